Background: an optimization exercise with open tools, aiming at small area. Do not read the settings as production practice. At most, simulation tests tie the RTL to the original design; equivalence was not proved. Runs are listed by start time; runs that overlapped did not see each other's results, and the first one shown may already differ from the original design. The series may have gaps, and a smaller design here may also do less where the tests do not look. The RTL of runs 1 to 3, 6 to 10, 12 to 15, 18 to 21, 23 and 24 was laid out without a check of its function.

==> design/flow/design.v <==
module  cordic_sin_cos
#(    
    parameter PIPELINE  = 16                         
)
(
    input                               clk,
    input                               rst_n,
    input       signed  [31:0]          angle,       
    input                               pre_vaild,
    output  reg signed  [31:0]          sin, 
    output  reg signed  [31:0]          cos,
    output  reg                         post_vaild
); 
wire signed [31:0]  angle_array[15:0];
assign angle_array[0]  = 32'sd2949120;     
assign angle_array[1]  = 32'sd1740992;     
assign angle_array[2]  = 32'sd919872;      
assign angle_array[3]  = 32'sd466944;      
assign angle_array[4]  = 32'sd234368;      
assign angle_array[5]  = 32'sd117312;      
assign angle_array[6]  = 32'sd58688;       
assign angle_array[7]  = 32'sd29312;       
assign angle_array[8]  = 32'sd14656;       
assign angle_array[9]  = 32'sd7360;        
assign angle_array[10] = 32'sd3648;        
assign angle_array[11] = 32'sd1856;	      
assign angle_array[12] = 32'sd896;         
assign angle_array[13] = 32'sd448;         
assign angle_array[14] = 32'sd256;         
assign angle_array[15] = 32'sd128;         
localparam K        = 32'h09b74;	   
reg signed  [31:0]  angle_map;
reg         [1:0]   site;
wire signed [15:0]  angle_t;
assign  angle_t = angle >>> 16;
always@(posedge clk or negedge rst_n)begin 
    if(!rst_n)begin
        angle_map   <=  0;
        site        <=  2'd1;
    end
    else    if((angle_t >= (-16'sd90))&&(angle_t <= 16'sd90))begin
        angle_map   <=  angle;
        site        <=  2'd1;
    end
    else    if(angle_t > 16'sd90 && angle_t <= 16'sd180)begin
        angle_map   <=  32'sd11796480 - angle;                   
        site        <=  2'd2;
    end
    else    begin
        angle_map   <=  -32'sd11796480 - angle;
        site        <=  2'd3;
    end
end   
reg signed 	[31:0] 		x[PIPELINE:0];
reg signed 	[31:0] 		y[PIPELINE:0];
reg signed 	[31:0] 		z[PIPELINE:0];
always@(posedge clk or negedge rst_n)begin
   if(!rst_n)begin
       x[0]    <=  32'sd0;
       y[0]    <=  32'sd0;
       z[0]    <=  32'sd0;
   end
   else    begin
       x[0]    <=   K;
       y[0]    <=   32'sd0;
       z[0]    <=   angle_map;
   end
end
genvar i;
generate
    for(i = 1;i < PIPELINE+1;i = i + 1)begin:cal_xyz
        always@(posedge clk or negedge rst_n)begin
            if(!rst_n)begin
                x[i]    <=  32'sd0;
                y[i]    <=  32'sd0;
                z[i]    <=  32'sd0;
            end
            else    if(z[i-1][31])begin
                x[i]    <=  x[i-1] + (y[i-1] >>> (i-1));
                y[i]    <=  y[i-1] - (x[i-1] >>> (i-1));
                z[i]    <=  z[i-1] + angle_array[i-1];
            end
            else    begin
                x[i]    <=  x[i-1] - (y[i-1] >>> (i-1));
                y[i]    <=  y[i-1] + (x[i-1] >>> (i-1));
                z[i]    <=  z[i-1] - angle_array[i-1];
            end
        end 
    end
endgenerate
reg     [PIPELINE+1:0]      vaild_r;
reg     [2*PIPELINE+1:0]    site_r;
always@(posedge clk or negedge rst_n)begin
    if(!rst_n)
        vaild_r <=  {(PIPELINE+2){1'b0}};
    else
        vaild_r <=  {vaild_r[PIPELINE:0],pre_vaild};
end
always@(posedge clk )begin
    site_r  <=  {site_r[2*PIPELINE-1:0],site};   
end
always@(posedge clk or negedge rst_n)begin
    if(!rst_n)
        post_vaild  <=  0;
    else
        post_vaild  <=  vaild_r[PIPELINE+1];
end
always@(posedge clk or negedge rst_n)begin
    if(!rst_n)begin
        sin <=  0;
        cos <=  0;
    end
    else    if(~vaild_r[PIPELINE+1])begin
        sin <=  0;
        cos <=  0;
    end
    else    begin
        case(site_r[2*PIPELINE+1:2*PIPELINE])
            2'd1:begin
                sin <=  y[PIPELINE];
                cos <=  x[PIPELINE];
            end
            2'd2:begin
                sin <=  y[PIPELINE];
                cos <=  ~x[PIPELINE] + 1;
            end
            2'd3:begin
                sin <=  y[PIPELINE];
                cos <=  ~x[PIPELINE] + 1;
            end      
            default:begin
                sin <=  y[PIPELINE];
                cos <=  x[PIPELINE];
            end
        endcase  
    end
end
endmodule
==> design/flow/run.sh <==
#!/bin/bash
# synth_recipe.tcl (not shown) runs the flow's synth.tcl, then flattens the netlist and writes it again
# the make line also repeats each setting of config.mk as NAME=value (left out here)
make -C /OpenROAD-flow-scripts/flow DESIGN_CONFIG=/design/flow/config.mk WORK_HOME=/design/flow/orfs CLKGATE_MAP_FILE= SYNTH_SCRIPT=/design/flow/synth_recipe.tcl finish
==> design/flow/config.mk <==
export PLATFORM = sky130hd
export DESIGN_NAME = cordic_sin_cos
export DESIGN_NICKNAME = cordic_sin_cos
export VERILOG_FILES = /design/flow/design.v
export SDC_FILE = /design/flow/constraint.sdc
export NUM_CORES = 4
export LEC_CHECK = 0
export CAP_MARGIN = 20
export CORE_MARGIN = 2
export CORE_UTILIZATION = 40
export SLEW_MARGIN = 20
==> design/flow/constraint.sdc <==
create_clock -name core_clock -period 6.0 [get_ports {clk}]
set_input_delay 1.2000 -clock core_clock [delete_from_list [all_inputs] [get_ports {clk}]]
set_output_delay 1.2000 -clock core_clock [all_outputs]
set_load 0.01 [all_outputs]
==> notes.md, run 1 <==
================================================================================
Multiplexer share of the synthesized area .........................      0.00999
Setup clock skew after layout .....................................    0.0633 ns
Number of H-tree branching levels .................................            4
Vias after detailed routing .......................................       86,300
Fraction of the yosys area taken by sequential cells ..............        0.336
Num CTS Buffers ...................................................          176
Max Freq ..........................................................      197 MHz
Max Transition Viols Final ........................................            0
Avg Vias per Cell .................................................         5.42
Antenna violations before repair ..................................            2
Share of the synthesized area in compound gates (AO/OA/AOI/OAI) ...        0.196
Antenna-violating nets left .......................................            0
Critical Path End Type ............................................     register
Fraction of layout instances using a drive strength above 1 .......       0.0434
Clock tree buffer depth ...........................................            4
Hold slack ........................................................     0.320 ns
Synthesized cell area ............................................. 110,000 sq um
Crit Path Max Fanout ..............................................            6
Worst flop-to-flop path endpoint ..................................     x[6][30]
Residual DRC ......................................................            0
Number of maximum-capacitance violations ..........................            0
Total number of nets in the final design ..........................       13,500
Number of core rows ...............................................          192
Worst Reg2Reg Path Length in Cells ................................           16
Post-DP HPWL ......................................................       217 mm
Placeable core region ............................................. 273,000 sq um
GR Util All Layers ................................................        0.192
Input/output buffers ..............................................           99
Run status ........................................................  timing/DRC/antenna clean
Final period util .................................................        0.845
Leading cell type in the layout, fill and taps excluded ........... sky130_fd_sc_hd__dfrtp_1
TNS Setup .........................................................         0 ns
Resize count post-CTS .............................................            0
Number of warning messages in the yosys log .......................            4
Cell with the largest stage delay on the worst path ............... sky130_fd_sc_hd__or4_1
Slew Limit Headroom ...............................................        0.301
IO Pins ...........................................................          100
Initial standard-cell utilization of the core .....................        0.402
Die outline height ................................................       528 um
Final count of hold timing violations .............................            0
CTS clk-pin slew, worst paths .....................................      0.06 ns
Async set-or-reset flop fraction in the synthesized netlist .......        0.988
Setup repair after global routing missed its margin ...............        false
Post-layout instance count excluding filler cells .................       15,900
Drt wl/cell .......................................................      17.1 um
Final min period ..................................................      5.07 ns
Share of the synthesized netlist area taken by xor and xnor gates .        0.137
Final weighted congestion in routability-driven placement .........        0.900
Dominant combinational cell family by area after synthesis ........ compound AO/OA/AOI/OAI gates
CP startpoint kind ................................................     register
Pin slew with the least headroom to its limit .....................      1.04 ns
Count of flip-flops with a built-in enable after synthesis ........            0
Die outline width .................................................       528 um
Yosys reg bits ....................................................        1,477
CTS tree ..........................................................          yes
Crit path arrival time ............................................      5.78 ns
Total global routing overflow .....................................            0
Number of cells produced by synthesis .............................       12,000
Quantity of hold-fixing buffers added after cts ...................            0
Final Setup Violations ............................................            0
Maximum number of pins on one net before global-route repair ......          162
Top flip-flop cell by instance count after synthesis .............. sky130_fd_sc_hd__dfrtp_1
Number of clock sinks seen by CTS .................................        1,477
Wire length of the first global-routing pass ......................       443 mm
Maximum cell stage delay along the critical path ..................      0.65 ns
Startpoint of the worst-slack reg-to-reg timing path ..............      y[5][8]
Most frequent cells in the layout ................................. sky130_fd_sc_hd__dfrtp_1, sky130_fd_sc_hd__ha_1, sky130_fd_sc_hd__a21oi_1
Clk latency of the worst-skew pair ................................      0.84 ns
Cell chain of the critical path ................................... or4_1 -> nor3b_1 -> a21oi_1 -> xor2_1 -> ha_1 -> or4_1 -> nor3_1 -> o21ai_0 -> a221o_1 -> o2bb2ai_1 -> o41ai_2 -> o21ai_1 -> o41ai_2 -> o21ai_0 -> o21ai_0 -> xnor2_1
Detailed-router iteration count before antenna repair .............            6
Register-to-Register Setup Slack ..................................      0.93 ns
Most frequent cell on the critical path ........................... sky130_fd_sc_hd__o21ai_0
Kind of critical path ............................................. register to register
Data required time of the worst path ..............................      6.71 ns
Inst Count DP .....................................................       15,600
Post CTS Setup Buffer Count .......................................            0
Synth Area in Adders ..............................................        0.152
Routed WL .........................................................       271 mm
Worst hold path type .............................................. input port to async pin
Area share of and/or/nand/nor cells after synthesis ...............        0.144
Net count after synthesis .........................................       13,400
Mean post-synth cell area .........................................   9.14 sq um
Total of fill cells in the finished design ........................       26,700
Die area .......................................................... 279,000 sq um
DRC violation total after the first TritonRoute iteration .........        5,357
Number of global-route vias before repair .........................       83,800
Layout overhead on the synthesized area ...........................        10.4%
Distinct cell type count of the synthesized netlist ...............           93
Root cell of the clock tree ....................................... sky130_fd_sc_hd__clkbuf_16
================================================================================
[critical path: cells and delay by family (launching register included)]
family,cells,cell delay (ns)
AOI/OAI and AO/OA,9,2.04
xor gates and xnor gates,2,0.31
adders and majority gates,1,0.25
DFF,1,0.46
and+or+nand+nor,4,1.90
[cells in the mapped netlist (18+ instances only)]
cell	n	area, sq um
sky130_fd_sc_hd__a31oi_1	144	901
sky130_fd_sc_hd__nand2_1	572	2150
sky130_fd_sc_hd__and2_1	125	782
sky130_fd_sc_hd__inv_1	508	1910
sky130_fd_sc_hd__a311oi_1	23	201
sky130_fd_sc_hd__mux2_2	53	597
sky130_fd_sc_hd__or3_1	106	663
sky130_fd_sc_hd__a21boi_0	24	180
sky130_fd_sc_hd__a41oi_1	20	175
sky130_fd_sc_hd__clkbuf_1	167	627
sky130_fd_sc_hd__o31a_1	26	228
sky130_fd_sc_hd__nand3_1	204	1020
sky130_fd_sc_hd__a21o_1	489	3670
sky130_fd_sc_hd__a211oi_1	111	833
sky130_fd_sc_hd__nor3_1	364	1820
sky130_fd_sc_hd__or2_2	34	213
sky130_fd_sc_hd__nand4_1	78	488
sky130_fd_sc_hd__and3_1	111	694
sky130_fd_sc_hd__a211o_1	28	245
sky130_fd_sc_hd__a31o_2	33	289
sky130_fd_sc_hd__buf_1	31	116
sky130_fd_sc_hd__o21ai_0	537	2690
sky130_fd_sc_hd__nor3b_1	23	173
sky130_fd_sc_hd__nor2b_1	176	1100
sky130_fd_sc_hd__or4_1	33	248
sky130_fd_sc_hd__a2111oi_0	24	210
sky130_fd_sc_hd__o41ai_1	37	324
sky130_fd_sc_hd__o211ai_1	65	488
sky130_fd_sc_hd__ha_1	1267	15900
sky130_fd_sc_hd__nor2_1	1120	4200
sky130_fd_sc_hd__dfrtp_1	1460	36500
sky130_fd_sc_hd__nor4_1	92	576
sky130_fd_sc_hd__xnor2_1	1157	10100
sky130_fd_sc_hd__o21bai_1	157	1180
sky130_fd_sc_hd__a21oi_1	1245	6230
sky130_fd_sc_hd__xor2_1	563	4930
sky130_fd_sc_hd__nand2b_1	164	1030
sky130_fd_sc_hd__mux2i_1	50	500
sky130_fd_sc_hd__fa_1	42	841
sky130_fd_sc_hd__o21a_1	182	1370
sky130_fd_sc_hd__nand3b_1	27	203
sky130_fd_sc_hd__o31ai_1	64	480
sky130_fd_sc_hd__o2111ai_1	18	158
[logic make-up after synthesis]
group	Yosys count
fa+ha+maj	1309
xor+xnor	1720
compound gates	3412
mux	103
other cells	1
simple gates	3283
flops	1477
buf+inv	713
[per-stage QoR]
step                setup WS [ns]  cell area (sq um)   util
floorplan                    1.38             110000      -
global placement            0.508             115000  0.422
finish                      0.930             121000  0.443
CTS                         0.917             121000  0.443
detailed placement          0.575             115000  0.422
global route                0.472             121000  0.443
[worst max-delay path by stage]
stage	from	endpoint	slack, ns	depth (start not counted)
after global placement	angle[22]	angle_map[31]	0.51	20
after floorplan	angle[22]	angle_map[31]	1.38	19
after global routing	y[12][21]	x[13][31]	0.47	18
after CTS	y[5][8]	x[6][30]	0.92	16
final	y[5][8]	x[6][30]	0.93	16
after detailed placement	angle[22]	angle_map[31]	0.58	20
[area by class of cell]
| class | count | area (sq um) | area share |
|---|---|---|---|
| inverter | 513 | 1930 | 0.0159 |
| timing repair buffer | 183 | 1740 | 0.0143 |
| clock buffer | 229 | 4870 | 0.0402 |
| multi-input combinational | 9828 | 70300 | 0.580 |
| sequential | 1477 | 36900 | 0.304 |
| tap | 3589 | 4490 | 0.0370 |
| clock inverter | 83 | 1020 | 0.00839 |
| antenna | 1 | 2.50 | 0.0000206 |
[state kept, by name, indices dropped and copies added, names as in the netlist]
register    count
cos            32
y             481
site_r         17
z             389
post_vaild      1
vaild_r        18
sin            32
x             480
angle_map      26
site            1
[layer usage]
layer | vias up | wire length, um | global-route usage
li1 | 43400 | - | -
met1 | 41200 | 124000 | 0.252
met2 | 1318 | 133000 | 0.339
met3 | 325 | 8900 | 0.0188
met4 | 2 | 5580 | 0.0414
met5 | - | 13 | 0
Power of run 1 is left out: the tool's default activity adds up to more than one toggle a clock period on the data nets, which glitch-free logic cannot reach.
==> run 2: changes to the inputs <==
==> design/flow/design.v (replaced) <==
module cordic_sin_cos (
    input clk, input rst_n,
    input signed [31:0] angle, input pre_vaild,
    output signed [31:0] sin, output signed [31:0] cos, output post_vaild);
wire [24:0] a = angle[24:0];
wire signed [8:0] at = a[24:16];
wire site1 = (at >= -9'sd90) && (at <= 9'sd90);
wire site2 = (at > 9'sd90);
wire amin = (a == 25'd21757952);
wire nz = |a[5:0];
wire s = ~site1;
wire d0 = site1 ? ~a[24] : (site2 | amin);
wire [16:0] k1 = site1 ? (d0 ? 17'd84992 : 17'd46080) : (site2 ? 17'd7168 : (amin ? 17'd31744 : 17'd123904));
wire ci1 = s & ~nz;
wire [16:0] h1 = k1 + (a[22:6] ^ {17{s}}) + ci1;
wire d1 = ~h1_q1[16];
wire [15:0] h2 = h1_q1[15:0] + (d1 ? 16'd38333 : 16'd27203);
wire d2 = ~h2[15];
wire [14:0] h3 = h2[14:0] + (d2 ? 15'd18395 : 15'd14373);
wire d3 = ~h3_q2[14];
wire [13:0] h4 = h3_q2[13:0] + (d3 ? 14'd9088 : 14'd7296);
wire d4 = ~h4[13];
wire [12:0] h5 = h4[12:0] + (d4 ? 13'd4530 : 13'd3662);
wire d5 = ~h5_q3[12];
wire [11:0] h6 = h5_q3[11:0] + (d5 ? 12'd2263 : 12'd1833);
wire d6 = ~h6[11];
wire [10:0] h7 = h6[10:0] + (d6 ? 11'd1131 : 11'd917);
wire d7 = ~h7_q4[10];
wire [9:0] h8 = h7_q4[9:0] + (d7 ? 10'd566 : 10'd458);
wire d8 = ~h8[9];
wire [8:0] h9 = h8[8:0] + (d8 ? 9'd283 : 9'd229);
wire d9 = ~h9_q5[8];
wire [7:0] h10 = h9_q5[7:0] + (d9 ? 8'd141 : 8'd115);
wire d10 = ~h10[7];
wire [6:0] h11 = h10[6:0] + (d10 ? 7'd71 : 7'd57);
wire d11 = ~h11_q6[6];
wire [5:0] h12 = h11_q6[5:0] + (d11 ? 6'd35 : 6'd29);
wire d12 = ~h12[5];
wire [4:0] h13 = h12[4:0] + (d12 ? 5'd18 : 5'd14);
wire d13 = ~h13[4];
wire [3:0] h14 = h13[3:0] + (d13 ? 4'd9 : 4'd7);
wire d14 = ~h14[3];
wire [2:0] h15 = h14[2:0] + (d14 ? 3'd4 : 3'd4);
wire d15 = ~h15[2];
reg [16:0] x4, yt4;
always @* begin
  case ({d3,d2_q2,d1_q2,d0_q2})
    4'd0: begin x4 = 17'd127962; yt4 = 17'd65783; end
    4'd1: begin x4 = 17'd65289; yt4 = 17'd127964; end
    4'd2: begin x4 = 17'd50366; yt4 = 17'd89412; end
    4'd3: begin x4 = 17'd41661; yt4 = 17'd50368; end
    4'd4: begin x4 = 17'd27982; yt4 = 17'd72000; end
    4'd5: begin x4 = 17'd59072; yt4 = 17'd27981; end
    4'd6: begin x4 = 17'd64047; yt4 = 17'd118014; end
    4'd7: begin x4 = 17'd13058; yt4 = 17'd64047; end
    4'd8: begin x4 = 17'd13058; yt4 = 17'd67025; end
    4'd9: begin x4 = 17'd64047; yt4 = 17'd13058; end
    4'd10: begin x4 = 17'd59072; yt4 = 17'd103090; end
    4'd11: begin x4 = 17'd27981; yt4 = 17'd59072; end
    4'd12: begin x4 = 17'd41662; yt4 = 17'd80704; end
    4'd13: begin x4 = 17'd50368; yt4 = 17'd41661; end
    4'd14: begin x4 = 17'd65291; yt4 = 17'd3108; end
    4'd15: begin x4 = 17'd127964; yt4 = 17'd65289; end
    default: begin x4 = 17'd0; yt4 = 17'd0; end
  endcase
end
wire [16:0] y4 = yt4 ^ {17{~d4}};
wire signed [16:0] xe4 = $signed(x4_q3);
wire signed [16:0] ye4 = $signed(y4_q3);
wire signed [16:0] sy4 = $signed(y4_q3) >>> 4;
wire signed [16:0] sx4 = $signed(x4_q3) >>> 4;
wire [16:0] x5 = xe4 + ~sy4 + d4_q3;
wire [16:0] yh5 = ye4 + sx4;
wire f4 = d4_q3 ^ d5;
wire [16:0] y5 = yh5 ^ {17{f4}};
wire signed [16:0] xe5 = $signed(x5);
wire signed [16:0] ye5 = $signed(y5);
wire signed [16:0] sy5 = $signed(y5) >>> 5;
wire signed [16:0] sx5 = $signed(x5) >>> 5;
wire [16:0] x6 = xe5 + ~sy5 + d5;
wire [16:0] yh6 = ye5 + sx5;
wire f5 = d5 ^ d6;
wire [16:0] y6 = yh6 ^ {17{f5}};
wire signed [16:0] xe6 = $signed(x6_q4);
wire signed [16:0] ye6 = $signed(y6_q4);
wire signed [16:0] sy6 = $signed(y6_q4) >>> 6;
wire signed [16:0] sx6 = $signed(x6_q4) >>> 6;
wire [16:0] x7 = xe6 + ~sy6 + d6_q4;
wire [16:0] yh7 = ye6 + sx6;
wire f6 = d6_q4 ^ d7;
wire [16:0] y7 = yh7 ^ {17{f6}};
wire signed [16:0] xe7 = $signed(x7);
wire signed [16:0] ye7 = $signed(y7);
wire signed [16:0] sy7 = $signed(y7) >>> 7;
wire signed [16:0] sx7 = $signed(x7) >>> 7;
wire [16:0] x8 = xe7 + ~sy7 + d7;
wire [16:0] yh8 = ye7 + sx7;
wire f7 = d7 ^ d8;
wire [16:0] y8 = yh8 ^ {17{f7}};
wire signed [16:0] xe8 = $signed(x8_q5);
wire signed [16:0] ye8 = $signed(y8_q5);
wire signed [16:0] sy8 = $signed(y8_q5) >>> 8;
wire signed [16:0] sx8 = $signed(x8_q5) >>> 8;
wire [16:0] x9 = xe8 + ~sy8 + d8_q5;
wire [16:0] yh9 = ye8 + sx8;
wire f8 = d8_q5 ^ d9;
wire [16:0] y9 = yh9 ^ {17{f8}};
wire signed [16:0] xe9 = $signed(x9);
wire signed [16:0] ye9 = $signed(y9);
wire signed [16:0] sy9 = $signed(y9) >>> 9;
wire signed [16:0] sx9 = $signed(x9) >>> 9;
wire [16:0] x10 = xe9 + ~sy9 + d9;
wire [16:0] yh10 = ye9 + sx9;
wire f9 = d9 ^ d10;
wire [16:0] y10 = yh10 ^ {17{f9}};
wire signed [17:0] xe10 = $signed(x10_q6);
wire signed [17:0] ye10 = $signed(y10_q6);
wire signed [17:0] sy10 = $signed(y10_q6) >>> 10;
wire signed [17:0] sx10 = $signed(x10_q6) >>> 10;
wire [17:0] x11 = xe10 + ~sy10 + d10_q6;
wire [17:0] yh11 = ye10 + sx10;
wire f10 = d10_q6 ^ d11;
wire [17:0] y11 = yh11 ^ {18{f10}};
wire signed [17:0] xe11 = $signed(x11);
wire signed [17:0] ye11 = $signed(y11);
wire signed [17:0] sy11 = $signed(y11) >>> 11;
wire signed [17:0] sx11 = $signed(x11) >>> 11;
wire [17:0] x12 = xe11 + ~sy11 + d11;
wire [17:0] yh12 = ye11 + sx11;
wire f11 = d11 ^ d12;
wire [17:0] y12 = yh12 ^ {18{f11}};
wire signed [17:0] xe12 = $signed(x12_q7);
wire signed [17:0] ye12 = $signed(y12_q7);
wire signed [17:0] sy12 = $signed(y12_q7) >>> 12;
wire signed [17:0] sx12 = $signed(x12_q7) >>> 12;
wire [17:0] x13 = xe12 + ~sy12 + d12_q7;
wire [17:0] yh13 = ye12 + sx12;
wire f12 = d12_q7 ^ d13_q7;
wire [17:0] y13 = yh13 ^ {18{f12}};
wire signed [17:0] xe13 = $signed(x13);
wire signed [17:0] ye13 = $signed(y13);
wire signed [17:0] sy13 = $signed(y13) >>> 13;
wire signed [17:0] sx13 = $signed(x13) >>> 13;
wire [17:0] x14 = xe13 + ~sy13 + d13_q7;
wire [17:0] yh14 = ye13 + sx13;
wire f13 = d13_q7 ^ d14_q7;
wire [17:0] y14 = yh14 ^ {18{f13}};
wire signed [17:0] xe14 = $signed(x14_q8);
wire signed [17:0] ye14 = $signed(y14_q8);
wire signed [17:0] sy14 = $signed(y14_q8) >>> 14;
wire signed [17:0] sx14 = $signed(x14_q8) >>> 14;
wire [17:0] x15 = xe14 + ~sy14 + d14_q8;
wire [17:0] yh15 = ye14 + sx14;
wire f14 = d14_q8 ^ d15_q8;
wire [17:0] y15 = yh15 ^ {18{f14}};
wire signed [4:0] v15 = $signed(y15_q9[17:15]);
wire signed [4:0] g15 = s_q9 ? (v15 + 5'sd2 - {4'd0,d15_q9}) : (-v15 - 5'sd1 + {4'd0,d15_q9});
wire [17:0] c16 = (x15_q9 ^ {18{s_q9}}) + {{13{g15[4]}}, g15};
wire signed [17:0] sx15 = $signed(x15_q9) >>> 15;
wire [17:0] y16 = (y15_q9 + sx15) ^ {18{~d15_q9}};
reg [16:0] h1_q1;
always @(posedge clk) h1_q1 <= h1;
reg [14:0] h3_q2;
always @(posedge clk) h3_q2 <= h3;
reg [12:0] h5_q3;
always @(posedge clk) h5_q3 <= h5;
reg [10:0] h7_q4;
always @(posedge clk) h7_q4 <= h7;
reg [8:0] h9_q5;
always @(posedge clk) h9_q5 <= h9;
reg [6:0] h11_q6;
always @(posedge clk) h11_q6 <= h11;
reg d2_q2;
always @(posedge clk) d2_q2 <= d2;
reg d1_q2;
always @(posedge clk) d1_q2 <= d1;
reg d0_q1;
always @(posedge clk) d0_q1 <= d0;
reg d0_q2;
always @(posedge clk) d0_q2 <= d0_q1;
reg [16:0] x4_q3;
always @(posedge clk) x4_q3 <= x4;
reg [16:0] y4_q3;
always @(posedge clk) y4_q3 <= y4;
reg d4_q3;
always @(posedge clk) d4_q3 <= d4;
reg [16:0] x6_q4;
always @(posedge clk) x6_q4 <= x6;
reg [16:0] y6_q4;
always @(posedge clk) y6_q4 <= y6;
reg d6_q4;
always @(posedge clk) d6_q4 <= d6;
reg [16:0] x8_q5;
always @(posedge clk) x8_q5 <= x8;
reg [16:0] y8_q5;
always @(posedge clk) y8_q5 <= y8;
reg d8_q5;
always @(posedge clk) d8_q5 <= d8;
reg [16:0] x10_q6;
always @(posedge clk) x10_q6 <= x10;
reg [16:0] y10_q6;
always @(posedge clk) y10_q6 <= y10;
reg d10_q6;
always @(posedge clk) d10_q6 <= d10;
reg [17:0] x12_q7;
always @(posedge clk) x12_q7 <= x12;
reg [17:0] y12_q7;
always @(posedge clk) y12_q7 <= y12;
reg d12_q7;
always @(posedge clk) d12_q7 <= d12;
reg d13_q7;
always @(posedge clk) d13_q7 <= d13;
reg d14_q7;
always @(posedge clk) d14_q7 <= d14;
reg [17:0] x14_q8;
always @(posedge clk) x14_q8 <= x14;
reg [17:0] y14_q8;
always @(posedge clk) y14_q8 <= y14;
reg d14_q8;
always @(posedge clk) d14_q8 <= d14_q7;
reg d15_q7;
always @(posedge clk) d15_q7 <= d15;
reg d15_q8;
always @(posedge clk) d15_q8 <= d15_q7;
reg s_q1;
always @(posedge clk) s_q1 <= s;
reg s_q2;
always @(posedge clk) s_q2 <= s_q1;
reg s_q3;
always @(posedge clk) s_q3 <= s_q2;
reg s_q4;
always @(posedge clk) s_q4 <= s_q3;
reg s_q5;
always @(posedge clk) s_q5 <= s_q4;
reg s_q6;
always @(posedge clk) s_q6 <= s_q5;
reg s_q7;
always @(posedge clk) s_q7 <= s_q6;
reg s_q8;
always @(posedge clk) s_q8 <= s_q7;
reg s_q9;
always @(posedge clk) s_q9 <= s_q8;
reg [17:0] x15_q9;
always @(posedge clk) x15_q9 <= x15;
reg [17:0] y15_q9;
always @(posedge clk) y15_q9 <= y15;
reg d15_q9;
always @(posedge clk) d15_q9 <= d15_q8;
reg [8:0] vr;
always @(posedge clk or negedge rst_n)
  if (!rst_n) vr <= 9'd0;
  else vr <= {vr[7:0], pre_vaild};
assign post_vaild = vr[8];
assign sin = {{14{y16[17]}}, y16};
assign cos = {{14{c16[17]}}, c16};
endmodule
==> run 2 against run 1 <==
Effect of this change:
- global-route usage shrank 2.5 points
- worst setup slack lost 0.61 ns
- largest cell class unchanged
- synthesized area is 70% lower
==> notes.md, run 2 <==
================================================================================
Run status ........................................................  timing/DRC/antenna clean
CP startpoint kind ................................................     register
Final standard cell utilization of the core .......................        0.450
Crit Path Max Fanout ..............................................            4
Total inserted antenna cells ......................................            0
Synth area leader ................................................. sky130_fd_sc_hd__dfxtp_1
Worst hold path type .............................................. register to register
Vias after detailed routing .......................................       26,000
Number of H-tree branching levels .................................            2
Total global routing overflow .....................................            0
Number of cells produced by synthesis .............................        3,870
Top-count cell post-synth ......................................... sky130_fd_sc_hd__xnor2_1
Detailed-router iteration count before antenna repair .............            6
Final min period ..................................................      5.68 ns
CTS tree ..........................................................          yes
Multi-input logic area ............................................ 24,600 sq um
Maximum cell stage delay along the critical path ..................      0.35 ns
Area taken by flip-flops and latches ..............................   7030 sq um
Routed metal-1 wire length ........................................      34.0 mm
Total number of nets in the final design ..........................        4,533
Net count after synthesis .........................................        4,429
Root cell of the clock tree ....................................... sky130_fd_sc_hd__clkbuf_16
DRC violation total after the first TritonRoute iteration .........        1,038
Quantity of hold-fixing buffers added after cts ...................            0
Num CTS Buffers ...................................................           40
Input/output buffers ..............................................           92
Fraction of the yosys area taken by sequential cells ..............        0.213
Clk latency of the worst-skew pair ................................      0.59 ns
WL met3 ...........................................................      1.71 mm
Leading cell type in the layout, fill and taps excluded ........... sky130_fd_sc_hd__xnor2_1
CTS clk-pin slew, worst paths .....................................      0.06 ns
Die outline height ................................................       291 um
Antenna-violating nets left .......................................            0
Die outline width .................................................       291 um
Top flip-flop cell by instance count after synthesis .............. sky130_fd_sc_hd__dfxtp_1
GR Util All Layers ................................................        0.167
Count of flip-flops with a built-in enable after synthesis ........            0
Die area .......................................................... 84,900 sq um
Initial standard-cell utilization of the core .....................        0.403
Clock tree buffer depth ...........................................            3
Crit path arrival time ............................................      4.48 ns
Layout overhead on the synthesized area ...........................        11.5%
Maximum number of pins on one net before global-route repair ......           39
Final Setup Violations ............................................            0
Synth cell count leaders .......................................... sky130_fd_sc_hd__xnor2_1, sky130_fd_sc_hd__ha_1, sky130_fd_sc_hd__dfxtp_1
Sum of met2 wire segment lengths after detailed routing ...........      34.2 mm
Most frequent cells in the layout ................................. sky130_fd_sc_hd__xnor2_1, sky130_fd_sc_hd__ha_1, sky130_fd_sc_hd__dfxtp_1
Number of maximum-capacitance violations ..........................            0
Setup clock skew after layout .....................................    0.0230 ns
Hold slack ........................................................     0.325 ns
Cell with the largest stage delay on the worst path ............... sky130_fd_sc_hd__o41a_1
Final count of hold timing violations .............................            0
Max Freq ..........................................................      176 MHz
Critical Path End Type ............................................  output port
Mean post-synth cell area .........................................   8.53 sq um
Distinct cell type count of the synthesized netlist ...............           98
Post-DP HPWL ......................................................      58.7 mm
Routed WL .........................................................      71.5 mm
Residual DRC ......................................................            0
Total of fill cells in the finished design ........................        8,087
Wire length of the first global-routing pass ......................       120 mm
Cell chain of the critical path ................................... inv_1 -> ha_2 -> inv_1 -> ha_1 -> inv_1 -> ha_1 -> mux2i_1 -> ha_1 -> a21oi_2 -> nand2b_4 -> a21boi_1 -> o41a_1 -> a41o_1 -> o41ai_4 -> o21ai_2 -> o41ai_2 -> xnor2_1 -> buf_2 -> buf_4 -> buf_4 -> clkdlybuf4s15_2
Placeable core region ............................................. 81,800 sq um
Pin slew with the least headroom to its limit .....................     0.973 ns
Synthesized cell area ............................................. 33,000 sq um
Async set-or-reset flop fraction in the synthesized netlist .......       0.0258
Max Transition Viols Final ........................................            0
Most area-consuming cells after synthesis ......................... sky130_fd_sc_hd__dfxtp_1, sky130_fd_sc_hd__ha_1, sky130_fd_sc_hd__xnor2_1, sky130_fd_sc_hd__xor2_1, sky130_fd_sc_hd__a21oi_1
Number of core rows ...............................................          105
Drt wl/cell .......................................................      14.1 um
Antenna violations before repair ..................................            0
Fraction of synthesized cell area taken by the top area cell type .        0.206
Yosys reg bits ....................................................          349
Final weighted congestion in routability-driven placement .........        0.850
Setup repair after global routing missed its margin ...............        false
Data required time of the worst path ..............................      4.80 ns
Avg Vias per Cell .................................................         5.12
TNS Setup .........................................................         0 ns
Fraction of layout instances using a drive strength above 1 .......       0.0509
IO Pins ...........................................................          100
Slew Limit Headroom ...............................................        0.351
Number of warning messages in the yosys log .......................            1
Number of global-route vias before repair .........................       24,700
Kind of critical path ............................................. register to output port
Final period util .................................................        0.946
Top routing layer in use ..........................................         met4
Number of clock sinks seen by CTS .................................          349
================================================================================
## run 2: critical path: cells and delay by family (launching register included)
kind | cells | cell delay (ns)
adder cells (fa/ha/maj) | 4 | 0.87
AND/OR/NAND/NOR | 1 | 0.14
XOR/XNOR | 1 | 0.19
multiplexers | 1 | 0.16
flip-flops | 1 | 0.32
AO/OA/AOI/OAI | 7 | 1.46
buffers and inverters | 7 | 0.75
## run 2: metrics by stage
step                area, sq um  worst slack, ns  cells
floorplan                 33000            0.301   3870
detailed placement        35200            0.129   4993
finish                    36800            0.323   5074
CTS                       36800           0.0106   5073
global placement          35200            0.171   4993
global route              36800           0.0545   5074
## run 2: cells by family (layout without fill, tap and decap cells)
kind of cell | Yosys count | count (layout) | synth area share
AOI/OAI and AO/OA | 988 | 988 | 0.200
adders and majority gates | 525 | 525 | 0.209
and+or+nand+nor | 884 | 884 | 0.131
buffers and inverters | 390 | 524 | 0.0479
DFF | 349 | 349 | 0.213
xor gates and xnor gates | 727 | 727 | 0.197
muxes | 7 | 7 | 0.00212
## run 2: path summary, 6_finish.rpt
path | startpoint | endpoint | slack, ns | cells after the start
max in group asynchronous | rst_n | vr[1] | 4.81 | 1
worst min-delay path | s_q5 | s_q6 | 0.33 | 0
worst min register to register | s_q5 | s_q6 | 0.33 | 0
worst max register to register | y10_q6[10] | y12_q7[17] | 0.52 | 22
min in group asynchronous | rst_n | vr[3] | 0.92 | 1
worst max-delay path | y15_q9[15] | cos[24] | 0.32 | 21
## run 2: layout make-up
type | count | area share
sequential | 349 | 0.191
timing repair buffer | 142 | 0.0353
tap | 1070 | 0.0364
clock buffer | 46 | 0.0294
inverter | 310 | 0.0316
multi-input combinational | 3131 | 0.667
clock inverter | 26 | 0.00898
## run 2: repair_timing
| action | CTS | global route |
|---|---|---|
| pin swaps | 9 | 7 |
| cloned | 1 | 0 |
| resized for setup | 43 | 8 |
| endpoints found under the setup margin | 17 | 18 |
| setup buffers | 7 | 1 |
## run 2: per-layer routing
layer | track usage | vias up
met4 | 0.0456 | 0
met3 | 0.0180 | 88
li1 | - | 13900
met1 | 0.215 | 11800
met5 | 0 | -
met2 | 0.295 | 251
Power of run 2 is left out for the same reason.
==> run 3: changes to the inputs <==
==> design/flow/design.v (replaced) <==
module cordic_sin_cos (
    input clk, input rst_n,
    input signed [31:0] angle, input pre_vaild,
    output signed [31:0] sin, output signed [31:0] cos, output post_vaild);
wire [24:0] a = angle[24:0];
wire signed [8:0] at = a[24:16];
wire site1 = (at >= -9'sd90) && (at <= 9'sd90);
wire site2 = (at > 9'sd90);
wire amin = (a == 25'd21757952);
wire nz = |a[5:0];
wire s = ~site1;
wire d0 = site1 ? ~a[24] : (site2 | amin);
wire [16:0] k1 = site1 ? (d0 ? 17'd84992 : 17'd46080) : (site2 ? 17'd7168 : (amin ? 17'd31744 : 17'd123904));
wire ci1 = s & ~nz;
wire [16:0] h1 = k1 + (a[22:6] ^ {17{s}}) + ci1;
wire d1 = ~h1_q1[16];
wire signed [20:0] hs1 = $signed(h1_q1);
wire [1:0] cm2;
assign cm2[0] = hs1 >= -21'sd27203;
assign cm2[1] = hs1 >= 21'sd27203;
wire d2 = cm2[{d1}];
wire [3:0] cm3;
assign cm3[0] = hs1 >= -21'sd41576;
assign cm3[1] = hs1 >= 21'sd12830;
assign cm3[2] = hs1 >= -21'sd12830;
assign cm3[3] = hs1 >= 21'sd41576;
wire d3 = cm3[{d2,d1}];
wire [7:0] cm4;
assign cm4[0] = hs1 >= -21'sd48872;
assign cm4[1] = hs1 >= 21'sd5534;
assign cm4[2] = hs1 >= -21'sd20126;
assign cm4[3] = hs1 >= 21'sd34280;
assign cm4[4] = hs1 >= -21'sd34280;
assign cm4[5] = hs1 >= 21'sd20126;
assign cm4[6] = hs1 >= -21'sd5534;
assign cm4[7] = hs1 >= 21'sd48872;
wire d4 = cm4[{d3,d2,d1}];
reg [12:0] t5;
always @* begin
  case ({d4,d3,d2,d1})
    4'd0: t5 = 13'd3382;
    4'd1: t5 = 13'd6320;
    4'd2: t5 = 13'd7404;
    4'd3: t5 = 13'd2150;
    4'd4: t5 = 13'd5174;
    4'd5: t5 = 13'd8112;
    4'd6: t5 = 13'd1004;
    4'd7: t5 = 13'd3942;
    4'd8: t5 = 13'd4250;
    4'd9: t5 = 13'd7188;
    4'd10: t5 = 13'd80;
    4'd11: t5 = 13'd3018;
    4'd12: t5 = 13'd6042;
    4'd13: t5 = 13'd788;
    4'd14: t5 = 13'd1872;
    4'd15: t5 = 13'd4810;
    default: t5 = 13'd0;
  endcase
end
wire [12:0] h5 = h1_q1[12:0] + t5;
wire d5 = ~h5_q2[12];
wire signed [16:0] hs5 = $signed(h5_q2);
wire [1:0] cm6;
assign cm6[0] = hs5 >= -17'sd1833;
assign cm6[1] = hs5 >= 17'sd1833;
wire d6 = cm6[{d5}];
wire [3:0] cm7;
assign cm7[0] = hs5 >= -17'sd2750;
assign cm7[1] = hs5 >= 17'sd916;
assign cm7[2] = hs5 >= -17'sd916;
assign cm7[3] = hs5 >= 17'sd2750;
wire d7 = cm7[{d6,d5}];
wire [7:0] cm8;
assign cm8[0] = hs5 >= -17'sd3208;
assign cm8[1] = hs5 >= 17'sd458;
assign cm8[2] = hs5 >= -17'sd1374;
assign cm8[3] = hs5 >= 17'sd2292;
assign cm8[4] = hs5 >= -17'sd2292;
assign cm8[5] = hs5 >= 17'sd1374;
assign cm8[6] = hs5 >= -17'sd458;
assign cm8[7] = hs5 >= 17'sd3208;
wire d8 = cm8[{d7,d6,d5}];
reg [8:0] t9;
always @* begin
  case ({d8,d7,d6,d5})
    4'd0: t9 = 9'd365;
    4'd1: t9 = 9'd283;
    4'd2: t9 = 9'd67;
    4'd3: t9 = 9'd497;
    4'd4: t9 = 9'd473;
    4'd5: t9 = 9'd391;
    4'd6: t9 = 9'd175;
    4'd7: t9 = 9'd93;
    4'd8: t9 = 9'd419;
    4'd9: t9 = 9'd337;
    4'd10: t9 = 9'd121;
    4'd11: t9 = 9'd39;
    4'd12: t9 = 9'd15;
    4'd13: t9 = 9'd445;
    4'd14: t9 = 9'd229;
    4'd15: t9 = 9'd147;
    default: t9 = 9'd0;
  endcase
end
wire [8:0] h9 = h5_q2[8:0] + t9;
wire d9 = ~h9_q3[8];
wire signed [12:0] hs9 = $signed(h9_q3);
wire [1:0] cm10;
assign cm10[0] = hs9 >= -13'sd115;
assign cm10[1] = hs9 >= 13'sd115;
wire d10 = cm10[{d9}];
wire [3:0] cm11;
assign cm11[0] = hs9 >= -13'sd172;
assign cm11[1] = hs9 >= 13'sd58;
assign cm11[2] = hs9 >= -13'sd58;
assign cm11[3] = hs9 >= 13'sd172;
wire d11 = cm11[{d10,d9}];
wire [7:0] cm12;
assign cm12[0] = hs9 >= -13'sd201;
assign cm12[1] = hs9 >= 13'sd29;
assign cm12[2] = hs9 >= -13'sd87;
assign cm12[3] = hs9 >= 13'sd143;
assign cm12[4] = hs9 >= -13'sd143;
assign cm12[5] = hs9 >= 13'sd87;
assign cm12[6] = hs9 >= -13'sd29;
assign cm12[7] = hs9 >= 13'sd201;
wire d12 = cm12[{d11,d10,d9}];
reg [4:0] t13;
always @* begin
  case ({d12,d11,d10,d9})
    4'd0: t13 = 5'd23;
    4'd1: t13 = 5'd17;
    4'd2: t13 = 5'd5;
    4'd3: t13 = 5'd31;
    4'd4: t13 = 5'd29;
    4'd5: t13 = 5'd23;
    4'd6: t13 = 5'd11;
    4'd7: t13 = 5'd5;
    4'd8: t13 = 5'd27;
    4'd9: t13 = 5'd21;
    4'd10: t13 = 5'd9;
    4'd11: t13 = 5'd3;
    4'd12: t13 = 5'd1;
    4'd13: t13 = 5'd27;
    4'd14: t13 = 5'd15;
    4'd15: t13 = 5'd9;
    default: t13 = 5'd0;
  endcase
end
wire [4:0] h13 = h9_q3[4:0] + t13;
wire d13 = ~h13[4];
wire signed [8:0] hs13 = $signed(h13);
wire [1:0] cm14;
assign cm14[0] = hs13 >= -9'sd7;
assign cm14[1] = hs13 >= 9'sd7;
wire d14 = cm14[{d13}];
wire [3:0] cm15;
assign cm15[0] = hs13 >= -9'sd11;
assign cm15[1] = hs13 >= 9'sd3;
assign cm15[2] = hs13 >= -9'sd3;
assign cm15[3] = hs13 >= 9'sd11;
wire d15 = cm15[{d14,d13}];
reg [16:0] x5, yt5;
always @* begin
  case ({d4_q2,d3_q2,d2_q2,d1_q2,d0_q2})
    5'd0: begin x5 = 17'd123881; yt5 = 17'd65978; end
    5'd1: begin x5 = 17'd65094; yt5 = 17'd123884; end
    5'd2: begin x5 = 17'd47762; yt5 = 17'd86265; end
    5'd3: begin x5 = 17'd44809; yt5 = 17'd47765; end
    5'd4: begin x5 = 17'd24290; yt5 = 17'd70252; end
    5'd5: begin x5 = 17'd60820; yt5 = 17'd24289; end
    5'd6: begin x5 = 17'd63230; yt5 = 17'd114012; end
    5'd7: begin x5 = 17'd17060; yt5 = 17'd63231; end
    5'd8: begin x5 = 17'd9055; yt5 = 17'd66209; end
    5'd9: begin x5 = 17'd64863; yt5 = 17'd9056; end
    5'd10: begin x5 = 17'd57323; yt5 = 17'd99398; end
    5'd11: begin x5 = 17'd31673; yt5 = 17'd57324; end
    5'd12: begin x5 = 17'd38514; yt5 = 17'd78101; end
    5'd13: begin x5 = 17'd52971; yt5 = 17'd38513; end
    5'd14: begin x5 = 17'd65485; yt5 = 17'd130100; end
    5'd15: begin x5 = 17'd972; yt5 = 17'd65484; end
    5'd16: begin x5 = 17'd971; yt5 = 17'd65588; end
    5'd17: begin x5 = 17'd65484; yt5 = 17'd972; end
    5'd18: begin x5 = 17'd52970; yt5 = 17'd92559; end
    5'd19: begin x5 = 17'd38513; yt5 = 17'd52971; end
    5'd20: begin x5 = 17'd31674; yt5 = 17'd73748; end
    5'd21: begin x5 = 17'd57324; yt5 = 17'd31673; end
    5'd22: begin x5 = 17'd64864; yt5 = 17'd122016; end
    5'd23: begin x5 = 17'd9056; yt5 = 17'd64863; end
    5'd24: begin x5 = 17'd17061; yt5 = 17'd67841; end
    5'd25: begin x5 = 17'd63231; yt5 = 17'd17060; end
    5'd26: begin x5 = 17'd60821; yt5 = 17'd106782; end
    5'd27: begin x5 = 17'd24289; yt5 = 17'd60820; end
    5'd28: begin x5 = 17'd44810; yt5 = 17'd83307; end
    5'd29: begin x5 = 17'd47765; yt5 = 17'd44809; end
    5'd30: begin x5 = 17'd65097; yt5 = 17'd7188; end
    5'd31: begin x5 = 17'd123884; yt5 = 17'd65094; end
    default: begin x5 = 17'd0; yt5 = 17'd0; end
  endcase
end
wire [16:0] y5 = yt5 ^ {17{~d5}};
wire [17:0] x6_c;
wire [16:0] x6;
assign x6_c[0] = d5_q3;
wire [12:0] x6_l = {1'b0, x5_q3[11], x5_q3[10], x5_q3[9], x5_q3[8], x5_q3[7], x5_q3[6], x5_q3[5], x5_q3[4], x5_q3[3], x5_q3[2], x5_q3[1], x5_q3[0]} + {1'b0, ~y5_q3[16], ~y5_q3[15], ~y5_q3[14], ~y5_q3[13], ~y5_q3[12], ~y5_q3[11], ~y5_q3[10], ~y5_q3[9], ~y5_q3[8], ~y5_q3[7], ~y5_q3[6], ~y5_q3[5]} + d5_q3;
assign x6[11:0] = x6_l[11:0];
assign x6_c[12] = x6_l[12];
wire x6_t = ~y5_q3[16];
assign x6[12] = x5_q3[12] ^ x6_t ^ x6_c[12];
wire x6_lc13 = x6_t ? (x5_q3[12] | x6_c[12]) : (x5_q3[12] & x6_c[12]);
assign x6[13] = x5_q3[13] ^ x6_t ^ x6_lc13;
wire x6_lc14 = x6_t ? (x5_q3[13] | x6_lc13) : (x5_q3[13] & x6_lc13);
assign x6[14] = x5_q3[14] ^ x6_t ^ x6_lc14;
wire x6_lc15 = x6_t ? (x5_q3[14] | x6_lc14) : (x5_q3[14] & x6_lc14);
assign x6[15] = x5_q3[15] ^ x6_t ^ x6_lc15;
assign x6_c[16] = x6_t ? ((x5_q3[12] | x5_q3[13] | x5_q3[14] | x5_q3[15]) | x6_c[12]) : ((x5_q3[12] & x5_q3[13] & x5_q3[14] & x5_q3[15]) & x6_c[12]);
assign x6[16] = x5_q3[16] ^ x6_t ^ x6_c[16];
assign x6_c[17] = x6_t ? ((x5_q3[16]) | x6_c[16]) : ((x5_q3[16]) & x6_c[16]);
wire [17:0] yh6_c;
wire [16:0] yh6;
assign yh6_c[0] = 1'b0;
wire [12:0] yh6_l = {1'b0, y5_q3[11], y5_q3[10], y5_q3[9], y5_q3[8], y5_q3[7], y5_q3[6], y5_q3[5], y5_q3[4], y5_q3[3], y5_q3[2], y5_q3[1], y5_q3[0]} + {1'b0, x5_q3[16], x5_q3[15], x5_q3[14], x5_q3[13], x5_q3[12], x5_q3[11], x5_q3[10], x5_q3[9], x5_q3[8], x5_q3[7], x5_q3[6], x5_q3[5]} + 1'b0;
assign yh6[11:0] = yh6_l[11:0];
assign yh6_c[12] = yh6_l[12];
wire yh6_t = x5_q3[16];
assign yh6[12] = y5_q3[12] ^ yh6_t ^ yh6_c[12];
wire yh6_lc13 = yh6_t ? (y5_q3[12] | yh6_c[12]) : (y5_q3[12] & yh6_c[12]);
assign yh6[13] = y5_q3[13] ^ yh6_t ^ yh6_lc13;
wire yh6_lc14 = yh6_t ? (y5_q3[13] | yh6_lc13) : (y5_q3[13] & yh6_lc13);
assign yh6[14] = y5_q3[14] ^ yh6_t ^ yh6_lc14;
wire yh6_lc15 = yh6_t ? (y5_q3[14] | yh6_lc14) : (y5_q3[14] & yh6_lc14);
assign yh6[15] = y5_q3[15] ^ yh6_t ^ yh6_lc15;
assign yh6_c[16] = yh6_t ? ((y5_q3[12] | y5_q3[13] | y5_q3[14] | y5_q3[15]) | yh6_c[12]) : ((y5_q3[12] & y5_q3[13] & y5_q3[14] & y5_q3[15]) & yh6_c[12]);
assign yh6[16] = y5_q3[16] ^ yh6_t ^ yh6_c[16];
assign yh6_c[17] = yh6_t ? ((y5_q3[16]) | yh6_c[16]) : ((y5_q3[16]) & yh6_c[16]);
wire f5 = d5_q3 ^ d6_q3;
wire [16:0] y6 = yh6 ^ {17{f5}};
wire [17:0] x7_c;
wire [16:0] x7;
assign x7_c[0] = d6_q3;
wire [11:0] x7_l = {1'b0, x6[10], x6[9], x6[8], x6[7], x6[6], x6[5], x6[4], x6[3], x6[2], x6[1], x6[0]} + {1'b0, ~y6[16], ~y6[15], ~y6[14], ~y6[13], ~y6[12], ~y6[11], ~y6[10], ~y6[9], ~y6[8], ~y6[7], ~y6[6]} + d6_q3;
assign x7[10:0] = x7_l[10:0];
assign x7_c[11] = x7_l[11];
wire x7_t = ~y6[16];
assign x7[11] = x6[11] ^ x7_t ^ x7_c[11];
wire x7_lc12 = x7_t ? (x6[11] | x7_c[11]) : (x6[11] & x7_c[11]);
assign x7[12] = x6[12] ^ x7_t ^ x7_lc12;
wire x7_lc13 = x7_t ? (x6[12] | x7_lc12) : (x6[12] & x7_lc12);
assign x7[13] = x6[13] ^ x7_t ^ x7_lc13;
wire x7_lc14 = x7_t ? (x6[13] | x7_lc13) : (x6[13] & x7_lc13);
assign x7[14] = x6[14] ^ x7_t ^ x7_lc14;
assign x7_c[15] = x7_t ? ((x6[11] | x6[12] | x6[13] | x6[14]) | x7_c[11]) : ((x6[11] & x6[12] & x6[13] & x6[14]) & x7_c[11]);
assign x7[15] = x6[15] ^ x7_t ^ x7_c[15];
wire x7_lc16 = x7_t ? (x6[15] | x7_c[15]) : (x6[15] & x7_c[15]);
assign x7[16] = x6[16] ^ x7_t ^ x7_lc16;
assign x7_c[17] = x7_t ? ((x6[15] | x6[16]) | x7_c[15]) : ((x6[15] & x6[16]) & x7_c[15]);
wire [17:0] yh7_c;
wire [16:0] yh7;
assign yh7_c[0] = 1'b0;
wire [11:0] yh7_l = {1'b0, y6[10], y6[9], y6[8], y6[7], y6[6], y6[5], y6[4], y6[3], y6[2], y6[1], y6[0]} + {1'b0, x6[16], x6[15], x6[14], x6[13], x6[12], x6[11], x6[10], x6[9], x6[8], x6[7], x6[6]} + 1'b0;
assign yh7[10:0] = yh7_l[10:0];
assign yh7_c[11] = yh7_l[11];
wire yh7_t = x6[16];
assign yh7[11] = y6[11] ^ yh7_t ^ yh7_c[11];
wire yh7_lc12 = yh7_t ? (y6[11] | yh7_c[11]) : (y6[11] & yh7_c[11]);
assign yh7[12] = y6[12] ^ yh7_t ^ yh7_lc12;
wire yh7_lc13 = yh7_t ? (y6[12] | yh7_lc12) : (y6[12] & yh7_lc12);
assign yh7[13] = y6[13] ^ yh7_t ^ yh7_lc13;
wire yh7_lc14 = yh7_t ? (y6[13] | yh7_lc13) : (y6[13] & yh7_lc13);
assign yh7[14] = y6[14] ^ yh7_t ^ yh7_lc14;
assign yh7_c[15] = yh7_t ? ((y6[11] | y6[12] | y6[13] | y6[14]) | yh7_c[11]) : ((y6[11] & y6[12] & y6[13] & y6[14]) & yh7_c[11]);
assign yh7[15] = y6[15] ^ yh7_t ^ yh7_c[15];
wire yh7_lc16 = yh7_t ? (y6[15] | yh7_c[15]) : (y6[15] & yh7_c[15]);
assign yh7[16] = y6[16] ^ yh7_t ^ yh7_lc16;
assign yh7_c[17] = yh7_t ? ((y6[15] | y6[16]) | yh7_c[15]) : ((y6[15] & y6[16]) & yh7_c[15]);
wire f6 = d6_q3 ^ d7_q3;
wire [16:0] y7 = yh7 ^ {17{f6}};
wire [17:0] x8_c;
wire [16:0] x8;
assign x8_c[0] = d7_q4;
wire [10:0] x8_l = {1'b0, x7_q4[9], x7_q4[8], x7_q4[7], x7_q4[6], x7_q4[5], x7_q4[4], x7_q4[3], x7_q4[2], x7_q4[1], x7_q4[0]} + {1'b0, ~y7_q4[16], ~y7_q4[15], ~y7_q4[14], ~y7_q4[13], ~y7_q4[12], ~y7_q4[11], ~y7_q4[10], ~y7_q4[9], ~y7_q4[8], ~y7_q4[7]} + d7_q4;
assign x8[9:0] = x8_l[9:0];
assign x8_c[10] = x8_l[10];
wire x8_t = ~y7_q4[16];
assign x8[10] = x7_q4[10] ^ x8_t ^ x8_c[10];
wire x8_lc11 = x8_t ? (x7_q4[10] | x8_c[10]) : (x7_q4[10] & x8_c[10]);
assign x8[11] = x7_q4[11] ^ x8_t ^ x8_lc11;
wire x8_lc12 = x8_t ? (x7_q4[11] | x8_lc11) : (x7_q4[11] & x8_lc11);
assign x8[12] = x7_q4[12] ^ x8_t ^ x8_lc12;
wire x8_lc13 = x8_t ? (x7_q4[12] | x8_lc12) : (x7_q4[12] & x8_lc12);
assign x8[13] = x7_q4[13] ^ x8_t ^ x8_lc13;
assign x8_c[14] = x8_t ? ((x7_q4[10] | x7_q4[11] | x7_q4[12] | x7_q4[13]) | x8_c[10]) : ((x7_q4[10] & x7_q4[11] & x7_q4[12] & x7_q4[13]) & x8_c[10]);
assign x8[14] = x7_q4[14] ^ x8_t ^ x8_c[14];
wire x8_lc15 = x8_t ? (x7_q4[14] | x8_c[14]) : (x7_q4[14] & x8_c[14]);
assign x8[15] = x7_q4[15] ^ x8_t ^ x8_lc15;
wire x8_lc16 = x8_t ? (x7_q4[15] | x8_lc15) : (x7_q4[15] & x8_lc15);
assign x8[16] = x7_q4[16] ^ x8_t ^ x8_lc16;
assign x8_c[17] = x8_t ? ((x7_q4[14] | x7_q4[15] | x7_q4[16]) | x8_c[14]) : ((x7_q4[14] & x7_q4[15] & x7_q4[16]) & x8_c[14]);
wire [17:0] yh8_c;
wire [16:0] yh8;
assign yh8_c[0] = 1'b0;
wire [10:0] yh8_l = {1'b0, y7_q4[9], y7_q4[8], y7_q4[7], y7_q4[6], y7_q4[5], y7_q4[4], y7_q4[3], y7_q4[2], y7_q4[1], y7_q4[0]} + {1'b0, x7_q4[16], x7_q4[15], x7_q4[14], x7_q4[13], x7_q4[12], x7_q4[11], x7_q4[10], x7_q4[9], x7_q4[8], x7_q4[7]} + 1'b0;
assign yh8[9:0] = yh8_l[9:0];
assign yh8_c[10] = yh8_l[10];
wire yh8_t = x7_q4[16];
assign yh8[10] = y7_q4[10] ^ yh8_t ^ yh8_c[10];
wire yh8_lc11 = yh8_t ? (y7_q4[10] | yh8_c[10]) : (y7_q4[10] & yh8_c[10]);
assign yh8[11] = y7_q4[11] ^ yh8_t ^ yh8_lc11;
wire yh8_lc12 = yh8_t ? (y7_q4[11] | yh8_lc11) : (y7_q4[11] & yh8_lc11);
assign yh8[12] = y7_q4[12] ^ yh8_t ^ yh8_lc12;
wire yh8_lc13 = yh8_t ? (y7_q4[12] | yh8_lc12) : (y7_q4[12] & yh8_lc12);
assign yh8[13] = y7_q4[13] ^ yh8_t ^ yh8_lc13;
assign yh8_c[14] = yh8_t ? ((y7_q4[10] | y7_q4[11] | y7_q4[12] | y7_q4[13]) | yh8_c[10]) : ((y7_q4[10] & y7_q4[11] & y7_q4[12] & y7_q4[13]) & yh8_c[10]);
assign yh8[14] = y7_q4[14] ^ yh8_t ^ yh8_c[14];
wire yh8_lc15 = yh8_t ? (y7_q4[14] | yh8_c[14]) : (y7_q4[14] & yh8_c[14]);
assign yh8[15] = y7_q4[15] ^ yh8_t ^ yh8_lc15;
wire yh8_lc16 = yh8_t ? (y7_q4[15] | yh8_lc15) : (y7_q4[15] & yh8_lc15);
assign yh8[16] = y7_q4[16] ^ yh8_t ^ yh8_lc16;
assign yh8_c[17] = yh8_t ? ((y7_q4[14] | y7_q4[15] | y7_q4[16]) | yh8_c[14]) : ((y7_q4[14] & y7_q4[15] & y7_q4[16]) & yh8_c[14]);
wire f7 = d7_q4 ^ d8_q4;
wire [16:0] y8 = yh8 ^ {17{f7}};
wire [17:0] x9_c;
wire [16:0] x9;
assign x9_c[0] = d8_q4;
wire [9:0] x9_l = {1'b0, x8[8], x8[7], x8[6], x8[5], x8[4], x8[3], x8[2], x8[1], x8[0]} + {1'b0, ~y8[16], ~y8[15], ~y8[14], ~y8[13], ~y8[12], ~y8[11], ~y8[10], ~y8[9], ~y8[8]} + d8_q4;
assign x9[8:0] = x9_l[8:0];
assign x9_c[9] = x9_l[9];
wire x9_t = ~y8[16];
assign x9[9] = x8[9] ^ x9_t ^ x9_c[9];
wire x9_lc10 = x9_t ? (x8[9] | x9_c[9]) : (x8[9] & x9_c[9]);
assign x9[10] = x8[10] ^ x9_t ^ x9_lc10;
wire x9_lc11 = x9_t ? (x8[10] | x9_lc10) : (x8[10] & x9_lc10);
assign x9[11] = x8[11] ^ x9_t ^ x9_lc11;
wire x9_lc12 = x9_t ? (x8[11] | x9_lc11) : (x8[11] & x9_lc11);
assign x9[12] = x8[12] ^ x9_t ^ x9_lc12;
assign x9_c[13] = x9_t ? ((x8[9] | x8[10] | x8[11] | x8[12]) | x9_c[9]) : ((x8[9] & x8[10] & x8[11] & x8[12]) & x9_c[9]);
assign x9[13] = x8[13] ^ x9_t ^ x9_c[13];
wire x9_lc14 = x9_t ? (x8[13] | x9_c[13]) : (x8[13] & x9_c[13]);
assign x9[14] = x8[14] ^ x9_t ^ x9_lc14;
wire x9_lc15 = x9_t ? (x8[14] | x9_lc14) : (x8[14] & x9_lc14);
assign x9[15] = x8[15] ^ x9_t ^ x9_lc15;
wire x9_lc16 = x9_t ? (x8[15] | x9_lc15) : (x8[15] & x9_lc15);
assign x9[16] = x8[16] ^ x9_t ^ x9_lc16;
assign x9_c[17] = x9_t ? ((x8[13] | x8[14] | x8[15] | x8[16]) | x9_c[13]) : ((x8[13] & x8[14] & x8[15] & x8[16]) & x9_c[13]);
wire [17:0] yh9_c;
wire [16:0] yh9;
assign yh9_c[0] = 1'b0;
wire [9:0] yh9_l = {1'b0, y8[8], y8[7], y8[6], y8[5], y8[4], y8[3], y8[2], y8[1], y8[0]} + {1'b0, x8[16], x8[15], x8[14], x8[13], x8[12], x8[11], x8[10], x8[9], x8[8]} + 1'b0;
assign yh9[8:0] = yh9_l[8:0];
assign yh9_c[9] = yh9_l[9];
wire yh9_t = x8[16];
assign yh9[9] = y8[9] ^ yh9_t ^ yh9_c[9];
wire yh9_lc10 = yh9_t ? (y8[9] | yh9_c[9]) : (y8[9] & yh9_c[9]);
assign yh9[10] = y8[10] ^ yh9_t ^ yh9_lc10;
wire yh9_lc11 = yh9_t ? (y8[10] | yh9_lc10) : (y8[10] & yh9_lc10);
assign yh9[11] = y8[11] ^ yh9_t ^ yh9_lc11;
wire yh9_lc12 = yh9_t ? (y8[11] | yh9_lc11) : (y8[11] & yh9_lc11);
assign yh9[12] = y8[12] ^ yh9_t ^ yh9_lc12;
assign yh9_c[13] = yh9_t ? ((y8[9] | y8[10] | y8[11] | y8[12]) | yh9_c[9]) : ((y8[9] & y8[10] & y8[11] & y8[12]) & yh9_c[9]);
assign yh9[13] = y8[13] ^ yh9_t ^ yh9_c[13];
wire yh9_lc14 = yh9_t ? (y8[13] | yh9_c[13]) : (y8[13] & yh9_c[13]);
assign yh9[14] = y8[14] ^ yh9_t ^ yh9_lc14;
wire yh9_lc15 = yh9_t ? (y8[14] | yh9_lc14) : (y8[14] & yh9_lc14);
assign yh9[15] = y8[15] ^ yh9_t ^ yh9_lc15;
wire yh9_lc16 = yh9_t ? (y8[15] | yh9_lc15) : (y8[15] & yh9_lc15);
assign yh9[16] = y8[16] ^ yh9_t ^ yh9_lc16;
assign yh9_c[17] = yh9_t ? ((y8[13] | y8[14] | y8[15] | y8[16]) | yh9_c[13]) : ((y8[13] & y8[14] & y8[15] & y8[16]) & yh9_c[13]);
wire f8 = d8_q4 ^ d9_q4;
wire [16:0] y9 = yh9 ^ {17{f8}};
wire [17:0] x10_c;
wire [16:0] x10;
assign x10_c[0] = d9_q5;
wire [8:0] x10_l = {1'b0, x9_q5[7], x9_q5[6], x9_q5[5], x9_q5[4], x9_q5[3], x9_q5[2], x9_q5[1], x9_q5[0]} + {1'b0, ~y9_q5[16], ~y9_q5[15], ~y9_q5[14], ~y9_q5[13], ~y9_q5[12], ~y9_q5[11], ~y9_q5[10], ~y9_q5[9]} + d9_q5;
assign x10[7:0] = x10_l[7:0];
assign x10_c[8] = x10_l[8];
wire x10_t = ~y9_q5[16];
assign x10[8] = x9_q5[8] ^ x10_t ^ x10_c[8];
wire x10_lc9 = x10_t ? (x9_q5[8] | x10_c[8]) : (x9_q5[8] & x10_c[8]);
assign x10[9] = x9_q5[9] ^ x10_t ^ x10_lc9;
wire x10_lc10 = x10_t ? (x9_q5[9] | x10_lc9) : (x9_q5[9] & x10_lc9);
assign x10[10] = x9_q5[10] ^ x10_t ^ x10_lc10;
wire x10_lc11 = x10_t ? (x9_q5[10] | x10_lc10) : (x9_q5[10] & x10_lc10);
assign x10[11] = x9_q5[11] ^ x10_t ^ x10_lc11;
assign x10_c[12] = x10_t ? ((x9_q5[8] | x9_q5[9] | x9_q5[10] | x9_q5[11]) | x10_c[8]) : ((x9_q5[8] & x9_q5[9] & x9_q5[10] & x9_q5[11]) & x10_c[8]);
assign x10[12] = x9_q5[12] ^ x10_t ^ x10_c[12];
wire x10_lc13 = x10_t ? (x9_q5[12] | x10_c[12]) : (x9_q5[12] & x10_c[12]);
assign x10[13] = x9_q5[13] ^ x10_t ^ x10_lc13;
wire x10_lc14 = x10_t ? (x9_q5[13] | x10_lc13) : (x9_q5[13] & x10_lc13);
assign x10[14] = x9_q5[14] ^ x10_t ^ x10_lc14;
wire x10_lc15 = x10_t ? (x9_q5[14] | x10_lc14) : (x9_q5[14] & x10_lc14);
assign x10[15] = x9_q5[15] ^ x10_t ^ x10_lc15;
assign x10_c[16] = x10_t ? ((x9_q5[12] | x9_q5[13] | x9_q5[14] | x9_q5[15]) | x10_c[12]) : ((x9_q5[12] & x9_q5[13] & x9_q5[14] & x9_q5[15]) & x10_c[12]);
assign x10[16] = x9_q5[16] ^ x10_t ^ x10_c[16];
assign x10_c[17] = x10_t ? ((x9_q5[16]) | x10_c[16]) : ((x9_q5[16]) & x10_c[16]);
wire [17:0] yh10_c;
wire [16:0] yh10;
assign yh10_c[0] = 1'b0;
wire [8:0] yh10_l = {1'b0, y9_q5[7], y9_q5[6], y9_q5[5], y9_q5[4], y9_q5[3], y9_q5[2], y9_q5[1], y9_q5[0]} + {1'b0, x9_q5[16], x9_q5[15], x9_q5[14], x9_q5[13], x9_q5[12], x9_q5[11], x9_q5[10], x9_q5[9]} + 1'b0;
assign yh10[7:0] = yh10_l[7:0];
assign yh10_c[8] = yh10_l[8];
wire yh10_t = x9_q5[16];
assign yh10[8] = y9_q5[8] ^ yh10_t ^ yh10_c[8];
wire yh10_lc9 = yh10_t ? (y9_q5[8] | yh10_c[8]) : (y9_q5[8] & yh10_c[8]);
assign yh10[9] = y9_q5[9] ^ yh10_t ^ yh10_lc9;
wire yh10_lc10 = yh10_t ? (y9_q5[9] | yh10_lc9) : (y9_q5[9] & yh10_lc9);
assign yh10[10] = y9_q5[10] ^ yh10_t ^ yh10_lc10;
wire yh10_lc11 = yh10_t ? (y9_q5[10] | yh10_lc10) : (y9_q5[10] & yh10_lc10);
assign yh10[11] = y9_q5[11] ^ yh10_t ^ yh10_lc11;
assign yh10_c[12] = yh10_t ? ((y9_q5[8] | y9_q5[9] | y9_q5[10] | y9_q5[11]) | yh10_c[8]) : ((y9_q5[8] & y9_q5[9] & y9_q5[10] & y9_q5[11]) & yh10_c[8]);
assign yh10[12] = y9_q5[12] ^ yh10_t ^ yh10_c[12];
wire yh10_lc13 = yh10_t ? (y9_q5[12] | yh10_c[12]) : (y9_q5[12] & yh10_c[12]);
assign yh10[13] = y9_q5[13] ^ yh10_t ^ yh10_lc13;
wire yh10_lc14 = yh10_t ? (y9_q5[13] | yh10_lc13) : (y9_q5[13] & yh10_lc13);
assign yh10[14] = y9_q5[14] ^ yh10_t ^ yh10_lc14;
wire yh10_lc15 = yh10_t ? (y9_q5[14] | yh10_lc14) : (y9_q5[14] & yh10_lc14);
assign yh10[15] = y9_q5[15] ^ yh10_t ^ yh10_lc15;
assign yh10_c[16] = yh10_t ? ((y9_q5[12] | y9_q5[13] | y9_q5[14] | y9_q5[15]) | yh10_c[12]) : ((y9_q5[12] & y9_q5[13] & y9_q5[14] & y9_q5[15]) & yh10_c[12]);
assign yh10[16] = y9_q5[16] ^ yh10_t ^ yh10_c[16];
assign yh10_c[17] = yh10_t ? ((y9_q5[16]) | yh10_c[16]) : ((y9_q5[16]) & yh10_c[16]);
wire f9 = d9_q5 ^ d10_q5;
wire [16:0] y10 = yh10 ^ {17{f9}};
wire [18:0] x11_c;
wire [17:0] x11;
assign x11_c[0] = d10_q5;
wire [7:0] x11_l = {1'b0, x10[6], x10[5], x10[4], x10[3], x10[2], x10[1], x10[0]} + {1'b0, ~y10[16], ~y10[15], ~y10[14], ~y10[13], ~y10[12], ~y10[11], ~y10[10]} + d10_q5;
assign x11[6:0] = x11_l[6:0];
assign x11_c[7] = x11_l[7];
wire x11_t = ~y10[16];
assign x11[7] = x10[7] ^ x11_t ^ x11_c[7];
wire x11_lc8 = x11_t ? (x10[7] | x11_c[7]) : (x10[7] & x11_c[7]);
assign x11[8] = x10[8] ^ x11_t ^ x11_lc8;
wire x11_lc9 = x11_t ? (x10[8] | x11_lc8) : (x10[8] & x11_lc8);
assign x11[9] = x10[9] ^ x11_t ^ x11_lc9;
wire x11_lc10 = x11_t ? (x10[9] | x11_lc9) : (x10[9] & x11_lc9);
assign x11[10] = x10[10] ^ x11_t ^ x11_lc10;
assign x11_c[11] = x11_t ? ((x10[7] | x10[8] | x10[9] | x10[10]) | x11_c[7]) : ((x10[7] & x10[8] & x10[9] & x10[10]) & x11_c[7]);
assign x11[11] = x10[11] ^ x11_t ^ x11_c[11];
wire x11_lc12 = x11_t ? (x10[11] | x11_c[11]) : (x10[11] & x11_c[11]);
assign x11[12] = x10[12] ^ x11_t ^ x11_lc12;
wire x11_lc13 = x11_t ? (x10[12] | x11_lc12) : (x10[12] & x11_lc12);
assign x11[13] = x10[13] ^ x11_t ^ x11_lc13;
wire x11_lc14 = x11_t ? (x10[13] | x11_lc13) : (x10[13] & x11_lc13);
assign x11[14] = x10[14] ^ x11_t ^ x11_lc14;
assign x11_c[15] = x11_t ? ((x10[11] | x10[12] | x10[13] | x10[14]) | x11_c[11]) : ((x10[11] & x10[12] & x10[13] & x10[14]) & x11_c[11]);
assign x11[15] = x10[15] ^ x11_t ^ x11_c[15];
wire x11_lc16 = x11_t ? (x10[15] | x11_c[15]) : (x10[15] & x11_c[15]);
assign x11[16] = x10[16] ^ x11_t ^ x11_lc16;
wire x11_lc17 = x11_t ? (x10[16] | x11_lc16) : (x10[16] & x11_lc16);
assign x11[17] = x10[16] ^ x11_t ^ x11_lc17;
assign x11_c[18] = x11_t ? ((x10[15] | x10[16] | x10[16]) | x11_c[15]) : ((x10[15] & x10[16] & x10[16]) & x11_c[15]);
wire [18:0] yh11_c;
wire [17:0] yh11;
assign yh11_c[0] = 1'b0;
wire [7:0] yh11_l = {1'b0, y10[6], y10[5], y10[4], y10[3], y10[2], y10[1], y10[0]} + {1'b0, x10[16], x10[15], x10[14], x10[13], x10[12], x10[11], x10[10]} + 1'b0;
assign yh11[6:0] = yh11_l[6:0];
assign yh11_c[7] = yh11_l[7];
wire yh11_t = x10[16];
assign yh11[7] = y10[7] ^ yh11_t ^ yh11_c[7];
wire yh11_lc8 = yh11_t ? (y10[7] | yh11_c[7]) : (y10[7] & yh11_c[7]);
assign yh11[8] = y10[8] ^ yh11_t ^ yh11_lc8;
wire yh11_lc9 = yh11_t ? (y10[8] | yh11_lc8) : (y10[8] & yh11_lc8);
assign yh11[9] = y10[9] ^ yh11_t ^ yh11_lc9;
wire yh11_lc10 = yh11_t ? (y10[9] | yh11_lc9) : (y10[9] & yh11_lc9);
assign yh11[10] = y10[10] ^ yh11_t ^ yh11_lc10;
assign yh11_c[11] = yh11_t ? ((y10[7] | y10[8] | y10[9] | y10[10]) | yh11_c[7]) : ((y10[7] & y10[8] & y10[9] & y10[10]) & yh11_c[7]);
assign yh11[11] = y10[11] ^ yh11_t ^ yh11_c[11];
wire yh11_lc12 = yh11_t ? (y10[11] | yh11_c[11]) : (y10[11] & yh11_c[11]);
assign yh11[12] = y10[12] ^ yh11_t ^ yh11_lc12;
wire yh11_lc13 = yh11_t ? (y10[12] | yh11_lc12) : (y10[12] & yh11_lc12);
assign yh11[13] = y10[13] ^ yh11_t ^ yh11_lc13;
wire yh11_lc14 = yh11_t ? (y10[13] | yh11_lc13) : (y10[13] & yh11_lc13);
assign yh11[14] = y10[14] ^ yh11_t ^ yh11_lc14;
assign yh11_c[15] = yh11_t ? ((y10[11] | y10[12] | y10[13] | y10[14]) | yh11_c[11]) : ((y10[11] & y10[12] & y10[13] & y10[14]) & yh11_c[11]);
assign yh11[15] = y10[15] ^ yh11_t ^ yh11_c[15];
wire yh11_lc16 = yh11_t ? (y10[15] | yh11_c[15]) : (y10[15] & yh11_c[15]);
assign yh11[16] = y10[16] ^ yh11_t ^ yh11_lc16;
wire yh11_lc17 = yh11_t ? (y10[16] | yh11_lc16) : (y10[16] & yh11_lc16);
assign yh11[17] = y10[16] ^ yh11_t ^ yh11_lc17;
assign yh11_c[18] = yh11_t ? ((y10[15] | y10[16] | y10[16]) | yh11_c[15]) : ((y10[15] & y10[16] & y10[16]) & yh11_c[15]);
wire f10 = d10_q5 ^ d11_q5;
wire [17:0] y11 = yh11 ^ {18{f10}};
wire [18:0] x12_c;
wire [17:0] x12;
assign x12_c[0] = d11_q6;
wire [7:0] x12_l = {1'b0, x11_q6[6], x11_q6[5], x11_q6[4], x11_q6[3], x11_q6[2], x11_q6[1], x11_q6[0]} + {1'b0, ~y11_q6[17], ~y11_q6[16], ~y11_q6[15], ~y11_q6[14], ~y11_q6[13], ~y11_q6[12], ~y11_q6[11]} + d11_q6;
assign x12[6:0] = x12_l[6:0];
assign x12_c[7] = x12_l[7];
wire x12_t = ~y11_q6[17];
assign x12[7] = x11_q6[7] ^ x12_t ^ x12_c[7];
wire x12_lc8 = x12_t ? (x11_q6[7] | x12_c[7]) : (x11_q6[7] & x12_c[7]);
assign x12[8] = x11_q6[8] ^ x12_t ^ x12_lc8;
wire x12_lc9 = x12_t ? (x11_q6[8] | x12_lc8) : (x11_q6[8] & x12_lc8);
assign x12[9] = x11_q6[9] ^ x12_t ^ x12_lc9;
wire x12_lc10 = x12_t ? (x11_q6[9] | x12_lc9) : (x11_q6[9] & x12_lc9);
assign x12[10] = x11_q6[10] ^ x12_t ^ x12_lc10;
assign x12_c[11] = x12_t ? ((x11_q6[7] | x11_q6[8] | x11_q6[9] | x11_q6[10]) | x12_c[7]) : ((x11_q6[7] & x11_q6[8] & x11_q6[9] & x11_q6[10]) & x12_c[7]);
assign x12[11] = x11_q6[11] ^ x12_t ^ x12_c[11];
wire x12_lc12 = x12_t ? (x11_q6[11] | x12_c[11]) : (x11_q6[11] & x12_c[11]);
assign x12[12] = x11_q6[12] ^ x12_t ^ x12_lc12;
wire x12_lc13 = x12_t ? (x11_q6[12] | x12_lc12) : (x11_q6[12] & x12_lc12);
assign x12[13] = x11_q6[13] ^ x12_t ^ x12_lc13;
wire x12_lc14 = x12_t ? (x11_q6[13] | x12_lc13) : (x11_q6[13] & x12_lc13);
assign x12[14] = x11_q6[14] ^ x12_t ^ x12_lc14;
assign x12_c[15] = x12_t ? ((x11_q6[11] | x11_q6[12] | x11_q6[13] | x11_q6[14]) | x12_c[11]) : ((x11_q6[11] & x11_q6[12] & x11_q6[13] & x11_q6[14]) & x12_c[11]);
assign x12[15] = x11_q6[15] ^ x12_t ^ x12_c[15];
wire x12_lc16 = x12_t ? (x11_q6[15] | x12_c[15]) : (x11_q6[15] & x12_c[15]);
assign x12[16] = x11_q6[16] ^ x12_t ^ x12_lc16;
wire x12_lc17 = x12_t ? (x11_q6[16] | x12_lc16) : (x11_q6[16] & x12_lc16);
assign x12[17] = x11_q6[17] ^ x12_t ^ x12_lc17;
assign x12_c[18] = x12_t ? ((x11_q6[15] | x11_q6[16] | x11_q6[17]) | x12_c[15]) : ((x11_q6[15] & x11_q6[16] & x11_q6[17]) & x12_c[15]);
wire [18:0] yh12_c;
wire [17:0] yh12;
assign yh12_c[0] = 1'b0;
wire [7:0] yh12_l = {1'b0, y11_q6[6], y11_q6[5], y11_q6[4], y11_q6[3], y11_q6[2], y11_q6[1], y11_q6[0]} + {1'b0, x11_q6[17], x11_q6[16], x11_q6[15], x11_q6[14], x11_q6[13], x11_q6[12], x11_q6[11]} + 1'b0;
assign yh12[6:0] = yh12_l[6:0];
assign yh12_c[7] = yh12_l[7];
wire yh12_t = x11_q6[17];
assign yh12[7] = y11_q6[7] ^ yh12_t ^ yh12_c[7];
wire yh12_lc8 = yh12_t ? (y11_q6[7] | yh12_c[7]) : (y11_q6[7] & yh12_c[7]);
assign yh12[8] = y11_q6[8] ^ yh12_t ^ yh12_lc8;
wire yh12_lc9 = yh12_t ? (y11_q6[8] | yh12_lc8) : (y11_q6[8] & yh12_lc8);
assign yh12[9] = y11_q6[9] ^ yh12_t ^ yh12_lc9;
wire yh12_lc10 = yh12_t ? (y11_q6[9] | yh12_lc9) : (y11_q6[9] & yh12_lc9);
assign yh12[10] = y11_q6[10] ^ yh12_t ^ yh12_lc10;
assign yh12_c[11] = yh12_t ? ((y11_q6[7] | y11_q6[8] | y11_q6[9] | y11_q6[10]) | yh12_c[7]) : ((y11_q6[7] & y11_q6[8] & y11_q6[9] & y11_q6[10]) & yh12_c[7]);
assign yh12[11] = y11_q6[11] ^ yh12_t ^ yh12_c[11];
wire yh12_lc12 = yh12_t ? (y11_q6[11] | yh12_c[11]) : (y11_q6[11] & yh12_c[11]);
assign yh12[12] = y11_q6[12] ^ yh12_t ^ yh12_lc12;
wire yh12_lc13 = yh12_t ? (y11_q6[12] | yh12_lc12) : (y11_q6[12] & yh12_lc12);
assign yh12[13] = y11_q6[13] ^ yh12_t ^ yh12_lc13;
wire yh12_lc14 = yh12_t ? (y11_q6[13] | yh12_lc13) : (y11_q6[13] & yh12_lc13);
assign yh12[14] = y11_q6[14] ^ yh12_t ^ yh12_lc14;
assign yh12_c[15] = yh12_t ? ((y11_q6[11] | y11_q6[12] | y11_q6[13] | y11_q6[14]) | yh12_c[11]) : ((y11_q6[11] & y11_q6[12] & y11_q6[13] & y11_q6[14]) & yh12_c[11]);
assign yh12[15] = y11_q6[15] ^ yh12_t ^ yh12_c[15];
wire yh12_lc16 = yh12_t ? (y11_q6[15] | yh12_c[15]) : (y11_q6[15] & yh12_c[15]);
assign yh12[16] = y11_q6[16] ^ yh12_t ^ yh12_lc16;
wire yh12_lc17 = yh12_t ? (y11_q6[16] | yh12_lc16) : (y11_q6[16] & yh12_lc16);
assign yh12[17] = y11_q6[17] ^ yh12_t ^ yh12_lc17;
assign yh12_c[18] = yh12_t ? ((y11_q6[15] | y11_q6[16] | y11_q6[17]) | yh12_c[15]) : ((y11_q6[15] & y11_q6[16] & y11_q6[17]) & yh12_c[15]);
wire f11 = d11_q6 ^ d12_q6;
wire [17:0] y12 = yh12 ^ {18{f11}};
wire [18:0] x13_c;
wire [17:0] x13;
assign x13_c[0] = d12_q6;
wire [6:0] x13_l = {1'b0, x12[5], x12[4], x12[3], x12[2], x12[1], x12[0]} + {1'b0, ~y12[17], ~y12[16], ~y12[15], ~y12[14], ~y12[13], ~y12[12]} + d12_q6;
assign x13[5:0] = x13_l[5:0];
assign x13_c[6] = x13_l[6];
wire x13_t = ~y12[17];
assign x13[6] = x12[6] ^ x13_t ^ x13_c[6];
wire x13_lc7 = x13_t ? (x12[6] | x13_c[6]) : (x12[6] & x13_c[6]);
assign x13[7] = x12[7] ^ x13_t ^ x13_lc7;
wire x13_lc8 = x13_t ? (x12[7] | x13_lc7) : (x12[7] & x13_lc7);
assign x13[8] = x12[8] ^ x13_t ^ x13_lc8;
wire x13_lc9 = x13_t ? (x12[8] | x13_lc8) : (x12[8] & x13_lc8);
assign x13[9] = x12[9] ^ x13_t ^ x13_lc9;
assign x13_c[10] = x13_t ? ((x12[6] | x12[7] | x12[8] | x12[9]) | x13_c[6]) : ((x12[6] & x12[7] & x12[8] & x12[9]) & x13_c[6]);
assign x13[10] = x12[10] ^ x13_t ^ x13_c[10];
wire x13_lc11 = x13_t ? (x12[10] | x13_c[10]) : (x12[10] & x13_c[10]);
assign x13[11] = x12[11] ^ x13_t ^ x13_lc11;
wire x13_lc12 = x13_t ? (x12[11] | x13_lc11) : (x12[11] & x13_lc11);
assign x13[12] = x12[12] ^ x13_t ^ x13_lc12;
wire x13_lc13 = x13_t ? (x12[12] | x13_lc12) : (x12[12] & x13_lc12);
assign x13[13] = x12[13] ^ x13_t ^ x13_lc13;
assign x13_c[14] = x13_t ? ((x12[10] | x12[11] | x12[12] | x12[13]) | x13_c[10]) : ((x12[10] & x12[11] & x12[12] & x12[13]) & x13_c[10]);
assign x13[14] = x12[14] ^ x13_t ^ x13_c[14];
wire x13_lc15 = x13_t ? (x12[14] | x13_c[14]) : (x12[14] & x13_c[14]);
assign x13[15] = x12[15] ^ x13_t ^ x13_lc15;
wire x13_lc16 = x13_t ? (x12[15] | x13_lc15) : (x12[15] & x13_lc15);
assign x13[16] = x12[16] ^ x13_t ^ x13_lc16;
wire x13_lc17 = x13_t ? (x12[16] | x13_lc16) : (x12[16] & x13_lc16);
assign x13[17] = x12[17] ^ x13_t ^ x13_lc17;
assign x13_c[18] = x13_t ? ((x12[14] | x12[15] | x12[16] | x12[17]) | x13_c[14]) : ((x12[14] & x12[15] & x12[16] & x12[17]) & x13_c[14]);
wire [18:0] yh13_c;
wire [17:0] yh13;
assign yh13_c[0] = 1'b0;
wire [6:0] yh13_l = {1'b0, y12[5], y12[4], y12[3], y12[2], y12[1], y12[0]} + {1'b0, x12[17], x12[16], x12[15], x12[14], x12[13], x12[12]} + 1'b0;
assign yh13[5:0] = yh13_l[5:0];
assign yh13_c[6] = yh13_l[6];
wire yh13_t = x12[17];
assign yh13[6] = y12[6] ^ yh13_t ^ yh13_c[6];
wire yh13_lc7 = yh13_t ? (y12[6] | yh13_c[6]) : (y12[6] & yh13_c[6]);
assign yh13[7] = y12[7] ^ yh13_t ^ yh13_lc7;
wire yh13_lc8 = yh13_t ? (y12[7] | yh13_lc7) : (y12[7] & yh13_lc7);
assign yh13[8] = y12[8] ^ yh13_t ^ yh13_lc8;
wire yh13_lc9 = yh13_t ? (y12[8] | yh13_lc8) : (y12[8] & yh13_lc8);
assign yh13[9] = y12[9] ^ yh13_t ^ yh13_lc9;
assign yh13_c[10] = yh13_t ? ((y12[6] | y12[7] | y12[8] | y12[9]) | yh13_c[6]) : ((y12[6] & y12[7] & y12[8] & y12[9]) & yh13_c[6]);
assign yh13[10] = y12[10] ^ yh13_t ^ yh13_c[10];
wire yh13_lc11 = yh13_t ? (y12[10] | yh13_c[10]) : (y12[10] & yh13_c[10]);
assign yh13[11] = y12[11] ^ yh13_t ^ yh13_lc11;
wire yh13_lc12 = yh13_t ? (y12[11] | yh13_lc11) : (y12[11] & yh13_lc11);
assign yh13[12] = y12[12] ^ yh13_t ^ yh13_lc12;
wire yh13_lc13 = yh13_t ? (y12[12] | yh13_lc12) : (y12[12] & yh13_lc12);
assign yh13[13] = y12[13] ^ yh13_t ^ yh13_lc13;
assign yh13_c[14] = yh13_t ? ((y12[10] | y12[11] | y12[12] | y12[13]) | yh13_c[10]) : ((y12[10] & y12[11] & y12[12] & y12[13]) & yh13_c[10]);
assign yh13[14] = y12[14] ^ yh13_t ^ yh13_c[14];
wire yh13_lc15 = yh13_t ? (y12[14] | yh13_c[14]) : (y12[14] & yh13_c[14]);
assign yh13[15] = y12[15] ^ yh13_t ^ yh13_lc15;
wire yh13_lc16 = yh13_t ? (y12[15] | yh13_lc15) : (y12[15] & yh13_lc15);
assign yh13[16] = y12[16] ^ yh13_t ^ yh13_lc16;
wire yh13_lc17 = yh13_t ? (y12[16] | yh13_lc16) : (y12[16] & yh13_lc16);
assign yh13[17] = y12[17] ^ yh13_t ^ yh13_lc17;
assign yh13_c[18] = yh13_t ? ((y12[14] | y12[15] | y12[16] | y12[17]) | yh13_c[14]) : ((y12[14] & y12[15] & y12[16] & y12[17]) & yh13_c[14]);
wire f12 = d12_q6 ^ d13_q6;
wire [17:0] y13 = yh13 ^ {18{f12}};
wire [18:0] x14_c;
wire [17:0] x14;
assign x14_c[0] = d13_q7;
wire [5:0] x14_l = {1'b0, x13_q7[4], x13_q7[3], x13_q7[2], x13_q7[1], x13_q7[0]} + {1'b0, ~y13_q7[17], ~y13_q7[16], ~y13_q7[15], ~y13_q7[14], ~y13_q7[13]} + d13_q7;
assign x14[4:0] = x14_l[4:0];
assign x14_c[5] = x14_l[5];
wire x14_t = ~y13_q7[17];
assign x14[5] = x13_q7[5] ^ x14_t ^ x14_c[5];
wire x14_lc6 = x14_t ? (x13_q7[5] | x14_c[5]) : (x13_q7[5] & x14_c[5]);
assign x14[6] = x13_q7[6] ^ x14_t ^ x14_lc6;
wire x14_lc7 = x14_t ? (x13_q7[6] | x14_lc6) : (x13_q7[6] & x14_lc6);
assign x14[7] = x13_q7[7] ^ x14_t ^ x14_lc7;
wire x14_lc8 = x14_t ? (x13_q7[7] | x14_lc7) : (x13_q7[7] & x14_lc7);
assign x14[8] = x13_q7[8] ^ x14_t ^ x14_lc8;
assign x14_c[9] = x14_t ? ((x13_q7[5] | x13_q7[6] | x13_q7[7] | x13_q7[8]) | x14_c[5]) : ((x13_q7[5] & x13_q7[6] & x13_q7[7] & x13_q7[8]) & x14_c[5]);
assign x14[9] = x13_q7[9] ^ x14_t ^ x14_c[9];
wire x14_lc10 = x14_t ? (x13_q7[9] | x14_c[9]) : (x13_q7[9] & x14_c[9]);
assign x14[10] = x13_q7[10] ^ x14_t ^ x14_lc10;
wire x14_lc11 = x14_t ? (x13_q7[10] | x14_lc10) : (x13_q7[10] & x14_lc10);
assign x14[11] = x13_q7[11] ^ x14_t ^ x14_lc11;
wire x14_lc12 = x14_t ? (x13_q7[11] | x14_lc11) : (x13_q7[11] & x14_lc11);
assign x14[12] = x13_q7[12] ^ x14_t ^ x14_lc12;
assign x14_c[13] = x14_t ? ((x13_q7[9] | x13_q7[10] | x13_q7[11] | x13_q7[12]) | x14_c[9]) : ((x13_q7[9] & x13_q7[10] & x13_q7[11] & x13_q7[12]) & x14_c[9]);
assign x14[13] = x13_q7[13] ^ x14_t ^ x14_c[13];
wire x14_lc14 = x14_t ? (x13_q7[13] | x14_c[13]) : (x13_q7[13] & x14_c[13]);
assign x14[14] = x13_q7[14] ^ x14_t ^ x14_lc14;
wire x14_lc15 = x14_t ? (x13_q7[14] | x14_lc14) : (x13_q7[14] & x14_lc14);
assign x14[15] = x13_q7[15] ^ x14_t ^ x14_lc15;
wire x14_lc16 = x14_t ? (x13_q7[15] | x14_lc15) : (x13_q7[15] & x14_lc15);
assign x14[16] = x13_q7[16] ^ x14_t ^ x14_lc16;
assign x14_c[17] = x14_t ? ((x13_q7[13] | x13_q7[14] | x13_q7[15] | x13_q7[16]) | x14_c[13]) : ((x13_q7[13] & x13_q7[14] & x13_q7[15] & x13_q7[16]) & x14_c[13]);
assign x14[17] = x13_q7[17] ^ x14_t ^ x14_c[17];
assign x14_c[18] = x14_t ? ((x13_q7[17]) | x14_c[17]) : ((x13_q7[17]) & x14_c[17]);
wire [18:0] yh14_c;
wire [17:0] yh14;
assign yh14_c[0] = 1'b0;
wire [5:0] yh14_l = {1'b0, y13_q7[4], y13_q7[3], y13_q7[2], y13_q7[1], y13_q7[0]} + {1'b0, x13_q7[17], x13_q7[16], x13_q7[15], x13_q7[14], x13_q7[13]} + 1'b0;
assign yh14[4:0] = yh14_l[4:0];
assign yh14_c[5] = yh14_l[5];
wire yh14_t = x13_q7[17];
assign yh14[5] = y13_q7[5] ^ yh14_t ^ yh14_c[5];
wire yh14_lc6 = yh14_t ? (y13_q7[5] | yh14_c[5]) : (y13_q7[5] & yh14_c[5]);
assign yh14[6] = y13_q7[6] ^ yh14_t ^ yh14_lc6;
wire yh14_lc7 = yh14_t ? (y13_q7[6] | yh14_lc6) : (y13_q7[6] & yh14_lc6);
assign yh14[7] = y13_q7[7] ^ yh14_t ^ yh14_lc7;
wire yh14_lc8 = yh14_t ? (y13_q7[7] | yh14_lc7) : (y13_q7[7] & yh14_lc7);
assign yh14[8] = y13_q7[8] ^ yh14_t ^ yh14_lc8;
assign yh14_c[9] = yh14_t ? ((y13_q7[5] | y13_q7[6] | y13_q7[7] | y13_q7[8]) | yh14_c[5]) : ((y13_q7[5] & y13_q7[6] & y13_q7[7] & y13_q7[8]) & yh14_c[5]);
assign yh14[9] = y13_q7[9] ^ yh14_t ^ yh14_c[9];
wire yh14_lc10 = yh14_t ? (y13_q7[9] | yh14_c[9]) : (y13_q7[9] & yh14_c[9]);
assign yh14[10] = y13_q7[10] ^ yh14_t ^ yh14_lc10;
wire yh14_lc11 = yh14_t ? (y13_q7[10] | yh14_lc10) : (y13_q7[10] & yh14_lc10);
assign yh14[11] = y13_q7[11] ^ yh14_t ^ yh14_lc11;
wire yh14_lc12 = yh14_t ? (y13_q7[11] | yh14_lc11) : (y13_q7[11] & yh14_lc11);
assign yh14[12] = y13_q7[12] ^ yh14_t ^ yh14_lc12;
assign yh14_c[13] = yh14_t ? ((y13_q7[9] | y13_q7[10] | y13_q7[11] | y13_q7[12]) | yh14_c[9]) : ((y13_q7[9] & y13_q7[10] & y13_q7[11] & y13_q7[12]) & yh14_c[9]);
assign yh14[13] = y13_q7[13] ^ yh14_t ^ yh14_c[13];
wire yh14_lc14 = yh14_t ? (y13_q7[13] | yh14_c[13]) : (y13_q7[13] & yh14_c[13]);
assign yh14[14] = y13_q7[14] ^ yh14_t ^ yh14_lc14;
wire yh14_lc15 = yh14_t ? (y13_q7[14] | yh14_lc14) : (y13_q7[14] & yh14_lc14);
assign yh14[15] = y13_q7[15] ^ yh14_t ^ yh14_lc15;
wire yh14_lc16 = yh14_t ? (y13_q7[15] | yh14_lc15) : (y13_q7[15] & yh14_lc15);
assign yh14[16] = y13_q7[16] ^ yh14_t ^ yh14_lc16;
assign yh14_c[17] = yh14_t ? ((y13_q7[13] | y13_q7[14] | y13_q7[15] | y13_q7[16]) | yh14_c[13]) : ((y13_q7[13] & y13_q7[14] & y13_q7[15] & y13_q7[16]) & yh14_c[13]);
assign yh14[17] = y13_q7[17] ^ yh14_t ^ yh14_c[17];
assign yh14_c[18] = yh14_t ? ((y13_q7[17]) | yh14_c[17]) : ((y13_q7[17]) & yh14_c[17]);
wire f13 = d13_q7 ^ d14_q7;
wire [17:0] y14 = yh14 ^ {18{f13}};
wire [18:0] x15_c;
wire [17:0] x15;
assign x15_c[0] = d14_q7;
wire [4:0] x15_l = {1'b0, x14[3], x14[2], x14[1], x14[0]} + {1'b0, ~y14[17], ~y14[16], ~y14[15], ~y14[14]} + d14_q7;
assign x15[3:0] = x15_l[3:0];
assign x15_c[4] = x15_l[4];
wire x15_t = ~y14[17];
assign x15[4] = x14[4] ^ x15_t ^ x15_c[4];
wire x15_lc5 = x15_t ? (x14[4] | x15_c[4]) : (x14[4] & x15_c[4]);
assign x15[5] = x14[5] ^ x15_t ^ x15_lc5;
wire x15_lc6 = x15_t ? (x14[5] | x15_lc5) : (x14[5] & x15_lc5);
assign x15[6] = x14[6] ^ x15_t ^ x15_lc6;
wire x15_lc7 = x15_t ? (x14[6] | x15_lc6) : (x14[6] & x15_lc6);
assign x15[7] = x14[7] ^ x15_t ^ x15_lc7;
assign x15_c[8] = x15_t ? ((x14[4] | x14[5] | x14[6] | x14[7]) | x15_c[4]) : ((x14[4] & x14[5] & x14[6] & x14[7]) & x15_c[4]);
assign x15[8] = x14[8] ^ x15_t ^ x15_c[8];
wire x15_lc9 = x15_t ? (x14[8] | x15_c[8]) : (x14[8] & x15_c[8]);
assign x15[9] = x14[9] ^ x15_t ^ x15_lc9;
wire x15_lc10 = x15_t ? (x14[9] | x15_lc9) : (x14[9] & x15_lc9);
assign x15[10] = x14[10] ^ x15_t ^ x15_lc10;
wire x15_lc11 = x15_t ? (x14[10] | x15_lc10) : (x14[10] & x15_lc10);
assign x15[11] = x14[11] ^ x15_t ^ x15_lc11;
assign x15_c[12] = x15_t ? ((x14[8] | x14[9] | x14[10] | x14[11]) | x15_c[8]) : ((x14[8] & x14[9] & x14[10] & x14[11]) & x15_c[8]);
assign x15[12] = x14[12] ^ x15_t ^ x15_c[12];
wire x15_lc13 = x15_t ? (x14[12] | x15_c[12]) : (x14[12] & x15_c[12]);
assign x15[13] = x14[13] ^ x15_t ^ x15_lc13;
wire x15_lc14 = x15_t ? (x14[13] | x15_lc13) : (x14[13] & x15_lc13);
assign x15[14] = x14[14] ^ x15_t ^ x15_lc14;
wire x15_lc15 = x15_t ? (x14[14] | x15_lc14) : (x14[14] & x15_lc14);
assign x15[15] = x14[15] ^ x15_t ^ x15_lc15;
assign x15_c[16] = x15_t ? ((x14[12] | x14[13] | x14[14] | x14[15]) | x15_c[12]) : ((x14[12] & x14[13] & x14[14] & x14[15]) & x15_c[12]);
assign x15[16] = x14[16] ^ x15_t ^ x15_c[16];
wire x15_lc17 = x15_t ? (x14[16] | x15_c[16]) : (x14[16] & x15_c[16]);
assign x15[17] = x14[17] ^ x15_t ^ x15_lc17;
assign x15_c[18] = x15_t ? ((x14[16] | x14[17]) | x15_c[16]) : ((x14[16] & x14[17]) & x15_c[16]);
wire [18:0] yh15_c;
wire [17:0] yh15;
assign yh15_c[0] = 1'b0;
wire [4:0] yh15_l = {1'b0, y14[3], y14[2], y14[1], y14[0]} + {1'b0, x14[17], x14[16], x14[15], x14[14]} + 1'b0;
assign yh15[3:0] = yh15_l[3:0];
assign yh15_c[4] = yh15_l[4];
wire yh15_t = x14[17];
assign yh15[4] = y14[4] ^ yh15_t ^ yh15_c[4];
wire yh15_lc5 = yh15_t ? (y14[4] | yh15_c[4]) : (y14[4] & yh15_c[4]);
assign yh15[5] = y14[5] ^ yh15_t ^ yh15_lc5;
wire yh15_lc6 = yh15_t ? (y14[5] | yh15_lc5) : (y14[5] & yh15_lc5);
assign yh15[6] = y14[6] ^ yh15_t ^ yh15_lc6;
wire yh15_lc7 = yh15_t ? (y14[6] | yh15_lc6) : (y14[6] & yh15_lc6);
assign yh15[7] = y14[7] ^ yh15_t ^ yh15_lc7;
assign yh15_c[8] = yh15_t ? ((y14[4] | y14[5] | y14[6] | y14[7]) | yh15_c[4]) : ((y14[4] & y14[5] & y14[6] & y14[7]) & yh15_c[4]);
assign yh15[8] = y14[8] ^ yh15_t ^ yh15_c[8];
wire yh15_lc9 = yh15_t ? (y14[8] | yh15_c[8]) : (y14[8] & yh15_c[8]);
assign yh15[9] = y14[9] ^ yh15_t ^ yh15_lc9;
wire yh15_lc10 = yh15_t ? (y14[9] | yh15_lc9) : (y14[9] & yh15_lc9);
assign yh15[10] = y14[10] ^ yh15_t ^ yh15_lc10;
wire yh15_lc11 = yh15_t ? (y14[10] | yh15_lc10) : (y14[10] & yh15_lc10);
assign yh15[11] = y14[11] ^ yh15_t ^ yh15_lc11;
assign yh15_c[12] = yh15_t ? ((y14[8] | y14[9] | y14[10] | y14[11]) | yh15_c[8]) : ((y14[8] & y14[9] & y14[10] & y14[11]) & yh15_c[8]);
assign yh15[12] = y14[12] ^ yh15_t ^ yh15_c[12];
wire yh15_lc13 = yh15_t ? (y14[12] | yh15_c[12]) : (y14[12] & yh15_c[12]);
assign yh15[13] = y14[13] ^ yh15_t ^ yh15_lc13;
wire yh15_lc14 = yh15_t ? (y14[13] | yh15_lc13) : (y14[13] & yh15_lc13);
assign yh15[14] = y14[14] ^ yh15_t ^ yh15_lc14;
wire yh15_lc15 = yh15_t ? (y14[14] | yh15_lc14) : (y14[14] & yh15_lc14);
assign yh15[15] = y14[15] ^ yh15_t ^ yh15_lc15;
assign yh15_c[16] = yh15_t ? ((y14[12] | y14[13] | y14[14] | y14[15]) | yh15_c[12]) : ((y14[12] & y14[13] & y14[14] & y14[15]) & yh15_c[12]);
assign yh15[16] = y14[16] ^ yh15_t ^ yh15_c[16];
wire yh15_lc17 = yh15_t ? (y14[16] | yh15_c[16]) : (y14[16] & yh15_c[16]);
assign yh15[17] = y14[17] ^ yh15_t ^ yh15_lc17;
assign yh15_c[18] = yh15_t ? ((y14[16] | y14[17]) | yh15_c[16]) : ((y14[16] & y14[17]) & yh15_c[16]);
wire f14 = d14_q7 ^ d15_q7;
wire [17:0] y15 = yh15 ^ {18{f14}};
wire signed [4:0] v15 = $signed(y15_q8[17:15]);
wire signed [4:0] g15 = s_q8 ? (v15 + 5'sd2 - {4'd0,d15_q8}) : (-v15 - 5'sd1 + {4'd0,d15_q8});
wire [17:0] c16 = (x15_q8 ^ {18{s_q8}}) + {{13{g15[4]}}, g15};
wire signed [17:0] sx15 = $signed(x15_q8) >>> 15;
wire [17:0] y16 = (y15_q8 + sx15) ^ {18{~d15_q8}};
reg [16:0] h1_q1;
always @(posedge clk) h1_q1 <= h1;
reg [12:0] h5_q2;
always @(posedge clk) h5_q2 <= h5;
reg [8:0] h9_q3;
always @(posedge clk) h9_q3 <= h9;
reg d4_q2;
always @(posedge clk) d4_q2 <= d4;
reg d3_q2;
always @(posedge clk) d3_q2 <= d3;
reg d2_q2;
always @(posedge clk) d2_q2 <= d2;
reg d1_q2;
always @(posedge clk) d1_q2 <= d1;
reg d0_q1;
always @(posedge clk) d0_q1 <= d0;
reg d0_q2;
always @(posedge clk) d0_q2 <= d0_q1;
reg [16:0] x5_q3;
always @(posedge clk) x5_q3 <= x5;
reg [16:0] y5_q3;
always @(posedge clk) y5_q3 <= y5;
reg d5_q3;
always @(posedge clk) d5_q3 <= d5;
reg d6_q3;
always @(posedge clk) d6_q3 <= d6;
reg d7_q3;
always @(posedge clk) d7_q3 <= d7;
reg [16:0] x7_q4;
always @(posedge clk) x7_q4 <= x7;
reg [16:0] y7_q4;
always @(posedge clk) y7_q4 <= y7;
reg d7_q4;
always @(posedge clk) d7_q4 <= d7_q3;
reg d8_q3;
always @(posedge clk) d8_q3 <= d8;
reg d8_q4;
always @(posedge clk) d8_q4 <= d8_q3;
reg d9_q4;
always @(posedge clk) d9_q4 <= d9;
reg [16:0] x9_q5;
always @(posedge clk) x9_q5 <= x9;
reg [16:0] y9_q5;
always @(posedge clk) y9_q5 <= y9;
reg d9_q5;
always @(posedge clk) d9_q5 <= d9_q4;
reg d10_q4;
always @(posedge clk) d10_q4 <= d10;
reg d10_q5;
always @(posedge clk) d10_q5 <= d10_q4;
reg d11_q4;
always @(posedge clk) d11_q4 <= d11;
reg d11_q5;
always @(posedge clk) d11_q5 <= d11_q4;
reg [17:0] x11_q6;
always @(posedge clk) x11_q6 <= x11;
reg [17:0] y11_q6;
always @(posedge clk) y11_q6 <= y11;
reg d11_q6;
always @(posedge clk) d11_q6 <= d11_q5;
reg d12_q4;
always @(posedge clk) d12_q4 <= d12;
reg d12_q5;
always @(posedge clk) d12_q5 <= d12_q4;
reg d12_q6;
always @(posedge clk) d12_q6 <= d12_q5;
reg d13_q4;
always @(posedge clk) d13_q4 <= d13;
reg d13_q5;
always @(posedge clk) d13_q5 <= d13_q4;
reg d13_q6;
always @(posedge clk) d13_q6 <= d13_q5;
reg [17:0] x13_q7;
always @(posedge clk) x13_q7 <= x13;
reg [17:0] y13_q7;
always @(posedge clk) y13_q7 <= y13;
reg d13_q7;
always @(posedge clk) d13_q7 <= d13_q6;
reg d14_q4;
always @(posedge clk) d14_q4 <= d14;
reg d14_q5;
always @(posedge clk) d14_q5 <= d14_q4;
reg d14_q6;
always @(posedge clk) d14_q6 <= d14_q5;
reg d14_q7;
always @(posedge clk) d14_q7 <= d14_q6;
reg d15_q4;
always @(posedge clk) d15_q4 <= d15;
reg d15_q5;
always @(posedge clk) d15_q5 <= d15_q4;
reg d15_q6;
always @(posedge clk) d15_q6 <= d15_q5;
reg d15_q7;
always @(posedge clk) d15_q7 <= d15_q6;
reg s_q1;
always @(posedge clk) s_q1 <= s;
reg s_q2;
always @(posedge clk) s_q2 <= s_q1;
reg s_q3;
always @(posedge clk) s_q3 <= s_q2;
reg s_q4;
always @(posedge clk) s_q4 <= s_q3;
reg s_q5;
always @(posedge clk) s_q5 <= s_q4;
reg s_q6;
always @(posedge clk) s_q6 <= s_q5;
reg s_q7;
always @(posedge clk) s_q7 <= s_q6;
reg s_q8;
always @(posedge clk) s_q8 <= s_q7;
reg [17:0] x15_q8;
always @(posedge clk) x15_q8 <= x15;
reg [17:0] y15_q8;
always @(posedge clk) y15_q8 <= y15;
reg d15_q8;
always @(posedge clk) d15_q8 <= d15_q7;
reg [7:0] vr;
always @(posedge clk or negedge rst_n)
  if (!rst_n) vr <= 8'd0;
  else vr <= {vr[6:0], pre_vaild};
assign post_vaild = vr[7];
assign sin = {{14{y16[17]}}, y16};
assign cos = {{14{c16[17]}}, c16};
endmodule
==> run 3 against run 2 <==
Effect of this change:
- still clean on timing, DRC and antenna
- register-to-register slack worse by 0.14 ns
- via count down 11%
- synthesized cell count down 14%
- fmax up 1.1%
- non-clock buffer count up 26
- routed wire length down 9.0%
- utilization up 0.65 points
- critical endpoint is now x11_q6[16]
- highest routed layer is now met5
==> notes.md, run 3 <==
================================================================================
Die outline width .................................................       268 um
Yosys reg bits ....................................................          329
Total of fill cells in the finished design ........................        6,839
Final weighted congestion in routability-driven placement .........        0.915
Routed metal-1 wire length ........................................      29.5 mm
Total global routing overflow .....................................            0
WL met3 ...........................................................      2.68 mm
Drt wl/cell .......................................................      14.9 um
Hold slack ........................................................     0.323 ns
Number of core rows ...............................................           96
Cell with the largest stage delay on the worst path ............... sky130_fd_sc_hd__fa_1
Avg Vias per Cell .................................................         5.27
Run status ........................................................  timing/DRC/antenna clean
Top routing layer in use ..........................................         met5
CTS clk-pin slew, worst paths .....................................      0.06 ns
Kind of critical path ............................................. register to register
Post-DP HPWL ......................................................      51.2 mm
Placeable core region ............................................. 68,700 sq um
Max Freq ..........................................................      178 MHz
Clock tree buffer depth ...........................................            3
Net count after synthesis .........................................        3,651
Final count of hold timing violations .............................            0
Quantity of hold-fixing buffers added after cts ...................            0
Sum of met2 wire segment lengths after detailed routing ...........      31.0 mm
Crit path arrival time ............................................      6.08 ns
Final min period ..................................................      5.62 ns
Initial standard-cell utilization of the core .....................        0.405
Number of cells produced by synthesis .............................        3,347
Data required time of the worst path ..............................      6.46 ns
Number of global-route vias before repair .........................       21,500
Die outline height ................................................       268 um
Async set-or-reset flop fraction in the synthesized netlist .......       0.0243
Most area-consuming cells after synthesis ......................... sky130_fd_sc_hd__dfxtp_1, sky130_fd_sc_hd__xnor2_1, sky130_fd_sc_hd__ha_1, sky130_fd_sc_hd__xor2_1, sky130_fd_sc_hd__a21oi_1
Total inserted antenna cells ......................................            0
Top-count cell post-synth ......................................... sky130_fd_sc_hd__xnor2_1
Cell chain of the critical path ................................... ha_1 -> inv_1 -> fa_1 -> nor2b_1 -> o2111ai_1 -> and3_1 -> o41a_1 -> a311oi_2 -> xor2_2 -> ha_1 -> a21oi_1 -> o21bai_1 -> a2111oi_1 -> or3_1 -> or2_2 -> o31ai_1 -> a22oi_2 -> nor3_1 -> a21oi_1 -> fa_1 -> inv_1
Count of flip-flops with a built-in enable after synthesis ........            0
CP startpoint kind ................................................     register
Maximum number of pins on one net before global-route repair ......           36
Max Transition Viols Final ........................................            0
Slew Limit Headroom ...............................................        0.412
Most frequent cells in the layout ................................. sky130_fd_sc_hd__xnor2_1, sky130_fd_sc_hd__dfxtp_1, sky130_fd_sc_hd__ha_1
Pin slew with the least headroom to its limit .....................     0.876 ns
Total number of nets in the final design ..........................        3,705
Layout overhead on the synthesized area ...........................        12.7%
Final Setup Violations ............................................            0
Critical Path End Type ............................................     register
Vias after detailed routing .......................................       23,000
DRC violation total after the first TritonRoute iteration .........        1,277
GR Util All Layers ................................................        0.180
Num CTS Buffers ...................................................           39
Worst hold path type .............................................. register to register
Top flip-flop cell by instance count after synthesis .............. sky130_fd_sc_hd__dfxtp_1
Antenna-violating nets left .......................................            0
Synthesized cell area ............................................. 27,800 sq um
Die area .......................................................... 71,700 sq um
IO Pins ...........................................................          100
Maximum cell stage delay along the critical path ..................      0.54 ns
Number of warning messages in the yosys log .......................            1
Number of H-tree branching levels .................................            2
Number of maximum-capacitance violations ..........................            0
Setup repair after global routing missed its margin ...............         true
Routed WL .........................................................      65.1 mm
Mean post-synth cell area .........................................   8.31 sq um
Fraction of the yosys area taken by sequential cells ..............        0.238
Input/output buffers ..............................................           92
Detailed-router iteration count before antenna repair .............            6
Synth cell count leaders .......................................... sky130_fd_sc_hd__xnor2_1, sky130_fd_sc_hd__dfxtp_1, sky130_fd_sc_hd__ha_1
Antenna violations before repair ..................................            1
Fraction of layout instances using a drive strength above 1 .......       0.0700
Leading cell type in the layout, fill and taps excluded ........... sky130_fd_sc_hd__xnor2_1
Root cell of the clock tree ....................................... sky130_fd_sc_hd__clkbuf_16
Register-to-Register Setup Slack ..................................      0.38 ns
Fraction of synthesized cell area taken by the top area cell type .        0.231
Crit Path Max Fanout ..............................................            6
Distinct cell type count of the synthesized netlist ...............          110
CTS tree ..........................................................          yes
Wire length of the first global-routing pass ......................       107 mm
Setup clock skew after layout .....................................    0.0154 ns
Clk latency of the worst-skew pair ................................      0.57 ns
Residual DRC ......................................................            0
Synth area leader ................................................. sky130_fd_sc_hd__dfxtp_1
Number of clock sinks seen by CTS .................................          329
Final period util .................................................        0.936
================================================================================
==> run 3: cell count changes after synthesis, sizes merged, moves of 21 or more <==
cell	previous run	this run
xnor2	551	447
o21a	53	26
mux2i	7	42
o21ai	170	149
a21oi	275	215
a21boi	36	10
clkbuf	38	102
ha	480	232
inv	309	197
or3	56	32
a21o	122	88
==> run 3: metrics by stage <==
stage               setup WS (ns)   util  area, sq um  cells  setup TNS (ns)
floorplan                   0.219      -        27800   3347               0
detailed placement          0.185  0.434        29800   4287               0
CTS                        0.0420  0.454        31200   4357               0
global placement            0.199  0.434        29800   4287               0
finish                      0.382  0.456        31300   4361               0
global route              -0.0496  0.456        31300   4361         -0.0496
==> run 3: kinds of logic after synthesis <==
kind of cell / after synthesis / share of synthesized area
adders and majority gates: 270 / 0.131
AOI/OAI and AO/OA: 808 / 0.195
buffers and inverters: 353 / 0.0521
muxes: 47 / 0.0171
DFF: 329 / 0.238
xor gates and xnor gates: 635 / 0.202
and+or+nand+nor: 905 / 0.164
==> run 3: layout make-up <==
class                   count  area, sq um  share of cell area
multi-input cells        2665        19900               0.635
flip-flops and latches    329         6630               0.211
repair buffers            168         1530              0.0489
well taps                 931         1160              0.0372
clock buffers              48         1070              0.0341
inverters                 198          743              0.0237
clock inverters            22          294             0.00938
==> run 3: metal layers <==
metal | GRT usage | vias to the layer above
li1 | - | 11900
met4 | 0.0592 | 2
met3 | 0.0264 | 114
met2 | 0.312 | 440
met1 | 0.228 | 10600
met5 | 0 | -
==> run 3: path summary, 6_finish.rpt <==
kind / depth (start not counted) / start / to
max: 21 / x9_q5[9] / x11_q6[16]
min: 0 / x5[4] / x5_q3[4]
max reg2reg: 21 / x9_q5[9] / x11_q6[16]
min reg2reg: 0 / x5[4] / x5_q3[4]
max in group asynchronous: 1 / rst_n / vr[3]
min in group asynchronous: 1 / rst_n / vr[5]
==> run 3: worst max-delay path, delay by kind of cell (launching register included) <==
kind                       cells  cell delay, ns
AOI/OAI and AO/OA              9            1.82
xor gates and xnor gates       1            0.34
adders and majority gates      4            1.37
buffers and inverters          2            0.09
DFF                            1            0.41
and+or+nand+nor                5            1.45
==> run 3: repair_timing <==
item	in CTS	in global routing
cloned	0	1
resized for setup	1	36
pin swaps	0	5
endpoints found under the setup margin	15	21
buffers inserted	0	2
Power of run 3 is left out for the same reason.
==> run 4: changes to the inputs <==
--- a/design/flow/design.v
+++ b/design/flow/design.v
@@ -14,7 +14,7 @@
 wire ci1 = s & ~nz;
 wire [16:0] h1 = k1 + (a[22:6] ^ {17{s}}) + ci1;
 wire d1 = ~h1_q1[16];
-wire signed [20:0] hs1 = $signed(h1_q1);
+wire signed [20:0] hs1 = {{4{h1_q1[16]}}, h1_q1};
 wire [1:0] cm2;
 assign cm2[0] = hs1 >= -21'sd27203;
 assign cm2[1] = hs1 >= 21'sd27203;
@@ -59,7 +59,7 @@
 end
 wire [12:0] h5 = h1_q1[12:0] + t5;
 wire d5 = ~h5_q2[12];
-wire signed [16:0] hs5 = $signed(h5_q2);
+wire signed [16:0] hs5 = {{4{h5_q2[12]}}, h5_q2};
 wire [1:0] cm6;
 assign cm6[0] = hs5 >= -17'sd1833;
 assign cm6[1] = hs5 >= 17'sd1833;
@@ -104,7 +104,7 @@
 end
 wire [8:0] h9 = h5_q2[8:0] + t9;
 wire d9 = ~h9_q3[8];
-wire signed [12:0] hs9 = $signed(h9_q3);
+wire signed [12:0] hs9 = {{4{h9_q3[8]}}, h9_q3};
 wire [1:0] cm10;
 assign cm10[0] = hs9 >= -13'sd115;
 assign cm10[1] = hs9 >= 13'sd115;
@@ -149,7 +149,7 @@
 end
 wire [4:0] h13 = h9_q3[4:0] + t13;
 wire d13 = ~h13[4];
-wire signed [8:0] hs13 = $signed(h13);
+wire signed [8:0] hs13 = {{4{h13[4]}}, h13};
 wire [1:0] cm14;
 assign cm14[0] = hs13 >= -9'sd7;
 assign cm14[1] = hs13 >= 9'sd7;
@@ -743,10 +743,11 @@
 assign yh15_c[18] = yh15_t ? ((y14[16] | y14[17]) | yh15_c[16]) : ((y14[16] & y14[17]) & yh15_c[16]);
 wire f14 = d14_q7 ^ d15_q7;
 wire [17:0] y15 = yh15 ^ {18{f14}};
-wire signed [4:0] v15 = $signed(y15_q8[17:15]);
+wire signed [4:0] v15 = {y15_q8[17], y15_q8[17], y15_q8[17:15]};
 wire signed [4:0] g15 = s_q8 ? (v15 + 5'sd2 - {4'd0,d15_q8}) : (-v15 - 5'sd1 + {4'd0,d15_q8});
 wire [17:0] c16 = (x15_q8 ^ {18{s_q8}}) + {{13{g15[4]}}, g15};
-wire signed [17:0] sx15 = $signed(x15_q8) >>> 15;
+wire signed [17:0] xs15 = x15_q8;
+wire signed [17:0] sx15 = xs15 >>> 15;
 wire [17:0] y16 = (y15_q8 + sx15) ^ {18{~d15_q8}};
 reg [16:0] h1_q1;
 always @(posedge clk) h1_q1 <= h1;
==> run 4 against run 3 <==
Effect of this change:
- synthesized cell count unchanged
- sequential share of layout area unchanged
- cell count unchanged
- first-iteration DRC count did not move
- synthesized area stayed put
- register-to-register slack is essentially flat
- global-route usage unchanged
- critical endpoint unchanged
==> notes.md, run 4 <==
================================================================================
Max Freq ..........................................................      178 MHz
Die outline width .................................................       268 um
Run status ........................................................  timing/DRC/antenna clean
Die area .......................................................... 71,700 sq um
Async set-or-reset flop fraction in the synthesized netlist .......       0.0243
Crit path arrival time ............................................      6.08 ns
Slew Limit Headroom ...............................................        0.412
Detailed-router iteration count before antenna repair .............            6
Fraction of synthesized cell area taken by the top area cell type .        0.231
Yosys reg bits ....................................................          329
Synth area leader ................................................. sky130_fd_sc_hd__dfxtp_1
Setup clock skew after layout .....................................    0.0154 ns
DRC violation total after the first TritonRoute iteration .........        1,277
Post-DP HPWL ......................................................      51.2 mm
Final Setup Violations ............................................            0
IO Pins ...........................................................          100
Synthesized cell area ............................................. 27,800 sq um
Worst path bufs/invs ..............................................            2
Root cell of the clock tree ....................................... sky130_fd_sc_hd__clkbuf_16
Total global routing overflow .....................................            0
CTS tree ..........................................................          yes
Placeable core region ............................................. 68,700 sq um
Number of global-route vias before repair .........................       21,500
Fraction of the yosys area taken by sequential cells ..............        0.238
Quantity of hold-fixing buffers added after cts ...................            0
Top-count cell post-synth ......................................... sky130_fd_sc_hd__xnor2_1
Antenna-violating nets left .......................................            0
Die outline height ................................................       268 um
Routed WL .........................................................      65.1 mm
Final count of hold timing violations .............................            0
Antenna violations before repair ..................................            1
Data required time of the worst path ..............................      6.46 ns
Startpoint of the worst setup timing path .........................     x9_q5[9]
Vias after detailed routing .......................................       23,000
Number of maximum-capacitance violations ..........................            0
Wire length of the first global-routing pass ......................       107 mm
Initial standard-cell utilization of the core .....................        0.405
Startpoint of the worst-slack reg-to-reg timing path ..............     x9_q5[9]
Clk latency of the worst-skew pair ................................      0.57 ns
Mean post-synth cell area .........................................   8.31 sq um
Worst hold path type .............................................. register to register
Number of core rows ...............................................           96
Number of cells produced by synthesis .............................        3,347
Residual DRC ......................................................            0
Maximum number of pins on one net before global-route repair ......           36
Clock tree buffer depth ...........................................            3
CTS clk-pin slew, worst paths .....................................      0.06 ns
Maximum cell stage delay along the critical path ..................      0.54 ns
Leading cell type in the layout, fill and taps excluded ........... sky130_fd_sc_hd__xnor2_1
Number of clock sinks seen by CTS .................................          329
Max Transition Viols Final ........................................            0
Total of fill cells in the finished design ........................        6,839
Pin slew with the least headroom to its limit .....................     0.876 ns
Final weighted congestion in routability-driven placement .........        0.915
Cell with the largest stage delay on the worst path ............... sky130_fd_sc_hd__fa_1
Distinct cell type count of the synthesized netlist ...............          110
Launch point of the worst hold path ...............................        x5[4]
Synth cell count leaders .......................................... sky130_fd_sc_hd__xnor2_1, sky130_fd_sc_hd__dfxtp_1, sky130_fd_sc_hd__ha_1
Setup repair after global routing missed its margin ...............         true
Post-DP Area ...................................................... 29,800 sq um
Final standard cell area without fillers .......................... 31,300 sq um
Avg Vias per Cell .................................................         5.27
Layout overhead on the synthesized area ...........................        12.7%
Critical Path End Type ............................................     register
Final period util .................................................        0.936
CP startpoint kind ................................................     register
Total number of nets in the final design ..........................        3,705
Count of flip-flops with a built-in enable after synthesis ........            0
GR Util All Layers ................................................        0.180
Number of warning messages in the yosys log .......................            1
Most frequent cells in the layout ................................. sky130_fd_sc_hd__xnor2_1, sky130_fd_sc_hd__dfxtp_1, sky130_fd_sc_hd__ha_1
Input/output buffers ..............................................           92
Top flip-flop cell by instance count after synthesis .............. sky130_fd_sc_hd__dfxtp_1
Most area-consuming cells after synthesis ......................... sky130_fd_sc_hd__dfxtp_1, sky130_fd_sc_hd__xnor2_1, sky130_fd_sc_hd__ha_1, sky130_fd_sc_hd__xor2_1, sky130_fd_sc_hd__a21oi_1
TNS Setup .........................................................         0 ns
Cell chain of the critical path ................................... ha_1 -> inv_1 -> fa_1 -> nor2b_1 -> o2111ai_1 -> and3_1 -> o41a_1 -> a311oi_2 -> xor2_2 -> ha_1 -> a21oi_1 -> o21bai_1 -> a2111oi_1 -> or3_1 -> or2_2 -> o31ai_1 -> a22oi_2 -> nor3_1 -> a21oi_1 -> fa_1 -> inv_1
Num CTS Buffers ...................................................           39
Number of H-tree branching levels .................................            2
Final min period ..................................................      5.62 ns
Crit Path Max Fanout ..............................................            6
Kind of critical path ............................................. register to register
Fraction of layout instances using a drive strength above 1 .......       0.0700
Drt wl/cell .......................................................      14.9 um
Top delay family on crit path ..................................... compound AO/OA/AOI/OAI gates
Total inserted antenna cells ......................................            0
Net count after synthesis .........................................        3,651
================================================================================
run 4: cell counts after synthesis:
Identical to the previous run, type by type.
run 4: cells by family (layout without fill, tap and decap cells):
group                    count (synthesis)  after routing  share of synthesized area
adder cells (fa/ha/maj)                270            270                      0.131
multiplexers                            47             47                     0.0171
buffers and inverters                  353            436                     0.0521
AND/OR/NAND/NOR                        905            905                      0.164
flip-flops                             329            329                      0.238
AO/OA/AOI/OAI                          808            808                      0.195
XOR/XNOR                               635            635                      0.202
run 4: metrics by stage:
step | hold WS, ns | std cells | util | setup slack (ns)
floorplan | 0.310 | 3347 | - | 0.219
global placement | 0.311 | 4287 | 0.434 | 0.199
detailed placement | 0.312 | 4287 | 0.434 | 0.185
CTS | 0.325 | 4357 | 0.454 | 0.0420
global route | 0.326 | 4361 | 0.456 | -0.0496
finish | 0.323 | 4361 | 0.456 | 0.382
run 4: final timing paths:
check,endpoint,slack [ns],cells past startpoint
min,x5_q3[4],0.32,0
max,x11_q6[16],0.38,21
min reg2reg,x5_q3[4],0.32,0
max reg2reg,x11_q6[16],0.38,21
min in group asynchronous,vr[5],0.91,1
max in group asynchronous,vr[3],4.84,1
run 4: worst reg2reg max path, delay by kind of cell, from the launching register on:
family	cells	cell delay, ns
buffers and inverters	2	0.09
flip-flops	1	0.41
AND/OR/NAND/NOR	5	1.46
adder cells (fa/ha/maj)	4	1.37
AO/OA/AOI/OAI	9	1.82
XOR/XNOR	1	0.34
run 4: area by class of cell:
class	instances	area (sq um)	area share
Multi-Input combinational cell	2665	19900	0.635
Sequential cell	329	6630	0.211
Timing Repair Buffer	168	1530	0.0489
Tap cell	931	1160	0.0372
Clock buffer	48	1070	0.0341
Inverter	198	743	0.0237
Clock inverter	22	294	0.00938
run 4: what timing repair did:
| item | in CTS | in global routing |
|---|---|---|
| buffers inserted | 0 | 2 |
| endpoints found under the hold margin | 0 | 0 |
| endpoints found under the setup margin | 15 | 21 |
| cloned | 0 | 1 |
| pin swaps | 0 | 5 |
| gates resized for setup | 1 | 36 |
run 4: metal layers:
layer  up-vias  routed length [um]  track usage
met4         2                1870       0.0592
met3       114                2680       0.0264
met1     10600               29500        0.228
met2       440               31000        0.312
li1      11900                   -            -
met5         -                  13            0
Power of run 4 is left out for the same reason.
==> run 5: changes to the inputs <==
--- a/design/flow/config.mk
+++ b/design/flow/config.mk
@@ -8,4 +8,6 @@
 export CAP_MARGIN = 20
 export CORE_MARGIN = 2
 export CORE_UTILIZATION = 40
+export CTS_BUF_LIST = sky130_fd_sc_hd__clkbuf_4
+export CTS_CLUSTER_SIZE = 20
 export SLEW_MARGIN = 20
==> run 5 against run 4 <==
Effect of this change:
- fmax down 1.3%
- count of clock-buffer cells in the layout up 71
- synthesized cell count unchanged
- critical endpoint is now cos[31]
- flip-flop and latch count unchanged
- design area down 1.2%
- still clean
- routed wire length up 0.82%
- first-iteration DRC count up 0.16%
- synthesized area unchanged
- via count up 1.7%
==> notes.md, run 5 <==
================================================================================
Inst Count DP .....................................................        4,287
Avg Vias per Cell .................................................         5.26
Number of cells produced by synthesis .............................        3,347
Number of global-route vias before repair .........................       22,000
Count of flip-flops with a built-in enable after synthesis ........            0
Top-count cell post-synth ......................................... sky130_fd_sc_hd__xnor2_1
Fraction of layout instances using a drive strength above 1 .......       0.0929
Setup clock skew after layout .....................................    0.0705 ns
Async set-or-reset flop fraction in the synthesized netlist .......       0.0243
Mean post-synth cell area .........................................   8.31 sq um
Layout overhead on the synthesized area ...........................        11.3%
Number of H-tree branching levels .................................            3
Residual DRC ......................................................            0
Distinct cell type count of the synthesized netlist ...............          110
Fraction of synthesized cell area taken by the top area cell type .        0.231
Critical Path End Type ............................................  output port
Register-to-Register Setup Slack ..................................      0.39 ns
Kind of critical path ............................................. register to output port
Antenna-violating nets left .......................................            0
Antenna violations before repair ..................................            4
DRC violation total after the first TritonRoute iteration .........        1,279
Synthesized cell area ............................................. 27,800 sq um
Number of clock sinks seen by CTS .................................          329
Run status ........................................................  timing/DRC/antenna clean
Capture point of the worst path ...................................      cos[31]
Leading cell type in the layout, fill and taps excluded ........... sky130_fd_sc_hd__xnor2_1
Quantity of hold-fixing buffers added after cts ...................            0
Worst hold path type .............................................. register to register
Input/output buffers ..............................................           92
Top flip-flop cell by instance count after synthesis .............. sky130_fd_sc_hd__dfxtp_1
Initial standard-cell utilization of the core .....................        0.405
Final standard cell area without fillers .......................... 31,000 sq um
Fraction of the yosys area taken by sequential cells ..............        0.238
Post-DP Area ...................................................... 29,800 sq um
Yosys reg bits ....................................................          329
Number of maximum-capacitance violations ..........................            0
Number of core rows ...............................................           96
Slew Limit Headroom ...............................................        0.412
Synth cell count leaders .......................................... sky130_fd_sc_hd__xnor2_1, sky130_fd_sc_hd__dfxtp_1, sky130_fd_sc_hd__ha_1
GR Util All Layers ................................................        0.182
Root cell of the clock tree ....................................... sky130_fd_sc_hd__clkbuf_4
Total global routing overflow .....................................            0
Final Setup Violations ............................................            0
Most area-consuming cells after synthesis ......................... sky130_fd_sc_hd__dfxtp_1, sky130_fd_sc_hd__xnor2_1, sky130_fd_sc_hd__ha_1, sky130_fd_sc_hd__xor2_1, sky130_fd_sc_hd__a21oi_1
Final period util .................................................        0.948
Post-DP HPWL ......................................................      51.2 mm
Net count after synthesis .........................................        3,651
Vias after detailed routing .......................................       23,400
TNS Setup .........................................................         0 ns
Detailed-router iteration count before antenna repair .............            5
Wire length of the first global-routing pass ......................       108 mm
Post-layout instance count excluding filler cells .................        4,444
Drt wl/cell .......................................................      14.8 um
Pin slew with the least headroom to its limit .....................     0.875 ns
Crit Path Max Fanout ..............................................           12
Final count of hold timing violations .............................            0
Worst flop-to-flop path endpoint ..................................   x11_q6[16]
Total number of nets in the final design ..........................        3,754
Max Transition Viols Final ........................................            0
Clock tree buffer depth ...........................................            3
Routed WL .........................................................      65.6 mm
Final min period ..................................................      5.69 ns
Final weighted congestion in routability-driven placement .........        0.915
Maximum number of pins on one net before global-route repair ......           36
Die area .......................................................... 71,700 sq um
Clk latency of the worst-skew pair ................................      0.87 ns
Num CTS Buffers ...................................................           88
IO Pins ...........................................................          100
Data required time of the worst path ..............................      4.80 ns
Number of warning messages in the yosys log .......................            1
Max Freq ..........................................................      176 MHz
Die outline width .................................................       268 um
Die outline height ................................................       268 um
Most frequent cells in the layout ................................. sky130_fd_sc_hd__xnor2_1, sky130_fd_sc_hd__dfxtp_1, sky130_fd_sc_hd__ha_1
CTS tree ..........................................................          yes
CP startpoint kind ................................................     register
Synth area leader ................................................. sky130_fd_sc_hd__dfxtp_1
Startpoint of the worst setup timing path .........................   y15_q8[15]
Startpoint of the worst-slack reg-to-reg timing path ..............     x9_q5[9]
Crit path arrival time ............................................      4.49 ns
Worst Reg2Reg Path Length in Cells ................................           21
CTS clk-pin slew, worst paths .....................................      0.07 ns
Placeable core region ............................................. 68,700 sq um
================================================================================
[run 5: cell types whose count changed in the layout (fill, tap and decap cells not counted), moves of 5 or more]
cell / before / now
sky130_fd_sc_hd__clkbuf_16: 39 / 0
sky130_fd_sc_hd__clkbuf_2: 0 / 15
sky130_fd_sc_hd__clkbuf_4: 0 / 119
sky130_fd_sc_hd__clkbuf_8: 6 / 0
sky130_fd_sc_hd__clkinv_1: 1 / 16
sky130_fd_sc_hd__clkinv_2: 1 / 6
sky130_fd_sc_hd__diode_2: 0 / 5
sky130_fd_sc_hd__dlymetal6s2s_1: 15 / 1
[run 5: metal layers]
metal | up-vias | global-route usage | routed length (um)
li1 | 12000 | - | -
met1 | 10800 | 0.227 | 29700
met2 | 437 | 0.312 | 31200
met3 | 151 | 0.0326 | 2480
met4 | 4 | 0.0717 | 2240
met5 | - | 0 | 27
[run 5: timing repair]
item,in CTS,in global routing
setup endpoints to repair,17,22
resized for setup,22,53
gates cloned,0,1
buffers inserted,0,2
pin swaps,0,8
[run 5: worst max-delay path, cell delays in order, from the launching register on]
cell	delay, ns
sky130_fd_sc_hd__dfxtp_2	0.33
sky130_fd_sc_hd__inv_1	0.04
sky130_fd_sc_hd__ha_1	0.20
sky130_fd_sc_hd__inv_1	0.07
sky130_fd_sc_hd__ha_1	0.14
sky130_fd_sc_hd__inv_1	0.04
sky130_fd_sc_hd__ha_1	0.19
sky130_fd_sc_hd__nand2_1	0.08
sky130_fd_sc_hd__o21ai_0	0.14
sky130_fd_sc_hd__buf_4	0.22
sky130_fd_sc_hd__ha_1	0.25
sky130_fd_sc_hd__or4_4	0.56
sky130_fd_sc_hd__a31oi_4	0.22
sky130_fd_sc_hd__a21oi_2	0.09
sky130_fd_sc_hd__nand2b_1	0.08
sky130_fd_sc_hd__nand3_1	0.10
sky130_fd_sc_hd__o41ai_2	0.34
sky130_fd_sc_hd__xor2_1	0.24
sky130_fd_sc_hd__buf_4	0.19
sky130_fd_sc_hd__clkbuf_2	0.14
[run 5: worst min-delay path by stage]
stage                start     end  slack (ns)  depth (start not counted)
floorplan           d10_q4  d10_q5        0.31                          0
global placement      s_q1    s_q2        0.31                          0
detailed placement    s_q4    s_q5        0.31                          0
CTS                  d8_q3   d8_q4        0.31                          0
global route        d10_q4  d10_q5        0.30                          0
finish               d8_q3   d8_q4        0.30                          0
[run 5: metrics by stage]
| step | worst slack (ns) | hold slack, ns | utilization |
|---|---|---|---|
| 3_3_place_gp | 0.199 | 0.311 | 0.434 |
| 4_1_cts | 0.0713 | 0.309 | 0.450 |
| 5_1_grt | -0.0328 | 0.298 | 0.451 |
| 3_5_place_dp | 0.185 | 0.312 | 0.434 |
| 2_1_floorplan | 0.219 | 0.310 | - |
| 6_report | 0.311 | 0.299 | 0.451 |
[run 5: logic make-up (layout without fill, tap and decap cells)]
kind of cell / Yosys count / in the layout / synth area share
simple gates: 905 / 905 / 0.164
compound gates: 808 / 808 / 0.195
xor+xnor: 635 / 635 / 0.202
buf+inv: 353 / 514 / 0.0521
flops: 329 / 329 / 0.238
fa+ha+maj: 270 / 270 / 0.131
mux: 47 / 47 / 0.0171
other cells: 0 / 5 / 0
[run 5: final cells by class]
type / instances / area, sq um
Fill cell: 6934 / 37700
Inverter: 198 / 743
Antenna cell: 5 / 12.5
Clock inverter: 29 / 176
Sequential cell: 329 / 6630
Timing Repair Buffer: 168 / 1420
Tap cell: 931 / 1160
Clock buffer: 119 / 893
Multi-Input combinational cell: 2665 / 19900
Power of run 5 is left out for the same reason.
==> run 6: too many edits to list; what changed since run 5 <==
design/flow/design.v: 875 -> 781 lines; modules unchanged: 0
  cordic_sin_cos: edited, 875 -> 781 lines, shown in part
==> module cordic_sin_cos as of run 6, first 40 of 781 lines <==
module cordic_sin_cos (
    input clk, input rst_n,
    input signed [31:0] angle, input pre_vaild,
    output signed [31:0] sin, output signed [31:0] cos, output post_vaild);
wire [24:0] a = angle[24:0];
wire signed [8:0] at = a[24:16];
wire site1 = (at >= -9'sd90) && (at <= 9'sd90);
wire site2 = (at > 9'sd90);
wire amin = (a == 25'd21757952);
wire nz = |a[5:0];
wire s = ~site1;
wire d0 = site1 ? ~a[24] : (site2 | amin);
wire [16:0] k1 = site1 ? (d0 ? 17'd84992 : 17'd46080) : (site2 ? 17'd7168 : (amin ? 17'd31744 : 17'd123904));
wire ci1 = s & ~nz;
wire [16:0] h1 = k1 + (a[22:6] ^ {17{s}}) + ci1;
wire d1 = ~h1_q1[16];
wire signed [20:0] hs1 = {{4{h1_q1[16]}}, h1_q1};
wire [1:0] cm2;
assign cm2[0] = hs1 >= -21'sd27203;
assign cm2[1] = hs1 >= 21'sd27203;
wire d2 = cm2[{d1}];
wire [3:0] cm3;
assign cm3[0] = hs1 >= -21'sd41576;
assign cm3[1] = hs1 >= 21'sd12830;
assign cm3[2] = hs1 >= -21'sd12830;
assign cm3[3] = hs1 >= 21'sd41576;
wire d3 = cm3[{d2,d1}];
wire [7:0] cm4;
assign cm4[0] = hs1 >= -21'sd48872;
assign cm4[1] = hs1 >= 21'sd5534;
assign cm4[2] = hs1 >= -21'sd20126;
assign cm4[3] = hs1 >= 21'sd34280;
assign cm4[4] = hs1 >= -21'sd34280;
assign cm4[5] = hs1 >= 21'sd20126;
assign cm4[6] = hs1 >= -21'sd5534;
assign cm4[7] = hs1 >= 21'sd48872;
wire d4 = cm4[{d3,d2,d1}];
wire [3:0] ts5 = {d4,d3,d2,d1};
wire [12:0] t5 = (ts5 == 4'd0) ? 13'd3382 : (ts5 == 4'd1) ? 13'd6320 : (ts5 == 4'd2) ? 13'd7404 : (ts5 == 4'd3) ? 13'd2150 : (ts5 == 4'd4) ? 13'd5174 : (ts5 == 4'd5) ? 13'd8112 : (ts5 == 4'd6) ? 13'd1004 : (ts5 == 4'd7) ? 13'd3942 : (ts5 == 4'd8) ? 13'd4250 : (ts5 == 4'd9) ? 13'd7188 : (ts5 == 4'd10) ? 13'd80 : (ts5 == 4'd11) ? 13'd3018 : (ts5 == 4'd12) ? 13'd6042 : (ts5 == 4'd13) ? 13'd788 : (ts5 == 4'd14) ? 13'd1872 : 13'd4810;
wire [12:0] h5 = h1_q1[12:0] + t5;
--- a/design/flow/config.mk
+++ b/design/flow/config.mk
@@ -8,6 +8,4 @@
 export CAP_MARGIN = 20
 export CORE_MARGIN = 2
 export CORE_UTILIZATION = 40
-export CTS_BUF_LIST = sky130_fd_sc_hd__clkbuf_4
-export CTS_CLUSTER_SIZE = 20
 export SLEW_MARGIN = 20
==> run 6 against run 5 <==
Effect of this change:
- design area shrank 6.2%
- worst hold slack better by 0.024 ns
- global-route usage decreased by 1.4 points
- critical path depth increased by 3
- synthesized cell count is 5.9% lower
- sequential share of layout area fell by 0.91 points
- register-to-register slack better by 0.13 ns
- die area shrank 7.1%
- count of clock-buffer cells in the layout down 73
- largest cell class unchanged
- cell count fell by 7.9%
==> notes.md, run 6 <==
================================================================================
Most area-consuming cells after synthesis ......................... sky130_fd_sc_hd__dfxtp_1, sky130_fd_sc_hd__xnor2_1, sky130_fd_sc_hd__ha_1, sky130_fd_sc_hd__xor2_1, sky130_fd_sc_hd__a21oi_1
Antenna-violating nets left .......................................            0
Cell with the largest stage delay on the worst path ............... sky130_fd_sc_hd__a211o_1
Number of H-tree branching levels .................................            2
Synth area leader ................................................. sky130_fd_sc_hd__dfxtp_1
Kind of critical path ............................................. register to output port
Number of maximum-capacitance violations ..........................            0
Worst path bufs/invs ..............................................            5
Total number of nets in the final design ..........................        3,492
Top-count cell post-synth ......................................... sky130_fd_sc_hd__xnor2_1
Final min period ..................................................      5.83 ns
Residual DRC ......................................................            0
Max Freq ..........................................................      172 MHz
Detailed-router iteration count before antenna repair .............            5
Top delay family on crit path ..................................... compound AO/OA/AOI/OAI gates
CP startpoint kind ................................................     register
Fraction of synthesized cell area taken by the top area cell type .        0.223
Fraction of the yosys area taken by sequential cells ..............        0.230
CTS tree ..........................................................          yes
Distinct cell type count of the synthesized netlist ...............           95
Cell chain of the critical path ................................... inv_2 -> ha_4 -> mux2i_1 -> inv_1 -> ha_2 -> mux2_4 -> a22oi_2 -> xnor2_1 -> ha_1 -> a21oi_2 -> nand2b_4 -> a21boi_2 -> nor4_1 -> nor3_1 -> nand3_1 -> a31oi_4 -> a211o_1 -> o31ai_2 -> xnor2_1 -> buf_2 -> buf_4 -> clkbuf_2
Die area .......................................................... 66,500 sq um
Synthesized cell area ............................................. 25,800 sq um
Clock tree buffer depth ...........................................            3
Input/output buffers ..............................................           92
Total global routing overflow .....................................            0
Die outline width .................................................       258 um
Number of warning messages in the yosys log .......................            1
Slew Limit Headroom ...............................................        0.418
Root cell of the clock tree ....................................... sky130_fd_sc_hd__clkbuf_16
Data required time of the worst path ..............................      4.80 ns
Crit path arrival time ............................................      4.63 ns
Num CTS Buffers ...................................................           36
Most frequent cells in the layout ................................. sky130_fd_sc_hd__xnor2_1, sky130_fd_sc_hd__dfxtp_1, sky130_fd_sc_hd__nor2_1
Total inserted antenna cells ......................................            0
Leading cell type in the layout, fill and taps excluded ........... sky130_fd_sc_hd__xnor2_1
Critical Path End Type ............................................  output port
Avg Vias per Cell .................................................         5.19
Quantity of hold-fixing buffers added after cts ...................            0
Placeable core region ............................................. 64,100 sq um
Final Setup Violations ............................................            0
Maximum number of pins on one net before global-route repair ......           37
Maximum cell stage delay along the critical path ..................      0.35 ns
Initial standard-cell utilization of the core .....................        0.402
Async set-or-reset flop fraction in the synthesized netlist .......       0.0271
Run status ........................................................  timing/DRC/antenna clean
Synth cell count leaders .......................................... sky130_fd_sc_hd__xnor2_1, sky130_fd_sc_hd__dfxtp_1, sky130_fd_sc_hd__nor2_1
Crit Path Max Fanout ..............................................            4
Clk latency of the worst-skew pair ................................      0.55 ns
Register-to-Register Setup Slack ..................................      0.52 ns
Drt wl/cell .......................................................      14.1 um
Wire length of the first global-routing pass ......................      95.4 mm
Count of flip-flops with a built-in enable after synthesis ........            0
IO Pins ...........................................................          100
Net count after synthesis .........................................        3,434
DRC violation total after the first TritonRoute iteration .........        1,168
Most frequent cell on the critical path ........................... sky130_fd_sc_hd__xnor2_1
Number of cells produced by synthesis .............................        3,150
Top flip-flop cell by instance count after synthesis .............. sky130_fd_sc_hd__dfxtp_1
Number of core rows ...............................................           93
Worst hold path type .............................................. register to register
Hold slack ........................................................     0.323 ns
Layout overhead on the synthesized area ...........................        12.5%
Routed WL .........................................................      57.5 mm
Mean post-synth cell area .........................................   8.19 sq um
Post-DP HPWL ......................................................      45.4 mm
Yosys reg bits ....................................................          295
Final count of hold timing violations .............................            0
Antenna violations before repair ..................................            0
Setup clock skew after layout .....................................    0.0187 ns
Die outline height ................................................       258 um
Number of clock sinks seen by CTS .................................          295
GR Util All Layers ................................................        0.169
Final period util .................................................        0.972
Pin slew with the least headroom to its limit .....................     0.867 ns
Vias after detailed routing .......................................       21,200
CTS clk-pin slew, worst paths .....................................      0.06 ns
Max Transition Viols Final ........................................            0
Final weighted congestion in routability-driven placement .........        0.882
Fraction of layout instances using a drive strength above 1 .......       0.0742
Number of global-route vias before repair .........................       19,800
================================================================================
-- run 6: cell count changes in the layout (fill, tap and decap cells not counted), moves of 30 or more --
cell,change
sky130_fd_sc_hd__nand2_1,-36
sky130_fd_sc_hd__clkbuf_4,-119
sky130_fd_sc_hd__nand3_1,-30
sky130_fd_sc_hd__clkbuf_16,+37
sky130_fd_sc_hd__dfxtp_1,-36
sky130_fd_sc_hd__o21ai_0,+31
-- run 6: stage by stage --
step | instances | util | setup TNS [ns] | setup WS, ns | cell area (sq um)
2_1_floorplan | 3150 | - | 0 | 0.335 | 25800
3_5_place_dp | 4007 | 0.430 | 0 | 0.251 | 27600
6_report | 4091 | 0.453 | 0 | 0.170 | 29000
5_1_grt | 4091 | 0.453 | -0.232 | -0.0440 | 29000
4_1_cts | 4079 | 0.451 | 0 | 0.00586 | 28900
3_3_place_gp | 4007 | 0.430 | 0 | 0.254 | 27600
-- run 6: final timing paths --
check	startpoint	end	cells after the start
setup / recovery	y15_q8[15]	cos[24]	22
hold / removal	d12_q4	d12_q5	0
setup reg to reg	x12_q6[12]	x14_q7[17]	23
hold reg to reg	d12_q4	d12_q5	0
max in group asynchronous	rst_n	vr[7]	1
min in group asynchronous	rst_n	vr[0]	1
-- run 6: metal layers --
| layer | track usage | up-vias | wire (um) |
|---|---|---|---|
| met5 | 0 | - | 0 |
| met4 | 0.0615 | 0 | 1640 |
| met3 | 0.0204 | 91 | 1810 |
| met2 | 0.309 | 346 | 28900 |
| met1 | 0.202 | 9698 | 25200 |
| li1 | - | 11100 | - |
-- run 6: worst reg2reg max path, stage by stage, from the launching register on --
cell	delay [ns]
sky130_fd_sc_hd__dfxtp_1	0.50
sky130_fd_sc_hd__ha_1	0.24
sky130_fd_sc_hd__fa_1	0.22
sky130_fd_sc_hd__a21oi_1	0.09
sky130_fd_sc_hd__o21ai_1	0.32
sky130_fd_sc_hd__a21o_1	0.23
sky130_fd_sc_hd__nand3_1	0.13
sky130_fd_sc_hd__or3_1	0.42
sky130_fd_sc_hd__nor2_1	0.20
sky130_fd_sc_hd__a21oi_1	0.12
sky130_fd_sc_hd__xnor2_1	0.14
sky130_fd_sc_hd__buf_4	0.17
sky130_fd_sc_hd__ha_1	0.27
sky130_fd_sc_hd__a21o_1	0.17
sky130_fd_sc_hd__a21oi_1	0.22
sky130_fd_sc_hd__nor2b_1	0.07
sky130_fd_sc_hd__o21ai_0	0.15
sky130_fd_sc_hd__nand2b_1	0.12
sky130_fd_sc_hd__a2111oi_2	0.35
sky130_fd_sc_hd__and4_1	0.34
sky130_fd_sc_hd__nor4bb_1	0.35
sky130_fd_sc_hd__nor3b_1	0.29
sky130_fd_sc_hd__mux2i_1	0.13
sky130_fd_sc_hd__xnor2_1	0.14
-- run 6: repair_timing --
item                       4_1_cts  5_1_grt
pin swaps                        0       15
gates cloned                     1        1
setup endpoints to repair       33       38
setup buffers                    5       11
gates resized for setup         24       57
-- run 6: area by class of cell --
cell class	instances	area (sq um)
Clock inverter	20	255
Tap cell	855	1070
Sequential cell	295	5950
Multi-Input combinational cell	2515	18600
Timing Repair Buffer	167	1430
Fill cell	6414	35100
Inverter	193	724
Clock buffer	46	1020
-- run 6: logic make-up after synthesis --
| family | after synthesis | synth area share |
|---|---|---|
| AO/OA/AOI/OAI | 788 | 0.195 |
| XOR/XNOR | 612 | 0.210 |
| adder cells (fa/ha/maj) | 249 | 0.132 |
| buffers and inverters | 340 | 0.0538 |
| flip-flops | 295 | 0.230 |
| multiplexers | 51 | 0.0202 |
| AND/OR/NAND/NOR | 815 | 0.158 |
Power of run 6 is left out for the same reason.
==> run 7: changes to the inputs <==
--- a/design/flow/design.v
+++ b/design/flow/design.v
@@ -25,71 +25,56 @@
 assign cm3[2] = hs1 >= -21'sd12830;
 assign cm3[3] = hs1 >= 21'sd41576;
 wire d3 = cm3[{d2,d1}];
-wire [7:0] cm4;
-assign cm4[0] = hs1 >= -21'sd48872;
-assign cm4[1] = hs1 >= 21'sd5534;
-assign cm4[2] = hs1 >= -21'sd20126;
-assign cm4[3] = hs1 >= 21'sd34280;
-assign cm4[4] = hs1 >= -21'sd34280;
-assign cm4[5] = hs1 >= 21'sd20126;
-assign cm4[6] = hs1 >= -21'sd5534;
-assign cm4[7] = hs1 >= 21'sd48872;
-wire d4 = cm4[{d3,d2,d1}];
-wire [3:0] ts5 = {d4,d3,d2,d1};
-wire [12:0] t5 = (ts5 == 4'd0) ? 13'd3382 : (ts5 == 4'd1) ? 13'd6320 : (ts5 == 4'd2) ? 13'd7404 : (ts5 == 4'd3) ? 13'd2150 : (ts5 == 4'd4) ? 13'd5174 : (ts5 == 4'd5) ? 13'd8112 : (ts5 == 4'd6) ? 13'd1004 : (ts5 == 4'd7) ? 13'd3942 : (ts5 == 4'd8) ? 13'd4250 : (ts5 == 4'd9) ? 13'd7188 : (ts5 == 4'd10) ? 13'd80 : (ts5 == 4'd11) ? 13'd3018 : (ts5 == 4'd12) ? 13'd6042 : (ts5 == 4'd13) ? 13'd788 : (ts5 == 4'd14) ? 13'd1872 : 13'd4810;
-wire [12:0] h5 = h1_q1[12:0] + t5;
-wire d5 = ~h5_q2[12];
-wire signed [16:0] hs5 = {{4{h5_q2[12]}}, h5_q2};
-wire [1:0] cm6;
-assign cm6[0] = hs5 >= -17'sd1833;
-assign cm6[1] = hs5 >= 17'sd1833;
-wire d6 = cm6[{d5}];
-wire [3:0] cm7;
-assign cm7[0] = hs5 >= -17'sd2750;
-assign cm7[1] = hs5 >= 17'sd916;
-assign cm7[2] = hs5 >= -17'sd916;
-assign cm7[3] = hs5 >= 17'sd2750;
-wire d7 = cm7[{d6,d5}];
-wire [7:0] cm8;
-assign cm8[0] = hs5 >= -17'sd3208;
-assign cm8[1] = hs5 >= 17'sd458;
-assign cm8[2] = hs5 >= -17'sd1374;
-assign cm8[3] = hs5 >= 17'sd2292;
-assign cm8[4] = hs5 >= -17'sd2292;
-assign cm8[5] = hs5 >= 17'sd1374;
-assign cm8[6] = hs5 >= -17'sd458;
-assign cm8[7] = hs5 >= 17'sd3208;
-wire d8 = cm8[{d7,d6,d5}];
-wire [3:0] ts9 = {d8,d7,d6,d5};
-wire [8:0] t9 = (ts9 == 4'd0) ? 9'd365 : (ts9 == 4'd1) ? 9'd283 : (ts9 == 4'd2) ? 9'd67 : (ts9 == 4'd3) ? 9'd497 : (ts9 == 4'd4) ? 9'd473 : (ts9 == 4'd5) ? 9'd391 : (ts9 == 4'd6) ? 9'd175 : (ts9 == 4'd7) ? 9'd93 : (ts9 == 4'd8) ? 9'd419 : (ts9 == 4'd9) ? 9'd337 : (ts9 == 4'd10) ? 9'd121 : (ts9 == 4'd11) ? 9'd39 : (ts9 == 4'd12) ? 9'd15 : (ts9 == 4'd13) ? 9'd445 : (ts9 == 4'd14) ? 9'd229 : 9'd147;
-wire [8:0] h9 = h5_q2[8:0] + t9;
-wire d9 = ~h9_q3[8];
-wire signed [12:0] hs9 = {{4{h9_q3[8]}}, h9_q3};
-wire [1:0] cm10;
-assign cm10[0] = hs9 >= -13'sd115;
-assign cm10[1] = hs9 >= 13'sd115;
-wire d10 = cm10[{d9}];
-wire [3:0] cm11;
-assign cm11[0] = hs9 >= -13'sd172;
-assign cm11[1] = hs9 >= 13'sd58;
-assign cm11[2] = hs9 >= -13'sd58;
-assign cm11[3] = hs9 >= 13'sd172;
-wire d11 = cm11[{d10,d9}];
-wire [7:0] cm12;
-assign cm12[0] = hs9 >= -13'sd201;
-assign cm12[1] = hs9 >= 13'sd29;
-assign cm12[2] = hs9 >= -13'sd87;
-assign cm12[3] = hs9 >= 13'sd143;
-assign cm12[4] = hs9 >= -13'sd143;
-assign cm12[5] = hs9 >= 13'sd87;
-assign cm12[6] = hs9 >= -13'sd29;
-assign cm12[7] = hs9 >= 13'sd201;
-wire d12 = cm12[{d11,d10,d9}];
-wire [3:0] ts13 = {d12,d11,d10,d9};
-wire [4:0] t13 = (ts13 == 4'd0) ? 5'd23 : (ts13 == 4'd1) ? 5'd17 : (ts13 == 4'd2) ? 5'd5 : (ts13 == 4'd3) ? 5'd31 : (ts13 == 4'd4) ? 5'd29 : (ts13 == 4'd5) ? 5'd23 : (ts13 == 4'd6) ? 5'd11 : (ts13 == 4'd7) ? 5'd5 : (ts13 == 4'd8) ? 5'd27 : (ts13 == 4'd9) ? 5'd21 : (ts13 == 4'd10) ? 5'd9 : (ts13 == 4'd11) ? 5'd3 : (ts13 == 4'd12) ? 5'd1 : (ts13 == 4'd13) ? 5'd27 : (ts13 == 4'd14) ? 5'd15 : 5'd9;
-wire [4:0] h13 = h9_q3[4:0] + t13;
-wire d13 = ~h13[4];
-wire signed [8:0] hs13 = {{4{h13[4]}}, h13};
+wire [2:0] ts4 = {d3,d2,d1};
+wire [13:0] t4 = (ts4 == 3'd0) ? 14'd16104 : (ts4 == 3'd1) ? 14'd10850 : (ts4 == 3'd2) ? 14'd3742 : (ts4 == 3'd3) ? 14'd14872 : (ts4 == 3'd4) ? 14'd1512 : (ts4 == 3'd5) ? 14'd12642 : (ts4 == 3'd6) ? 14'd5534 : 14'd280;
+wire [13:0] h4 = h1_q1[13:0] + t4;
+wire d4 = ~h4[13];
+wire signed [17:0] hs4 = {{4{h4[13]}}, h4};
+wire [1:0] cm5;
+assign cm5[0] = hs4 >= -18'sd3662;
+assign cm5[1] = hs4 >= 18'sd3662;
+wire d5 = cm5[{d4}];
+wire [3:0] cm6;
+assign cm6[0] = hs4 >= -18'sd5495;
+assign cm6[1] = hs4 >= 18'sd1829;
+assign cm6[2] = hs4 >= -18'sd1829;
+assign cm6[3] = hs4 >= 18'sd5495;
+wire d6 = cm6[{d5,d4}];
+wire [2:0] ts7 = {d6,d5,d4};
+wire [10:0] t7 = (ts7 == 3'd0) ? 11'd268 : (ts7 == 3'd1) ? 11'd1136 : (ts7 == 3'd2) ? 11'd698 : (ts7 == 3'd3) ? 11'd1566 : (ts7 == 3'd4) ? 11'd482 : (ts7 == 3'd5) ? 11'd1350 : (ts7 == 3'd6) ? 11'd912 : 11'd1780;
+wire [10:0] h7 = h4[10:0] + t7;
+wire d7 = ~h7_q2[10];
+wire signed [14:0] hs7 = {{4{h7_q2[10]}}, h7_q2};
+wire [1:0] cm8;
+assign cm8[0] = hs7 >= -15'sd458;
+assign cm8[1] = hs7 >= 15'sd458;
+wire d8 = cm8[{d7}];
+wire [3:0] cm9;
+assign cm9[0] = hs7 >= -15'sd687;
+assign cm9[1] = hs7 >= 15'sd229;
+assign cm9[2] = hs7 >= -15'sd229;
+assign cm9[3] = hs7 >= 15'sd687;
+wire d9 = cm9[{d8,d7}];
+wire [2:0] ts10 = {d9,d8,d7};
+wire [7:0] t10 = (ts10 == 3'd0) ? 8'd34 : (ts10 == 3'd1) ? 8'd142 : (ts10 == 3'd2) ? 8'd88 : (ts10 == 3'd3) ? 8'd196 : (ts10 == 3'd4) ? 8'd60 : (ts10 == 3'd5) ? 8'd168 : (ts10 == 3'd6) ? 8'd114 : 8'd222;
+wire [7:0] h10 = h7_q2[7:0] + t10;
+wire d10 = ~h10[7];
+wire signed [11:0] hs10 = {{4{h10[7]}}, h10};
+wire [1:0] cm11;
+assign cm11[0] = hs10 >= -12'sd57;
+assign cm11[1] = hs10 >= 12'sd57;
+wire d11 = cm11[{d10}];
+wire [3:0] cm12;
+assign cm12[0] = hs10 >= -12'sd86;
+assign cm12[1] = hs10 >= 12'sd28;
+assign cm12[2] = hs10 >= -12'sd28;
+assign cm12[3] = hs10 >= 12'sd86;
+wire d12 = cm12[{d11,d10}];
+wire [2:0] ts13 = {d12,d11,d10};
+wire [4:0] t13 = (ts13 == 3'd0) ? 5'd4 : (ts13 == 3'd1) ? 5'd18 : (ts13 == 3'd2) ? 5'd10 : (ts13 == 3'd3) ? 5'd24 : (ts13 == 3'd4) ? 5'd8 : (ts13 == 3'd5) ? 5'd22 : (ts13 == 3'd6) ? 5'd14 : 5'd28;
+wire [4:0] h13 = h10[4:0] + t13;
+wire d13 = ~h13_q3[4];
+wire signed [8:0] hs13 = {{4{h13_q3[4]}}, h13_q3};
 wire [1:0] cm14;
 assign cm14[0] = hs13 >= -9'sd7;
 assign cm14[1] = hs13 >= 9'sd7;
@@ -103,11 +88,11 @@
 wire [4:0] rs5 = {d4_q2,d3_q2,d2_q2,d1_q2,d0_q2};
 wire [16:0] x5 = (rs5 == 5'd0) ? 17'd123881 : (rs5 == 5'd1) ? 17'd65094 : (rs5 == 5'd2) ? 17'd47762 : (rs5 == 5'd3) ? 17'd44809 : (rs5 == 5'd4) ? 17'd24290 : (rs5 == 5'd5) ? 17'd60820 : (rs5 == 5'd6) ? 17'd63230 : (rs5 == 5'd7) ? 17'd17060 : (rs5 == 5'd8) ? 17'd9055 : (rs5 == 5'd9) ? 17'd64863 : (rs5 == 5'd10) ? 17'd57323 : (rs5 == 5'd11) ? 17'd31673 : (rs5 == 5'd12) ? 17'd38514 : (rs5 == 5'd13) ? 17'd52971 : (rs5 == 5'd14) ? 17'd65485 : (rs5 == 5'd15) ? 17'd972 : (rs5 == 5'd16) ? 17'd971 : (rs5 == 5'd17) ? 17'd65484 : (rs5 == 5'd18) ? 17'd52970 : (rs5 == 5'd19) ? 17'd38513 : (rs5 == 5'd20) ? 17'd31674 : (rs5 == 5'd21) ? 17'd57324 : (rs5 == 5'd22) ? 17'd64864 : (rs5 == 5'd23) ? 17'd9056 : (rs5 == 5'd24) ? 17'd17061 : (rs5 == 5'd25) ? 17'd63231 : (rs5 == 5'd26) ? 17'd60821 : (rs5 == 5'd27) ? 17'd24289 : (rs5 == 5'd28) ? 17'd44810 : (rs5 == 5'd29) ? 17'd47765 : (rs5 == 5'd30) ? 17'd65097 : 17'd123884;
 wire [16:0] yt5 = (rs5 == 5'd0) ? 17'd65978 : (rs5 == 5'd1) ? 17'd123884 : (rs5 == 5'd2) ? 17'd86265 : (rs5 == 5'd3) ? 17'd47765 : (rs5 == 5'd4) ? 17'd70252 : (rs5 == 5'd5) ? 17'd24289 : (rs5 == 5'd6) ? 17'd114012 : (rs5 == 5'd7) ? 17'd63231 : (rs5 == 5'd8) ? 17'd66209 : (rs5 == 5'd9) ? 17'd9056 : (rs5 == 5'd10) ? 17'd99398 : (rs5 == 5'd11) ? 17'd57324 : (rs5 == 5'd12) ? 17'd78101 : (rs5 == 5'd13) ? 17'd38513 : (rs5 == 5'd14) ? 17'd130100 : (rs5 == 5'd15) ? 17'd65484 : (rs5 == 5'd16) ? 17'd65588 : (rs5 == 5'd17) ? 17'd972 : (rs5 == 5'd18) ? 17'd92559 : (rs5 == 5'd19) ? 17'd52971 : (rs5 == 5'd20) ? 17'd73748 : (rs5 == 5'd21) ? 17'd31673 : (rs5 == 5'd22) ? 17'd122016 : (rs5 == 5'd23) ? 17'd64863 : (rs5 == 5'd24) ? 17'd67841 : (rs5 == 5'd25) ? 17'd17060 : (rs5 == 5'd26) ? 17'd106782 : (rs5 == 5'd27) ? 17'd60820 : (rs5 == 5'd28) ? 17'd83307 : (rs5 == 5'd29) ? 17'd44809 : (rs5 == 5'd30) ? 17'd7188 : 17'd65094;
-wire [16:0] y5 = yt5 ^ {17{~d5}};
+wire [16:0] y5 = yt5 ^ {17{~d5_q2}};
 wire [17:0] x6_c;
 wire [16:0] x6;
-assign x6_c[0] = d5;
-wire [12:0] x6_l = {1'b0, x5[11], x5[10], x5[9], x5[8], x5[7], x5[6], x5[5], x5[4], x5[3], x5[2], x5[1], x5[0]} + {1'b0, ~y5[16], ~y5[15], ~y5[14], ~y5[13], ~y5[12], ~y5[11], ~y5[10], ~y5[9], ~y5[8], ~y5[7], ~y5[6], ~y5[5]} + d5;
+assign x6_c[0] = d5_q2;
+wire [12:0] x6_l = {1'b0, x5[11], x5[10], x5[9], x5[8], x5[7], x5[6], x5[5], x5[4], x5[3], x5[2], x5[1], x5[0]} + {1'b0, ~y5[16], ~y5[15], ~y5[14], ~y5[13], ~y5[12], ~y5[11], ~y5[10], ~y5[9], ~y5[8], ~y5[7], ~y5[6], ~y5[5]} + d5_q2;
 assign x6[11:0] = x6_l[11:0];
 assign x6_c[12] = x6_l[12];
 wire x6_t = ~y5[16];
@@ -138,7 +123,7 @@
 assign yh6_c[16] = yh6_t ? ((y5[12] | y5[13] | y5[14] | y5[15]) | yh6_c[12]) : ((y5[12] & y5[13] & y5[14] & y5[15]) & yh6_c[12]);
 assign yh6[16] = y5[16] ^ yh6_t ^ yh6_c[16];
 assign yh6_c[17] = yh6_t ? ((y5[16]) | yh6_c[16]) : ((y5[16]) & yh6_c[16]);
-wire f5 = d5 ^ d6;
+wire f5 = d5_q2 ^ d6_q2;
 wire [16:0] y6 = yh6 ^ {17{f5}};
 wire [17:0] x7_c;
 wire [16:0] x7;
@@ -658,19 +643,21 @@
 assign yh15_c[18] = yh15_t ? ((y14_q7[16] | y14_q7[17]) | yh15_c[16]) : ((y14_q7[16] & y14_q7[17]) & yh15_c[16]);
 wire f14 = ~d14_q7;
 wire [17:0] y15 = yh15 ^ {18{f14}};
+wire [17:0] x15n = x15 ^ {18{s_q7}};
 wire signed [3:0] v15 = {y15_q8[17], y15_q8[17:15]};
 wire signed [3:0] e15 = d15_q8 ? v15 : -v15;
 wire signed [3:0] g15 = s_q8 ? (4'sd1 + e15) : -e15;
-wire [17:0] c16 = (x15_q8 ^ {18{s_q8}}) + {{14{g15[3]}}, g15};
-wire signed [3:0] u15 = {x15_q8[17], x15_q8[17:15]};
+wire [17:0] c16 = x15n_q8 + {{14{g15[3]}}, g15};
+wire [2:0] xt15 = x15n_q8[17:15] ^ {3{s_q8}};
+wire signed [3:0] u15 = {xt15[2], xt15};
 wire signed [3:0] w15 = d15_q8 ? u15 : -u15;
 wire [17:0] y16 = y15_q8 + {{14{w15[3]}}, w15};
 reg [16:0] h1_q1;
 always @(posedge clk) h1_q1 <= h1;
-reg [12:0] h5_q2;
-always @(posedge clk) h5_q2 <= h5;
-reg [8:0] h9_q3;
-always @(posedge clk) h9_q3 <= h9;
+reg [10:0] h7_q2;
+always @(posedge clk) h7_q2 <= h7;
+reg [4:0] h13_q3;
+always @(posedge clk) h13_q3 <= h13;
 reg d4_q2;
 always @(posedge clk) d4_q2 <= d4;
 reg d3_q2;
@@ -683,12 +670,16 @@
 always @(posedge clk) d0_q1 <= d0;
 reg d0_q2;
 always @(posedge clk) d0_q2 <= d0_q1;
+reg d5_q2;
+always @(posedge clk) d5_q2 <= d5;
+reg d6_q2;
+always @(posedge clk) d6_q2 <= d6;
 reg [16:0] x6_q3;
 always @(posedge clk) x6_q3 <= x6;
 reg [16:0] y6_q3;
 always @(posedge clk) y6_q3 <= y6;
 reg d6_q3;
-always @(posedge clk) d6_q3 <= d6;
+always @(posedge clk) d6_q3 <= d6_q2;
 reg d7_q3;
 always @(posedge clk) d7_q3 <= d7;
 reg d8_q3;
@@ -699,22 +690,30 @@
 always @(posedge clk) y8_q4 <= y8;
 reg d8_q4;
 always @(posedge clk) d8_q4 <= d8_q3;
+reg d9_q3;
+always @(posedge clk) d9_q3 <= d9;
 reg d9_q4;
-always @(posedge clk) d9_q4 <= d9;
+always @(posedge clk) d9_q4 <= d9_q3;
+reg d10_q3;
+always @(posedge clk) d10_q3 <= d10;
 reg d10_q4;
-always @(posedge clk) d10_q4 <= d10;
+always @(posedge clk) d10_q4 <= d10_q3;
 reg [16:0] x10_q5;
 always @(posedge clk) x10_q5 <= x10;
 reg [16:0] y10_q5;
 always @(posedge clk) y10_q5 <= y10;
 reg d10_q5;
 always @(posedge clk) d10_q5 <= d10_q4;
+reg d11_q3;
+always @(posedge clk) d11_q3 <= d11;
 reg d11_q4;
-always @(posedge clk) d11_q4 <= d11;
+always @(posedge clk) d11_q4 <= d11_q3;
 reg d11_q5;
 always @(posedge clk) d11_q5 <= d11_q4;
+reg d12_q3;
+always @(posedge clk) d12_q3 <= d12;
 reg d12_q4;
-always @(posedge clk) d12_q4 <= d12;
+always @(posedge clk) d12_q4 <= d12_q3;
 reg d12_q5;
 always @(posedge clk) d12_q5 <= d12_q4;
 reg [17:0] x12_q6;
@@ -765,12 +764,12 @@
 always @(posedge clk) s_q7 <= s_q6;
 reg s_q8;
 always @(posedge clk) s_q8 <= s_q7;
-reg [17:0] x15_q8;
-always @(posedge clk) x15_q8 <= x15;
 reg [17:0] y15_q8;
 always @(posedge clk) y15_q8 <= y15;
 reg d15_q8;
 always @(posedge clk) d15_q8 <= d15_q7;
+reg [17:0] x15n_q8;
+always @(posedge clk) x15n_q8 <= x15n;
 reg [7:0] vr;
 always @(posedge clk or negedge rst_n)
   if (!rst_n) vr <= 8'd0;
--- a/design/flow/config.mk
+++ b/design/flow/config.mk
@@ -8,4 +8,7 @@
 export CAP_MARGIN = 20
 export CORE_MARGIN = 2
 export CORE_UTILIZATION = 40
+export CTS_BUF_LIST = sky130_fd_sc_hd__clkbuf_8
+export CTS_CLUSTER_DIAMETER = 50
+export CTS_CLUSTER_SIZE = 20
 export SLEW_MARGIN = 20
==> run 7 against run 6 <==
Effect of this change:
- still clean on timing, DRC and antenna
- first-iteration DRC count decreased by 11%
- flip-flop and latch count unchanged
- global-route usage up 0.62 points
- design area is 0.42% higher
- count of clock-buffer cells in the layout down 5
- via count increased by 0.26%
- synthesized area fell by 0.14%
- worst setup slack improved by 0.070 ns
- synthesized cell count down 0.79%
- critical path depth shrank 1
- non-clock buffer count grew 21
- routed wire length grew 2.8%
- critical path type unchanged
- largest cell class unchanged
==> notes.md, run 7 <==
================================================================================
Die outline height ................................................       258 um
Detailed-router iteration count before antenna repair .............            5
Synth cell count leaders .......................................... sky130_fd_sc_hd__xnor2_1, sky130_fd_sc_hd__dfxtp_1, sky130_fd_sc_hd__a21oi_1
Top-count cell post-synth ......................................... sky130_fd_sc_hd__xnor2_1
Die area .......................................................... 66,500 sq um
Residual DRC ......................................................            0
Number of H-tree branching levels .................................            2
Setup clock skew after layout .....................................    0.0292 ns
Num CTS Buffers ...................................................           40
Met1 layer usage reported by global route .........................        0.215
Number of clock sinks seen by CTS .................................          295
Pin slew with the least headroom to its limit .....................      1.11 ns
Routed WL .........................................................      59.1 mm
Crit Path Max Fanout ..............................................            7
Leading cell type in the layout, fill and taps excluded ........... sky130_fd_sc_hd__xnor2_1
Wire length of the first global-routing pass ......................      98.2 mm
Top flip-flop cell by instance count after synthesis .............. sky130_fd_sc_hd__dfxtp_1
Root cell of the clock tree ....................................... sky130_fd_sc_hd__clkbuf_8
Kind of critical path ............................................. register to output port
Most area-consuming cells after synthesis ......................... sky130_fd_sc_hd__dfxtp_1, sky130_fd_sc_hd__xnor2_1, sky130_fd_sc_hd__ha_1, sky130_fd_sc_hd__xor2_1, sky130_fd_sc_hd__a21oi_1
Post-layout instance count excluding filler cells .................        4,126
Quantity of hold-fixing buffers added after cts ...................            0
Mean post-synth cell area .........................................   8.24 sq um
Initial standard-cell utilization of the core .....................        0.402
Synthesized cell area ............................................. 25,800 sq um
Inst Count DP .....................................................        4,030
IO Pins ...........................................................          100
Met2 Track Usage GR ...............................................        0.314
Drt wl/cell .......................................................      14.3 um
Number of core rows ...............................................           93
Vias after detailed routing .......................................       21,300
Post-DP HPWL ......................................................      47.1 mm
Synth area leader ................................................. sky130_fd_sc_hd__dfxtp_1
Max Transition Viols Final ........................................            0
Final count of hold timing violations .............................            0
Clk latency of the worst-skew pair ................................      0.63 ns
Post-DP Area ...................................................... 27,800 sq um
Die outline width .................................................       258 um
CP startpoint kind ................................................     register
Async set-or-reset flop fraction in the synthesized netlist .......       0.0271
Number of maximum-capacitance violations ..........................            0
Antenna-violating nets left .......................................            0
Fraction of layout instances using a drive strength above 1 .......       0.0832
CTS tree ..........................................................          yes
Clock tree buffer depth ...........................................            3
Number of global-route vias before repair .........................       20,200
Max Freq ..........................................................      174 MHz
Total number of nets in the final design ..........................        3,534
Number of cells produced by synthesis .............................        3,125
Distinct cell type count of the synthesized netlist ...............           94
Layout overhead on the synthesized area ...........................        13.2%
Number of warning messages in the yosys log .......................            1
Run status ........................................................  timing/DRC/antenna clean
CTS clk-pin slew, worst paths .....................................      0.09 ns
Worst hold path type .............................................. register to register
GR Util All Layers ................................................        0.175
Final min period ..................................................      5.76 ns
GR Util met3 ......................................................       0.0228
Maximum number of pins on one net before global-route repair ......           31
Final standard cell area without fillers .......................... 29,200 sq um
Avg Vias per Cell .................................................         5.16
Input/output buffers ..............................................           92
Net count after synthesis .........................................        3,420
Crit path arrival time ............................................      4.56 ns
Slew Limit Headroom ...............................................        0.260
Final weighted congestion in routability-driven placement .........        0.894
Total global routing overflow .....................................            0
Fraction of synthesized cell area taken by the top area cell type .        0.223
Yosys reg bits ....................................................          295
Antenna violations before repair ..................................            1
Critical Path End Type ............................................  output port
TNS Setup .........................................................         0 ns
Most frequent cells in the layout ................................. sky130_fd_sc_hd__xnor2_1, sky130_fd_sc_hd__dfxtp_1, sky130_fd_sc_hd__a21oi_1
Count of flip-flops with a built-in enable after synthesis ........            0
Final Setup Violations ............................................            0
Final period util .................................................        0.960
Fraction of the yosys area taken by sequential cells ..............        0.231
DRC violation total after the first TritonRoute iteration .........        1,036
Data required time of the worst path ..............................      4.80 ns
Placeable core region ............................................. 64,100 sq um
Layer with the highest usage ......................................         met2
Setup repair after global routing missed its margin ...............         true
Hold slack ........................................................     0.328 ns
================================================================================
-- run 7: cell count changes after synthesis, sizes merged, moves of 9 or more --
cell    change
a211oi      -9
clkbuf     -30
ha         +10
inv        +11
mux2i      +11
nand2      +25
nor2       -30
nor3       +10
o21ai      -24
xnor2      +21
xor2       -16
-- run 7: repair_timing --
action,in CTS,in global routing
buffers inserted,6,14
pin swaps,2,22
resized for setup,34,72
setup endpoints to repair,32,36
cloned,1,1
-- run 7: worst max-delay path, stage by stage (launching register included) --
cell                            delay [ns]
sky130_fd_sc_hd__dfxtp_4              0.41
sky130_fd_sc_hd__xor2_2               0.17
sky130_fd_sc_hd__inv_1                0.07
sky130_fd_sc_hd__ha_1                 0.29
sky130_fd_sc_hd__nor2_2               0.04
sky130_fd_sc_hd__a21oi_2              0.16
sky130_fd_sc_hd__ha_1                 0.25
sky130_fd_sc_hd__a21o_1               0.17
sky130_fd_sc_hd__a21oi_2              0.16
sky130_fd_sc_hd__o21ai_1              0.12
sky130_fd_sc_hd__o41ai_2              0.30
sky130_fd_sc_hd__buf_4                0.16
sky130_fd_sc_hd__o21bai_1             0.10
sky130_fd_sc_hd__o21a_1               0.23
sky130_fd_sc_hd__nand2b_1             0.10
sky130_fd_sc_hd__nand3_2              0.11
sky130_fd_sc_hd__o31ai_4              0.27
sky130_fd_sc_hd__xnor2_2              0.19
sky130_fd_sc_hd__buf_4                0.17
sky130_fd_sc_hd__buf_6                0.11
sky130_fd_sc_hd__buf_4                0.10
sky130_fd_sc_hd__dlygate4sd2_1        0.25
-- run 7: per-layer routing --
layer  share of wire  vias to the layer above
li1                -                    11200
met1            0.45                     9712
met2            0.49                      343
met3           0.034                       93
met4           0.029                        0
met5               0                        -
-- run 7: metrics by stage --
step	util	setup WS [ns]
floorplan	-	0.263
global placement	0.434	0.0458
detailed placement	0.434	0.0636
CTS	0.449	0.00206
global route	0.455	-0.198
finish	0.455	0.240
-- run 7: path summary, 6_finish.rpt --
check,startpoint,end,slack [ns],cells after the start
worst max-delay path,s_q8,sin[24],0.24,21
worst min-delay path,s_q4,s_q5,0.33,0
worst max register to register,h1_q1[1],h7_q2[10],0.31,28
worst min register to register,s_q4,s_q5,0.33,0
max in group asynchronous,rst_n,vr[7],4.90,1
min in group asynchronous,rst_n,vr[6],0.85,1
-- run 7: final cells by class --
type / count / area, sq um
antenna: 1 / 2.50
clock buffer: 41 / 564
clock inverter: 32 / 298
fill: 6369 / 35000
inverter: 203 / 762
multi-input combinational: 2511 / 18800
sequential: 295 / 5960
tap: 855 / 1070
timing repair buffer: 188 / 1680
-- run 7: logic make-up after synthesis --
| logic type | Yosys count | share of synthesized area |
|---|---|---|
| buf+inv | 319 | 0.0510 |
| simple gates | 813 | 0.156 |
| fa+ha+maj | 261 | 0.139 |
| xor+xnor | 617 | 0.210 |
| flops | 295 | 0.231 |
| compound gates | 761 | 0.190 |
| mux | 59 | 0.0236 |
Power of run 7 is left out for the same reason.
==> run 8: changes to the inputs <==
--- a/design/flow/config.mk
+++ b/design/flow/config.mk
@@ -8,7 +8,7 @@
 export CAP_MARGIN = 20
 export CORE_MARGIN = 2
 export CORE_UTILIZATION = 40
-export CTS_BUF_LIST = sky130_fd_sc_hd__clkbuf_8
-export CTS_CLUSTER_DIAMETER = 50
-export CTS_CLUSTER_SIZE = 20
+export CTS_BUF_LIST = sky130_fd_sc_hd__clkbuf_4
+export CTS_CLUSTER_DIAMETER = 40
+export CTS_CLUSTER_SIZE = 12
 export SLEW_MARGIN = 20
==> run 8 against run 7 <==
Effect of this change:
- count of clock-buffer cells in the layout grew 11
- worst setup slack gained 0.0071 ns
- cell count grew 0.63%
- critical endpoint is now h7_q2[10]
- utilization shrank 0.055 points
==> notes.md, run 8 <==
================================================================================
Vias after detailed routing .......................................       21,400
Top-count cell post-synth ......................................... sky130_fd_sc_hd__xnor2_1
Number of warning messages in the yosys log .......................            1
Leading cell type in the layout, fill and taps excluded ........... sky130_fd_sc_hd__xnor2_1
Placeable core region ............................................. 64,100 sq um
Inst Count DP .....................................................        4,030
Number of global-route vias before repair .........................       20,300
Initial standard-cell utilization of the core .....................        0.402
Total global routing overflow .....................................            0
CTS clk-pin slew, worst paths .....................................      0.11 ns
Layout overhead on the synthesized area ...........................        13.0%
Worst Reg2Reg Path Length in Cells ................................           30
Final min period ..................................................      5.75 ns
Critical Path End Type ............................................     register
Mean post-synth cell area .........................................   8.24 sq um
Worst hold path type .............................................. register to register
Cell with the largest stage delay on the worst path ............... sky130_fd_sc_hd__or4_4
Most frequent cells in the layout ................................. sky130_fd_sc_hd__xnor2_1, sky130_fd_sc_hd__dfxtp_1, sky130_fd_sc_hd__a21oi_1
Root cell of the clock tree ....................................... sky130_fd_sc_hd__clkbuf_4
Die area .......................................................... 66,500 sq um
Fraction of layout instances using a drive strength above 1 .......        0.102
Run status ........................................................  timing/DRC/antenna clean
Slew Limit Headroom ...............................................        0.258
Count of flip-flops with a built-in enable after synthesis ........            0
Detailed-router iteration count before antenna repair .............            6
Final weighted congestion in routability-driven placement .........        0.894
Max Freq ..........................................................      174 MHz
Most area-consuming cells after synthesis ......................... sky130_fd_sc_hd__dfxtp_1, sky130_fd_sc_hd__xnor2_1, sky130_fd_sc_hd__ha_1, sky130_fd_sc_hd__xor2_1, sky130_fd_sc_hd__a21oi_1
Clock tree buffer depth ...........................................            3
Synth area leader ................................................. sky130_fd_sc_hd__dfxtp_1
DRC violation total after the first TritonRoute iteration .........        1,098
Number of maximum-capacitance violations ..........................            0
Crit path arrival time ............................................      6.47 ns
Data required time of the worst path ..............................      6.71 ns
Hold Crit Depth ...................................................            0
Kind of critical path ............................................. register to register
Fraction of the yosys area taken by sequential cells ..............        0.231
CP startpoint kind ................................................     register
Num CTS Buffers ...................................................           49
Final period util .................................................        0.959
Antenna-violating nets left .......................................            0
GR Util All Layers ................................................        0.176
CTS tree ..........................................................          yes
Number of cells produced by synthesis .............................        3,125
Number of clock sinks seen by CTS .................................          295
Avg Vias per Cell .................................................         5.16
IO Pins ...........................................................          100
Die outline height ................................................       258 um
Yosys reg bits ....................................................          295
Final count of hold timing violations .............................            0
Final standard cell utilization of the core .......................        0.454
Input/output buffers ..............................................           92
Synthesized cell area ............................................. 25,800 sq um
Maximum cell stage delay along the critical path ..................      0.51 ns
Crit Path Max Fanout ..............................................            5
Routed WL .........................................................      59.4 mm
Top flip-flop cell by instance count after synthesis .............. sky130_fd_sc_hd__dfxtp_1
Setup repair after global routing missed its margin ...............         true
Quantity of hold-fixing buffers added after cts ...................            0
Die outline width .................................................       258 um
Maximum number of pins on one net before global-route repair ......           31
Setup clock skew after layout .....................................    0.0512 ns
Total number of nets in the final design ..........................        3,554
Post-layout instance count excluding filler cells .................        4,152
Number of core rows ...............................................           93
Antenna violations before repair ..................................            2
Clk latency of the worst-skew pair ................................      0.81 ns
Synth cell count leaders .......................................... sky130_fd_sc_hd__xnor2_1, sky130_fd_sc_hd__dfxtp_1, sky130_fd_sc_hd__a21oi_1
Residual DRC ......................................................            0
Async set-or-reset flop fraction in the synthesized netlist .......       0.0271
Post-DP Area ...................................................... 27,800 sq um
Final Setup Violations ............................................            0
Fraction of synthesized cell area taken by the top area cell type .        0.223
Drt wl/cell .......................................................      14.3 um
Wire length of the first global-routing pass ......................      98.8 mm
Distinct cell type count of the synthesized netlist ...............           94
Number of H-tree branching levels .................................            2
Post-DP HPWL ......................................................      47.1 mm
Final standard cell area without fillers .......................... 29,100 sq um
Pin slew with the least headroom to its limit .....................      1.11 ns
Net count after synthesis .........................................        3,420
Max Transition Viols Final ........................................            0
================================================================================
-- run 8: cell count changes in the layout (fill, tap and decap cells not counted), sizes merged, moves of 5 or more --
cell           previous run  this run
buf                      95       124
dlymetal6s2s             20         4
clkbuf                   44        57
inv                     222       212
dlygate4sd2               9         2
clkinv                   11        17
bufinv                    0         5
clkdlybuf4s15             1         6
-- run 8: layout make-up --
class                   count  area (sq um)
fillers                  6380         35000
multi-input cells        2512         18900
flip-flops and latches    295          5960
repair buffers            198          1660
well taps                 855          1070
inverters                 203           762
clock buffers              52           390
clock inverters            36           375
diodes                      1          2.50
-- run 8: what timing repair did --
item	in CTS	in global routing
resized for setup	101	100
endpoints found under the setup margin	39	48
buffers inserted	19	12
pin swaps	20	34
cloned	1	1
-- run 8: worst max-delay path, delay by kind of cell, from the launching register on --
kind	cells	cell delay (ns)
AO/OA/AOI/OAI	16	2.91
AND/OR/NAND/NOR	5	0.98
buffers and inverters	5	0.61
adder cells (fa/ha/maj)	2	0.52
flip-flops	1	0.35
XOR/XNOR	2	0.32
-- run 8: metal layers --
metal	vias up	track usage	wire length [um]
met5	-	0	12
met3	103	0.0231	2080
li1	11200	-	-
met4	2	0.0617	1800
met1	9763	0.215	26300
met2	370	0.317	29300
-- run 8: final timing paths --
kind | startpoint | to | slack (ns)
worst max-delay path | h1_q1[0] | h7_q2[10] | 0.25
min in group asynchronous | rst_n | vr[7] | 0.66
worst max register to register | h1_q1[0] | h7_q2[10] | 0.25
max in group asynchronous | rst_n | vr[3] | 5.09
worst min-delay path | s_q4 | s_q5 | 0.30
worst min register to register | s_q4 | s_q5 | 0.30
-- run 8: stage by stage --
| stage | setup slack (ns) | TNS, ns | hold WS [ns] |
|---|---|---|---|
| final | 0.247 | 0 | 0.302 |
| after global routing | -0.249 | -0.296 | 0.334 |
| after CTS | -0.0504 | -0.518 | 0.298 |
| after detailed placement | 0.0636 | 0 | 0.312 |
| after global placement | 0.0458 | 0 | 0.310 |
| after floorplan | 0.263 | 0 | 0.310 |
-- run 8: cell families (layout without fill, tap and decap cells) --
logic type               Yosys count  count (layout)  synth area share
multiplexers                      59              59            0.0236
other                              0               1                 0
adder cells (fa/ha/maj)          261             261             0.139
XOR/XNOR                         617             618             0.210
AND/OR/NAND/NOR                  813             813             0.156
flip-flops                       295             295             0.231
buffers and inverters            319             489            0.0510
AO/OA/AOI/OAI                    761             761             0.190
Power of run 8 is left out for the same reason.
==> run 9: too many edits to list; what changed since run 8 <==
design/flow/design.v: 780 -> 726 lines; modules unchanged: 0
  cordic_sin_cos: edited, 780 -> 726 lines, shown in part
==> module cordic_sin_cos as of run 9, first 43 of 726 lines <==
module cordic_sin_cos (
    input clk, input rst_n,
    input signed [31:0] angle, input pre_vaild,
    output signed [31:0] sin, output signed [31:0] cos, output post_vaild);
wire [24:0] a = angle[24:0];
wire signed [8:0] at = a[24:16];
wire site1 = (at >= -9'sd90) && (at <= 9'sd90);
wire site2 = (at > 9'sd90);
wire amin = (a == 25'd21757952);
wire nz = |a[5:0];
wire s = ~site1;
wire d0 = site1 ? ~a[24] : (site2 | amin);
wire [16:0] k1 = site1 ? (d0 ? 17'd84992 : 17'd46080) : (site2 ? 17'd7168 : (amin ? 17'd31744 : 17'd123904));
wire ci1 = s & ~nz;
wire [16:0] h1 = k1 + (a[22:6] ^ {17{s}}) + ci1;
wire d1 = ~h1_q1[16];
wire signed [20:0] hs1 = {{4{h1_q1[16]}}, h1_q1};
wire [1:0] cm2;
assign cm2[0] = hs1 >= -21'sd27203;
assign cm2[1] = hs1 >= 21'sd27203;
wire d2 = cm2[{d1}];
wire [3:0] cm3;
assign cm3[0] = hs1 >= -21'sd41576;
assign cm3[1] = hs1 >= 21'sd12830;
assign cm3[2] = hs1 >= -21'sd12830;
assign cm3[3] = hs1 >= 21'sd41576;
wire d3 = cm3[{d2,d1}];
wire [2:0] ts4 = {d3,d2,d1};
wire [13:0] t4 = (ts4 == 3'd0) ? 14'd16104 : (ts4 == 3'd1) ? 14'd10850 : (ts4 == 3'd2) ? 14'd3742 : (ts4 == 3'd3) ? 14'd14872 : (ts4 == 3'd4) ? 14'd1512 : (ts4 == 3'd5) ? 14'd12642 : (ts4 == 3'd6) ? 14'd5534 : 14'd280;
wire [13:0] h4 = h1_q1[13:0] + t4;
wire d4 = ~h4[13];
wire signed [17:0] hs4 = {{4{h4[13]}}, h4};
wire [1:0] cm5;
assign cm5[0] = hs4 >= -18'sd3662;
assign cm5[1] = hs4 >= 18'sd3662;
wire d5 = cm5[{d4}];
wire [3:0] cm6;
assign cm6[0] = hs4 >= -18'sd5495;
assign cm6[1] = hs4 >= 18'sd1829;
assign cm6[2] = hs4 >= -18'sd1829;
assign cm6[3] = hs4 >= 18'sd5495;
wire d6 = cm6[{d5,d4}];
wire [2:0] ts7 = {d6,d5,d4};
--- a/design/flow/config.mk
+++ b/design/flow/config.mk
@@ -8,7 +8,7 @@
 export CAP_MARGIN = 20
 export CORE_MARGIN = 2
 export CORE_UTILIZATION = 40
-export CTS_BUF_LIST = sky130_fd_sc_hd__clkbuf_4
-export CTS_CLUSTER_DIAMETER = 40
-export CTS_CLUSTER_SIZE = 12
+export CTS_BUF_LIST = sky130_fd_sc_hd__clkbuf_8
+export CTS_CLUSTER_DIAMETER = 50
+export CTS_CLUSTER_SIZE = 20
 export SLEW_MARGIN = 20
==> run 9 against run 8 <==
Effect of this change:
- fmax decreased by 0.44%
- global-route usage increased by 1.9 points
- non-clock buffer count up 103
- synthesized cell count barely moved
- worst hold slack gained 0.014 ns
- worst setup slack got worse by 0.025 ns
- critical path depth up 1
- cell count down 0.55%
- register-to-register slack got worse by 0.03 ns
- synthesized area is 3.6% lower
==> notes.md, run 9 <==
================================================================================
Share of the synthesized netlist area taken by xor and xnor gates .        0.203
Final count of hold timing violations .............................            0
Synth Area in Adders ..............................................        0.130
Crit Path Max Fanout ..............................................            5
Maximum number of pins on one net before global-route repair ......           85
Pin slew with the least headroom to its limit .....................      1.03 ns
Fraction of synthesized cell area taken by the top area cell type .        0.198
Final Setup Violations ............................................            0
CTS clk-pin slew, worst paths .....................................      0.08 ns
Number of clock sinks seen by CTS .................................          253
Routed WL .........................................................      64.1 mm
Final period util .................................................        0.963
Maximum cell stage delay along the critical path ..................      0.34 ns
Data required time of the worst path ..............................      6.52 ns
Placeable core region ............................................. 61,500 sq um
Final min period ..................................................      5.78 ns
Dominant combinational cell family by area after synthesis ........ compound AO/OA/AOI/OAI gates
Residual DRC ......................................................            0
Async set-or-reset flop fraction in the synthesized netlist .......       0.0277
Fraction of the yosys area taken by sequential cells ..............        0.205
Detailed-router iteration count before antenna repair .............           10
Startpoint of the worst-slack reg-to-reg timing path ..............     h1_q1[1]
Mean post-synth cell area .........................................   7.95 sq um
Kind of critical path ............................................. register to register
Final weighted congestion in routability-driven placement .........        0.974
Synthesized cell area ............................................. 24,800 sq um
Net count after synthesis .........................................        3,391
Setup clock skew after layout .....................................    0.0222 ns
Total number of nets in the final design ..........................        3,581
Top-count cell post-synth ......................................... sky130_fd_sc_hd__xnor2_1
Number of warning messages in the yosys log .......................            1
Top flip-flop cell by instance count after synthesis .............. sky130_fd_sc_hd__dfxtp_1
Startpoint of the worst setup timing path .........................     h1_q1[1]
Antenna violations before repair ..................................            1
Drt wl/cell .......................................................      15.5 um
Cell with the largest stage delay on the worst path ............... sky130_fd_sc_hd__a2111oi_2
IO Pins ...........................................................          100
CTS tree ..........................................................          yes
Number of H-tree branching levels .................................            2
Total global routing overflow .....................................            0
Multiplexer share of the synthesized area .........................       0.0159
Wire length of the first global-routing pass ......................       104 mm
Area share of and/or/nand/nor cells after synthesis ...............        0.169
Post-layout instance count excluding filler cells .................        4,129
Root cell of the clock tree ....................................... sky130_fd_sc_hd__clkbuf_8
Inst Count DP .....................................................        4,052
Die area .......................................................... 64,100 sq um
Number of core rows ...............................................           91
Number of cells produced by synthesis .............................        3,122
Critical Path End Type ............................................     register
Vias after detailed routing .......................................       22,400
Share of the synthesized area in compound gates (AO/OA/AOI/OAI) ...        0.222
Fraction of layout instances using a drive strength above 1 .......        0.121
Antenna-violating nets left .......................................            0
Max Transition Viols Final ........................................            0
Initial standard-cell utilization of the core .....................        0.404
Post-DP HPWL ......................................................      50.4 mm
Layout overhead on the synthesized area ...........................        16.1%
Distinct cell type count of the synthesized netlist ...............           91
Yosys reg bits ....................................................          253
Run status ........................................................  timing/DRC/antenna clean
Num CTS Buffers ...................................................           35
Crit path arrival time ............................................      6.30 ns
Clk latency of the worst-skew pair ................................      0.60 ns
Final standard cell utilization of the core .......................        0.469
Max Freq ..........................................................      173 MHz
Count of flip-flops with a built-in enable after synthesis ........            0
Setup repair after global routing missed its margin ...............         true
Leading cell type in the layout, fill and taps excluded ........... sky130_fd_sc_hd__xnor2_1
Die outline width .................................................       253 um
GR Util All Layers ................................................        0.195
Most frequent cells in the layout ................................. sky130_fd_sc_hd__xnor2_1, sky130_fd_sc_hd__nor2_1, sky130_fd_sc_hd__dfxtp_1
TNS Setup .........................................................         0 ns
Register-to-Register Setup Slack ..................................      0.22 ns
Most area-consuming cells after synthesis ......................... sky130_fd_sc_hd__dfxtp_1, sky130_fd_sc_hd__xnor2_1, sky130_fd_sc_hd__ha_1, sky130_fd_sc_hd__xor2_1, sky130_fd_sc_hd__a21oi_1
Die outline height ................................................       253 um
Input/output buffers ..............................................           92
Clock tree buffer depth ...........................................            3
Synth cell count leaders .......................................... sky130_fd_sc_hd__xnor2_1, sky130_fd_sc_hd__dfxtp_1, sky130_fd_sc_hd__nor2_1
Number of global-route vias before repair .........................       21,000
Worst hold path type .............................................. register to register
Synth area leader ................................................. sky130_fd_sc_hd__dfxtp_1
Launch point of the worst hold path ...............................       d15_q6
Avg Vias per Cell .................................................         5.43
Slew Limit Headroom ...............................................        0.301
DRC violation total after the first TritonRoute iteration .........        1,667
Number of maximum-capacitance violations ..........................            0
CP startpoint kind ................................................     register
================================================================================
## run 9: cell count changes in the layout (fill, tap and decap cells not counted), moves of 16 or more
cell,before,now
sky130_fd_sc_hd__buf_4,103,205
sky130_fd_sc_hd__clkbuf_4,52,0
sky130_fd_sc_hd__dfxtp_1,277,236
sky130_fd_sc_hd__clkbuf_8,0,39
sky130_fd_sc_hd__xnor2_1,453,420
sky130_fd_sc_hd__nor2_1,206,236
sky130_fd_sc_hd__o22ai_1,20,41
sky130_fd_sc_hd__or2_2,15,34
sky130_fd_sc_hd__mux2i_1,54,36
sky130_fd_sc_hd__o21ai_0,137,154
sky130_fd_sc_hd__ha_1,212,196
## run 9: per-stage QoR
step                hold slack [ns]  cell area, sq um  worst slack (ns)
CTS                           0.314             28500           0.00851
finish                        0.317             28800             0.221
floorplan                     0.310             24800             0.153
detailed placement            0.312             27600            -0.264
global placement              0.310             27600            -0.259
global route                  0.325             28800            -0.198
## run 9: cell families after synthesis
family          count (synthesis)
compound gates                849
simple gates                  840
xor+xnor                      572
buf+inv                       334
flops                         253
fa+ha+maj                     235
mux                            39
## run 9: final timing paths
path                             end  cells past startpoint
setup / recovery           h7_q2[10]                     31
hold / removal                d15_q7                      0
setup reg to reg           h7_q2[10]                     31
hold reg to reg               d15_q7                      0
max in group asynchronous      vr[3]                      1
min in group asynchronous      vr[1]                      1
## run 9: metal layers
metal | track usage | wire length, um
met4 | 0.0722 | 2030
met1 | 0.247 | 28300
met5 | 0 | 0
met3 | 0.0237 | 3230
met2 | 0.339 | 30500
## run 9: worst max-delay path, delay by kind of cell (launching register included)
family          cells  cell delay (ns)
compound gates     18             3.18
xor+xnor            2             0.34
fa+ha+maj           2             0.47
buf+inv             4             0.61
flops               1             0.32
simple gates        5             0.77
## run 9: area by class of cell
type	count	area [sq um]
antenna	1	2.50
clock buffer	39	537
clock inverter	24	236
fill	6146	32700
inverter	186	698
multi-input combinational	2535	18700
sequential	253	5110
tap	790	988
timing repair buffer	301	2530
## run 9: timing repair
| item | CTS | global route |
|---|---|---|
| endpoints found under the setup margin | 38 | 53 |
| gates resized for setup | 41 | 70 |
| setup buffers | 7 | 4 |
| cloned | 1 | 1 |
| hold buffers | 0 | 0 |
| pin swaps | 9 | 20 |
Power of run 9 is left out for the same reason.
==> run 10: changes to the inputs <==
--- a/design/flow/config.mk
+++ b/design/flow/config.mk
@@ -8,7 +8,4 @@
 export CAP_MARGIN = 20
 export CORE_MARGIN = 2
 export CORE_UTILIZATION = 40
-export CTS_BUF_LIST = sky130_fd_sc_hd__clkbuf_8
-export CTS_CLUSTER_DIAMETER = 50
-export CTS_CLUSTER_SIZE = 20
 export SLEW_MARGIN = 20
==> run 10 against run 9 <==
Effect of this change:
- still clean on timing, DRC and antenna
- worst hold slack better by 0.0037 ns
- utilization up 0.45 points
- synthesized area unchanged
- fmax up 0.54%
- synthesized cell count unchanged
- register-to-register slack better by 0.05 ns
- count of clock-buffer cells in the layout down 1
- flip-flop and latch count unchanged
- design area up 0.95%
- clock skew down 0.0092 ns
- critical path type is now register to output port
- highest routed layer unchanged
==> notes.md, run 10 <==
================================================================================
Total inserted antenna cells ......................................            0
Total global routing overflow .....................................            0
Data required time of the worst path ..............................      4.80 ns
Root cell of the clock tree ....................................... sky130_fd_sc_hd__clkbuf_16
Mean post-synth cell area .........................................   7.95 sq um
Die outline width .................................................       253 um
Input/output buffers ..............................................           92
DRC violation total after the first TritonRoute iteration .........        1,628
Setup repair after global routing missed its margin ...............         true
Crit Path Max Fanout ..............................................            7
Synthesized cell area ............................................. 24,800 sq um
Number of core rows ...............................................           91
Async set-or-reset flop fraction in the synthesized netlist .......       0.0277
Number of cells produced by synthesis .............................        3,122
Number of warning messages in the yosys log .......................            1
Top-count cell post-synth ......................................... sky130_fd_sc_hd__xnor2_1
Die area .......................................................... 64,100 sq um
Final min period ..................................................      5.75 ns
Number of global-route vias before repair .........................       21,000
Cell chain of the critical path ................................... xnor2_1 -> ha_1 -> nor2_1 -> a21oi_2 -> ha_1 -> a21o_1 -> a21oi_2 -> o21bai_1 -> a21oi_2 -> o21ai_2 -> a41oi_2 -> a21oi_1 -> nor2b_1 -> nor3b_2 -> a21oi_1 -> xnor2_1 -> buf_2 -> clkdlybuf4s50_1
Total of fill cells in the finished design ........................        6,091
Max Transition Viols Final ........................................            0
Wire length of the first global-routing pass ......................       105 mm
Quantity of hold-fixing buffers added after cts ...................            0
Maximum cell stage delay along the critical path ..................      0.55 ns
CP startpoint kind ................................................     register
Final Setup Violations ............................................            0
Most frequent cell on the critical path ........................... sky130_fd_sc_hd__a21oi_2
Clk latency of the worst-skew pair ................................      0.58 ns
Critical Path End Type ............................................  output port
Count of flip-flops with a built-in enable after synthesis ........            0
IO Pins ...........................................................          100
Fraction of synthesized cell area taken by the top area cell type .        0.198
Antenna-violating nets left .......................................            0
Fraction of the yosys area taken by sequential cells ..............        0.205
Cell with the largest stage delay on the worst path ............... sky130_fd_sc_hd__clkdlybuf4s50_1
Avg Vias per Cell .................................................         5.43
Drt wl/cell .......................................................      15.6 um
Leading cell type in the layout, fill and taps excluded ........... sky130_fd_sc_hd__xnor2_1
Run status ........................................................  timing/DRC/antenna clean
Most area-consuming cells after synthesis ......................... sky130_fd_sc_hd__dfxtp_1, sky130_fd_sc_hd__xnor2_1, sky130_fd_sc_hd__ha_1, sky130_fd_sc_hd__xor2_1, sky130_fd_sc_hd__a21oi_1
Number of clock sinks seen by CTS .................................          253
Worst hold path type .............................................. register to register
Post-DP HPWL ......................................................      50.4 mm
Layout overhead on the synthesized area ...........................        17.2%
Vias after detailed routing .......................................       22,400
Yosys reg bits ....................................................          253
Net count after synthesis .........................................        3,391
GR Util All Layers ................................................        0.195
Final period util .................................................        0.958
Die outline height ................................................       253 um
Synth cell count leaders .......................................... sky130_fd_sc_hd__xnor2_1, sky130_fd_sc_hd__dfxtp_1, sky130_fd_sc_hd__nor2_1
Number of H-tree branching levels .................................            1
CTS tree ..........................................................          yes
Synth area leader ................................................. sky130_fd_sc_hd__dfxtp_1
Placeable core region ............................................. 61,500 sq um
Max Freq ..........................................................      174 MHz
Slew Limit Headroom ...............................................        0.298
Initial standard-cell utilization of the core .....................        0.404
CTS clk-pin slew, worst paths .....................................      0.06 ns
Total number of nets in the final design ..........................        3,577
Num CTS Buffers ...................................................           31
Final count of hold timing violations .............................            0
Crit path arrival time ............................................      4.55 ns
Distinct cell type count of the synthesized netlist ...............           91
Routed WL .........................................................      64.4 mm
Pin slew with the least headroom to its limit .....................      1.04 ns
Number of maximum-capacitance violations ..........................            0
Clock tree buffer depth ...........................................            3
Final weighted congestion in routability-driven placement .........        0.974
Residual DRC ......................................................            0
Final standard cell area without fillers .......................... 29,100 sq um
Setup clock skew after layout .....................................    0.0130 ns
Post-DP Area ...................................................... 27,600 sq um
Antenna violations before repair ..................................            0
Top flip-flop cell by instance count after synthesis .............. sky130_fd_sc_hd__dfxtp_1
Fraction of layout instances using a drive strength above 1 .......        0.116
Detailed-router iteration count before antenna repair .............            8
Maximum number of pins on one net before global-route repair ......           85
Most frequent cells in the layout ................................. sky130_fd_sc_hd__xnor2_1, sky130_fd_sc_hd__dfxtp_1, sky130_fd_sc_hd__nor2_1
Kind of critical path ............................................. register to output port
================================================================================
-- run 10: cell families after synthesis --
logic type,Yosys count,share of synthesized area
AOI/OAI and AO/OA,849,0.222
and+or+nand+nor,840,0.169
xor gates and xnor gates,572,0.203
buffers and inverters,334,0.0552
DFF,253,0.205
adders and majority gates,235,0.130
muxes,39,0.0159
-- run 10: per-stage QoR --
stage	instances	hold WS, ns	setup WS [ns]	TNS [ns]	util
5_1_grt	4122	0.322	-0.147	-0.310	0.473
2_1_floorplan	3122	0.310	0.153	0	-
3_3_place_gp	4052	0.310	-0.259	-0.274	0.449
4_1_cts	4115	0.326	0.00576	0	0.469
3_5_place_dp	4052	0.312	-0.264	-0.318	0.449
6_report	4122	0.320	0.252	0	0.473
-- run 10: final cells by class --
type | instances | area, sq um | area share
tap | 790 | 988 | 0.0340
inverter | 186 | 698 | 0.0240
clock inverter | 19 | 267 | 0.00916
clock buffer | 38 | 832 | 0.0286
sequential | 253 | 5110 | 0.176
timing repair buffer | 301 | 2520 | 0.0866
multi-input combinational | 2535 | 18700 | 0.642
-- run 10: worst paths after layout --
check / depth (start not counted) / from / slack, ns / endpoint
worst max register to register: 31 / h1_q1[8] / 0.27 / h7_q2[10]
worst min-delay path: 0 / d15_q6 / 0.32 / d15_q7
worst max-delay path: 18 / s_q7 / 0.25 / sin[29]
max in group asynchronous: 1 / rst_n / 4.90 / vr[0]
min in group asynchronous: 1 / rst_n / 0.88 / vr[6]
worst min register to register: 0 / d15_q6 / 0.32 / d15_q7
-- run 10: per-layer routing --
layer	wire (um)	track usage
met1	28500	0.248
met2	30600	0.342
met3	3240	0.0232
met4	2090	0.0607
met5	0	0
-- run 10: critical path, delay by kind of cell, from the launching register on --
family	cells	cell delay [ns]
buffers and inverters	2	0.76
xor gates and xnor gates	2	0.50
DFF	1	0.34
AOI/OAI and AO/OA	9	1.31
adders and majority gates	2	0.58
and+or+nand+nor	3	0.49
-- run 10: repair_timing --
action,CTS,global route
setup buffers,5,6
resized for setup,36,63
gates cloned,1,1
hold endpoints to repair,0,0
pin swaps,6,13
endpoints found under the setup margin,37,52
Power of run 10 is left out for the same reason.
==> run 11: changes to the inputs <==
--- a/design/flow/design.v
+++ b/design/flow/design.v
@@ -25,56 +25,71 @@
 assign cm3[2] = hs1 >= -21'sd12830;
 assign cm3[3] = hs1 >= 21'sd41576;
 wire d3 = cm3[{d2,d1}];
-wire [2:0] ts4 = {d3,d2,d1};
-wire [13:0] t4 = (ts4 == 3'd0) ? 14'd16104 : (ts4 == 3'd1) ? 14'd10850 : (ts4 == 3'd2) ? 14'd3742 : (ts4 == 3'd3) ? 14'd14872 : (ts4 == 3'd4) ? 14'd1512 : (ts4 == 3'd5) ? 14'd12642 : (ts4 == 3'd6) ? 14'd5534 : 14'd280;
-wire [13:0] h4 = h1_q1[13:0] + t4;
-wire d4 = ~h4[13];
-wire signed [17:0] hs4 = {{4{h4[13]}}, h4};
-wire [1:0] cm5;
-assign cm5[0] = hs4 >= -18'sd3662;
-assign cm5[1] = hs4 >= 18'sd3662;
-wire d5 = cm5[{d4}];
-wire [3:0] cm6;
-assign cm6[0] = hs4 >= -18'sd5495;
-assign cm6[1] = hs4 >= 18'sd1829;
-assign cm6[2] = hs4 >= -18'sd1829;
-assign cm6[3] = hs4 >= 18'sd5495;
-wire d6 = cm6[{d5,d4}];
-wire [2:0] ts7 = {d6,d5,d4};
-wire [10:0] t7 = (ts7 == 3'd0) ? 11'd268 : (ts7 == 3'd1) ? 11'd1136 : (ts7 == 3'd2) ? 11'd698 : (ts7 == 3'd3) ? 11'd1566 : (ts7 == 3'd4) ? 11'd482 : (ts7 == 3'd5) ? 11'd1350 : (ts7 == 3'd6) ? 11'd912 : 11'd1780;
-wire [10:0] h7 = h4[10:0] + t7;
-wire d7 = ~h7_q2[10];
-wire signed [14:0] hs7 = {{4{h7_q2[10]}}, h7_q2};
-wire [1:0] cm8;
-assign cm8[0] = hs7 >= -15'sd458;
-assign cm8[1] = hs7 >= 15'sd458;
-wire d8 = cm8[{d7}];
-wire [3:0] cm9;
-assign cm9[0] = hs7 >= -15'sd687;
-assign cm9[1] = hs7 >= 15'sd229;
-assign cm9[2] = hs7 >= -15'sd229;
-assign cm9[3] = hs7 >= 15'sd687;
-wire d9 = cm9[{d8,d7}];
-wire [2:0] ts10 = {d9,d8,d7};
-wire [7:0] t10 = (ts10 == 3'd0) ? 8'd34 : (ts10 == 3'd1) ? 8'd142 : (ts10 == 3'd2) ? 8'd88 : (ts10 == 3'd3) ? 8'd196 : (ts10 == 3'd4) ? 8'd60 : (ts10 == 3'd5) ? 8'd168 : (ts10 == 3'd6) ? 8'd114 : 8'd222;
-wire [7:0] h10 = h7_q2[7:0] + t10;
-wire d10 = ~h10[7];
-wire signed [11:0] hs10 = {{4{h10[7]}}, h10};
-wire [1:0] cm11;
-assign cm11[0] = hs10 >= -12'sd57;
-assign cm11[1] = hs10 >= 12'sd57;
-wire d11 = cm11[{d10}];
-wire [3:0] cm12;
-assign cm12[0] = hs10 >= -12'sd86;
-assign cm12[1] = hs10 >= 12'sd28;
-assign cm12[2] = hs10 >= -12'sd28;
-assign cm12[3] = hs10 >= 12'sd86;
-wire d12 = cm12[{d11,d10}];
-wire [2:0] ts13 = {d12,d11,d10};
-wire [4:0] t13 = (ts13 == 3'd0) ? 5'd4 : (ts13 == 3'd1) ? 5'd18 : (ts13 == 3'd2) ? 5'd10 : (ts13 == 3'd3) ? 5'd24 : (ts13 == 3'd4) ? 5'd8 : (ts13 == 3'd5) ? 5'd22 : (ts13 == 3'd6) ? 5'd14 : 5'd28;
-wire [4:0] h13 = h10[4:0] + t13;
-wire d13 = ~h13_q3[4];
-wire signed [8:0] hs13 = {{4{h13_q3[4]}}, h13_q3};
+wire [7:0] cm4;
+assign cm4[0] = hs1 >= -21'sd48872;
+assign cm4[1] = hs1 >= 21'sd5534;
+assign cm4[2] = hs1 >= -21'sd20126;
+assign cm4[3] = hs1 >= 21'sd34280;
+assign cm4[4] = hs1 >= -21'sd34280;
+assign cm4[5] = hs1 >= 21'sd20126;
+assign cm4[6] = hs1 >= -21'sd5534;
+assign cm4[7] = hs1 >= 21'sd48872;
+wire d4 = cm4[{d3,d2,d1}];
+wire [3:0] ts5 = {d4,d3,d2,d1};
+wire [12:0] t5 = (ts5 == 4'd0) ? 13'd3382 : (ts5 == 4'd1) ? 13'd6320 : (ts5 == 4'd2) ? 13'd7404 : (ts5 == 4'd3) ? 13'd2150 : (ts5 == 4'd4) ? 13'd5174 : (ts5 == 4'd5) ? 13'd8112 : (ts5 == 4'd6) ? 13'd1004 : (ts5 == 4'd7) ? 13'd3942 : (ts5 == 4'd8) ? 13'd4250 : (ts5 == 4'd9) ? 13'd7188 : (ts5 == 4'd10) ? 13'd80 : (ts5 == 4'd11) ? 13'd3018 : (ts5 == 4'd12) ? 13'd6042 : (ts5 == 4'd13) ? 13'd788 : (ts5 == 4'd14) ? 13'd1872 : 13'd4810;
+wire [12:0] h5 = h1_q1[12:0] + t5;
+wire d5 = ~h5_q2[12];
+wire signed [16:0] hs5 = {{4{h5_q2[12]}}, h5_q2};
+wire [1:0] cm6;
+assign cm6[0] = hs5 >= -17'sd1833;
+assign cm6[1] = hs5 >= 17'sd1833;
+wire d6 = cm6[{d5}];
+wire [3:0] cm7;
+assign cm7[0] = hs5 >= -17'sd2750;
+assign cm7[1] = hs5 >= 17'sd916;
+assign cm7[2] = hs5 >= -17'sd916;
+assign cm7[3] = hs5 >= 17'sd2750;
+wire d7 = cm7[{d6,d5}];
+wire [7:0] cm8;
+assign cm8[0] = hs5 >= -17'sd3208;
+assign cm8[1] = hs5 >= 17'sd458;
+assign cm8[2] = hs5 >= -17'sd1374;
+assign cm8[3] = hs5 >= 17'sd2292;
+assign cm8[4] = hs5 >= -17'sd2292;
+assign cm8[5] = hs5 >= 17'sd1374;
+assign cm8[6] = hs5 >= -17'sd458;
+assign cm8[7] = hs5 >= 17'sd3208;
+wire d8 = cm8[{d7,d6,d5}];
+wire [3:0] ts9 = {d8,d7,d6,d5};
+wire [8:0] t9 = (ts9 == 4'd0) ? 9'd365 : (ts9 == 4'd1) ? 9'd283 : (ts9 == 4'd2) ? 9'd67 : (ts9 == 4'd3) ? 9'd497 : (ts9 == 4'd4) ? 9'd473 : (ts9 == 4'd5) ? 9'd391 : (ts9 == 4'd6) ? 9'd175 : (ts9 == 4'd7) ? 9'd93 : (ts9 == 4'd8) ? 9'd419 : (ts9 == 4'd9) ? 9'd337 : (ts9 == 4'd10) ? 9'd121 : (ts9 == 4'd11) ? 9'd39 : (ts9 == 4'd12) ? 9'd15 : (ts9 == 4'd13) ? 9'd445 : (ts9 == 4'd14) ? 9'd229 : 9'd147;
+wire [8:0] h9 = h5_q2[8:0] + t9;
+wire d9 = ~h9_q3[8];
+wire signed [12:0] hs9 = {{4{h9_q3[8]}}, h9_q3};
+wire [1:0] cm10;
+assign cm10[0] = hs9 >= -13'sd115;
+assign cm10[1] = hs9 >= 13'sd115;
+wire d10 = cm10[{d9}];
+wire [3:0] cm11;
+assign cm11[0] = hs9 >= -13'sd172;
+assign cm11[1] = hs9 >= 13'sd58;
+assign cm11[2] = hs9 >= -13'sd58;
+assign cm11[3] = hs9 >= 13'sd172;
+wire d11 = cm11[{d10,d9}];
+wire [7:0] cm12;
+assign cm12[0] = hs9 >= -13'sd201;
+assign cm12[1] = hs9 >= 13'sd29;
+assign cm12[2] = hs9 >= -13'sd87;
+assign cm12[3] = hs9 >= 13'sd143;
+assign cm12[4] = hs9 >= -13'sd143;
+assign cm12[5] = hs9 >= 13'sd87;
+assign cm12[6] = hs9 >= -13'sd29;
+assign cm12[7] = hs9 >= 13'sd201;
+wire d12 = cm12[{d11,d10,d9}];
+wire [3:0] ts13 = {d12,d11,d10,d9};
+wire [4:0] t13 = (ts13 == 4'd0) ? 5'd23 : (ts13 == 4'd1) ? 5'd17 : (ts13 == 4'd2) ? 5'd5 : (ts13 == 4'd3) ? 5'd31 : (ts13 == 4'd4) ? 5'd29 : (ts13 == 4'd5) ? 5'd23 : (ts13 == 4'd6) ? 5'd11 : (ts13 == 4'd7) ? 5'd5 : (ts13 == 4'd8) ? 5'd27 : (ts13 == 4'd9) ? 5'd21 : (ts13 == 4'd10) ? 5'd9 : (ts13 == 4'd11) ? 5'd3 : (ts13 == 4'd12) ? 5'd1 : (ts13 == 4'd13) ? 5'd27 : (ts13 == 4'd14) ? 5'd15 : 5'd9;
+wire [4:0] h13 = h9_q3[4:0] + t13;
+wire d13 = ~h13[4];
+wire signed [8:0] hs13 = {{4{h13[4]}}, h13};
 wire [1:0] cm14;
 assign cm14[0] = hs13 >= -9'sd7;
 assign cm14[1] = hs13 >= 9'sd7;
@@ -85,14 +100,14 @@
 assign cm15[2] = hs13 >= -9'sd3;
 assign cm15[3] = hs13 >= 9'sd11;
 wire d15 = cm15[{d14,d13}];
-wire [5:0] rs6 = {d5_q2,d4_q2,d3_q2,d2_q2,d1_q2,d0_q2};
+wire [5:0] rs6 = {d5,d4_q2,d3_q2,d2_q2,d1_q2,d0_q2};
 wire [16:0] x6 = (rs6 == 6'd0) ? 17'd121846 : (rs6 == 6'd1) ? 17'd64869 : (rs6 == 6'd2) ? 17'd46361 : (rs6 == 6'd3) ? 17'd46301 : (rs6 == 6'd4) ? 17'd22389 : (rs6 == 6'd5) ? 17'd61579 : (rs6 == 6'd6) ? 17'd62696 : (rs6 == 6'd7) ? 17'd19035 : (rs6 == 6'd8) ? 17'd7028 : (rs6 == 6'd9) ? 17'd65146 : (rs6 == 6'd10) ? 17'd56333 : (rs6 == 6'd11) ? 17'd33464 : (rs6 == 6'd12) ? 17'd36858 : (rs6 == 6'd13) ? 17'd54174 : (rs6 == 6'd14) ? 17'd65454 : (rs6 == 6'd15) ? 17'd3018 : (rs6 == 6'd16) ? 17'd129996 : (rs6 == 6'd17) ? 17'd65514 : (rs6 == 6'd18) ? 17'd51766 : (rs6 == 6'd19) ? 17'd40168 : (rs6 == 6'd20) ? 17'd29882 : (rs6 == 6'd21) ? 17'd58313 : (rs6 == 6'd22) ? 17'd64581 : (rs6 == 6'd23) ? 17'd11082 : (rs6 == 6'd24) ? 17'd15085 : (rs6 == 6'd25) ? 17'd63764 : (rs6 == 6'd26) ? 17'd60061 : (rs6 == 6'd27) ? 17'd26189 : (rs6 == 6'd28) ? 17'd43317 : (rs6 == 6'd29) ? 17'd49165 : (rs6 == 6'd30) ? 17'd65321 : (rs6 == 6'd31) ? 17'd125918 : (rs6 == 6'd32) ? 17'd125916 : (rs6 == 6'd33) ? 17'd65319 : (rs6 == 6'd34) ? 17'd49163 : (rs6 == 6'd35) ? 17'd43317 : (rs6 == 6'd36) ? 17'd26191 : (rs6 == 6'd37) ? 17'd60061 : (rs6 == 6'd38) ? 17'd63764 : (rs6 == 6'd39) ? 17'd15085 : (rs6 == 6'd40) ? 17'd11082 : (rs6 == 6'd41) ? 17'd64580 : (rs6 == 6'd42) ? 17'd58313 : (rs6 == 6'd43) ? 17'd29882 : (rs6 == 6'd44) ? 17'd40170 : (rs6 == 6'd45) ? 17'd51768 : (rs6 == 6'd46) ? 17'd65516 : (rs6 == 6'd47) ? 17'd129998 : (rs6 == 6'd48) ? 17'd3018 : (rs6 == 6'd49) ? 17'd65454 : (rs6 == 6'd50) ? 17'd54174 : (rs6 == 6'd51) ? 17'd36858 : (rs6 == 6'd52) ? 17'd33466 : (rs6 == 6'd53) ? 17'd56335 : (rs6 == 6'd54) ? 17'd65147 : (rs6 == 6'd55) ? 17'd7030 : (rs6 == 6'd56) ? 17'd19037 : (rs6 == 6'd57) ? 17'd62698 : (rs6 == 6'd58) ? 17'd61581 : (rs6 == 6'd59) ? 17'd22389 : (rs6 == 6'd60) ? 17'd46303 : (rs6 == 6'd61) ? 17'd46365 : (rs6 == 6'd62) ? 17'd64873 : 17'd121850;
 wire [16:0] yt6 = (rs6 == 6'd0) ? 17'd66203 : (rs6 == 6'd1) ? 17'd121850 : (rs6 == 6'd2) ? 17'd84773 : (rs6 == 6'd3) ? 17'd46365 : (rs6 == 6'd4) ? 17'd69493 : (rs6 == 6'd5) ? 17'd22389 : (rs6 == 6'd6) ? 17'd112037 : (rs6 == 6'd7) ? 17'd62698 : (rs6 == 6'd8) ? 17'd65927 : (rs6 == 6'd9) ? 17'd7030 : (rs6 == 6'd10) ? 17'd97607 : (rs6 == 6'd11) ? 17'd56335 : (rs6 == 6'd12) ? 17'd76898 : (rs6 == 6'd13) ? 17'd36858 : (rs6 == 6'd14) ? 17'd128054 : (rs6 == 6'd15) ? 17'd65454 : (rs6 == 6'd16) ? 17'd65558 : (rs6 == 6'd17) ? 17'd129998 : (rs6 == 6'd18) ? 17'd90904 : (rs6 == 6'd19) ? 17'd51768 : (rs6 == 6'd20) ? 17'd72759 : (rs6 == 6'd21) ? 17'd29882 : (rs6 == 6'd22) ? 17'd119989 : (rs6 == 6'd23) ? 17'd64580 : (rs6 == 6'd24) ? 17'd67308 : (rs6 == 6'd25) ? 17'd15085 : (rs6 == 6'd26) ? 17'd104882 : (rs6 == 6'd27) ? 17'd60061 : (rs6 == 6'd28) ? 17'd81907 : (rs6 == 6'd29) ? 17'd43317 : (rs6 == 6'd30) ? 17'd5154 : (rs6 == 6'd31) ? 17'd65319 : (rs6 == 6'd32) ? 17'd65753 : (rs6 == 6'd33) ? 17'd125918 : (rs6 == 6'd34) ? 17'd87757 : (rs6 == 6'd35) ? 17'd49165 : (rs6 == 6'd36) ? 17'd71011 : (rs6 == 6'd37) ? 17'd26189 : (rs6 == 6'd38) ? 17'd115987 : (rs6 == 6'd39) ? 17'd63764 : (rs6 == 6'd40) ? 17'd66491 : (rs6 == 6'd41) ? 17'd11082 : (rs6 == 6'd42) ? 17'd101189 : (rs6 == 6'd43) ? 17'd58313 : (rs6 == 6'd44) ? 17'd79304 : (rs6 == 6'd45) ? 17'd40168 : (rs6 == 6'd46) ? 17'd1074 : (rs6 == 6'd47) ? 17'd65514 : (rs6 == 6'd48) ? 17'd65618 : (rs6 == 6'd49) ? 17'd3018 : (rs6 == 6'd50) ? 17'd94214 : (rs6 == 6'd51) ? 17'd54174 : (rs6 == 6'd52) ? 17'd74737 : (rs6 == 6'd53) ? 17'd33464 : (rs6 == 6'd54) ? 17'd124043 : (rs6 == 6'd55) ? 17'd65146 : (rs6 == 6'd56) ? 17'd68374 : (rs6 == 6'd57) ? 17'd19035 : (rs6 == 6'd58) ? 17'd108682 : (rs6 == 6'd59) ? 17'd61579 : (rs6 == 6'd60) ? 17'd84707 : (rs6 == 6'd61) ? 17'd46301 : (rs6 == 6'd62) ? 17'd9222 : 17'd64869;
-wire [16:0] y6 = yt6 ^ {17{~d6_q2}};
+wire [16:0] y6 = yt6 ^ {17{~d6}};
 wire [17:0] x7_c;
 wire [16:0] x7;
-assign x7_c[0] = d6_q2;
-wire [11:0] x7_l = {1'b0, x6[10], x6[9], x6[8], x6[7], x6[6], x6[5], x6[4], x6[3], x6[2], x6[1], x6[0]} + {1'b0, ~y6[16], ~y6[15], ~y6[14], ~y6[13], ~y6[12], ~y6[11], ~y6[10], ~y6[9], ~y6[8], ~y6[7], ~y6[6]} + d6_q2;
+assign x7_c[0] = d6;
+wire [11:0] x7_l = {1'b0, x6[10], x6[9], x6[8], x6[7], x6[6], x6[5], x6[4], x6[3], x6[2], x6[1], x6[0]} + {1'b0, ~y6[16], ~y6[15], ~y6[14], ~y6[13], ~y6[12], ~y6[11], ~y6[10], ~y6[9], ~y6[8], ~y6[7], ~y6[6]} + d6;
 assign x7[10:0] = x7_l[10:0];
 assign x7_c[11] = x7_l[11];
 wire x7_t = ~y6[16];
@@ -127,7 +142,7 @@
 wire yh7_lc16 = yh7_t ? (y6[15] | yh7_c[15]) : (y6[15] & yh7_c[15]);
 assign yh7[16] = y6[16] ^ yh7_t ^ yh7_lc16;
 assign yh7_c[17] = yh7_t ? ((y6[15] | y6[16]) | yh7_c[15]) : ((y6[15] & y6[16]) & yh7_c[15]);
-wire f6 = d6_q2 ^ d7;
+wire f6 = d6 ^ d7;
 wire [16:0] y7 = yh7 ^ {17{f6}};
 wire [17:0] x8_c;
 wire [16:0] x8;
@@ -219,7 +234,7 @@
 wire yh9_lc16 = yh9_t ? (y8[15] | yh9_lc15) : (y8[15] & yh9_lc15);
 assign yh9[16] = y8[16] ^ yh9_t ^ yh9_lc16;
 assign yh9_c[17] = yh9_t ? ((y8[13] | y8[14] | y8[15] | y8[16]) | yh9_c[13]) : ((y8[13] & y8[14] & y8[15] & y8[16]) & yh9_c[13]);
-wire f8 = d8_q3 ^ d9_q3;
+wire f8 = d8_q3 ^ d9;
 wire [16:0] y9 = yh9 ^ {17{f8}};
 wire [17:0] x10_c;
 wire [16:0] x10;
@@ -528,14 +543,9 @@
 wire [18:0] x15_c;
 wire [17:0] x15;
 assign x15_c[0] = d14_q6;
-assign x15[0] = x14[0] ^ ~y14[14] ^ x15_c[0];
-assign x15_c[1] = (x14[0] & ~y14[14]) | (x14[0] & x15_c[0]) | (~y14[14] & x15_c[0]);
-assign x15[1] = x14[1] ^ ~y14[15] ^ x15_c[1];
-assign x15_c[2] = (x14[1] & ~y14[15]) | (x14[1] & x15_c[1]) | (~y14[15] & x15_c[1]);
-assign x15[2] = x14[2] ^ ~y14[16] ^ x15_c[2];
-assign x15_c[3] = (x14[2] & ~y14[16]) | (x14[2] & x15_c[2]) | (~y14[16] & x15_c[2]);
-assign x15[3] = x14[3] ^ ~y14[17] ^ x15_c[3];
-assign x15_c[4] = (x14[3] & ~y14[17]) | (x14[3] & x15_c[3]) | (~y14[17] & x15_c[3]);
+wire [4:0] x15_l = {1'b0, x14[3], x14[2], x14[1], x14[0]} + {1'b0, ~y14[17], ~y14[16], ~y14[15], ~y14[14]} + d14_q6;
+assign x15[3:0] = x15_l[3:0];
+assign x15_c[4] = x15_l[4];
 wire x15_t = ~y14[17];
 assign x15[4] = x14[4] ^ x15_t ^ x15_c[4];
 wire x15_lc5 = x15_t ? (x14[4] | x15_c[4]) : (x14[4] & x15_c[4]);
@@ -568,14 +578,9 @@
 wire [18:0] yh15_c;
 wire [17:0] yh15;
 assign yh15_c[0] = 1'b0;
-assign yh15[0] = y14[0] ^ x14[14] ^ yh15_c[0];
-assign yh15_c[1] = (y14[0] & x14[14]) | (y14[0] & yh15_c[0]) | (x14[14] & yh15_c[0]);
-assign yh15[1] = y14[1] ^ x14[15] ^ yh15_c[1];
-assign yh15_c[2] = (y14[1] & x14[15]) | (y14[1] & yh15_c[1]) | (x14[15] & yh15_c[1]);
-assign yh15[2] = y14[2] ^ x14[16] ^ yh15_c[2];
-assign yh15_c[3] = (y14[2] & x14[16]) | (y14[2] & yh15_c[2]) | (x14[16] & yh15_c[2]);
-assign yh15[3] = y14[3] ^ x14[17] ^ yh15_c[3];
-assign yh15_c[4] = (y14[3] & x14[17]) | (y14[3] & yh15_c[3]) | (x14[17] & yh15_c[3]);
+wire [4:0] yh15_l = {1'b0, y14[3], y14[2], y14[1], y14[0]} + {1'b0, x14[17], x14[16], x14[15], x14[14]} + 1'b0;
+assign yh15[3:0] = yh15_l[3:0];
+assign yh15_c[4] = yh15_l[4];
 wire yh15_t = x14[17];
 assign yh15[4] = y14[4] ^ yh15_t ^ yh15_c[4];
 wire yh15_lc5 = yh15_t ? (y14[4] | yh15_c[4]) : (y14[4] & yh15_c[4]);
@@ -618,12 +623,10 @@
 wire [17:0] y16 = y15_q7 + {{14{w15[3]}}, w15};
 reg [16:0] h1_q1;
 always @(posedge clk) h1_q1 <= h1;
-reg [10:0] h7_q2;
-always @(posedge clk) h7_q2 <= h7;
-reg [4:0] h13_q3;
-always @(posedge clk) h13_q3 <= h13;
-reg d5_q2;
-always @(posedge clk) d5_q2 <= d5;
+reg [12:0] h5_q2;
+always @(posedge clk) h5_q2 <= h5;
+reg [8:0] h9_q3;
+always @(posedge clk) h9_q3 <= h9;
 reg d4_q2;
 always @(posedge clk) d4_q2 <= d4;
 reg d3_q2;
@@ -636,8 +639,6 @@
 always @(posedge clk) d0_q1 <= d0;
 reg d0_q2;
 always @(posedge clk) d0_q2 <= d0_q1;
-reg d6_q2;
-always @(posedge clk) d6_q2 <= d6;
 reg [16:0] x7_q3;
 always @(posedge clk) x7_q3 <= x7;
 reg [16:0] y7_q3;
@@ -646,32 +647,24 @@
 always @(posedge clk) d7_q3 <= d7;
 reg d8_q3;
 always @(posedge clk) d8_q3 <= d8;
-reg d9_q3;
-always @(posedge clk) d9_q3 <= d9;
 reg [16:0] x9_q4;
 always @(posedge clk) x9_q4 <= x9;
 reg [16:0] y9_q4;
 always @(posedge clk) y9_q4 <= y9;
 reg d9_q4;
-always @(posedge clk) d9_q4 <= d9_q3;
-reg d10_q3;
-always @(posedge clk) d10_q3 <= d10;
+always @(posedge clk) d9_q4 <= d9;
 reg d10_q4;
-always @(posedge clk) d10_q4 <= d10_q3;
-reg d11_q3;
-always @(posedge clk) d11_q3 <= d11;
+always @(posedge clk) d10_q4 <= d10;
 reg d11_q4;
-always @(posedge clk) d11_q4 <= d11_q3;
+always @(posedge clk) d11_q4 <= d11;
 reg [17:0] x11_q5;
 always @(posedge clk) x11_q5 <= x11;
 reg [17:0] y11_q5;
 always @(posedge clk) y11_q5 <= y11;
 reg d11_q5;
 always @(posedge clk) d11_q5 <= d11_q4;
-reg d12_q3;
-always @(posedge clk) d12_q3 <= d12;
 reg d12_q4;
-always @(posedge clk) d12_q4 <= d12_q3;
+always @(posedge clk) d12_q4 <= d12;
 reg d12_q5;
 always @(posedge clk) d12_q5 <= d12_q4;
 reg d13_q4;
==> design/flow/flow/run.sh (new file) <==
#!/bin/bash
set -euo pipefail
export BUFFER_PORTS_ARGS="-buffer_cell sky130_fd_sc_hd__buf_1"
export CTS_ARGS="-sink_clustering_enable -repair_clock_nets -dont_use_dummy_load -buf_list sky130_fd_sc_hd__clkbuf_8 -sink_clustering_size 20 -sink_clustering_max_diameter 50"
bash standard.sh > standard.log 2>&1
==> design/flow/standard.sh (new file) <==
#!/bin/bash
# synth_recipe.tcl (not shown) runs the flow's synth.tcl, then flattens the netlist and writes it again
# the make line also repeats each setting of config.mk as NAME=value (left out here)
make -C /OpenROAD-flow-scripts/flow DESIGN_CONFIG=/design/flow/config.mk WORK_HOME=/design/flow/orfs CLKGATE_MAP_FILE= SYNTH_SCRIPT=/design/flow/synth_recipe.tcl "${@:-finish}"
removed: design/flow/run.sh
==> run 11 against run 10 <==
Effect of this change:
- count of clock-buffer cells in the layout unchanged
- global-route usage increased by 0.75 points
- critical path depth increased by 2
- flip-flop and latch count unchanged
- worst setup slack got worse by 0.0092 ns
- non-clock buffer count decreased by 117
- die area increased by 3.1%
- synthesized area increased by 3.2%
- worst hold slack got worse by 0.045 ns
- design area decreased by 4.9%
- still clean
==> notes.md, run 11 <==
================================================================================
Run status ........................................................  timing/DRC/antenna clean
Async set-or-reset flop fraction in the synthesized netlist .......       0.0277
Total inserted antenna cells ......................................            0
Number of maximum-capacitance violations ..........................            0
Top flip-flop cell by instance count after synthesis .............. sky130_fd_sc_hd__dfxtp_1
Startpoint of the worst setup timing path .........................   y15_q7[15]
Number of global-route vias before repair .........................       21,800
Input/output buffers ..............................................           92
Number of warning messages in the yosys log .......................            1
CTS clk-pin slew, worst paths .....................................      0.07 ns
Quantity of hold-fixing buffers added after cts ...................            0
Startpoint of the worst-slack reg-to-reg timing path ..............       d11_q5
Layout overhead on the synthesized area ...........................        8.09%
Avg Vias per Cell .................................................         5.55
Num CTS Buffers ...................................................           38
DRC violation total after the first TritonRoute iteration .........        1,649
Final weighted congestion in routability-driven placement .........        0.957
Synth area leader ................................................. sky130_fd_sc_hd__dfxtp_1
Top-count cell post-synth ......................................... sky130_fd_sc_hd__xnor2_1
CTS tree ..........................................................          yes
Placeable core region ............................................. 63,200 sq um
Critical Path End Type ............................................  output port
Number of cells produced by synthesis .............................        3,268
Mean post-synth cell area .........................................   7.84 sq um
Worst path bufs/invs ..............................................            4
Wire length of the first global-routing pass ......................       112 mm
Max Transition Viols Final ........................................            0
Synthesized cell area ............................................. 25,600 sq um
Total global routing overflow .....................................            0
Most area-consuming cells after synthesis ......................... sky130_fd_sc_hd__dfxtp_1, sky130_fd_sc_hd__xnor2_1, sky130_fd_sc_hd__ha_1, sky130_fd_sc_hd__a21oi_1, sky130_fd_sc_hd__xor2_1
Top delay family on crit path ..................................... compound AO/OA/AOI/OAI gates
Fraction of the yosys area taken by sequential cells ..............        0.199
IO Pins ...........................................................          100
Vias after detailed routing .......................................       23,100
Pin slew with the least headroom to its limit .....................      1.05 ns
CP startpoint kind ................................................     register
Detailed-router iteration count before antenna repair .............            8
Routed WL .........................................................      68.8 mm
Most frequent cell on the critical path ........................... sky130_fd_sc_hd__ha_1
Setup repair after global routing missed its margin ...............         true
Antenna-violating nets left .......................................            0
Final count of hold timing violations .............................            0
Final period util .................................................        0.959
Crit path arrival time ............................................      4.56 ns
Synth cell count leaders .......................................... sky130_fd_sc_hd__xnor2_1, sky130_fd_sc_hd__dfxtp_1, sky130_fd_sc_hd__nor2_1
Slew Limit Headroom ...............................................        0.300
Clock tree buffer depth ...........................................            3
Final Setup Violations ............................................            0
Launch point of the worst hold path ...............................         s_q4
Final min period ..................................................      5.76 ns
GR Util All Layers ................................................        0.202
Most frequent cells in the layout ................................. sky130_fd_sc_hd__xnor2_1, sky130_fd_sc_hd__nor2_1, sky130_fd_sc_hd__dfxtp_1
Kind of critical path ............................................. register to output port
Total number of nets in the final design ..........................        3,569
Residual DRC ......................................................            0
Clk latency of the worst-skew pair ................................      0.61 ns
Root cell of the clock tree ....................................... sky130_fd_sc_hd__clkbuf_8
Max Freq ..........................................................      174 MHz
Setup clock skew after layout .....................................    0.0673 ns
Antenna violations before repair ..................................            0
Cell with the largest stage delay on the worst path ............... sky130_fd_sc_hd__o41a_1
Die outline width .................................................       257 um
Register-to-Register Setup Slack ..................................      0.37 ns
Worst hold path type .............................................. register to register
Post-DP HPWL ......................................................      53.5 mm
Inst Count DP .....................................................        4,107
Maximum number of pins on one net before global-route repair ......           80
Data required time of the worst path ..............................      4.80 ns
Die outline height ................................................       257 um
Initial standard-cell utilization of the core .....................        0.405
Die area .......................................................... 66,100 sq um
Maximum cell stage delay along the critical path ..................      0.41 ns
Cell chain of the critical path ................................... inv_2 -> ha_4 -> mux2i_4 -> inv_1 -> ha_1 -> nand2_1 -> o21ai_1 -> xnor2_1 -> ha_1 -> a21oi_2 -> nor2b_1 -> o21a_1 -> o41a_1 -> a21bo_2 -> o21ai_2 -> o211ai_1 -> o31ai_2 -> buf_4 -> xnor2_4 -> buf_1
Number of clock sinks seen by CTS .................................          253
Count of flip-flops with a built-in enable after synthesis ........            0
Fraction of synthesized cell area taken by the top area cell type .        0.192
Drt wl/cell .......................................................      16.6 um
Net count after synthesis .........................................        3,528
Total of fill cells in the finished design ........................        6,491
Leading cell type in the layout, fill and taps excluded ........... sky130_fd_sc_hd__xnor2_1
Number of core rows ...............................................           92
Distinct cell type count of the synthesized netlist ...............           99
Yosys reg bits ....................................................          253
Fraction of layout instances using a drive strength above 1 .......       0.0699
Number of H-tree branching levels .................................            2
Crit Path Max Fanout ..............................................            8
Post-layout instance count excluding filler cells .................        4,153
================================================================================
[run 11: changes by cell type in the layout (fill, tap and decap cells not counted), sizes merged, moves of 11 or more]
cell / change
nand3: +11
buf: -26
nor3: +15
xor2: -20
and2: +15
clkdlybuf4s50: -71
inv: -11
[run 11: metrics by stage]
step	setup slack (ns)	setup TNS [ns]	utilization	hold slack (ns)	area, sq um
finish	0.243	0	0.438	0.276	27700
global route	-0.0293	-0.131	0.438	0.277	27700
CTS	0.0382	0	0.435	0.266	27500
detailed placement	0.185	0	0.426	0.312	26900
global placement	0.312	0	0.426	0.310	26900
floorplan	0.320	0	-	0.310	25600
[run 11: final timing paths]
| check | endpoint | cells past startpoint |
|---|---|---|
| min reg2reg | s_q5 | 0 |
| min in group asynchronous | vr[3] | 1 |
| max in group asynchronous | vr[2] | 1 |
| max | cos[20] | 20 |
| max reg2reg | y13_q6[16] | 21 |
| min | s_q5 | 0 |
[run 11: what timing repair did]
item | CTS | global route
gates cloned | 1 | 1
gates resized for setup | 12 | 36
pin swaps | 2 | 13
setup buffers | 1 | 5
endpoints found under the hold margin | 0 | 0
endpoints found under the setup margin | 30 | 38
[run 11: final cells by class]
| type | instances | area [sq um] | share of cell area |
|---|---|---|---|
| sequential | 253 | 5110 | 0.185 |
| inverter | 179 | 672 | 0.0243 |
| tap | 846 | 1060 | 0.0382 |
| multi-input combinational | 2653 | 19300 | 0.696 |
| timing repair buffer | 184 | 1070 | 0.0386 |
| clock buffer | 38 | 523 | 0.0189 |
[run 11: layer usage]
layer	global-route usage	share of wire	up-vias
met5	0	0	-
met3	0.0292	0.053	167
met2	0.344	0.47	667
met4	0.0785	0.038	0
met1	0.258	0.44	10500
li1	-	-	11700
[run 11: cells by family after synthesis]
kind of cell,after synthesis,share of synthesized area
multiplexers,31,0.0122
buffers and inverters,364,0.0578
flip-flops,253,0.199
adder cells (fa/ha/maj),225,0.120
AO/OA/AOI/OAI,942,0.244
AND/OR/NAND/NOR,893,0.174
XOR/XNOR,560,0.194
Power of run 11 is left out for the same reason.
==> run 12: changes to the inputs <==
--- a/design/flow/design.v
+++ b/design/flow/design.v
@@ -543,9 +543,14 @@
 wire [18:0] x15_c;
 wire [17:0] x15;
 assign x15_c[0] = d14_q6;
-wire [4:0] x15_l = {1'b0, x14[3], x14[2], x14[1], x14[0]} + {1'b0, ~y14[17], ~y14[16], ~y14[15], ~y14[14]} + d14_q6;
-assign x15[3:0] = x15_l[3:0];
-assign x15_c[4] = x15_l[4];
+assign x15[0] = x14[0] ^ ~y14[14] ^ x15_c[0];
+assign x15_c[1] = (x14[0] & ~y14[14]) | (x14[0] & x15_c[0]) | (~y14[14] & x15_c[0]);
+assign x15[1] = x14[1] ^ ~y14[15] ^ x15_c[1];
+assign x15_c[2] = (x14[1] & ~y14[15]) | (x14[1] & x15_c[1]) | (~y14[15] & x15_c[1]);
+assign x15[2] = x14[2] ^ ~y14[16] ^ x15_c[2];
+assign x15_c[3] = (x14[2] & ~y14[16]) | (x14[2] & x15_c[2]) | (~y14[16] & x15_c[2]);
+assign x15[3] = x14[3] ^ ~y14[17] ^ x15_c[3];
+assign x15_c[4] = (x14[3] & ~y14[17]) | (x14[3] & x15_c[3]) | (~y14[17] & x15_c[3]);
 wire x15_t = ~y14[17];
 assign x15[4] = x14[4] ^ x15_t ^ x15_c[4];
 wire x15_lc5 = x15_t ? (x14[4] | x15_c[4]) : (x14[4] & x15_c[4]);
@@ -578,9 +583,14 @@
 wire [18:0] yh15_c;
 wire [17:0] yh15;
 assign yh15_c[0] = 1'b0;
-wire [4:0] yh15_l = {1'b0, y14[3], y14[2], y14[1], y14[0]} + {1'b0, x14[17], x14[16], x14[15], x14[14]} + 1'b0;
-assign yh15[3:0] = yh15_l[3:0];
-assign yh15_c[4] = yh15_l[4];
+assign yh15[0] = y14[0] ^ x14[14] ^ yh15_c[0];
+assign yh15_c[1] = (y14[0] & x14[14]) | (y14[0] & yh15_c[0]) | (x14[14] & yh15_c[0]);
+assign yh15[1] = y14[1] ^ x14[15] ^ yh15_c[1];
+assign yh15_c[2] = (y14[1] & x14[15]) | (y14[1] & yh15_c[1]) | (x14[15] & yh15_c[1]);
+assign yh15[2] = y14[2] ^ x14[16] ^ yh15_c[2];
+assign yh15_c[3] = (y14[2] & x14[16]) | (y14[2] & yh15_c[2]) | (x14[16] & yh15_c[2]);
+assign yh15[3] = y14[3] ^ x14[17] ^ yh15_c[3];
+assign yh15_c[4] = (y14[3] & x14[17]) | (y14[3] & yh15_c[3]) | (x14[17] & yh15_c[3]);
 wire yh15_t = x14[17];
 assign yh15[4] = y14[4] ^ yh15_t ^ yh15_c[4];
 wire yh15_lc5 = yh15_t ? (y14[4] | yh15_c[4]) : (y14[4] & yh15_c[4]);
==> run 12 against run 11 <==
Effect of this change:
- still clean
- routed wire length fell by 8.4%
- via count fell by 2.6%
- global-route usage fell by 1.5 points
- count of clock-buffer cells in the layout fell by 2
- die area fell by 1.2%
- synthesized area fell by 1.3%
- design area fell by 1.2%
- flip-flop and latch count did not move
- fmax rose by 0.99%
- critical path type unchanged
- highest routed layer unchanged
==> notes.md, run 12 <==
================================================================================
Mean post-synth cell area .........................................   7.83 sq um
Input/output buffers ..............................................           92
Residual DRC ......................................................            0
Final Setup Violations ............................................            0
Fraction of the yosys area taken by sequential cells ..............        0.202
Critical Path End Type ............................................  output port
Root cell of the clock tree ....................................... sky130_fd_sc_hd__clkbuf_8
Crit Path Max Fanout ..............................................            4
Top delay family on crit path ..................................... compound AO/OA/AOI/OAI gates
Final period util .................................................        0.950
Wire length of the first global-routing pass ......................       103 mm
IO Pins ...........................................................          100
Clk latency of the worst-skew pair ................................      0.62 ns
Final min period ..................................................      5.70 ns
Total global routing overflow .....................................            0
Synth area leader ................................................. sky130_fd_sc_hd__dfxtp_1
Num CTS Buffers ...................................................           36
Cell chain of the critical path ................................... inv_1 -> ha_1 -> mux2_2 -> ha_1 -> inv_1 -> mux2i_1 -> xnor2_1 -> ha_1 -> a21o_1 -> a21oi_2 -> o21bai_1 -> a21o_1 -> a21oi_1 -> o21ai_1 -> o41ai_2 -> buf_4 -> o21ai_0 -> a21oi_1 -> xnor2_1 -> clkbuf_2
Fraction of synthesized cell area taken by the top area cell type .        0.195
Total number of nets in the final design ..........................        3,536
Antenna-violating nets left .......................................            0
Layout overhead on the synthesized area ...........................        8.16%
Synthesized cell area ............................................. 25,300 sq um
Die outline width .................................................       255 um
Crit path arrival time ............................................      4.50 ns
Number of global-route vias before repair .........................       20,900
Placeable core region ............................................. 62,700 sq um
Detailed-router iteration count before antenna repair .............            7
Distinct cell type count of the synthesized netlist ...............           93
Number of maximum-capacitance violations ..........................            0
Final weighted congestion in routability-driven placement .........        0.956
Final count of hold timing violations .............................            0
Kind of critical path ............................................. register to output port
Async set-or-reset flop fraction in the synthesized netlist .......       0.0277
Avg Vias per Cell .................................................         5.44
Max Transition Viols Final ........................................            0
Data required time of the worst path ..............................      4.80 ns
Inst Count DP .....................................................        4,083
Number of cells produced by synthesis .............................        3,230
Die outline height ................................................       255 um
Maximum cell stage delay along the critical path ..................      0.35 ns
DRC violation total after the first TritonRoute iteration .........        1,745
Vias after detailed routing .......................................       22,400
Initial standard-cell utilization of the core .....................        0.403
Antenna violations before repair ..................................            0
Final standard cell utilization of the core .......................        0.436
Post-DP HPWL ......................................................      49.7 mm
Number of clock sinks seen by CTS .................................          253
Most frequent cells in the layout ................................. sky130_fd_sc_hd__xnor2_1, sky130_fd_sc_hd__nor2_1, sky130_fd_sc_hd__a21oi_1, sky130_fd_sc_hd__dfxtp_1, sky130_fd_sc_hd__nand2_1
Most area-consuming cells after synthesis ......................... sky130_fd_sc_hd__dfxtp_1, sky130_fd_sc_hd__xnor2_1, sky130_fd_sc_hd__ha_1, sky130_fd_sc_hd__xor2_1, sky130_fd_sc_hd__a21oi_1
Cell with the largest stage delay on the worst path ............... sky130_fd_sc_hd__dfxtp_2
Top flip-flop cell by instance count after synthesis .............. sky130_fd_sc_hd__dfxtp_1
Max Freq ..........................................................      175 MHz
Synth cell count leaders .......................................... sky130_fd_sc_hd__xnor2_1, sky130_fd_sc_hd__nor2_1, sky130_fd_sc_hd__dfxtp_1
Top-count cell post-synth ......................................... sky130_fd_sc_hd__xnor2_1
Run status ........................................................  timing/DRC/antenna clean
Count of flip-flops with a built-in enable after synthesis ........            0
Pin slew with the least headroom to its limit .....................     0.941 ns
Die area .......................................................... 65,300 sq um
Worst hold path type .............................................. register to register
CTS tree ..........................................................          yes
Hold slack ........................................................     0.321 ns
Yosys reg bits ....................................................          253
Slew Limit Headroom ...............................................        0.356
Number of warning messages in the yosys log .......................            1
Net count after synthesis .........................................        3,488
Setup clock skew after layout .....................................    0.0689 ns
Fraction of layout instances using a drive strength above 1 .......       0.0647
Routed WL .........................................................      63.0 mm
Drt wl/cell .......................................................      15.3 um
Worst path bufs/invs ..............................................            4
Number of H-tree branching levels .................................            2
Clock tree buffer depth ...........................................            3
Leading cell type in the layout, fill and taps excluded ........... sky130_fd_sc_hd__xnor2_1
GR Util All Layers ................................................        0.187
Number of core rows ...............................................           92
CTS clk-pin slew, worst paths .....................................      0.09 ns
Most frequent cell on the critical path ........................... sky130_fd_sc_hd__ha_1
Quantity of hold-fixing buffers added after cts ...................            0
CP startpoint kind ................................................     register
Maximum number of pins on one net before global-route repair ......           84
Post-layout instance count excluding filler cells .................        4,123
================================================================================
-- run 12: changes by cell type in the layout (fill, tap and decap cells not counted), sizes merged, moves of 12 or more --
cell    change
a22oi      -16
o211ai     -14
o21ai      +21
o21a       -15
nand2      +17
a21oi      +15
a21o       -21
xor2       +28
and2       -19
mux2i      +12
xnor2      -24
nand2b     +14
-- run 12: path summary, 6_finish.rpt --
| kind | from | endpoint | slack [ns] | cells after the start |
|---|---|---|---|---|
| worst min-delay path | h1_q1[0] | h5_q2[0] | 0.32 | 0 |
| worst max-delay path | y15_q7[16] | cos[16] | 0.30 | 20 |
| worst min register to register | h1_q1[0] | h5_q2[0] | 0.32 | 0 |
| min in group asynchronous | rst_n | vr[5] | 0.50 | 1 |
| max in group asynchronous | rst_n | vr[0] | 5.24 | 1 |
| worst max register to register | d9_q4 | y11_q5[16] | 0.42 | 24 |
-- run 12: layer usage --
layer | up-vias | GRT usage | part of all wire
met5 | - | 0 | 0
met4 | 0 | 0.0796 | 0.038
met3 | 146 | 0.0254 | 0.048
met2 | 569 | 0.321 | 0.48
met1 | 10200 | 0.234 | 0.44
li1 | 11500 | - | -
-- run 12: logic make-up (layout without fill, tap and decap cells) --
kind of cell / after synthesis / in the layout / synth area share
muxes: 47 / 47 / 0.0188
adders and majority gates: 223 / 223 / 0.121
xor gates and xnor gates: 567 / 568 / 0.198
other: 0 / 1 / 0
buffers and inverters: 347 / 392 / 0.0561
DFF: 253 / 253 / 0.202
and+or+nand+nor: 927 / 927 / 0.184
AOI/OAI and AO/OA: 866 / 866 / 0.221
-- run 12: repair_timing --
item                                    in CTS  in global routing
cloned                                       1                  0
resized for setup                            8                 20
endpoints found under the setup margin      31                 36
pin swaps                                    1                  4
setup buffers                                0                  2
-- run 12: through the flow --
stage / worst slack, ns / TNS (ns) / instance area (sq um)
floorplan: 0.176 / 0 / 25300
global placement: 0.291 / 0 / 26700
detailed placement: 0.277 / 0 / 26700
CTS: 0.0395 / 0 / 27300
global route: -0.0142 / -0.147 / 27400
finish: 0.299 / 0 / 27400
-- run 12: final cells by class --
type,count,area (sq um)
Antenna cell,1,2.50
Inverter,174,653
Sequential cell,253,5110
Fill cell,6388,35400
Multi-Input combinational cell,2631,19000
Tap cell,846,1060
Clock buffer,36,495
Timing Repair Buffer,182,1060
Power of run 12 is left out for the same reason.
==> run 13: changes to the inputs <==
--- a/design/flow/config.mk
+++ b/design/flow/config.mk
@@ -5,7 +5,7 @@
 export SDC_FILE = /design/flow/constraint.sdc
 export NUM_CORES = 4
 export LEC_CHECK = 0
-export CAP_MARGIN = 20
+export CAP_MARGIN = 0
 export CORE_MARGIN = 2
 export CORE_UTILIZATION = 40
-export SLEW_MARGIN = 20
+export SLEW_MARGIN = 0
==> run 13 against run 12 <==
Effect of this change:
- via count grew 0.16%
- critical endpoint unchanged
- flip-flop and latch count stayed put
- non-clock buffer count unchanged
- count of clock-buffer cells in the layout did not move
==> notes.md, run 13 <==
================================================================================
Routed WL .........................................................      63.1 mm
CTS tree ..........................................................          yes
Clk latency of the worst-skew pair ................................      0.62 ns
Final min period ..................................................      5.70 ns
Max Freq ..........................................................      175 MHz
TNS Setup .........................................................         0 ns
Multiplexer share of the synthesized area .........................       0.0188
Fraction of synthesized cell area taken by the top area cell type .        0.195
Clock tree buffer depth ...........................................            3
Worst flop-to-flop path endpoint ..................................   y11_q5[16]
Total number of nets in the final design ..........................        3,536
Number of global-route vias before repair .........................       20,900
Total of fill cells in the finished design ........................        6,387
Top-count cell post-synth ......................................... sky130_fd_sc_hd__xnor2_1
Kind of critical path ............................................. register to output port
Crit path arrival time ............................................      4.50 ns
Antenna-violating nets left .......................................            0
GR Util All Layers ................................................        0.187
Quantity of hold-fixing buffers added after cts ...................            0
Number of H-tree branching levels .................................            2
Inst Count DP .....................................................        4,083
Number of maximum-capacitance violations ..........................            0
IO Pins ...........................................................          100
Maximum number of pins on one net before global-route repair ......           84
Area taken by flip-flops and latches ..............................   5110 sq um
Share of the synthesized netlist area taken by xor and xnor gates .        0.198
Initial standard-cell utilization of the core .....................        0.403
Synth area leader ................................................. sky130_fd_sc_hd__dfxtp_1
Most frequent cells in the layout ................................. sky130_fd_sc_hd__xnor2_1, sky130_fd_sc_hd__nor2_1, sky130_fd_sc_hd__a21oi_1, sky130_fd_sc_hd__dfxtp_1, sky130_fd_sc_hd__nand2_1
Dominant combinational cell family by area after synthesis ........ compound AO/OA/AOI/OAI gates
Worst Hold Endpoint ...............................................     h5_q2[0]
Async set-or-reset flop fraction in the synthesized netlist .......       0.0277
Multi-input logic area ............................................ 19,000 sq um
Vias after detailed routing .......................................       22,500
Area share of and/or/nand/nor cells after synthesis ...............        0.184
Hold slack ........................................................     0.319 ns
Share of the synthesized area in compound gates (AO/OA/AOI/OAI) ...        0.221
Post-layout instance count excluding filler cells .................        4,123
Hold Crit Depth ...................................................            0
Wire length of the first global-routing pass ......................       103 mm
Distinct cell type count of the synthesized netlist ...............           93
Detailed-router iteration count before antenna repair .............            6
Worst hold path type .............................................. register to register
Final weighted congestion in routability-driven placement .........        0.956
Avg Vias per Cell .................................................         5.45
Register-to-Register Setup Slack ..................................      0.43 ns
Fraction of the yosys area taken by sequential cells ..............        0.202
Leading cell type in the layout, fill and taps excluded ........... sky130_fd_sc_hd__xnor2_1
Number of clock sinks seen by CTS .................................          253
Total global routing overflow .....................................            0
Worst Reg2Reg Path Length in Cells ................................           24
Net count after synthesis .........................................        3,488
Launch point of the worst hold path ...............................     h1_q1[0]
Num CTS Buffers ...................................................           36
Top flip-flop cell by instance count after synthesis .............. sky130_fd_sc_hd__dfxtp_1
DRC violation total after the first TritonRoute iteration .........        1,639
Final count of hold timing violations .............................            0
Setup clock skew after layout .....................................    0.0676 ns
CP startpoint kind ................................................     register
Number of core rows ...............................................           92
Residual DRC ......................................................            0
Synthesized cell area ............................................. 25,300 sq um
Pin slew with the least headroom to its limit .....................      1.11 ns
Critical Path End Type ............................................  output port
Startpoint of the worst-slack reg-to-reg timing path ..............        d9_q4
Die outline width .................................................       255 um
Number of warning messages in the yosys log .......................            1
Max Transition Viols Final ........................................            0
Input/output buffers ..............................................           92
Root cell of the clock tree ....................................... sky130_fd_sc_hd__clkbuf_8
Layout overhead on the synthesized area ...........................        8.12%
Post-DP HPWL ......................................................      49.7 mm
Placeable core region ............................................. 62,700 sq um
Synth Area in Adders ..............................................        0.121
Mean post-synth cell area .........................................   7.83 sq um
Fraction of layout instances using a drive strength above 1 .......       0.0647
Final Setup Violations ............................................            0
Slew Limit Headroom ...............................................        0.263
Synth cell count leaders .......................................... sky130_fd_sc_hd__xnor2_1, sky130_fd_sc_hd__nor2_1, sky130_fd_sc_hd__dfxtp_1
Die area .......................................................... 65,300 sq um
Final standard cell utilization of the core .......................        0.436
Final period util .................................................        0.950
Count of flip-flops with a built-in enable after synthesis ........            0
Run status ........................................................  timing/DRC/antenna clean
Drt wl/cell .......................................................      15.3 um
Die outline height ................................................       255 um
Antenna violations before repair ..................................            0
Crit Path Max Fanout ..............................................            4
Yosys reg bits ....................................................          253
CTS clk-pin slew, worst paths .....................................      0.09 ns
Number of cells produced by synthesis .............................        3,230
Data required time of the worst path ..............................      4.80 ns
Most area-consuming cells after synthesis ......................... sky130_fd_sc_hd__dfxtp_1, sky130_fd_sc_hd__xnor2_1, sky130_fd_sc_hd__ha_1, sky130_fd_sc_hd__xor2_1, sky130_fd_sc_hd__a21oi_1
================================================================================
==> run 13: cell count changes in the layout (fill, tap and decap cells not counted) <==
| cell | previous run | this run |
|---|---|---|
| sky130_fd_sc_hd__xor2_2 | 7 | 8 |
| sky130_fd_sc_hd__xor2_4 | 1 | 0 |
==> run 13: how the worst max path moves through the flow <==
stage	startpoint	end	cells after the start
detailed placement	d9_q4	y11_q5[16]	24
global route	s_q7	sin[28]	18
floorplan	s_q7	sin[18]	14
global placement	d9_q4	y11_q5[16]	24
CTS	y15_q7[16]	cos[16]	20
finish	y15_q7[16]	cos[16]	20
==> run 13: metrics by stage <==
stage                     setup slack [ns]  area (sq um)
after global placement               0.291         26700
after CTS                           0.0395         27300
final                                0.298         27300
after detailed placement             0.277         26700
after floorplan                      0.176         25300
after global routing               -0.0142         27300
==> run 13: cells by family after synthesis <==
group           Yosys count
simple gates            927
compound gates          866
xor+xnor                567
buf+inv                 347
flops                   253
fa+ha+maj               223
mux                      47
==> run 13: per-layer routing <==
layer	track usage	vias to the layer above	part of all wire
met5	0	-	0
met4	0.0796	0	0.038
met3	0.0254	147	0.047
met2	0.321	601	0.48
met1	0.234	10200	0.44
li1	-	11500	-
==> run 13: final cells by class <==
class | count | share of cell area
multi-input combinational | 2631 | 0.693
sequential | 253 | 0.187
timing repair buffer | 182 | 0.0388
tap | 846 | 0.0387
inverter | 174 | 0.0239
clock buffer | 36 | 0.0181
antenna | 1 | 0.0000915
==> run 13: worst max-delay path, stage by stage (launching register included) <==
cell,delay [ns]
sky130_fd_sc_hd__dfxtp_2,0.35
sky130_fd_sc_hd__inv_1,0.06
sky130_fd_sc_hd__ha_1,0.28
sky130_fd_sc_hd__mux2_2,0.30
sky130_fd_sc_hd__ha_1,0.18
sky130_fd_sc_hd__inv_1,0.05
sky130_fd_sc_hd__mux2i_1,0.07
sky130_fd_sc_hd__xnor2_1,0.13
sky130_fd_sc_hd__ha_1,0.33
sky130_fd_sc_hd__a21o_1,0.23
sky130_fd_sc_hd__a21oi_2,0.21
sky130_fd_sc_hd__o21bai_1,0.08
sky130_fd_sc_hd__a21o_1,0.21
sky130_fd_sc_hd__a21oi_1,0.20
sky130_fd_sc_hd__o21ai_1,0.18
sky130_fd_sc_hd__o41ai_2,0.26
sky130_fd_sc_hd__buf_4,0.19
sky130_fd_sc_hd__o21ai_0,0.08
sky130_fd_sc_hd__a21oi_1,0.19
sky130_fd_sc_hd__xnor2_1,0.17
sky130_fd_sc_hd__clkbuf_2,0.17
==> run 13: timing repair <==
action / in CTS / in global routing
endpoints found under the setup margin: 31 / 36
pin swaps: 1 / 4
buffers inserted: 0 / 2
cloned: 1 / 0
gates resized for setup: 8 / 20
Power of run 13 is left out for the same reason.
==> run 14: changes to the inputs <==
==> design/flow/flow/run.sh (replaced) <==
#!/bin/bash
set -euo pipefail
export BUFFER_PORTS_ARGS="-buffer_cell sky130_fd_sc_hd__buf_1"
export CTS_ARGS="-sink_clustering_enable -repair_clock_nets -dont_use_dummy_load -buf_list sky130_fd_sc_hd__clkbuf_8 -sink_clustering_size 20 -sink_clustering_max_diameter 80"
bash standard.sh > standard.log 2>&1
==> run 14 against run 13 <==
Effect of this change:
- via count decreased by 0.16%
- global-route usage decreased by 0.17 points
- design area decreased by 0.55%
- fmax about the same
- sequential share of layout area increased by 0.12 points
- non-clock buffer count unchanged
- largest cell class unchanged
- critical endpoint unchanged
- register-to-register slack got worse by 0.02 ns
- clock skew increased by 0.0059 ns
==> notes.md, run 14 <==
================================================================================
Run status ........................................................  timing/DRC/antenna clean
Number of global-route vias before repair .........................       20,800
Max Transition Viols Final ........................................            0
Count of flip-flops with a built-in enable after synthesis ........            0
Fraction of layout instances using a drive strength above 1 .......       0.0622
Share of the synthesized netlist area taken by xor and xnor gates .        0.198
Top delay family on crit path ..................................... compound AO/OA/AOI/OAI gates
Most frequent cell on the critical path ........................... sky130_fd_sc_hd__ha_1
Mean post-synth cell area .........................................   7.83 sq um
Final count of hold timing violations .............................            0
Distinct cell type count of the synthesized netlist ...............           93
Slew Limit Headroom ...............................................        0.257
Multiplexer share of the synthesized area .........................       0.0188
Die outline width .................................................       255 um
Critical Path End Type ............................................  output port
Number of H-tree branching levels .................................            1
Die area .......................................................... 65,300 sq um
Total global routing overflow .....................................            0
Yosys reg bits ....................................................          253
Initial standard-cell utilization of the core .....................        0.403
Number of cells produced by synthesis .............................        3,230
Layout overhead on the synthesized area ...........................        7.52%
Post-DP HPWL ......................................................      49.7 mm
Worst flop-to-flop path endpoint ..................................   y11_q5[16]
Data required time of the worst path ..............................      4.80 ns
Num CTS Buffers ...................................................           22
Startpoint of the worst setup timing path .........................   y15_q7[16]
Final weighted congestion in routability-driven placement .........        0.956
Vias after detailed routing .......................................       22,400
Most frequent cells in the layout ................................. sky130_fd_sc_hd__xnor2_1, sky130_fd_sc_hd__nor2_1, sky130_fd_sc_hd__dfxtp_1
Routed WL .........................................................      62.8 mm
Synthesized cell area ............................................. 25,300 sq um
Synth Area in Adders ..............................................        0.121
Register-to-Register Setup Slack ..................................      0.41 ns
Worst Reg2Reg Path Length in Cells ................................           24
Worst Setup Slack post-DPL ........................................     0.277 ns
Top-count cell post-synth ......................................... sky130_fd_sc_hd__xnor2_1
Number of core rows ...............................................           92
Avg Vias per Cell .................................................         5.46
Max Freq ..........................................................      175 MHz
Fraction of synthesized cell area taken by the top area cell type .        0.195
Synth area leader ................................................. sky130_fd_sc_hd__dfxtp_1
Drt wl/cell .......................................................      15.3 um
Setup clock skew after layout .....................................    0.0736 ns
Kind of critical path ............................................. register to output port
CTS tree ..........................................................          yes
Net count after synthesis .........................................        3,488
Placeable core region ............................................. 62,700 sq um
Antenna violations before repair ..................................            1
Input/output buffers ..............................................           92
Maximum number of pins on one net before global-route repair ......           84
Wire length of the first global-routing pass ......................       103 mm
Share of the synthesized area in compound gates (AO/OA/AOI/OAI) ...        0.221
Fraction of the yosys area taken by sequential cells ..............        0.202
Number of warning messages in the yosys log .......................            1
Top flip-flop cell by instance count after synthesis .............. sky130_fd_sc_hd__dfxtp_1
Final period util .................................................        0.951
Clk latency of the worst-skew pair ................................      0.61 ns
Worst path bufs/invs ..............................................            4
Leading cell type in the layout, fill and taps excluded ........... sky130_fd_sc_hd__xnor2_1
Dominant combinational cell family by area after synthesis ........ compound AO/OA/AOI/OAI gates
Clock tree buffer depth ...........................................            3
Most area-consuming cells after synthesis ......................... sky130_fd_sc_hd__dfxtp_1, sky130_fd_sc_hd__xnor2_1, sky130_fd_sc_hd__ha_1, sky130_fd_sc_hd__xor2_1, sky130_fd_sc_hd__a21oi_1
Count of cell instances traversed by the critical path ............           20
Die outline height ................................................       255 um
Final min period ..................................................      5.71 ns
Crit Path Max Fanout ..............................................            4
Antenna-violating nets left .......................................            0
CP startpoint kind ................................................     register
Total number of nets in the final design ..........................        3,522
Synth cell count leaders .......................................... sky130_fd_sc_hd__xnor2_1, sky130_fd_sc_hd__nor2_1, sky130_fd_sc_hd__dfxtp_1
Final Setup Violations ............................................            0
Area share of and/or/nand/nor cells after synthesis ...............        0.184
Final setup slack of the worst path ...............................     0.294 ns
Launch point of the worst hold path ...............................        d0_q1
CTS clk-pin slew, worst paths .....................................      0.09 ns
Number of clock sinks seen by CTS .................................          253
Startpoint of the worst-slack reg-to-reg timing path ..............        d9_q4
Async set-or-reset flop fraction in the synthesized netlist .......       0.0277
DRC violation total after the first TritonRoute iteration .........        1,812
Residual DRC ......................................................            0
Pin slew with the least headroom to its limit .....................      1.11 ns
Detailed-router iteration count before antenna repair .............            6
Capture point of the worst path ...................................      cos[16]
Cell chain of the critical path ................................... inv_1 -> ha_1 -> mux2_2 -> ha_1 -> inv_1 -> mux2i_1 -> xnor2_1 -> ha_1 -> a21o_1 -> a21oi_2 -> o21bai_1 -> a21o_1 -> a21oi_1 -> o21ai_1 -> o41ai_2 -> buf_4 -> o21ai_0 -> a21oi_1 -> xnor2_1 -> buf_1
Root cell of the clock tree ....................................... sky130_fd_sc_hd__clkbuf_8
Cell with the largest stage delay on the worst path ............... sky130_fd_sc_hd__dfxtp_2
Inst Count DP .....................................................        4,083
Post-layout instance count excluding filler cells .................        4,109
IO Pins ...........................................................          100
Number of maximum-capacitance violations ..........................            0
Worst hold path type .............................................. register to register
GR Util All Layers ................................................        0.185
Crit path arrival time ............................................      4.51 ns
Maximum cell stage delay along the critical path ..................      0.37 ns
Quantity of hold-fixing buffers added after cts ...................            0
================================================================================
run 14: cell counts after synthesis:
Identical to the previous run, type by type.
run 14: worst min path at each step:
stage               slack, ns  cells after the start      to
finish                   0.33                      0   d0_q2
global route             0.34                      0  d15_q5
CTS                      0.33                      0   d0_q2
detailed placement       0.31                      0   d0_q2
global placement         0.31                      0   d0_q2
floorplan                0.31                      0   d0_q2
run 14: cell families after synthesis:
| logic type | after synthesis |
|---|---|
| DFF | 253 |
| adders and majority gates | 223 |
| buffers and inverters | 347 |
| muxes | 47 |
| and+or+nand+nor | 927 |
| AOI/OAI and AO/OA | 866 |
| xor gates and xnor gates | 567 |
run 14: layout make-up:
| class | count | area [sq um] |
|---|---|---|
| Fill cell | 6386 | 35500 |
| Timing Repair Buffer | 182 | 1060 |
| Tap cell | 846 | 1060 |
| Multi-Input combinational cell | 2631 | 19000 |
| Antenna cell | 1 | 2.50 |
| Sequential cell | 253 | 5110 |
| Inverter | 174 | 653 |
| Clock buffer | 22 | 303 |
run 14: through the flow:
step	util	hold slack [ns]	instance area, sq um	setup TNS (ns)
6_report	0.433	0.329	27200	0
5_1_grt	0.433	0.340	27200	-0.0401
4_1_cts	0.431	0.329	27100	0
3_5_place_dp	0.425	0.312	26700	0
3_3_place_gp	0.425	0.310	26700	0
2_1_floorplan	-	0.310	25300	0
run 14: what timing repair did:
action / 4_1_cts / 5_1_grt
buffers inserted: 0 / 2
gates resized for setup: 8 / 28
setup endpoints to repair: 31 / 36
pin swaps: 1 / 4
cloned: 1 / 0
run 14: routing by layer:
| layer | part of all wire | track usage | up-vias |
|---|---|---|---|
| met5 | 0 | 0 | - |
| met4 | 0.040 | 0.0747 | 0 |
| met3 | 0.044 | 0.0165 | 144 |
| met2 | 0.48 | 0.323 | 592 |
| met1 | 0.44 | 0.235 | 10300 |
| li1 | - | - | 11500 |
run 14: worst register-to-register path, cell delays in order, from the launching register on:
cell and delay (ns):
sky130_fd_sc_hd__dfxtp_1 0.39, sky130_fd_sc_hd__inv_1 0.07, sky130_fd_sc_hd__fa_1 0.38, sky130_fd_sc_hd__inv_1 0.08
sky130_fd_sc_hd__fa_1 0.21, sky130_fd_sc_hd__a21oi_1 0.11, sky130_fd_sc_hd__nand4b_1 0.28, sky130_fd_sc_hd__a41oi_4 0.28
sky130_fd_sc_hd__nor3_1 0.10, sky130_fd_sc_hd__a2bb2oi_1 0.28, sky130_fd_sc_hd__xor2_2 0.29, sky130_fd_sc_hd__inv_1 0.13
sky130_fd_sc_hd__ha_1 0.30, sky130_fd_sc_hd__a21o_1 0.18, sky130_fd_sc_hd__a21o_1 0.20, sky130_fd_sc_hd__a21o_1 0.17
sky130_fd_sc_hd__a21oi_1 0.27, sky130_fd_sc_hd__o2bb2ai_1 0.23, sky130_fd_sc_hd__and4_1 0.28, sky130_fd_sc_hd__nand4_1 0.16
sky130_fd_sc_hd__nor3_1 0.24, sky130_fd_sc_hd__o21a_1 0.14, sky130_fd_sc_hd__a21oi_1 0.05, sky130_fd_sc_hd__fa_1 0.45
sky130_fd_sc_hd__xor2_1 0.16
Power of run 14 is left out for the same reason.
==> run 15: changes to the inputs <==
--- a/design/flow/design.v
+++ b/design/flow/design.v
@@ -44,50 +44,36 @@
 assign cm6[0] = hs5 >= -17'sd1833;
 assign cm6[1] = hs5 >= 17'sd1833;
 wire d6 = cm6[{d5}];
-wire [3:0] cm7;
-assign cm7[0] = hs5 >= -17'sd2750;
-assign cm7[1] = hs5 >= 17'sd916;
-assign cm7[2] = hs5 >= -17'sd916;
-assign cm7[3] = hs5 >= 17'sd2750;
-wire d7 = cm7[{d6,d5}];
-wire [7:0] cm8;
-assign cm8[0] = hs5 >= -17'sd3208;
-assign cm8[1] = hs5 >= 17'sd458;
-assign cm8[2] = hs5 >= -17'sd1374;
-assign cm8[3] = hs5 >= 17'sd2292;
-assign cm8[4] = hs5 >= -17'sd2292;
-assign cm8[5] = hs5 >= 17'sd1374;
-assign cm8[6] = hs5 >= -17'sd458;
-assign cm8[7] = hs5 >= 17'sd3208;
-wire d8 = cm8[{d7,d6,d5}];
-wire [3:0] ts9 = {d8,d7,d6,d5};
-wire [8:0] t9 = (ts9 == 4'd0) ? 9'd365 : (ts9 == 4'd1) ? 9'd283 : (ts9 == 4'd2) ? 9'd67 : (ts9 == 4'd3) ? 9'd497 : (ts9 == 4'd4) ? 9'd473 : (ts9 == 4'd5) ? 9'd391 : (ts9 == 4'd6) ? 9'd175 : (ts9 == 4'd7) ? 9'd93 : (ts9 == 4'd8) ? 9'd419 : (ts9 == 4'd9) ? 9'd337 : (ts9 == 4'd10) ? 9'd121 : (ts9 == 4'd11) ? 9'd39 : (ts9 == 4'd12) ? 9'd15 : (ts9 == 4'd13) ? 9'd445 : (ts9 == 4'd14) ? 9'd229 : 9'd147;
-wire [8:0] h9 = h5_q2[8:0] + t9;
+wire [1:0] ts7 = {d6,d5};
+wire [10:0] t7 = (ts7 == 2'd0) ? 11'd702 : (ts7 == 2'd1) ? 11'd1132 : (ts7 == 2'd2) ? 11'd916 : 11'd1346;
+wire [10:0] h7 = h5_q2[10:0] + t7;
+wire d7 = ~h7[10];
+wire signed [14:0] hs7 = {{4{h7[10]}}, h7};
+wire [1:0] cm8;
+assign cm8[0] = hs7 >= -15'sd458;
+assign cm8[1] = hs7 >= 15'sd458;
+wire d8 = cm8[{d7}];
+wire [1:0] ts9 = {d8,d7};
+wire [8:0] t9 = (ts9 == 2'd0) ? 9'd175 : (ts9 == 2'd1) ? 9'd283 : (ts9 == 2'd2) ? 9'd229 : 9'd337;
+wire [8:0] h9 = h7[8:0] + t9;
 wire d9 = ~h9_q3[8];
 wire signed [12:0] hs9 = {{4{h9_q3[8]}}, h9_q3};
 wire [1:0] cm10;
 assign cm10[0] = hs9 >= -13'sd115;
 assign cm10[1] = hs9 >= 13'sd115;
 wire d10 = cm10[{d9}];
-wire [3:0] cm11;
-assign cm11[0] = hs9 >= -13'sd172;
-assign cm11[1] = hs9 >= 13'sd58;
-assign cm11[2] = hs9 >= -13'sd58;
-assign cm11[3] = hs9 >= 13'sd172;
-wire d11 = cm11[{d10,d9}];
-wire [7:0] cm12;
-assign cm12[0] = hs9 >= -13'sd201;
-assign cm12[1] = hs9 >= 13'sd29;
-assign cm12[2] = hs9 >= -13'sd87;
-assign cm12[3] = hs9 >= 13'sd143;
-assign cm12[4] = hs9 >= -13'sd143;
-assign cm12[5] = hs9 >= 13'sd87;
-assign cm12[6] = hs9 >= -13'sd29;
-assign cm12[7] = hs9 >= 13'sd201;
-wire d12 = cm12[{d11,d10,d9}];
-wire [3:0] ts13 = {d12,d11,d10,d9};
-wire [4:0] t13 = (ts13 == 4'd0) ? 5'd23 : (ts13 == 4'd1) ? 5'd17 : (ts13 == 4'd2) ? 5'd5 : (ts13 == 4'd3) ? 5'd31 : (ts13 == 4'd4) ? 5'd29 : (ts13 == 4'd5) ? 5'd23 : (ts13 == 4'd6) ? 5'd11 : (ts13 == 4'd7) ? 5'd5 : (ts13 == 4'd8) ? 5'd27 : (ts13 == 4'd9) ? 5'd21 : (ts13 == 4'd10) ? 5'd9 : (ts13 == 4'd11) ? 5'd3 : (ts13 == 4'd12) ? 5'd1 : (ts13 == 4'd13) ? 5'd27 : (ts13 == 4'd14) ? 5'd15 : 5'd9;
-wire [4:0] h13 = h9_q3[4:0] + t13;
+wire [1:0] ts11 = {d10,d9};
+wire [6:0] t11 = (ts11 == 2'd0) ? 7'd44 : (ts11 == 2'd1) ? 7'd70 : (ts11 == 2'd2) ? 7'd58 : 7'd84;
+wire [6:0] h11 = h9_q3[6:0] + t11;
+wire d11 = ~h11[6];
+wire signed [10:0] hs11 = {{4{h11[6]}}, h11};
+wire [1:0] cm12;
+assign cm12[0] = hs11 >= -11'sd29;
+assign cm12[1] = hs11 >= 11'sd29;
+wire d12 = cm12[{d11}];
+wire [1:0] ts13 = {d12,d11};
+wire [4:0] t13 = (ts13 == 2'd0) ? 5'd11 : (ts13 == 2'd1) ? 5'd17 : (ts13 == 2'd2) ? 5'd15 : 5'd21;
+wire [4:0] h13 = h11[4:0] + t13;
 wire d13 = ~h13[4];
 wire signed [8:0] hs13 = {{4{h13[4]}}, h13};
 wire [1:0] cm14;
@@ -626,11 +612,21 @@
 wire signed [3:0] v15 = {y15_q7[17], y15_q7[17:15]};
 wire signed [3:0] e15 = d15_q7 ? v15 : -v15;
 wire signed [3:0] g15 = s_q7 ? (4'sd1 + e15) : -e15;
-wire [17:0] c16 = x15n_q7 + {{14{g15[3]}}, g15};
+wire [4:0] c16_l = {1'b0, x15n_q7[3:0]} + {1'b0, g15[3:0]};
+wire [13:0] c16_p = x15n_q7[17:4] + 14'd1;
+wire [13:0] c16_m = x15n_q7[17:4] - 14'd1;
+wire c16_inc = c16_l[4] & ~g15[3];
+wire c16_dec = ~c16_l[4] & g15[3];
+wire [17:0] c16 = {c16_inc ? c16_p : (c16_dec ? c16_m : x15n_q7[17:4]), c16_l[3:0]};
 wire [2:0] xt15 = x15n_q7[17:15] ^ {3{s_q7}};
 wire signed [3:0] u15 = {xt15[2], xt15};
 wire signed [3:0] w15 = d15_q7 ? u15 : -u15;
-wire [17:0] y16 = y15_q7 + {{14{w15[3]}}, w15};
+wire [4:0] y16_l = {1'b0, y15_q7[3:0]} + {1'b0, w15[3:0]};
+wire [13:0] y16_p = y15_q7[17:4] + 14'd1;
+wire [13:0] y16_m = y15_q7[17:4] - 14'd1;
+wire y16_inc = y16_l[4] & ~w15[3];
+wire y16_dec = ~y16_l[4] & w15[3];
+wire [17:0] y16 = {y16_inc ? y16_p : (y16_dec ? y16_m : y15_q7[17:4]), y16_l[3:0]};
 reg [16:0] h1_q1;
 always @(posedge clk) h1_q1 <= h1;
 reg [12:0] h5_q2;
==> design/flow/flow/run.sh (replaced) <==
#!/bin/bash
set -euo pipefail
export BUFFER_PORTS_ARGS="-buffer_cell sky130_fd_sc_hd__buf_1"
export CTS_ARGS="-sink_clustering_enable -repair_clock_nets -dont_use_dummy_load -buf_list sky130_fd_sc_hd__clkbuf_8 -sink_clustering_size 20 -sink_clustering_max_diameter 65"
bash standard.sh > standard.log 2>&1
--- a/design/flow/config.mk
+++ b/design/flow/config.mk
@@ -5,7 +5,7 @@
 export SDC_FILE = /design/flow/constraint.sdc
 export NUM_CORES = 4
 export LEC_CHECK = 0
-export CAP_MARGIN = 0
+export CAP_MARGIN = 20
 export CORE_MARGIN = 2
 export CORE_UTILIZATION = 40
-export SLEW_MARGIN = 0
+export SLEW_MARGIN = 20
==> run 15 against run 14 <==
Effect of this change:
- still clean on timing, DRC and antenna
- flip-flop and latch count did not move
- global-route usage rose by 1.1 points
- register-to-register slack got worse by 0.02 ns
- critical path depth rose by 7
- non-clock buffer count rose by 6
- worst setup slack improved by 0.094 ns
- via count fell by 0.37%
- utilization fell by 0.15 points
- routed wire length rose by 3.7%
- cell count fell by 0.46%
- highest routed layer unchanged
==> notes.md, run 15 <==
================================================================================
Num CTS Buffers ...................................................           24
Final weighted congestion in routability-driven placement .........        0.984
Count of flip-flops with a built-in enable after synthesis ........            0
Wire length of the first global-routing pass ......................       106 mm
Worst Setup Slack post-DPL ........................................    0.0808 ns
Pin slew with the least headroom to its limit .....................      1.13 ns
Final min period ..................................................      5.61 ns
Top flip-flop cell by instance count after synthesis .............. sky130_fd_sc_hd__dfxtp_1
Number of clock sinks seen by CTS .................................          253
Input/output buffers ..............................................           92
Routed WL .........................................................      65.1 mm
Critical Path End Type ............................................     register
IO Pins ...........................................................          100
Fraction of layout instances using a drive strength above 1 .......       0.0642
Final Setup Violations ............................................            0
Setup clock skew after layout .....................................    0.0591 ns
Synthesized cell area ............................................. 25,300 sq um
Crit path arrival time ............................................      6.06 ns
Initial standard-cell utilization of the core .....................        0.403
Run status ........................................................  timing/DRC/antenna clean
Most frequent cells in the layout ................................. sky130_fd_sc_hd__xnor2_1, sky130_fd_sc_hd__nor2_1, sky130_fd_sc_hd__dfxtp_1
Most area-consuming cells after synthesis ......................... sky130_fd_sc_hd__dfxtp_1, sky130_fd_sc_hd__xnor2_1, sky130_fd_sc_hd__ha_1, sky130_fd_sc_hd__xor2_1, sky130_fd_sc_hd__a21oi_1
Synth area leader ................................................. sky130_fd_sc_hd__dfxtp_1
Max Transition Viols Final ........................................            0
Antenna violations before repair ..................................            1
Fraction of synthesized cell area taken by the top area cell type .        0.195
Number of core rows ...............................................           92
CTS tree ..........................................................          yes
Die outline width .................................................       255 um
Maximum number of pins on one net before global-route repair ......           79
Number of maximum-capacitance violations ..........................            0
Synth cell count leaders .......................................... sky130_fd_sc_hd__xnor2_1, sky130_fd_sc_hd__dfxtp_1, sky130_fd_sc_hd__nor2_1
Drt wl/cell .......................................................      15.9 um
Kind of critical path ............................................. register to register
Root cell of the clock tree ....................................... sky130_fd_sc_hd__clkbuf_8
Die outline height ................................................       255 um
Top-count cell post-synth ......................................... sky130_fd_sc_hd__xnor2_1
Post-DP HPWL ......................................................      51.2 mm
Vias after detailed routing .......................................       22,400
Number of warning messages in the yosys log .......................            1
Final count of hold timing violations .............................            0
Antenna-violating nets left .......................................            0
Data required time of the worst path ..............................      6.45 ns
Detailed-router iteration count before antenna repair .............            8
Leading cell type in the layout, fill and taps excluded ........... sky130_fd_sc_hd__xnor2_1
Async set-or-reset flop fraction in the synthesized netlist .......       0.0277
Number of H-tree branching levels .................................            1
Slew Limit Headroom ...............................................        0.224
Worst hold path type .............................................. register to register
Clock tree buffer depth ...........................................            3
Number of cells produced by synthesis .............................        3,193
Mean post-synth cell area .........................................   7.91 sq um
Final period util .................................................        0.935
Avg Vias per Cell .................................................         5.47
Final setup slack of the worst path ...............................     0.388 ns
CP startpoint kind ................................................     register
Total number of nets in the final design ..........................        3,500
Final standard cell utilization of the core .......................        0.432
Max Freq ..........................................................      178 MHz
Layout overhead on the synthesized area ...........................        7.30%
Die area .......................................................... 65,200 sq um
DRC violation total after the first TritonRoute iteration .........        1,802
CTS clk-pin slew, worst paths .....................................      0.11 ns
GR Util All Layers ................................................        0.197
Placeable core region ............................................. 62,700 sq um
Number of global-route vias before repair .........................       20,900
Residual DRC ......................................................            0
Yosys reg bits ....................................................          253
Crit Path Max Fanout ..............................................            6
Clk latency of the worst-skew pair ................................      0.61 ns
Net count after synthesis .........................................        3,449
Total of fill cells in the finished design ........................        6,462
Total global routing overflow .....................................            0
Distinct cell type count of the synthesized netlist ...............          103
Quantity of hold-fixing buffers added after cts ...................            0
Fraction of the yosys area taken by sequential cells ..............        0.202
================================================================================
## run 15: area by class of cell
type                    count  area [sq um]  share of cell area
clock buffers              24           330              0.0122
well taps                 846          1060              0.0391
inverters                 174           653              0.0241
flip-flops and latches    253          5110               0.189
multi-input cells        2603         18900               0.697
diodes                      2          5.00            0.000185
repair buffers            188          1070              0.0393
## run 15: timing repair
item / in CTS / in global routing
endpoints found under the setup margin: 0 / 51
gates resized for setup: 0 / 21
buffers inserted: 0 / 2
## run 15: worst max-delay path: stages, from the launching register on
cell,delay (ns)
sky130_fd_sc_hd__dfxtp_1,0.32
sky130_fd_sc_hd__inv_1,0.06
sky130_fd_sc_hd__fa_1,0.17
sky130_fd_sc_hd__inv_1,0.06
sky130_fd_sc_hd__fa_1,0.38
sky130_fd_sc_hd__a21o_1,0.18
sky130_fd_sc_hd__a21oi_2,0.16
sky130_fd_sc_hd__o21bai_2,0.11
sky130_fd_sc_hd__a2111oi_2,0.30
sky130_fd_sc_hd__buf_4,0.19
sky130_fd_sc_hd__nor3_1,0.06
sky130_fd_sc_hd__or3_1,0.39
sky130_fd_sc_hd__nand2_1,0.10
sky130_fd_sc_hd__inv_1,0.06
sky130_fd_sc_hd__ha_1,0.29
sky130_fd_sc_hd__a21o_1,0.15
sky130_fd_sc_hd__a21o_1,0.19
sky130_fd_sc_hd__a21o_1,0.20
sky130_fd_sc_hd__a2111oi_2,0.36
sky130_fd_sc_hd__nor3_1,0.10
sky130_fd_sc_hd__buf_4,0.17
sky130_fd_sc_hd__nor4bb_4,0.30
sky130_fd_sc_hd__nand2_1,0.08
sky130_fd_sc_hd__o2bb2ai_1,0.16
sky130_fd_sc_hd__o31ai_1,0.21
sky130_fd_sc_hd__a21oi_1,0.11
sky130_fd_sc_hd__fa_1,0.45
sky130_fd_sc_hd__xor2_1,0.17
## run 15: logic make-up (layout without fill, tap and decap cells)
kind of cell / Yosys count / after routing / share of synthesized area
multiplexers: 41 / 41 / 0.0169
buffers and inverters: 337 / 386 / 0.0559
AND/OR/NAND/NOR: 893 / 893 / 0.172
other: 0 / 2 / 0
adder cells (fa/ha/maj): 221 / 221 / 0.121
AO/OA/AOI/OAI: 865 / 865 / 0.227
XOR/XNOR: 583 / 583 / 0.205
flip-flops: 253 / 253 / 0.202
## run 15: worst paths after layout
check	startpoint	cells past startpoint	slack, ns	endpoint
setup / recovery	d9_q4	27	0.39	y11_q5[16]
hold / removal	s_q1	0	0.29	s_q2
setup reg to reg	d9_q4	27	0.39	y11_q5[16]
hold reg to reg	s_q1	0	0.29	s_q2
max in group asynchronous	rst_n	1	5.26	vr[5]
min in group asynchronous	rst_n	1	0.49	vr[4]
## run 15: metrics by stage
step | area [sq um] | hold slack [ns] | setup TNS [ns] | cells
3_3_place_gp | 26700 | 0.311 | 0 | 4062
5_1_grt | 27100 | 0.287 | -0.00180 | 4090
2_1_floorplan | 25300 | 0.310 | 0 | 3193
3_5_place_dp | 26700 | 0.312 | 0 | 4062
6_report | 27100 | 0.287 | 0 | 4090
4_1_cts | 27000 | 0.272 | 0 | 4086
## run 15: per-layer routing
| metal | global-route usage | vias up | wire, um |
|---|---|---|---|
| met5 | 0 | - | 0 |
| met4 | 0.0693 | 0 | 2400 |
| met1 | 0.257 | 10300 | 29500 |
| met3 | 0.0223 | 136 | 2890 |
| li1 | - | 11400 | - |
| met2 | 0.334 | 584 | 30300 |
Power of run 15 is left out for the same reason.
==> run 16: changes to the inputs <==
--- a/design/flow/design.v
+++ b/design/flow/design.v
@@ -44,36 +44,50 @@
 assign cm6[0] = hs5 >= -17'sd1833;
 assign cm6[1] = hs5 >= 17'sd1833;
 wire d6 = cm6[{d5}];
-wire [1:0] ts7 = {d6,d5};
-wire [10:0] t7 = (ts7 == 2'd0) ? 11'd702 : (ts7 == 2'd1) ? 11'd1132 : (ts7 == 2'd2) ? 11'd916 : 11'd1346;
-wire [10:0] h7 = h5_q2[10:0] + t7;
-wire d7 = ~h7[10];
-wire signed [14:0] hs7 = {{4{h7[10]}}, h7};
-wire [1:0] cm8;
-assign cm8[0] = hs7 >= -15'sd458;
-assign cm8[1] = hs7 >= 15'sd458;
-wire d8 = cm8[{d7}];
-wire [1:0] ts9 = {d8,d7};
-wire [8:0] t9 = (ts9 == 2'd0) ? 9'd175 : (ts9 == 2'd1) ? 9'd283 : (ts9 == 2'd2) ? 9'd229 : 9'd337;
-wire [8:0] h9 = h7[8:0] + t9;
+wire [3:0] cm7;
+assign cm7[0] = hs5 >= -17'sd2750;
+assign cm7[1] = hs5 >= 17'sd916;
+assign cm7[2] = hs5 >= -17'sd916;
+assign cm7[3] = hs5 >= 17'sd2750;
+wire d7 = cm7[{d6,d5}];
+wire [7:0] cm8;
+assign cm8[0] = hs5 >= -17'sd3208;
+assign cm8[1] = hs5 >= 17'sd458;
+assign cm8[2] = hs5 >= -17'sd1374;
+assign cm8[3] = hs5 >= 17'sd2292;
+assign cm8[4] = hs5 >= -17'sd2292;
+assign cm8[5] = hs5 >= 17'sd1374;
+assign cm8[6] = hs5 >= -17'sd458;
+assign cm8[7] = hs5 >= 17'sd3208;
+wire d8 = cm8[{d7,d6,d5}];
+wire [3:0] ts9 = {d8,d7,d6,d5};
+wire [8:0] t9 = (ts9 == 4'd0) ? 9'd365 : (ts9 == 4'd1) ? 9'd283 : (ts9 == 4'd2) ? 9'd67 : (ts9 == 4'd3) ? 9'd497 : (ts9 == 4'd4) ? 9'd473 : (ts9 == 4'd5) ? 9'd391 : (ts9 == 4'd6) ? 9'd175 : (ts9 == 4'd7) ? 9'd93 : (ts9 == 4'd8) ? 9'd419 : (ts9 == 4'd9) ? 9'd337 : (ts9 == 4'd10) ? 9'd121 : (ts9 == 4'd11) ? 9'd39 : (ts9 == 4'd12) ? 9'd15 : (ts9 == 4'd13) ? 9'd445 : (ts9 == 4'd14) ? 9'd229 : 9'd147;
+wire [8:0] h9 = h5_q2[8:0] + t9;
 wire d9 = ~h9_q3[8];
 wire signed [12:0] hs9 = {{4{h9_q3[8]}}, h9_q3};
 wire [1:0] cm10;
 assign cm10[0] = hs9 >= -13'sd115;
 assign cm10[1] = hs9 >= 13'sd115;
 wire d10 = cm10[{d9}];
-wire [1:0] ts11 = {d10,d9};
-wire [6:0] t11 = (ts11 == 2'd0) ? 7'd44 : (ts11 == 2'd1) ? 7'd70 : (ts11 == 2'd2) ? 7'd58 : 7'd84;
-wire [6:0] h11 = h9_q3[6:0] + t11;
-wire d11 = ~h11[6];
-wire signed [10:0] hs11 = {{4{h11[6]}}, h11};
-wire [1:0] cm12;
-assign cm12[0] = hs11 >= -11'sd29;
-assign cm12[1] = hs11 >= 11'sd29;
-wire d12 = cm12[{d11}];
-wire [1:0] ts13 = {d12,d11};
-wire [4:0] t13 = (ts13 == 2'd0) ? 5'd11 : (ts13 == 2'd1) ? 5'd17 : (ts13 == 2'd2) ? 5'd15 : 5'd21;
-wire [4:0] h13 = h11[4:0] + t13;
+wire [3:0] cm11;
+assign cm11[0] = hs9 >= -13'sd172;
+assign cm11[1] = hs9 >= 13'sd58;
+assign cm11[2] = hs9 >= -13'sd58;
+assign cm11[3] = hs9 >= 13'sd172;
+wire d11 = cm11[{d10,d9}];
+wire [7:0] cm12;
+assign cm12[0] = hs9 >= -13'sd201;
+assign cm12[1] = hs9 >= 13'sd29;
+assign cm12[2] = hs9 >= -13'sd87;
+assign cm12[3] = hs9 >= 13'sd143;
+assign cm12[4] = hs9 >= -13'sd143;
+assign cm12[5] = hs9 >= 13'sd87;
+assign cm12[6] = hs9 >= -13'sd29;
+assign cm12[7] = hs9 >= 13'sd201;
+wire d12 = cm12[{d11,d10,d9}];
+wire [3:0] ts13 = {d12,d11,d10,d9};
+wire [4:0] t13 = (ts13 == 4'd0) ? 5'd23 : (ts13 == 4'd1) ? 5'd17 : (ts13 == 4'd2) ? 5'd5 : (ts13 == 4'd3) ? 5'd31 : (ts13 == 4'd4) ? 5'd29 : (ts13 == 4'd5) ? 5'd23 : (ts13 == 4'd6) ? 5'd11 : (ts13 == 4'd7) ? 5'd5 : (ts13 == 4'd8) ? 5'd27 : (ts13 == 4'd9) ? 5'd21 : (ts13 == 4'd10) ? 5'd9 : (ts13 == 4'd11) ? 5'd3 : (ts13 == 4'd12) ? 5'd1 : (ts13 == 4'd13) ? 5'd27 : (ts13 == 4'd14) ? 5'd15 : 5'd9;
+wire [4:0] h13 = h9_q3[4:0] + t13;
 wire d13 = ~h13[4];
 wire signed [8:0] hs13 = {{4{h13[4]}}, h13};
 wire [1:0] cm14;
--- a/design/flow/config.mk
+++ b/design/flow/config.mk
@@ -7,5 +7,5 @@
 export LEC_CHECK = 0
 export CAP_MARGIN = 20
 export CORE_MARGIN = 2
-export CORE_UTILIZATION = 40
+export CORE_UTILIZATION = 60
 export SLEW_MARGIN = 20
==> run 16 against run 15 <==
Effect of this change:
- count of clock-buffer cells in the layout grew 1
- flip-flop and latch count is the same
- routed wire length up 1.6%
- fmax down 1.7%
- cell count decreased by 8.1%
- design area down 2.3%
- die area fell by 33%
- global-route usage increased by 9.7 points
- first-iteration DRC count is 10% higher
- synthesized area about the same
- worst setup slack worse by 0.095 ns
- sequential share of layout area increased by 0.43 points
==> notes.md, run 16 <==
================================================================================
Maximum number of pins on one net before global-route repair ......           56
Setup clock skew after layout .....................................    0.0644 ns
Number of clock sinks seen by CTS .................................          253
Placeable core region ............................................. 41,800 sq um
Fraction of layout instances using a drive strength above 1 .......       0.0525
Input/output buffers ..............................................           92
Final count of hold timing violations .............................            0
Fraction of the yosys area taken by sequential cells ..............        0.202
Data required time of the worst path ..............................      4.80 ns
Share of the synthesized area in compound gates (AO/OA/AOI/OAI) ...        0.237
Area share of and/or/nand/nor cells after synthesis ...............        0.177
DRC violation total after the first TritonRoute iteration .........        1,985
CP startpoint kind ................................................     register
Number of H-tree branching levels .................................            1
Count of flip-flops with a built-in enable after synthesis ........            0
Distinct cell type count of the synthesized netlist ...............           91
Mean post-synth cell area .........................................   7.85 sq um
Most frequent cells in the layout ................................. sky130_fd_sc_hd__xnor2_1, sky130_fd_sc_hd__dfxtp_1, sky130_fd_sc_hd__nor2_1
Run status ........................................................  timing/DRC/antenna clean
Drt wl/cell .......................................................      17.6 um
Quantity of hold-fixing buffers added after cts ...................            0
Number of core rows ...............................................           75
Max Transition Viols Final ........................................            0
Dominant combinational cell family by area after synthesis ........ compound AO/OA/AOI/OAI gates
Fraction of synthesized cell area taken by the top area cell type .        0.195
Multi-input logic area ............................................ 18,900 sq um
Multiplexer share of the synthesized area .........................       0.0153
Yosys reg bits ....................................................          253
Area taken by flip-flops and latches ..............................   5110 sq um
Post-DP HPWL ......................................................      51.3 mm
Total inserted antenna cells ......................................            0
Residual DRC ......................................................            0
CTS clk-pin slew, worst paths .....................................      0.10 ns
Share of the synthesized netlist area taken by xor and xnor gates .        0.201
Avg Vias per Cell .................................................         6.22
CTS tree ..........................................................          yes
Final weighted congestion in routability-driven placement .........         1.03
Critical Path End Type ............................................  output port
Num CTS Buffers ...................................................           25
Routed WL .........................................................      66.1 mm
Antenna violations before repair ..................................            0
Die outline height ................................................       209 um
Crit Path Max Fanout ..............................................            8
GR Util All Layers ................................................        0.293
Layout overhead on the synthesized area ...........................        4.83%
Root cell of the clock tree ....................................... sky130_fd_sc_hd__clkbuf_8
Detailed-router iteration count before antenna repair .............            7
Final period util .................................................        0.951
Top flip-flop cell by instance count after synthesis .............. sky130_fd_sc_hd__dfxtp_1
Setup repair after global routing missed its margin ...............        false
Most area-consuming cells after synthesis ......................... sky130_fd_sc_hd__dfxtp_1, sky130_fd_sc_hd__xnor2_1, sky130_fd_sc_hd__ha_1, sky130_fd_sc_hd__a21oi_1, sky130_fd_sc_hd__xor2_1
Final Setup Violations ............................................            0
Number of cells produced by synthesis .............................        3,219
Number of maximum-capacitance violations ..........................            0
Synth cell count leaders .......................................... sky130_fd_sc_hd__xnor2_1, sky130_fd_sc_hd__dfxtp_1, sky130_fd_sc_hd__nor2_1
Synthesized cell area ............................................. 25,300 sq um
Die outline width .................................................       209 um
IO Pins ...........................................................          100
Kind of critical path ............................................. register to output port
Wire length of the first global-routing pass ......................       108 mm
Antenna-violating nets left .......................................            0
Clock tree buffer depth ...........................................            3
Pin slew with the least headroom to its limit .....................      1.04 ns
Synth Area in Adders ..............................................        0.112
Total number of nets in the final design ..........................        3,462
Clk latency of the worst-skew pair ................................      0.62 ns
Total global routing overflow .....................................            0
Net count after synthesis .........................................        3,458
Number of warning messages in the yosys log .......................            1
TNS Setup .........................................................         0 ns
Leading cell type in the layout, fill and taps excluded ........... sky130_fd_sc_hd__xnor2_1
Number of global-route vias before repair .........................       21,800
Die area .......................................................... 43,800 sq um
Top-count cell post-synth ......................................... sky130_fd_sc_hd__xnor2_1
Worst hold path type .............................................. register to register
Initial standard-cell utilization of the core .....................        0.605
Max Freq ..........................................................      175 MHz
Final standard cell utilization of the core .......................        0.634
Crit path arrival time ............................................      4.51 ns
Total of fill cells in the finished design ........................        3,725
Final min period ..................................................      5.71 ns
Synth area leader ................................................. sky130_fd_sc_hd__dfxtp_1
Async set-or-reset flop fraction in the synthesized netlist .......       0.0277
Slew Limit Headroom ...............................................        0.307
Vias after detailed routing .......................................       23,400
================================================================================
run 16: cell count changes after synthesis, moves of 8 or more:
cell / previous run / this run
sky130_fd_sc_hd__ha_1: 182 / 167
sky130_fd_sc_hd__xor2_1: 141 / 128
sky130_fd_sc_hd__clkbuf_1: 93 / 128
sky130_fd_sc_hd__a22oi_1: 33 / 23
sky130_fd_sc_hd__nand3_1: 64 / 72
sky130_fd_sc_hd__and2_1: 19 / 34
sky130_fd_sc_hd__o31ai_1: 12 / 28
sky130_fd_sc_hd__a31oi_1: 39 / 50
sky130_fd_sc_hd__a31o_2: 2 / 11
sky130_fd_sc_hd__buf_1: 25 / 16
sky130_fd_sc_hd__o21ai_1: 10 / 2
sky130_fd_sc_hd__a21oi_1: 222 / 238
sky130_fd_sc_hd__nand2_1: 233 / 209
run 16: path summary, 6_finish.rpt:
kind	from	end	slack [ns]	cells after the start
worst max register to register	y13_q6[17]	y15_q7[16]	0.38	18
worst max-delay path	y15_q7[15]	cos[13]	0.29	16
worst min register to register	d15_q5	d15_q6	0.28	0
min in group asynchronous	rst_n	vr[0]	0.46	1
max in group asynchronous	rst_n	vr[1]	5.25	1
worst min-delay path	d15_q5	d15_q6	0.28	0
run 16: area by class of cell:
class	count	area share
Tap cell	539	0.0255
Sequential cell	253	0.193
Clock buffer	25	0.0130
Inverter	162	0.0230
Multi-Input combinational cell	2624	0.714
Timing Repair Buffer	157	0.0319
run 16: logic make-up (layout without fill, tap and decap cells):
kind of cell             Yosys count  after routing
AO/OA/AOI/OAI                    909            909
XOR/XNOR                         573            573
adder cells (fa/ha/maj)          204            204
buffers and inverters            342            344
flip-flops                       253            253
multiplexers                      38             38
AND/OR/NAND/NOR                  900            900
run 16: timing repair:
| item | CTS | global route |
|---|---|---|
| gates resized for setup | 4 | 14 |
| pin swaps | 0 | 1 |
| endpoints found under the setup margin | 34 | 51 |
| setup buffers | 0 | 3 |
run 16: layer usage:
| layer | wire (um) | global-route usage |
|---|---|---|
| met1 | 29000 | 0.393 |
| met2 | 30700 | 0.493 |
| met3 | 3910 | 0.0277 |
| met4 | 2480 | 0.106 |
| met5 | 0 | 0 |
run 16: critical path, cell delays in order (launching register included):
cell and delay (ns):
sky130_fd_sc_hd__dfxtp_2 0.44, sky130_fd_sc_hd__inv_1 0.13, sky130_fd_sc_hd__ha_1 0.29, sky130_fd_sc_hd__mux2_2 0.29
sky130_fd_sc_hd__o21ai_0 0.18, sky130_fd_sc_hd__a21oi_1 0.11, sky130_fd_sc_hd__xnor2_1 0.20, sky130_fd_sc_hd__buf_4 0.21
sky130_fd_sc_hd__ha_1 0.28, sky130_fd_sc_hd__a21oi_2 0.41, sky130_fd_sc_hd__and2_1 0.27, sky130_fd_sc_hd__nand2_1 0.10
sky130_fd_sc_hd__or4_1 0.43, sky130_fd_sc_hd__nor3_1 0.16, sky130_fd_sc_hd__a31oi_1 0.08, sky130_fd_sc_hd__xnor2_1 0.15
sky130_fd_sc_hd__buf_1 0.17
run 16: stage by stage:
stage          instances  cell area [sq um]  setup WS (ns)  hold WS [ns]
2_1_floorplan       3219              25300          0.720         0.310
3_3_place_gp        3732              26000          0.392         0.313
3_5_place_dp        3732              26000          0.261         0.312
4_1_cts             3757              26400         0.0243         0.288
5_1_grt             3760              26500        0.00589         0.298
6_report            3760              26500          0.292         0.283
Power of run 16 is left out for the same reason.
==> run 17: changes to the inputs <==
==> design/flow/flow/run.sh (replaced) <==
#!/bin/bash
set -euo pipefail
export BUFFER_PORTS_ARGS="-buffer_cell sky130_fd_sc_hd__buf_1"
export CTS_ARGS="-sink_clustering_enable -repair_clock_nets -dont_use_dummy_load -buf_list sky130_fd_sc_hd__clkbuf_8 -sink_clustering_size 20 -sink_clustering_max_diameter 50"
bash standard.sh > standard.log 2>&1
--- a/design/flow/config.mk
+++ b/design/flow/config.mk
@@ -7,5 +7,5 @@
 export LEC_CHECK = 0
 export CAP_MARGIN = 20
 export CORE_MARGIN = 2
-export CORE_UTILIZATION = 60
+export CORE_UTILIZATION = 40
 export SLEW_MARGIN = 20
==> run 17 against run 16 <==
Effect of this change:
- still clean
- sequential share of layout area is 0.32 points lower
- register-to-register slack gained 0.10 ns
- fmax up 1.4%
- worst hold slack got worse by 0.0053 ns
- count of clock-buffer cells in the layout rose by 3
- critical path type unchanged
- largest cell class unchanged
==> notes.md, run 17 <==
================================================================================
Max Freq ..........................................................      178 MHz
Yosys reg bits ....................................................          253
Distinct cell type count of the synthesized netlist ...............           91
Die outline height ................................................       255 um
IO Pins ...........................................................          100
Worst Reg2Reg Path Length in Cells ................................           19
Total number of nets in the final design ..........................        3,475
CTS tree ..........................................................          yes
Post CTS Setup Buffer Count .......................................            0
TNS Setup .........................................................         0 ns
Worst hold path type .............................................. register to register
Clk latency of the worst-skew pair ................................      0.64 ns
Synth cell count leaders .......................................... sky130_fd_sc_hd__xnor2_1, sky130_fd_sc_hd__dfxtp_1, sky130_fd_sc_hd__nor2_1
Hold Crit Depth ...................................................            0
Run status ........................................................  timing/DRC/antenna clean
Antenna-violating nets left .......................................            0
Initial standard-cell utilization of the core .....................        0.403
Number of warning messages in the yosys log .......................            1
Top flip-flop cell by instance count after synthesis .............. sky130_fd_sc_hd__dfxtp_1
Post-layout instance count excluding filler cells .................        4,081
Multiplexer share of the synthesized area .........................       0.0153
Avg Vias per Cell .................................................         5.57
Number of global-route vias before repair .........................       20,900
Multi-input logic area ............................................ 18,900 sq um
Routed WL .........................................................      64.6 mm
Die outline width .................................................       255 um
Area share of and/or/nand/nor cells after synthesis ...............        0.177
Net count after synthesis .........................................        3,458
Count of flip-flops with a built-in enable after synthesis ........            0
Crit Path Max Fanout ..............................................            8
Number of core rows ...............................................           92
Vias after detailed routing .......................................       22,700
Total of fill cells in the finished design ........................        6,462
Synth Area in Adders ..............................................        0.112
CP startpoint kind ................................................     register
Pin slew with the least headroom to its limit .....................      1.04 ns
Total global routing overflow .....................................            0
Antenna violations before repair ..................................            1
Wire length of the first global-routing pass ......................       106 mm
Final min period ..................................................      5.63 ns
GR Util All Layers ................................................        0.191
Critical Path End Type ............................................  output port
Detailed-router iteration count before antenna repair .............            6
Synthesized cell area ............................................. 25,300 sq um
Final Setup Violations ............................................            0
Resize count post-CTS .............................................            1
Share of the synthesized netlist area taken by xor and xnor gates .        0.201
Clock tree buffer depth ...........................................            3
Final count of hold timing violations .............................            0
Inst Count DP .....................................................        4,052
Most area-consuming cells after synthesis ......................... sky130_fd_sc_hd__dfxtp_1, sky130_fd_sc_hd__xnor2_1, sky130_fd_sc_hd__ha_1, sky130_fd_sc_hd__a21oi_1, sky130_fd_sc_hd__xor2_1
Input/output buffers ..............................................           92
Number of cells produced by synthesis .............................        3,219
Residual DRC ......................................................            0
CTS clk-pin slew, worst paths .....................................      0.10 ns
Max Transition Viols Final ........................................            0
Root cell of the clock tree ....................................... sky130_fd_sc_hd__clkbuf_8
Most frequent cells in the layout ................................. sky130_fd_sc_hd__xnor2_1, sky130_fd_sc_hd__dfxtp_1, sky130_fd_sc_hd__nor2_1
Worst Hold Endpoint ...............................................         s_q4
Kind of critical path ............................................. register to output port
Num CTS Buffers ...................................................           28
Area taken by flip-flops and latches ..............................   5110 sq um
Share of the synthesized area in compound gates (AO/OA/AOI/OAI) ...        0.237
Setup repair after global routing missed its margin ...............        false
Number of clock sinks seen by CTS .................................          253
Leading cell type in the layout, fill and taps excluded ........... sky130_fd_sc_hd__xnor2_1
Slew Limit Headroom ...............................................        0.304
Maximum number of pins on one net before global-route repair ......           92
Quantity of hold-fixing buffers added after cts ...................            0
Dominant combinational cell family by area after synthesis ........ compound AO/OA/AOI/OAI gates
Mean post-synth cell area .........................................   7.85 sq um
Register-to-Register Setup Slack ..................................      0.48 ns
DRC violation total after the first TritonRoute iteration .........        1,606
Post-DP HPWL ......................................................      50.3 mm
Placeable core region ............................................. 62,700 sq um
Final period util .................................................        0.938
Synth area leader ................................................. sky130_fd_sc_hd__dfxtp_1
Die area .......................................................... 65,200 sq um
Final weighted congestion in routability-driven placement .........        0.953
Startpoint of the worst-slack reg-to-reg timing path ..............   x11_q5[11]
Number of H-tree branching levels .................................            1
Fraction of layout instances using a drive strength above 1 .......       0.0541
Top-count cell post-synth ......................................... sky130_fd_sc_hd__xnor2_1
Worst flop-to-flop path endpoint ..................................   x13_q6[17]
Layout overhead on the synthesized area ...........................        6.62%
Data required time of the worst path ..............................      4.80 ns
Async set-or-reset flop fraction in the synthesized netlist .......       0.0277
Launch point of the worst hold path ...............................         s_q3
Fraction of the yosys area taken by sequential cells ..............        0.202
Fraction of synthesized cell area taken by the top area cell type .        0.195
Crit path arrival time ............................................      4.43 ns
Drt wl/cell .......................................................      15.8 um
Number of maximum-capacitance violations ..........................            0
Setup clock skew after layout .....................................    0.0836 ns
================================================================================
run 17: changes by cell type in the layout (fill, tap and decap cells not counted), sizes merged:
cell    delta
buf       +10
diode      +1
clkbuf     +3
run 17: cell type report:
type,instances,area share
repair buffers,167,0.0342
diodes,1,0.0000929
well taps,846,0.0393
inverters,162,0.0226
multi-input cells,2624,0.700
clock buffers,28,0.0143
flip-flops and latches,253,0.190
run 17: cell families (layout without fill, tap and decap cells):
group,after synthesis,count (layout)
compound gates,909,909
flops,253,253
simple gates,900,900
buf+inv,342,357
mux,38,38
other cells,0,1
fa+ha+maj,204,204
xor+xnor,573,573
run 17: how the worst max path moves through the flow:
stage                 from         end  slack (ns)  depth (start not counted)
2_1_floorplan   y15_q7[15]     cos[18]        0.72                         14
3_3_place_gp      x9_q4[9]  x11_q5[15]        0.40                         18
3_5_place_dp      x9_q4[9]  x11_q5[15]        0.37                         18
4_1_cts        x15n_q7[15]     sin[22]        0.04                         14
5_1_grt        x15n_q7[15]     sin[23]       0.003                         14
6_report        y15_q7[16]     cos[13]        0.37                         17
run 17: worst max-delay path: stages, from the launching register on:
cell	delay (ns)
sky130_fd_sc_hd__dfxtp_1	0.42
sky130_fd_sc_hd__inv_1	0.13
sky130_fd_sc_hd__ha_1	0.30
sky130_fd_sc_hd__mux2_2	0.28
sky130_fd_sc_hd__ha_1	0.18
sky130_fd_sc_hd__nor2_1	0.08
sky130_fd_sc_hd__a21oi_1	0.05
sky130_fd_sc_hd__xnor2_1	0.19
sky130_fd_sc_hd__ha_1	0.30
sky130_fd_sc_hd__a21o_1	0.20
sky130_fd_sc_hd__a21oi_2	0.30
sky130_fd_sc_hd__nor2_2	0.13
sky130_fd_sc_hd__buf_4	0.19
sky130_fd_sc_hd__or4_1	0.52
sky130_fd_sc_hd__nor3_1	0.15
sky130_fd_sc_hd__a31oi_1	0.07
sky130_fd_sc_hd__xnor2_1	0.15
sky130_fd_sc_hd__buf_1	0.17
run 17: layer usage:
metal	wire length, um	up-vias	track usage
met4	2660	0	0.0784
li1	-	11500	-
met5	0	-	0
met2	30400	624	0.327
met3	3220	150	0.0246
met1	28400	10400	0.242
run 17: through the flow:
stage / hold slack, ns / util / cell area (sq um) / setup slack (ns)
after global placement: 0.310 / 0.422 / 26500 / 0.399
final: 0.277 / 0.429 / 26900 / 0.372
after detailed placement: 0.312 / 0.422 / 26500 / 0.371
after CTS: 0.280 / 0.429 / 26900 / 0.0374
after floorplan: 0.310 / - / 25300 / 0.720
after global routing: 0.296 / 0.429 / 26900 / 0.00327
Power of run 17 is left out for the same reason.
--- run 18: outline of the changes from run 17 ---
design/flow/design.v: 739 -> 757 lines; modules unchanged: 0
  cordic_sin_cos: edited, 739 -> 757 lines, shown in part
==> module cordic_sin_cos, changes in run 18, first 30 of 632 lines <==
@@ -116,13 +116,13 @@
 assign x7[12] = x6[12] ^ x7_t ^ x7_lc12;
 wire x7_lc13 = x7_t ? (x6[12] | x7_lc12) : (x6[12] & x7_lc12);
 assign x7[13] = x6[13] ^ x7_t ^ x7_lc13;
-wire x7_lc14 = x7_t ? (x6[13] | x7_lc13) : (x6[13] & x7_lc13);
-assign x7[14] = x6[14] ^ x7_t ^ x7_lc14;
-assign x7_c[15] = x7_t ? ((x6[11] | x6[12] | x6[13] | x6[14]) | x7_c[11]) : ((x6[11] & x6[12] & x6[13] & x6[14]) & x7_c[11]);
-assign x7[15] = x6[15] ^ x7_t ^ x7_c[15];
-wire x7_lc16 = x7_t ? (x6[15] | x7_c[15]) : (x6[15] & x7_c[15]);
+assign x7_c[14] = x7_t ? ((x6[11] | x6[12] | x6[13]) | x7_c[11]) : ((x6[11] & x6[12] & x6[13]) & x7_c[11]);
+assign x7[14] = x6[14] ^ x7_t ^ x7_c[14];
+wire x7_lc15 = x7_t ? (x6[14] | x7_c[14]) : (x6[14] & x7_c[14]);
+assign x7[15] = x6[15] ^ x7_t ^ x7_lc15;
+wire x7_lc16 = x7_t ? (x6[15] | x7_lc15) : (x6[15] & x7_lc15);
 assign x7[16] = x6[16] ^ x7_t ^ x7_lc16;
-assign x7_c[17] = x7_t ? ((x6[15] | x6[16]) | x7_c[15]) : ((x6[15] & x6[16]) & x7_c[15]);
+assign x7_c[17] = x7_t ? ((x6[14] | x6[15] | x6[16]) | x7_c[14]) : ((x6[14] & x6[15] & x6[16]) & x7_c[14]);
 wire [17:0] yh7_c;
 wire [16:0] yh7;
 assign yh7_c[0] = 1'b0;
@@ -135,13 +135,13 @@
 assign yh7[12] = y6[12] ^ yh7_t ^ yh7_lc12;
 wire yh7_lc13 = yh7_t ? (y6[12] | yh7_lc12) : (y6[12] & yh7_lc12);
 assign yh7[13] = y6[13] ^ yh7_t ^ yh7_lc13;
-wire yh7_lc14 = yh7_t ? (y6[13] | yh7_lc13) : (y6[13] & yh7_lc13);
-assign yh7[14] = y6[14] ^ yh7_t ^ yh7_lc14;
-assign yh7_c[15] = yh7_t ? ((y6[11] | y6[12] | y6[13] | y6[14]) | yh7_c[11]) : ((y6[11] & y6[12] & y6[13] & y6[14]) & yh7_c[11]);
-assign yh7[15] = y6[15] ^ yh7_t ^ yh7_c[15];
-wire yh7_lc16 = yh7_t ? (y6[15] | yh7_c[15]) : (y6[15] & yh7_c[15]);
+assign yh7_c[14] = yh7_t ? ((y6[11] | y6[12] | y6[13]) | yh7_c[11]) : ((y6[11] & y6[12] & y6[13]) & yh7_c[11]);
==> run 18 against run 17 <==
Effect of this change:
- still clean
- synthesized area fell by 0.13%
- cell count rose by 0.71%
- non-clock buffer count rose by 16
- flip-flop and latch count did not move
- worst hold slack improved by 0.024 ns
- utilization rose by 0.30 points
- clock skew fell by 0.020 ns
- global-route usage rose by 0.30 points
- critical path type is now register to register
- largest cell class unchanged
- highest routed layer unchanged
==> notes.md, run 18 <==
================================================================================
Distinct cell type count of the synthesized netlist ...............           95
Final standard cell area without fillers .......................... 27,100 sq um
Most frequent cells in the layout ................................. sky130_fd_sc_hd__xnor2_1, sky130_fd_sc_hd__dfxtp_1, sky130_fd_sc_hd__a21oi_1
Startpoint of the worst setup timing path .........................        d9_q4
Antenna violations before repair ..................................            1
Number of warning messages in the yosys log .......................            1
Critical Path End Type ............................................     register
Synth cell count leaders .......................................... sky130_fd_sc_hd__xnor2_1, sky130_fd_sc_hd__dfxtp_1, sky130_fd_sc_hd__a21oi_1
GR Util All Layers ................................................        0.194
Num CTS Buffers ...................................................           35
Most frequent cell on the critical path ........................... sky130_fd_sc_hd__inv_1
Crit Path Max Fanout ..............................................            4
Worst path bufs/invs ..............................................            3
Startpoint of the worst-slack reg-to-reg timing path ..............        d9_q4
Fraction of layout instances using a drive strength above 1 .......       0.0641
Fraction of the yosys area taken by sequential cells ..............        0.202
Final count of hold timing violations .............................            0
Synth Area in Adders ..............................................        0.115
Post-DP HPWL ......................................................      49.7 mm
Net count after synthesis .........................................        3,468
Top flip-flop cell by instance count after synthesis .............. sky130_fd_sc_hd__dfxtp_1
CTS clk-pin slew, worst paths .....................................      0.08 ns
Input/output buffers ..............................................           92
Synth area leader ................................................. sky130_fd_sc_hd__dfxtp_1
Total of fill cells in the finished design ........................        6,457
Yosys reg bits ....................................................          253
Max Freq ..........................................................      179 MHz
Run status ........................................................  timing/DRC/antenna clean
Detailed-router iteration count before antenna repair .............            6
Maximum number of pins on one net before global-route repair ......           66
Cell chain of the critical path ................................... inv_1 -> fa_1 -> inv_1 -> fa_2 -> a21oi_2 -> o22ai_1 -> o21a_1 -> or4_1 -> o22ai_1 -> xnor2_1 -> inv_1 -> ha_1 -> a21o_1 -> a21oi_1 -> o21a_1 -> nor3_2 -> or2_2 -> or4_1 -> nor2_2 -> a31o_2 -> o21ai_0 -> fa_1 -> xor2_1
Die area .......................................................... 65,100 sq um
Top delay family on crit path ..................................... compound AO/OA/AOI/OAI gates
Setup clock skew after layout .....................................    0.0637 ns
Most area-consuming cells after synthesis ......................... sky130_fd_sc_hd__dfxtp_1, sky130_fd_sc_hd__xnor2_1, sky130_fd_sc_hd__ha_1, sky130_fd_sc_hd__xor2_1, sky130_fd_sc_hd__a21oi_1
Launch point of the worst hold path ...............................         s_q5
CP startpoint kind ................................................     register
IO Pins ...........................................................          100
Number of core rows ...............................................           92
Drt wl/cell .......................................................      15.5 um
Maximum cell stage delay along the critical path ..................      0.49 ns
Wire length of the first global-routing pass ......................       105 mm
Leading cell type in the layout, fill and taps excluded ........... sky130_fd_sc_hd__xnor2_1
Layout overhead on the synthesized area ...........................        7.50%
Mean post-synth cell area .........................................   7.81 sq um
Worst hold path type .............................................. register to register
Initial standard-cell utilization of the core .....................        0.402
TNS Setup .........................................................         0 ns
Synthesized cell area ............................................. 25,200 sq um
Area share of and/or/nand/nor cells after synthesis ...............        0.188
Root cell of the clock tree ....................................... sky130_fd_sc_hd__clkbuf_8
Count of flip-flops with a built-in enable after synthesis ........            0
DRC violation total after the first TritonRoute iteration .........        1,642
Async set-or-reset flop fraction in the synthesized netlist .......       0.0277
Cell with the largest stage delay on the worst path ............... sky130_fd_sc_hd__or4_1
Avg Vias per Cell .................................................         5.48
Number of cells produced by synthesis .............................        3,229
Placeable core region ............................................. 62,700 sq um
Final min period ..................................................      5.59 ns
Residual DRC ......................................................            0
Share of the synthesized netlist area taken by xor and xnor gates .        0.195
Pin slew with the least headroom to its limit .....................     0.916 ns
Number of global-route vias before repair .........................       21,000
Clk latency of the worst-skew pair ................................      0.61 ns
Number of H-tree branching levels .................................            2
Top-count cell post-synth ......................................... sky130_fd_sc_hd__xnor2_1
Final standard cell utilization of the core .......................        0.432
Routed WL .........................................................      63.8 mm
Number of clock sinks seen by CTS .................................          253
Antenna-violating nets left .......................................            0
Slew Limit Headroom ...............................................        0.389
Multiplexer share of the synthesized area .........................       0.0193
Crit path arrival time ............................................      6.02 ns
Die outline height ................................................       255 um
Fraction of synthesized cell area taken by the top area cell type .        0.195
Clock tree buffer depth ...........................................            3
Dominant combinational cell family by area after synthesis ........ compound AO/OA/AOI/OAI gates
Kind of critical path ............................................. register to register
Setup repair after global routing missed its margin ...............        false
Share of the synthesized area in compound gates (AO/OA/AOI/OAI) ...        0.221
CTS tree ..........................................................          yes
Final period util .................................................        0.931
Vias after detailed routing .......................................       22,500
Final Setup Violations ............................................            0
Die outline width .................................................       255 um
Final weighted congestion in routability-driven placement .........        0.951
Total number of nets in the final design ..........................        3,504
Total global routing overflow .....................................            0
Number of maximum-capacitance violations ..........................            0
Data required time of the worst path ..............................      6.43 ns
Post-DP Area ...................................................... 26,600 sq um
Max Transition Viols Final ........................................            0
================================================================================
-- run 18: path summary, 6_finish.rpt --
path,cells past startpoint,slack (ns),to
max in group asynchronous,1,5.24,vr[5]
max,23,0.41,y11_q5[16]
min in group asynchronous,1,0.51,vr[1]
min,0,0.30,s_q6
min reg2reg,0,0.30,s_q6
max reg2reg,23,0.41,y11_q5[16]
-- run 18: repair_timing --
item                                   CTS  global route
gates resized for setup                  2             9
pin swaps                                0             2
hold buffers                             0             0
buffers inserted                         0             1
setup endpoints to repair               19            23
endpoints found under the hold margin    0             0
-- run 18: cell families (layout without fill, tap and decap cells) --
| logic type | after synthesis | count (layout) |
|---|---|---|
| adder cells (fa/ha/maj) | 206 | 206 |
| AND/OR/NAND/NOR | 947 | 947 |
| multiplexers | 48 | 48 |
| XOR/XNOR | 559 | 559 |
| flip-flops | 253 | 253 |
| buffers and inverters | 362 | 396 |
| AO/OA/AOI/OAI | 854 | 854 |
| other | 0 | 1 |
-- run 18: worst reg2reg max path, cell delays in order, from the launching register on --
cell	delay (ns)
sky130_fd_sc_hd__dfxtp_1	0.33
sky130_fd_sc_hd__inv_1	0.07
sky130_fd_sc_hd__fa_1	0.18
sky130_fd_sc_hd__inv_1	0.06
sky130_fd_sc_hd__fa_2	0.37
sky130_fd_sc_hd__a21oi_2	0.18
sky130_fd_sc_hd__o22ai_1	0.15
sky130_fd_sc_hd__o21a_1	0.23
sky130_fd_sc_hd__or4_1	0.50
sky130_fd_sc_hd__o22ai_1	0.20
sky130_fd_sc_hd__xnor2_1	0.20
sky130_fd_sc_hd__inv_1	0.12
sky130_fd_sc_hd__ha_1	0.35
sky130_fd_sc_hd__a21o_1	0.20
sky130_fd_sc_hd__a21oi_1	0.20
sky130_fd_sc_hd__o21a_1	0.15
sky130_fd_sc_hd__nor3_2	0.08
sky130_fd_sc_hd__or2_2	0.34
sky130_fd_sc_hd__or4_1	0.47
sky130_fd_sc_hd__nor2_2	0.13
sky130_fd_sc_hd__a31o_2	0.15
sky130_fd_sc_hd__o21ai_0	0.13
sky130_fd_sc_hd__fa_1	0.48
sky130_fd_sc_hd__xor2_1	0.17
-- run 18: final cells by class --
type                       count  area (sq um)  share of cell area
inverter                     178           668              0.0246
sequential                   253          5110               0.188
timing repair buffer         183          1070              0.0393
multi-input combinational   2614         18700               0.691
tap                          846          1060              0.0390
clock buffer                  35           482              0.0178
antenna                        1          2.50           0.0000923
-- run 18: layer usage --
layer	global-route usage	vias up	routed length [um]
met5	0	-	0
met3	0.0289	119	2890
met2	0.334	563	30200
li1	-	11500	-
met1	0.247	10400	28800
met4	0.0642	0	1870
-- run 18: through the flow --
stage,hold slack (ns),instances,worst slack (ns)
after floorplan,0.310,3229,0.530
final,0.302,4110,0.413
after global routing,0.301,4110,0.00903
after global placement,0.310,4073,0.198
after CTS,0.294,4108,0.0836
after detailed placement,0.312,4073,0.240
Power of run 18 is left out for the same reason.
==> run 19: changes to the inputs <==
--- a/design/flow/design.v
+++ b/design/flow/design.v
@@ -116,13 +116,13 @@
 assign x7[12] = x6[12] ^ x7_t ^ x7_lc12;
 wire x7_lc13 = x7_t ? (x6[12] | x7_lc12) : (x6[12] & x7_lc12);
 assign x7[13] = x6[13] ^ x7_t ^ x7_lc13;
-assign x7_c[14] = x7_t ? ((x6[11] | x6[12] | x6[13]) | x7_c[11]) : ((x6[11] & x6[12] & x6[13]) & x7_c[11]);
-assign x7[14] = x6[14] ^ x7_t ^ x7_c[14];
-wire x7_lc15 = x7_t ? (x6[14] | x7_c[14]) : (x6[14] & x7_c[14]);
-assign x7[15] = x6[15] ^ x7_t ^ x7_lc15;
-wire x7_lc16 = x7_t ? (x6[15] | x7_lc15) : (x6[15] & x7_lc15);
+wire x7_lc14 = x7_t ? (x6[13] | x7_lc13) : (x6[13] & x7_lc13);
+assign x7[14] = x6[14] ^ x7_t ^ x7_lc14;
+assign x7_c[15] = x7_t ? ((x6[11] | x6[12] | x6[13] | x6[14]) | x7_c[11]) : ((x6[11] & x6[12] & x6[13] & x6[14]) & x7_c[11]);
+assign x7[15] = x6[15] ^ x7_t ^ x7_c[15];
+wire x7_lc16 = x7_t ? (x6[15] | x7_c[15]) : (x6[15] & x7_c[15]);
 assign x7[16] = x6[16] ^ x7_t ^ x7_lc16;
-assign x7_c[17] = x7_t ? ((x6[14] | x6[15] | x6[16]) | x7_c[14]) : ((x6[14] & x6[15] & x6[16]) & x7_c[14]);
+assign x7_c[17] = x7_t ? ((x6[15] | x6[16]) | x7_c[15]) : ((x6[15] & x6[16]) & x7_c[15]);
 wire [17:0] yh7_c;
 wire [16:0] yh7;
 assign yh7_c[0] = 1'b0;
@@ -135,13 +135,13 @@
 assign yh7[12] = y6[12] ^ yh7_t ^ yh7_lc12;
 wire yh7_lc13 = yh7_t ? (y6[12] | yh7_lc12) : (y6[12] & yh7_lc12);
 assign yh7[13] = y6[13] ^ yh7_t ^ yh7_lc13;
-assign yh7_c[14] = yh7_t ? ((y6[11] | y6[12] | y6[13]) | yh7_c[11]) : ((y6[11] & y6[12] & y6[13]) & yh7_c[11]);
-assign yh7[14] = y6[14] ^ yh7_t ^ yh7_c[14];
-wire yh7_lc15 = yh7_t ? (y6[14] | yh7_c[14]) : (y6[14] & yh7_c[14]);
-assign yh7[15] = y6[15] ^ yh7_t ^ yh7_lc15;
-wire yh7_lc16 = yh7_t ? (y6[15] | yh7_lc15) : (y6[15] & yh7_lc15);
+wire yh7_lc14 = yh7_t ? (y6[13] | yh7_lc13) : (y6[13] & yh7_lc13);
+assign yh7[14] = y6[14] ^ yh7_t ^ yh7_lc14;
+assign yh7_c[15] = yh7_t ? ((y6[11] | y6[12] | y6[13] | y6[14]) | yh7_c[11]) : ((y6[11] & y6[12] & y6[13] & y6[14]) & yh7_c[11]);
+assign yh7[15] = y6[15] ^ yh7_t ^ yh7_c[15];
+wire yh7_lc16 = yh7_t ? (y6[15] | yh7_c[15]) : (y6[15] & yh7_c[15]);
 assign yh7[16] = y6[16] ^ yh7_t ^ yh7_lc16;
-assign yh7_c[17] = yh7_t ? ((y6[14] | y6[15] | y6[16]) | yh7_c[14]) : ((y6[14] & y6[15] & y6[16]) & yh7_c[14]);
+assign yh7_c[17] = yh7_t ? ((y6[15] | y6[16]) | yh7_c[15]) : ((y6[15] & y6[16]) & yh7_c[15]);
 wire f6 = d6 ^ d7;
 wire [16:0] y7 = yh7 ^ {17{f6}};
 wire [17:0] x8_c;
@@ -156,15 +156,15 @@
 assign x8[11] = x7_q3[11] ^ x8_t ^ x8_lc11;
 wire x8_lc12 = x8_t ? (x7_q3[11] | x8_lc11) : (x7_q3[11] & x8_lc11);
 assign x8[12] = x7_q3[12] ^ x8_t ^ x8_lc12;
-assign x8_c[13] = x8_t ? ((x7_q3[10] | x7_q3[11] | x7_q3[12]) | x8_c[10]) : ((x7_q3[10] & x7_q3[11] & x7_q3[12]) & x8_c[10]);
-assign x8[13] = x7_q3[13] ^ x8_t ^ x8_c[13];
-wire x8_lc14 = x8_t ? (x7_q3[13] | x8_c[13]) : (x7_q3[13] & x8_c[13]);
-assign x8[14] = x7_q3[14] ^ x8_t ^ x8_lc14;
-wire x8_lc15 = x8_t ? (x7_q3[14] | x8_lc14) : (x7_q3[14] & x8_lc14);
+wire x8_lc13 = x8_t ? (x7_q3[12] | x8_lc12) : (x7_q3[12] & x8_lc12);
+assign x8[13] = x7_q3[13] ^ x8_t ^ x8_lc13;
+assign x8_c[14] = x8_t ? ((x7_q3[10] | x7_q3[11] | x7_q3[12] | x7_q3[13]) | x8_c[10]) : ((x7_q3[10] & x7_q3[11] & x7_q3[12] & x7_q3[13]) & x8_c[10]);
+assign x8[14] = x7_q3[14] ^ x8_t ^ x8_c[14];
+wire x8_lc15 = x8_t ? (x7_q3[14] | x8_c[14]) : (x7_q3[14] & x8_c[14]);
 assign x8[15] = x7_q3[15] ^ x8_t ^ x8_lc15;
-assign x8_c[16] = x8_t ? ((x7_q3[13] | x7_q3[14] | x7_q3[15]) | x8_c[13]) : ((x7_q3[13] & x7_q3[14] & x7_q3[15]) & x8_c[13]);
-assign x8[16] = x7_q3[16] ^ x8_t ^ x8_c[16];
-assign x8_c[17] = x8_t ? ((x7_q3[16]) | x8_c[16]) : ((x7_q3[16]) & x8_c[16]);
+wire x8_lc16 = x8_t ? (x7_q3[15] | x8_lc15) : (x7_q3[15] & x8_lc15);
+assign x8[16] = x7_q3[16] ^ x8_t ^ x8_lc16;
+assign x8_c[17] = x8_t ? ((x7_q3[14] | x7_q3[15] | x7_q3[16]) | x8_c[14]) : ((x7_q3[14] & x7_q3[15] & x7_q3[16]) & x8_c[14]);
 wire [17:0] yh8_c;
 wire [16:0] yh8;
 assign yh8_c[0] = 1'b0;
@@ -177,15 +177,15 @@
 assign yh8[11] = y7_q3[11] ^ yh8_t ^ yh8_lc11;
 wire yh8_lc12 = yh8_t ? (y7_q3[11] | yh8_lc11) : (y7_q3[11] & yh8_lc11);
 assign yh8[12] = y7_q3[12] ^ yh8_t ^ yh8_lc12;
-assign yh8_c[13] = yh8_t ? ((y7_q3[10] | y7_q3[11] | y7_q3[12]) | yh8_c[10]) : ((y7_q3[10] & y7_q3[11] & y7_q3[12]) & yh8_c[10]);
-assign yh8[13] = y7_q3[13] ^ yh8_t ^ yh8_c[13];
-wire yh8_lc14 = yh8_t ? (y7_q3[13] | yh8_c[13]) : (y7_q3[13] & yh8_c[13]);
-assign yh8[14] = y7_q3[14] ^ yh8_t ^ yh8_lc14;
-wire yh8_lc15 = yh8_t ? (y7_q3[14] | yh8_lc14) : (y7_q3[14] & yh8_lc14);
+wire yh8_lc13 = yh8_t ? (y7_q3[12] | yh8_lc12) : (y7_q3[12] & yh8_lc12);
+assign yh8[13] = y7_q3[13] ^ yh8_t ^ yh8_lc13;
+assign yh8_c[14] = yh8_t ? ((y7_q3[10] | y7_q3[11] | y7_q3[12] | y7_q3[13]) | yh8_c[10]) : ((y7_q3[10] & y7_q3[11] & y7_q3[12] & y7_q3[13]) & yh8_c[10]);
+assign yh8[14] = y7_q3[14] ^ yh8_t ^ yh8_c[14];
+wire yh8_lc15 = yh8_t ? (y7_q3[14] | yh8_c[14]) : (y7_q3[14] & yh8_c[14]);
 assign yh8[15] = y7_q3[15] ^ yh8_t ^ yh8_lc15;
-assign yh8_c[16] = yh8_t ? ((y7_q3[13] | y7_q3[14] | y7_q3[15]) | yh8_c[13]) : ((y7_q3[13] & y7_q3[14] & y7_q3[15]) & yh8_c[13]);
-assign yh8[16] = y7_q3[16] ^ yh8_t ^ yh8_c[16];
-assign yh8_c[17] = yh8_t ? ((y7_q3[16]) | yh8_c[16]) : ((y7_q3[16]) & yh8_c[16]);
+wire yh8_lc16 = yh8_t ? (y7_q3[15] | yh8_lc15) : (y7_q3[15] & yh8_lc15);
+assign yh8[16] = y7_q3[16] ^ yh8_t ^ yh8_lc16;
+assign yh8_c[17] = yh8_t ? ((y7_q3[14] | y7_q3[15] | y7_q3[16]) | yh8_c[14]) : ((y7_q3[14] & y7_q3[15] & y7_q3[16]) & yh8_c[14]);
 wire f7 = d7_q3 ^ d8_q3;
 wire [16:0] y8 = yh8 ^ {17{f7}};
 wire [17:0] x9_c;
@@ -200,17 +200,17 @@
 assign x9[10] = x8[10] ^ x9_t ^ x9_lc10;
 wire x9_lc11 = x9_t ? (x8[10] | x9_lc10) : (x8[10] & x9_lc10);
 assign x9[11] = x8[11] ^ x9_t ^ x9_lc11;
-assign x9_c[12] = x9_t ? ((x8[9] | x8[10] | x8[11]) | x9_c[9]) : ((x8[9] & x8[10] & x8[11]) & x9_c[9]);
-assign x9[12] = x8[12] ^ x9_t ^ x9_c[12];
-wire x9_lc13 = x9_t ? (x8[12] | x9_c[12]) : (x8[12] & x9_c[12]);
-assign x9[13] = x8[13] ^ x9_t ^ x9_lc13;
-wire x9_lc14 = x9_t ? (x8[13] | x9_lc13) : (x8[13] & x9_lc13);
+wire x9_lc12 = x9_t ? (x8[11] | x9_lc11) : (x8[11] & x9_lc11);
+assign x9[12] = x8[12] ^ x9_t ^ x9_lc12;
+assign x9_c[13] = x9_t ? ((x8[9] | x8[10] | x8[11] | x8[12]) | x9_c[9]) : ((x8[9] & x8[10] & x8[11] & x8[12]) & x9_c[9]);
+assign x9[13] = x8[13] ^ x9_t ^ x9_c[13];
+wire x9_lc14 = x9_t ? (x8[13] | x9_c[13]) : (x8[13] & x9_c[13]);
 assign x9[14] = x8[14] ^ x9_t ^ x9_lc14;
-assign x9_c[15] = x9_t ? ((x8[12] | x8[13] | x8[14]) | x9_c[12]) : ((x8[12] & x8[13] & x8[14]) & x9_c[12]);
-assign x9[15] = x8[15] ^ x9_t ^ x9_c[15];
-wire x9_lc16 = x9_t ? (x8[15] | x9_c[15]) : (x8[15] & x9_c[15]);
+wire x9_lc15 = x9_t ? (x8[14] | x9_lc14) : (x8[14] & x9_lc14);
+assign x9[15] = x8[15] ^ x9_t ^ x9_lc15;
+wire x9_lc16 = x9_t ? (x8[15] | x9_lc15) : (x8[15] & x9_lc15);
 assign x9[16] = x8[16] ^ x9_t ^ x9_lc16;
-assign x9_c[17] = x9_t ? ((x8[15] | x8[16]) | x9_c[15]) : ((x8[15] & x8[16]) & x9_c[15]);
+assign x9_c[17] = x9_t ? ((x8[13] | x8[14] | x8[15] | x8[16]) | x9_c[13]) : ((x8[13] & x8[14] & x8[15] & x8[16]) & x9_c[13]);
 wire [17:0] yh9_c;
 wire [16:0] yh9;
 assign yh9_c[0] = 1'b0;
@@ -223,17 +223,17 @@
 assign yh9[10] = y8[10] ^ yh9_t ^ yh9_lc10;
 wire yh9_lc11 = yh9_t ? (y8[10] | yh9_lc10) : (y8[10] & yh9_lc10);
 assign yh9[11] = y8[11] ^ yh9_t ^ yh9_lc11;
-assign yh9_c[12] = yh9_t ? ((y8[9] | y8[10] | y8[11]) | yh9_c[9]) : ((y8[9] & y8[10] & y8[11]) & yh9_c[9]);
-assign yh9[12] = y8[12] ^ yh9_t ^ yh9_c[12];
-wire yh9_lc13 = yh9_t ? (y8[12] | yh9_c[12]) : (y8[12] & yh9_c[12]);
-assign yh9[13] = y8[13] ^ yh9_t ^ yh9_lc13;
-wire yh9_lc14 = yh9_t ? (y8[13] | yh9_lc13) : (y8[13] & yh9_lc13);
+wire yh9_lc12 = yh9_t ? (y8[11] | yh9_lc11) : (y8[11] & yh9_lc11);
+assign yh9[12] = y8[12] ^ yh9_t ^ yh9_lc12;
+assign yh9_c[13] = yh9_t ? ((y8[9] | y8[10] | y8[11] | y8[12]) | yh9_c[9]) : ((y8[9] & y8[10] & y8[11] & y8[12]) & yh9_c[9]);
+assign yh9[13] = y8[13] ^ yh9_t ^ yh9_c[13];
+wire yh9_lc14 = yh9_t ? (y8[13] | yh9_c[13]) : (y8[13] & yh9_c[13]);
 assign yh9[14] = y8[14] ^ yh9_t ^ yh9_lc14;
-assign yh9_c[15] = yh9_t ? ((y8[12] | y8[13] | y8[14]) | yh9_c[12]) : ((y8[12] & y8[13] & y8[14]) & yh9_c[12]);
-assign yh9[15] = y8[15] ^ yh9_t ^ yh9_c[15];
-wire yh9_lc16 = yh9_t ? (y8[15] | yh9_c[15]) : (y8[15] & yh9_c[15]);
+wire yh9_lc15 = yh9_t ? (y8[14] | yh9_lc14) : (y8[14] & yh9_lc14);
+assign yh9[15] = y8[15] ^ yh9_t ^ yh9_lc15;
+wire yh9_lc16 = yh9_t ? (y8[15] | yh9_lc15) : (y8[15] & yh9_lc15);
 assign yh9[16] = y8[16] ^ yh9_t ^ yh9_lc16;
-assign yh9_c[17] = yh9_t ? ((y8[15] | y8[16]) | yh9_c[15]) : ((y8[15] & y8[16]) & yh9_c[15]);
+assign yh9_c[17] = yh9_t ? ((y8[13] | y8[14] | y8[15] | y8[16]) | yh9_c[13]) : ((y8[13] & y8[14] & y8[15] & y8[16]) & yh9_c[13]);
 wire f8 = d8_q3 ^ d9;
 wire [16:0] y9 = yh9 ^ {17{f8}};
 wire [17:0] x10_c;
@@ -248,19 +248,19 @@
 assign x10[9] = x9_q4[9] ^ x10_t ^ x10_lc9;
 wire x10_lc10 = x10_t ? (x9_q4[9] | x10_lc9) : (x9_q4[9] & x10_lc9);
 assign x10[10] = x9_q4[10] ^ x10_t ^ x10_lc10;
-assign x10_c[11] = x10_t ? ((x9_q4[8] | x9_q4[9] | x9_q4[10]) | x10_c[8]) : ((x9_q4[8] & x9_q4[9] & x9_q4[10]) & x10_c[8]);
-assign x10[11] = x9_q4[11] ^ x10_t ^ x10_c[11];
-wire x10_lc12 = x10_t ? (x9_q4[11] | x10_c[11]) : (x9_q4[11] & x10_c[11]);
-assign x10[12] = x9_q4[12] ^ x10_t ^ x10_lc12;
-wire x10_lc13 = x10_t ? (x9_q4[12] | x10_lc12) : (x9_q4[12] & x10_lc12);
+wire x10_lc11 = x10_t ? (x9_q4[10] | x10_lc10) : (x9_q4[10] & x10_lc10);
+assign x10[11] = x9_q4[11] ^ x10_t ^ x10_lc11;
+assign x10_c[12] = x10_t ? ((x9_q4[8] | x9_q4[9] | x9_q4[10] | x9_q4[11]) | x10_c[8]) : ((x9_q4[8] & x9_q4[9] & x9_q4[10] & x9_q4[11]) & x10_c[8]);
+assign x10[12] = x9_q4[12] ^ x10_t ^ x10_c[12];
+wire x10_lc13 = x10_t ? (x9_q4[12] | x10_c[12]) : (x9_q4[12] & x10_c[12]);
 assign x10[13] = x9_q4[13] ^ x10_t ^ x10_lc13;
-assign x10_c[14] = x10_t ? ((x9_q4[11] | x9_q4[12] | x9_q4[13]) | x10_c[11]) : ((x9_q4[11] & x9_q4[12] & x9_q4[13]) & x10_c[11]);
-assign x10[14] = x9_q4[14] ^ x10_t ^ x10_c[14];
-wire x10_lc15 = x10_t ? (x9_q4[14] | x10_c[14]) : (x9_q4[14] & x10_c[14]);
+wire x10_lc14 = x10_t ? (x9_q4[13] | x10_lc13) : (x9_q4[13] & x10_lc13);
+assign x10[14] = x9_q4[14] ^ x10_t ^ x10_lc14;
+wire x10_lc15 = x10_t ? (x9_q4[14] | x10_lc14) : (x9_q4[14] & x10_lc14);
 assign x10[15] = x9_q4[15] ^ x10_t ^ x10_lc15;
-wire x10_lc16 = x10_t ? (x9_q4[15] | x10_lc15) : (x9_q4[15] & x10_lc15);
-assign x10[16] = x9_q4[16] ^ x10_t ^ x10_lc16;
-assign x10_c[17] = x10_t ? ((x9_q4[14] | x9_q4[15] | x9_q4[16]) | x10_c[14]) : ((x9_q4[14] & x9_q4[15] & x9_q4[16]) & x10_c[14]);
+assign x10_c[16] = x10_t ? ((x9_q4[12] | x9_q4[13] | x9_q4[14] | x9_q4[15]) | x10_c[12]) : ((x9_q4[12] & x9_q4[13] & x9_q4[14] & x9_q4[15]) & x10_c[12]);
+assign x10[16] = x9_q4[16] ^ x10_t ^ x10_c[16];
+assign x10_c[17] = x10_t ? ((x9_q4[16]) | x10_c[16]) : ((x9_q4[16]) & x10_c[16]);
 wire [17:0] yh10_c;
 wire [16:0] yh10;
 assign yh10_c[0] = 1'b0;
@@ -273,19 +273,19 @@
 assign yh10[9] = y9_q4[9] ^ yh10_t ^ yh10_lc9;
 wire yh10_lc10 = yh10_t ? (y9_q4[9] | yh10_lc9) : (y9_q4[9] & yh10_lc9);
 assign yh10[10] = y9_q4[10] ^ yh10_t ^ yh10_lc10;
-assign yh10_c[11] = yh10_t ? ((y9_q4[8] | y9_q4[9] | y9_q4[10]) | yh10_c[8]) : ((y9_q4[8] & y9_q4[9] & y9_q4[10]) & yh10_c[8]);
-assign yh10[11] = y9_q4[11] ^ yh10_t ^ yh10_c[11];
-wire yh10_lc12 = yh10_t ? (y9_q4[11] | yh10_c[11]) : (y9_q4[11] & yh10_c[11]);
-assign yh10[12] = y9_q4[12] ^ yh10_t ^ yh10_lc12;
-wire yh10_lc13 = yh10_t ? (y9_q4[12] | yh10_lc12) : (y9_q4[12] & yh10_lc12);
+wire yh10_lc11 = yh10_t ? (y9_q4[10] | yh10_lc10) : (y9_q4[10] & yh10_lc10);
+assign yh10[11] = y9_q4[11] ^ yh10_t ^ yh10_lc11;
+assign yh10_c[12] = yh10_t ? ((y9_q4[8] | y9_q4[9] | y9_q4[10] | y9_q4[11]) | yh10_c[8]) : ((y9_q4[8] & y9_q4[9] & y9_q4[10] & y9_q4[11]) & yh10_c[8]);
+assign yh10[12] = y9_q4[12] ^ yh10_t ^ yh10_c[12];
+wire yh10_lc13 = yh10_t ? (y9_q4[12] | yh10_c[12]) : (y9_q4[12] & yh10_c[12]);
 assign yh10[13] = y9_q4[13] ^ yh10_t ^ yh10_lc13;
-assign yh10_c[14] = yh10_t ? ((y9_q4[11] | y9_q4[12] | y9_q4[13]) | yh10_c[11]) : ((y9_q4[11] & y9_q4[12] & y9_q4[13]) & yh10_c[11]);
-assign yh10[14] = y9_q4[14] ^ yh10_t ^ yh10_c[14];
-wire yh10_lc15 = yh10_t ? (y9_q4[14] | yh10_c[14]) : (y9_q4[14] & yh10_c[14]);
+wire yh10_lc14 = yh10_t ? (y9_q4[13] | yh10_lc13) : (y9_q4[13] & yh10_lc13);
+assign yh10[14] = y9_q4[14] ^ yh10_t ^ yh10_lc14;
+wire yh10_lc15 = yh10_t ? (y9_q4[14] | yh10_lc14) : (y9_q4[14] & yh10_lc14);
 assign yh10[15] = y9_q4[15] ^ yh10_t ^ yh10_lc15;
-wire yh10_lc16 = yh10_t ? (y9_q4[15] | yh10_lc15) : (y9_q4[15] & yh10_lc15);
-assign yh10[16] = y9_q4[16] ^ yh10_t ^ yh10_lc16;
-assign yh10_c[17] = yh10_t ? ((y9_q4[14] | y9_q4[15] | y9_q4[16]) | yh10_c[14]) : ((y9_q4[14] & y9_q4[15] & y9_q4[16]) & yh10_c[14]);
+assign yh10_c[16] = yh10_t ? ((y9_q4[12] | y9_q4[13] | y9_q4[14] | y9_q4[15]) | yh10_c[12]) : ((y9_q4[12] & y9_q4[13] & y9_q4[14] & y9_q4[15]) & yh10_c[12]);
+assign yh10[16] = y9_q4[16] ^ yh10_t ^ yh10_c[16];
+assign yh10_c[17] = yh10_t ? ((y9_q4[16]) | yh10_c[16]) : ((y9_q4[16]) & yh10_c[16]);
 wire f9 = d9_q4 ^ d10_q4;
 wire [16:0] y10 = yh10 ^ {17{f9}};
 wire [18:0] x11_c;
@@ -300,23 +300,23 @@
 assign x11[8] = x10[8] ^ x11_t ^ x11_lc8;
 wire x11_lc9 = x11_t ? (x10[8] | x11_lc8) : (x10[8] & x11_lc8);
 assign x11[9] = x10[9] ^ x11_t ^ x11_lc9;
-assign x11_c[10] = x11_t ? ((x10[7] | x10[8] | x10[9]) | x11_c[7]) : ((x10[7] & x10[8] & x10[9]) & x11_c[7]);
-assign x11[10] = x10[10] ^ x11_t ^ x11_c[10];
-wire x11_lc11 = x11_t ? (x10[10] | x11_c[10]) : (x10[10] & x11_c[10]);
-assign x11[11] = x10[11] ^ x11_t ^ x11_lc11;
-wire x11_lc12 = x11_t ? (x10[11] | x11_lc11) : (x10[11] & x11_lc11);
+wire x11_lc10 = x11_t ? (x10[9] | x11_lc9) : (x10[9] & x11_lc9);
+assign x11[10] = x10[10] ^ x11_t ^ x11_lc10;
+assign x11_c[11] = x11_t ? ((x10[7] | x10[8] | x10[9] | x10[10]) | x11_c[7]) : ((x10[7] & x10[8] & x10[9] & x10[10]) & x11_c[7]);
+assign x11[11] = x10[11] ^ x11_t ^ x11_c[11];
+wire x11_lc12 = x11_t ? (x10[11] | x11_c[11]) : (x10[11] & x11_c[11]);
 assign x11[12] = x10[12] ^ x11_t ^ x11_lc12;
-assign x11_c[13] = x11_t ? ((x10[10] | x10[11] | x10[12]) | x11_c[10]) : ((x10[10] & x10[11] & x10[12]) & x11_c[10]);
-assign x11[13] = x10[13] ^ x11_t ^ x11_c[13];
-wire x11_lc14 = x11_t ? (x10[13] | x11_c[13]) : (x10[13] & x11_c[13]);
+wire x11_lc13 = x11_t ? (x10[12] | x11_lc12) : (x10[12] & x11_lc12);
+assign x11[13] = x10[13] ^ x11_t ^ x11_lc13;
+wire x11_lc14 = x11_t ? (x10[13] | x11_lc13) : (x10[13] & x11_lc13);
 assign x11[14] = x10[14] ^ x11_t ^ x11_lc14;
-wire x11_lc15 = x11_t ? (x10[14] | x11_lc14) : (x10[14] & x11_lc14);
-assign x11[15] = x10[15] ^ x11_t ^ x11_lc15;
-assign x11_c[16] = x11_t ? ((x10[13] | x10[14] | x10[15]) | x11_c[13]) : ((x10[13] & x10[14] & x10[15]) & x11_c[13]);
-assign x11[16] = x10[16] ^ x11_t ^ x11_c[16];
-wire x11_lc17 = x11_t ? (x10[16] | x11_c[16]) : (x10[16] & x11_c[16]);
+assign x11_c[15] = x11_t ? ((x10[11] | x10[12] | x10[13] | x10[14]) | x11_c[11]) : ((x10[11] & x10[12] & x10[13] & x10[14]) & x11_c[11]);
+assign x11[15] = x10[15] ^ x11_t ^ x11_c[15];
+wire x11_lc16 = x11_t ? (x10[15] | x11_c[15]) : (x10[15] & x11_c[15]);
+assign x11[16] = x10[16] ^ x11_t ^ x11_lc16;
+wire x11_lc17 = x11_t ? (x10[16] | x11_lc16) : (x10[16] & x11_lc16);
 assign x11[17] = x10[16] ^ x11_t ^ x11_lc17;
-assign x11_c[18] = x11_t ? ((x10[16] | x10[16]) | x11_c[16]) : ((x10[16] & x10[16]) & x11_c[16]);
+assign x11_c[18] = x11_t ? ((x10[15] | x10[16] | x10[16]) | x11_c[15]) : ((x10[15] & x10[16] & x10[16]) & x11_c[15]);
 wire [18:0] yh11_c;
 wire [17:0] yh11;
 assign yh11_c[0] = 1'b0;
@@ -329,23 +329,23 @@
 assign yh11[8] = y10[8] ^ yh11_t ^ yh11_lc8;
 wire yh11_lc9 = yh11_t ? (y10[8] | yh11_lc8) : (y10[8] & yh11_lc8);
 assign yh11[9] = y10[9] ^ yh11_t ^ yh11_lc9;
-assign yh11_c[10] = yh11_t ? ((y10[7] | y10[8] | y10[9]) | yh11_c[7]) : ((y10[7] & y10[8] & y10[9]) & yh11_c[7]);
-assign yh11[10] = y10[10] ^ yh11_t ^ yh11_c[10];
-wire yh11_lc11 = yh11_t ? (y10[10] | yh11_c[10]) : (y10[10] & yh11_c[10]);
-assign yh11[11] = y10[11] ^ yh11_t ^ yh11_lc11;
-wire yh11_lc12 = yh11_t ? (y10[11] | yh11_lc11) : (y10[11] & yh11_lc11);
+wire yh11_lc10 = yh11_t ? (y10[9] | yh11_lc9) : (y10[9] & yh11_lc9);
+assign yh11[10] = y10[10] ^ yh11_t ^ yh11_lc10;
+assign yh11_c[11] = yh11_t ? ((y10[7] | y10[8] | y10[9] | y10[10]) | yh11_c[7]) : ((y10[7] & y10[8] & y10[9] & y10[10]) & yh11_c[7]);
+assign yh11[11] = y10[11] ^ yh11_t ^ yh11_c[11];
+wire yh11_lc12 = yh11_t ? (y10[11] | yh11_c[11]) : (y10[11] & yh11_c[11]);
 assign yh11[12] = y10[12] ^ yh11_t ^ yh11_lc12;
-assign yh11_c[13] = yh11_t ? ((y10[10] | y10[11] | y10[12]) | yh11_c[10]) : ((y10[10] & y10[11] & y10[12]) & yh11_c[10]);
-assign yh11[13] = y10[13] ^ yh11_t ^ yh11_c[13];
-wire yh11_lc14 = yh11_t ? (y10[13] | yh11_c[13]) : (y10[13] & yh11_c[13]);
+wire yh11_lc13 = yh11_t ? (y10[12] | yh11_lc12) : (y10[12] & yh11_lc12);
+assign yh11[13] = y10[13] ^ yh11_t ^ yh11_lc13;
+wire yh11_lc14 = yh11_t ? (y10[13] | yh11_lc13) : (y10[13] & yh11_lc13);
 assign yh11[14] = y10[14] ^ yh11_t ^ yh11_lc14;
-wire yh11_lc15 = yh11_t ? (y10[14] | yh11_lc14) : (y10[14] & yh11_lc14);
-assign yh11[15] = y10[15] ^ yh11_t ^ yh11_lc15;
-assign yh11_c[16] = yh11_t ? ((y10[13] | y10[14] | y10[15]) | yh11_c[13]) : ((y10[13] & y10[14] & y10[15]) & yh11_c[13]);
-assign yh11[16] = y10[16] ^ yh11_t ^ yh11_c[16];
-wire yh11_lc17 = yh11_t ? (y10[16] | yh11_c[16]) : (y10[16] & yh11_c[16]);
+assign yh11_c[15] = yh11_t ? ((y10[11] | y10[12] | y10[13] | y10[14]) | yh11_c[11]) : ((y10[11] & y10[12] & y10[13] & y10[14]) & yh11_c[11]);
+assign yh11[15] = y10[15] ^ yh11_t ^ yh11_c[15];
+wire yh11_lc16 = yh11_t ? (y10[15] | yh11_c[15]) : (y10[15] & yh11_c[15]);
+assign yh11[16] = y10[16] ^ yh11_t ^ yh11_lc16;
+wire yh11_lc17 = yh11_t ? (y10[16] | yh11_lc16) : (y10[16] & yh11_lc16);
 assign yh11[17] = y10[16] ^ yh11_t ^ yh11_lc17;
-assign yh11_c[18] = yh11_t ? ((y10[16] | y10[16]) | yh11_c[16]) : ((y10[16] & y10[16]) & yh11_c[16]);
+assign yh11_c[18] = yh11_t ? ((y10[15] | y10[16] | y10[16]) | yh11_c[15]) : ((y10[15] & y10[16] & y10[16]) & yh11_c[15]);
 wire f10 = d10_q4 ^ d11_q4;
 wire [17:0] y11 = yh11 ^ {18{f10}};
 wire [18:0] x12_c;
@@ -360,23 +360,23 @@
 assign x12[8] = x11_q5[8] ^ x12_t ^ x12_lc8;
 wire x12_lc9 = x12_t ? (x11_q5[8] | x12_lc8) : (x11_q5[8] & x12_lc8);
 assign x12[9] = x11_q5[9] ^ x12_t ^ x12_lc9;
-assign x12_c[10] = x12_t ? ((x11_q5[7] | x11_q5[8] | x11_q5[9]) | x12_c[7]) : ((x11_q5[7] & x11_q5[8] & x11_q5[9]) & x12_c[7]);
-assign x12[10] = x11_q5[10] ^ x12_t ^ x12_c[10];
-wire x12_lc11 = x12_t ? (x11_q5[10] | x12_c[10]) : (x11_q5[10] & x12_c[10]);
-assign x12[11] = x11_q5[11] ^ x12_t ^ x12_lc11;
-wire x12_lc12 = x12_t ? (x11_q5[11] | x12_lc11) : (x11_q5[11] & x12_lc11);
+wire x12_lc10 = x12_t ? (x11_q5[9] | x12_lc9) : (x11_q5[9] & x12_lc9);
+assign x12[10] = x11_q5[10] ^ x12_t ^ x12_lc10;
+assign x12_c[11] = x12_t ? ((x11_q5[7] | x11_q5[8] | x11_q5[9] | x11_q5[10]) | x12_c[7]) : ((x11_q5[7] & x11_q5[8] & x11_q5[9] & x11_q5[10]) & x12_c[7]);
+assign x12[11] = x11_q5[11] ^ x12_t ^ x12_c[11];
+wire x12_lc12 = x12_t ? (x11_q5[11] | x12_c[11]) : (x11_q5[11] & x12_c[11]);
 assign x12[12] = x11_q5[12] ^ x12_t ^ x12_lc12;
-assign x12_c[13] = x12_t ? ((x11_q5[10] | x11_q5[11] | x11_q5[12]) | x12_c[10]) : ((x11_q5[10] & x11_q5[11] & x11_q5[12]) & x12_c[10]);
-assign x12[13] = x11_q5[13] ^ x12_t ^ x12_c[13];
-wire x12_lc14 = x12_t ? (x11_q5[13] | x12_c[13]) : (x11_q5[13] & x12_c[13]);
+wire x12_lc13 = x12_t ? (x11_q5[12] | x12_lc12) : (x11_q5[12] & x12_lc12);
+assign x12[13] = x11_q5[13] ^ x12_t ^ x12_lc13;
+wire x12_lc14 = x12_t ? (x11_q5[13] | x12_lc13) : (x11_q5[13] & x12_lc13);
 assign x12[14] = x11_q5[14] ^ x12_t ^ x12_lc14;
-wire x12_lc15 = x12_t ? (x11_q5[14] | x12_lc14) : (x11_q5[14] & x12_lc14);
-assign x12[15] = x11_q5[15] ^ x12_t ^ x12_lc15;
-assign x12_c[16] = x12_t ? ((x11_q5[13] | x11_q5[14] | x11_q5[15]) | x12_c[13]) : ((x11_q5[13] & x11_q5[14] & x11_q5[15]) & x12_c[13]);
-assign x12[16] = x11_q5[16] ^ x12_t ^ x12_c[16];
-wire x12_lc17 = x12_t ? (x11_q5[16] | x12_c[16]) : (x11_q5[16] & x12_c[16]);
+assign x12_c[15] = x12_t ? ((x11_q5[11] | x11_q5[12] | x11_q5[13] | x11_q5[14]) | x12_c[11]) : ((x11_q5[11] & x11_q5[12] & x11_q5[13] & x11_q5[14]) & x12_c[11]);
+assign x12[15] = x11_q5[15] ^ x12_t ^ x12_c[15];
+wire x12_lc16 = x12_t ? (x11_q5[15] | x12_c[15]) : (x11_q5[15] & x12_c[15]);
+assign x12[16] = x11_q5[16] ^ x12_t ^ x12_lc16;
+wire x12_lc17 = x12_t ? (x11_q5[16] | x12_lc16) : (x11_q5[16] & x12_lc16);
 assign x12[17] = x11_q5[17] ^ x12_t ^ x12_lc17;
-assign x12_c[18] = x12_t ? ((x11_q5[16] | x11_q5[17]) | x12_c[16]) : ((x11_q5[16] & x11_q5[17]) & x12_c[16]);
+assign x12_c[18] = x12_t ? ((x11_q5[15] | x11_q5[16] | x11_q5[17]) | x12_c[15]) : ((x11_q5[15] & x11_q5[16] & x11_q5[17]) & x12_c[15]);
 wire [18:0] yh12_c;
 wire [17:0] yh12;
 assign yh12_c[0] = 1'b0;
@@ -389,23 +389,23 @@
 assign yh12[8] = y11_q5[8] ^ yh12_t ^ yh12_lc8;
 wire yh12_lc9 = yh12_t ? (y11_q5[8] | yh12_lc8) : (y11_q5[8] & yh12_lc8);
 assign yh12[9] = y11_q5[9] ^ yh12_t ^ yh12_lc9;
-assign yh12_c[10] = yh12_t ? ((y11_q5[7] | y11_q5[8] | y11_q5[9]) | yh12_c[7]) : ((y11_q5[7] & y11_q5[8] & y11_q5[9]) & yh12_c[7]);
-assign yh12[10] = y11_q5[10] ^ yh12_t ^ yh12_c[10];
-wire yh12_lc11 = yh12_t ? (y11_q5[10] | yh12_c[10]) : (y11_q5[10] & yh12_c[10]);
-assign yh12[11] = y11_q5[11] ^ yh12_t ^ yh12_lc11;
-wire yh12_lc12 = yh12_t ? (y11_q5[11] | yh12_lc11) : (y11_q5[11] & yh12_lc11);
+wire yh12_lc10 = yh12_t ? (y11_q5[9] | yh12_lc9) : (y11_q5[9] & yh12_lc9);
+assign yh12[10] = y11_q5[10] ^ yh12_t ^ yh12_lc10;
+assign yh12_c[11] = yh12_t ? ((y11_q5[7] | y11_q5[8] | y11_q5[9] | y11_q5[10]) | yh12_c[7]) : ((y11_q5[7] & y11_q5[8] & y11_q5[9] & y11_q5[10]) & yh12_c[7]);
+assign yh12[11] = y11_q5[11] ^ yh12_t ^ yh12_c[11];
+wire yh12_lc12 = yh12_t ? (y11_q5[11] | yh12_c[11]) : (y11_q5[11] & yh12_c[11]);
 assign yh12[12] = y11_q5[12] ^ yh12_t ^ yh12_lc12;
-assign yh12_c[13] = yh12_t ? ((y11_q5[10] | y11_q5[11] | y11_q5[12]) | yh12_c[10]) : ((y11_q5[10] & y11_q5[11] & y11_q5[12]) & yh12_c[10]);
-assign yh12[13] = y11_q5[13] ^ yh12_t ^ yh12_c[13];
-wire yh12_lc14 = yh12_t ? (y11_q5[13] | yh12_c[13]) : (y11_q5[13] & yh12_c[13]);
+wire yh12_lc13 = yh12_t ? (y11_q5[12] | yh12_lc12) : (y11_q5[12] & yh12_lc12);
+assign yh12[13] = y11_q5[13] ^ yh12_t ^ yh12_lc13;
+wire yh12_lc14 = yh12_t ? (y11_q5[13] | yh12_lc13) : (y11_q5[13] & yh12_lc13);
 assign yh12[14] = y11_q5[14] ^ yh12_t ^ yh12_lc14;
-wire yh12_lc15 = yh12_t ? (y11_q5[14] | yh12_lc14) : (y11_q5[14] & yh12_lc14);
-assign yh12[15] = y11_q5[15] ^ yh12_t ^ yh12_lc15;
-assign yh12_c[16] = yh12_t ? ((y11_q5[13] | y11_q5[14] | y11_q5[15]) | yh12_c[13]) : ((y11_q5[13] & y11_q5[14] & y11_q5[15]) & yh12_c[13]);
-assign yh12[16] = y11_q5[16] ^ yh12_t ^ yh12_c[16];
-wire yh12_lc17 = yh12_t ? (y11_q5[16] | yh12_c[16]) : (y11_q5[16] & yh12_c[16]);
+assign yh12_c[15] = yh12_t ? ((y11_q5[11] | y11_q5[12] | y11_q5[13] | y11_q5[14]) | yh12_c[11]) : ((y11_q5[11] & y11_q5[12] & y11_q5[13] & y11_q5[14]) & yh12_c[11]);
+assign yh12[15] = y11_q5[15] ^ yh12_t ^ yh12_c[15];
+wire yh12_lc16 = yh12_t ? (y11_q5[15] | yh12_c[15]) : (y11_q5[15] & yh12_c[15]);
+assign yh12[16] = y11_q5[16] ^ yh12_t ^ yh12_lc16;
+wire yh12_lc17 = yh12_t ? (y11_q5[16] | yh12_lc16) : (y11_q5[16] & yh12_lc16);
 assign yh12[17] = y11_q5[17] ^ yh12_t ^ yh12_lc17;
-assign yh12_c[18] = yh12_t ? ((y11_q5[16] | y11_q5[17]) | yh12_c[16]) : ((y11_q5[16] & y11_q5[17]) & yh12_c[16]);
+assign yh12_c[18] = yh12_t ? ((y11_q5[15] | y11_q5[16] | y11_q5[17]) | yh12_c[15]) : ((y11_q5[15] & y11_q5[16] & y11_q5[17]) & yh12_c[15]);
 wire f11 = d11_q5 ^ d12_q5;
 wire [17:0] y12 = yh12 ^ {18{f11}};
 wire [18:0] x13_c;
@@ -429,25 +429,25 @@
 assign x13[7] = x12[7] ^ x13_t ^ x13_lc7;
 wire x13_lc8 = x13_t ? (x12[7] | x13_lc7) : (x12[7] & x13_lc7);
 assign x13[8] = x12[8] ^ x13_t ^ x13_lc8;
-assign x13_c[9] = x13_t ? ((x12[6] | x12[7] | x12[8]) | x13_c[6]) : ((x12[6] & x12[7] & x12[8]) & x13_c[6]);
-assign x13[9] = x12[9] ^ x13_t ^ x13_c[9];
-wire x13_lc10 = x13_t ? (x12[9] | x13_c[9]) : (x12[9] & x13_c[9]);
-assign x13[10] = x12[10] ^ x13_t ^ x13_lc10;
-wire x13_lc11 = x13_t ? (x12[10] | x13_lc10) : (x12[10] & x13_lc10);
+wire x13_lc9 = x13_t ? (x12[8] | x13_lc8) : (x12[8] & x13_lc8);
+assign x13[9] = x12[9] ^ x13_t ^ x13_lc9;
+assign x13_c[10] = x13_t ? ((x12[6] | x12[7] | x12[8] | x12[9]) | x13_c[6]) : ((x12[6] & x12[7] & x12[8] & x12[9]) & x13_c[6]);
+assign x13[10] = x12[10] ^ x13_t ^ x13_c[10];
+wire x13_lc11 = x13_t ? (x12[10] | x13_c[10]) : (x12[10] & x13_c[10]);
 assign x13[11] = x12[11] ^ x13_t ^ x13_lc11;
-assign x13_c[12] = x13_t ? ((x12[9] | x12[10] | x12[11]) | x13_c[9]) : ((x12[9] & x12[10] & x12[11]) & x13_c[9]);
-assign x13[12] = x12[12] ^ x13_t ^ x13_c[12];
-wire x13_lc13 = x13_t ? (x12[12] | x13_c[12]) : (x12[12] & x13_c[12]);
+wire x13_lc12 = x13_t ? (x12[11] | x13_lc11) : (x12[11] & x13_lc11);
+assign x13[12] = x12[12] ^ x13_t ^ x13_lc12;
+wire x13_lc13 = x13_t ? (x12[12] | x13_lc12) : (x12[12] & x13_lc12);
 assign x13[13] = x12[13] ^ x13_t ^ x13_lc13;
-wire x13_lc14 = x13_t ? (x12[13] | x13_lc13) : (x12[13] & x13_lc13);
-assign x13[14] = x12[14] ^ x13_t ^ x13_lc14;
-assign x13_c[15] = x13_t ? ((x12[12] | x12[13] | x12[14]) | x13_c[12]) : ((x12[12] & x12[13] & x12[14]) & x13_c[12]);
-assign x13[15] = x12[15] ^ x13_t ^ x13_c[15];
-wire x13_lc16 = x13_t ? (x12[15] | x13_c[15]) : (x12[15] & x13_c[15]);
+assign x13_c[14] = x13_t ? ((x12[10] | x12[11] | x12[12] | x12[13]) | x13_c[10]) : ((x12[10] & x12[11] & x12[12] & x12[13]) & x13_c[10]);
+assign x13[14] = x12[14] ^ x13_t ^ x13_c[14];
+wire x13_lc15 = x13_t ? (x12[14] | x13_c[14]) : (x12[14] & x13_c[14]);
+assign x13[15] = x12[15] ^ x13_t ^ x13_lc15;
+wire x13_lc16 = x13_t ? (x12[15] | x13_lc15) : (x12[15] & x13_lc15);
 assign x13[16] = x12[16] ^ x13_t ^ x13_lc16;
 wire x13_lc17 = x13_t ? (x12[16] | x13_lc16) : (x12[16] & x13_lc16);
 assign x13[17] = x12[17] ^ x13_t ^ x13_lc17;
-assign x13_c[18] = x13_t ? ((x12[15] | x12[16] | x12[17]) | x13_c[15]) : ((x12[15] & x12[16] & x12[17]) & x13_c[15]);
+assign x13_c[18] = x13_t ? ((x12[14] | x12[15] | x12[16] | x12[17]) | x13_c[14]) : ((x12[14] & x12[15] & x12[16] & x12[17]) & x13_c[14]);
 wire [18:0] yh13_c;
 wire [17:0] yh13;
 assign yh13_c[0] = 1'b0;
@@ -469,25 +469,25 @@
 assign yh13[7] = y12[7] ^ yh13_t ^ yh13_lc7;
 wire yh13_lc8 = yh13_t ? (y12[7] | yh13_lc7) : (y12[7] & yh13_lc7);
 assign yh13[8] = y12[8] ^ yh13_t ^ yh13_lc8;
-assign yh13_c[9] = yh13_t ? ((y12[6] | y12[7] | y12[8]) | yh13_c[6]) : ((y12[6] & y12[7] & y12[8]) & yh13_c[6]);
-assign yh13[9] = y12[9] ^ yh13_t ^ yh13_c[9];
-wire yh13_lc10 = yh13_t ? (y12[9] | yh13_c[9]) : (y12[9] & yh13_c[9]);
-assign yh13[10] = y12[10] ^ yh13_t ^ yh13_lc10;
-wire yh13_lc11 = yh13_t ? (y12[10] | yh13_lc10) : (y12[10] & yh13_lc10);
+wire yh13_lc9 = yh13_t ? (y12[8] | yh13_lc8) : (y12[8] & yh13_lc8);
+assign yh13[9] = y12[9] ^ yh13_t ^ yh13_lc9;
+assign yh13_c[10] = yh13_t ? ((y12[6] | y12[7] | y12[8] | y12[9]) | yh13_c[6]) : ((y12[6] & y12[7] & y12[8] & y12[9]) & yh13_c[6]);
+assign yh13[10] = y12[10] ^ yh13_t ^ yh13_c[10];
+wire yh13_lc11 = yh13_t ? (y12[10] | yh13_c[10]) : (y12[10] & yh13_c[10]);
 assign yh13[11] = y12[11] ^ yh13_t ^ yh13_lc11;
-assign yh13_c[12] = yh13_t ? ((y12[9] | y12[10] | y12[11]) | yh13_c[9]) : ((y12[9] & y12[10] & y12[11]) & yh13_c[9]);
-assign yh13[12] = y12[12] ^ yh13_t ^ yh13_c[12];
-wire yh13_lc13 = yh13_t ? (y12[12] | yh13_c[12]) : (y12[12] & yh13_c[12]);
+wire yh13_lc12 = yh13_t ? (y12[11] | yh13_lc11) : (y12[11] & yh13_lc11);
+assign yh13[12] = y12[12] ^ yh13_t ^ yh13_lc12;
+wire yh13_lc13 = yh13_t ? (y12[12] | yh13_lc12) : (y12[12] & yh13_lc12);
 assign yh13[13] = y12[13] ^ yh13_t ^ yh13_lc13;
-wire yh13_lc14 = yh13_t ? (y12[13] | yh13_lc13) : (y12[13] & yh13_lc13);
-assign yh13[14] = y12[14] ^ yh13_t ^ yh13_lc14;
-assign yh13_c[15] = yh13_t ? ((y12[12] | y12[13] | y12[14]) | yh13_c[12]) : ((y12[12] & y12[13] & y12[14]) & yh13_c[12]);
-assign yh13[15] = y12[15] ^ yh13_t ^ yh13_c[15];
-wire yh13_lc16 = yh13_t ? (y12[15] | yh13_c[15]) : (y12[15] & yh13_c[15]);
+assign yh13_c[14] = yh13_t ? ((y12[10] | y12[11] | y12[12] | y12[13]) | yh13_c[10]) : ((y12[10] & y12[11] & y12[12] & y12[13]) & yh13_c[10]);
+assign yh13[14] = y12[14] ^ yh13_t ^ yh13_c[14];
+wire yh13_lc15 = yh13_t ? (y12[14] | yh13_c[14]) : (y12[14] & yh13_c[14]);
+assign yh13[15] = y12[15] ^ yh13_t ^ yh13_lc15;
+wire yh13_lc16 = yh13_t ? (y12[15] | yh13_lc15) : (y12[15] & yh13_lc15);
 assign yh13[16] = y12[16] ^ yh13_t ^ yh13_lc16;
 wire yh13_lc17 = yh13_t ? (y12[16] | yh13_lc16) : (y12[16] & yh13_lc16);
 assign yh13[17] = y12[17] ^ yh13_t ^ yh13_lc17;
-assign yh13_c[18] = yh13_t ? ((y12[15] | y12[16] | y12[17]) | yh13_c[15]) : ((y12[15] & y12[16] & y12[17]) & yh13_c[15]);
+assign yh13_c[18] = yh13_t ? ((y12[14] | y12[15] | y12[16] | y12[17]) | yh13_c[14]) : ((y12[14] & y12[15] & y12[16] & y12[17]) & yh13_c[14]);
 wire f12 = d12_q5 ^ d13_q5;
 wire [17:0] y13 = yh13 ^ {18{f12}};
 wire [18:0] x14_c;
@@ -502,25 +502,25 @@
 assign x14[6] = x13_q6[6] ^ x14_t ^ x14_lc6;
 wire x14_lc7 = x14_t ? (x13_q6[6] | x14_lc6) : (x13_q6[6] & x14_lc6);
 assign x14[7] = x13_q6[7] ^ x14_t ^ x14_lc7;
-assign x14_c[8] = x14_t ? ((x13_q6[5] | x13_q6[6] | x13_q6[7]) | x14_c[5]) : ((x13_q6[5] & x13_q6[6] & x13_q6[7]) & x14_c[5]);
-assign x14[8] = x13_q6[8] ^ x14_t ^ x14_c[8];
-wire x14_lc9 = x14_t ? (x13_q6[8] | x14_c[8]) : (x13_q6[8] & x14_c[8]);
-assign x14[9] = x13_q6[9] ^ x14_t ^ x14_lc9;
-wire x14_lc10 = x14_t ? (x13_q6[9] | x14_lc9) : (x13_q6[9] & x14_lc9);
+wire x14_lc8 = x14_t ? (x13_q6[7] | x14_lc7) : (x13_q6[7] & x14_lc7);
+assign x14[8] = x13_q6[8] ^ x14_t ^ x14_lc8;
+assign x14_c[9] = x14_t ? ((x13_q6[5] | x13_q6[6] | x13_q6[7] | x13_q6[8]) | x14_c[5]) : ((x13_q6[5] & x13_q6[6] & x13_q6[7] & x13_q6[8]) & x14_c[5]);
+assign x14[9] = x13_q6[9] ^ x14_t ^ x14_c[9];
+wire x14_lc10 = x14_t ? (x13_q6[9] | x14_c[9]) : (x13_q6[9] & x14_c[9]);
 assign x14[10] = x13_q6[10] ^ x14_t ^ x14_lc10;
-assign x14_c[11] = x14_t ? ((x13_q6[8] | x13_q6[9] | x13_q6[10]) | x14_c[8]) : ((x13_q6[8] & x13_q6[9] & x13_q6[10]) & x14_c[8]);
-assign x14[11] = x13_q6[11] ^ x14_t ^ x14_c[11];
-wire x14_lc12 = x14_t ? (x13_q6[11] | x14_c[11]) : (x13_q6[11] & x14_c[11]);
+wire x14_lc11 = x14_t ? (x13_q6[10] | x14_lc10) : (x13_q6[10] & x14_lc10);
+assign x14[11] = x13_q6[11] ^ x14_t ^ x14_lc11;
+wire x14_lc12 = x14_t ? (x13_q6[11] | x14_lc11) : (x13_q6[11] & x14_lc11);
 assign x14[12] = x13_q6[12] ^ x14_t ^ x14_lc12;
-wire x14_lc13 = x14_t ? (x13_q6[12] | x14_lc12) : (x13_q6[12] & x14_lc12);
-assign x14[13] = x13_q6[13] ^ x14_t ^ x14_lc13;
-assign x14_c[14] = x14_t ? ((x13_q6[11] | x13_q6[12] | x13_q6[13]) | x14_c[11]) : ((x13_q6[11] & x13_q6[12] & x13_q6[13]) & x14_c[11]);
-assign x14[14] = x13_q6[14] ^ x14_t ^ x14_c[14];
-wire x14_lc15 = x14_t ? (x13_q6[14] | x14_c[14]) : (x13_q6[14] & x14_c[14]);
+assign x14_c[13] = x14_t ? ((x13_q6[9] | x13_q6[10] | x13_q6[11] | x13_q6[12]) | x14_c[9]) : ((x13_q6[9] & x13_q6[10] & x13_q6[11] & x13_q6[12]) & x14_c[9]);
+assign x14[13] = x13_q6[13] ^ x14_t ^ x14_c[13];
+wire x14_lc14 = x14_t ? (x13_q6[13] | x14_c[13]) : (x13_q6[13] & x14_c[13]);
+assign x14[14] = x13_q6[14] ^ x14_t ^ x14_lc14;
+wire x14_lc15 = x14_t ? (x13_q6[14] | x14_lc14) : (x13_q6[14] & x14_lc14);
 assign x14[15] = x13_q6[15] ^ x14_t ^ x14_lc15;
 wire x14_lc16 = x14_t ? (x13_q6[15] | x14_lc15) : (x13_q6[15] & x14_lc15);
 assign x14[16] = x13_q6[16] ^ x14_t ^ x14_lc16;
-assign x14_c[17] = x14_t ? ((x13_q6[14] | x13_q6[15] | x13_q6[16]) | x14_c[14]) : ((x13_q6[14] & x13_q6[15] & x13_q6[16]) & x14_c[14]);
+assign x14_c[17] = x14_t ? ((x13_q6[13] | x13_q6[14] | x13_q6[15] | x13_q6[16]) | x14_c[13]) : ((x13_q6[13] & x13_q6[14] & x13_q6[15] & x13_q6[16]) & x14_c[13]);
 assign x14[17] = x13_q6[17] ^ x14_t ^ x14_c[17];
 assign x14_c[18] = x14_t ? ((x13_q6[17]) | x14_c[17]) : ((x13_q6[17]) & x14_c[17]);
 wire [18:0] yh14_c;
@@ -535,25 +535,25 @@
 assign yh14[6] = y13_q6[6] ^ yh14_t ^ yh14_lc6;
 wire yh14_lc7 = yh14_t ? (y13_q6[6] | yh14_lc6) : (y13_q6[6] & yh14_lc6);
 assign yh14[7] = y13_q6[7] ^ yh14_t ^ yh14_lc7;
-assign yh14_c[8] = yh14_t ? ((y13_q6[5] | y13_q6[6] | y13_q6[7]) | yh14_c[5]) : ((y13_q6[5] & y13_q6[6] & y13_q6[7]) & yh14_c[5]);
-assign yh14[8] = y13_q6[8] ^ yh14_t ^ yh14_c[8];
-wire yh14_lc9 = yh14_t ? (y13_q6[8] | yh14_c[8]) : (y13_q6[8] & yh14_c[8]);
-assign yh14[9] = y13_q6[9] ^ yh14_t ^ yh14_lc9;
-wire yh14_lc10 = yh14_t ? (y13_q6[9] | yh14_lc9) : (y13_q6[9] & yh14_lc9);
+wire yh14_lc8 = yh14_t ? (y13_q6[7] | yh14_lc7) : (y13_q6[7] & yh14_lc7);
+assign yh14[8] = y13_q6[8] ^ yh14_t ^ yh14_lc8;
+assign yh14_c[9] = yh14_t ? ((y13_q6[5] | y13_q6[6] | y13_q6[7] | y13_q6[8]) | yh14_c[5]) : ((y13_q6[5] & y13_q6[6] & y13_q6[7] & y13_q6[8]) & yh14_c[5]);
+assign yh14[9] = y13_q6[9] ^ yh14_t ^ yh14_c[9];
+wire yh14_lc10 = yh14_t ? (y13_q6[9] | yh14_c[9]) : (y13_q6[9] & yh14_c[9]);
 assign yh14[10] = y13_q6[10] ^ yh14_t ^ yh14_lc10;
-assign yh14_c[11] = yh14_t ? ((y13_q6[8] | y13_q6[9] | y13_q6[10]) | yh14_c[8]) : ((y13_q6[8] & y13_q6[9] & y13_q6[10]) & yh14_c[8]);
-assign yh14[11] = y13_q6[11] ^ yh14_t ^ yh14_c[11];
-wire yh14_lc12 = yh14_t ? (y13_q6[11] | yh14_c[11]) : (y13_q6[11] & yh14_c[11]);
+wire yh14_lc11 = yh14_t ? (y13_q6[10] | yh14_lc10) : (y13_q6[10] & yh14_lc10);
+assign yh14[11] = y13_q6[11] ^ yh14_t ^ yh14_lc11;
+wire yh14_lc12 = yh14_t ? (y13_q6[11] | yh14_lc11) : (y13_q6[11] & yh14_lc11);
 assign yh14[12] = y13_q6[12] ^ yh14_t ^ yh14_lc12;
-wire yh14_lc13 = yh14_t ? (y13_q6[12] | yh14_lc12) : (y13_q6[12] & yh14_lc12);
-assign yh14[13] = y13_q6[13] ^ yh14_t ^ yh14_lc13;
-assign yh14_c[14] = yh14_t ? ((y13_q6[11] | y13_q6[12] | y13_q6[13]) | yh14_c[11]) : ((y13_q6[11] & y13_q6[12] & y13_q6[13]) & yh14_c[11]);
-assign yh14[14] = y13_q6[14] ^ yh14_t ^ yh14_c[14];
-wire yh14_lc15 = yh14_t ? (y13_q6[14] | yh14_c[14]) : (y13_q6[14] & yh14_c[14]);
+assign yh14_c[13] = yh14_t ? ((y13_q6[9] | y13_q6[10] | y13_q6[11] | y13_q6[12]) | yh14_c[9]) : ((y13_q6[9] & y13_q6[10] & y13_q6[11] & y13_q6[12]) & yh14_c[9]);
+assign yh14[13] = y13_q6[13] ^ yh14_t ^ yh14_c[13];
+wire yh14_lc14 = yh14_t ? (y13_q6[13] | yh14_c[13]) : (y13_q6[13] & yh14_c[13]);
+assign yh14[14] = y13_q6[14] ^ yh14_t ^ yh14_lc14;
+wire yh14_lc15 = yh14_t ? (y13_q6[14] | yh14_lc14) : (y13_q6[14] & yh14_lc14);
 assign yh14[15] = y13_q6[15] ^ yh14_t ^ yh14_lc15;
 wire yh14_lc16 = yh14_t ? (y13_q6[15] | yh14_lc15) : (y13_q6[15] & yh14_lc15);
 assign yh14[16] = y13_q6[16] ^ yh14_t ^ yh14_lc16;
-assign yh14_c[17] = yh14_t ? ((y13_q6[14] | y13_q6[15] | y13_q6[16]) | yh14_c[14]) : ((y13_q6[14] & y13_q6[15] & y13_q6[16]) & yh14_c[14]);
+assign yh14_c[17] = yh14_t ? ((y13_q6[13] | y13_q6[14] | y13_q6[15] | y13_q6[16]) | yh14_c[13]) : ((y13_q6[13] & y13_q6[14] & y13_q6[15] & y13_q6[16]) & yh14_c[13]);
 assign yh14[17] = y13_q6[17] ^ yh14_t ^ yh14_c[17];
 assign yh14_c[18] = yh14_t ? ((y13_q6[17]) | yh14_c[17]) : ((y13_q6[17]) & yh14_c[17]);
 wire f13 = d13_q6 ^ d14_q6;
@@ -575,25 +575,25 @@
 assign x15[5] = x14[5] ^ x15_t ^ x15_lc5;
 wire x15_lc6 = x15_t ? (x14[5] | x15_lc5) : (x14[5] & x15_lc5);
 assign x15[6] = x14[6] ^ x15_t ^ x15_lc6;
-assign x15_c[7] = x15_t ? ((x14[4] | x14[5] | x14[6]) | x15_c[4]) : ((x14[4] & x14[5] & x14[6]) & x15_c[4]);
-assign x15[7] = x14[7] ^ x15_t ^ x15_c[7];
-wire x15_lc8 = x15_t ? (x14[7] | x15_c[7]) : (x14[7] & x15_c[7]);
-assign x15[8] = x14[8] ^ x15_t ^ x15_lc8;
-wire x15_lc9 = x15_t ? (x14[8] | x15_lc8) : (x14[8] & x15_lc8);
+wire x15_lc7 = x15_t ? (x14[6] | x15_lc6) : (x14[6] & x15_lc6);
+assign x15[7] = x14[7] ^ x15_t ^ x15_lc7;
+assign x15_c[8] = x15_t ? ((x14[4] | x14[5] | x14[6] | x14[7]) | x15_c[4]) : ((x14[4] & x14[5] & x14[6] & x14[7]) & x15_c[4]);
+assign x15[8] = x14[8] ^ x15_t ^ x15_c[8];
+wire x15_lc9 = x15_t ? (x14[8] | x15_c[8]) : (x14[8] & x15_c[8]);
 assign x15[9] = x14[9] ^ x15_t ^ x15_lc9;
-assign x15_c[10] = x15_t ? ((x14[7] | x14[8] | x14[9]) | x15_c[7]) : ((x14[7] & x14[8] & x14[9]) & x15_c[7]);
-assign x15[10] = x14[10] ^ x15_t ^ x15_c[10];
-wire x15_lc11 = x15_t ? (x14[10] | x15_c[10]) : (x14[10] & x15_c[10]);
+wire x15_lc10 = x15_t ? (x14[9] | x15_lc9) : (x14[9] & x15_lc9);
+assign x15[10] = x14[10] ^ x15_t ^ x15_lc10;
+wire x15_lc11 = x15_t ? (x14[10] | x15_lc10) : (x14[10] & x15_lc10);
 assign x15[11] = x14[11] ^ x15_t ^ x15_lc11;
-wire x15_lc12 = x15_t ? (x14[11] | x15_lc11) : (x14[11] & x15_lc11);
-assign x15[12] = x14[12] ^ x15_t ^ x15_lc12;
-assign x15_c[13] = x15_t ? ((x14[10] | x14[11] | x14[12]) | x15_c[10]) : ((x14[10] & x14[11] & x14[12]) & x15_c[10]);
-assign x15[13] = x14[13] ^ x15_t ^ x15_c[13];
-wire x15_lc14 = x15_t ? (x14[13] | x15_c[13]) : (x14[13] & x15_c[13]);
+assign x15_c[12] = x15_t ? ((x14[8] | x14[9] | x14[10] | x14[11]) | x15_c[8]) : ((x14[8] & x14[9] & x14[10] & x14[11]) & x15_c[8]);
+assign x15[12] = x14[12] ^ x15_t ^ x15_c[12];
+wire x15_lc13 = x15_t ? (x14[12] | x15_c[12]) : (x14[12] & x15_c[12]);
+assign x15[13] = x14[13] ^ x15_t ^ x15_lc13;
+wire x15_lc14 = x15_t ? (x14[13] | x15_lc13) : (x14[13] & x15_lc13);
 assign x15[14] = x14[14] ^ x15_t ^ x15_lc14;
 wire x15_lc15 = x15_t ? (x14[14] | x15_lc14) : (x14[14] & x15_lc14);
 assign x15[15] = x14[15] ^ x15_t ^ x15_lc15;
-assign x15_c[16] = x15_t ? ((x14[13] | x14[14] | x14[15]) | x15_c[13]) : ((x14[13] & x14[14] & x14[15]) & x15_c[13]);
+assign x15_c[16] = x15_t ? ((x14[12] | x14[13] | x14[14] | x14[15]) | x15_c[12]) : ((x14[12] & x14[13] & x14[14] & x14[15]) & x15_c[12]);
 assign x15[16] = x14[16] ^ x15_t ^ x15_c[16];
 wire x15_lc17 = x15_t ? (x14[16] | x15_c[16]) : (x14[16] & x15_c[16]);
 assign x15[17] = x14[17] ^ x15_t ^ x15_lc17;
@@ -615,25 +615,25 @@
 assign yh15[5] = y14[5] ^ yh15_t ^ yh15_lc5;
 wire yh15_lc6 = yh15_t ? (y14[5] | yh15_lc5) : (y14[5] & yh15_lc5);
 assign yh15[6] = y14[6] ^ yh15_t ^ yh15_lc6;
-assign yh15_c[7] = yh15_t ? ((y14[4] | y14[5] | y14[6]) | yh15_c[4]) : ((y14[4] & y14[5] & y14[6]) & yh15_c[4]);
-assign yh15[7] = y14[7] ^ yh15_t ^ yh15_c[7];
-wire yh15_lc8 = yh15_t ? (y14[7] | yh15_c[7]) : (y14[7] & yh15_c[7]);
-assign yh15[8] = y14[8] ^ yh15_t ^ yh15_lc8;
-wire yh15_lc9 = yh15_t ? (y14[8] | yh15_lc8) : (y14[8] & yh15_lc8);
+wire yh15_lc7 = yh15_t ? (y14[6] | yh15_lc6) : (y14[6] & yh15_lc6);
+assign yh15[7] = y14[7] ^ yh15_t ^ yh15_lc7;
+assign yh15_c[8] = yh15_t ? ((y14[4] | y14[5] | y14[6] | y14[7]) | yh15_c[4]) : ((y14[4] & y14[5] & y14[6] & y14[7]) & yh15_c[4]);
+assign yh15[8] = y14[8] ^ yh15_t ^ yh15_c[8];
+wire yh15_lc9 = yh15_t ? (y14[8] | yh15_c[8]) : (y14[8] & yh15_c[8]);
 assign yh15[9] = y14[9] ^ yh15_t ^ yh15_lc9;
-assign yh15_c[10] = yh15_t ? ((y14[7] | y14[8] | y14[9]) | yh15_c[7]) : ((y14[7] & y14[8] & y14[9]) & yh15_c[7]);
-assign yh15[10] = y14[10] ^ yh15_t ^ yh15_c[10];
-wire yh15_lc11 = yh15_t ? (y14[10] | yh15_c[10]) : (y14[10] & yh15_c[10]);
+wire yh15_lc10 = yh15_t ? (y14[9] | yh15_lc9) : (y14[9] & yh15_lc9);
+assign yh15[10] = y14[10] ^ yh15_t ^ yh15_lc10;
+wire yh15_lc11 = yh15_t ? (y14[10] | yh15_lc10) : (y14[10] & yh15_lc10);
 assign yh15[11] = y14[11] ^ yh15_t ^ yh15_lc11;
-wire yh15_lc12 = yh15_t ? (y14[11] | yh15_lc11) : (y14[11] & yh15_lc11);
-assign yh15[12] = y14[12] ^ yh15_t ^ yh15_lc12;
-assign yh15_c[13] = yh15_t ? ((y14[10] | y14[11] | y14[12]) | yh15_c[10]) : ((y14[10] & y14[11] & y14[12]) & yh15_c[10]);
-assign yh15[13] = y14[13] ^ yh15_t ^ yh15_c[13];
-wire yh15_lc14 = yh15_t ? (y14[13] | yh15_c[13]) : (y14[13] & yh15_c[13]);
+assign yh15_c[12] = yh15_t ? ((y14[8] | y14[9] | y14[10] | y14[11]) | yh15_c[8]) : ((y14[8] & y14[9] & y14[10] & y14[11]) & yh15_c[8]);
+assign yh15[12] = y14[12] ^ yh15_t ^ yh15_c[12];
+wire yh15_lc13 = yh15_t ? (y14[12] | yh15_c[12]) : (y14[12] & yh15_c[12]);
+assign yh15[13] = y14[13] ^ yh15_t ^ yh15_lc13;
+wire yh15_lc14 = yh15_t ? (y14[13] | yh15_lc13) : (y14[13] & yh15_lc13);
 assign yh15[14] = y14[14] ^ yh15_t ^ yh15_lc14;
 wire yh15_lc15 = yh15_t ? (y14[14] | yh15_lc14) : (y14[14] & yh15_lc14);
 assign yh15[15] = y14[15] ^ yh15_t ^ yh15_lc15;
-assign yh15_c[16] = yh15_t ? ((y14[13] | y14[14] | y14[15]) | yh15_c[13]) : ((y14[13] & y14[14] & y14[15]) & yh15_c[13]);
+assign yh15_c[16] = yh15_t ? ((y14[12] | y14[13] | y14[14] | y14[15]) | yh15_c[12]) : ((y14[12] & y14[13] & y14[14] & y14[15]) & yh15_c[12]);
 assign yh15[16] = y14[16] ^ yh15_t ^ yh15_c[16];
 wire yh15_lc17 = yh15_t ? (y14[16] | yh15_c[16]) : (y14[16] & yh15_c[16]);
 assign yh15[17] = y14[17] ^ yh15_t ^ yh15_lc17;
==> run 19 against run 18 <==
Effect of this change:
- still clean
- die area down 1.2%
- synthesized area decreased by 1.2%
- global-route usage down 0.64 points
- worst hold slack gained 0.012 ns
- cell count decreased by 2.1%
- utilization decreased by 0.080 points
- first-iteration DRC count grew 12%
==> notes.md, run 19 <==
================================================================================
Count of flip-flops with a built-in enable after synthesis ........            0
Number of global-route vias before repair .........................       19,900
Residual DRC ......................................................            0
Total number of nets in the final design ..........................        3,425
Number of clock sinks seen by CTS .................................          253
Setup repair after global routing missed its margin ...............        false
Vias after detailed routing .......................................       21,700
Crit Path Max Fanout ..............................................           15
Final Setup Violations ............................................            0
Slew Limit Headroom ...............................................        0.341
Worst Setup Slack post-DPL ........................................   -0.0234 ns
Wire length of the first global-routing pass ......................       101 mm
Final count of hold timing violations .............................            0
Number of core rows ...............................................           91
Crit path arrival time ............................................      4.47 ns
Die outline width .................................................       254 um
Total of fill cells in the finished design ........................        6,395
CP startpoint kind ................................................     register
Run status ........................................................  timing/DRC/antenna clean
CTS tree ..........................................................          yes
Final weighted congestion in routability-driven placement .........        0.994
Synth area leader ................................................. sky130_fd_sc_hd__dfxtp_1
Mean post-synth cell area .........................................   7.87 sq um
DRC violation total after the first TritonRoute iteration .........        1,833
Input/output buffers ..............................................           92
GR Util All Layers ................................................        0.188
Max Transition Viols Final ........................................            0
Async set-or-reset flop fraction in the synthesized netlist .......       0.0277
Total global routing overflow .....................................            0
Net count after synthesis .........................................        3,404
Root cell of the clock tree ....................................... sky130_fd_sc_hd__clkbuf_8
Data required time of the worst path ..............................      4.80 ns
Clock tree buffer depth ...........................................            3
Num CTS Buffers ...................................................           31
Fraction of layout instances using a drive strength above 1 .......       0.0650
Final period util .................................................        0.945
Yosys reg bits ....................................................          253
Antenna-violating nets left .......................................            0
Most area-consuming cells after synthesis ......................... sky130_fd_sc_hd__dfxtp_1, sky130_fd_sc_hd__xnor2_1, sky130_fd_sc_hd__ha_1, sky130_fd_sc_hd__xor2_1, sky130_fd_sc_hd__a21oi_1
IO Pins ...........................................................          100
Die area .......................................................... 64,400 sq um
Setup clock skew after layout .....................................    0.0653 ns
Synth cell count leaders .......................................... sky130_fd_sc_hd__xnor2_1, sky130_fd_sc_hd__nor2_1, sky130_fd_sc_hd__dfxtp_1
Top-count cell post-synth ......................................... sky130_fd_sc_hd__xnor2_1
Number of H-tree branching levels .................................            1
Number of warning messages in the yosys log .......................            1
Synthesized cell area ............................................. 24,900 sq um
Avg Vias per Cell .................................................         5.40
Layout overhead on the synthesized area ...........................        6.81%
CTS clk-pin slew, worst paths .....................................      0.08 ns
Leading cell type in the layout, fill and taps excluded ........... sky130_fd_sc_hd__xnor2_1
Antenna violations before repair ..................................            1
Detailed-router iteration count before antenna repair .............            9
Placeable core region ............................................. 61,700 sq um
Final setup slack of the worst path ...............................     0.332 ns
Number of maximum-capacitance violations ..........................            0
Clk latency of the worst-skew pair ................................      0.64 ns
Routed WL .........................................................      62.0 mm
Kind of critical path ............................................. register to output port
Critical Path End Type ............................................  output port
Final min period ..................................................      5.67 ns
Distinct cell type count of the synthesized netlist ...............          115
Pin slew with the least headroom to its limit .....................     0.987 ns
Maximum number of pins on one net before global-route repair ......           92
Most frequent cells in the layout ................................. sky130_fd_sc_hd__xnor2_1, sky130_fd_sc_hd__nor2_1, sky130_fd_sc_hd__dfxtp_1
Max Freq ..........................................................      176 MHz
Fraction of synthesized cell area taken by the top area cell type .        0.198
Top flip-flop cell by instance count after synthesis .............. sky130_fd_sc_hd__dfxtp_1
Initial standard-cell utilization of the core .....................        0.404
Die outline height ................................................       254 um
Drt wl/cell .......................................................      15.4 um
Number of cells produced by synthesis .............................        3,167
Post-DP HPWL ......................................................      48.4 mm
Fraction of the yosys area taken by sequential cells ..............        0.205
Hold slack ........................................................     0.313 ns
Worst hold path type .............................................. register to register
================================================================================
run 19: cell types whose count changed after synthesis, moves of 10 or more:
cell,delta
sky130_fd_sc_hd__o21a_1,-15
sky130_fd_sc_hd__nor2_1,+16
sky130_fd_sc_hd__nand3_1,-10
sky130_fd_sc_hd__o21ai_1,+11
sky130_fd_sc_hd__a31oi_1,-10
sky130_fd_sc_hd__clkbuf_1,-26
sky130_fd_sc_hd__nor3_1,-10
sky130_fd_sc_hd__nor4_1,-10
sky130_fd_sc_hd__xnor2_1,-10
run 19: through the flow:
stage	TNS [ns]	std cells	utilization	cell area [sq um]
2_1_floorplan	0	3167	-	24900
3_3_place_gp	0	3990	0.423	26100
3_5_place_dp	-0.0234	3990	0.423	26100
4_1_cts	0	4021	0.430	26500
5_1_grt	0	4024	0.432	26600
6_report	0	4024	0.432	26600
run 19: cell families after synthesis:
kind of cell,Yosys count,share of synthesized area
fa+ha+maj,203,0.115
simple gates,934,0.191
buf+inv,356,0.0612
compound gates,821,0.212
flops,253,0.205
mux,46,0.0186
xor+xnor,554,0.198
run 19: critical path, stage by stage, from the launching register on:
cell                      delay [ns]
sky130_fd_sc_hd__dfxtp_1        0.44
sky130_fd_sc_hd__inv_1          0.16
sky130_fd_sc_hd__maj3_1         0.36
sky130_fd_sc_hd__o21ai_0        0.19
sky130_fd_sc_hd__xor2_1         0.18
sky130_fd_sc_hd__ha_1           0.28
sky130_fd_sc_hd__a21o_1         0.19
sky130_fd_sc_hd__a21oi_1        0.39
sky130_fd_sc_hd__nor2_1         0.27
sky130_fd_sc_hd__or4_1          0.47
sky130_fd_sc_hd__nor2_1         0.22
sky130_fd_sc_hd__nand3_1        0.10
sky130_fd_sc_hd__nand2_1        0.08
sky130_fd_sc_hd__xor2_1         0.14
sky130_fd_sc_hd__buf_4          0.19
sky130_fd_sc_hd__buf_1          0.17
run 19: path summary, 6_finish.rpt:
kind / slack, ns / startpoint / cells past startpoint / to
max: 0.33 / x15n_q7[15] / 15 / sin[29]
min: 0.31 / d14_q5 / 0 / d14_q6
max reg2reg: 0.36 / x11_q5[14] / 21 / x13_q6[17]
min reg2reg: 0.31 / d14_q5 / 0 / d14_q6
max in group asynchronous: 5.27 / rst_n / 1 / vr[4]
min in group asynchronous: 0.43 / rst_n / 1 / vr[5]
run 19: metal layers:
metal | share of wire | track usage | wire (um) | vias up
li1 | - | - | - | 11200
met1 | 0.45 | 0.242 | 27700 | 9948
met2 | 0.48 | 0.330 | 29800 | 529
met3 | 0.045 | 0.0213 | 2800 | 105
met4 | 0.027 | 0.0508 | 1680 | 0
met5 | 0 | 0 | 0 | -
run 19: layout make-up:
type / count / area (sq um) / share of cell area
clock buffers: 31 / 427 / 0.0160
inverters: 180 / 676 / 0.0254
multi-input cells: 2558 / 18500 / 0.693
repair buffers: 164 / 923 / 0.0347
diodes: 1 / 2.50 / 0.0000940
well taps: 837 / 1050 / 0.0393
flip-flops and latches: 253 / 5110 / 0.192
run 19: what timing repair did:
| item | in CTS | in global routing |
|---|---|---|
| buffers inserted | 0 | 2 |
| hold buffers | 0 | 0 |
| endpoints found under the setup margin | 1 | 29 |
| pin swaps | 0 | 5 |
| gates cloned | 0 | 0 |
| gates resized for setup | 1 | 15 |
Power of run 19 is left out for the same reason.
==> run 20: changes to the inputs <==
--- a/design/flow/design.v
+++ b/design/flow/design.v
@@ -44,50 +44,36 @@
 assign cm6[0] = hs5 >= -17'sd1833;
 assign cm6[1] = hs5 >= 17'sd1833;
 wire d6 = cm6[{d5}];
-wire [3:0] cm7;
-assign cm7[0] = hs5 >= -17'sd2750;
-assign cm7[1] = hs5 >= 17'sd916;
-assign cm7[2] = hs5 >= -17'sd916;
-assign cm7[3] = hs5 >= 17'sd2750;
-wire d7 = cm7[{d6,d5}];
-wire [7:0] cm8;
-assign cm8[0] = hs5 >= -17'sd3208;
-assign cm8[1] = hs5 >= 17'sd458;
-assign cm8[2] = hs5 >= -17'sd1374;
-assign cm8[3] = hs5 >= 17'sd2292;
-assign cm8[4] = hs5 >= -17'sd2292;
-assign cm8[5] = hs5 >= 17'sd1374;
-assign cm8[6] = hs5 >= -17'sd458;
-assign cm8[7] = hs5 >= 17'sd3208;
-wire d8 = cm8[{d7,d6,d5}];
-wire [3:0] ts9 = {d8,d7,d6,d5};
-wire [8:0] t9 = (ts9 == 4'd0) ? 9'd365 : (ts9 == 4'd1) ? 9'd283 : (ts9 == 4'd2) ? 9'd67 : (ts9 == 4'd3) ? 9'd497 : (ts9 == 4'd4) ? 9'd473 : (ts9 == 4'd5) ? 9'd391 : (ts9 == 4'd6) ? 9'd175 : (ts9 == 4'd7) ? 9'd93 : (ts9 == 4'd8) ? 9'd419 : (ts9 == 4'd9) ? 9'd337 : (ts9 == 4'd10) ? 9'd121 : (ts9 == 4'd11) ? 9'd39 : (ts9 == 4'd12) ? 9'd15 : (ts9 == 4'd13) ? 9'd445 : (ts9 == 4'd14) ? 9'd229 : 9'd147;
-wire [8:0] h9 = h5_q2[8:0] + t9;
+wire [1:0] ts7 = {d6,d5};
+wire [10:0] t7 = (ts7 == 2'd0) ? 11'd702 : (ts7 == 2'd1) ? 11'd1132 : (ts7 == 2'd2) ? 11'd916 : 11'd1346;
+wire [10:0] h7 = h5_q2[10:0] + t7;
+wire d7 = ~h7[10];
+wire signed [14:0] hs7 = {{4{h7[10]}}, h7};
+wire [1:0] cm8;
+assign cm8[0] = hs7 >= -15'sd458;
+assign cm8[1] = hs7 >= 15'sd458;
+wire d8 = cm8[{d7}];
+wire [1:0] ts9 = {d8,d7};
+wire [8:0] t9 = (ts9 == 2'd0) ? 9'd175 : (ts9 == 2'd1) ? 9'd283 : (ts9 == 2'd2) ? 9'd229 : 9'd337;
+wire [8:0] h9 = h7[8:0] + t9;
 wire d9 = ~h9_q3[8];
 wire signed [12:0] hs9 = {{4{h9_q3[8]}}, h9_q3};
 wire [1:0] cm10;
 assign cm10[0] = hs9 >= -13'sd115;
 assign cm10[1] = hs9 >= 13'sd115;
 wire d10 = cm10[{d9}];
-wire [3:0] cm11;
-assign cm11[0] = hs9 >= -13'sd172;
-assign cm11[1] = hs9 >= 13'sd58;
-assign cm11[2] = hs9 >= -13'sd58;
-assign cm11[3] = hs9 >= 13'sd172;
-wire d11 = cm11[{d10,d9}];
-wire [7:0] cm12;
-assign cm12[0] = hs9 >= -13'sd201;
-assign cm12[1] = hs9 >= 13'sd29;
-assign cm12[2] = hs9 >= -13'sd87;
-assign cm12[3] = hs9 >= 13'sd143;
-assign cm12[4] = hs9 >= -13'sd143;
-assign cm12[5] = hs9 >= 13'sd87;
-assign cm12[6] = hs9 >= -13'sd29;
-assign cm12[7] = hs9 >= 13'sd201;
-wire d12 = cm12[{d11,d10,d9}];
-wire [3:0] ts13 = {d12,d11,d10,d9};
-wire [4:0] t13 = (ts13 == 4'd0) ? 5'd23 : (ts13 == 4'd1) ? 5'd17 : (ts13 == 4'd2) ? 5'd5 : (ts13 == 4'd3) ? 5'd31 : (ts13 == 4'd4) ? 5'd29 : (ts13 == 4'd5) ? 5'd23 : (ts13 == 4'd6) ? 5'd11 : (ts13 == 4'd7) ? 5'd5 : (ts13 == 4'd8) ? 5'd27 : (ts13 == 4'd9) ? 5'd21 : (ts13 == 4'd10) ? 5'd9 : (ts13 == 4'd11) ? 5'd3 : (ts13 == 4'd12) ? 5'd1 : (ts13 == 4'd13) ? 5'd27 : (ts13 == 4'd14) ? 5'd15 : 5'd9;
-wire [4:0] h13 = h9_q3[4:0] + t13;
+wire [1:0] ts11 = {d10,d9};
+wire [6:0] t11 = (ts11 == 2'd0) ? 7'd44 : (ts11 == 2'd1) ? 7'd70 : (ts11 == 2'd2) ? 7'd58 : 7'd84;
+wire [6:0] h11 = h9_q3[6:0] + t11;
+wire d11 = ~h11[6];
+wire signed [10:0] hs11 = {{4{h11[6]}}, h11};
+wire [1:0] cm12;
+assign cm12[0] = hs11 >= -11'sd29;
+assign cm12[1] = hs11 >= 11'sd29;
+wire d12 = cm12[{d11}];
+wire [1:0] ts13 = {d12,d11};
+wire [4:0] t13 = (ts13 == 2'd0) ? 5'd11 : (ts13 == 2'd1) ? 5'd17 : (ts13 == 2'd2) ? 5'd15 : 5'd21;
+wire [4:0] h13 = h11[4:0] + t13;
 wire d13 = ~h13[4];
 wire signed [8:0] hs13 = {{4{h13[4]}}, h13};
 wire [1:0] cm14;
==> run 20 against run 19 <==
Effect of this change:
- fmax grew 1.6%
- utilization is 0.26 points higher
- first-iteration DRC count decreased by 6.1%
- global-route usage increased by 0.58 points
- register-to-register slack better by 0.06 ns
- clock skew decreased by 0.0055 ns
- via count up 0.98%
- cell count hardly changed
==> notes.md, run 20 <==
================================================================================
Layout overhead on the synthesized area ...........................        7.53%
CTS clk-pin slew, worst paths .....................................      0.09 ns
Final min period ..................................................      5.58 ns
GR Util All Layers ................................................        0.193
Detailed-router iteration count before antenna repair .............            6
Worst flop-to-flop path endpoint ..................................   x11_q5[16]
Capture point of the worst path ...................................      cos[16]
Clock tree buffer depth ...........................................            3
Top flip-flop cell by instance count after synthesis .............. sky130_fd_sc_hd__dfxtp_1
Number of core rows ...............................................           91
Final standard cell utilization of the core .......................        0.434
CP startpoint kind ................................................     register
Wire length of the first global-routing pass ......................       104 mm
Setup clock skew after layout .....................................    0.0597 ns
Post-DP Area ...................................................... 26,200 sq um
Routed WL .........................................................      63.2 mm
Synthesized cell area ............................................. 24,900 sq um
Input/output buffers ..............................................           92
Yosys reg bits ....................................................          253
Distinct cell type count of the synthesized netlist ...............           93
Antenna violations before repair ..................................            1
Die area .......................................................... 64,200 sq um
Cell with the largest stage delay on the worst path ............... sky130_fd_sc_hd__dfxtp_2
DRC violation total after the first TritonRoute iteration .........        1,722
Number of H-tree branching levels .................................            1
Synth cell count leaders .......................................... sky130_fd_sc_hd__xnor2_1, sky130_fd_sc_hd__dfxtp_1, sky130_fd_sc_hd__nor2_1
IO Pins ...........................................................          100
Num CTS Buffers ...................................................           31
Kind of critical path ............................................. register to output port
Initial standard-cell utilization of the core .....................        0.404
Worst path bufs/invs ..............................................            4
TNS Setup .........................................................         0 ns
Final count of hold timing violations .............................            0
Final standard cell area without fillers .......................... 26,700 sq um
Fraction of synthesized cell area taken by the top area cell type .        0.198
Fraction of the yosys area taken by sequential cells ..............        0.205
Avg Vias per Cell .................................................         5.46
Clk latency of the worst-skew pair ................................      0.64 ns
Drt wl/cell .......................................................      15.7 um
Run status ........................................................  timing/DRC/antenna clean
Crit path arrival time ............................................      4.38 ns
Count of cell instances traversed by the critical path ............           18
Top delay family on crit path ..................................... simple AND/OR/NAND/NOR gates
Post CTS Setup Buffer Count .......................................            0
Most frequent cells in the layout ................................. sky130_fd_sc_hd__xnor2_1, sky130_fd_sc_hd__dfxtp_1, sky130_fd_sc_hd__nor2_1
Worst Reg2Reg Path Length in Cells ................................           20
Placeable core region ............................................. 61,600 sq um
Most frequent cell on the critical path ........................... sky130_fd_sc_hd__ha_1
Pin slew with the least headroom to its limit .....................     0.880 ns
Register-to-Register Setup Slack ..................................      0.42 ns
Setup repair after global routing missed its margin ...............         true
Most area-consuming cells after synthesis ......................... sky130_fd_sc_hd__dfxtp_1, sky130_fd_sc_hd__xnor2_1, sky130_fd_sc_hd__ha_1, sky130_fd_sc_hd__xor2_1, sky130_fd_sc_hd__a21oi_1
Count of flip-flops with a built-in enable after synthesis ........            0
Die outline width .................................................       253 um
Total global routing overflow .....................................            0
CTS tree ..........................................................          yes
Startpoint of the worst-slack reg-to-reg timing path ..............     x9_q4[9]
Number of global-route vias before repair .........................       20,500
Root cell of the clock tree ....................................... sky130_fd_sc_hd__clkbuf_8
Startpoint of the worst setup timing path .........................   y15_q7[15]
Slew Limit Headroom ...............................................        0.411
Worst hold path type .............................................. register to register
Synth area leader ................................................. sky130_fd_sc_hd__dfxtp_1
Number of warning messages in the yosys log .......................            1
Fraction of layout instances using a drive strength above 1 .......       0.0587
Net count after synthesis .........................................        3,394
Die outline height ................................................       253 um
Maximum cell stage delay along the critical path ..................      0.44 ns
Total number of nets in the final design ..........................        3,440
Residual DRC ......................................................            0
Number of maximum-capacitance violations ..........................            0
Top-count cell post-synth ......................................... sky130_fd_sc_hd__xnor2_1
Vias after detailed routing .......................................       22,000
Cell chain of the critical path ................................... inv_1 -> ha_1 -> mux2_2 -> ha_1 -> inv_1 -> mux2i_1 -> xnor2_1 -> ha_1 -> a21o_1 -> a21oi_1 -> nor2_1 -> buf_4 -> nor3_1 -> nor3b_1 -> a31oi_1 -> nor3_1 -> xnor2_1 -> buf_1
Mean post-synth cell area .........................................   7.92 sq um
Max Freq ..........................................................      179 MHz
Max Transition Viols Final ........................................            0
Leading cell type in the layout, fill and taps excluded ........... sky130_fd_sc_hd__xnor2_1
Final weighted congestion in routability-driven placement .........         1.00
Post-DP HPWL ......................................................      49.9 mm
Antenna-violating nets left .......................................            0
Final period util .................................................        0.930
Crit Path Max Fanout ..............................................           11
Critical Path End Type ............................................  output port
Final Setup Violations ............................................            0
Number of cells produced by synthesis .............................        3,139
Data required time of the worst path ..............................      4.80 ns
Number of clock sinks seen by CTS .................................          253
Maximum number of pins on one net before global-route repair ......           85
Async set-or-reset flop fraction in the synthesized netlist .......       0.0277
================================================================================
## run 20: changes by cell type after synthesis, sizes merged, moves of 11 or more
cell    delta
buf       -27
a21oi     -35
xnor2     +14
o22ai     +12
nand3     +16
nor3      -17
a21o      +12
o211ai    +12
clkbuf    +18
ha        +16
nand2     -11
nor2      -26
## run 20: routing by layer
layer / vias up / GRT usage / routed length, um
met4: 0 / 0.0671 / 2230
met3: 149 / 0.0251 / 3420
met5: - / 0 / 0
met1: 9999 / 0.252 / 28200
li1: 11200 / - / -
met2: 637 / 0.326 / 29300
## run 20: worst min path at each step
stage,startpoint,endpoint,cells past startpoint
2_1_floorplan,d0_q1,d0_q2,0
3_3_place_gp,d15_q4,d15_q5,0
3_5_place_dp,s_q3,s_q4,0
4_1_cts,d13_q4,d13_q5,0
5_1_grt,d15_q5,d15_q6,0
6_report,d13_q4,d13_q5,0
## run 20: per-stage QoR
step | setup slack, ns | hold slack [ns] | cells
global route | -0.00467 | 0.301 | 4021
detailed placement | 0.141 | 0.312 | 3989
global placement | 0.210 | 0.310 | 3989
floorplan | 0.477 | 0.310 | 3139
finish | 0.421 | 0.298 | 4021
CTS | 0.114 | 0.299 | 4020
## run 20: cell type report
class,count,area (sq um)
timing repair buffer,180,1010
tap,837,1050
multi-input combinational,2532,18500
antenna,1,2.50
sequential,253,5110
clock buffer,31,427
inverter,187,702
fill,6305,34900
## run 20: what timing repair did
item / in CTS / in global routing
endpoints found under the setup margin: 1 / 46
resized for setup: 1 / 14
hold buffers: 0 / 0
## run 20: kinds of logic after synthesis
kind of cell / Yosys count / synth area share
adders and majority gates: 221 / 0.125
muxes: 42 / 0.0177
AOI/OAI and AO/OA: 814 / 0.212
xor gates and xnor gates: 565 / 0.202
DFF: 253 / 0.205
and+or+nand+nor: 890 / 0.180
buffers and inverters: 354 / 0.0578
Power of run 20 is left out for the same reason.
==> run 21: changes to the inputs <==
--- a/design/flow/design.v
+++ b/design/flow/design.v
@@ -25,55 +25,51 @@
 assign cm3[2] = hs1 >= -21'sd12830;
 assign cm3[3] = hs1 >= 21'sd41576;
 wire d3 = cm3[{d2,d1}];
-wire [7:0] cm4;
-assign cm4[0] = hs1 >= -21'sd48872;
-assign cm4[1] = hs1 >= 21'sd5534;
-assign cm4[2] = hs1 >= -21'sd20126;
-assign cm4[3] = hs1 >= 21'sd34280;
-assign cm4[4] = hs1 >= -21'sd34280;
-assign cm4[5] = hs1 >= 21'sd20126;
-assign cm4[6] = hs1 >= -21'sd5534;
-assign cm4[7] = hs1 >= 21'sd48872;
-wire d4 = cm4[{d3,d2,d1}];
-wire [3:0] ts5 = {d4,d3,d2,d1};
-wire [12:0] t5 = (ts5 == 4'd0) ? 13'd3382 : (ts5 == 4'd1) ? 13'd6320 : (ts5 == 4'd2) ? 13'd7404 : (ts5 == 4'd3) ? 13'd2150 : (ts5 == 4'd4) ? 13'd5174 : (ts5 == 4'd5) ? 13'd8112 : (ts5 == 4'd6) ? 13'd1004 : (ts5 == 4'd7) ? 13'd3942 : (ts5 == 4'd8) ? 13'd4250 : (ts5 == 4'd9) ? 13'd7188 : (ts5 == 4'd10) ? 13'd80 : (ts5 == 4'd11) ? 13'd3018 : (ts5 == 4'd12) ? 13'd6042 : (ts5 == 4'd13) ? 13'd788 : (ts5 == 4'd14) ? 13'd1872 : 13'd4810;
-wire [12:0] h5 = h1_q1[12:0] + t5;
-wire d5 = ~h5_q2[12];
-wire signed [16:0] hs5 = {{4{h5_q2[12]}}, h5_q2};
-wire [1:0] cm6;
-assign cm6[0] = hs5 >= -17'sd1833;
-assign cm6[1] = hs5 >= 17'sd1833;
-wire d6 = cm6[{d5}];
-wire [1:0] ts7 = {d6,d5};
-wire [10:0] t7 = (ts7 == 2'd0) ? 11'd702 : (ts7 == 2'd1) ? 11'd1132 : (ts7 == 2'd2) ? 11'd916 : 11'd1346;
-wire [10:0] h7 = h5_q2[10:0] + t7;
-wire d7 = ~h7[10];
-wire signed [14:0] hs7 = {{4{h7[10]}}, h7};
-wire [1:0] cm8;
-assign cm8[0] = hs7 >= -15'sd458;
-assign cm8[1] = hs7 >= 15'sd458;
-wire d8 = cm8[{d7}];
-wire [1:0] ts9 = {d8,d7};
-wire [8:0] t9 = (ts9 == 2'd0) ? 9'd175 : (ts9 == 2'd1) ? 9'd283 : (ts9 == 2'd2) ? 9'd229 : 9'd337;
-wire [8:0] h9 = h7[8:0] + t9;
-wire d9 = ~h9_q3[8];
-wire signed [12:0] hs9 = {{4{h9_q3[8]}}, h9_q3};
-wire [1:0] cm10;
-assign cm10[0] = hs9 >= -13'sd115;
-assign cm10[1] = hs9 >= 13'sd115;
-wire d10 = cm10[{d9}];
-wire [1:0] ts11 = {d10,d9};
-wire [6:0] t11 = (ts11 == 2'd0) ? 7'd44 : (ts11 == 2'd1) ? 7'd70 : (ts11 == 2'd2) ? 7'd58 : 7'd84;
-wire [6:0] h11 = h9_q3[6:0] + t11;
-wire d11 = ~h11[6];
-wire signed [10:0] hs11 = {{4{h11[6]}}, h11};
-wire [1:0] cm12;
-assign cm12[0] = hs11 >= -11'sd29;
-assign cm12[1] = hs11 >= 11'sd29;
-wire d12 = cm12[{d11}];
-wire [1:0] ts13 = {d12,d11};
-wire [4:0] t13 = (ts13 == 2'd0) ? 5'd11 : (ts13 == 2'd1) ? 5'd17 : (ts13 == 2'd2) ? 5'd15 : 5'd21;
-wire [4:0] h13 = h11[4:0] + t13;
+wire [2:0] ts4 = {d3,d2,d1};
+wire [13:0] t4 = (ts4 == 3'd0) ? 14'd16104 : (ts4 == 3'd1) ? 14'd10850 : (ts4 == 3'd2) ? 14'd3742 : (ts4 == 3'd3) ? 14'd14872 : (ts4 == 3'd4) ? 14'd1512 : (ts4 == 3'd5) ? 14'd12642 : (ts4 == 3'd6) ? 14'd5534 : 14'd280;
+wire [13:0] h4 = h1_q1[13:0] + t4;
+wire d4 = ~h4[13];
+wire signed [17:0] hs4 = {{4{h4[13]}}, h4};
+wire [1:0] cm5;
+assign cm5[0] = hs4 >= -18'sd3662;
+assign cm5[1] = hs4 >= 18'sd3662;
+wire d5 = cm5[{d4}];
+wire [1:0] ts6 = {d5,d4};
+wire [11:0] t6 = (ts6 == 2'd0) ? 12'd1399 : (ts6 == 2'd1) ? 12'd2267 : (ts6 == 2'd2) ? 12'd1829 : 12'd2697;
+wire [11:0] h6 = h4[11:0] + t6;
+wire d6 = ~h6_q2[11];
+wire signed [15:0] hs6 = {{4{h6_q2[11]}}, h6_q2};
+wire [1:0] cm7;
+assign cm7[0] = hs6 >= -16'sd917;
+assign cm7[1] = hs6 >= 16'sd917;
+wire d7 = cm7[{d6}];
+wire [1:0] ts8 = {d7,d6};
+wire [9:0] t8 = (ts8 == 2'd0) ? 10'd351 : (ts8 == 2'd1) ? 10'd565 : (ts8 == 2'd2) ? 10'd459 : 10'd673;
+wire [9:0] h8 = h6_q2[9:0] + t8;
+wire d8 = ~h8[9];
+wire signed [13:0] hs8 = {{4{h8[9]}}, h8};
+wire [1:0] cm9;
+assign cm9[0] = hs8 >= -14'sd229;
+assign cm9[1] = hs8 >= 14'sd229;
+wire d9 = cm9[{d8}];
+wire [1:0] ts10 = {d9,d8};
+wire [7:0] t10 = (ts10 == 2'd0) ? 8'd88 : (ts10 == 2'd1) ? 8'd142 : (ts10 == 2'd2) ? 8'd114 : 8'd168;
+wire [7:0] h10 = h8[7:0] + t10;
+wire d10 = ~h10_q3[7];
+wire signed [11:0] hs10 = {{4{h10_q3[7]}}, h10_q3};
+wire [1:0] cm11;
+assign cm11[0] = hs10 >= -12'sd57;
+assign cm11[1] = hs10 >= 12'sd57;
+wire d11 = cm11[{d10}];
+wire [3:0] cm12;
+assign cm12[0] = hs10 >= -12'sd86;
+assign cm12[1] = hs10 >= 12'sd28;
+assign cm12[2] = hs10 >= -12'sd28;
+assign cm12[3] = hs10 >= 12'sd86;
+wire d12 = cm12[{d11,d10}];
+wire [2:0] ts13 = {d12,d11,d10};
+wire [4:0] t13 = (ts13 == 3'd0) ? 5'd4 : (ts13 == 3'd1) ? 5'd18 : (ts13 == 3'd2) ? 5'd10 : (ts13 == 3'd3) ? 5'd24 : (ts13 == 3'd4) ? 5'd8 : (ts13 == 3'd5) ? 5'd22 : (ts13 == 3'd6) ? 5'd14 : 5'd28;
+wire [4:0] h13 = h10_q3[4:0] + t13;
 wire d13 = ~h13[4];
 wire signed [8:0] hs13 = {{4{h13[4]}}, h13};
 wire [1:0] cm14;
@@ -86,7 +82,7 @@
 assign cm15[2] = hs13 >= -9'sd3;
 assign cm15[3] = hs13 >= 9'sd11;
 wire d15 = cm15[{d14,d13}];
-wire [5:0] rs6 = {d5,d4_q2,d3_q2,d2_q2,d1_q2,d0_q2};
+wire [5:0] rs6 = {d5_q2,d4_q2,d3_q2,d2_q2,d1_q2,d0_q2};
 wire [16:0] x6 = (rs6 == 6'd0) ? 17'd121846 : (rs6 == 6'd1) ? 17'd64869 : (rs6 == 6'd2) ? 17'd46361 : (rs6 == 6'd3) ? 17'd46301 : (rs6 == 6'd4) ? 17'd22389 : (rs6 == 6'd5) ? 17'd61579 : (rs6 == 6'd6) ? 17'd62696 : (rs6 == 6'd7) ? 17'd19035 : (rs6 == 6'd8) ? 17'd7028 : (rs6 == 6'd9) ? 17'd65146 : (rs6 == 6'd10) ? 17'd56333 : (rs6 == 6'd11) ? 17'd33464 : (rs6 == 6'd12) ? 17'd36858 : (rs6 == 6'd13) ? 17'd54174 : (rs6 == 6'd14) ? 17'd65454 : (rs6 == 6'd15) ? 17'd3018 : (rs6 == 6'd16) ? 17'd129996 : (rs6 == 6'd17) ? 17'd65514 : (rs6 == 6'd18) ? 17'd51766 : (rs6 == 6'd19) ? 17'd40168 : (rs6 == 6'd20) ? 17'd29882 : (rs6 == 6'd21) ? 17'd58313 : (rs6 == 6'd22) ? 17'd64581 : (rs6 == 6'd23) ? 17'd11082 : (rs6 == 6'd24) ? 17'd15085 : (rs6 == 6'd25) ? 17'd63764 : (rs6 == 6'd26) ? 17'd60061 : (rs6 == 6'd27) ? 17'd26189 : (rs6 == 6'd28) ? 17'd43317 : (rs6 == 6'd29) ? 17'd49165 : (rs6 == 6'd30) ? 17'd65321 : (rs6 == 6'd31) ? 17'd125918 : (rs6 == 6'd32) ? 17'd125916 : (rs6 == 6'd33) ? 17'd65319 : (rs6 == 6'd34) ? 17'd49163 : (rs6 == 6'd35) ? 17'd43317 : (rs6 == 6'd36) ? 17'd26191 : (rs6 == 6'd37) ? 17'd60061 : (rs6 == 6'd38) ? 17'd63764 : (rs6 == 6'd39) ? 17'd15085 : (rs6 == 6'd40) ? 17'd11082 : (rs6 == 6'd41) ? 17'd64580 : (rs6 == 6'd42) ? 17'd58313 : (rs6 == 6'd43) ? 17'd29882 : (rs6 == 6'd44) ? 17'd40170 : (rs6 == 6'd45) ? 17'd51768 : (rs6 == 6'd46) ? 17'd65516 : (rs6 == 6'd47) ? 17'd129998 : (rs6 == 6'd48) ? 17'd3018 : (rs6 == 6'd49) ? 17'd65454 : (rs6 == 6'd50) ? 17'd54174 : (rs6 == 6'd51) ? 17'd36858 : (rs6 == 6'd52) ? 17'd33466 : (rs6 == 6'd53) ? 17'd56335 : (rs6 == 6'd54) ? 17'd65147 : (rs6 == 6'd55) ? 17'd7030 : (rs6 == 6'd56) ? 17'd19037 : (rs6 == 6'd57) ? 17'd62698 : (rs6 == 6'd58) ? 17'd61581 : (rs6 == 6'd59) ? 17'd22389 : (rs6 == 6'd60) ? 17'd46303 : (rs6 == 6'd61) ? 17'd46365 : (rs6 == 6'd62) ? 17'd64873 : 17'd121850;
 wire [16:0] yt6 = (rs6 == 6'd0) ? 17'd66203 : (rs6 == 6'd1) ? 17'd121850 : (rs6 == 6'd2) ? 17'd84773 : (rs6 == 6'd3) ? 17'd46365 : (rs6 == 6'd4) ? 17'd69493 : (rs6 == 6'd5) ? 17'd22389 : (rs6 == 6'd6) ? 17'd112037 : (rs6 == 6'd7) ? 17'd62698 : (rs6 == 6'd8) ? 17'd65927 : (rs6 == 6'd9) ? 17'd7030 : (rs6 == 6'd10) ? 17'd97607 : (rs6 == 6'd11) ? 17'd56335 : (rs6 == 6'd12) ? 17'd76898 : (rs6 == 6'd13) ? 17'd36858 : (rs6 == 6'd14) ? 17'd128054 : (rs6 == 6'd15) ? 17'd65454 : (rs6 == 6'd16) ? 17'd65558 : (rs6 == 6'd17) ? 17'd129998 : (rs6 == 6'd18) ? 17'd90904 : (rs6 == 6'd19) ? 17'd51768 : (rs6 == 6'd20) ? 17'd72759 : (rs6 == 6'd21) ? 17'd29882 : (rs6 == 6'd22) ? 17'd119989 : (rs6 == 6'd23) ? 17'd64580 : (rs6 == 6'd24) ? 17'd67308 : (rs6 == 6'd25) ? 17'd15085 : (rs6 == 6'd26) ? 17'd104882 : (rs6 == 6'd27) ? 17'd60061 : (rs6 == 6'd28) ? 17'd81907 : (rs6 == 6'd29) ? 17'd43317 : (rs6 == 6'd30) ? 17'd5154 : (rs6 == 6'd31) ? 17'd65319 : (rs6 == 6'd32) ? 17'd65753 : (rs6 == 6'd33) ? 17'd125918 : (rs6 == 6'd34) ? 17'd87757 : (rs6 == 6'd35) ? 17'd49165 : (rs6 == 6'd36) ? 17'd71011 : (rs6 == 6'd37) ? 17'd26189 : (rs6 == 6'd38) ? 17'd115987 : (rs6 == 6'd39) ? 17'd63764 : (rs6 == 6'd40) ? 17'd66491 : (rs6 == 6'd41) ? 17'd11082 : (rs6 == 6'd42) ? 17'd101189 : (rs6 == 6'd43) ? 17'd58313 : (rs6 == 6'd44) ? 17'd79304 : (rs6 == 6'd45) ? 17'd40168 : (rs6 == 6'd46) ? 17'd1074 : (rs6 == 6'd47) ? 17'd65514 : (rs6 == 6'd48) ? 17'd65618 : (rs6 == 6'd49) ? 17'd3018 : (rs6 == 6'd50) ? 17'd94214 : (rs6 == 6'd51) ? 17'd54174 : (rs6 == 6'd52) ? 17'd74737 : (rs6 == 6'd53) ? 17'd33464 : (rs6 == 6'd54) ? 17'd124043 : (rs6 == 6'd55) ? 17'd65146 : (rs6 == 6'd56) ? 17'd68374 : (rs6 == 6'd57) ? 17'd19035 : (rs6 == 6'd58) ? 17'd108682 : (rs6 == 6'd59) ? 17'd61579 : (rs6 == 6'd60) ? 17'd84707 : (rs6 == 6'd61) ? 17'd46301 : (rs6 == 6'd62) ? 17'd9222 : 17'd64869;
 wire [16:0] y6 = yt6 ^ {17{~d6}};
@@ -220,7 +216,7 @@
 wire yh9_lc16 = yh9_t ? (y8[15] | yh9_lc15) : (y8[15] & yh9_lc15);
 assign yh9[16] = y8[16] ^ yh9_t ^ yh9_lc16;
 assign yh9_c[17] = yh9_t ? ((y8[13] | y8[14] | y8[15] | y8[16]) | yh9_c[13]) : ((y8[13] & y8[14] & y8[15] & y8[16]) & yh9_c[13]);
-wire f8 = d8_q3 ^ d9;
+wire f8 = d8_q3 ^ d9_q3;
 wire [16:0] y9 = yh9 ^ {17{f8}};
 wire [17:0] x10_c;
 wire [16:0] x10;
@@ -647,10 +643,12 @@
 wire [17:0] y16 = {y16_inc ? y16_p : (y16_dec ? y16_m : y15_q7[17:4]), y16_l[3:0]};
 reg [16:0] h1_q1;
 always @(posedge clk) h1_q1 <= h1;
-reg [12:0] h5_q2;
-always @(posedge clk) h5_q2 <= h5;
-reg [8:0] h9_q3;
-always @(posedge clk) h9_q3 <= h9;
+reg [11:0] h6_q2;
+always @(posedge clk) h6_q2 <= h6;
+reg [7:0] h10_q3;
+always @(posedge clk) h10_q3 <= h10;
+reg d5_q2;
+always @(posedge clk) d5_q2 <= d5;
 reg d4_q2;
 always @(posedge clk) d4_q2 <= d4;
 reg d3_q2;
@@ -671,12 +669,14 @@
 always @(posedge clk) d7_q3 <= d7;
 reg d8_q3;
 always @(posedge clk) d8_q3 <= d8;
+reg d9_q3;
+always @(posedge clk) d9_q3 <= d9;
 reg [16:0] x9_q4;
 always @(posedge clk) x9_q4 <= x9;
 reg [16:0] y9_q4;
 always @(posedge clk) y9_q4 <= y9;
 reg d9_q4;
-always @(posedge clk) d9_q4 <= d9;
+always @(posedge clk) d9_q4 <= d9_q3;
 reg d10_q4;
 always @(posedge clk) d10_q4 <= d10;
 reg d11_q4;
==> run 21 against run 20 <==
Effect of this change:
- still clean
- worst setup slack lost 0.099 ns
- synthesized cell count shrank 4.1%
- cell count fell by 3.5%
- flip-flop and latch count is the same
- global-route usage down 0.96 points
- critical endpoint is now x11_q5[16]
==> notes.md, run 21 <==
================================================================================
Synth cell count leaders .......................................... sky130_fd_sc_hd__xnor2_1, sky130_fd_sc_hd__dfxtp_1, sky130_fd_sc_hd__a21oi_1
Slew Limit Headroom ...............................................        0.298
Net count after synthesis .........................................        3,271
Max Transition Viols Final ........................................            0
IO Pins ...........................................................          100
Initial standard-cell utilization of the core .....................        0.405
Layer with the highest usage ......................................         met2
Vias after detailed routing .......................................       21,000
Kind of critical path ............................................. register to register
DRC violation total after the first TritonRoute iteration .........        1,360
Num CTS Buffers ...................................................           34
Final weighted congestion in routability-driven placement .........        0.924
Synth area leader ................................................. sky130_fd_sc_hd__dfxtp_1
Number of cells produced by synthesis .............................        3,010
Inst Count DP .....................................................        3,844
Most frequent cells in the layout ................................. sky130_fd_sc_hd__xnor2_1, sky130_fd_sc_hd__dfxtp_1, sky130_fd_sc_hd__nand2_1
Die area .......................................................... 62,900 sq um
Total global routing overflow .....................................            0
Drt wl/cell .......................................................      15.3 um
Antenna violations before repair ..................................            1
Input/output buffers ..............................................           92
Distinct cell type count of the synthesized netlist ...............          103
Wire length of the first global-routing pass ......................      97.5 mm
CP startpoint kind ................................................     register
Post-DP HPWL ......................................................      46.4 mm
Die outline width .................................................       251 um
Multi-input logic area ............................................ 18,200 sq um
Antenna-violating nets left .......................................            0
Number of clock sinks seen by CTS .................................          253
Max Freq ..........................................................      176 MHz
Number of core rows ...............................................           90
Layout overhead on the synthesized area ...........................        8.77%
Met2 Track Usage GR ...............................................        0.315
Mean post-synth cell area .........................................   8.10 sq um
Total of fill cells in the finished design ........................        6,087
Total number of nets in the final design ..........................        3,359
Post-layout instance count excluding filler cells .................        3,879
Quantity of hold-fixing buffers added after cts ...................            0
Root cell of the clock tree ....................................... sky130_fd_sc_hd__clkbuf_8
Worst hold path type .............................................. register to register
Clock tree buffer depth ...........................................            3
Count of flip-flops with a built-in enable after synthesis ........            0
Placeable core region ............................................. 60,200 sq um
Final period util .................................................        0.946
Post-DP Area ...................................................... 25,900 sq um
Detailed-router iteration count before antenna repair .............            7
Met1 layer usage reported by global route .........................        0.239
Leading cell type in the layout, fill and taps excluded ........... sky130_fd_sc_hd__xnor2_1
Post CTS Setup Buffer Count .......................................            0
Synthesized cell area ............................................. 24,400 sq um
Number of global-route vias before repair .........................       19,700
Yosys reg bits ....................................................          253
Final Setup Violations ............................................            0
Area taken by flip-flops and latches ..............................   5100 sq um
Async set-or-reset flop fraction in the synthesized netlist .......       0.0277
Final min period ..................................................      5.68 ns
Number of maximum-capacitance violations ..........................            0
Die outline height ................................................       251 um
GR Util All Layers ................................................        0.184
Run status ........................................................  timing/DRC/antenna clean
Fraction of layout instances using a drive strength above 1 .......       0.0785
Routed WL .........................................................      59.4 mm
Setup clock skew after layout .....................................    0.0476 ns
CTS tree ..........................................................          yes
Final count of hold timing violations .............................            0
Maximum number of pins on one net before global-route repair ......           90
Hold slack ........................................................     0.308 ns
Crit path arrival time ............................................      6.19 ns
Avg Vias per Cell .................................................         5.41
Clk latency of the worst-skew pair ................................      0.58 ns
Critical Path End Type ............................................     register
Top-count cell post-synth ......................................... sky130_fd_sc_hd__xnor2_1
Data required time of the worst path ..............................      6.51 ns
Final standard cell area without fillers .......................... 26,500 sq um
Crit Path Max Fanout ..............................................            5
GR Util met3 ......................................................       0.0191
Fraction of the yosys area taken by sequential cells ..............        0.209
Number of warning messages in the yosys log .......................            1
Top flip-flop cell by instance count after synthesis .............. sky130_fd_sc_hd__dfxtp_1
Most area-consuming cells after synthesis ......................... sky130_fd_sc_hd__dfxtp_1, sky130_fd_sc_hd__xnor2_1, sky130_fd_sc_hd__ha_1, sky130_fd_sc_hd__xor2_1, sky130_fd_sc_hd__a21oi_1
Residual DRC ......................................................            0
Fraction of synthesized cell area taken by the top area cell type .        0.202
CTS clk-pin slew, worst paths .....................................      0.08 ns
Number of H-tree branching levels .................................            2
Resize count post-CTS .............................................            0
Pin slew with the least headroom to its limit .....................      1.05 ns
================================================================================
[run 21: cell types whose count changed after synthesis, sizes merged, moves of 13 or more]
| cell | delta |
|---|---|
| o31ai | -15 |
| o21ai | -25 |
| o22ai | -13 |
| nor2 | -24 |
| clkbuf | -23 |
| inv | -29 |
| a21o | -15 |
| xnor2 | +13 |
[run 21: per-stage QoR]
stage               worst slack (ns)   util  setup TNS, ns
finish                         0.322  0.440              0
global route                 -0.0358  0.440        -0.0358
CTS                           0.0490  0.437              0
detailed placement             0.121  0.430              0
global placement               0.114  0.430              0
floorplan                     0.0522      -              0
[run 21: cell families after synthesis]
logic type | after synthesis | synth area share
simple gates | 856 | 0.178
flops | 253 | 0.209
xor+xnor | 580 | 0.212
compound gates | 747 | 0.200
fa+ha+maj | 228 | 0.131
mux | 40 | 0.0171
buf+inv | 306 | 0.0519
[run 21: metal layers]
layer,part of all wire,wire (um)
met5,0,0
met4,0.033,1990
met3,0.040,2350
met2,0.47,28000
met1,0.46,27100
[run 21: path summary, 6_finish.rpt]
| kind | start | endpoint | slack [ns] | cells after the start |
|---|---|---|---|---|
| min | s_q2 | s_q3 | 0.31 | 0 |
| min reg2reg | s_q2 | s_q3 | 0.31 | 0 |
| max in group asynchronous | rst_n | vr[0] | 5.24 | 1 |
| min in group asynchronous | rst_n | vr[5] | 0.51 | 1 |
| max reg2reg | x9_q4[9] | x11_q5[16] | 0.32 | 22 |
| max | x9_q4[9] | x11_q5[16] | 0.32 | 22 |
[run 21: worst max-delay path, cell delays in order, from the launching register on]
cell	delay [ns]
sky130_fd_sc_hd__dfxtp_1	0.32
sky130_fd_sc_hd__ha_1	0.23
sky130_fd_sc_hd__fa_1	0.41
sky130_fd_sc_hd__a21oi_1	0.20
sky130_fd_sc_hd__nand4b_1	0.16
sky130_fd_sc_hd__nand3_1	0.25
sky130_fd_sc_hd__and2_1	0.32
sky130_fd_sc_hd__a31oi_1	0.22
sky130_fd_sc_hd__xor2_1	0.26
sky130_fd_sc_hd__inv_1	0.09
sky130_fd_sc_hd__fa_1	0.39
sky130_fd_sc_hd__a21o_1	0.17
sky130_fd_sc_hd__a21oi_1	0.22
sky130_fd_sc_hd__nor2b_1	0.08
sky130_fd_sc_hd__o21a_1	0.19
sky130_fd_sc_hd__o41a_1	0.36
sky130_fd_sc_hd__or2_2	0.35
sky130_fd_sc_hd__nor3_1	0.30
sky130_fd_sc_hd__nand2_1	0.15
sky130_fd_sc_hd__o31a_1	0.26
sky130_fd_sc_hd__o22ai_1	0.19
sky130_fd_sc_hd__fa_1	0.45
sky130_fd_sc_hd__inv_1	0.06
[run 21: cell type report]
cell class | instances | share of cell area
antenna | 1 | 0.0000944
clock buffer | 34 | 0.0177
inverter | 157 | 0.0222
multi-input combinational | 2451 | 0.686
sequential | 253 | 0.193
tap | 782 | 0.0369
timing repair buffer | 201 | 0.0444
Power of run 21 is left out for the same reason.
==> run 22: changes to the inputs <==
--- a/design/flow/design.v
+++ b/design/flow/design.v
@@ -61,27 +61,24 @@
 assign cm11[0] = hs10 >= -12'sd57;
 assign cm11[1] = hs10 >= 12'sd57;
 wire d11 = cm11[{d10}];
-wire [3:0] cm12;
-assign cm12[0] = hs10 >= -12'sd86;
-assign cm12[1] = hs10 >= 12'sd28;
-assign cm12[2] = hs10 >= -12'sd28;
-assign cm12[3] = hs10 >= 12'sd86;
-wire d12 = cm12[{d11,d10}];
-wire [2:0] ts13 = {d12,d11,d10};
-wire [4:0] t13 = (ts13 == 3'd0) ? 5'd4 : (ts13 == 3'd1) ? 5'd18 : (ts13 == 3'd2) ? 5'd10 : (ts13 == 3'd3) ? 5'd24 : (ts13 == 3'd4) ? 5'd8 : (ts13 == 3'd5) ? 5'd22 : (ts13 == 3'd6) ? 5'd14 : 5'd28;
-wire [4:0] h13 = h10_q3[4:0] + t13;
-wire d13 = ~h13[4];
-wire signed [8:0] hs13 = {{4{h13[4]}}, h13};
-wire [1:0] cm14;
-assign cm14[0] = hs13 >= -9'sd7;
-assign cm14[1] = hs13 >= 9'sd7;
-wire d14 = cm14[{d13}];
-wire [3:0] cm15;
-assign cm15[0] = hs13 >= -9'sd11;
-assign cm15[1] = hs13 >= 9'sd3;
-assign cm15[2] = hs13 >= -9'sd3;
-assign cm15[3] = hs13 >= 9'sd11;
-wire d15 = cm15[{d14,d13}];
+wire [1:0] ts12 = {d11,d10};
+wire [5:0] t12 = (ts12 == 2'd0) ? 6'd22 : (ts12 == 2'd1) ? 6'd36 : (ts12 == 2'd2) ? 6'd28 : 6'd42;
+wire [5:0] h12 = h10_q3[5:0] + t12;
+wire d12 = ~h12[5];
+wire signed [9:0] hs12 = {{4{h12[5]}}, h12};
+wire [1:0] cm13;
+assign cm13[0] = hs12 >= -10'sd14;
+assign cm13[1] = hs12 >= 10'sd14;
+wire d13 = cm13[{d12}];
+wire [1:0] ts14 = {d13,d12};
+wire [3:0] t14 = (ts14 == 2'd0) ? 4'd5 : (ts14 == 2'd1) ? 4'd9 : (ts14 == 2'd2) ? 4'd7 : 4'd11;
+wire [3:0] h14 = h12[3:0] + t14;
+wire d14 = ~h14[3];
+wire signed [7:0] hs14 = {{4{h14[3]}}, h14};
+wire [1:0] cm15;
+assign cm15[0] = hs14 >= -8'sd4;
+assign cm15[1] = hs14 >= 8'sd4;
+wire d15 = cm15[{d14}];
 wire [5:0] rs6 = {d5_q2,d4_q2,d3_q2,d2_q2,d1_q2,d0_q2};
 wire [16:0] x6 = (rs6 == 6'd0) ? 17'd121846 : (rs6 == 6'd1) ? 17'd64869 : (rs6 == 6'd2) ? 17'd46361 : (rs6 == 6'd3) ? 17'd46301 : (rs6 == 6'd4) ? 17'd22389 : (rs6 == 6'd5) ? 17'd61579 : (rs6 == 6'd6) ? 17'd62696 : (rs6 == 6'd7) ? 17'd19035 : (rs6 == 6'd8) ? 17'd7028 : (rs6 == 6'd9) ? 17'd65146 : (rs6 == 6'd10) ? 17'd56333 : (rs6 == 6'd11) ? 17'd33464 : (rs6 == 6'd12) ? 17'd36858 : (rs6 == 6'd13) ? 17'd54174 : (rs6 == 6'd14) ? 17'd65454 : (rs6 == 6'd15) ? 17'd3018 : (rs6 == 6'd16) ? 17'd129996 : (rs6 == 6'd17) ? 17'd65514 : (rs6 == 6'd18) ? 17'd51766 : (rs6 == 6'd19) ? 17'd40168 : (rs6 == 6'd20) ? 17'd29882 : (rs6 == 6'd21) ? 17'd58313 : (rs6 == 6'd22) ? 17'd64581 : (rs6 == 6'd23) ? 17'd11082 : (rs6 == 6'd24) ? 17'd15085 : (rs6 == 6'd25) ? 17'd63764 : (rs6 == 6'd26) ? 17'd60061 : (rs6 == 6'd27) ? 17'd26189 : (rs6 == 6'd28) ? 17'd43317 : (rs6 == 6'd29) ? 17'd49165 : (rs6 == 6'd30) ? 17'd65321 : (rs6 == 6'd31) ? 17'd125918 : (rs6 == 6'd32) ? 17'd125916 : (rs6 == 6'd33) ? 17'd65319 : (rs6 == 6'd34) ? 17'd49163 : (rs6 == 6'd35) ? 17'd43317 : (rs6 == 6'd36) ? 17'd26191 : (rs6 == 6'd37) ? 17'd60061 : (rs6 == 6'd38) ? 17'd63764 : (rs6 == 6'd39) ? 17'd15085 : (rs6 == 6'd40) ? 17'd11082 : (rs6 == 6'd41) ? 17'd64580 : (rs6 == 6'd42) ? 17'd58313 : (rs6 == 6'd43) ? 17'd29882 : (rs6 == 6'd44) ? 17'd40170 : (rs6 == 6'd45) ? 17'd51768 : (rs6 == 6'd46) ? 17'd65516 : (rs6 == 6'd47) ? 17'd129998 : (rs6 == 6'd48) ? 17'd3018 : (rs6 == 6'd49) ? 17'd65454 : (rs6 == 6'd50) ? 17'd54174 : (rs6 == 6'd51) ? 17'd36858 : (rs6 == 6'd52) ? 17'd33466 : (rs6 == 6'd53) ? 17'd56335 : (rs6 == 6'd54) ? 17'd65147 : (rs6 == 6'd55) ? 17'd7030 : (rs6 == 6'd56) ? 17'd19037 : (rs6 == 6'd57) ? 17'd62698 : (rs6 == 6'd58) ? 17'd61581 : (rs6 == 6'd59) ? 17'd22389 : (rs6 == 6'd60) ? 17'd46303 : (rs6 == 6'd61) ? 17'd46365 : (rs6 == 6'd62) ? 17'd64873 : 17'd121850;
 wire [16:0] yt6 = (rs6 == 6'd0) ? 17'd66203 : (rs6 == 6'd1) ? 17'd121850 : (rs6 == 6'd2) ? 17'd84773 : (rs6 == 6'd3) ? 17'd46365 : (rs6 == 6'd4) ? 17'd69493 : (rs6 == 6'd5) ? 17'd22389 : (rs6 == 6'd6) ? 17'd112037 : (rs6 == 6'd7) ? 17'd62698 : (rs6 == 6'd8) ? 17'd65927 : (rs6 == 6'd9) ? 17'd7030 : (rs6 == 6'd10) ? 17'd97607 : (rs6 == 6'd11) ? 17'd56335 : (rs6 == 6'd12) ? 17'd76898 : (rs6 == 6'd13) ? 17'd36858 : (rs6 == 6'd14) ? 17'd128054 : (rs6 == 6'd15) ? 17'd65454 : (rs6 == 6'd16) ? 17'd65558 : (rs6 == 6'd17) ? 17'd129998 : (rs6 == 6'd18) ? 17'd90904 : (rs6 == 6'd19) ? 17'd51768 : (rs6 == 6'd20) ? 17'd72759 : (rs6 == 6'd21) ? 17'd29882 : (rs6 == 6'd22) ? 17'd119989 : (rs6 == 6'd23) ? 17'd64580 : (rs6 == 6'd24) ? 17'd67308 : (rs6 == 6'd25) ? 17'd15085 : (rs6 == 6'd26) ? 17'd104882 : (rs6 == 6'd27) ? 17'd60061 : (rs6 == 6'd28) ? 17'd81907 : (rs6 == 6'd29) ? 17'd43317 : (rs6 == 6'd30) ? 17'd5154 : (rs6 == 6'd31) ? 17'd65319 : (rs6 == 6'd32) ? 17'd65753 : (rs6 == 6'd33) ? 17'd125918 : (rs6 == 6'd34) ? 17'd87757 : (rs6 == 6'd35) ? 17'd49165 : (rs6 == 6'd36) ? 17'd71011 : (rs6 == 6'd37) ? 17'd26189 : (rs6 == 6'd38) ? 17'd115987 : (rs6 == 6'd39) ? 17'd63764 : (rs6 == 6'd40) ? 17'd66491 : (rs6 == 6'd41) ? 17'd11082 : (rs6 == 6'd42) ? 17'd101189 : (rs6 == 6'd43) ? 17'd58313 : (rs6 == 6'd44) ? 17'd79304 : (rs6 == 6'd45) ? 17'd40168 : (rs6 == 6'd46) ? 17'd1074 : (rs6 == 6'd47) ? 17'd65514 : (rs6 == 6'd48) ? 17'd65618 : (rs6 == 6'd49) ? 17'd3018 : (rs6 == 6'd50) ? 17'd94214 : (rs6 == 6'd51) ? 17'd54174 : (rs6 == 6'd52) ? 17'd74737 : (rs6 == 6'd53) ? 17'd33464 : (rs6 == 6'd54) ? 17'd124043 : (rs6 == 6'd55) ? 17'd65146 : (rs6 == 6'd56) ? 17'd68374 : (rs6 == 6'd57) ? 17'd19035 : (rs6 == 6'd58) ? 17'd108682 : (rs6 == 6'd59) ? 17'd61579 : (rs6 == 6'd60) ? 17'd84707 : (rs6 == 6'd61) ? 17'd46301 : (rs6 == 6'd62) ? 17'd9222 : 17'd64869;
==> run 22 against run 21 <==
Effect of this change:
- still clean
- clock skew rose by 0.042 ns
- count of clock-buffer cells in the layout fell by 3
- sequential share of layout area rose by 0.17 points
- worst setup slack improved by 0.034 ns
- critical path depth fell by 6
- first-iteration DRC count rose by 5.1%
- register-to-register slack improved by 0.06 ns
- routed wire length fell by 1.6%
- utilization fell by 0.20 points
- cell count fell by 0.15%
- synthesized cell count fell by 0.47%
- flip-flop and latch count did not move
- critical path type is now register to output port
- largest cell class unchanged
==> notes.md, run 22 <==
================================================================================
Run status ........................................................  timing/DRC/antenna clean
Fraction of synthesized cell area taken by the top area cell type .        0.204
Final standard cell area without fillers .......................... 26,300 sq um
Total global routing overflow .....................................            0
Wire length of the first global-routing pass ......................      95.5 mm
Number of global-route vias before repair .........................       19,700
Number of core rows ...............................................           90
Area taken by flip-flops and latches ..............................   5110 sq um
Net count after synthesis .........................................        3,258
Placeable core region ............................................. 60,000 sq um
Routed WL .........................................................      58.4 mm
Most area-consuming cells after synthesis ......................... sky130_fd_sc_hd__dfxtp_1, sky130_fd_sc_hd__xnor2_1, sky130_fd_sc_hd__ha_1, sky130_fd_sc_hd__xor2_1, sky130_fd_sc_hd__a21oi_1
Die outline height ................................................       250 um
Total number of nets in the final design ..........................        3,354
Setup repair after global routing missed its margin ...............         true
Antenna violations before repair ..................................            1
Final count of hold timing violations .............................            0
Drt wl/cell .......................................................      15.1 um
Max Transition Viols Final ........................................            0
Synth area leader ................................................. sky130_fd_sc_hd__dfxtp_1
Avg Vias per Cell .................................................         5.35
Total of fill cells in the finished design ........................        6,085
Clk latency of the worst-skew pair ................................      0.64 ns
Detailed-router iteration count before antenna repair .............            8
Max Freq ..........................................................      177 MHz
Critical Path End Type ............................................  output port
Maximum number of pins on one net before global-route repair ......           80
Count of flip-flops with a built-in enable after synthesis ........            0
Die area .......................................................... 62,400 sq um
Number of maximum-capacitance violations ..........................            0
Initial standard-cell utilization of the core .....................        0.403
Mean post-synth cell area .........................................   8.07 sq um
CP startpoint kind ................................................     register
Number of H-tree branching levels .................................            1
Hold Crit Depth ...................................................            0
Slew Limit Headroom ...............................................        0.336
Top-count cell post-synth ......................................... sky130_fd_sc_hd__xnor2_1
Most frequent cells in the layout ................................. sky130_fd_sc_hd__xnor2_1, sky130_fd_sc_hd__dfxtp_1, sky130_fd_sc_hd__nor2_1
Layout overhead on the synthesized area ...........................        8.70%
Residual DRC ......................................................            0
Fraction of the yosys area taken by sequential cells ..............        0.211
Num CTS Buffers ...................................................           31
Post-DP HPWL ......................................................      46.8 mm
Number of cells produced by synthesis .............................        2,996
CTS clk-pin slew, worst paths .....................................      0.10 ns
Post-DP Area ...................................................... 25,700 sq um
Final min period ..................................................      5.64 ns
Synth cell count leaders .......................................... sky130_fd_sc_hd__xnor2_1, sky130_fd_sc_hd__dfxtp_1, sky130_fd_sc_hd__nor2_1
Fraction of layout instances using a drive strength above 1 .......       0.0735
Clock tree buffer depth ...........................................            3
Synthesized cell area ............................................. 24,200 sq um
Top flip-flop cell by instance count after synthesis .............. sky130_fd_sc_hd__dfxtp_1
Number of clock sinks seen by CTS .................................          253
Kind of critical path ............................................. register to output port
Worst hold path type .............................................. register to register
IO Pins ...........................................................          100
Antenna-violating nets left .......................................            0
Root cell of the clock tree ....................................... sky130_fd_sc_hd__clkbuf_8
Inst Count DP .....................................................        3,837
Final period util .................................................        0.941
Die outline width .................................................       250 um
Async set-or-reset flop fraction in the synthesized netlist .......       0.0277
GR Util All Layers ................................................        0.180
Crit path arrival time ............................................      4.44 ns
Input/output buffers ..............................................           92
Final Setup Violations ............................................            0
Number of warning messages in the yosys log .......................            1
Data required time of the worst path ..............................      4.80 ns
Final weighted congestion in routability-driven placement .........        0.944
CTS tree ..........................................................          yes
Distinct cell type count of the synthesized netlist ...............           95
Multi-input logic area ............................................ 17,800 sq um
Worst Reg2Reg Path Length in Cells ................................           31
Leading cell type in the layout, fill and taps excluded ........... sky130_fd_sc_hd__xnor2_1
Post-layout instance count excluding filler cells .................        3,873
Yosys reg bits ....................................................          253
Pin slew with the least headroom to its limit .....................     0.996 ns
Vias after detailed routing .......................................       20,700
Crit Path Max Fanout ..............................................           15
DRC violation total after the first TritonRoute iteration .........        1,429
Setup clock skew after layout .....................................    0.0891 ns
================================================================================
[run 22: what timing repair did]
item,CTS,global route
gates resized for setup,1,21
setup buffers,0,4
pin swaps,0,6
endpoints found under the setup margin,1,43
hold buffers,0,0
[run 22: layer usage]
layer | share of wire | routed length [um] | track usage | up-vias
met1 | 0.43 | 25000 | 0.219 | 9521
met3 | 0.042 | 2470 | 0.0199 | 121
met2 | 0.50 | 29000 | 0.327 | 477
li1 | - | - | - | 10600
met4 | 0.033 | 1940 | 0.0630 | 0
met5 | 0 | 0 | 0 | -
[run 22: worst paths after layout]
kind	end	start	slack, ns
worst min-delay path	s_q5	s_q4	0.31
max in group asynchronous	vr[1]	rst_n	5.29
worst max-delay path	cos[28]	y15_q7[15]	0.36
worst min register to register	s_q5	s_q4	0.31
min in group asynchronous	vr[4]	rst_n	0.46
worst max register to register	h6_q2[11]	h1_q1[10]	0.38
[run 22: kinds of logic after synthesis]
kind of cell | after synthesis | synth area share
AND/OR/NAND/NOR | 815 | 0.167
multiplexers | 44 | 0.0188
buffers and inverters | 345 | 0.0590
flip-flops | 253 | 0.211
adder cells (fa/ha/maj) | 227 | 0.132
XOR/XNOR | 584 | 0.214
AO/OA/AOI/OAI | 728 | 0.198
[run 22: area by class of cell]
class | count | share of cell area
well taps | 782 | 0.0372
repair buffers | 214 | 0.0480
diodes | 1 | 0.0000952
clock buffers | 31 | 0.0162
flip-flops and latches | 253 | 0.194
inverters | 194 | 0.0277
multi-input cells | 2398 | 0.677
[run 22: critical path, stage by stage (launching register included)]
cell and delay, ns:
sky130_fd_sc_hd__dfxtp_1 0.52, sky130_fd_sc_hd__inv_1 0.15, sky130_fd_sc_hd__ha_1 0.29, sky130_fd_sc_hd__mux2_2 0.29, sky130_fd_sc_hd__ha_1 0.18, sky130_fd_sc_hd__inv_1 0.05
sky130_fd_sc_hd__mux2i_1 0.07, sky130_fd_sc_hd__xnor2_1 0.15, sky130_fd_sc_hd__ha_1 0.32, sky130_fd_sc_hd__a21o_1 0.20, sky130_fd_sc_hd__a21oi_2 0.27, sky130_fd_sc_hd__nand2_1 0.26
sky130_fd_sc_hd__a21boi_0 0.22, sky130_fd_sc_hd__a211oi_1 0.25, sky130_fd_sc_hd__xor2_1 0.21, sky130_fd_sc_hd__buf_4 0.20, sky130_fd_sc_hd__buf_1 0.16
[run 22: per-stage QoR]
stage	util	hold WS [ns]	worst slack (ns)	TNS (ns)
global route	0.438	0.322	-0.0619	-0.0663
global placement	0.429	0.310	-0.0309	-0.0309
detailed placement	0.429	0.312	-0.0232	-0.0232
finish	0.438	0.307	0.356	0
floorplan	-	0.310	0.0634	0
CTS	0.436	0.319	0.0676	0
Power of run 22 is left out for the same reason.
--- run 23: outline of the changes from run 22 ---
design/flow/design.v: 740 -> 743 lines; modules unchanged: 0
  cordic_sin_cos: edited, 740 -> 743 lines, shown in part
==> module cordic_sin_cos, changes in run 23, first 44 of 586 lines <==
@@ -61,24 +61,27 @@
 assign cm11[0] = hs10 >= -12'sd57;
 assign cm11[1] = hs10 >= 12'sd57;
 wire d11 = cm11[{d10}];
-wire [1:0] ts12 = {d11,d10};
-wire [5:0] t12 = (ts12 == 2'd0) ? 6'd22 : (ts12 == 2'd1) ? 6'd36 : (ts12 == 2'd2) ? 6'd28 : 6'd42;
-wire [5:0] h12 = h10_q3[5:0] + t12;
-wire d12 = ~h12[5];
-wire signed [9:0] hs12 = {{4{h12[5]}}, h12};
-wire [1:0] cm13;
-assign cm13[0] = hs12 >= -10'sd14;
-assign cm13[1] = hs12 >= 10'sd14;
-wire d13 = cm13[{d12}];
-wire [1:0] ts14 = {d13,d12};
-wire [3:0] t14 = (ts14 == 2'd0) ? 4'd5 : (ts14 == 2'd1) ? 4'd9 : (ts14 == 2'd2) ? 4'd7 : 4'd11;
-wire [3:0] h14 = h12[3:0] + t14;
-wire d14 = ~h14[3];
-wire signed [7:0] hs14 = {{4{h14[3]}}, h14};
-wire [1:0] cm15;
-assign cm15[0] = hs14 >= -8'sd4;
-assign cm15[1] = hs14 >= 8'sd4;
-wire d15 = cm15[{d14}];
+wire [3:0] cm12;
+assign cm12[0] = hs10 >= -12'sd86;
+assign cm12[1] = hs10 >= 12'sd28;
+assign cm12[2] = hs10 >= -12'sd28;
+assign cm12[3] = hs10 >= 12'sd86;
+wire d12 = cm12[{d11,d10}];
+wire [2:0] ts13 = {d12,d11,d10};
+wire [4:0] t13 = (ts13 == 3'd0) ? 5'd4 : (ts13 == 3'd1) ? 5'd18 : (ts13 == 3'd2) ? 5'd10 : (ts13 == 3'd3) ? 5'd24 : (ts13 == 3'd4) ? 5'd8 : (ts13 == 3'd5) ? 5'd22 : (ts13 == 3'd6) ? 5'd14 : 5'd28;
+wire [4:0] h13 = h10_q3[4:0] + t13;
+wire d13 = ~h13[4];
+wire signed [8:0] hs13 = {{4{h13[4]}}, h13};
+wire [1:0] cm14;
+assign cm14[0] = hs13 >= -9'sd7;
+assign cm14[1] = hs13 >= 9'sd7;
+wire d14 = cm14[{d13}];
+wire [3:0] cm15;
+assign cm15[0] = hs13 >= -9'sd11;
+assign cm15[1] = hs13 >= 9'sd3;
+assign cm15[2] = hs13 >= -9'sd3;
+assign cm15[3] = hs13 >= 9'sd11;
+wire d15 = cm15[{d14,d13}];
 wire [5:0] rs6 = {d5_q2,d4_q2,d3_q2,d2_q2,d1_q2,d0_q2};
==> run 23 against run 22 <==
Effect of this change:
- utilization grew 0.42 points
- fmax shrank 0.58%
- via count grew 2.7%
- synthesized area grew 0.86%
- critical path depth grew 15
==> notes.md, run 23 <==
================================================================================
Worst hold path type .............................................. register to register
Synth cell count leaders .......................................... sky130_fd_sc_hd__xnor2_1, sky130_fd_sc_hd__dfxtp_1, sky130_fd_sc_hd__nor2_1
Top flip-flop cell by instance count after synthesis .............. sky130_fd_sc_hd__dfxtp_1
Setup repair after global routing missed its margin ...............         true
Net count after synthesis .........................................        3,313
Drt wl/cell .......................................................      15.3 um
Most area-consuming cells after synthesis ......................... sky130_fd_sc_hd__dfxtp_1, sky130_fd_sc_hd__xnor2_1, sky130_fd_sc_hd__ha_1, sky130_fd_sc_hd__xor2_1, sky130_fd_sc_hd__a21oi_1
Number of clock sinks seen by CTS .................................          253
Clock tree buffer depth ...........................................            3
Clk latency of the worst-skew pair ................................      0.59 ns
Die outline width .................................................       251 um
Antenna-violating nets left .......................................            0
Routed WL .........................................................      60.4 mm
Crit path arrival time ............................................      6.13 ns
Antenna violations before repair ..................................            1
Post-DP HPWL ......................................................      47.4 mm
Number of global-route vias before repair .........................       20,100
Total number of nets in the final design ..........................        3,416
Total of fill cells in the finished design ........................        6,184
Fraction of the yosys area taken by sequential cells ..............        0.209
Maximum cell stage delay along the critical path ..................      0.37 ns
Data required time of the worst path ..............................      6.45 ns
Cell with the largest stage delay on the worst path ............... sky130_fd_sc_hd__dfxtp_4
Final min period ..................................................      5.68 ns
Leading cell type in the layout, fill and taps excluded ........... sky130_fd_sc_hd__xnor2_1
Synthesized cell area ............................................. 24,400 sq um
Critical Path End Type ............................................     register
Async set-or-reset flop fraction in the synthesized netlist .......       0.0277
Final standard cell utilization of the core .......................        0.442
Run status ........................................................  timing/DRC/antenna clean
Pin slew with the least headroom to its limit .....................     0.943 ns
Launch point of the worst hold path ...............................         s_q1
Die outline height ................................................       251 um
Initial standard-cell utilization of the core .....................        0.404
Hold slack ........................................................     0.290 ns
Number of cells produced by synthesis .............................        3,052
Count of flip-flops with a built-in enable after synthesis ........            0
Number of H-tree branching levels .................................            2
Fraction of layout instances using a drive strength above 1 .......       0.0815
Layout overhead on the synthesized area ...........................        9.41%
Input/output buffers ..............................................           92
Yosys reg bits ....................................................          253
Number of core rows ...............................................           90
Most frequent cells in the layout ................................. sky130_fd_sc_hd__xnor2_1, sky130_fd_sc_hd__dfxtp_1, sky130_fd_sc_hd__nor2_1
Post-DP Area ...................................................... 25,900 sq um
Synth area leader ................................................. sky130_fd_sc_hd__dfxtp_1
Detailed-router iteration count before antenna repair .............            6
Final period util .................................................        0.946
GR Util All Layers ................................................        0.187
Startpoint of the worst-slack reg-to-reg timing path ..............     h1_q1[0]
Slew Limit Headroom ...............................................        0.371
Startpoint of the worst setup timing path .........................     h1_q1[0]
IO Pins ...........................................................          100
Crit Path Max Fanout ..............................................            4
Mean post-synth cell area .........................................   7.99 sq um
CTS tree ..........................................................          yes
Number of maximum-capacitance violations ..........................            0
Avg Vias per Cell .................................................         5.41
Final Setup Violations ............................................            0
CP startpoint kind ................................................     register
Final weighted congestion in routability-driven placement .........        0.937
Final count of hold timing violations .............................            0
Final standard cell area without fillers .......................... 26,700 sq um
Residual DRC ......................................................            0
Placeable core region ............................................. 60,400 sq um
Total global routing overflow .....................................            0
Kind of critical path ............................................. register to register
Fraction of synthesized cell area taken by the top area cell type .        0.202
Top-count cell post-synth ......................................... sky130_fd_sc_hd__xnor2_1
Max Transition Viols Final ........................................            0
Root cell of the clock tree ....................................... sky130_fd_sc_hd__clkbuf_8
Max Freq ..........................................................      176 MHz
Vias after detailed routing .......................................       21,300
Maximum number of pins on one net before global-route repair ......           84
Wire length of the first global-routing pass ......................      99.4 mm
DRC violation total after the first TritonRoute iteration .........        1,402
Most frequent cell on the critical path ........................... sky130_fd_sc_hd__a21oi_2
Quantity of hold-fixing buffers added after cts ...................            0
CTS clk-pin slew, worst paths .....................................      0.09 ns
Setup clock skew after layout .....................................    0.0664 ns
Die area .......................................................... 63,000 sq um
Distinct cell type count of the synthesized netlist ...............           92
Num CTS Buffers ...................................................           34
Number of warning messages in the yosys log .......................            1
================================================================================
-- run 23: critical path, delay by kind of cell (launching register included) --
family                   cells  cell delay (ns)
AO/OA/AOI/OAI               22             3.46
adder cells (fa/ha/maj)      3             0.84
XOR/XNOR                     2             0.41
flip-flops                   1             0.37
AND/OR/NAND/NOR              3             0.25
buffers and inverters        1             0.18
-- run 23: layout make-up --
class,count,area [sq um],area share
Sequential cell,253,5110,0.191
Timing Repair Buffer,209,1240,0.0463
Inverter,179,672,0.0252
Tap cell,782,978,0.0367
Clock buffer,34,468,0.0175
Multi-Input combinational cell,2478,18200,0.683
Antenna cell,1,2.50,0.0000938
-- run 23: what timing repair did --
| action | in CTS | in global routing |
|---|---|---|
| buffers inserted | 0 | 7 |
| resized for setup | 4 | 54 |
| pin swaps | 0 | 40 |
| setup endpoints to repair | 2 | 25 |
-- run 23: kinds of logic after synthesis --
kind of cell / count (synthesis) / share of synthesized area
buf+inv: 321 / 0.0542
xor+xnor: 566 / 0.205
compound gates: 773 / 0.207
simple gates: 866 / 0.174
flops: 253 / 0.209
fa+ha+maj: 226 / 0.130
mux: 47 / 0.0205
-- run 23: worst paths after layout --
check                                 end  slack [ns]  cells past startpoint
worst max-delay path            h6_q2[11]        0.32                     31
worst min-delay path                 s_q2        0.29                      0
worst max register to register  h6_q2[11]        0.32                     31
worst min register to register       s_q2        0.29                      0
max in group asynchronous           vr[6]        5.24                      1
min in group asynchronous           vr[1]        0.48                      1
-- run 23: stage by stage --
| step | setup TNS [ns] | worst slack [ns] | instances |
|---|---|---|---|
| after floorplan | 0 | 0.0650 | 3052 |
| after global placement | -0.103 | -0.0958 | 3894 |
| after detailed placement | -0.0865 | -0.0820 | 3894 |
| after CTS | 0 | 0.0208 | 3928 |
| after global routing | -0.201 | -0.125 | 3936 |
| final | 0 | 0.323 | 3936 |
-- run 23: layer usage --
metal / routed length [um] / track usage / vias to the layer above
li1: - / - / 10900
met1: 27700 / 0.245 / 9702
met2: 28100 / 0.318 / 546
met3: 2700 / 0.0224 / 126
met4: 1860 / 0.0658 / 0
met5: 0 / 0 / -
Power of run 23 is left out for the same reason.
## Run 24: large edit since run 23, in outline
design/flow/design.v: 743 -> 740 lines; modules unchanged: 0
  cordic_sin_cos: edited, 743 -> 740 lines, shown in part
==> module cordic_sin_cos, changes in run 24, first 44 of 656 lines <==
@@ -61,27 +61,24 @@
 assign cm11[0] = hs10 >= -12'sd57;
 assign cm11[1] = hs10 >= 12'sd57;
 wire d11 = cm11[{d10}];
-wire [3:0] cm12;
-assign cm12[0] = hs10 >= -12'sd86;
-assign cm12[1] = hs10 >= 12'sd28;
-assign cm12[2] = hs10 >= -12'sd28;
-assign cm12[3] = hs10 >= 12'sd86;
-wire d12 = cm12[{d11,d10}];
-wire [2:0] ts13 = {d12,d11,d10};
-wire [4:0] t13 = (ts13 == 3'd0) ? 5'd4 : (ts13 == 3'd1) ? 5'd18 : (ts13 == 3'd2) ? 5'd10 : (ts13 == 3'd3) ? 5'd24 : (ts13 == 3'd4) ? 5'd8 : (ts13 == 3'd5) ? 5'd22 : (ts13 == 3'd6) ? 5'd14 : 5'd28;
-wire [4:0] h13 = h10_q3[4:0] + t13;
-wire d13 = ~h13[4];
-wire signed [8:0] hs13 = {{4{h13[4]}}, h13};
-wire [1:0] cm14;
-assign cm14[0] = hs13 >= -9'sd7;
-assign cm14[1] = hs13 >= 9'sd7;
-wire d14 = cm14[{d13}];
-wire [3:0] cm15;
-assign cm15[0] = hs13 >= -9'sd11;
-assign cm15[1] = hs13 >= 9'sd3;
-assign cm15[2] = hs13 >= -9'sd3;
-assign cm15[3] = hs13 >= 9'sd11;
-wire d15 = cm15[{d14,d13}];
+wire [1:0] ts12 = {d11,d10};
+wire [5:0] t12 = (ts12 == 2'd0) ? 6'd22 : (ts12 == 2'd1) ? 6'd36 : (ts12 == 2'd2) ? 6'd28 : 6'd42;
+wire [5:0] h12 = h10_q3[5:0] + t12;
+wire d12 = ~h12[5];
+wire signed [9:0] hs12 = {{4{h12[5]}}, h12};
+wire [1:0] cm13;
+assign cm13[0] = hs12 >= -10'sd14;
+assign cm13[1] = hs12 >= 10'sd14;
+wire d13 = cm13[{d12}];
+wire [1:0] ts14 = {d13,d12};
+wire [3:0] t14 = (ts14 == 2'd0) ? 4'd5 : (ts14 == 2'd1) ? 4'd9 : (ts14 == 2'd2) ? 4'd7 : 4'd11;
+wire [3:0] h14 = h12[3:0] + t14;
+wire d14 = ~h14[3];
+wire signed [7:0] hs14 = {{4{h14[3]}}, h14};
+wire [1:0] cm15;
+assign cm15[0] = hs14 >= -8'sd4;
+assign cm15[1] = hs14 >= 8'sd4;
+wire d15 = cm15[{d14}];
 wire [5:0] rs6 = {d5_q2,d4_q2,d3_q2,d2_q2,d1_q2,d0_q2};
==> run 24 against run 23 <==
Effect of this change:
- flip-flop and latch count unchanged
- synthesized cell count is 0.85% higher
- critical path depth down 5
- die area increased by 1.9%
- synthesized area up 2.0%
- largest cell class unchanged
- non-clock buffer count is 4 lower
- still clean
- clock skew rose by 0.047 ns
- count of clock-buffer cells in the layout down 3
==> notes.md, run 24 <==
================================================================================
GR Util All Layers ................................................        0.185
Multi-input logic area ............................................ 18,400 sq um
Total of fill cells in the finished design ........................        6,312
Num CTS Buffers ...................................................           31
Number of H-tree branching levels .................................            1
Post-DP HPWL ......................................................      48.0 mm
Data required time of the worst path ..............................      6.48 ns
Input/output buffers ..............................................           92
Worst hold path type .............................................. register to register
Antenna-violating nets left .......................................            0
Cell with the largest stage delay on the worst path ............... sky130_fd_sc_hd__a2111o_1
Drt wl/cell .......................................................      15.2 um
Total number of nets in the final design ..........................        3,417
CP startpoint kind ................................................     register
Worst flop-to-flop path endpoint ..................................    h6_q2[11]
Area share of and/or/nand/nor cells after synthesis ...............        0.174
Layout overhead on the synthesized area ...........................        8.33%
Synthesized cell area ............................................. 24,900 sq um
Setup repair after global routing missed its margin ...............         true
Startpoint of the worst setup timing path .........................     h1_q1[2]
Residual DRC ......................................................            0
Quantity of hold-fixing buffers added after cts ...................            0
Die outline width .................................................       253 um
Top delay family on crit path ..................................... compound AO/OA/AOI/OAI gates
Yosys reg bits ....................................................          253
Maximum cell stage delay along the critical path ..................      0.41 ns
Pin slew with the least headroom to its limit .....................      1.02 ns
Detailed-router iteration count before antenna repair .............            8
Die outline height ................................................       253 um
Crit path arrival time ............................................      6.16 ns
Number of maximum-capacitance violations ..........................            0
Slew Limit Headroom ...............................................        0.319
Die area .......................................................... 64,200 sq um
Synth Area in Adders ..............................................        0.129
CTS tree ..........................................................          yes
Dominant combinational cell family by area after synthesis ........ XOR/XNOR gates
Fraction of synthesized cell area taken by the top area cell type .        0.198
Share of the synthesized area in compound gates (AO/OA/AOI/OAI) ...        0.206
Synth cell count leaders .......................................... sky130_fd_sc_hd__xnor2_1, sky130_fd_sc_hd__dfxtp_1, sky130_fd_sc_hd__a21oi_1
Most frequent cells in the layout ................................. sky130_fd_sc_hd__xnor2_1, sky130_fd_sc_hd__dfxtp_1, sky130_fd_sc_hd__a21oi_1
Avg Vias per Cell .................................................         5.34
Number of core rows ...............................................           91
Top flip-flop cell by instance count after synthesis .............. sky130_fd_sc_hd__dfxtp_1
Synth area leader ................................................. sky130_fd_sc_hd__dfxtp_1
Antenna violations before repair ..................................            0
Maximum number of pins on one net before global-route repair ......           95
Setup clock skew after layout .....................................     0.114 ns
DRC violation total after the first TritonRoute iteration .........        1,467
Worst Reg2Reg Path Length in Cells ................................           26
Number of warning messages in the yosys log .......................            1
IO Pins ...........................................................          100
Most frequent cell on the critical path ........................... sky130_fd_sc_hd__a21oi_2
Mean post-synth cell area .........................................   8.08 sq um
Routed WL .........................................................      60.5 mm
Launch point of the worst hold path ...............................         s_q1
Multiplexer share of the synthesized area .........................       0.0192
Root cell of the clock tree ....................................... sky130_fd_sc_hd__clkbuf_8
Startpoint of the worst-slack reg-to-reg timing path ..............     h1_q1[2]
Worst path bufs/invs ..............................................            2
Number of clock sinks seen by CTS .................................          253
Fraction of the yosys area taken by sequential cells ..............        0.205
Final min period ..................................................      5.68 ns
Initial standard-cell utilization of the core .....................        0.404
Count of flip-flops with a built-in enable after synthesis ........            0
Area taken by flip-flops and latches ..............................   5110 sq um
Top-count cell post-synth ......................................... sky130_fd_sc_hd__xnor2_1
Clock tree buffer depth ...........................................            3
Async set-or-reset flop fraction in the synthesized netlist .......       0.0277
Hold Crit Depth ...................................................            0
Vias after detailed routing .......................................       21,300
Clk latency of the worst-skew pair ................................      0.66 ns
Final count of hold timing violations .............................            0
Wire length of the first global-routing pass ......................      99.6 mm
Net count after synthesis .........................................        3,341
Number of global-route vias before repair .........................       20,200
Final period util .................................................        0.947
Placeable core region ............................................. 61,600 sq um
Max Transition Viols Final ........................................            0
Register-to-Register Setup Slack ..................................      0.32 ns
Max Freq ..........................................................      176 MHz
Fraction of layout instances using a drive strength above 1 .......       0.0784
Final weighted congestion in routability-driven placement .........        0.931
Most area-consuming cells after synthesis ......................... sky130_fd_sc_hd__dfxtp_1, sky130_fd_sc_hd__xnor2_1, sky130_fd_sc_hd__ha_1, sky130_fd_sc_hd__xor2_1, sky130_fd_sc_hd__a21oi_1
Share of the synthesized netlist area taken by xor and xnor gates .        0.208
Number of cells produced by synthesis .............................        3,078
Crit Path Max Fanout ..............................................            3
CTS clk-pin slew, worst paths .....................................      0.09 ns
Total global routing overflow .....................................            0
Worst Hold Endpoint ...............................................         s_q2
Final Setup Violations ............................................            0
Distinct cell type count of the synthesized netlist ...............          110
Leading cell type in the layout, fill and taps excluded ........... sky130_fd_sc_hd__xnor2_1
Hold slack ........................................................     0.241 ns
Critical Path End Type ............................................     register
Run status ........................................................  timing/DRC/antenna clean
Kind of critical path ............................................. register to register
================================================================================
## run 24: cell types whose count changed after synthesis, sizes merged, moves of 8 or more
cell / change
a21boi: -8
a21oi: +13
and3: -10
buf: +10
clkbuf: +10
nand2: -10
nor2: -28
nor4: -12
o21ai: -12
or3: +18
xnor2: +20
## run 24: what timing repair did
item | CTS | global route
buffers inserted | 0 | 8
endpoints found under the setup margin | 16 | 52
pin swaps | 0 | 17
resized for setup | 2 | 27
## run 24: cell families after synthesis
kind of cell               count (synthesis)
and+or+nand+nor                          850
AOI/OAI and AO/OA                        776
xor gates and xnor gates                 580
buffers and inverters                    344
DFF                                      253
adders and majority gates                228
muxes                                     47
## run 24: how the worst max path moves through the flow
stage	cells after the start	to	slack, ns
2_1_floorplan	23	y13_q6[17]	0.19
3_3_place_gp	30	h6_q2[10]	0.15
3_5_place_dp	19	x13_q6[15]	0.13
4_1_cts	26	h6_q2[11]	0.03
5_1_grt	26	h6_q2[11]	-0.08
6_report	26	h6_q2[11]	0.32
## run 24: area by class of cell
class                   count  share of cell area
well taps                 837              0.0389
inverters                 182              0.0254
diodes                      1           0.0000929
repair buffers            205              0.0454
clock buffers              31              0.0158
multi-input cells        2481               0.685
flip-flops and latches    253               0.190
## run 24: metrics by stage
stage	setup slack (ns)	cell area [sq um]	cells	utilization	setup TNS, ns
finish	0.316	26900	3990	0.437	0
floorplan	0.185	24900	3078	-	0
detailed placement	0.126	26300	3950	0.428	0
CTS	0.0295	26800	3981	0.435	0
global placement	0.153	26300	3950	0.428	0
global route	-0.0782	26900	3989	0.437	-0.0782
## run 24: worst reg2reg max path: cells and delay by family, from the launching register on
family | cells | cell delay (ns)
DFF | 1 | 0.34
xor gates and xnor gates | 3 | 0.45
buffers and inverters | 2 | 0.31
adders and majority gates | 2 | 0.59
and+or+nand+nor | 4 | 0.69
AOI/OAI and AO/OA | 15 | 3.12
## run 24: per-layer routing
layer / part of all wire / vias to the layer above / track usage
met1: 0.44 / 9727 / 0.230
met4: 0.032 / 0 / 0.0598
li1: - / 11000 / -
met2: 0.48 / 495 / 0.329
met5: 0 / - / 0
met3: 0.043 / 116 / 0.0231
Power of run 24 is left out for the same reason.
==> run 25: changes to the inputs <==
==> design/flow/design.v: back to that of run 22 <==
==> design/flow/flow/run.sh (replaced) <==
#!/bin/bash
set -euo pipefail
export BUFFER_PORTS_ARGS="-buffer_cell sky130_fd_sc_hd__buf_1"
export CTS_ARGS="-sink_clustering_enable -repair_clock_nets -dont_use_dummy_load -buf_list sky130_fd_sc_hd__clkbuf_8 -sink_clustering_size 20 -sink_clustering_max_diameter 65"
bash standard.sh > standard.log 2>&1
--- a/design/flow/config.mk
+++ b/design/flow/config.mk
@@ -7,5 +7,5 @@
 export LEC_CHECK = 0
 export CAP_MARGIN = 20
 export CORE_MARGIN = 2
-export CORE_UTILIZATION = 40
+export CORE_UTILIZATION = 60
 export SLEW_MARGIN = 20
==> run 25 against run 24 <==
Effect of this change:
- count of clock-buffer cells in the layout decreased by 4
- via count is 0.27% lower
- first-iteration DRC count rose by 9.1%
- worst setup slack worse by 0.042 ns
- flip-flop and latch count unchanged
- fmax decreased by 0.74%
- synthesized area decreased by 2.8%
- clock skew down 0.022 ns
- global-route usage grew 9.9 points
- utilization up 21 points
- routed wire length grew 0.49%
==> notes.md, run 25 <==
================================================================================
Initial standard-cell utilization of the core .....................        0.609
Total number of nets in the final design ..........................        3,323
Capture point of the worst path ...................................    h6_q2[11]
Number of maximum-capacitance violations ..........................            0
Input/output buffers ..............................................           92
Max Freq ..........................................................      175 MHz
Placeable core region ............................................. 39,700 sq um
Wire length of the first global-routing pass ......................      99.4 mm
Most frequent cell on the critical path ........................... sky130_fd_sc_hd__a21oi_2
Most area-consuming cells after synthesis ......................... sky130_fd_sc_hd__dfxtp_1, sky130_fd_sc_hd__xnor2_1, sky130_fd_sc_hd__ha_1, sky130_fd_sc_hd__xor2_1, sky130_fd_sc_hd__a21oi_1
Startpoint of the worst-slack reg-to-reg timing path ..............     h1_q1[8]
Startpoint of the worst setup timing path .........................     h1_q1[8]
Post-DP HPWL ......................................................      47.6 mm
Leading cell type in the layout, fill and taps excluded ........... sky130_fd_sc_hd__xnor2_1
Crit path arrival time ............................................      6.18 ns
Routed WL .........................................................      60.8 mm
Worst flop-to-flop path endpoint ..................................    h6_q2[11]
Fraction of the yosys area taken by sequential cells ..............        0.211
Die outline height ................................................       205 um
Cell with the largest stage delay on the worst path ............... sky130_fd_sc_hd__o41a_1
Root cell of the clock tree ....................................... sky130_fd_sc_hd__clkbuf_8
Mean post-synth cell area .........................................   8.07 sq um
Quantity of hold-fixing buffers added after cts ...................            0
Num CTS Buffers ...................................................           27
Final setup slack of the worst path ...............................     0.274 ns
Avg Vias per Cell .................................................         5.93
GR Util All Layers ................................................        0.284
DRC violation total after the first TritonRoute iteration .........        1,601
Synth cell count leaders .......................................... sky130_fd_sc_hd__xnor2_1, sky130_fd_sc_hd__dfxtp_1, sky130_fd_sc_hd__nor2_1
Die outline width .................................................       205 um
Number of core rows ...............................................           73
Worst Setup Slack post-DPL ........................................    0.0772 ns
Die area .......................................................... 41,900 sq um
Setup clock skew after layout .....................................    0.0912 ns
Number of warning messages in the yosys log .......................            1
Max Transition Viols Final ........................................            0
Number of clock sinks seen by CTS .................................          253
Pin slew with the least headroom to its limit .....................     0.934 ns
Total inserted antenna cells ......................................            0
Kind of critical path ............................................. register to register
Antenna-violating nets left .......................................            0
Number of H-tree branching levels .................................            1
Final period util .................................................        0.954
Crit Path Max Fanout ..............................................            4
Net count after synthesis .........................................        3,258
Final count of hold timing violations .............................            0
Worst Reg2Reg Path Length in Cells ................................           31
Data required time of the worst path ..............................      6.45 ns
Number of cells produced by synthesis .............................        2,996
Fraction of layout instances using a drive strength above 1 .......       0.0686
Maximum cell stage delay along the critical path ..................      0.43 ns
Slew Limit Headroom ...............................................        0.377
CTS tree ..........................................................          yes
IO Pins ...........................................................          100
Synth area leader ................................................. sky130_fd_sc_hd__dfxtp_1
Layout overhead on the synthesized area ...........................        6.77%
Register-to-Register Setup Slack ..................................      0.27 ns
Antenna violations before repair ..................................            0
Number of global-route vias before repair .........................       20,000
Run status ........................................................  timing/DRC/antenna clean
Top flip-flop cell by instance count after synthesis .............. sky130_fd_sc_hd__dfxtp_1
Drt wl/cell .......................................................      17.0 um
Launch point of the worst hold path ...............................       d13_q4
CP startpoint kind ................................................     register
Total of fill cells in the finished design ........................        3,500
Fraction of synthesized cell area taken by the top area cell type .        0.204
Maximum number of pins on one net before global-route repair ......           60
Distinct cell type count of the synthesized netlist ...............           95
Count of flip-flops with a built-in enable after synthesis ........            0
Synthesized cell area ............................................. 24,200 sq um
Clk latency of the worst-skew pair ................................      0.62 ns
Total global routing overflow .....................................            0
Clock tree buffer depth ...........................................            3
Yosys reg bits ....................................................          253
Critical Path End Type ............................................     register
CTS clk-pin slew, worst paths .....................................      0.10 ns
TNS Setup .........................................................         0 ns
Final weighted congestion in routability-driven placement .........        0.957
Most frequent cells in the layout ................................. sky130_fd_sc_hd__xnor2_1, sky130_fd_sc_hd__dfxtp_1, sky130_fd_sc_hd__nor2_1
Residual DRC ......................................................            0
Async set-or-reset flop fraction in the synthesized netlist .......       0.0277
Top-count cell post-synth ......................................... sky130_fd_sc_hd__xnor2_1
Setup repair after global routing missed its margin ...............         true
Final min period ..................................................      5.73 ns
Worst hold path type .............................................. register to register
Vias after detailed routing .......................................       21,200
Detailed-router iteration count before antenna repair .............            6
Final standard cell utilization of the core .......................        0.650
Final Setup Violations ............................................            0
================================================================================
[run 25: changes by cell type after synthesis, sizes merged, moves of 7 or more]
cell,before,now
nand4,32,25
inv,180,194
nor2,200,213
o211ai,17,24
o21ai,148,124
and2,27,13
a211oi,26,14
nand3,74,50
a21boi,5,15
o21bai,24,35
a21oi,219,201
clkbuf,98,84
[run 25: stage by stage]
step	hold slack [ns]	cells	instance area [sq um]
floorplan	0.310	2996	24200
global placement	0.312	3555	25200
detailed placement	0.312	3555	25200
CTS	0.310	3582	25600
global route	0.313	3584	25800
finish	0.311	3584	25800
[run 25: cells by family after synthesis]
kind of cell	count (synthesis)	share of synthesized area
buffers and inverters	345	0.0590
DFF	253	0.211
AOI/OAI and AO/OA	728	0.198
adders and majority gates	227	0.132
muxes	44	0.0188
and+or+nand+nor	815	0.167
xor gates and xnor gates	584	0.214
[run 25: critical path, delay by kind of cell, from the launching register on]
family / cells / cell delay [ns]
flip-flops: 1 / 0.37
XOR/XNOR: 3 / 0.34
AO/OA/AOI/OAI: 20 / 3.33
adder cells (fa/ha/maj): 3 / 0.90
AND/OR/NAND/NOR: 5 / 0.65
[run 25: final cells by class]
type	instances	area, sq um	share of cell area
repair buffers	187	1070	0.0415
inverters	194	728	0.0282
multi-input cells	2398	17900	0.693
well taps	525	657	0.0254
clock buffers	27	372	0.0144
flip-flops and latches	253	5110	0.198
[run 25: worst min path at each step]
stage	to	slack (ns)	depth (start not counted)
after floorplan	d0_q2	0.31	0
after detailed placement	d12_q5	0.31	0
after global routing	d15_q6	0.31	0
after CTS	d13_q5	0.31	0
after global placement	d12_q5	0.31	0
final	d13_q5	0.31	0
[run 25: repair_timing]
action / 4_1_cts / 5_1_grt
resized for setup: 0 / 39
endpoints found under the setup margin: 0 / 54
buffers inserted: 0 / 2
[run 25: per-layer routing]
metal  global-route usage  wire length [um]
met5                    0                 0
met4               0.0864              1880
met3               0.0304              2940
met2                0.472             28200
met1                0.387             27800
Power of run 25 is left out for the same reason.
==> run 26: changes to the inputs <==
--- a/design/flow/config.mk
+++ b/design/flow/config.mk
@@ -7,5 +7,5 @@
 export LEC_CHECK = 0
 export CAP_MARGIN = 20
 export CORE_MARGIN = 2
-export CORE_UTILIZATION = 60
+export CORE_UTILIZATION = 70
 export SLEW_MARGIN = 20
==> run 26 against run 25 <==
Effect of this change:
- clock skew is 0.052 ns lower
- via count rose by 2.9%
- utilization up 10 points
- critical path type unchanged
- largest cell class unchanged
==> notes.md, run 26 <==
================================================================================
Fraction of layout instances using a drive strength above 1 .......       0.0731
Maximum number of pins on one net before global-route repair ......           56
DRC violation total after the first TritonRoute iteration .........        1,858
Max Freq ..........................................................      172 MHz
Initial standard-cell utilization of the core .....................        0.705
Worst hold path type .............................................. register to register
Avg Vias per Cell .................................................         6.21
Slew Limit Headroom ...............................................        0.304
IO Pins ...........................................................          100
Most frequent cell on the critical path ........................... sky130_fd_sc_hd__a21oi_2
Antenna violations before repair ..................................            0
Wire length of the first global-routing pass ......................       101 mm
Drt wl/cell .......................................................      17.7 um
Pin slew with the least headroom to its limit .....................      1.04 ns
Most frequent cells in the layout ................................. sky130_fd_sc_hd__xnor2_1, sky130_fd_sc_hd__dfxtp_1, sky130_fd_sc_hd__nor2_1
Cell with the largest stage delay on the worst path ............... sky130_fd_sc_hd__o41a_1
Total number of nets in the final design ..........................        3,329
Kind of critical path ............................................. register to register
GR Util All Layers ................................................        0.333
TNS Setup .........................................................         0 ns
Max Transition Viols Final ........................................            0
Vias after detailed routing .......................................       21,900
Mean post-synth cell area .........................................   8.07 sq um
Quantity of hold-fixing buffers added after cts ...................            0
Net count after synthesis .........................................        3,258
Fraction of the yosys area taken by sequential cells ..............        0.211
Synth cell count leaders .......................................... sky130_fd_sc_hd__xnor2_1, sky130_fd_sc_hd__dfxtp_1, sky130_fd_sc_hd__nor2_1
Final count of hold timing violations .............................            0
Num CTS Buffers ...................................................           22
Count of flip-flops with a built-in enable after synthesis ........            0
Yosys reg bits ....................................................          253
Detailed-router iteration count before antenna repair .............            6
Most area-consuming cells after synthesis ......................... sky130_fd_sc_hd__dfxtp_1, sky130_fd_sc_hd__xnor2_1, sky130_fd_sc_hd__ha_1, sky130_fd_sc_hd__xor2_1, sky130_fd_sc_hd__a21oi_1
Number of H-tree branching levels .................................            1
Input/output buffers ..............................................           92
Data required time of the worst path ..............................      6.49 ns
Post-DP Area ...................................................... 25,200 sq um
Number of warning messages in the yosys log .......................            1
Crit path arrival time ............................................      6.29 ns
Crit Path Max Fanout ..............................................            7
CTS tree ..........................................................          yes
Top flip-flop cell by instance count after synthesis .............. sky130_fd_sc_hd__dfxtp_1
Run status ........................................................  timing/DRC/antenna clean
Leading cell type in the layout, fill and taps excluded ........... sky130_fd_sc_hd__xnor2_1
Synthesized cell area ............................................. 24,200 sq um
Root cell of the clock tree ....................................... sky130_fd_sc_hd__clkbuf_8
Die area .......................................................... 36,000 sq um
Hold slack ........................................................     0.325 ns
Number of maximum-capacitance violations ..........................            0
Top-count cell post-synth ......................................... sky130_fd_sc_hd__xnor2_1
Synth area leader ................................................. sky130_fd_sc_hd__dfxtp_1
Inst Count DP .....................................................        3,495
Total of fill cells in the finished design ........................        2,551
Register-to-Register Setup Slack ..................................      0.20 ns
Critical Path End Type ............................................     register
Distinct cell type count of the synthesized netlist ...............           95
Routed WL .........................................................      62.3 mm
Clk latency of the worst-skew pair ................................      0.57 ns
Post-layout instance count excluding filler cells .................        3,520
Number of cells produced by synthesis .............................        2,996
Setup repair after global routing missed its margin ...............         true
Die outline height ................................................       190 um
CTS clk-pin slew, worst paths .....................................      0.08 ns
Clock tree buffer depth ...........................................            3
Final standard cell area without fillers .......................... 25,700 sq um
Number of core rows ...............................................           68
Total global routing overflow .....................................            0
CP startpoint kind ................................................     register
Final min period ..................................................      5.80 ns
Setup clock skew after layout .....................................    0.0390 ns
Final Setup Violations ............................................            0
Fraction of synthesized cell area taken by the top area cell type .        0.204
Number of clock sinks seen by CTS .................................          253
Placeable core region ............................................. 34,300 sq um
Async set-or-reset flop fraction in the synthesized netlist .......       0.0277
Final weighted congestion in routability-driven placement .........        0.968
Maximum cell stage delay along the critical path ..................      0.44 ns
Residual DRC ......................................................            0
Antenna-violating nets left .......................................            0
Number of global-route vias before repair .........................       21,100
Layout overhead on the synthesized area ...........................        6.43%
Die outline width .................................................       190 um
Post-DP HPWL ......................................................      48.5 mm
Total inserted antenna cells ......................................            0
Final period util .................................................        0.967
================================================================================
==> run 26: cell types whose count changed in the layout (fill, tap and decap cells not counted), sizes merged <==
| cell | change |
|---|---|
| buf | +11 |
| clkbuf | -5 |
==> run 26: cells by family (layout without fill, tap and decap cells) <==
logic type / count (synthesis) / count (layout) / synth area share
fa+ha+maj: 227 / 227 / 0.132
xor+xnor: 584 / 584 / 0.214
buf+inv: 345 / 414 / 0.0590
flops: 253 / 253 / 0.211
mux: 44 / 44 / 0.0188
simple gates: 815 / 815 / 0.167
compound gates: 728 / 728 / 0.198
==> run 26: per-stage QoR <==
stage | setup WS, ns | utilization
6_report | 0.196 | 0.751
5_1_grt | -0.166 | 0.751
4_1_cts | 0.00772 | 0.745
3_5_place_dp | -0.308 | 0.736
3_3_place_gp | 0.0822 | 0.736
2_1_floorplan | 0.0634 | -
==> run 26: critical path: cells and delay by family, from the launching register on <==
family,cells,cell delay [ns]
compound gates,20,3.34
fa+ha+maj,3,0.92
simple gates,6,0.65
xor+xnor,3,0.42
flops,1,0.37
==> run 26: layout make-up <==
class                           instances  area (sq um)  area share
Inverter                              194           728      0.0283
Multi-Input combinational cell       2398         17900       0.695
Sequential cell                       253          5110       0.199
Timing Repair Buffer                  198          1140      0.0445
Tap cell                              455           569      0.0221
Clock buffer                           22           303      0.0118
==> run 26: worst paths after layout <==
path | cells after the start | endpoint | start
max | 32 | h6_q2[11] | h1_q1[3]
min | 0 | d0_q2 | d0_q1
max reg2reg | 32 | h6_q2[11] | h1_q1[3]
min reg2reg | 0 | d0_q2 | d0_q1
max in group asynchronous | 1 | vr[5] | rst_n
min in group asynchronous | 1 | vr[1] | rst_n
==> run 26: routing by layer <==
layer,track usage,share of wire,vias up
met2,0.600,0.49,773
met3,0.0371,0.053,170
met1,0.409,0.41,10300
li1,-,-,10600
met4,0.126,0.038,0
met5,0,0,-
==> run 26: what timing repair did <==
action | CTS | global route
cloned | 0 | 0
gates resized for setup | 6 | 40
pin swaps | 4 | 8
setup endpoints to repair | 2 | 35
buffers inserted | 1 | 1
Power of run 26 is left out for the same reason.

separate check: timing with driven ports:
The results above use ideal ports. As a check the final layouts listed here were re-extracted and re-timed, cells and wires unchanged.
Step 1 (the two cells are an assumption about what drives the block):
set clk [get_ports {clk}]
set_driving_cell -lib_cell sky130_fd_sc_hd__clkbuf_16 $clk
set_driving_cell -lib_cell sky130_fd_sc_hd__buf_2 [delete_from_list [all_inputs] $clk]
Step 2 moves the port delays by t, midway between the first and last clock arrival at a register: inputs arrive t later, outputs are due t later. That takes back most of the time a late clock gives input paths.
a / b / c = ideal / step 1 / step 2; a / b = the first two.
run | t, ns | slack for setup (ns) | cell pins on the clock port's net
run 1 | 0.898 | 0.930 / 0.930 / 0.551 | 1
run 2 | 0.635 | 0.323 / 0.261 / 0.519 | 1
run 3 | 0.621 | 0.382 / 0.357 / 0.382 | 1
run 4 | 0.621 | 0.382 / 0.357 / 0.382 | 1
run 5 | 0.899 | 0.311 / 0.251 / 0.386 | 1
run 6 | 0.605 | 0.170 / 0.108 / 0.517 | 1
run 7 | 0.671 | 0.240 / 0.181 / 0.308 | 1
run 8 | 0.843 | 0.247 / 0.224 / 0.247 | 1
run 9 | 0.641 | 0.221 / 0.221 / 0.221 | 1
run 10 | 0.627 | 0.252 / 0.196 / 0.265 | 1
run 11 | 0.636 | 0.243 / 0.188 / 0.366 | 1
run 12 | 0.642 | 0.299 / 0.244 / 0.424 | 1
run 13 | 0.641 | 0.298 / 0.243 / 0.426 | 1
run 14 | 0.620 | 0.294 / 0.237 / 0.408 | 1
run 15 | 0.643 | 0.388 / 0.388 / 0.388 | 1
run 16 | 0.643 | 0.292 / 0.236 / 0.382 | 1
run 17 | 0.661 | 0.372 / 0.309 / 0.479 | 1
run 18 | 0.633 | 0.413 / 0.413 / 0.413 | 1
run 19 | 0.678 | 0.332 / 0.272 / 0.360 | 1
run 20 | 0.670 | 0.421 / 0.361 / 0.423 | 1
run 21 | 0.615 | 0.322 / 0.322 / 0.322 | 1
run 22 | 0.659 | 0.356 / 0.299 / 0.380 | 1
run 23 | 0.612 | 0.323 / 0.323 / 0.323 | 1
run 24 | 0.659 | 0.316 / 0.316 / 0.316 | 1
run 25 | 0.616 | 0.274 / 0.274 / 0.274 | 1
run 26 | 0.603 | 0.196 / 0.196 / 0.196 | 1
After both steps setup and hold are still met in every run listed. For run 1, which loses most, drivers alone change the setup slack by 0.000 ns; drivers and shift together by -0.379 ns.
